What follows belongs to an exercise in optimizing a design on an open flow for small area, a short achievable clock period and few clock cycles; a production flow would make more cautious choices. At most, simulation tests tie the RTL to the original design; equivalence was not proved. The runs stand in the order in which they began. Some may have run side by side, so a run need not build on the results above it, and the first need not be the original design. The series may have gaps, and a smaller design here may also do less where the tests do not look. The RTL of runs 5 to 9, 14, 16, 17, 22, 23, 29 to 31, 33, 34 and 38 was laid out without a check of its function.

==> flow/design.v <==
module demosaic(clk, reset, in_en, data_in, wr_r, addr_r, wdata_r, rdata_r, wr_g, addr_g, wdata_g, rdata_g, wr_b, addr_b, wdata_b, rdata_b, done);
input clk;
input reset;
input in_en;
input [7:0] data_in;
output reg wr_r;
output reg [13:0] addr_r;
output reg [7:0] wdata_r;
input [7:0] rdata_r;
output reg wr_g;
output reg [13:0] addr_g;
output reg [7:0] wdata_g;
input [7:0] rdata_g;
output reg wr_b;
output reg [13:0] addr_b;
output reg [7:0] wdata_b;
input [7:0] rdata_b;
output reg done;
reg [3:0] state,nextState;
parameter S0=0, S1=1,S6=14,S7=15;
parameter S2_0=2, S2_1=3, S2_2=4;
parameter S3_0=5, S3_1=6, S3_2=7;
parameter S4_0=8, S4_1=9, S4_2=10;
parameter S5_0=11, S5_1=12, S5_2=13;
reg [6:0] col,row;
reg [13:0] r_queue[3:0],g_queue[3:0],b_queue[3:0];
reg [2:0] count;
wire [13:0] position;
assign position={row[6:0],col[6:0]};
always @(*) begin
    case(state)
        S0:begin
			if(&col & &row)nextState<=S1;
            else nextState <= S0;
        end
        S1:begin
            nextState = S7;
        end
        S2_0:begin
            nextState<=S2_1;
        end
        S2_1:begin
            if (count==2) nextState<=S2_2;
            else nextState<=S2_1;            
        end
        S2_2:begin
            nextState<=S6;
        end
        S3_0:begin
            nextState<=S3_1;
        end
        S3_1:begin
            if (count==4) nextState<=S3_2;
            else nextState<=S3_1;            
        end
        S3_2:begin
            nextState<=S6;
        end
        S4_0:begin
            nextState<=S4_1;
        end
        S4_1:begin
            if (count==4) nextState<=S4_2;
            else nextState<=S4_1;            
        end
        S4_2:begin
            nextState<=S6;
        end
        S5_0:begin
            nextState<=S5_1;
        end
        S5_1:begin
            if (count==2) nextState<=S5_2;
            else nextState<=S5_1;            
        end
        S5_2:begin
            nextState<=S6;
        end
        S6:begin
            nextState<=S7;
        end			
		S7:begin
			if (row[0]) begin
                if (col[0]) begin
                    nextState<=S2_0;
                end
                else begin
                    nextState<=S3_0;
                end
            end
            else begin
                if (col[0]) begin
                    nextState<=S4_0;
                end
                else begin
                    nextState<=S5_0;
                end
            end
		end
        default:begin
            nextState = S0;
        end
    endcase
end
always @(posedge clk or posedge reset) begin
    if(reset) state <= S0;
    else state <= nextState;
end
always @(posedge clk) begin
    case (state)
        S0:begin
            if (reset) begin
                wr_r<=0; 
                wr_g<=0; 
                wr_b<=0; 
                row<=0;col<=0;
                done<=0;
            end
            else if (in_en) begin
                wr_r<=0;
                wr_g<=0;
                wr_b<=0;
                if (row[0]) begin
                    if (col[0]) begin
                        wr_g<=1;
                    end
                    else begin
                        wr_b<=1;
                    end
                end
                else begin
                    if (col[0]) begin
                        wr_r<=1;
                    end
                    else begin
                        wr_g<=1;
                    end
                end
                addr_r<=position;
                wdata_r<=data_in;
                addr_g<=position;
                wdata_g<=data_in;
                addr_b<=position;
                wdata_b<=data_in;
                col<=col+1;
                if(&col) begin
                    row<=row+1;
                end
            end
        end
        S1:begin
            row<=1;col<=1;
            wr_r<=0;wr_g<=0;wr_b<=0;   
            count<=0;         
        end
        S2_0:begin
            r_queue[0]<=position-128;
            r_queue[1]<=position+128;
            b_queue[0]<=position-1;
            b_queue[1]<=position+1;
        end
        S2_1:begin
            if (count<2) begin
                addr_r<=r_queue[count];
                addr_b<=b_queue[count];
            end
            if (count) begin
                r_queue[count-1]<=rdata_r;
                b_queue[count-1]<=rdata_b;
            end
            count<=count+1;
        end
        S2_2:begin
            wr_r<=1;wr_b<=1;
            addr_r<=position;
            addr_b<=position;
            wdata_r<=(r_queue[0]+r_queue[1])>>1;
            wdata_b<=(b_queue[0]+b_queue[1])>>1;
        end
        S3_0:begin
            g_queue[0]<=position-128;
            g_queue[1]<=position+128;
            g_queue[2]<=position+1;
            g_queue[3]<=position-1;
            r_queue[0]<=position-129;
            r_queue[1]<=position-127;
            r_queue[2]<=position+127;
            r_queue[3]<=position+129;
        end
        S3_1:begin
            if (count<4) begin
                addr_g<=g_queue[count];
                addr_r<=r_queue[count];
            end
            if (count) begin
                g_queue[count-1]<=rdata_g;
                r_queue[count-1]<=rdata_r;
            end
            count<=count+1;
        end
        S3_2:begin
            wr_g<=1;wr_r<=1;
            addr_g<=position;
            addr_r<=position;
            wdata_g<=((g_queue[0]+g_queue[1])+(g_queue[2]+g_queue[3]))>>2;
            wdata_r<=((r_queue[0]+r_queue[1])+(r_queue[2]+r_queue[3]))>>2;            
        end
        S4_0:begin
            g_queue[0]<=position-128;
            g_queue[1]<=position+128;
            g_queue[2]<=position+1;
            g_queue[3]<=position-1;
            b_queue[0]<=position-129;
            b_queue[1]<=position-127;
            b_queue[2]<=position+127;
            b_queue[3]<=position+129;
        end
        S4_1:begin
            if (count<4) begin
                addr_g<=g_queue[count];
                addr_b<=b_queue[count];
            end
            if (count) begin
                g_queue[count-1]<=rdata_g;
                b_queue[count-1]<=rdata_b;
            end
            count<=count+1;
        end
        S4_2:begin
            wr_g<=1;wr_b<=1;
            addr_g<=position;
            addr_b<=position;
            wdata_g<=((g_queue[0]+g_queue[1])+(g_queue[2]+g_queue[3]))>>2;
            wdata_b<=((b_queue[0]+b_queue[1])+(b_queue[2]+b_queue[3]))>>2;
        end
        S5_0:begin
            b_queue[0]<=position-128;
            b_queue[1]<=position+128;
            r_queue[0]<=position-1;
            r_queue[1]<=position+1;
        end
        S5_1:begin
            if (count<2) begin
                addr_r<=r_queue[count];
                addr_b<=b_queue[count];
            end
            if (count) begin
                r_queue[count-1]<=rdata_r;
                b_queue[count-1]<=rdata_b;
            end
            count<=count+1;
        end
        S5_2:begin
            wr_r<=1;wr_b<=1;
            addr_r<=position;
            addr_b<=position;
            wdata_r<=(r_queue[0]+r_queue[1])>>1;
            wdata_b<=(b_queue[0]+b_queue[1])>>1;
        end
        S6:begin
            wr_r<=0;wr_g<=0;wr_b<=0;    
            count<=0;            
            if(col==127) begin
                row<=row+1;
                col<=0;
            end
            else col<=col+1;
        end
        S7:begin
            if (&row) begin
                done<=1;
            end
        end
    endcase
end
endmodule
==> flow/run.sh <==
#!/bin/bash
# synth_recipe.tcl (not shown) runs the flow's synth.tcl, then flattens the netlist and writes it again
# the make line also repeats each setting of config.mk as NAME=value (left out here)
make -C /OpenROAD-flow-scripts/flow DESIGN_CONFIG=/design/flow/config.mk WORK_HOME=/design/flow/orfs CLKGATE_MAP_FILE= SYNTH_SCRIPT=/design/flow/synth_recipe.tcl finish
==> flow/config.mk <==
export PLATFORM = sky130hd
export DESIGN_NAME = demosaic
export DESIGN_NICKNAME = demosaic
export VERILOG_FILES = /design/flow/design.v
export SDC_FILE = /design/flow/constraint.sdc
export NUM_CORES = 4
export LEC_CHECK = 0
export CAP_MARGIN = 20
export CORE_MARGIN = 2
export CORE_UTILIZATION = 40
export SLEW_MARGIN = 20
==> flow/constraint.sdc <==
create_clock -name core_clock -period 5.5 [get_ports {clk}]
set_input_delay 1.1000 -clock core_clock [delete_from_list [all_inputs] [get_ports {clk}]]
set_output_delay 1.1000 -clock core_clock [all_outputs]
set_load 0.01 [all_outputs]
==> results of run 1 <==
worst paths after layout:
check	start	endpoint	slack (ns)	depth (start not counted)
setup / recovery	b_queue[1][0]$_DFFE_PP_	wdata_b[7]$_DFFE_PP_	1.26	17
hold / removal	b_queue[2][11]$_SDFFE_PP0P_	b_queue[2][11]$_SDFFE_PP0P_	0.48	2
setup reg to reg	b_queue[1][0]$_DFFE_PP_	wdata_b[7]$_DFFE_PP_	1.26	17
hold reg to reg	b_queue[2][11]$_SDFFE_PP0P_	b_queue[2][11]$_SDFFE_PP0P_	0.48	2
max in group asynchronous	reset	state[0]$_DFF_PP0_	4.19	2
min in group asynchronous	reset	state[1]$_DFF_PP0_	1.09	2
metrics by stage:
stage | instances | hold slack (ns)
after floorplan | 1631 | 0.444
after global placement | 2194 | 0.460
after detailed placement | 2194 | 0.468
after CTS | 2250 | 0.478
after global routing | 2250 | 0.496
final | 2250 | 0.475
cells in the mapped netlist (all sizes together), types with 7 or more instances:
cell type    n
xor2        37
a211oi      27
or3          7
nand3       21
nand2b      18
and3         9
clkbuf      54
a21oi      114
edfxtp     219
mux4        42
nand2      193
dfxtp       38
o21ai      127
xnor2       67
nor2b       17
a22oi       14
ha          57
nor3        19
nor2       175
a21o         7
o31ai        9
fa          38
inv         90
a31oi        9
buf         53
mux2        44
o22ai       35
o221ai      13
registers in the layout, summed over array words and instances, names as in the netlist, named ones only:
name     cells
done         1
b_queue     56
r_queue     56
wdata_g      8
addr_b      14
wr_b         1
wdata_b      8
wdata_r      8
row          7
wr_r         1
col          7
addr_g      14
addr_r      14
g_queue     56
wr_g         1
count        3
state        4
layout make-up:
cell class	count	area, sq um
clock buffers	40	861
clock inverters	16	166
fillers	3829	21800
inverters	91	342
multi-input cells	1172	8480
flip-flops and latches	261	7440
well taps	532	666
repair buffers	138	1300
worst max-delay path, cell delays in order, from the launching register on:
cell and delay [ns]:
edfxtp_1 0.39, ha_1 0.23, inv_1 0.08, fa_1 0.22, nor2b_1 0.06, o21ai_0 0.24, a21boi_0 0.16, or4_1 0.41
a31oi_1 0.21, xor2_1 0.14, fa_1 0.54, inv_1 0.04, ha_1 0.34, nor2b_1 0.15, a311o_1 0.33, xnor2_1 0.17
xnor2_1 0.14, o221ai_1 0.11
cells by family after synthesis:
family / after synthesis / synth area share [%]
AOI/OAI and AO/OA: 407 / 14.9
xor gates and xnor gates: 104 / 5.46
muxes: 87 / 8.70
DFF: 261 / 44.6
adders and majority gates: 95 / 8.83
buffers and inverters: 198 / 4.89
and+or+nand+nor: 479 / 12.6
routing by layer:
layer	GRT usage [%]	vias up
li1	-	6000
met1	33.0	6477
met2	40.0	683
met3	3.64	136
met4	10.7	0
met5	0	-
==> results by group, run 1 <==
Floorplan
  – Ports: 105
  – DIE WIDTH: 208 um
  – DIE AREA: 43400 sq um
  – Row Count: 74
  – Initial core utilization: ~40%
  – Core area: 41000 sq um
  – Die height: about 210 um

Clock tree
  – Clock buffer depth: 3
  – Clock transition at path regs: 0.06 ns
  – CTS HTree Levels: 1
  – CTS tree: done
  – Total CTS buffers: 30
  – PostCTS Resize Cnt: 0
  – Hold Buf Count CTS: 0
  – Root Driver: clkbuf_16
  – Clock latency on the worst-skew pair: 0.58 ns
  – TritonCTS Sinks: 261
  – Setup Fix Bufs, Post-CTS: 0

Worst setup path
  – CP Launch Type: flip-flop
  – Setup CP Type: flip-flop to flip-flop
  – Arrival time of the worst setup path: approximately 4.5 ns
  – CP required: 5.79 ns
  – CP endpoint kind: flip-flop
  – CP Max Fanout: 4

Layout
  – Most common cell after layout, fill and taps aside: edfxtp_1
  – Layout Utilization: 46.9%
  – Final net count: 1824
  – P&R area growth vs syn: 15.3%
  – Design area: 19200 sq um
  – Commonest cells after routing, fill and taps aside: edfxtp_1, nand2_1, nor2_1
  – Share of post-route cells with drive strength above 1: 11.7%
  – Antenna diodes: 0

Yosys
  – Synth top area cells: edfxtp_1, mux4_2, dfxtp_1
  – Post-synthesis cell count: 1631
  – Async SR Flop Fraction: 1.53%
  – Top-area cell type share of the netlist area: between 30% and 40%
  – Cell Area, Synth: 16700 sq um
  – Synth Warn #: 1
  – Area leader, netlist: edfxtp_1
  – #FFs+latches synth: roughly 260
  – Main flop type after synthesis: edfxtp_1
  – Avg Cell Area, Syn: 10.2 sq um
  – Synth Net Count: 1761
  – Post-synthesis sequential area ratio: ~45%
  – Cell variety after synth: 77
  – EDFF count, synth: 219

Route
  – Total routed wirelength: 53900 um
  – Vias per std cell: 5.91
  – Remaining antenna violation count after routing: 0
  – WL met2: 24800 um
  – Top Metal Used: met4
  – WL met1: 22300 um
  – Residual DRC: 0
  – DR WL/cell: 24.0 um
  – DRT iter0 DRCs: 1565
  – TritonRoute pass-1 iters: 6
  – Via count: 13300
  – Total length of routed met3 wires: a little over 4000 um

Placement
  – Placed cell areas: 18200 sq um
  – Routability Congestion: 0.976
  – Pre-CTS WS: around 1.3 ns
  – Port Buf Inserts: 104
  – Detailed Place HPWL: slightly below 40000 um

STA
  – Setup repair after global routing missed its margin: no
  – Setup skew after layout: 0.0152 ns
  – Final WS setup: 1.26 ns
  – FMAX: 236 MHz
  – Setup violators final: 0
  – Slew Limit Headroom: a little over a fifth
  – Fin. max-slew vios: 0
  – Worst Max-Slew Pin Slew: roughly 1.2 ns
  – Final Cycle Share: 77.1%
  – Minimum clock period: 4.24 ns
  – Final hold viol count: 0
  – Setup TNS: 0 ns

Status
  – Status: no timing/DRC/antenna violations

Global route
  – Vias in the first global route: 13000
  – Largest net degree at the start of global routing: 54
  – Initial antenna violation count: 0
  – First-pass GRT wire length: around 81000 um
  – Total GRT Usage: 24.7%
  – Aggregate global routing overflow: 0

Run
  – Max-Cap Viols: 0

Hold path
  – Worst hold path type: flip-flop to flip-flop
Testbench counts, summed over its fixed seeds: cycles 2,326,448.
Power of run 1 is not shown: the default activity estimate is doubtful for this run.
==> run 2, diff against run 1 <==
==> flow/design.v (replaced) <==
module demosaic(clk, reset, in_en, data_in, wr_r, addr_r, wdata_r, rdata_r, wr_g, addr_g, wdata_g, rdata_g, wr_b, addr_b, wdata_b, rdata_b, done);
input clk;
input reset;
input in_en;
input [7:0] data_in;
output reg wr_r;
output reg [13:0] addr_r;
output reg [7:0] wdata_r;
input [7:0] rdata_r;
output reg wr_g;
output reg [13:0] addr_g;
output reg [7:0] wdata_g;
input [7:0] rdata_g;
output reg wr_b;
output reg [13:0] addr_b;
output reg [7:0] wdata_b;
input [7:0] rdata_b;
output reg done;
localparam M_STREAM = 2'd0, M_LAST = 2'd1, M_INIT = 2'd2, M_POST = 2'd3;
reg [1:0] mode;
reg [13:0] pos;
reg [5:0] s;      
reg [5:0] c6;     
reg pre;          
reg [1:0] ph;     
reg [7:0] te_a, te_b, de_a, de_b, ue, mo_p, mo_q, uo, to_p, to_q, do_, me_a, me_b;
wire [6:0] x = pos[13:7];
wire [6:0] y = pos[6:0];
wire is_r = ~x[0] &  y[0];
wire is_b =  x[0] & ~y[0];
wire is_g = ~(is_r | is_b);
wire [6:0] ym2 = y - 7'd2;
wire [6:0] xb  = x[0] ? x - 7'd2 : x + 7'd2;
wire [13:0] s_addr_r = {is_g ? xb : x, is_r ? y : ym2};
wire [13:0] s_addr_g = {is_b ? xb : x, is_g ? y : ym2};
wire [13:0] s_addr_b = {is_r ? xb : x, is_b ? y : ym2};
wire last = (c6 == 6'd63) & ~pre;
reg [5:0] n_s, n_c6;
reg n_pre, n_fin;
reg [1:0] n_ph;
always @(*) begin
    n_s = s; n_c6 = c6; n_pre = pre; n_ph = ph; n_fin = 1'b0;
    if (mode == M_INIT) begin
        n_s = 6'd0; n_c6 = 6'd63; n_pre = 1'b1; n_ph = 2'd0;
    end else begin
        case (ph)
            2'd0: n_ph = 2'd1;
            2'd1: if (last) begin
                      n_fin = (s == 6'd62);
                      n_s = s + 6'd1; n_c6 = 6'd63; n_pre = 1'b1; n_ph = 2'd0;
                  end else n_ph = 2'd2;
            default: begin n_ph = 2'd0; n_pre = 1'b0; n_c6 = c6 + 6'd1; end
        endcase
    end
end
wire n_last = (n_c6 == 6'd63) & ~n_pre;
wire [6:0] rT  = {n_s, 1'b1};
wire [6:0] rM  = {n_s + 6'd1, 1'b0};
wire [6:0] rM2 = {n_s + 6'd2, 1'b0};
wire [6:0] cc0 = {n_c6, 1'b0};
wire [6:0] cc1 = {n_c6, 1'b1};
wire [6:0] cc4 = {n_c6 + 6'd2, 1'b0};
function [7:0] avg2(input [7:0] a, input [7:0] b);
    reg [8:0] t;
    begin t = a + b; avg2 = t[8:1]; end
endfunction
function [7:0] avg4(input [7:0] a, input [7:0] b, input [7:0] c, input [7:0] d);
    reg [9:0] t;
    begin t = (a + b) + (c + d); avg4 = t[9:2]; end
endfunction
always @(posedge clk or posedge reset) begin
    if (reset) begin
        mode <= M_STREAM;
        done <= 1'b0;
    end else begin
        case (mode)
            M_STREAM: if (in_en && pos == 14'h3fff) mode <= M_LAST;
            M_LAST:   mode <= M_INIT;
            M_INIT:   mode <= M_POST;
            default:  if (n_fin) done <= 1'b1;
        endcase
    end
end
always @(posedge clk) begin
    if (reset) begin
        pos <= 14'd0;
        wr_r <= 1'b0; wr_g <= 1'b0; wr_b <= 1'b0;
    end else begin
        case (mode)
            M_STREAM: begin
                wr_r <= in_en; wr_g <= in_en; wr_b <= in_en;
                addr_r <= s_addr_r; addr_g <= s_addr_g; addr_b <= s_addr_b;
                wdata_r <= data_in; wdata_g <= data_in; wdata_b <= data_in;
                if (in_en) pos <= pos + 14'd1;
            end
            M_LAST: begin
                wr_r <= 1'b0; wr_g <= 1'b0; wr_b <= 1'b0;
                addr_g <= {7'd2, 7'd0};
            end
            default: if (done) begin
                wr_r <= 1'b0; wr_g <= 1'b0; wr_b <= 1'b0;
            end else begin
                s <= n_s; c6 <= n_c6; pre <= n_pre; ph <= n_ph;
                if (mode == M_INIT) me_b <= rdata_g;
                else case (ph)
                    2'd0: begin te_b <= rdata_r; de_b <= rdata_g; end
                    2'd1: begin
                        ue <= rdata_r;
                        mo_p <= mo_q; mo_q <= rdata_g;
                        to_p <= to_q; to_q <= rdata_b;
                        if (last) me_b <= rdata_g;
                    end
                    default: begin
                        do_ <= rdata_r; uo <= rdata_b;
                        me_a <= me_b; me_b <= rdata_g;
                        te_a <= te_b; de_a <= de_b;
                    end
                endcase
                case (n_ph)
                    2'd0: begin
                        addr_r <= {rT, cc0}; addr_g <= {rT, cc0}; addr_b <= {rM, cc0};
                        wr_r <= ~n_pre & ~n_fin; wr_g <= ~n_pre & ~n_fin; wr_b <= ~n_pre & ~n_fin;
                        wdata_r <= avg4(uo, mo_p, rdata_b, mo_q);
                        wdata_g <= avg4(ue, me_b, to_p, to_q);
                        wdata_b <= avg2(te_b, de_b);
                    end
                    2'd1: begin
                        addr_r <= {rM, cc0};
                        addr_g <= n_last ? {rM2, 7'd0} : {rM, cc1};
                        addr_b <= {rT, cc1};
                        wr_r <= ~n_pre; wr_g <= ~n_pre & ~n_last; wr_b <= ~n_pre & ~n_last;
                        wdata_r <= avg2(mo_p, mo_q);
                        wdata_g <= avg4(to_q, do_, me_a, me_b);
                        wdata_b <= avg2(te_a, rdata_r);
                    end
                    default: begin
                        addr_r <= {rT, cc1}; addr_g <= {rM, cc4}; addr_b <= {rM, cc1};
                        wr_r <= ~n_pre; wr_g <= 1'b0; wr_b <= ~n_pre;
                        wdata_r <= avg2(uo, mo_q);
                        wdata_b <= avg4(te_a, te_b, de_a, de_b);
                    end
                endcase
            end
        endcase
    end
end
endmodule
==> run 2 against run 1 <==
Compared with the run above:
- clock skew fell by 0.0030 ns
- wire length down 41%
- highest routed layer unchanged
- core utilization is 0.50 points higher
- still clean
- final cell count decreased by 26%
==> results by group, run 2 <==
Worst setup path
  – Critical path capture point: wdata_r[7]$_DFFE_PP_
  – Reg2reg end: de_a[7]$_DFFE_PP_
  – Reg2Reg Setup Slack: 1.45 ns
  – Worst r2r path cells: 9
  – CP Max Fanout: 3
  – Crit path from: rdata_b[1]
  – CP endpoint kind: flip-flop
  – Setup CP Type: input pin to flip-flop
  – Critical R2R Launch: mode[1]$_DFFE_PP0P_
  – CP required: 5.75 ns
  – Arrival time of the worst setup path: 4.62 ns
  – CP Launch Type: input pin

Placement
  – Port Buf Inserts: between 100 and 150
  – Placed cell areas: 14200 sq um
  – Pre-CTS WS: 0.586 ns
  – Routability Congestion: 0.873
  – Detailed Place HPWL: ~24000 um

Clock tree
  – Root Driver: clkbuf_16
  – TritonCTS Sinks: 205
  – CTS tree: done
  – PostCTS Resize Cnt: 0
  – CTS HTree Levels: 1
  – Hold Buf Count CTS: 0
  – Clock buffer depth: 3
  – Setup Fix Bufs, Post-CTS: 0
  – Clock latency on the worst-skew pair: 0.52 ns
  – Clock transition at path regs: 0.07 ns
  – Total CTS buffers: 23

Yosys
  – Cell variety after synth: 79
  – Complex-gate fraction of the synthesized area: between 10% and 20%
  – Async SR Flop Fraction: 1.46%
  – Main flop type after synthesis: edfxtp_1
  – Post-synthesis cell count: 1137
  – Synth Net Count: 1309
  – #FFs+latches synth: 205
  – Simple-gate share of the synthesized area: between 10% and 20%
  – Synth Warn #: 1
  – Multiplexer share of the synthesized area: 0.808%
  – Most common library cells after synthesis: edfxtp_1, inv_1, nand2_1
  – EDFF count, synth: 185
  – Synth top area cells: edfxtp_1, fa_1, ha_1
  – Top-count cell post-synth: edfxtp_1
  – Avg Cell Area, Syn: 11.2 sq um
  – Synth Area in XOR/XNOR: between 6 and 7%
  – Post-synthesis sequential area ratio: 47.0%
  – Top-area cell type share of the netlist area: 43.7%
  – Adder-Cell Fraction of Synth Area: 17.5%
  – Area leader, netlist: edfxtp_1
  – Largest family of logic cells by synthesized area: adder cells
  – Cell Area, Synth: 12700 sq um

STA
  – Final hold viol count: 0
  – Final Cycle Share: 79.3%
  – Minimum clock period: 4.36 ns
  – Setup TNS: 0 ns
  – Worst Max-Slew Pin Slew: 1.06 ns
  – Setup skew after layout: around 0.012 ns
  – Fin. max-slew vios: 0
  – Setup violators final: 0
  – Slew Limit Headroom: 29.2%
  – FMAX: 229 MHz
  – Final WS setup: between 1 and 1.5 ns
  – Setup repair after global routing missed its margin: no

Route
  – TritonRoute pass-1 iters: 5
  – Total routed wirelength: 31600 um
  – Residual DRC: 0
  – DR WL/cell: 19.1 um
  – Via count: 8817
  – Vias per std cell: 5.33
  – DRT iter0 DRCs: 570
  – Remaining antenna violation count after routing: 0

Global route
  – Initial antenna violation count: 0
  – First-pass GRT wire length: 50200 um
  – Aggregate global routing overflow: 0
  – Largest net degree at the start of global routing: 80
  – Total GRT Usage: 19.4%
  – Vias in the first global route: 9150

Layout
  – Most common cell after layout, fill and taps aside: edfxtp_1
  – Design area: 14900 sq um
  – Commonest cells after routing, fill and taps aside: edfxtp_1, inv_1, clkdlybuf4s50_1
  – Share of post-route cells with drive strength above 1: under 10%
  – Final net count: 1411
  – P&R area growth vs syn: 17.2%
  – Antenna diodes: 0
  – Fillers: 2895

Hold path
  – Worst hold path type: flip-flop to flip-flop

Floorplan
  – Die height: 182 um
  – Row Count: 65
  – DIE WIDTH: roughly 180 um
  – Core area: 31400 sq um
  – Initial core utilization: 40.5%
  – Ports: approximately 110
  – DIE AREA: 33200 sq um

Run
  – Max-Cap Viols: 0

Status
  – Status: no timing/DRC/antenna violations
[run 2: changes by cell type in the layout (fill, tap and decap cells not counted), sizes merged, moves of 20 or more]
cell	previous run	this run
nor2	175	76
buf	34	14
a21oi	114	67
mux2	44	2
o21ai	127	55
inv	92	136
nand2	193	91
o22ai	35	4
a211oi	27	1
dfxtp	38	17
fa	38	68
mux4	42	0
edfxtp	219	185
[run 2: cell families after synthesis]
kind of cell | after synthesis
buf+inv | 178
simple gates | 284
mux | 10
fa+ha+maj | 137
compound gates | 233
xor+xnor | 90
flops | 205
[run 2: stage by stage]
stage / instances / utilization (%) / hold WS (ns)
floorplan: 1137 / - / 0.426
global placement: 1616 / 45.3 / 0.434
detailed placement: 1616 / 45.3 / 0.439
CTS: 1655 / 47.4 / 0.452
global route: 1655 / 47.4 / 0.480
finish: 1655 / 47.4 / 0.452
[run 2: area by class of cell]
class / instances / area, sq um / share of cell area, %
multi-input combinational: 754 / 6070 / 40.8
clock inverter: 9 / 68.8 / 0.462
inverter: 137 / 514 / 3.45
sequential: 205 / 5970 / 40.1
tap: 402 / 503 / 3.38
timing repair buffer: 118 / 1150 / 7.70
clock buffer: 30 / 612 / 4.11
[run 2: metal layers]
layer	vias up	track usage, %	wire, um
met1	4332	24.7	13600
li1	4209	-	-
met5	-	0	0
met2	217	34.4	15600
met3	59	2.43	1430
met4	0	6.29	1020
[run 2: how the worst min path moves through the flow]
stage | startpoint | to | slack, ns | cells past startpoint
after floorplan | me_b[1]$_DFFE_PP_ | me_a[1]$_DFFE_PP_ | 0.43 | 0
after global placement | me_b[3]$_DFFE_PP_ | me_a[3]$_DFFE_PP_ | 0.43 | 0
after detailed placement | me_b[4]$_DFFE_PP_ | me_a[4]$_DFFE_PP_ | 0.44 | 0
after CTS | me_b[4]$_DFFE_PP_ | me_a[4]$_DFFE_PP_ | 0.45 | 0
after global routing | me_b[1]$_DFFE_PP_ | me_a[1]$_DFFE_PP_ | 0.48 | 0
final | me_b[4]$_DFFE_PP_ | me_a[4]$_DFFE_PP_ | 0.45 | 0
[run 2: critical path: stages]
cell and delay [ns]:
clkdlybuf4s50_1 0.50, inv_1 0.07, fa_1 0.49, fa_1 0.54, and3b_1 0.19, fa_1 0.39, a21o_1 0.18, a21oi_1 0.25
o21bai_1 0.11, a21oi_1 0.23, o21bai_1 0.09, a2111oi_0 0.39, nor3_1 0.08
Testbench counts for the RTL of run 2, summed over its fixed seeds: cycles 457,760.
Power of run 2 is not shown: the default activity estimate is doubtful for this run.
==> run 3, diff against run 2 <==
--- a/flow/design.v
+++ b/flow/design.v
@@ -60,14 +60,22 @@
 wire [6:0] cc0 = {n_c6, 1'b0};
 wire [6:0] cc1 = {n_c6, 1'b1};
 wire [6:0] cc4 = {n_c6 + 6'd2, 1'b0};
-function [7:0] avg2(input [7:0] a, input [7:0] b);
-    reg [8:0] t;
-    begin t = a + b; avg2 = t[8:1]; end
-endfunction
-function [7:0] avg4(input [7:0] a, input [7:0] b, input [7:0] c, input [7:0] d);
-    reg [9:0] t;
-    begin t = (a + b) + (c + d); avg4 = t[9:2]; end
-endfunction
+wire p0 = (n_ph == 2'd0), p1 = (n_ph == 2'd1), p2 = ~p0 & ~p1;
+wire [7:0] r1 = uo & {8{~p1}};
+wire [7:0] r2 = mo_p & {8{~p2}};
+wire [7:0] r3 = rdata_b & {8{p0}};
+wire [9:0] tr = (r1 + r2) + (r3 + mo_q);
+wire [7:0] sum_r = p0 ? tr[9:2] : tr[8:1];
+wire [7:0] g1 = p0 ? ue : do_;
+wire [7:0] g3 = p0 ? to_p : me_a;
+wire [9:0] tg = (g1 + me_b) + (g3 + to_q);
+wire [7:0] sum_g = tg[9:2];
+wire [7:0] b1 = te_a & {8{~p0}};
+wire [7:0] b2 = p1 ? rdata_r : te_b;
+wire [7:0] b3 = de_a & {8{p2}};
+wire [7:0] b4 = de_b & {8{~p1}};
+wire [9:0] tb = (b1 + b2) + (b3 + b4);
+wire [7:0] sum_b = p2 ? tb[9:2] : tb[8:1];
 always @(posedge clk or posedge reset) begin
     if (reset) begin
         mode <= M_STREAM;
@@ -89,13 +97,10 @@
         case (mode)
             M_STREAM: begin
                 wr_r <= in_en; wr_g <= in_en; wr_b <= in_en;
-                addr_r <= s_addr_r; addr_g <= s_addr_g; addr_b <= s_addr_b;
-                wdata_r <= data_in; wdata_g <= data_in; wdata_b <= data_in;
                 if (in_en) pos <= pos + 14'd1;
             end
             M_LAST: begin
                 wr_r <= 1'b0; wr_g <= 1'b0; wr_b <= 1'b0;
-                addr_g <= {7'd2, 7'd0};
             end
             default: if (done) begin
                 wr_r <= 1'b0; wr_g <= 1'b0; wr_b <= 1'b0;
@@ -118,30 +123,30 @@
                 endcase
                 case (n_ph)
                     2'd0: begin
-                        addr_r <= {rT, cc0}; addr_g <= {rT, cc0}; addr_b <= {rM, cc0};
                         wr_r <= ~n_pre & ~n_fin; wr_g <= ~n_pre & ~n_fin; wr_b <= ~n_pre & ~n_fin;
-                        wdata_r <= avg4(uo, mo_p, rdata_b, mo_q);
-                        wdata_g <= avg4(ue, me_b, to_p, to_q);
-                        wdata_b <= avg2(te_b, de_b);
                     end
                     2'd1: begin
-                        addr_r <= {rM, cc0};
-                        addr_g <= n_last ? {rM2, 7'd0} : {rM, cc1};
-                        addr_b <= {rT, cc1};
                         wr_r <= ~n_pre; wr_g <= ~n_pre & ~n_last; wr_b <= ~n_pre & ~n_last;
-                        wdata_r <= avg2(mo_p, mo_q);
-                        wdata_g <= avg4(to_q, do_, me_a, me_b);
-                        wdata_b <= avg2(te_a, rdata_r);
                     end
                     default: begin
-                        addr_r <= {rT, cc1}; addr_g <= {rM, cc4}; addr_b <= {rM, cc1};
                         wr_r <= ~n_pre; wr_g <= 1'b0; wr_b <= ~n_pre;
-                        wdata_r <= avg2(uo, mo_q);
-                        wdata_b <= avg4(te_a, te_b, de_a, de_b);
                     end
                 endcase
             end
         endcase
     end
 end
+always @(posedge clk) begin
+    if (mode[1] && !done) begin
+        case (n_ph)
+            2'd0: begin addr_r <= {rT, cc0}; addr_g <= {rT, cc0}; addr_b <= {rM, cc0}; end
+            2'd1: begin addr_r <= {rM, cc0}; addr_g <= n_last ? {rM2, 7'd0} : {rM, cc1}; addr_b <= {rT, cc1}; end
+            default: begin addr_r <= {rT, cc1}; addr_g <= {rM, cc4}; addr_b <= {rM, cc1}; end
+        endcase
+        wdata_r <= sum_r; wdata_g <= sum_g; wdata_b <= sum_b;
+    end else begin
+        addr_r <= s_addr_r; addr_g <= (mode == M_LAST) ? {7'd2, 7'd0} : s_addr_g; addr_b <= s_addr_b;
+        wdata_r <= data_in; wdata_g <= data_in; wdata_b <= data_in;
+    end
+end
 endmodule
==> run 3 against run 2 <==
Compared with the run above:
- still clean
- count of clock-buffer cells in the layout up 4
- worst hold slack lost 0.0042 ns
- register-to-register slack worse by 1.0 ns
- sequential cell count did not move
- final cell count shrank 9.8%
- area after synthesis fell by 14%
- critical path depth rose by 5
- maximum frequency shrank 14%
- final area down 11%
- first-iteration DRC count fell by 11%
- non-clock buffer count rose by 7
- synthesized cell count shrank 9.1%
- largest cell class is now registers
==> results by group, run 3 <==
Yosys
  – Avg Cell Area, Syn: 10.6 sq um
  – Cell variety after synth: around 70
  – Area leader, netlist: edfxtp_1
  – Top-count cell post-synth: edfxtp_1
  – Main flop type after synthesis: edfxtp_1
  – Synth Warn #: 1
  – Top-area cell type share of the netlist area: 32.8%
  – Synth Area in XOR/XNOR: under 10%
  – Synth Net Count: 1160
  – Cell Area, Synth: approximately 11000 sq um
  – Async SR Flop Fraction: 1.46%
  – Adder-Cell Fraction of Synth Area: between 10% and 20%
  – #FFs+latches synth: about 210
  – EDFF count, synth: 119
  – Most common library cells after synthesis: edfxtp_1, nand2_1, inv_1
  – Simple-gate share of the synthesized area: 13.4%
  – Largest family of logic cells by synthesized area: adder cells
  – Post-synthesis sequential area ratio: between 40% and 50%
  – Multiplexer share of the synthesized area: roughly 2.9%
  – Complex-gate fraction of the synthesized area: 10.5%
  – Synth top area cells: edfxtp_1, dfxtp_1, fa_1
  – Post-synthesis cell count: 1033

Clock tree
  – Root Driver: clkbuf_16
  – Total CTS buffers: 24
  – Hold Buf Count CTS: 0
  – Clock buffer depth: 3
  – TritonCTS Sinks: 205
  – CTS tree: done
  – CTS HTree Levels: 1
  – Clock latency on the worst-skew pair: 0.52 ns
  – Clock transition at path regs: approximately 0.060 ns

Global route
  – Gr busiest metal: met2
  – Aggregate global routing overflow: 0
  – Largest net degree at the start of global routing: 59
  – First-pass GRT wire length: roughly 43000 um
  – Total GRT Usage: 19.4%
  – Routing usage on met2: 32.3%
  – Met3 GRT Util: 2.64%
  – Initial antenna violation count: 0
  – Vias in the first global route: 7784
  – M1 GR Usage: 27.1%

Layout
  – Most common cell after layout, fill and taps aside: edfxtp_1
  – Share of post-route cells with drive strength above 1: 6.69%
  – Fillers: roughly 2500
  – Antenna diodes: 0
  – P&R area growth vs syn: 21.1%
  – Commonest cells after routing, fill and taps aside: edfxtp_1, nand2_1, clkdlybuf4s50_1
  – Final net count: 1261

Hold path
  – Min-delay src: me_b[4]$_DFFE_PP_
  – Hold path depth: 0
  – End of the worst hold path: me_a[4]$_DFFE_PP_
  – Worst hold path type: flip-flop to flip-flop

Placement
  – Routability Congestion: 0.857
  – Port Buf Inserts: 104
  – Detailed Place HPWL: 19800 um

Worst setup path
  – CP Max Fanout: 8
  – CP endpoint kind: flip-flop
  – Buf/Inv on CP: 3
  – CP cell instances: ha_1 > nand3b_2 > o211ai_1 > buf_4 > nand2_1 > and2_1 > fa_1 > inv_1 > fa_1 > inv_1 > ha_1 > a21o_1 > a21oi_1 > o21bai_1 > a2111oi_0 > nor2_1 > xnor2_1 > a311oi_1
  – Setup CP Type: flip-flop to flip-flop
  – Crit-path slowest cell: fa_1
  – Reg2reg end: wdata_b[7]$_DFF_P_
  – Critical R2R Launch: c6[0]$_DFFE_PP_
  – CP peak stage delay: between 0.5 and 0.6 ns
  – Crit-path leading delay family: adder cells
  – Reg2Reg Setup Slack: between 0.4 and 0.5 ns
  – CP Launch Type: flip-flop
  – Arrival time of the worst setup path: 5.47 ns
  – Worst r2r path cells: 18
  – CP required: 5.91 ns

Floorplan
  – DIE WIDTH: roughly 170 um
  – Row Count: 60
  – Core area: 26900 sq um
  – Initial core utilization: 40.6%
  – Ports: 105
  – DIE AREA: 28600 sq um
  – Die height: between 150 and 200 um

STA
  – Setup violators final: 0
  – FMAX: 198 MHz
  – Final Cycle Share: 92.0%
  – Setup repair after global routing missed its margin: no
  – Minimum clock period: 5.06 ns
  – Worst Max-Slew Pin Slew: 0.851 ns
  – Fin. max-slew vios: 0
  – Final hold viol count: 0
  – Setup skew after layout: roughly 0.011 ns
  – Setup TNS: 0 ns
  – Slew Limit Headroom: between 40% and 50%

Route
  – Total routed wirelength: 27300 um
  – Via count: 7781
  – DRT iter0 DRCs: 506
  – Remaining antenna violation count after routing: 0
  – TritonRoute pass-1 iters: 5
  – Vias per std cell: around 5.2
  – DR WL/cell: 18.3 um
  – Residual DRC: 0

Status
  – Status: no timing/DRC/antenna violations

Run
  – Max-Cap Viols: 0
==> run 3: cell count changes after synthesis, moves of 12 or more <==
cell | before | now
ha_1 | 69 | 43
inv_1 | 133 | 101
edfxtp_1 | 185 | 119
nand2_1 | 91 | 113
a21o_1 | 22 | 8
xor2_1 | 33 | 20
mux2i_1 | 8 | 27
o21ai_0 | 51 | 37
xnor2_1 | 56 | 44
dfxtp_1 | 17 | 83
and2_1 | 8 | 24
fa_1 | 68 | 49
clkbuf_1 | 28 | 40
==> run 3: per-stage QoR <==
stage	setup WS (ns)	utilization, %	area, sq um	std cells	hold slack, ns
floorplan	0.504	-	10900	1033	0.417
finish	0.442	49.1	13200	1492	0.448
global route	0.0639	49.1	13200	1492	0.453
CTS	0.0380	49.1	13200	1491	0.448
global placement	0.333	46.0	12400	1448	0.428
detailed placement	0.0457	46.0	12400	1448	0.434
==> run 3: cell type report <==
class	instances	area [sq um]	share of cell area, %
multi-input combinational	676	5030	38.1
tap	341	427	3.23
clock inverter	9	77.6	0.587
clock buffer	34	763	5.78
sequential	205	5310	40.2
timing repair buffer	125	1210	9.17
inverter	102	387	2.93
==> run 3: worst max-delay path by stage <==
stage | start | end | slack (ns) | cells past startpoint
after floorplan | reset | de_a[0]$_DFFE_PP_ | 0.50 | 3
after global placement | c6[1]$_DFFE_PP_ | wdata_b[7]$_DFF_P_ | 0.33 | 17
after detailed placement | c6[0]$_DFFE_PP_ | wdata_b[7]$_DFF_P_ | 0.05 | 17
after CTS | c6[0]$_DFFE_PP_ | wdata_b[7]$_DFF_P_ | 0.04 | 17
after global routing | c6[0]$_DFFE_PP_ | wdata_b[7]$_DFF_P_ | 0.06 | 18
final | c6[0]$_DFFE_PP_ | wdata_b[7]$_DFF_P_ | 0.44 | 18
==> run 3: logic make-up after synthesis <==
kind of cell,count (synthesis)
DFF,205
and+or+nand+nor,307
xor gates and xnor gates,64
muxes,30
buffers and inverters,152
AOI/OAI and AO/OA,183
adders and majority gates,92
==> run 3: timing repair <==
action,4_1_cts,5_1_grt
gates resized for setup,0,1
setup buffers,0,1
endpoints found under the setup margin,0,3
==> run 3: metal layers <==
metal | vias to the layer above | routed length (um)
met5 | - | 0
met4 | 0 | 433
met3 | 31 | 1420
met2 | 229 | 12900
met1 | 3775 | 12500
li1 | 3746 | -
Testbench counts for the RTL of run 3, summed over its fixed seeds: cycles 457,760.
Power of run 3 is not shown: the default activity estimate is doubtful for this run.
==> run 4, diff against run 3 <==
--- a/flow/config.mk
+++ b/flow/config.mk
@@ -5,7 +5,9 @@
 export SDC_FILE = /design/flow/constraint.sdc
 export NUM_CORES = 4
 export LEC_CHECK = 0
+export ABC_CLOCK_PERIOD_IN_PS = 2500
 export CAP_MARGIN = 20
 export CORE_MARGIN = 2
 export CORE_UTILIZATION = 40
+export SETUP_SLACK_MARGIN = 3
 export SLEW_MARGIN = 20
==> run 4 against run 3 <==
Compared with the run above:
- highest routed layer unchanged
- non-clock buffer count is 123 higher
- worst hold slack got worse by 0.0077 ns
- sequential share of layout area down 5.5 points
- maximum frequency increased by 20%
==> results by group, run 4 <==
STA
  – Setup skew after layout: 0.0254 ns
  – Slew Limit Headroom: 48.0%
  – Final hold viol count: 0
  – Setup TNS: 0 ns
  – Setup violators final: 0
  – FMAX: 238 MHz
  – Worst Max-Slew Pin Slew: 0.778 ns
  – Minimum clock period: 4.21 ns
  – Setup repair after global routing missed its margin: yes
  – Fin. max-slew vios: 0
  – Final Cycle Share: 76.5%

Floorplan
  – Die height: ~170 um
  – DIE WIDTH: around 170 um
  – Ports: 105
  – Initial core utilization: 40.6%
  – DIE AREA: between 20000 and 30000 sq um
  – Core area: 26900 sq um
  – Row Count: 60

Layout
  – Most common cell after layout, fill and taps aside: edfxtp_1
  – Antenna diodes: 0
  – Share of post-route cells with drive strength above 1: 27.1%
  – P&R area growth vs syn: 40.5%
  – Final net count: 1383
  – Fillers: 2240
  – Commonest cells after routing, fill and taps aside: edfxtp_1, nand2_1, buf_4

Global route
  – Total GRT Usage: 21.4%
  – First-pass GRT wire length: 47300 um
  – Vias in the first global route: roughly 8400
  – Aggregate global routing overflow: 0
  – Initial antenna violation count: 0
  – Largest net degree at the start of global routing: 45

Yosys
  – EDFF count, synth: about 120
  – Post-synthesis sequential area ratio: 48.7%
  – Synth Net Count: approximately 1200
  – Top-count cell post-synth: edfxtp_1
  – Cell variety after synth: just under 70
  – Most common library cells after synthesis: edfxtp_1, nand2_1, inv_1
  – Top-area cell type share of the netlist area: 32.8%
  – Async SR Flop Fraction: 1.46%
  – Post-synthesis cell count: 1033
  – Main flop type after synthesis: edfxtp_1
  – Synth top area cells: edfxtp_1, dfxtp_1, fa_1
  – Synth Warn #: 1
  – Area leader, netlist: edfxtp_1
  – #FFs+latches synth: around 200
  – Cell Area, Synth: 10900 sq um
  – Avg Cell Area, Syn: 10.6 sq um

Route
  – Remaining antenna violation count after routing: 0
  – WL met1: 14000 um
  – Via count: 8548
  – Vias per std cell: 5.30
  – WL met2: 14400 um
  – DR WL/cell: 19.3 um
  – Total routed wirelength: 31200 um
  – DRT iter0 DRCs: roughly 640
  – Total length of routed met3 wires: approximately 2000 um
  – Residual DRC: 0
  – Top Metal Used: met4
  – TritonRoute pass-1 iters: 5

Clock tree
  – CTS HTree Levels: 1
  – Total CTS buffers: 23
  – CTS tree: done
  – Clock transition at path regs: about 0.060 ns
  – TritonCTS Sinks: 205
  – Root Driver: clkbuf_16
  – Clock buffer depth: 3
  – Clock latency on the worst-skew pair: roughly 0.53 ns

Status
  – Status: no timing/DRC/antenna violations

Hold path
  – Worst hold path type: flip-flop to flip-flop

Run
  – Max-Cap Viols: 0

Worst setup path
  – Arrival time of the worst setup path: 4.61 ns
  – Buf/Inv on CP: 2
  – Crit-path leading delay family: adder cells
  – Critical path's most frequent cell: a21oi_2
  – CP Launch Type: flip-flop
  – CP cell instances: ha_4 > nand3b_4 > buf_4 > o21ai_4 > mux2i_2 > fa_1 > fa_1 > nor2_2 > nand2_1 > mux2_4 > inv_2 > fa_2 > a21o_1 > a21oi_2 > o21bai_1 > a21oi_2 > nor2b_1 > o21ai_1 > a21oi_2
  – CP peak stage delay: 0.56 ns
  – Crit-path slowest cell: fa_1
  – CP endpoint kind: flip-flop
  – CP Max Fanout: 4
  – Setup CP Type: flip-flop to flip-flop
  – CP required: between 5 and 6 ns

Placement
  – Port Buf Inserts: 104
  – Routability Congestion: 0.874
  – Detailed Place HPWL: 20000 um
run 4: cell counts after synthesis:
Identical to the previous run, type by type.
run 4: area by class of cell:
class                      count  area, sq um  share of cell area [%]
clock buffer                  33          634                    4.14
inverter                     102          395                    2.58
clock inverter                 9         88.8                   0.580
timing repair buffer         248         2470                    16.1
multi-input combinational    676         5990                    39.1
sequential                   205         5310                    34.7
tap                          341          427                    2.79
run 4: layer usage:
metal  vias to the layer above  GRT usage [%]
met5                         -              0
met4                         0           6.21
met3                        63           4.02
met2                       299           33.4
met1                      4192           30.6
li1                       3994              -
run 4: logic make-up after synthesis:
family	Yosys count	share of synthesized area, %
compound gates	183	10.5
xor+xnor	64	5.14
fa+ha+maj	92	13.9
buf+inv	152	5.43
flops	205	48.7
mux	30	2.89
simple gates	307	13.4
run 4: path summary, 6_finish.rpt:
kind | start | endpoint | slack, ns | cells after the start
setup reg to reg | c6[1]$_DFFE_PP_ | wdata_g[7]$_DFF_P_ | 1.29 | 19
max in group asynchronous | reset | mode[1]$_DFFE_PP0P_ | 4.45 | 4
setup / recovery | c6[1]$_DFFE_PP_ | wdata_g[7]$_DFF_P_ | 1.29 | 19
hold reg to reg | te_b[6]$_DFFE_PP_ | te_a[6]$_DFFE_PP_ | 0.44 | 0
min in group asynchronous | reset | done$_DFFE_PP0P_ | 0.90 | 4
hold / removal | te_b[6]$_DFFE_PP_ | te_a[6]$_DFFE_PP_ | 0.44 | 0
run 4: through the flow:
step	utilization, %	cell area (sq um)	hold slack [ns]	setup WS [ns]	cells
6_report	57.0	15300	0.441	1.29	1614
2_1_floorplan	-	11100	0.417	1.06	1033
3_3_place_gp	46.2	12400	0.430	0.822	1444
3_5_place_dp	46.2	12400	0.436	0.780	1444
5_1_grt	57.0	15300	0.453	1.13	1614
4_1_cts	54.5	14600	0.435	1.35	1581
run 4: worst reg2reg max path: stages, from the launching register on:
cell and delay, ns:
edfxtp_1 0.43, ha_4 0.18, nand3b_4 0.08, buf_4 0.16
o21ai_4 0.21, mux2i_2 0.29, fa_1 0.48, fa_1 0.56
nor2_2 0.05, nand2_1 0.06, mux2_4 0.17, inv_2 0.05
fa_2 0.34, a21o_1 0.18, a21oi_2 0.18, o21bai_1 0.12
a21oi_2 0.21, nor2b_1 0.08, o21ai_1 0.17, a21oi_2 0.09
run 4: timing repair:
action / in CTS / in global routing
cloned: 5 / 0
hold endpoints to repair: 0 / 0
hold buffers: 0 / 0
endpoints found under the setup margin: 171 / 140
gates resized for setup: 188 / 94
pin swaps: 94 / 60
buffers inserted: 90 / 33
Power of run 4 is not shown: the default activity estimate is doubtful for this run.
==> run 5, diff against run 4 <==
==> flow/design.v (replaced) <==
module demosaic(clk, reset, in_en, data_in, wr_r, addr_r, wdata_r, rdata_r, wr_g, addr_g, wdata_g, rdata_g, wr_b, addr_b, wdata_b, rdata_b, done);
input clk;
input reset;
input in_en;
input [7:0] data_in;
output reg wr_r;
output reg [13:0] addr_r;
output reg [7:0] wdata_r;
input [7:0] rdata_r;
output reg wr_g;
output reg [13:0] addr_g;
output reg [7:0] wdata_g;
input [7:0] rdata_g;
output reg wr_b;
output reg [13:0] addr_b;
output reg [7:0] wdata_b;
input [7:0] rdata_b;
output reg done;
localparam M_STREAM = 2'd0, M_LAST = 2'd1, M_POST = 2'd2;
reg [1:0] mode;
reg [13:0] pos;
reg [5:0] s;      
reg [5:0] sm;     
reg [5:0] c6;     
reg pre;          
reg q0, q1, q2;   
reg [7:0] te_a, te_b, de_a, de_b, ue, mo_p, mo_q, uo, to_p, to_q, do_, me_a, me_b;
wire [6:0] x = pos[13:7];
wire [6:0] y = pos[6:0];
wire is_r = ~x[0] &  y[0];
wire is_b =  x[0] & ~y[0];
wire is_g = ~(is_r | is_b);
wire [6:0] ym2 = y - 7'd2;
wire [6:0] xb  = x[0] ? x - 7'd2 : x + 7'd2;
wire [13:0] s_addr_r = {is_g ? xb : x, is_r ? y : ym2};
wire [13:0] s_addr_g = {is_b ? xb : x, is_g ? y : ym2};
wire [13:0] s_addr_b = {is_r ? xb : x, is_b ? y : ym2};
wire post = (mode == M_POST) & ~done;
wire last = (&c6) & ~pre;
wire fin  = q1 & last & (s == 6'd62);
wire [5:0] c6p1 = c6 + 6'd1;
wire [5:0] c6p2 = c6 + 6'd2;
wire [5:0] smp1 = sm + 6'd1;
wire [9:0] sr0 = (uo & {8{~q0}}) + (mo_p & {8{~q1}}) + mo_q;
wire [9:0] tr  = sr0 + (rdata_b & {8{q2}});
wire [7:0] sum_r = q2 ? tr[9:2] : tr[8:1];
wire [7:0] g1 = q2 ? ue : do_;
wire [7:0] g3 = q2 ? to_p : me_a;
wire [9:0] tg = (g1 + me_b) + (g3 + to_q);
wire [7:0] sum_g = tg[9:2];
wire [9:0] sb0 = (te_a & {8{~q2}}) + (te_b & {8{~q0}}) + (de_a & {8{q1}}) + (de_b & {8{~q0}});
wire [9:0] tb  = sb0 + (rdata_r & {8{q0}});
wire [7:0] sum_b = q1 ? tb[9:2] : tb[8:1];
always @(posedge clk or posedge reset) begin
    if (reset) begin
        mode <= M_STREAM;
        done <= 1'b0;
    end else begin
        case (mode)
            M_STREAM: if (in_en && (&pos)) mode <= M_LAST;
            M_LAST:   mode <= M_POST;
            default:  if (post && fin) done <= 1'b1;
        endcase
    end
end
always @(posedge clk) begin
    if (reset) begin
        pos <= 14'd0;
        wr_r <= 1'b0; wr_g <= 1'b0; wr_b <= 1'b0;
    end else if (mode == M_STREAM) begin
        wr_r <= in_en; wr_g <= in_en; wr_b <= in_en;
        if (in_en) pos <= pos + 14'd1;
    end else if (mode == M_LAST) begin
        wr_r <= 1'b0; wr_g <= 1'b0; wr_b <= 1'b0;
        s <= 6'd63; sm <= 6'd0; c6 <= 6'd63; pre <= 1'b0;
        q0 <= 1'b0; q1 <= 1'b1; q2 <= 1'b0;
    end else if (post) begin
        q0 <= q2 | (q1 & last);
        q1 <= q0;
        q2 <= q1 & ~last;
        if (q1 & last) begin
            s <= s + 6'd1; sm <= smp1; pre <= 1'b1;
        end
        if (q2) begin
            pre <= 1'b0; c6 <= c6p1;
        end
        wr_r <= (q0 & ~pre) | (q1 & ~last & ~pre) | q2;
        wr_g <= (q0 & ~pre & ~last) | q2;
        wr_b <= (q0 & ~pre & ~last) | (q1 & ~last & ~pre) | q2;
    end else begin
        wr_r <= 1'b0; wr_g <= 1'b0; wr_b <= 1'b0;
    end
end
always @(posedge clk) begin
    if (post) begin
        if (q0) begin
            te_b <= rdata_r; de_b <= rdata_g;
        end
        if (q1) begin
            ue <= rdata_r;
            mo_p <= mo_q; mo_q <= rdata_g;
            to_p <= to_q; to_q <= rdata_b;
            if (last) me_b <= rdata_g;
        end
        if (q2) begin
            do_ <= rdata_r; uo <= rdata_b;
            me_a <= me_b; me_b <= rdata_g;
            te_a <= te_b; de_a <= de_b;
        end
    end
end
always @(posedge clk) begin
    if (mode == M_STREAM) begin
        addr_r <= s_addr_r; addr_g <= s_addr_g; addr_b <= s_addr_b;
        wdata_r <= data_in; wdata_g <= data_in; wdata_b <= data_in;
    end else begin
        if (q0 | mode[0]) begin
            addr_r <= {sm, 1'b0, c6, 1'b0};
            addr_g <= mode[0] ? {7'd2, 7'd0} : last ? {smp1, 8'd0} : {sm, 1'b0, c6, 1'b1};
            addr_b <= {s, 1'b1, c6, 1'b1};
        end else if (q1 & ~last) begin
            addr_r <= {s, 1'b1, c6, 1'b1};
            addr_g <= {sm, 1'b0, c6p2, 1'b0};
            addr_b <= {sm, 1'b0, c6, 1'b1};
        end else begin
            addr_r <= {q2 ? s : sm, 1'b1, q2 ? c6p1 : c6, 1'b0};
            addr_g <= {q2 ? s : sm, 1'b1, q2 ? c6p1 : c6, 1'b0};
            addr_b <= {sm, 1'b0, c6p1, 1'b0};
        end
        wdata_r <= sum_r; wdata_g <= sum_g; wdata_b <= sum_b;
    end
end
endmodule
==> run 5 against run 4 <==
Compared with the run above:
- first-iteration DRC count rose by 13%
- sequential cell count rose by 7
- highest routed layer unchanged
- die area rose by 4.0%
- core utilization fell by 3.7 points
- worst hold slack improved by 0.0059 ns
- sequential share of layout area rose by 2.5 points
- maximum frequency rose by 9.1%
- non-clock buffer count fell by 66
- final cell count fell by 1.7%
- register-to-register slack improved by 0.35 ns
- clock skew fell by 0.013 ns
- still clean on timing, DRC and antenna
- setup slack improved by 0.35 ns
- critical path type unchanged
==> results by group, run 5 <==
Placement
  – Port Buf Inserts: 104
  – Routability Congestion: between 0.8 and 0.9
  – Detailed Place HPWL: about 20000 um

STA
  – Setup repair after global routing missed its margin: yes
  – Final hold viol count: 0
  – Fin. max-slew vios: 0
  – Setup TNS: 0 ns
  – FMAX: 259 MHz
  – Minimum clock period: between 3 and 4 ns
  – Slew Limit Headroom: between 30% and 40%
  – Setup violators final: 0
  – Final Cycle Share: between 70% and 80%
  – Worst Max-Slew Pin Slew: 0.983 ns
  – Setup skew after layout: 0.0128 ns

Hold path
  – Worst hold path type: flip-flop to flip-flop

Layout
  – Share of post-route cells with drive strength above 1: 20.8%
  – Commonest cells after routing, fill and taps aside: edfxtp_1, nand2_1, dfxtp_1
  – P&R area growth vs syn: 30.9%
  – Final net count: 1320
  – Antenna diodes: 0
  – Most common cell after layout, fill and taps aside: edfxtp_1

Yosys
  – Most common library cells after synthesis: edfxtp_1, nand2_1, nor2_1
  – Synth Net Count: 1171
  – Async SR Flop Fraction: 1.42%
  – Cell variety after synth: 68
  – Synth Warn #: 1
  – Top-count cell post-synth: edfxtp_1
  – #FFs+latches synth: 212
  – Avg Cell Area, Syn: 10.9 sq um
  – Cell Area, Synth: 11300 sq um
  – Area leader, netlist: edfxtp_1
  – Post-synthesis sequential area ratio: 48.6%
  – EDFF count, synth: 126
  – Top-area cell type share of the netlist area: about a third
  – Main flop type after synthesis: edfxtp_1
  – Synth top area cells: edfxtp_1, dfxtp_1, fa_1
  – Post-synthesis cell count: between 1000 and 1500

Floorplan
  – DIE AREA: 29700 sq um
  – Core area: 27900 sq um
  – Ports: ~110
  – Initial core utilization: 40.7%
  – Die height: 172 um
  – DIE WIDTH: 172 um
  – Row Count: 61

Clock tree
  – Hold Buf Count CTS: 0
  – Clock latency on the worst-skew pair: 0.53 ns
  – TritonCTS Sinks: 212
  – CTS tree: done
  – Clock buffer depth: 3
  – Clock transition at path regs: 0.07 ns
  – CTS HTree Levels: 1
  – Total CTS buffers: 24
  – Root Driver: clkbuf_16

Global route
  – First-pass GRT wire length: about 45000 um
  – Vias in the first global route: 7905
  – Initial antenna violation count: 0
  – Largest net degree at the start of global routing: between 40 and 50
  – Total GRT Usage: between 10% and 20%
  – Aggregate global routing overflow: 0

Route
  – Vias per std cell: 5.18
  – TritonRoute pass-1 iters: 5
  – Via count: between 8000 and 9000
  – Remaining antenna violation count after routing: 0
  – Residual DRC: 0
  – Total routed wirelength: 29300 um
  – DRT iter0 DRCs: 727
  – DR WL/cell: 18.5 um

Status
  – Status: no timing/DRC/antenna violations

Worst setup path
  – CP Max Fanout: 4
  – CP required: 5.92 ns
  – CP Launch Type: flip-flop
  – CP endpoint kind: flip-flop
  – Setup CP Type: flip-flop to flip-flop
  – Arrival time of the worst setup path: 4.27 ns

Run
  – Max-Cap Viols: 0
## run 5: changes by cell type in the layout (fill, tap and decap cells not counted), moves of 8 or more
| cell | before | now |
|---|---|---|
| nand2_1 | 108 | 89 |
| buf_4 | 106 | 54 |
| inv_1 | 88 | 67 |
| nand3_1 | 13 | 23 |
| nor2b_1 | 10 | 21 |
| xor2_1 | 20 | 33 |
| mux2_2 | 1 | 15 |
| nor2_1 | 63 | 78 |
| dlygate4sd2_1 | 18 | 10 |
| nand2b_1 | 3 | 15 |
| xnor2_2 | 13 | 3 |
| o21ai_0 | 15 | 34 |
## run 5: cells by family after synthesis
kind of cell               count (synthesis)  synth area share [%]
AOI/OAI and AO/OA                        184                  10.5
muxes                                     34                  3.20
DFF                                      212                  48.6
and+or+nand+nor                          313                  13.3
adders and majority gates                 95                  14.2
buffers and inverters                    134                  4.78
xor gates and xnor gates                  69                  5.33
## run 5: through the flow
| stage | setup slack (ns) | instance area [sq um] | util [%] | hold WS, ns | std cells |
|---|---|---|---|---|---|
| final | 1.64 | 14900 | 53.3 | 0.446 | 1586 |
| after detailed placement | 1.30 | 12900 | 46.3 | 0.430 | 1474 |
| after global placement | 1.39 | 12900 | 46.3 | 0.424 | 1474 |
| after CTS | 1.68 | 14300 | 51.4 | 0.448 | 1560 |
| after floorplan | 1.68 | 11600 | - | 0.417 | 1041 |
| after global routing | 1.51 | 14900 | 53.3 | 0.459 | 1586 |
## run 5: area by class of cell
| class | instances | area, sq um |
|---|---|---|
| flip-flops and latches | 212 | 5530 |
| multi-input cells | 696 | 5890 |
| clock inverters | 11 | 114 |
| inverters | 74 | 282 |
| clock buffers | 33 | 727 |
| fillers | 2424 | 13000 |
| well taps | 378 | 473 |
| repair buffers | 182 | 1840 |
## run 5: metal layers
layer | vias to the layer above | GRT usage [%] | routed length (um)
met5 | - | 0 | 0
met4 | 0 | 5.70 | 992
met3 | 54 | 2.24 | 1200
met2 | 226 | 34.8 | 14800
met1 | 4042 | 25.5 | 12300
li1 | 3889 | - | -
## run 5: worst max-delay path, stage by stage (launching register included)
cell and delay, ns:
edfxtp_1 0.46, buf_6 0.15, nor2b_4 0.04, fa_1 0.51
inv_2 0.04, fa_1 0.50, inv_1 0.05, fa_1 0.49
ha_2 0.19, inv_2 0.04, fa_2 0.41, nor2b_4 0.14
buf_4 0.11, o21ai_1 0.05, nand2b_1 0.11, xnor2_2 0.13
mux2i_1 0.11, o21ba_2 0.20
## run 5: path summary, 6_finish.rpt
check / start / to / slack, ns / cells past startpoint
worst max-delay path: q0$_SDFFCE_PP0P_ / wdata_b[3]$_DFF_P_ / 1.64 / 17
worst min-delay path: mo_q[7]$_DFFE_PP_ / mo_p[7]$_DFFE_PP_ / 0.45 / 0
worst max register to register: q0$_SDFFCE_PP0P_ / wdata_b[3]$_DFF_P_ / 1.64 / 17
worst min register to register: mo_q[7]$_DFFE_PP_ / mo_p[7]$_DFFE_PP_ / 0.45 / 0
max in group asynchronous: reset / mode[1]$_DFFE_PP0P_ / 4.29 / 2
min in group asynchronous: reset / done$_DFFE_PP0P_ / 1.03 / 2
## run 5: repair_timing
item,in CTS,in global routing
cloned,2,1
resized for setup,74,79
endpoints found under the setup margin,175,99
buffers inserted,40,25
pin swaps,37,51
Power of run 5 is not shown: the default activity estimate is doubtful for this run.
==> run 6, diff against run 5 <==
--- a/flow/design.v
+++ b/flow/design.v
@@ -24,7 +24,12 @@
 reg [5:0] c6;     
 reg pre;          
 reg q0, q1, q2;   
-reg [7:0] te_a, te_b, de_a, de_b, ue, mo_p, mo_q, uo, to_p, to_q, do_, me_a, me_b;
+reg [7:0] mo_p, mo_q, uo;    
+reg [8:0] vr;                
+reg [7:0] to_q, me_b;        
+reg [8:0] p1, p2;            
+reg [7:0] te;                
+reg [8:0] w_a, w_b;          
 wire [6:0] x = pos[13:7];
 wire [6:0] y = pos[6:0];
 wire is_r = ~x[0] &  y[0];
@@ -41,16 +46,14 @@
 wire [5:0] c6p1 = c6 + 6'd1;
 wire [5:0] c6p2 = c6 + 6'd2;
 wire [5:0] smp1 = sm + 6'd1;
-wire [9:0] sr0 = (uo & {8{~q0}}) + (mo_p & {8{~q1}}) + mo_q;
-wire [9:0] tr  = sr0 + (rdata_b & {8{q2}});
+wire [8:0] ra = q0 ? {1'b0, mo_p} : q1 ? {1'b0, uo} : vr;
+wire [9:0] tr = ra + mo_q + (rdata_b & {8{q2}});
 wire [7:0] sum_r = q2 ? tr[9:2] : tr[8:1];
-wire [7:0] g1 = q2 ? ue : do_;
-wire [7:0] g3 = q2 ? to_p : me_a;
-wire [9:0] tg = (g1 + me_b) + (g3 + to_q);
+wire [9:0] tg = p1 + p2;
 wire [7:0] sum_g = tg[9:2];
-wire [9:0] sb0 = (te_a & {8{~q2}}) + (te_b & {8{~q0}}) + (de_a & {8{q1}}) + (de_b & {8{~q0}});
-wire [9:0] tb  = sb0 + (rdata_r & {8{q0}});
-wire [7:0] sum_b = q1 ? tb[9:2] : tb[8:1];
+wire [8:0] bl = te + rdata_r;
+wire [9:0] bd = w_a + w_b;
+wire [7:0] sum_b = q0 ? bl[8:1] : q1 ? bd[9:2] : w_b[8:1];
 always @(posedge clk or posedge reset) begin
     if (reset) begin
         mode <= M_STREAM;
@@ -94,18 +97,23 @@
 always @(posedge clk) begin
     if (post) begin
         if (q0) begin
-            te_b <= rdata_r; de_b <= rdata_g;
+            te <= rdata_r;
+            w_b <= rdata_r + rdata_g;
         end
         if (q1) begin
-            ue <= rdata_r;
             mo_p <= mo_q; mo_q <= rdata_g;
-            to_p <= to_q; to_q <= rdata_b;
+            vr <= tr[8:0];
+            to_q <= rdata_b;
             if (last) me_b <= rdata_g;
         end
         if (q2) begin
-            do_ <= rdata_r; uo <= rdata_b;
-            me_a <= me_b; me_b <= rdata_g;
-            te_a <= te_b; de_a <= de_b;
+            uo <= rdata_b;
+            me_b <= rdata_g;
+            w_a <= w_b;
+        end
+        if (q1 | q2) begin
+            p1 <= me_b + to_q;
+            p2 <= rdata_r + (q1 ? rdata_b : rdata_g);
         end
     end
 end
==> run 6 against run 5 <==
Compared with the run above:
- sequential cell count is 11 lower
- global-route usage hardly changed
- critical path depth is 6 lower
- die area is 4.2% lower
- count of clock-buffer cells in the layout is 1 lower
- non-clock buffer count is 32 lower
- register-to-register slack better by 0.90 ns
- worst hold slack better by 0.0013 ns
==> results by group, run 6 <==
Route
  – Vias per std cell: 5.38
  – DR WL/cell: 18.5 um
  – Residual DRC: 0
  – DRT iter0 DRCs: 602
  – Via count: between 8000 and 9000
  – TritonRoute pass-1 iters: 5
  – Total routed wirelength: 28500 um
  – Remaining antenna violation count after routing: 0

Worst setup path
  – CP Max Fanout: 5
  – Crit-path slowest cell: fa_1
  – Crit-path leading delay family: compound AO/OA/AOI/OAI gates
  – Buf/Inv on CP: 2
  – Setup CP Type: input pin to flip-flop
  – Crit path depth: 11
  – CP peak stage delay: 0.49 ns
  – Critical path's most frequent cell: o31a_1
  – CP cell instances: dlygate4sd2_1 > and2_1 > fa_1 > ha_4 > o21a_1 > o31a_1 > o31a_1 > buf_6 > nor2_4 > nand2_1 > a31oi_1
  – Worst r2r path cells: 14
  – CP Launch Type: input pin
  – CP required: between 5 and 6 ns
  – CP endpoint kind: flip-flop
  – Arrival time of the worst setup path: 3.43 ns

Layout
  – Multi-input logic area: 5630 sq um
  – FF/Latch Area: 5200 sq um
  – Final net count: 1297
  – Fillers: 2415
  – Design area: 13500 sq um
  – Antenna diodes: 0
  – Share of post-route cells with drive strength above 1: 14.9%
  – Commonest cells after routing, fill and taps aside: edfxtp_1, nand2_1, nor2_1
  – P&R area growth vs syn: 24.6%
  – Most common cell after layout, fill and taps aside: edfxtp_1

Placement
  – Detailed Place HPWL: 20400 um
  – Placed cell areas: 12200 sq um
  – Port Buf Inserts: 104
  – Routability Congestion: 0.838

Global route
  – Vias in the first global route: about 8000
  – Total GRT Usage: between 10% and 20%
  – Aggregate global routing overflow: 0
  – Initial antenna violation count: 1
  – Largest net degree at the start of global routing: 52
  – First-pass GRT wire length: 44100 um

STA
  – Setup TNS: 0 ns
  – Setup skew after layout: 0.0131 ns
  – Slew Limit Headroom: 45.9%
  – Setup repair after global routing missed its margin: yes
  – Final hold viol count: 0
  – Fin. max-slew vios: 0
  – Setup violators final: 0
  – FMAX: 334 MHz
  – Final Cycle Share: between 50 and 60%
  – Worst Max-Slew Pin Slew: 0.812 ns
  – Minimum clock period: 2.99 ns

Clock tree
  – Clock latency on the worst-skew pair: 0.52 ns
  – Hold Buf Count CTS: 0
  – Root Driver: clkbuf_16
  – CTS tree: done
  – Clock transition at path regs: 0.06 ns
  – Clock buffer depth: 3
  – Total CTS buffers: 23
  – TritonCTS Sinks: 201
  – CTS HTree Levels: 1

Yosys
  – Cell Area, Synth: 10900 sq um
  – Top-count cell post-synth: edfxtp_1
  – Synth Warn #: 1
  – Async SR Flop Fraction: 1.49%
  – Top-area cell type share of the netlist area: 31.8%
  – Cell variety after synth: 68
  – #FFs+latches synth: 201
  – Area leader, netlist: edfxtp_1
  – Post-synthesis cell count: 1057
  – Synth Net Count: 1175
  – EDFF count, synth: 115
  – Post-synthesis sequential area ratio: 47.8%
  – Most common library cells after synthesis: edfxtp_1, nor2_1, nand2_1
  – Main flop type after synthesis: edfxtp_1
  – Synth top area cells: edfxtp_1, dfxtp_1, ha_1
  – Avg Cell Area, Syn: 10.3 sq um

Run
  – Max-Cap Viols: 0

Floorplan
  – Initial core utilization: 40.5%
  – DIE AREA: 28500 sq um
  – Core area: 26800 sq um
  – DIE WIDTH: roughly 170 um
  – Row Count: 60
  – Die height: 169 um
  – Ports: 105

Status
  – Status: no timing/DRC/antenna violations

Hold path
  – Worst hold path type: flip-flop to flip-flop
  – Hold path depth: 0
==> run 6: final cells by class <==
class                           instances  share of cell area [%]
Multi-Input combinational cell        764                    41.6
Clock inverter                         10                   0.490
Sequential cell                       201                    38.4
Timing Repair Buffer                  150                    10.4
Inverter                               39                    1.14
Clock buffer                           32                    4.81
Tap cell                              341                    3.15
==> run 6: path summary, 6_finish.rpt <==
| kind | startpoint | to | slack [ns] |
|---|---|---|---|
| min in group asynchronous | reset | mode[1]$_DFFE_PP0P_ | 1.02 |
| worst max-delay path | rdata_b[4] | wdata_r[6]$_DFF_P_ | 2.51 |
| worst max register to register | q1$_SDFFCE_PP1P_ | wdata_r[6]$_DFF_P_ | 2.54 |
| worst min register to register | mo_q[0]$_DFFE_PP_ | mo_p[0]$_DFFE_PP_ | 0.45 |
| worst min-delay path | mo_q[0]$_DFFE_PP_ | mo_p[0]$_DFFE_PP_ | 0.45 |
| max in group asynchronous | reset | mode[1]$_DFFE_PP0P_ | 4.26 |
==> run 6: per-stage QoR <==
step                      setup WS [ns]  cells  utilization, %  hold WS (ns)
after floorplan                    2.39   1057               -         0.426
after global placement             1.73   1457            45.7         0.437
after detailed placement           1.71   1457            45.7         0.439
after CTS                          2.60   1523            49.6         0.449
after global routing               2.34   1537            50.5         0.464
final                              2.51   1537            50.5         0.448
==> run 6: routing by layer <==
layer  vias to the layer above  wire length (um)  track usage (%)
li1                       4047                 -                -
met1                      3885             12500             25.8
met2                       283             13500             33.3
met3                        59              1530             3.06
met4                         2               980             6.78
met5                         -                16                0
==> run 6: cells by family (layout without fill, tap and decap cells) <==
logic type / Yosys count / count (layout) / share of synthesized area [%]
adder cells (fa/ha/maj): 83 / 83 / 10.5
buffers and inverters: 92 / 231 / 3.46
AND/OR/NAND/NOR: 316 / 316 / 13.4
AO/OA/AOI/OAI: 235 / 235 / 13.7
XOR/XNOR: 87 / 87 / 7.09
flip-flops: 201 / 201 / 47.8
multiplexers: 43 / 43 / 4.08
==> run 6: what timing repair did <==
item / in CTS / in global routing
pin swaps: 18 / 21
endpoints found under the setup margin: 181 / 56
hold endpoints to repair: 0 / 0
gates resized for setup: 91 / 46
buffers inserted: 24 / 14
==> run 6: worst reg2reg max path, delay by kind of cell (launching register included) <==
family / cells / cell delay, ns
flip-flops: 1 / 0.40
multiplexers: 1 / 0.12
buffers and inverters: 3 / 0.37
adder cells (fa/ha/maj): 3 / 0.86
AO/OA/AOI/OAI: 4 / 0.93
AND/OR/NAND/NOR: 3 / 0.20
Power of run 6 is not shown: the default activity estimate is doubtful for this run.
==> run 7, diff against run 6 <==
==> flow/flow/run.sh (new file) <==
#!/bin/bash
# Standard layout, but with small port buffers instead of the delay-cell
# default that buffer_ports picks.
cp standard.sh standard_sh_copy.log
export BUFFER_PORTS_ARGS="-buffer_cell sky130_fd_sc_hd__buf_2"
bash standard.sh > standard.log 2>&1
==> flow/standard.sh (new file) <==
#!/bin/bash
# synth_recipe.tcl (not shown) runs the flow's synth.tcl, then flattens the netlist and writes it again
# the make line also repeats each setting of config.mk as NAME=value (left out here)
make -C /OpenROAD-flow-scripts/flow DESIGN_CONFIG=/design/flow/config.mk WORK_HOME=/design/flow/orfs CLKGATE_MAP_FILE= SYNTH_SCRIPT=/design/flow/synth_recipe.tcl "${@:-finish}"
removed: flow/run.sh
==> run 7 against run 6 <==
Compared with the run above:
- still clean on timing, DRC and antenna
- die area unchanged
- first-iteration DRC count down 8.5%
- area after synthesis unchanged
==> results by group, run 7 <==
Global route
  – Total GRT Usage: 20.1%
  – First-pass GRT wire length: 44700 um
  – Largest net degree at the start of global routing: 34
  – Aggregate global routing overflow: 0
  – Vias in the first global route: 7906
  – Initial antenna violation count: 0

Yosys
  – Async SR Flop Fraction: ~1.5%
  – EDFF count, synth: 115
  – Synth Warn #: 1
  – Synth top area cells: edfxtp_1, dfxtp_1, ha_1
  – Cell Area, Synth: 10900 sq um
  – Synth Net Count: 1175
  – Most common library cells after synthesis: edfxtp_1, nor2_1, nand2_1
  – Post-synthesis cell count: between 1000 and 1500
  – Post-synthesis sequential area ratio: 47.8%
  – Main flop type after synthesis: edfxtp_1
  – Top-count cell post-synth: edfxtp_1
  – #FFs+latches synth: between 200 and 250
  – Area leader, netlist: edfxtp_1
  – Top-area cell type share of the netlist area: 31.8%
  – Cell variety after synth: 68
  – Avg Cell Area, Syn: 10.3 sq um

Route
  – Vias per std cell: 5.45
  – DR WL/cell: 18.9 um
  – Total routed wirelength: 29200 um
  – Via count: between 8000 and 9000
  – Residual DRC: 0
  – DRT iter0 DRCs: 551
  – Remaining antenna violation count after routing: 0
  – TritonRoute pass-1 iters: 5

Worst setup path
  – Critical R2R Launch: q1$_SDFFCE_PP1P_
  – Reg2reg end: vr[7]$_DFFE_PP_
  – Critical path capture point: vr[7]$_DFFE_PP_
  – CP Max Fanout: 6
  – Reg2Reg Setup Slack: 2.45 ns
  – CP cell instances: buf_12 > mux2i_1 > nor2_1 > a21oi_1 > fa_2 > inv_1 > ha_2 > inv_2 > fa_2 > nor2b_2 > o31a_1 > o31a_1 > buf_4 > nor2_2 > buf_4
  – CP endpoint kind: flip-flop
  – Buf/Inv on CP: 5
  – Crit-path leading delay family: adder cells
  – CP Launch Type: flip-flop
  – CP required: roughly 5.8 ns
  – Crit path from: q1$_SDFFCE_PP1P_
  – Crit-path slowest cell: edfxtp_1
  – Arrival time of the worst setup path: 3.33 ns
  – Crit path depth: 15
  – Setup CP Type: flip-flop to flip-flop
  – CP peak stage delay: between 0.4 and 0.5 ns
  – Worst r2r path cells: 15

Floorplan
  – Initial core utilization: 40.5%
  – Ports: 105
  – DIE AREA: ~28000 sq um
  – DIE WIDTH: 169 um
  – Row Count: 60
  – Die height: 169 um
  – Core area: 26800 sq um

STA
  – Fin. max-slew vios: 0
  – Final Cycle Share: 55.4%
  – Minimum clock period: 3.05 ns
  – FMAX: 328 MHz
  – Setup repair after global routing missed its margin: yes
  – Setup skew after layout: around 0.012 ns
  – Setup violators final: 0
  – Fin Hold WS: 0.456 ns
  – Worst Max-Slew Pin Slew: 0.686 ns
  – Slew Limit Headroom: 54.2%
  – Final hold viol count: 0
  – Setup TNS: 0 ns

Placement
  – Port Buf Inserts: 104
  – Detailed Place HPWL: 20500 um
  – Routability Congestion: a little under 0.9

Layout
  – Antenna diodes: 0
  – Commonest cells after routing, fill and taps aside: edfxtp_1, buf_2, nand2_1
  – Layout Utilization: 48.7%
  – P&R area growth vs syn: 20.3%
  – Final net count: 1303
  – Most common cell after layout, fill and taps aside: edfxtp_1
  – Share of post-route cells with drive strength above 1: 22.1%

Clock tree
  – CTS HTree Levels: 1
  – Clock latency on the worst-skew pair: 0.51 ns
  – Hold Buf Count CTS: 0
  – Total CTS buffers: 23
  – Root Driver: clkbuf_16
  – Clock buffer depth: 3
  – TritonCTS Sinks: 201
  – CTS tree: done
  – Clock transition at path regs: 0.07 ns

Status
  – Status: no timing/DRC/antenna violations

Hold path
  – Worst hold path type: flip-flop to flip-flop

Run
  – Max-Cap Viols: 0
run 7: worst register-to-register path, stage by stage, from the launching register on:
cell and delay, ns:
edfxtp_1 0.45, buf_12 0.18, mux2i_1 0.13, nor2_1 0.15
a21oi_1 0.08, fa_2 0.36, inv_1 0.06, ha_2 0.18
inv_2 0.04, fa_2 0.35, nor2b_2 0.15, o31a_1 0.20
o31a_1 0.19, buf_4 0.14, nor2_2 0.04, buf_4 0.13
run 7: kinds of logic (layout without fill, tap and decap cells):
group / after synthesis / count (layout) / share of synthesized area (%)
xor+xnor: 87 / 87 / 7.09
buf+inv: 92 / 234 / 3.46
flops: 201 / 201 / 47.8
fa+ha+maj: 83 / 83 / 10.5
compound gates: 235 / 235 / 13.7
simple gates: 316 / 318 / 13.4
mux: 43 / 43 / 4.08
run 7: area by class of cell:
cell class,instances,area (sq um)
Tap cell,341,427
Fill cell,2464,13700
Inverter,39,154
Sequential cell,201,5200
Multi-Input combinational cell,766,5580
Clock inverter,6,40.0
Clock buffer,35,683
Timing Repair Buffer,154,981
run 7: worst min path at each step:
stage | startpoint | end | cells after the start
floorplan | mo_q[0]$_DFFE_PP_ | mo_p[0]$_DFFE_PP_ | 0
global placement | mo_q[0]$_DFFE_PP_ | mo_p[0]$_DFFE_PP_ | 0
detailed placement | mo_q[0]$_DFFE_PP_ | mo_p[0]$_DFFE_PP_ | 0
CTS | mo_q[0]$_DFFE_PP_ | mo_p[0]$_DFFE_PP_ | 0
global route | mo_q[0]$_DFFE_PP_ | mo_p[0]$_DFFE_PP_ | 0
finish | mo_q[0]$_DFFE_PP_ | mo_p[0]$_DFFE_PP_ | 0
run 7: routing by layer:
metal	track usage, %	routed length (um)
met5	0	0
met3	2.64	1440
met2	33.7	13700
met4	6.60	1080
met1	26.8	12900
run 7: repair_timing:
item                       CTS  global route
pin swaps                   29            22
setup endpoints to repair  174            99
resized for setup           40            19
cloned                       2             1
buffers inserted            31            10
run 7: through the flow:
stage                     setup slack, ns  instance area [sq um]  instances
after global placement               2.11                  11700       1457
after detailed placement             1.87                  11700       1457
after CTS                            2.50                  12900       1531
after floorplan                      2.39                  10900       1057
final                                2.45                  13100       1542
after global routing                 2.36                  13100       1542
Power of run 7 is not shown: the default activity estimate is doubtful for this run.
==> run 8, diff against run 7 <==
--- a/flow/design.v
+++ b/flow/design.v
@@ -19,13 +19,11 @@
 localparam M_STREAM = 2'd0, M_LAST = 2'd1, M_POST = 2'd2;
 reg [1:0] mode;
 reg [13:0] pos;
-reg [5:0] s;      
-reg [5:0] sm;     
-reg [5:0] c6;     
 reg pre;          
+reg last;         
 reg q0, q1, q2;   
 reg [7:0] mo_p, mo_q, uo;    
-reg [8:0] vr;                
+reg [9:0] vm;                
 reg [7:0] to_q, me_b;        
 reg [8:0] p1, p2;            
 reg [7:0] te;                
@@ -41,14 +39,16 @@
 wire [13:0] s_addr_g = {is_b ? xb : x, is_g ? y : ym2};
 wire [13:0] s_addr_b = {is_r ? xb : x, is_b ? y : ym2};
 wire post = (mode == M_POST) & ~done;
-wire last = (&c6) & ~pre;
-wire fin  = q1 & last & (s == 6'd62);
+wire [5:0] s  = pos[13:8];
+wire [5:0] c6 = pos[5:0];
+wire [5:0] sm = s + 6'd1;      
+wire [5:0] smp1 = s + 6'd2;
 wire [5:0] c6p1 = c6 + 6'd1;
 wire [5:0] c6p2 = c6 + 6'd2;
-wire [5:0] smp1 = sm + 6'd1;
-wire [8:0] ra = q0 ? {1'b0, mo_p} : q1 ? {1'b0, uo} : vr;
-wire [9:0] tr = ra + mo_q + (rdata_b & {8{q2}});
-wire [7:0] sum_r = q2 ? tr[9:2] : tr[8:1];
+wire fin = q1 & last & (s == 6'd62);
+wire [8:0] ra = (q0 ? mo_p : uo) + mo_q;
+wire [9:0] rd = vm + rdata_b;
+wire [7:0] sum_r = q2 ? rd[9:2] : ra[8:1];
 wire [9:0] tg = p1 + p2;
 wire [7:0] sum_g = tg[9:2];
 wire [8:0] bl = te + rdata_r;
@@ -75,17 +75,18 @@
         if (in_en) pos <= pos + 14'd1;
     end else if (mode == M_LAST) begin
         wr_r <= 1'b0; wr_g <= 1'b0; wr_b <= 1'b0;
-        s <= 6'd63; sm <= 6'd0; c6 <= 6'd63; pre <= 1'b0;
+        pos <= {6'd63, 2'd0, 6'd63};
+        pre <= 1'b0; last <= 1'b1;
         q0 <= 1'b0; q1 <= 1'b1; q2 <= 1'b0;
     end else if (post) begin
         q0 <= q2 | (q1 & last);
         q1 <= q0;
         q2 <= q1 & ~last;
         if (q1 & last) begin
-            s <= s + 6'd1; sm <= smp1; pre <= 1'b1;
+            pos[13:8] <= sm; pre <= 1'b1; last <= 1'b0;
         end
         if (q2) begin
-            pre <= 1'b0; c6 <= c6p1;
+            pre <= 1'b0; pos[5:0] <= c6p1; last <= (c6 == 6'd62);
         end
         wr_r <= (q0 & ~pre) | (q1 & ~last & ~pre) | q2;
         wr_g <= (q0 & ~pre & ~last) | q2;
@@ -95,26 +96,24 @@
     end
 end
 always @(posedge clk) begin
-    if (post) begin
-        if (q0) begin
-            te <= rdata_r;
-            w_b <= rdata_r + rdata_g;
-        end
-        if (q1) begin
-            mo_p <= mo_q; mo_q <= rdata_g;
-            vr <= tr[8:0];
-            to_q <= rdata_b;
-            if (last) me_b <= rdata_g;
-        end
-        if (q2) begin
-            uo <= rdata_b;
-            me_b <= rdata_g;
-            w_a <= w_b;
-        end
-        if (q1 | q2) begin
-            p1 <= me_b + to_q;
-            p2 <= rdata_r + (q1 ? rdata_b : rdata_g);
-        end
+    if (q0) begin
+        te <= rdata_r;
+        w_b <= rdata_r + rdata_g;
+    end
+    if (q1) begin
+        mo_p <= mo_q; mo_q <= rdata_g;
+        vm <= ra + rdata_g;
+        to_q <= rdata_b;
+        if (last) me_b <= rdata_g;
+    end
+    if (q2) begin
+        uo <= rdata_b;
+        me_b <= rdata_g;
+        w_a <= w_b;
+    end
+    if (q1 | q2) begin
+        p1 <= me_b + to_q;
+        p2 <= rdata_r + (q1 ? rdata_b : rdata_g);
     end
 end
 always @(posedge clk) begin
==> flow/flow/run.sh (replaced) <==
#!/bin/bash
# Standard layout, but with small port buffers instead of the delay-cell
# default that buffer_ports picks.
cp standard.sh standard_sh_copy.log
export BUFFER_PORTS_ARGS="-buffer_cell sky130_fd_sc_hd__buf_1"
bash standard.sh > standard.log 2>&1
==> run 8 against run 7 <==
Compared with the run above:
- still clean on timing, DRC and antenna
- area after synthesis fell by 3.6%
- core utilization fell by 1.1 points
- register-to-register slack worse by 0.02 ns
- wire length shrank 5.0%
- die area shrank 3.5%
- critical path type unchanged
- highest routed layer unchanged
==> results by group, run 8 <==
Status
  – Status: no timing/DRC/antenna violations

Layout
  – Share of post-route cells with drive strength above 1: 13.4%
  – Antenna diodes: 0
  – Fillers: 2388
  – Layout Utilization: 47.7%
  – Multi-input logic area: around 5700 sq um
  – FF/Latch Area: 4710 sq um
  – P&R area growth vs syn: 17.7%
  – Finished Layout Cells: roughly 1500
  – Most common cell after layout, fill and taps aside: edfxtp_1
  – Design area: 12300 sq um
  – Final net count: 1283
  – Commonest cells after routing, fill and taps aside: edfxtp_1, buf_1, nor2_1

STA
  – Setup violators final: 0
  – Setup skew after layout: approximately 0.014 ns
  – Fin. max-slew vios: 0
  – Final hold viol count: 0
  – FMAX: 326 MHz
  – Setup TNS: 0 ns
  – Worst Max-Slew Pin Slew: 0.921 ns
  – Setup repair after global routing missed its margin: yes
  – Minimum clock period: 3.07 ns
  – Final Cycle Share: around 56%
  – Slew Limit Headroom: 38.6%

Hold path
  – End of the worst hold path: mo_p[7]$_DFFE_PP_
  – Min-delay src: mo_q[7]$_DFFE_PP_
  – Worst hold path type: flip-flop to flip-flop
  – Hold path depth: 0

Placement
  – Detailed Place HPWL: roughly 19000 um
  – Routability Congestion: between 0.8 and 0.9
  – Port Buf Inserts: 104
  – Placed cell areas: 11200 sq um
  – Dpl cells: 1450

Worst setup path
  – Buf/Inv on CP: 0
  – CP Max Fanout: 3
  – CP endpoint kind: flip-flop
  – Crit-path slowest cell: edfxtp_1
  – Critical path's most frequent cell: a21oi_2
  – Arrival time of the worst setup path: 3.26 ns
  – Reg2reg end: vm[8]$_DFFE_PP_
  – Setup CP Type: flip-flop to flip-flop
  – CP Launch Type: flip-flop
  – Crit-path leading delay family: adder cells
  – CP peak stage delay: approximately 0.47 ns
  – Worst r2r path cells: 12
  – Reg2Reg Setup Slack: 2.43 ns
  – CP required: between 5 and 6 ns
  – Critical R2R Launch: q0$_SDFFCE_PP0P_
  – CP cell instances: mux2_4 > ha_4 > fa_2 > a211oi_2 > o21ai_1 > a21oi_2 > xnor2_2 > ha_1 > or2_4 > a21oi_2 > a21oi_1 > xnor2_1

Floorplan
  – DIE AREA: 27500 sq um
  – Initial core utilization: between 40 and 50%
  – Ports: 105
  – DIE WIDTH: around 170 um
  – Die height: ~170 um
  – Row Count: 59
  – Core area: 25800 sq um

Route
  – Vias per std cell: 5.56
  – TritonRoute pass-1 iters: 5
  – DRT iter0 DRCs: 707
  – Via count: 8372
  – Residual DRC: 0
  – DR WL/cell: between 15 and 20 um
  – Remaining antenna violation count after routing: 0
  – Total routed wirelength: 27800 um

Clock tree
  – CTS HTree Levels: 4
  – Clock latency on the worst-skew pair: 0.44 ns
  – Clock transition at path regs: approximately 0.070 ns
  – Total CTS buffers: 17
  – TritonCTS Sinks: about 190
  – CTS tree: done
  – Root Driver: clkbuf_16
  – Hold Buf Count CTS: 0
  – Clock buffer depth: 2

Global route
  – Total GRT Usage: 20.0%
  – First-pass GRT wire length: 43500 um
  – Largest net degree at the start of global routing: 56
  – M1 GR Usage: around 28%
  – Vias in the first global route: 8028
  – Aggregate global routing overflow: 0
  – Initial antenna violation count: 0
  – Routing usage on met2: 31.8%
  – Met3 GRT Util: 3.29%
  – Gr busiest metal: met2

Yosys
  – Simple-gate share of the synthesized area: 13.3%
  – Cell Area, Synth: 10500 sq um
  – Top-count cell post-synth: edfxtp_1
  – #FFs+latches synth: 185
  – Synth Warn #: 1
  – Avg Cell Area, Syn: 9.86 sq um
  – Top-area cell type share of the netlist area: 28.4%
  – Most common library cells after synthesis: edfxtp_1, a21oi_1, nor2_1
  – Main flop type after synthesis: edfxtp_1
  – Cell variety after synth: 74
  – Largest family of logic cells by synthesized area: compound AO/OA/AOI/OAI gates
  – Synth top area cells: edfxtp_1, dfxtp_1, ha_1
  – Area leader, netlist: edfxtp_1
  – Async SR Flop Fraction: 1.62%
  – Multiplexer share of the synthesized area: 2.89%
  – Synth Area in XOR/XNOR: 7.36%
  – Synth Net Count: ~1200
  – Post-synthesis sequential area ratio: between 40% and 50%
  – Adder-Cell Fraction of Synth Area: ~11%
  – EDFF count, synth: 99
  – Post-synthesis cell count: 1061
  – Complex-gate fraction of the synthesized area: 16.7%

Run
  – Max-Cap Viols: 0
-- run 8: cell families (layout without fill, tap and decap cells) --
family	after synthesis	in the layout
mux	28	28
xor+xnor	88	88
buf+inv	92	203
flops	185	185
simple gates	299	299
compound gates	280	280
fa+ha+maj	89	89
-- run 8: cell type report --
type	instances	area share (%)
Multi-Input combinational cell	784	46.3
Sequential cell	185	38.3
Timing Repair Buffer	135	5.93
Clock buffer	18	3.48
Tap cell	335	3.40
Clock inverter	14	1.55
Inverter	36	1.12
-- run 8: timing repair --
action / in CTS / in global routing
pin swaps: 20 / 26
cloned: 2 / 0
endpoints found under the setup margin: 32 / 27
gates resized for setup: 25 / 29
setup buffers: 15 / 8
-- run 8: stage by stage --
step | hold WS (ns) | worst slack, ns
6_report | 0.465 | 2.43
5_1_grt | 0.499 | 2.28
4_1_cts | 0.466 | 2.43
3_5_place_dp | 0.449 | 2.02
3_3_place_gp | 0.445 | 2.10
2_1_floorplan | 0.433 | 1.89
-- run 8: routing by layer --
layer / vias up / part of all wire (%)
li1: 4053 / -
met1: 4041 / 47
met2: 254 / 46
met3: 24 / 5.8
met4: 0 / 1.3
met5: - / 0
-- run 8: how the worst max path moves through the flow --
stage	from	to	slack (ns)	depth (start not counted)
after global placement	q0$_SDFFCE_PP0P_	vm[8]$_DFFE_PP_	2.10	12
after detailed placement	q0$_SDFFCE_PP0P_	vm[7]$_DFFE_PP_	2.02	12
after global routing	q0$_SDFFCE_PP0P_	vm[9]$_DFFE_PP_	2.28	13
after CTS	q0$_SDFFCE_PP0P_	vm[8]$_DFFE_PP_	2.43	12
final	q0$_SDFFCE_PP0P_	vm[8]$_DFFE_PP_	2.43	12
after floorplan	q0$_SDFFCE_PP0P_	vm[8]$_DFFE_PP_	1.89	14
Power of run 8 is not shown: the default activity estimate is doubtful for this run.
==> run 9, diff against run 8 <==
==> flow/flow/run.sh (replaced) <==
#!/bin/bash
# Standard layout, but with small port buffers instead of the delay-cell
# default that buffer_ports picks.
cp standard.sh standard_sh_copy.log
export BUFFER_PORTS_ARGS="-buffer_cell sky130_fd_sc_hd__buf_2"
bash standard.sh > standard.log 2>&1
==> run 9 against run 8 <==
Compared with the run above:
- still clean on timing, DRC and antenna
- die area stayed put
- register-to-register slack worse by 0.09 ns
- setup slack worse by 0.088 ns
- global-route usage is 0.092 points higher
- sequential share of layout area is 1.2 points lower
- final area is 3.3% higher
- first-iteration DRC count is 25% lower
- critical endpoint unchanged
==> results by group, run 9 <==
Status
  – Status: no timing/DRC/antenna violations

Hold path
  – Min-delay src: mo_q[7]$_DFFE_PP_
  – Worst hold path type: flip-flop to flip-flop
  – End of the worst hold path: mo_p[7]$_DFFE_PP_
  – Hold path depth: 0

STA
  – Setup violators final: 0
  – Setup skew after layout: 0.0153 ns
  – Final Cycle Share: 57.4%
  – Setup TNS: 0 ns
  – Minimum clock period: 3.16 ns
  – Slew Limit Headroom: 49.5%
  – Setup repair after global routing missed its margin: yes
  – Fin. max-slew vios: 0
  – FMAX: 317 MHz
  – Final hold viol count: 0
  – Final WS setup: 2.34 ns
  – Worst Max-Slew Pin Slew: 0.757 ns

Route
  – WL met2: 12600 um
  – DRT iter0 DRCs: 529
  – Via count: 8389
  – Residual DRC: 0
  – Top Metal Used: met5
  – TritonRoute pass-1 iters: 5
  – Vias per std cell: 5.49
  – WL met1: 13100 um
  – DR WL/cell: 18.1 um
  – Total length of routed met3 wires: 1450 um
  – Total routed wirelength: between 20000 and 30000 um
  – Remaining antenna violation count after routing: 0

Worst setup path
  – Worst r2r path cells: 12
  – Arrival time of the worst setup path: 3.35 ns
  – CP Max Fanout: 4
  – Setup CP Type: flip-flop to flip-flop
  – Critical R2R Launch: q0$_SDFFCE_PP0P_
  – CP endpoint kind: flip-flop
  – Reg2reg end: vm[8]$_DFFE_PP_
  – Reg2Reg Setup Slack: 2.34 ns
  – CP Launch Type: flip-flop
  – CP required: 5.69 ns

Placement
  – Port Buf Inserts: 104
  – Pre-CTS WS: 2.11 ns
  – Routability Congestion: about 0.9
  – Detailed Place HPWL: about 19000 um

Yosys
  – Area leader, netlist: edfxtp_1
  – Post-synthesis cell count: 1061
  – Synth Net Count: 1185
  – Most common library cells after synthesis: edfxtp_1, a21oi_1, nor2_1
  – Top-area cell type share of the netlist area: 28.4%
  – Avg Cell Area, Syn: 9.86 sq um
  – Adder-Cell Fraction of Synth Area: 11.1%
  – Top-count cell post-synth: edfxtp_1
  – #FFs+latches synth: 185
  – Cell Area, Synth: between 10000 and 15000 sq um
  – Multiplexer share of the synthesized area: 2.89%
  – Complex-gate fraction of the synthesized area: 16.7%
  – Synth Area in XOR/XNOR: 7.36%
  – Async SR Flop Fraction: 1.62%
  – Main flop type after synthesis: edfxtp_1
  – Simple-gate share of the synthesized area: 13.3%
  – Cell variety after synth: between 70 and 80
  – Post-synthesis sequential area ratio: 45.0%
  – EDFF count, synth: 99
  – Synth Warn #: 1
  – Synth top area cells: edfxtp_1, dfxtp_1, ha_1
  – Largest family of logic cells by synthesized area: compound AO/OA/AOI/OAI gates

Floorplan
  – DIE AREA: around 27000 sq um
  – DIE WIDTH: about 170 um
  – Row Count: 59
  – Initial core utilization: just over 40%
  – Ports: 105
  – Die height: 166 um
  – Core area: 25800 sq um

Layout
  – Commonest cells after routing, fill and taps aside: buf_2, edfxtp_1, nor2_1
  – Most common cell after layout, fill and taps aside: buf_2
  – Final net count: approximately 1300
  – Antenna diodes: 0
  – Share of post-route cells with drive strength above 1: 23.7%
  – Fillers: 2407
  – P&R area growth vs syn: 21.5%

Clock tree
  – Clock transition at path regs: 0.08 ns
  – Total CTS buffers: 17
  – CTS HTree Levels: 4
  – TritonCTS Sinks: 185
  – Clock latency on the worst-skew pair: 0.44 ns
  – CTS tree: done
  – Root Driver: clkbuf_16
  – Clock buffer depth: 2

Global route
  – Largest net degree at the start of global routing: 56
  – Aggregate global routing overflow: 0
  – Vias in the first global route: around 8000
  – Total GRT Usage: 20.1%
  – Initial antenna violation count: 1
  – First-pass GRT wire length: 43900 um

Run
  – Max-Cap Viols: 0
-- run 9: cell counts after synthesis --
Identical to the previous run, type by type.
-- run 9: repair_timing --
item	CTS	global route
setup endpoints to repair	22	40
hold buffers	0	0
gates resized for setup	27	37
pin swaps	31	23
setup buffers	33	9
cloned	2	0
-- run 9: critical path: stages, from the launching register on --
cell      delay [ns]
edfxtp_1        0.47
buf_4           0.18
mux2_4          0.32
fa_2            0.40
a211oi_2        0.25
o21ai_1         0.11
a21oi_2         0.19
xnor2_2         0.15
ha_1            0.28
or2_4           0.25
a21oi_2         0.12
a21oi_1         0.06
xnor2_1         0.13
-- run 9: layer usage --
layer  GRT usage [%]  vias to the layer above
li1                -                     4086
met5               0                        -
met3            3.41                       31
met1            28.4                     4011
met2            31.7                      259
met4            5.97                        2
-- run 9: how the worst max path moves through the flow --
stage / start / to / slack [ns]
floorplan: q0$_SDFFCE_PP0P_ / vm[8]$_DFFE_PP_ / 1.89
detailed placement: q0$_SDFFCE_PP0P_ / vm[8]$_DFFE_PP_ / 2.11
finish: q0$_SDFFCE_PP0P_ / vm[8]$_DFFE_PP_ / 2.34
global placement: q0$_SDFFCE_PP0P_ / vm[8]$_DFFE_PP_ / 2.21
global route: q0$_SDFFCE_PP0P_ / vm[9]$_DFFE_PP_ / 2.23
CTS: q0$_SDFFCE_PP0P_ / vm[8]$_DFFE_PP_ / 2.42
-- run 9: cells by family after synthesis --
logic type,after synthesis
multiplexers,28
XOR/XNOR,88
flip-flops,185
adder cells (fa/ha/maj),89
AND/OR/NAND/NOR,299
AO/OA/AOI/OAI,280
buffers and inverters,92
-- run 9: per-stage QoR --
step | cell area, sq um | utilization (%) | std cells | hold slack [ns]
6_report | 12700 | 49.2 | 1527 | 0.469
3_5_place_dp | 11400 | 44.0 | 1451 | 0.451
5_1_grt | 12700 | 49.2 | 1527 | 0.497
4_1_cts | 12500 | 48.5 | 1518 | 0.469
3_3_place_gp | 11400 | 44.0 | 1451 | 0.440
2_1_floorplan | 10700 | - | 1061 | 0.433
-- run 9: cell type report --
type | instances | area, sq um | share of cell area, %
Multi-Input combinational cell | 784 | 5740 | 45.2
Sequential cell | 185 | 4710 | 37.1
Timing Repair Buffer | 155 | 1010 | 7.96
Clock buffer | 18 | 429 | 3.37
Tap cell | 335 | 419 | 3.30
Clock inverter | 14 | 259 | 2.04
Inverter | 36 | 144 | 1.13
Power of run 9 is not shown: the default activity estimate is doubtful for this run.
==> run 10, diff against run 9 <==
--- a/flow/design.v
+++ b/flow/design.v
@@ -23,6 +23,7 @@
 reg last;         
 reg q0, q1, q2;   
 reg [7:0] mo_p, mo_q, uo;    
+reg [8:0] vr;                
 reg [9:0] vm;                
 reg [7:0] to_q, me_b;        
 reg [8:0] p1, p2;            
@@ -46,9 +47,9 @@
 wire [5:0] c6p1 = c6 + 6'd1;
 wire [5:0] c6p2 = c6 + 6'd2;
 wire fin = q1 & last & (s == 6'd62);
-wire [8:0] ra = (q0 ? mo_p : uo) + mo_q;
+wire [8:0] rl = mo_p + mo_q;
 wire [9:0] rd = vm + rdata_b;
-wire [7:0] sum_r = q2 ? rd[9:2] : ra[8:1];
+wire [7:0] sum_r = q0 ? rl[8:1] : q1 ? vr[8:1] : rd[9:2];
 wire [9:0] tg = p1 + p2;
 wire [7:0] sum_g = tg[9:2];
 wire [8:0] bl = te + rdata_r;
@@ -96,25 +97,21 @@
     end
 end
 always @(posedge clk) begin
-    if (q0) begin
-        te <= rdata_r;
-        w_b <= rdata_r + rdata_g;
-    end
+    if (q0) te <= rdata_r;
     if (q1) begin
         mo_p <= mo_q; mo_q <= rdata_g;
-        vm <= ra + rdata_g;
         to_q <= rdata_b;
-        if (last) me_b <= rdata_g;
     end
-    if (q2) begin
-        uo <= rdata_b;
-        me_b <= rdata_g;
-        w_a <= w_b;
-    end
-    if (q1 | q2) begin
-        p1 <= me_b + to_q;
-        p2 <= rdata_r + (q1 ? rdata_b : rdata_g);
-    end
+    if (q2) uo <= rdata_b;
+    if (q2 | (q1 & last)) me_b <= rdata_g;
+end
+always @(posedge clk) begin
+    w_b <= q0 ? rdata_r + rdata_g : w_b;
+    w_a <= w_b;                         
+    vr  <= uo + mo_q;                   
+    vm  <= vr + rdata_g;                
+    p1  <= me_b + to_q;                 
+    p2  <= rdata_r + (q1 ? rdata_b : rdata_g);
 end
 always @(posedge clk) begin
     if (mode == M_STREAM) begin
==> flow/flow/run.sh (replaced) <==
#!/bin/bash
# Standard layout, but with small port buffers instead of the delay-cell
# default that buffer_ports picks.
cp standard.sh standard_sh_copy.log
export BUFFER_PORTS_ARGS="-buffer_cell sky130_fd_sc_hd__buf_1"
bash standard.sh > standard.log 2>&1
==> run 10 against run 9 <==
Compared with the run above:
- final cell count fell by 0.20%
- critical path depth fell by 3
- area after synthesis fell by 0.67%
- sequential share of layout area rose by 0.95 points
- maximum frequency rose by 29%
- synthesized cell count rose by 2.6%
- worst hold slack got worse by 0.062 ns
- highest routed layer is now met4
==> results by group, run 10 <==
STA
  – Setup skew after layout: approximately 0.018 ns
  – Final Cycle Share: 44.7%
  – Setup violators final: 0
  – Setup TNS: 0 ns
  – Setup repair after global routing missed its margin: yes
  – FMAX: 407 MHz
  – Fin Hold WS: just over 0.4 ns
  – Final hold viol count: 0
  – Fin. max-slew vios: 0
  – Minimum clock period: 2.46 ns
  – Slew Limit Headroom: 33.0%
  – Worst Max-Slew Pin Slew: between 1 and 1.5 ns

Yosys
  – Synth top area cells: dfxtp_1, edfxtp_1, ha_1
  – Top-area cell type share of the netlist area: 24.8%
  – EDFF count, synth: 62
  – Most common library cells after synthesis: dfxtp_1, nand2_1, nor2_1
  – Complex-gate fraction of the synthesized area: around a fifth
  – Multiplexer share of the synthesized area: 2.21%
  – Post-synthesis cell count: 1089
  – Synth Net Count: 1219
  – Largest family of logic cells by synthesized area: compound AO/OA/AOI/OAI gates
  – Cell variety after synth: 73
  – Adder-Cell Fraction of Synth Area: about an eighth
  – #FFs+latches synth: 194
  – Async SR Flop Fraction: 1.55%
  – Top-count cell post-synth: dfxtp_1
  – Synth Area in XOR/XNOR: 6.91%
  – Main flop type after synthesis: dfxtp_1
  – Area leader, netlist: dfxtp_1
  – Post-synthesis sequential area ratio: 43.5%
  – Cell Area, Synth: just over 10000 sq um
  – Simple-gate share of the synthesized area: 13.0%
  – Avg Cell Area, Syn: 9.55 sq um
  – Synth Warn #: 1

Route
  – Vias per std cell: approximately 5.6
  – Residual DRC: 0
  – DR WL/cell: 17.8 um
  – Total routed wirelength: 27100 um
  – DRT iter0 DRCs: roughly 620
  – TritonRoute pass-1 iters: 5
  – Via count: 8489
  – Remaining antenna violation count after routing: 0

Clock tree
  – Clock transition at path regs: 0.08 ns
  – Total CTS buffers: 17
  – TritonCTS Sinks: a little under 200
  – Clock latency on the worst-skew pair: ~0.45 ns
  – CTS HTree Levels: 4
  – Root Driver: clkbuf_16
  – CTS tree: done
  – Clock buffer depth: 2

Run
  – Max-Cap Viols: 0

Worst setup path
  – Reg2Reg Setup Slack: ~3.1 ns
  – Crit path from: rdata_g[0]
  – Worst r2r path cells: 9
  – CP endpoint kind: flip-flop
  – Setup CP Type: input pin to flip-flop
  – Reg2reg end: p2[6]$_DFF_P_
  – Critical R2R Launch: q1$_SDFFCE_PP1P_
  – Critical path capture point: p2[6]$_DFF_P_
  – CP required: 5.83 ns
  – CP Launch Type: input pin
  – Arrival time of the worst setup path: 2.78 ns
  – CP Max Fanout: 5

Layout
  – Final net count: 1306
  – Design area: about 12000 sq um
  – FF/Latch Area: 4530 sq um
  – P&R area growth vs syn: 14.6%
  – Share of post-route cells with drive strength above 1: between 10% and 20%
  – Most common cell after layout, fill and taps aside: dfxtp_1
  – Fillers: 2481
  – Commonest cells after routing, fill and taps aside: dfxtp_1, nand2_1, buf_1
  – Multi-input logic area: 5670 sq um
  – Antenna diodes: 0

Floorplan
  – Die height: ~170 um
  – DIE WIDTH: approximately 170 um
  – DIE AREA: 27300 sq um
  – Row Count: 59
  – Ports: approximately 110
  – Core area: between 20000 and 30000 sq um
  – Initial core utilization: approximately two fifths

Status
  – Status: no timing/DRC/antenna violations

Global route
  – Total GRT Usage: 20.0%
  – Initial antenna violation count: 0
  – Largest net degree at the start of global routing: 68
  – First-pass GRT wire length: about 42000 um
  – Vias in the first global route: 7804
  – Aggregate global routing overflow: 0

Placement
  – Placed cell areas: 11100 sq um
  – Routability Congestion: 0.893
  – Port Buf Inserts: between 100 and 150
  – Detailed Place HPWL: 19400 um

Hold path
  – Worst hold path type: flip-flop to flip-flop
## run 10: cell types whose count changed in the layout (fill, tap and decap cells not counted), moves of 11 or more
cell,change
buf_4,-32
dfxtp_1,+44
nand2_1,+12
buf_1,+97
o21ai_0,+43
buf_2,-98
ha_1,+11
edfxtp_1,-37
o21ai_1,-20
## run 10: cells by family after synthesis
kind of cell	Yosys count
AOI/OAI and AO/OA	315
and+or+nand+nor	299
DFF	194
adders and majority gates	95
xor gates and xnor gates	82
buffers and inverters	82
muxes	22
## run 10: per-stage QoR
step	worst slack, ns	std cells	util [%]
6_report	3.04	1524	46.2
4_1_cts	2.92	1512	45.4
3_3_place_gp	2.20	1480	43.0
2_1_floorplan	2.72	1089	-
3_5_place_dp	2.16	1480	43.0
5_1_grt	2.98	1524	46.2
## run 10: layout make-up
type                       instances  share of cell area [%]
timing repair buffer             122                    5.07
clock buffer                      20                    3.93
sequential                       194                    38.0
clock inverter                    12                   0.977
multi-input combinational        813                    47.6
tap                              335                    3.52
inverter                          28                   0.882
## run 10: timing repair
item	CTS	global route
gates cloned	0	2
resized for setup	10	36
pin swaps	0	11
endpoints found under the setup margin	14	28
buffers inserted	0	10
hold buffers	0	0
## run 10: worst max-delay path, cell delays in order
cell and delay (ns):
buf_8 0.11, mux2_4 0.28, ha_4 0.17, fa_2 0.35, a21o_1 0.20, a21oi_2 0.18, o21bai_1 0.11, a21oi_2 0.19
xnor2_1 0.09
## run 10: metal layers
| metal | global-route usage, % | share of wire [%] |
|---|---|---|
| met1 | 28.7 | 46 |
| met2 | 31.5 | 46 |
| met3 | 2.90 | 6.4 |
| met4 | 5.61 | 1.3 |
| met5 | 0 | 0 |
## run 10: worst min-delay path by stage
stage	depth (start not counted)	start	slack (ns)	endpoint
after floorplan	0	w_b[2]$_DFFE_PP_	0.37	w_a[2]$_DFF_P_
after global placement	0	w_b[2]$_DFFE_PP_	0.38	w_a[2]$_DFF_P_
after detailed placement	0	w_b[2]$_DFFE_PP_	0.39	w_a[2]$_DFF_P_
after CTS	0	w_b[2]$_DFFE_PP_	0.41	w_a[2]$_DFF_P_
after global routing	0	w_b[3]$_DFFE_PP_	0.43	w_a[3]$_DFF_P_
final	0	w_b[0]$_DFFE_PP_	0.41	w_a[0]$_DFF_P_
Testbench counts for the RTL of run 10, summed over its fixed seeds: cycles 457,760.
Power of run 10 is not shown: the default activity estimate is doubtful for this run.
==> run 11, diff against run 10 <==
--- a/flow/config.mk
+++ b/flow/config.mk
@@ -9,5 +9,6 @@
 export CAP_MARGIN = 20
 export CORE_MARGIN = 2
 export CORE_UTILIZATION = 40
+export CTS_BUF_LIST = sky130_fd_sc_hd__clkbuf_8
 export SETUP_SLACK_MARGIN = 3
 export SLEW_MARGIN = 20
==> run 11 against run 10 <==
Compared with the run above:
- wire length is 0.55% lower
- synthesized cell count stayed put
- die area stayed put
- final cell count hardly changed
- setup slack better by 0.012 ns
- worst hold slack better by 0.0074 ns
==> results by group, run 11 <==
STA
  – Worst Max-Slew Pin Slew: 1.05 ns
  – Fin Hold WS: 0.414 ns
  – Setup skew after layout: around 0.024 ns
  – Setup TNS: 0 ns
  – Final WS setup: 3.06 ns
  – FMAX: 409 MHz
  – Setup repair after global routing missed its margin: yes
  – Setup violators final: 0
  – Final Cycle Share: 44.4%
  – Final hold viol count: 0
  – Minimum clock period: 2.44 ns
  – Slew Limit Headroom: 30.3%
  – Fin. max-slew vios: 0

Worst setup path
  – CP required: 5.91 ns
  – Arrival time of the worst setup path: between 2 and 3 ns
  – CP endpoint kind: flip-flop
  – CP Max Fanout: 5
  – CP Launch Type: input pin
  – Setup CP Type: input pin to flip-flop

Yosys
  – Cell variety after synth: 73
  – Synth Net Count: 1219
  – Area leader, netlist: dfxtp_1
  – Main flop type after synthesis: dfxtp_1
  – Synth top area cells: dfxtp_1, edfxtp_1, ha_1
  – Async SR Flop Fraction: under 10%
  – Top-count cell post-synth: dfxtp_1
  – EDFF count, synth: 62
  – Synth Warn #: 1
  – Avg Cell Area, Syn: 9.55 sq um
  – Post-synthesis sequential area ratio: 43.5%
  – #FFs+latches synth: 194
  – Top-area cell type share of the netlist area: 24.8%
  – Cell Area, Synth: roughly 10000 sq um
  – Post-synthesis cell count: ~1100
  – Most common library cells after synthesis: dfxtp_1, nand2_1, nor2_1

Global route
  – Initial antenna violation count: 0
  – First-pass GRT wire length: 41700 um
  – Aggregate global routing overflow: 0
  – Vias in the first global route: 7796
  – Largest net degree at the start of global routing: between 60 and 70
  – Total GRT Usage: 19.7%

Layout
  – Commonest cells after routing, fill and taps aside: dfxtp_1, nand2_1, buf_1
  – Final net count: 1307
  – Antenna diodes: 0
  – P&R area growth vs syn: 12.5%
  – Layout Utilization: between 40% and 50%
  – Most common cell after layout, fill and taps aside: dfxtp_1
  – Share of post-route cells with drive strength above 1: 9.58%

Route
  – Vias per std cell: between 5 and 6
  – DR WL/cell: approximately 18 um
  – Total routed wirelength: 27000 um
  – Remaining antenna violation count after routing: 0
  – Residual DRC: 0
  – DRT iter0 DRCs: about 620
  – TritonRoute pass-1 iters: 6
  – Via count: approximately 8500

Clock tree
  – Clock latency on the worst-skew pair: 0.48 ns
  – Clock buffer depth: 2
  – Clock transition at path regs: 0.11 ns
  – Root Driver: clkbuf_8
  – Hold Buf Count CTS: 0
  – TritonCTS Sinks: 194
  – Total CTS buffers: 17
  – CTS HTree Levels: 4
  – CTS tree: done

Floorplan
  – Initial core utilization: between 40% and 50%
  – Row Count: 59
  – DIE AREA: 27300 sq um
  – Core area: 25800 sq um
  – Die height: 165 um
  – DIE WIDTH: 165 um
  – Ports: 105

Hold path
  – Worst hold path type: flip-flop to flip-flop

Placement
  – Detailed Place HPWL: 19400 um
  – Pre-CTS WS: 2.16 ns
  – Port Buf Inserts: about 100
  – Routability Congestion: 0.893

Status
  – Status: no timing/DRC/antenna violations

Run
  – Max-Cap Viols: 0
## run 11: final timing paths
path / start / cells past startpoint / endpoint / slack, ns
setup / recovery: rdata_g[0] / 9 / p2[6]$_DFF_P_ / 3.06
hold / removal: w_b[0]$_DFFE_PP_ / 0 / w_a[0]$_DFF_P_ / 0.41
setup reg to reg: q1$_SDFFCE_PP1P_ / 9 / p2[6]$_DFF_P_ / 3.06
hold reg to reg: w_b[0]$_DFFE_PP_ / 0 / w_a[0]$_DFF_P_ / 0.41
max in group asynchronous: reset / 2 / mode[0]$_DFFE_PP0P_ / 4.35
min in group asynchronous: reset / 2 / mode[1]$_DFFE_PP0P_ / 0.95
## run 11: layout make-up
class	instances	area, sq um
fillers	2508	14100
repair buffers	123	593
multi-input cells	813	5650
well taps	335	419
inverters	28	105
clock inverters	14	150
flip-flops and latches	194	4530
clock buffers	18	248
## run 11: cells by family after synthesis
family,count (synthesis),share of synthesized area (%)
flops,194,43.5
compound gates,315,19.2
simple gates,299,13.0
xor+xnor,82,6.91
mux,22,2.21
buf+inv,82,3.30
fa+ha+maj,95,11.9
## run 11: per-layer routing
layer	track usage [%]	wire length [um]	vias to the layer above
li1	-	-	4112
met1	28.6	12600	4061
met2	30.8	12300	254
met3	2.77	1560	32
met4	5.49	442	0
met5	0	0	-
## run 11: what timing repair did
action | 4_1_cts | 5_1_grt
gates cloned | 0 | 2
setup buffers | 0 | 11
pin swaps | 0 | 8
resized for setup | 7 | 26
endpoints found under the setup margin | 10 | 30
## run 11: stage by stage
step                      std cells  cell area (sq um)
after floorplan                1089              10500
after global placement         1480              11100
after detailed placement       1480              11100
after CTS                      1512              11500
after global routing           1525              11700
final                          1525              11700
## run 11: worst max-delay path, cell delays in order
cell and delay [ns]:
buf_4 0.13, mux2_4 0.29, ha_4 0.17, fa_2 0.35, a21o_1 0.20, a21oi_2 0.17
o21bai_1 0.11, a21oi_2 0.19, xnor2_1 0.13
Power of run 11 is not shown: the default activity estimate is doubtful for this run.
==> run 12, diff against run 11 <==
--- a/flow/config.mk
+++ b/flow/config.mk
@@ -8,7 +8,7 @@
 export ABC_CLOCK_PERIOD_IN_PS = 2500
 export CAP_MARGIN = 20
 export CORE_MARGIN = 2
-export CORE_UTILIZATION = 40
+export CORE_UTILIZATION = 55
 export CTS_BUF_LIST = sky130_fd_sc_hd__clkbuf_8
 export SETUP_SLACK_MARGIN = 3
 export SLEW_MARGIN = 20
==> run 12 against run 11 <==
Compared with the run above:
- still clean
- area after synthesis stayed put
- core utilization is 16 points higher
- global-route usage is 7.0 points higher
- wire length is 3.6% lower
- die area is 27% lower
- final area is 2.4% lower
- clock skew is 0.0016 ns lower
- critical path type unchanged
- critical endpoint unchanged
==> results by group, run 12 <==
Status
  – Status: no timing/DRC/antenna violations

Global route
  – Total GRT Usage: 26.7%
  – Aggregate global routing overflow: 0
  – Initial antenna violation count: 0
  – Vias in the first global route: a little under 8000
  – First-pass GRT wire length: slightly above 40000 um
  – Largest net degree at the start of global routing: 50

Route
  – Remaining antenna violation count after routing: 0
  – DRT iter0 DRCs: 735
  – Via count: 8370
  – Vias per std cell: 5.91
  – Residual DRC: 0
  – DR WL/cell: 18.4 um
  – TritonRoute pass-1 iters: 5
  – Total routed wirelength: 26000 um

Worst setup path
  – CP Max Fanout: 5
  – Critical R2R Launch: q1$_SDFFCE_PP1P_
  – Reg2reg end: p2[6]$_DFF_P_
  – Crit path from: rdata_g[0]
  – Worst r2r path cells: 9
  – CP required: 5.90 ns
  – CP endpoint kind: flip-flop
  – Critical path capture point: p2[6]$_DFF_P_
  – CP Launch Type: input pin
  – Reg2Reg Setup Slack: 3.13 ns
  – Setup CP Type: input pin to flip-flop
  – Arrival time of the worst setup path: 2.86 ns

STA
  – Fin. max-slew vios: 0
  – Minimum clock period: roughly 2.5 ns
  – Slew Limit Headroom: 29.4%
  – Final hold viol count: 0
  – Setup repair after global routing missed its margin: yes
  – Final Cycle Share: 44.8%
  – Setup violators final: 0
  – Setup TNS: 0 ns
  – Worst Max-Slew Pin Slew: 1.06 ns
  – Setup skew after layout: 0.0222 ns
  – FMAX: 406 MHz

Clock tree
  – Clock transition at path regs: 0.10 ns
  – Root Driver: clkbuf_8
  – CTS tree: done
  – Clock buffer depth: 2
  – Total CTS buffers: 17
  – Hold Buf Count CTS: 0
  – CTS HTree Levels: 4
  – TritonCTS Sinks: approximately 190
  – Clock latency on the worst-skew pair: 0.48 ns

Yosys
  – Cell Area, Synth: 10400 sq um
  – Post-synthesis sequential area ratio: 43.5%
  – Top-area cell type share of the netlist area: 24.8%
  – #FFs+latches synth: 194
  – Post-synthesis cell count: 1089
  – Avg Cell Area, Syn: 9.55 sq um
  – Most common library cells after synthesis: dfxtp_1, nand2_1, nor2_1
  – Area leader, netlist: dfxtp_1
  – Main flop type after synthesis: dfxtp_1
  – Synth Net Count: around 1200
  – Async SR Flop Fraction: 1.55%
  – Cell variety after synth: 73
  – Synth Warn #: 1
  – Synth top area cells: dfxtp_1, edfxtp_1, ha_1
  – EDFF count, synth: 62
  – Top-count cell post-synth: dfxtp_1

Floorplan
  – Row Count: 50
  – DIE WIDTH: 141 um
  – Die height: roughly 140 um
  – Ports: 105
  – Initial core utilization: between 50% and 60%
  – DIE AREA: 20000 sq um
  – Core area: 18600 sq um

Layout
  – Final net count: between 1000 and 1500
  – P&R area growth vs syn: 9.81%
  – Share of post-route cells with drive strength above 1: 8.80%
  – Commonest cells after routing, fill and taps aside: dfxtp_1, nand2_1, buf_1
  – Antenna diodes: 0
  – Most common cell after layout, fill and taps aside: dfxtp_1
  – Fillers: 1658

Hold path
  – Worst hold path type: flip-flop to flip-flop

Placement
  – Routability Congestion: 0.876
  – Detailed Place HPWL: 18600 um
  – Port Buf Inserts: 104

Run
  – Max-Cap Viols: 0
-- run 12: cell types whose count changed in the layout (fill, tap and decap cells not counted), moves of 2 or more --
| cell | change |
|---|---|
| ha_1 | +2 |
| nor2_2 | +3 |
| clkinvlp_4 | +2 |
| clkinv_1 | +2 |
| buf_2 | +2 |
| nor2_1 | -2 |
| buf_4 | -7 |
| clkbuf_16 | -2 |
| inv_8 | -4 |
| ha_2 | -2 |
| inv_6 | +3 |
-- run 12: worst min path at each step --
stage / from / endpoint / slack, ns / cells past startpoint
floorplan: w_b[2]$_DFFE_PP_ / w_a[2]$_DFF_P_ / 0.37 / 0
global placement: w_b[2]$_DFFE_PP_ / w_a[2]$_DFF_P_ / 0.38 / 0
finish: w_b[2]$_DFFE_PP_ / w_a[2]$_DFF_P_ / 0.40 / 0
global route: w_b[2]$_DFFE_PP_ / w_a[2]$_DFF_P_ / 0.42 / 0
CTS: w_b[2]$_DFFE_PP_ / w_a[2]$_DFF_P_ / 0.41 / 0
detailed placement: w_b[2]$_DFFE_PP_ / w_a[2]$_DFF_P_ / 0.39 / 0
-- run 12: logic make-up (layout without fill, tap and decap cells) --
logic type	count (synthesis)	in the layout	synth area share (%)
AOI/OAI and AO/OA	315	315	19.2
xor gates and xnor gates	82	82	6.91
adders and majority gates	95	95	11.9
buffers and inverters	82	174	3.30
DFF	194	194	43.5
muxes	22	22	2.21
and+or+nand+nor	299	300	13.0
-- run 12: what timing repair did --
action / in CTS / in global routing
buffers inserted: 3 / 1
setup endpoints to repair: 45 / 29
pin swaps: 1 / 4
gates cloned: 1 / 0
gates resized for setup: 6 / 20
hold endpoints to repair: 0 / 0
-- run 12: per-layer routing --
metal | up-vias | global-route usage, % | wire length, um
met4 | 0 | 7.00 | 325
met1 | 3949 | 40.0 | 12900
met5 | - | 0 | 0
met2 | 295 | 39.6 | 11100
met3 | 23 | 5.30 | 1730
li1 | 4103 | - | -
-- run 12: area by class of cell --
type	instances	area, sq um	area share, %
multi-input cells	814	5650	49.5
clock inverters	15	133	1.16
flip-flops and latches	194	4530	39.7
inverters	28	105	0.921
repair buffers	114	475	4.17
clock buffers	17	234	2.05
well taps	234	293	2.56
-- run 12: worst max-delay path: stages --
cell and delay (ns):
clkbuf_2 0.14, mux2_4 0.30, ha_4 0.17, fa_2 0.39, a21o_1 0.17, a21oi_2 0.16
o21bai_1 0.10, a21oi_2 0.18, xnor2_1 0.14
-- run 12: stage by stage --
stage | setup slack, ns | instance area (sq um) | cells | util [%] | hold WS (ns)
floorplan | 2.72 | 10500 | 1089 | - | 0.366
global placement | 2.24 | 11000 | 1379 | 58.8 | 0.383
detailed placement | 2.13 | 11000 | 1379 | 58.8 | 0.386
CTS | 3.02 | 11400 | 1415 | 61.0 | 0.410
global route | 3.00 | 11400 | 1416 | 61.2 | 0.424
finish | 3.04 | 11400 | 1416 | 61.2 | 0.403
Power of run 12 is not shown: the default activity estimate is doubtful for this run.
==> run 13, diff against run 12 <==
--- a/flow/config.mk
+++ b/flow/config.mk
@@ -5,10 +5,11 @@
 export SDC_FILE = /design/flow/constraint.sdc
 export NUM_CORES = 4
 export LEC_CHECK = 0
+export ABC_AREA = 1
 export ABC_CLOCK_PERIOD_IN_PS = 2500
 export CAP_MARGIN = 20
 export CORE_MARGIN = 2
-export CORE_UTILIZATION = 55
+export CORE_UTILIZATION = 40
 export CTS_BUF_LIST = sky130_fd_sc_hd__clkbuf_8
 export SETUP_SLACK_MARGIN = 3
 export SLEW_MARGIN = 20
==> run 13 against run 12 <==
Compared with the run above:
- still clean
- critical path depth unchanged
- core utilization down 17 points
- count of clock-buffer cells in the layout up 2
- synthesized cell count up 24%
- first-iteration DRC count up 1.4%
- clock skew up 0.0015 ns
- global-route usage down 5.3 points
- sequential share of layout area down 1.8 points
- final area up 4.6%
- area after synthesis up 4.2%
- final cell count up 27%
- register-to-register slack about the same
- critical path type is now flip-flop to flip-flop
==> results by group, run 13 <==
Clock tree
  – Root Driver: clkbuf_8
  – Total CTS buffers: 17
  – Clock buffer depth: 2
  – Clock latency on the worst-skew pair: between 0.4 and 0.5 ns
  – Clock transition at path regs: 0.11 ns
  – TritonCTS Sinks: 194
  – CTS tree: done
  – CTS HTree Levels: 4
  – Hold Buf Count CTS: 0

Placement
  – Routability Congestion: 0.964
  – Port Buf Inserts: 104
  – Detailed Place HPWL: 22900 um

Global route
  – Total GRT Usage: 21.4%
  – Vias in the first global route: 8643
  – First-pass GRT wire length: around 47000 um
  – Largest net degree at the start of global routing: 47
  – Initial antenna violation count: 1
  – Aggregate global routing overflow: 0

Worst setup path
  – CP required: between 5 and 6 ns
  – Critical path's most frequent cell: nand2_1
  – CP endpoint kind: flip-flop
  – Buf/Inv on CP: 2
  – Reg2reg end: pos[8]$_SDFFE_PP0P_
  – Arrival time of the worst setup path: 2.75 ns
  – Reg2Reg Setup Slack: between 3 and 4 ns
  – Crit-path leading delay family: simple AND/OR/NAND/NOR gates
  – CP peak stage delay: roughly 0.54 ns
  – Crit-path slowest cell: dfrtp_1
  – Setup CP Type: flip-flop to flip-flop
  – CP Max Fanout: 37
  – CP cell instances: nor2_4 > buf_4 > nand2_1 > a21oi_4 > inv_2 > a21oi_2 > nand3_1 > nand2_1 > nor2_1
  – CP Launch Type: flip-flop
  – Critical R2R Launch: mode[1]$_DFFE_PP0P_
  – Crit path from: mode[1]$_DFFE_PP0P_
  – Worst r2r path cells: 9

STA
  – Final Cycle Share: 43.3%
  – Setup skew after layout: 0.0237 ns
  – FMAX: 420 MHz
  – Setup TNS: 0 ns
  – Setup repair after global routing missed its margin: yes
  – Minimum clock period: 2.38 ns
  – Setup violators final: 0
  – Fin. max-slew vios: 0
  – Worst Max-Slew Pin Slew: 0.954 ns
  – Slew Limit Headroom: 36.3%
  – Final hold viol count: 0

Yosys
  – Area leader, netlist: dfxtp_1
  – Cell variety after synth: between 40 and 50
  – Top-count cell post-synth: nand2_1
  – Synth top area cells: dfxtp_1, edfxtp_1, nand2_1
  – Async SR Flop Fraction: 1.55%
  – Avg Cell Area, Syn: 8.01 sq um
  – EDFF count, synth: 62
  – Post-synthesis sequential area ratio: 41.7%
  – Most common library cells after synthesis: nand2_1, inv_1, dfxtp_1
  – Synth Warn #: 1
  – Synth Net Count: between 1000 and 1500
  – Top-area cell type share of the netlist area: 23.8%
  – #FFs+latches synth: 194
  – Post-synthesis cell count: between 1000 and 1500
  – Cell Area, Synth: between 10000 and 15000 sq um
  – Main flop type after synthesis: dfxtp_1

Floorplan
  – DIE WIDTH: 169 um
  – Initial core utilization: 40.4%
  – Die height: 169 um
  – DIE AREA: 28400 sq um
  – Core area: 26800 sq um
  – Row Count: 60
  – Ports: approximately 110

Route
  – Total routed wirelength: 30100 um
  – DR WL/cell: 16.8 um
  – Residual DRC: 0
  – DRT iter0 DRCs: around 750
  – TritonRoute pass-1 iters: 5
  – Vias per std cell: 5.17
  – Remaining antenna violation count after routing: 0
  – Via count: between 9000 and 10000

Layout
  – Antenna diodes: 0
  – Most common cell after layout, fill and taps aside: nand2_1
  – Share of post-route cells with drive strength above 1: 4.47%
  – Commonest cells after routing, fill and taps aside: nand2_1, inv_1, dfxtp_1
  – P&R area growth vs syn: 10.2%
  – Final net count: 1571

Run
  – Max-Cap Viols: 0

Hold path
  – Min-delay src: w_b[0]$_DFFE_PP_
  – Hold path depth: 0
  – Worst hold path type: flip-flop to flip-flop
  – End of the worst hold path: w_a[0]$_DFF_P_

Status
  – Status: no timing/DRC/antenna violations
## run 13: per-layer routing
metal  wire [um]  part of all wire, %  track usage [%]  up-vias
met5           0                    0                0        -
met4         504                  1.7             5.85        0
met3        1880                  6.2             2.95       34
met2       13000                   43             33.2      308
met1       14700                   49             31.4     4251
li1            -                    -                -     4694
## run 13: cell families (layout without fill, tap and decap cells)
group / count (synthesis) / after routing / share of synthesized area (%)
adder cells (fa/ha/maj): 95 / 95 / 11.5
flip-flops: 194 / 194 / 41.7
AND/OR/NAND/NOR: 549 / 549 / 21.0
buffers and inverters: 189 / 290 / 6.92
AO/OA/AOI/OAI: 264 / 264 / 13.9
XOR/XNOR: 62 / 62 / 5.01
## run 13: final cells by class
cell class | count | area (sq um)
fill | 2714 | 14900
multi-input combinational | 970 | 5590
sequential | 194 | 4520
inverter | 149 | 564
timing repair buffer | 109 | 454
tap | 341 | 427
clock buffer | 19 | 262
clock inverter | 13 | 123
## run 13: worst max path at each step
| stage | to | slack (ns) | cells after the start |
|---|---|---|---|
| 2_1_floorplan | p2[8]$_DFF_P_ | 2.87 | 15 |
| 3_3_place_gp | w_b[6]$_DFFE_PP_ | 2.61 | 9 |
| 3_5_place_dp | p2[5]$_DFF_P_ | 2.57 | 9 |
| 6_report | pos[8]$_SDFFE_PP0P_ | 3.12 | 9 |
| 4_1_cts | p2[8]$_DFF_P_ | 3.06 | 14 |
| 5_1_grt | addr_r[13]$_DFF_P_ | 2.96 | 7 |
## run 13: timing repair
item	in CTS	in global routing
setup buffers	1	0
pin swaps	0	0
endpoints found under the setup margin	9	12
endpoints found under the hold margin	0	0
resized for setup	2	9
## run 13: metrics by stage
step	hold slack (ns)	area [sq um]	setup slack (ns)	util (%)	std cells
2_1_floorplan	0.349	10900	2.87	-	1353
3_3_place_gp	0.363	11500	2.61	43.0	1761
3_5_place_dp	0.364	11500	2.57	43.0	1762
4_1_cts	0.372	11900	3.06	44.5	1795
5_1_grt	0.385	11900	2.96	44.6	1795
6_report	0.370	11900	3.12	44.6	1795
Power of run 13 is not shown: the default activity estimate is doubtful for this run.
==> run 14, diff against run 13 <==
--- a/flow/design.v
+++ b/flow/design.v
@@ -47,14 +47,16 @@
 wire [5:0] c6p1 = c6 + 6'd1;
 wire [5:0] c6p2 = c6 + 6'd2;
 wire fin = q1 & last & (s == 6'd62);
-wire [8:0] rl = mo_p + mo_q;
-wire [9:0] rd = vm + rdata_b;
-wire [7:0] sum_r = q0 ? rl[8:1] : q1 ? vr[8:1] : rd[9:2];
+wire [7:0] ai = q0 ? rdata_r : q1 ? rdata_g : rdata_b;
+wire [9:0] ar = q0 ? {2'b0, te} : q1 ? {1'b0, vr} : vm;
+wire [9:0] ax = ar + ai;         
+wire [8:0] py = rdata_r + (q1 ? rdata_b : rdata_g);    
+wire [8:0] s2 = (q0 ? mo_p : me_b) + (q0 ? mo_q : to_q);    
+wire [9:0] s3 = (q0 ? {1'b0, uo} : w_a) + (q0 ? {1'b0, mo_q} : w_b);   
+wire [7:0] sum_r = q0 ? s2[8:1] : q1 ? vr[8:1] : ax[9:2];
 wire [9:0] tg = p1 + p2;
 wire [7:0] sum_g = tg[9:2];
-wire [8:0] bl = te + rdata_r;
-wire [9:0] bd = w_a + w_b;
-wire [7:0] sum_b = q0 ? bl[8:1] : q1 ? bd[9:2] : w_b[8:1];
+wire [7:0] sum_b = q0 ? ax[8:1] : q1 ? s3[9:2] : w_b[8:1];
 always @(posedge clk or posedge reset) begin
     if (reset) begin
         mode <= M_STREAM;
@@ -76,9 +78,9 @@
         if (in_en) pos <= pos + 14'd1;
     end else if (mode == M_LAST) begin
         wr_r <= 1'b0; wr_g <= 1'b0; wr_b <= 1'b0;
-        pos <= {6'd63, 2'd0, 6'd63};
-        pre <= 1'b0; last <= 1'b1;
-        q0 <= 1'b0; q1 <= 1'b1; q2 <= 1'b0;
+        pos <= {6'd0, 2'd0, 6'd63};
+        pre <= 1'b1; last <= 1'b0;
+        q0 <= 1'b1; q1 <= 1'b0; q2 <= 1'b0;
     end else if (post) begin
         q0 <= q2 | (q1 & last);
         q1 <= q0;
@@ -103,24 +105,27 @@
         to_q <= rdata_b;
     end
     if (q2) uo <= rdata_b;
-    if (q2 | (q1 & last)) me_b <= rdata_g;
+    if (q2) me_b <= rdata_g;
+    else if (q0 & pre) me_b <= rdata_b;    
 end
 always @(posedge clk) begin
-    w_b <= q0 ? rdata_r + rdata_g : w_b;
+    if (q0) w_b <= py;
     w_a <= w_b;                         
-    vr  <= uo + mo_q;                   
-    vm  <= vr + rdata_g;                
-    p1  <= me_b + to_q;                 
-    p2  <= rdata_r + (q1 ? rdata_b : rdata_g);
+    vr  <= s3[8:0];                     
+    vm  <= ax;                          
+    p1  <= s2;                          
+    p2  <= py;
 end
 always @(posedge clk) begin
     if (mode == M_STREAM) begin
         addr_r <= s_addr_r; addr_g <= s_addr_g; addr_b <= s_addr_b;
         wdata_r <= data_in; wdata_g <= data_in; wdata_b <= data_in;
     end else begin
-        if (q0 | mode[0]) begin
+        if (mode[0]) begin
+            addr_r <= {7'd1, 7'd126}; addr_g <= {7'd1, 7'd126}; addr_b <= {7'd2, 7'd126};
+        end else if (q0) begin
             addr_r <= {sm, 1'b0, c6, 1'b0};
-            addr_g <= mode[0] ? {7'd2, 7'd0} : last ? {smp1, 8'd0} : {sm, 1'b0, c6, 1'b1};
+            addr_g <= {sm, 1'b0, c6, 1'b1};
             addr_b <= {s, 1'b1, c6, 1'b1};
         end else if (q1 & ~last) begin
             addr_r <= {s, 1'b1, c6, 1'b1};
@@ -129,7 +134,7 @@
         end else begin
             addr_r <= {q2 ? s : sm, 1'b1, q2 ? c6p1 : c6, 1'b0};
             addr_g <= {q2 ? s : sm, 1'b1, q2 ? c6p1 : c6, 1'b0};
-            addr_b <= {sm, 1'b0, c6p1, 1'b0};
+            addr_b <= {q2 ? sm : smp1, 1'b0, q2 ? c6p1 : c6, 1'b0};
         end
         wdata_r <= sum_r; wdata_g <= sum_g; wdata_b <= sum_b;
     end
--- a/flow/config.mk
+++ b/flow/config.mk
@@ -5,7 +5,6 @@
 export SDC_FILE = /design/flow/constraint.sdc
 export NUM_CORES = 4
 export LEC_CHECK = 0
-export ABC_AREA = 1
 export ABC_CLOCK_PERIOD_IN_PS = 2500
 export CAP_MARGIN = 20
 export CORE_MARGIN = 2
==> run 14 against run 13 <==
Compared with the run above:
- register-to-register slack got worse by 0.61 ns
- first-iteration DRC count decreased by 4.8%
- wire length decreased by 3.4%
- global-route usage increased by 0.12 points
- count of clock-buffer cells in the layout decreased by 1
- clock skew decreased by 0.0011 ns
- final cell count decreased by 16%
- die area decreased by 7.6%
- critical path depth increased by 6
- highest routed layer unchanged
==> results by group, run 14 <==
Status
  – Status: no timing/DRC/antenna violations

STA
  – Fin Hold WS: 0.382 ns
  – FMAX: 334 MHz
  – Setup repair after global routing missed its margin: yes
  – Setup violators final: 0
  – Minimum clock period: around 3.0 ns
  – Setup TNS: 0 ns
  – Worst Max-Slew Pin Slew: 0.825 ns
  – Slew Limit Headroom: 44.9%
  – Final Cycle Share: 54.4%
  – Setup skew after layout: roughly 0.023 ns
  – Fin. max-slew vios: 0
  – Final WS setup: 2.51 ns
  – Final hold viol count: 0

Route
  – DRT iter0 DRCs: about 710
  – Total routed wirelength: 29100 um
  – TritonRoute pass-1 iters: 5
  – Remaining antenna violation count after routing: 0
  – Residual DRC: 0
  – DR WL/cell: between 15 and 20 um
  – Vias per std cell: 5.50
  – Via count: ~8300

Yosys
  – Synth Warn #: 1
  – Post-synthesis sequential area ratio: 45.2%
  – Avg Cell Area, Syn: 9.61 sq um
  – Main flop type after synthesis: dfxtp_1
  – Synth top area cells: dfxtp_1, edfxtp_1, ha_1
  – EDFF count, synth: 62
  – Top-area cell type share of the netlist area: 25.8%
  – Post-synthesis cell count: 1040
  – Synth Net Count: roughly 1100
  – Area leader, netlist: dfxtp_1
  – Cell variety after synth: 77
  – #FFs+latches synth: 194
  – Async SR Flop Fraction: around 1.5%
  – Top-count cell post-synth: dfxtp_1
  – Most common library cells after synthesis: dfxtp_1, o21ai_0, nand2_1
  – Cell Area, Synth: between 9000 and 10000 sq um

Placement
  – Pre-CTS WS: 1.99 ns
  – Port Buf Inserts: 104
  – Routability Congestion: about 0.86
  – Detailed Place HPWL: 18500 um

Clock tree
  – Hold Buf Count CTS: 0
  – CTS HTree Levels: 4
  – Clock buffer depth: 2
  – Clock transition at path regs: 0.09 ns
  – Clock latency on the worst-skew pair: around 0.48 ns
  – CTS tree: done
  – Total CTS buffers: 17
  – TritonCTS Sinks: 194
  – Root Driver: clkbuf_8

Worst setup path
  – Setup CP Type: flip-flop to flip-flop
  – Critical R2R Launch: q0$_SDFFCE_PP1P_
  – CP endpoint kind: flip-flop
  – CP required: about 6 ns
  – Reg2Reg Setup Slack: 2.51 ns
  – CP Max Fanout: 6
  – Arrival time of the worst setup path: ~3.4 ns
  – CP Launch Type: flip-flop
  – Reg2reg end: wdata_b[6]$_DFF_P_
  – Worst r2r path cells: 15

Global route
  – Total GRT Usage: 21.6%
  – First-pass GRT wire length: about 44000 um
  – Aggregate global routing overflow: 0
  – Initial antenna violation count: 0
  – Vias in the first global route: around 7800
  – Largest net degree at the start of global routing: 58

Floorplan
  – Ports: roughly 110
  – DIE AREA: 26300 sq um
  – Die height: 162 um
  – DIE WIDTH: between 150 and 200 um
  – Row Count: 57
  – Initial core utilization: 41.0%
  – Core area: around 24000 sq um

Layout
  – Layout Utilization: between 50% and 60%
  – Antenna diodes: 0
  – Final net count: 1265
  – Share of post-route cells with drive strength above 1: 20.2%
  – Most common cell after layout, fill and taps aside: dfxtp_1
  – Commonest cells after routing, fill and taps aside: dfxtp_1, buf_1, o21ai_0
  – P&R area growth vs syn: 23.2%

Hold path
  – Worst hold path type: flip-flop to flip-flop
  – End of the worst hold path: w_a[4]$_DFF_P_
  – Min-delay src: w_b[4]$_DFFE_PP_
  – Hold path depth: 0

Run
  – Max-Cap Viols: 0
-- run 14: through the flow --
step,cells,cell area [sq um]
after floorplan,1040,10200
after global placement,1416,10700
after detailed placement,1416,10700
after CTS,1490,11800
after global routing,1510,12300
final,1510,12300
-- run 14: kinds of logic (layout without fill, tap and decap cells) --
| family | Yosys count | in the layout | synth area share, % |
|---|---|---|---|
| adder cells (fa/ha/maj) | 57 | 57 | 7.44 |
| flip-flops | 194 | 194 | 45.2 |
| XOR/XNOR | 65 | 65 | 5.70 |
| buffers and inverters | 111 | 257 | 4.66 |
| AND/OR/NAND/NOR | 266 | 266 | 12.9 |
| AO/OA/AOI/OAI | 289 | 289 | 17.9 |
| multiplexers | 58 | 58 | 6.22 |
-- run 14: what timing repair did --
item | CTS | global route
endpoints found under the setup margin | 87 | 48
pin swaps | 34 | 44
cloned | 6 | 0
buffers inserted | 36 | 20
resized for setup | 71 | 67
-- run 14: critical path: stages, from the launching register on --
cell and delay, ns:
edfxtp_1 0.42, buf_6 0.17, buf_12 0.13, buf_4 0.13, buf_8 0.12, nand2_2 0.05
o21a_1 0.19, inv_2 0.07, ha_4 0.21, a21o_1 0.20, and4_4 0.20, a311oi_4 0.27
buf_6 0.19, o22ai_4 0.11, a221oi_4 0.29, a211o_2 0.18
-- run 14: cell type report --
class / count / area [sq um]
Clock buffer: 18 / 248
Clock inverter: 14 / 153
Fill cell: 2272 / 12100
Inverter: 50 / 191
Multi-Input combinational cell: 735 / 5580
Sequential cell: 194 / 4520
Tap cell: 324 / 405
Timing Repair Buffer: 175 / 1200
-- run 14: worst max path at each step --
stage                     start            endpoint  slack, ns  depth (start not counted)
2_1_floorplan  q0$_SDFFCE_PP1P_  wdata_b[6]$_DFF_P_       2.15                         12
3_3_place_gp         rdata_b[1]  wdata_r[5]$_DFF_P_       2.04                         11
3_5_place_dp         rdata_b[1]  wdata_r[5]$_DFF_P_       1.99                         11
4_1_cts        q0$_SDFFCE_PP1P_  wdata_b[6]$_DFF_P_       2.61                         11
5_1_grt        q0$_SDFFCE_PP1P_  wdata_b[6]$_DFF_P_       2.49                         15
6_report       q0$_SDFFCE_PP1P_  wdata_b[6]$_DFF_P_       2.51                         15
-- run 14: routing by layer --
layer  wire length, um  global-route usage (%)  part of all wire (%)  vias up
met4               539                    6.60                   1.9        0
met5                 0                       0                     0        -
met1             12700                    28.5                    44     4010
li1                  -                       -                     -     3964
met3              1610                    3.88                   5.5       38
met2             14300                    36.0                    49      300
Power of run 14 is not shown: the default activity estimate is doubtful for this run.
==> run 15, diff against run 14 <==
--- a/flow/design.v
+++ b/flow/design.v
@@ -47,16 +47,14 @@
 wire [5:0] c6p1 = c6 + 6'd1;
 wire [5:0] c6p2 = c6 + 6'd2;
 wire fin = q1 & last & (s == 6'd62);
-wire [7:0] ai = q0 ? rdata_r : q1 ? rdata_g : rdata_b;
-wire [9:0] ar = q0 ? {2'b0, te} : q1 ? {1'b0, vr} : vm;
-wire [9:0] ax = ar + ai;         
-wire [8:0] py = rdata_r + (q1 ? rdata_b : rdata_g);    
-wire [8:0] s2 = (q0 ? mo_p : me_b) + (q0 ? mo_q : to_q);    
-wire [9:0] s3 = (q0 ? {1'b0, uo} : w_a) + (q0 ? {1'b0, mo_q} : w_b);   
-wire [7:0] sum_r = q0 ? s2[8:1] : q1 ? vr[8:1] : ax[9:2];
+wire [8:0] rl = mo_p + mo_q;
+wire [9:0] rd = vm + rdata_b;
+wire [7:0] sum_r = q0 ? rl[8:1] : q1 ? vr[8:1] : rd[9:2];
 wire [9:0] tg = p1 + p2;
 wire [7:0] sum_g = tg[9:2];
-wire [7:0] sum_b = q0 ? ax[8:1] : q1 ? s3[9:2] : w_b[8:1];
+wire [8:0] bl = te + rdata_r;
+wire [9:0] bd = w_a + w_b;
+wire [7:0] sum_b = q0 ? bl[8:1] : q1 ? bd[9:2] : w_b[8:1];
 always @(posedge clk or posedge reset) begin
     if (reset) begin
         mode <= M_STREAM;
@@ -109,12 +107,12 @@
     else if (q0 & pre) me_b <= rdata_b;    
 end
 always @(posedge clk) begin
-    if (q0) w_b <= py;
+    w_b <= q0 ? rdata_r + rdata_g : w_b;
     w_a <= w_b;                         
-    vr  <= s3[8:0];                     
-    vm  <= ax;                          
-    p1  <= s2;                          
-    p2  <= py;
+    vr  <= uo + mo_q;                   
+    vm  <= vr + rdata_g;                
+    p1  <= me_b + to_q;                 
+    p2  <= rdata_r + (q1 ? rdata_b : rdata_g);
 end
 always @(posedge clk) begin
     if (mode == M_STREAM) begin
==> run 15 against run 14 <==
Compared with the run above:
- core utilization fell by 4.6 points
- setup slack gained 0.52 ns
- via count is 2.6% lower
- critical path depth decreased by 6
- sequential cell count unchanged
- first-iteration DRC count up 0.14%
- sequential share of layout area rose by 2.2 points
- maximum frequency rose by 21%
- die area is 3.8% higher
- non-clock buffer count down 54
- register-to-register slack gained 0.64 ns
- critical path type is now input pin to flip-flop
- largest cell class unchanged
- highest routed layer unchanged
==> results by group, run 15 <==
Floorplan
  – Core area: 25300 sq um
  – DIE AREA: 27300 sq um
  – Die height: 165 um
  – Ports: 105
  – Row Count: 58
  – Initial core utilization: 41.0%
  – DIE WIDTH: 165 um

Hold path
  – Worst hold path type: flip-flop to flip-flop
  – Hold path depth: 0

Yosys
  – Async SR Flop Fraction: 1.55%
  – Top-count cell post-synth: dfxtp_1
  – Post-synthesis sequential area ratio: 43.5%
  – Area leader, netlist: dfxtp_1
  – Synth top area cells: dfxtp_1, edfxtp_1, ha_1
  – Avg Cell Area, Syn: 9.80 sq um
  – EDFF count, synth: slightly above 60
  – Most common library cells after synthesis: dfxtp_1, a21oi_1, ha_1
  – Synth Warn #: 1
  – Cell Area, Synth: just over 10000 sq um
  – Synth Net Count: 1189
  – Cell variety after synth: 73
  – #FFs+latches synth: 194
  – Top-area cell type share of the netlist area: 24.9%
  – Post-synthesis cell count: 1059
  – Main flop type after synthesis: dfxtp_1

Route
  – Vias per std cell: 5.41
  – DR WL/cell: between 15 and 20 um
  – DRT iter0 DRCs: a little over 700
  – Total routed wirelength: approximately 27000 um
  – TritonRoute pass-1 iters: 5
  – Remaining antenna violation count after routing: 0
  – Via count: 8095
  – Residual DRC: 0

STA
  – Setup violators final: 0
  – Setup skew after layout: 0.0179 ns
  – Fin. max-slew vios: 0
  – Final Cycle Share: 44.9%
  – Final hold viol count: 0
  – Setup TNS: 0 ns
  – FMAX: 405 MHz
  – Slew Limit Headroom: 43.9%
  – Worst Max-Slew Pin Slew: ~0.84 ns
  – Setup repair after global routing missed its margin: yes
  – Minimum clock period: 2.47 ns

Placement
  – Routability Congestion: about 0.86
  – Detailed Place HPWL: 18800 um
  – Port Buf Inserts: approximately 100
  – Dpl cells: 1448

Global route
  – Aggregate global routing overflow: 0
  – Total GRT Usage: roughly a fifth
  – Largest net degree at the start of global routing: 60
  – First-pass GRT wire length: 41600 um
  – Initial antenna violation count: 1
  – Vias in the first global route: just under 8000

Worst setup path
  – CP Launch Type: input pin
  – Crit-path leading delay family: compound AO/OA/AOI/OAI gates
  – CP cell instances: buf_6 > ha_2 > fa_2 > a21o_1 > a21oi_2 > nor2b_1 > o21a_1 > o41a_1 > xor2_1
  – Buf/Inv on CP: 1
  – CP endpoint kind: flip-flop
  – CP required: a little under 6 ns
  – Crit path depth: 9
  – Arrival time of the worst setup path: approximately 2.8 ns
  – CP peak stage delay: 0.35 ns
  – Crit-path slowest cell: fa_2
  – Worst r2r path cells: 9
  – Setup CP Type: input pin to flip-flop
  – CP Max Fanout: 5

Clock tree
  – Root Driver: clkbuf_8
  – CTS tree: done
  – Hold Buf Count CTS: 0
  – Clock transition at path regs: 0.12 ns
  – Clock buffer depth: 2
  – TritonCTS Sinks: roughly 190
  – Clock latency on the worst-skew pair: 0.49 ns
  – Total CTS buffers: 17
  – CTS HTree Levels: 4

Layout
  – Most common cell after layout, fill and taps aside: dfxtp_1
  – Finished Layout Cells: about 1500
  – Share of post-route cells with drive strength above 1: 9.97%
  – Fillers: about 2400
  – Commonest cells after routing, fill and taps aside: dfxtp_1, buf_1, a21oi_1
  – P&R area growth vs syn: 11.8%
  – Final net count: 1280

Status
  – Status: no timing/DRC/antenna violations

Run
  – Max-Cap Viols: 0
-- run 15: path summary, 6_finish.rpt --
path | to | from | slack [ns]
min reg2reg | w_a[4]$_DFF_P_ | w_b[4]$_DFFE_PP_ | 0.40
max reg2reg | p2[6]$_DFF_P_ | q1$_SDFFCE_PP0P_ | 3.15
max in group asynchronous | mode[1]$_DFFE_PP0P_ | reset | 4.33
min | w_a[4]$_DFF_P_ | w_b[4]$_DFFE_PP_ | 0.40
max | vm[8]$_DFF_P_ | rdata_g[0] | 3.03
min in group asynchronous | mode[0]$_DFFE_PP0P_ | reset | 0.93
-- run 15: layout make-up --
type	count	area, sq um	area share [%]
flip-flops and latches	194	4520	39.0
well taps	330	413	3.56
repair buffers	121	597	5.14
inverters	29	114	0.981
clock buffers	17	234	2.02
diodes	2	5.00	0.0431
clock inverters	15	144	1.24
multi-input cells	787	5580	48.1
-- run 15: cell families (layout without fill, tap and decap cells) --
kind of cell | after synthesis | after routing | share of synthesized area (%)
XOR/XNOR | 86 | 86 | 7.26
AND/OR/NAND/NOR | 290 | 291 | 13.4
adder cells (fa/ha/maj) | 95 | 95 | 12.0
buffers and inverters | 79 | 182 | 3.74
other | 0 | 2 | 0
AO/OA/AOI/OAI | 291 | 291 | 17.6
multiplexers | 24 | 24 | 2.51
flip-flops | 194 | 194 | 43.5
-- run 15: routing by layer --
metal | track usage [%] | vias up | wire length [um]
met4 | 5.81 | 0 | 367
li1 | - | 4013 | -
met1 | 28.8 | 3840 | 13000
met5 | 0 | - | 0
met2 | 30.6 | 209 | 11900
met3 | 3.75 | 33 | 1410
-- run 15: through the flow --
| step | cell area, sq um | util (%) | worst slack [ns] | hold WS [ns] |
|---|---|---|---|---|
| after detailed placement | 11000 | 43.5 | 2.29 | 0.392 |
| after CTS | 11500 | 45.3 | 3.02 | 0.413 |
| after global routing | 11600 | 45.8 | 2.98 | 0.432 |
| final | 11600 | 45.8 | 3.03 | 0.404 |
| after global placement | 11000 | 43.5 | 2.30 | 0.386 |
| after floorplan | 10500 | - | 2.54 | 0.366 |
-- run 15: worst register-to-register path: cells and delay by family, from the launching register on --
family / cells / cell delay, ns
AOI/OAI and AO/OA: 4 / 0.64
DFF: 1 / 0.48
adders and majority gates: 2 / 0.56
xor gates and xnor gates: 1 / 0.13
muxes: 1 / 0.31
buffers and inverters: 1 / 0.19
-- run 15: timing repair --
action,in CTS,in global routing
gates cloned,2,1
resized for setup,12,16
buffers inserted,1,9
endpoints found under the setup margin,26,14
pin swaps,2,8
Testbench counts for the RTL of run 15, summed over its fixed seeds: cycles 457,744.
Power of run 15 is not shown: the default activity estimate is doubtful for this run.
==> run 16, diff against run 15 <==
--- a/flow/design.v
+++ b/flow/design.v
@@ -26,7 +26,8 @@
 reg [8:0] vr;                
 reg [9:0] vm;                
 reg [7:0] to_q, me_b;        
-reg [8:0] p1, p2;            
+reg [8:0] p1;                
+reg [8:0] gy, gz;            
 reg [7:0] te;                
 reg [8:0] w_a, w_b;          
 wire [6:0] x = pos[13:7];
@@ -49,8 +50,9 @@
 wire fin = q1 & last & (s == 6'd62);
 wire [8:0] rl = mo_p + mo_q;
 wire [9:0] rd = vm + rdata_b;
+wire [8:0] gzs = rdata_r + rdata_g;    
 wire [7:0] sum_r = q0 ? rl[8:1] : q1 ? vr[8:1] : rd[9:2];
-wire [9:0] tg = p1 + p2;
+wire [9:0] tg = p1 + (q2 ? gy : gz);
 wire [7:0] sum_g = tg[9:2];
 wire [8:0] bl = te + rdata_r;
 wire [9:0] bd = w_a + w_b;
@@ -107,12 +109,13 @@
     else if (q0 & pre) me_b <= rdata_b;    
 end
 always @(posedge clk) begin
-    w_b <= q0 ? rdata_r + rdata_g : w_b;
+    if (q0) w_b <= gzs;
     w_a <= w_b;                         
     vr  <= uo + mo_q;                   
     vm  <= vr + rdata_g;                
     p1  <= me_b + to_q;                 
-    p2  <= rdata_r + (q1 ? rdata_b : rdata_g);
+    gy  <= rdata_r + rdata_b;           
+    gz  <= gzs;                         
 end
 always @(posedge clk) begin
     if (mode == M_STREAM) begin
--- a/flow/config.mk
+++ b/flow/config.mk
@@ -10,5 +10,5 @@
 export CORE_MARGIN = 2
 export CORE_UTILIZATION = 40
 export CTS_BUF_LIST = sky130_fd_sc_hd__clkbuf_8
-export SETUP_SLACK_MARGIN = 3
+export SETUP_SLACK_MARGIN = 3.2
 export SLEW_MARGIN = 20
==> run 16 against run 15 <==
Compared with the run above:
- still clean
- global-route usage up 0.27 points
- critical endpoint is now wdata_g[6]$_DFF_P_
- core utilization up 2.3 points
- critical path depth down 1
- synthesized cell count up 5.4%
- die area up 3.2%
==> results by group, run 16 <==
STA
  – Final Cycle Share: 43.1%
  – Minimum clock period: 2.37 ns
  – Setup violators final: 0
  – Fin. max-slew vios: 0
  – Slew Limit Headroom: between 50% and 60%
  – Worst Max-Slew Pin Slew: 0.651 ns
  – Setup skew after layout: approximately 0.023 ns
  – FMAX: between 400 and 500 MHz
  – Final hold viol count: 0
  – Setup TNS: 0 ns
  – Setup repair after global routing missed its margin: yes

Layout
  – P&R area growth vs syn: 17.7%
  – Commonest cells after routing, fill and taps aside: dfxtp_1, nand2_1, nor2_1
  – Antenna diodes: 0
  – Layout Utilization: 48.1%
  – Most common cell after layout, fill and taps aside: dfxtp_1
  – Final net count: roughly 1400
  – Share of post-route cells with drive strength above 1: approximately 15%

Status
  – Status: no timing/DRC/antenna violations

Clock tree
  – Clock buffer depth: 3
  – CTS HTree Levels: 2
  – Clock latency on the worst-skew pair: 0.54 ns
  – Root Driver: clkbuf_8
  – Clock transition at path regs: about 0.06 ns
  – CTS tree: done
  – Hold Buf Count CTS: 0
  – Total CTS buffers: 37
  – TritonCTS Sinks: 203

Yosys
  – #FFs+latches synth: 203
  – EDFF count, synth: 62
  – Async SR Flop Fraction: between 1 and 1.5%
  – Avg Cell Area, Syn: 9.60 sq um
  – Post-synthesis sequential area ratio: 43.8%
  – Top-area cell type share of the netlist area: ~26%
  – Area leader, netlist: dfxtp_1
  – Main flop type after synthesis: dfxtp_1
  – Top-count cell post-synth: dfxtp_1
  – Post-synthesis cell count: ~1100
  – Most common library cells after synthesis: dfxtp_1, nand2_1, nor2_1
  – Synth Warn #: 1
  – Synth top area cells: dfxtp_1, edfxtp_1, ha_1
  – Synth Net Count: 1246
  – Cell Area, Synth: 10700 sq um
  – Cell variety after synth: 77

Worst setup path
  – CP endpoint kind: flip-flop
  – CP Max Fanout: 9
  – Arrival time of the worst setup path: 2.79 ns
  – Worst r2r path cells: 8
  – CP Launch Type: flip-flop
  – CP required: slightly below 6 ns
  – Setup CP Type: flip-flop to flip-flop
  – Reg2Reg Setup Slack: 3.13 ns

Global route
  – Aggregate global routing overflow: 0
  – Largest net degree at the start of global routing: 49
  – Vias in the first global route: 8397
  – First-pass GRT wire length: 45100 um
  – Initial antenna violation count: 0
  – Total GRT Usage: 20.3%

Floorplan
  – Initial core utilization: 40.9%
  – Ports: about 110
  – Die height: approximately 170 um
  – Core area: 26200 sq um
  – DIE WIDTH: 168 um
  – Row Count: 59
  – DIE AREA: 28100 sq um

Route
  – Residual DRC: 0
  – Total routed wirelength: 28500 um
  – DRT iter0 DRCs: 533
  – Vias per std cell: 5.44
  – TritonRoute pass-1 iters: 5
  – Via count: 8639
  – Remaining antenna violation count after routing: 0
  – DR WL/cell: 17.9 um

Placement
  – Detailed Place HPWL: 20000 um
  – Port Buf Inserts: 104
  – Routability Congestion: between 0.8 and 0.9

Run
  – Max-Cap Viols: 0

Hold path
  – Hold path depth: 0
  – Worst hold path type: flip-flop to flip-flop
-- run 16: cells by family (layout without fill, tap and decap cells) --
| family | Yosys count | after routing | share of synthesized area [%] |
|---|---|---|---|
| simple gates | 313 | 313 | 13.5 |
| compound gates | 299 | 299 | 17.2 |
| flops | 203 | 203 | 43.8 |
| fa+ha+maj | 95 | 95 | 11.6 |
| buf+inv | 90 | 228 | 3.85 |
| xor+xnor | 89 | 89 | 7.27 |
| mux | 27 | 27 | 2.71 |
-- run 16: critical path: stages (launching register included) --
cell and delay [ns]:
edfxtp_1 0.43, buf_12 0.17, mux2_4 0.31, ha_4 0.23, and2_1 0.16, o2111ai_2 0.17, o21ai_2 0.09, or4_1 0.46
a31o_2 0.24
-- run 16: path summary, 6_finish.rpt --
path	to	startpoint
worst max-delay path	wdata_g[6]$_DFF_P_	q2$_SDFFCE_PP0P_
max in group asynchronous	done$_DFFE_PP0P_	reset
worst max register to register	wdata_g[6]$_DFF_P_	q2$_SDFFCE_PP0P_
worst min-delay path	w_a[0]$_DFF_P_	w_b[0]$_DFFE_PP_
worst min register to register	w_a[0]$_DFF_P_	w_b[0]$_DFFE_PP_
min in group asynchronous	mode[1]$_DFFE_PP0P_	reset
-- run 16: timing repair --
action | in CTS | in global routing
gates cloned | 1 | 0
endpoints found under the hold margin | 0 | 0
resized for setup | 17 | 49
endpoints found under the setup margin | 54 | 34
buffers inserted | 4 | 6
pin swaps | 0 | 15
-- run 16: metrics by stage --
step,setup slack (ns),hold slack [ns],instance area [sq um],std cells
after floorplan,2.90,0.349,11000,1116
after global placement,2.55,0.357,11600,1511
after detailed placement,2.50,0.374,11600,1511
after CTS,3.13,0.389,12400,1583
after global routing,3.06,0.411,12600,1589
final,3.13,0.386,12600,1589
-- run 16: routing by layer --
metal  global-route usage (%)  part of all wire [%]
met5                        0                     0
met4                     6.77                   2.7
met1                     28.9                    48
met3                     3.76                   6.1
met2                     31.1                    43
-- run 16: layout make-up --
class | count | area [sq um]
Timing Repair Buffer | 122 | 626
Clock inverter | 25 | 156
Sequential cell | 203 | 4710
Inverter | 39 | 155
Clock buffer | 42 | 578
Multi-Input combinational cell | 823 | 5970
Fill cell | 2479 | 13600
Tap cell | 335 | 419
Power of run 16 is not shown: the default activity estimate is doubtful for this run.
==> run 17, diff against run 16 <==
--- a/flow/config.mk
+++ b/flow/config.mk
@@ -10,5 +10,5 @@
 export CORE_MARGIN = 2
 export CORE_UTILIZATION = 40
 export CTS_BUF_LIST = sky130_fd_sc_hd__clkbuf_8
-export SETUP_SLACK_MARGIN = 3.2
+export SETUP_SLACK_MARGIN = 3
 export SLEW_MARGIN = 20
==> run 17 against run 16 <==
Compared with the run above:
- still clean on timing, DRC and antenna
- first-iteration DRC count rose by 9.9%
- register-to-register slack got worse by 0.11 ns
- clock skew rose by 0.0050 ns
==> results by group, run 17 <==
Yosys
  – Synth top area cells: dfxtp_1, edfxtp_1, ha_1
  – Cell variety after synth: 77
  – Avg Cell Area, Syn: 9.60 sq um
  – Synth Warn #: 1
  – Post-synthesis cell count: around 1100
  – Main flop type after synthesis: dfxtp_1
  – Cell Area, Synth: around 11000 sq um
  – Top-area cell type share of the netlist area: between 20 and 30%
  – Post-synthesis sequential area ratio: 43.8%
  – Async SR Flop Fraction: 1.48%
  – EDFF count, synth: 62
  – #FFs+latches synth: 203
  – Synth Net Count: 1246
  – Most common library cells after synthesis: dfxtp_1, nand2_1, nor2_1
  – Top-count cell post-synth: dfxtp_1
  – Area leader, netlist: dfxtp_1

Layout
  – Fillers: 2520
  – Most common cell after layout, fill and taps aside: dfxtp_1
  – Multi-input logic area: about 5700 sq um
  – Share of post-route cells with drive strength above 1: around a tenth
  – Commonest cells after routing, fill and taps aside: dfxtp_1, buf_1, nand2_1
  – Final net count: 1346
  – FF/Latch Area: 4700 sq um
  – P&R area growth vs syn: 14.4%
  – Antenna diodes: 0

Clock tree
  – CTS tree: done
  – Hold Buf Count CTS: 0
  – Clock transition at path regs: 0.07 ns
  – Clock buffer depth: 3
  – Total CTS buffers: 37
  – TritonCTS Sinks: 203
  – Root Driver: clkbuf_8
  – CTS HTree Levels: 2
  – Clock latency on the worst-skew pair: 0.55 ns

STA
  – FMAX: 404 MHz
  – Setup skew after layout: 0.0281 ns
  – Setup TNS: 0 ns
  – Minimum clock period: roughly 2.5 ns
  – Slew Limit Headroom: 37.8%
  – Final hold viol count: 0
  – Setup violators final: 0
  – Setup repair after global routing missed its margin: yes
  – Fin. max-slew vios: 0
  – Worst Max-Slew Pin Slew: about 0.93 ns
  – Final Cycle Share: 45.0%

Run
  – Max-Cap Viols: 0

Global route
  – First-pass GRT wire length: 44400 um
  – Largest net degree at the start of global routing: 49
  – Aggregate global routing overflow: 0
  – Initial antenna violation count: 0
  – Vias in the first global route: 8331
  – Total GRT Usage: between 15 and 20%

Placement
  – Detailed Place HPWL: slightly above 20000 um
  – Port Buf Inserts: 104
  – Routability Congestion: slightly below 0.9

Worst setup path
  – CP peak stage delay: 0.47 ns
  – Crit-path slowest cell: or4_1
  – CP Launch Type: flip-flop
  – Setup CP Type: flip-flop to flip-flop
  – CP endpoint kind: flip-flop
  – Worst r2r path cells: 8
  – CP cell instances: buf_6 > mux2_2 > ha_1 > and2_1 > o2111ai_2 > o21ai_2 > or4_1 > a31o_2
  – CP Max Fanout: 18
  – CP required: 5.93 ns
  – Arrival time of the worst setup path: 2.91 ns

Route
  – TritonRoute pass-1 iters: 4
  – Via count: 8586
  – DRT iter0 DRCs: 586
  – Total routed wirelength: 28300 um
  – Residual DRC: 0
  – Remaining antenna violation count after routing: 0
  – DR WL/cell: 17.9 um
  – Vias per std cell: around 5.4

Hold path
  – Worst hold path type: flip-flop to flip-flop
  – Hold path depth: 0

Floorplan
  – Initial core utilization: roughly 41%
  – DIE AREA: 28100 sq um
  – Core area: 26200 sq um
  – DIE WIDTH: 168 um
  – Die height: 168 um
  – Row Count: 59
  – Ports: roughly 110

Status
  – Status: no timing/DRC/antenna violations
==> run 17: cell counts after synthesis <==
No cell type changed its count.
==> run 17: per-layer routing <==
| layer | vias up | track usage, % | part of all wire (%) |
|---|---|---|---|
| met5 | - | 0 | 0 |
| met4 | 0 | 5.71 | 2.0 |
| met3 | 43 | 3.47 | 6.4 |
| met2 | 274 | 30.2 | 43 |
| met1 | 4068 | 29.1 | 49 |
| li1 | 4201 | - | - |
==> run 17: layout make-up <==
type	count	area share (%)
flip-flops and latches	203	38.3
inverters	39	1.27
well taps	335	3.42
multi-input cells	823	46.7
clock inverters	27	1.91
repair buffers	112	3.79
clock buffers	41	4.60
==> run 17: worst paths after layout <==
kind                                  startpoint             endpoint  slack (ns)
worst max-delay path            q2$_SDFFCE_PP0P_   wdata_g[6]$_DFF_P_        3.02
worst min-delay path            w_b[0]$_DFFE_PP_       w_a[0]$_DFF_P_        0.40
worst max register to register  q2$_SDFFCE_PP0P_   wdata_g[6]$_DFF_P_        3.02
worst min register to register  w_b[0]$_DFFE_PP_       w_a[0]$_DFF_P_        0.40
max in group asynchronous                  reset     done$_DFFE_PP0P_        4.37
min in group asynchronous                  reset  mode[1]$_DFFE_PP0P_        0.92
==> run 17: cells by family after synthesis <==
family	count (synthesis)	synth area share, %
mux	27	2.71
simple gates	313	13.5
flops	203	43.8
xor+xnor	89	7.27
compound gates	299	17.2
buf+inv	90	3.85
fa+ha+maj	95	11.6
==> run 17: stage by stage <==
step	hold WS, ns	setup WS, ns	utilization (%)	cell area, sq um	instances
floorplan	0.349	2.90	-	10800	1116
global placement	0.362	2.39	43.5	11400	1510
detailed placement	0.385	2.38	43.5	11400	1510
CTS	0.398	2.95	46.6	12200	1580
global route	0.410	2.91	46.8	12300	1580
finish	0.396	3.02	46.8	12300	1580
==> run 17: what timing repair did <==
item / 4_1_cts / 5_1_grt
buffers inserted: 2 / 0
cloned: 0 / 0
gates resized for setup: 3 / 15
endpoints found under the setup margin: 23 / 23
==> run 17: critical path: cells and delay by family, from the launching register on <==
family	cells	cell delay (ns)
AOI/OAI and AO/OA	3	0.50
muxes	1	0.36
and+or+nand+nor	2	0.63
buffers and inverters	1	0.24
DFF	1	0.40
adders and majority gates	1	0.21
Power of run 17 is not shown: the default activity estimate is doubtful for this run.
==> run 18, diff against run 17 <==
--- a/flow/design.v
+++ b/flow/design.v
@@ -26,8 +26,7 @@
 reg [8:0] vr;                
 reg [9:0] vm;                
 reg [7:0] to_q, me_b;        
-reg [8:0] p1;                
-reg [8:0] gy, gz;            
+reg [8:0] p1, p2;            
 reg [7:0] te;                
 reg [8:0] w_a, w_b;          
 wire [6:0] x = pos[13:7];
@@ -50,9 +49,8 @@
 wire fin = q1 & last & (s == 6'd62);
 wire [8:0] rl = mo_p + mo_q;
 wire [9:0] rd = vm + rdata_b;
-wire [8:0] gzs = rdata_r + rdata_g;    
 wire [7:0] sum_r = q0 ? rl[8:1] : q1 ? vr[8:1] : rd[9:2];
-wire [9:0] tg = p1 + (q2 ? gy : gz);
+wire [9:0] tg = p1 + p2;
 wire [7:0] sum_g = tg[9:2];
 wire [8:0] bl = te + rdata_r;
 wire [9:0] bd = w_a + w_b;
@@ -109,13 +107,12 @@
     else if (q0 & pre) me_b <= rdata_b;    
 end
 always @(posedge clk) begin
-    if (q0) w_b <= gzs;
+    w_b <= q0 ? rdata_r + rdata_g : w_b;
     w_a <= w_b;                         
     vr  <= uo + mo_q;                   
     vm  <= vr + rdata_g;                
     p1  <= me_b + to_q;                 
-    gy  <= rdata_r + rdata_b;           
-    gz  <= gzs;                         
+    p2  <= rdata_r + (q1 ? rdata_b : rdata_g);
 end
 always @(posedge clk) begin
     if (mode == M_STREAM) begin
--- a/flow/config.mk
+++ b/flow/config.mk
@@ -10,5 +10,7 @@
 export CORE_MARGIN = 2
 export CORE_UTILIZATION = 40
 export CTS_BUF_LIST = sky130_fd_sc_hd__clkbuf_8
+export CTS_CLUSTER_DIAMETER = 80
+export CTS_CLUSTER_SIZE = 20
 export SETUP_SLACK_MARGIN = 3
 export SLEW_MARGIN = 20
==> run 18 against run 17 <==
Compared with the run above:
- still clean
- maximum frequency rose by 0.31%
- wire length fell by 5.8%
- critical path depth rose by 1
- synthesized cell count decreased by 5.1%
- final area decreased by 5.3%
- worst hold slack better by 0.0080 ns
- via count is 5.7% lower
- die area down 3.1%
- sequential share of layout area grew 0.63 points
- core utilization down 0.96 points
- critical endpoint is now vm[8]$_DFF_P_
- largest cell class unchanged
- highest routed layer unchanged
==> results by group, run 18 <==
Global route
  – Total GRT Usage: around 20%
  – First-pass GRT wire length: 41600 um
  – Initial antenna violation count: 1
  – Vias in the first global route: 7855
  – Largest net degree at the start of global routing: 60
  – Aggregate global routing overflow: 0

Yosys
  – Post-synthesis sequential area ratio: 43.5%
  – Area leader, netlist: dfxtp_1
  – Main flop type after synthesis: dfxtp_1
  – EDFF count, synth: 62
  – Complex-gate fraction of the synthesized area: 17.6%
  – Cell Area, Synth: 10400 sq um
  – Cell variety after synth: 73
  – Most common library cells after synthesis: dfxtp_1, a21oi_1, ha_1
  – Async SR Flop Fraction: about 1.5%
  – Top-count cell post-synth: dfxtp_1
  – Top-area cell type share of the netlist area: 24.9%
  – Simple-gate share of the synthesized area: a little over an eighth
  – Synth Warn #: 1
  – Avg Cell Area, Syn: 9.80 sq um
  – Adder-Cell Fraction of Synth Area: 12.0%
  – Multiplexer share of the synthesized area: about 2.5%
  – Synth Area in XOR/XNOR: between 7 and 8%
  – Largest family of logic cells by synthesized area: compound AO/OA/AOI/OAI gates
  – #FFs+latches synth: 194
  – Synth top area cells: dfxtp_1, edfxtp_1, ha_1
  – Synth Net Count: 1189
  – Post-synthesis cell count: ~1100

Worst setup path
  – CP peak stage delay: roughly 0.35 ns
  – Crit-path leading delay family: compound AO/OA/AOI/OAI gates
  – Crit-path slowest cell: fa_2
  – Crit path from: rdata_g[0]
  – CP Max Fanout: 5
  – CP required: about 6 ns
  – Buf/Inv on CP: 1
  – CP Launch Type: input pin
  – Arrival time of the worst setup path: 2.84 ns
  – Critical R2R Launch: q1$_SDFFCE_PP0P_
  – Setup CP Type: input pin to flip-flop
  – CP cell instances: buf_6 > ha_2 > fa_2 > a21o_1 > a21oi_2 > nor2b_1 > o21a_1 > o41a_1 > xor2_1
  – CP endpoint kind: flip-flop

Floorplan
  – Die height: 165 um
  – DIE WIDTH: 165 um
  – DIE AREA: 27300 sq um
  – Core area: ~25000 sq um
  – Ports: approximately 110
  – Initial core utilization: 41.0%
  – Row Count: 58

Placement
  – Port Buf Inserts: around 100
  – Dpl cells: about 1400
  – Detailed Place HPWL: around 19000 um
  – Routability Congestion: between 0.8 and 0.9

STA
  – Setup violators final: 0
  – FMAX: between 400 and 500 MHz
  – Setup TNS: 0 ns
  – Final hold viol count: 0
  – Setup skew after layout: 0.0179 ns
  – Slew Limit Headroom: a little over two fifths
  – Fin. max-slew vios: 0
  – Final Cycle Share: 44.9%
  – Worst Max-Slew Pin Slew: 0.841 ns
  – Minimum clock period: 2.47 ns
  – Setup repair after global routing missed its margin: yes

Route
  – TritonRoute pass-1 iters: 5
  – DR WL/cell: 17.8 um
  – Residual DRC: 0
  – DRT iter0 DRCs: 710
  – Remaining antenna violation count after routing: 0
  – Via count: 8095
  – Vias per std cell: 5.41
  – Total routed wirelength: roughly 27000 um

Clock tree
  – Total CTS buffers: 17
  – CTS HTree Levels: 4
  – TritonCTS Sinks: 194
  – Hold Buf Count CTS: 0
  – Clock transition at path regs: between 0.1 and 0.15 ns
  – CTS tree: done
  – Root Driver: clkbuf_8
  – Clock buffer depth: 2
  – Clock latency on the worst-skew pair: approximately 0.49 ns

Layout
  – Most common cell after layout, fill and taps aside: dfxtp_1
  – Finished Layout Cells: 1495
  – P&R area growth vs syn: 11.8%
  – Share of post-route cells with drive strength above 1: 9.97%
  – Commonest cells after routing, fill and taps aside: dfxtp_1, buf_1, a21oi_1
  – Final net count: roughly 1300

Hold path
  – Min-delay src: w_b[4]$_DFFE_PP_
  – Worst hold path type: flip-flop to flip-flop

Status
  – Status: no timing/DRC/antenna violations

Run
  – Max-Cap Viols: 0
==> run 18: cell count changes after synthesis, moves of 8 or more <==
cell and delta:
nand2_1 -27, o21ai_0 -16, xnor2_1 -11, nor2_1 -10
dfxtp_1 -9, inv_1 -9, o21a_1 +9, xor2_1 +8
==> run 18: metal layers <==
layer,wire length (um),GRT usage (%)
met1,13000,28.8
met4,367,5.81
met3,1410,3.75
met5,0,0
met2,11900,30.6
==> run 18: timing repair <==
| item | in CTS | in global routing |
|---|---|---|
| gates cloned | 2 | 1 |
| setup endpoints to repair | 26 | 14 |
| pin swaps | 2 | 8 |
| buffers inserted | 1 | 9 |
| resized for setup | 12 | 16 |
==> run 18: logic make-up after synthesis <==
group | Yosys count
AO/OA/AOI/OAI | 291
AND/OR/NAND/NOR | 290
flip-flops | 194
adder cells (fa/ha/maj) | 95
XOR/XNOR | 86
buffers and inverters | 79
multiplexers | 24
==> run 18: worst paths after layout <==
kind / endpoint / slack (ns) / depth (start not counted)
worst max-delay path: vm[8]$_DFF_P_ / 3.03 / 9
worst min-delay path: w_a[4]$_DFF_P_ / 0.40 / 0
worst max register to register: p2[6]$_DFF_P_ / 3.15 / 9
worst min register to register: w_a[4]$_DFF_P_ / 0.40 / 0
max in group asynchronous: mode[1]$_DFFE_PP0P_ / 4.33 / 2
min in group asynchronous: mode[0]$_DFFE_PP0P_ / 0.93 / 2
==> run 18: cell type report <==
type / count / area [sq um]
Fill cell: 2413 / 13700
Multi-Input combinational cell: 787 / 5580
Sequential cell: 194 / 4520
Timing Repair Buffer: 121 / 597
Tap cell: 330 / 413
Clock buffer: 17 / 234
Clock inverter: 15 / 144
Inverter: 29 / 114
Antenna cell: 2 / 5.00
==> run 18: stage by stage <==
step	setup WS (ns)	utilization, %	instance area (sq um)	hold slack [ns]
2_1_floorplan	2.54	-	10500	0.366
5_1_grt	2.98	45.8	11600	0.432
4_1_cts	3.02	45.3	11500	0.413
3_3_place_gp	2.30	43.5	11000	0.386
6_report	3.03	45.8	11600	0.404
3_5_place_dp	2.29	43.5	11000	0.392
Testbench counts for the RTL of run 18, summed over its fixed seeds: cycles 457,744.
Power of run 18 is not shown: the default activity estimate is doubtful for this run.
==> run 19, diff against run 18 <==
--- a/flow/config.mk
+++ b/flow/config.mk
@@ -10,7 +10,7 @@
 export CORE_MARGIN = 2
 export CORE_UTILIZATION = 40
 export CTS_BUF_LIST = sky130_fd_sc_hd__clkbuf_8
-export CTS_CLUSTER_DIAMETER = 80
-export CTS_CLUSTER_SIZE = 20
+export CTS_CLUSTER_DIAMETER = 150
+export CTS_CLUSTER_SIZE = 30
 export SETUP_SLACK_MARGIN = 3
 export SLEW_MARGIN = 20
==> run 19 against run 18 <==
Compared with the run above:
- setup slack is the same
- count of clock-buffer cells in the layout is the same
- die area unchanged
- final area stayed put
- worst hold slack is the same
- global-route usage did not move
- critical path depth did not move
- synthesized cell count did not move
- wire length unchanged
- largest cell class unchanged
- still clean
- final cell count unchanged
==> results by group, run 19 <==
Status
  – Status: no timing/DRC/antenna violations

Yosys
  – Main flop type after synthesis: dfxtp_1
  – Avg Cell Area, Syn: 9.80 sq um
  – Cell variety after synth: 73
  – Async SR Flop Fraction: 1.55%
  – Post-synthesis sequential area ratio: between 40% and 50%
  – Synth Net Count: 1189
  – Cell Area, Synth: around 10000 sq um
  – Area leader, netlist: dfxtp_1
  – Synth Area in XOR/XNOR: 7.26%
  – Synth Warn #: 1
  – Top-area cell type share of the netlist area: approximately a quarter
  – Largest family of logic cells by synthesized area: compound AO/OA/AOI/OAI gates
  – Adder-Cell Fraction of Synth Area: 12.0%
  – Complex-gate fraction of the synthesized area: 17.6%
  – Synth top area cells: dfxtp_1, edfxtp_1, ha_1
  – Simple-gate share of the synthesized area: 13.4%
  – Most common library cells after synthesis: dfxtp_1, a21oi_1, ha_1
  – EDFF count, synth: 62
  – #FFs+latches synth: a little under 200
  – Multiplexer share of the synthesized area: 2.51%
  – Post-synthesis cell count: approximately 1100
  – Top-count cell post-synth: dfxtp_1

Worst setup path
  – Reg2reg end: p2[6]$_DFF_P_
  – CP endpoint kind: flip-flop
  – CP cell instances: buf_6 > ha_2 > fa_2 > a21o_1 > a21oi_2 > nor2b_1 > o21a_1 > o41a_1 > xor2_1
  – Reg2Reg Setup Slack: 3.15 ns
  – CP peak stage delay: 0.35 ns
  – CP Max Fanout: 5
  – Crit-path leading delay family: compound AO/OA/AOI/OAI gates
  – Arrival time of the worst setup path: 2.84 ns
  – Critical R2R Launch: q1$_SDFFCE_PP0P_
  – Worst r2r path cells: 9
  – Setup CP Type: input pin to flip-flop
  – Crit path depth: 9
  – CP required: 5.87 ns
  – Buf/Inv on CP: 1
  – CP Launch Type: input pin
  – Crit-path slowest cell: fa_2

Clock tree
  – CTS HTree Levels: 4
  – Clock transition at path regs: around 0.12 ns
  – Clock latency on the worst-skew pair: 0.49 ns
  – CTS tree: done
  – Total CTS buffers: 17
  – TritonCTS Sinks: 194
  – Clock buffer depth: 2
  – Hold Buf Count CTS: 0
  – Root Driver: clkbuf_8

Hold path
  – Min-delay src: w_b[4]$_DFFE_PP_
  – Worst hold path type: flip-flop to flip-flop
  – Hold path depth: 0
  – End of the worst hold path: w_a[4]$_DFF_P_

Route
  – Vias per std cell: 5.41
  – Residual DRC: 0
  – TritonRoute pass-1 iters: 5
  – Remaining antenna violation count after routing: 0
  – Total routed wirelength: 26700 um
  – DRT iter0 DRCs: between 700 and 800
  – Via count: 8095
  – DR WL/cell: 17.8 um

STA
  – Minimum clock period: 2.47 ns
  – Worst Max-Slew Pin Slew: 0.841 ns
  – Setup skew after layout: 0.0179 ns
  – Fin. max-slew vios: 0
  – Setup repair after global routing missed its margin: yes
  – Slew Limit Headroom: 43.9%
  – Setup TNS: 0 ns
  – Final Cycle Share: 44.9%
  – Final hold viol count: 0
  – Setup violators final: 0
  – FMAX: 405 MHz

Layout
  – Design area: 11600 sq um
  – Share of post-route cells with drive strength above 1: between 9 and 10%
  – Most common cell after layout, fill and taps aside: dfxtp_1
  – P&R area growth vs syn: 11.8%
  – Layout Utilization: a little under half
  – Final net count: roughly 1300
  – Commonest cells after routing, fill and taps aside: dfxtp_1, buf_1, a21oi_1

Floorplan
  – Core area: 25300 sq um
  – Die height: 165 um
  – Row Count: 58
  – DIE WIDTH: 165 um
  – Initial core utilization: 41.0%
  – DIE AREA: roughly 27000 sq um
  – Ports: 105

Placement
  – Port Buf Inserts: between 100 and 150
  – Routability Congestion: 0.857
  – Placed cell areas: roughly 11000 sq um
  – Detailed Place HPWL: 18800 um

Global route
  – Aggregate global routing overflow: 0
  – First-pass GRT wire length: between 40000 and 50000 um
  – Vias in the first global route: 7855
  – Total GRT Usage: 20.0%
  – Largest net degree at the start of global routing: 60
  – Initial antenna violation count: 1

Run
  – Max-Cap Viols: 0
## run 19: cell counts after synthesis
Identical to the previous run, type by type.
## run 19: final cells by class
class,instances,area [sq um]
multi-input cells,787,5580
clock buffers,17,234
repair buffers,121,597
inverters,29,114
well taps,330,413
diodes,2,5.00
fillers,2413,13700
flip-flops and latches,194,4520
clock inverters,15,144
## run 19: cells by family after synthesis
logic type | Yosys count
adders and majority gates | 95
muxes | 24
and+or+nand+nor | 290
AOI/OAI and AO/OA | 291
xor gates and xnor gates | 86
buffers and inverters | 79
DFF | 194
## run 19: worst max path at each step
stage	slack (ns)	start	end
floorplan	2.54	q1$_SDFFCE_PP0P_	p2[6]$_DFF_P_
global placement	2.30	rdata_g[1]	p2[7]$_DFF_P_
detailed placement	2.29	rdata_g[1]	p2[7]$_DFF_P_
CTS	3.02	rdata_g[0]	vm[8]$_DFF_P_
global route	2.98	q1$_SDFFCE_PP0P_	addr_g[6]$_DFF_P_
finish	3.03	rdata_g[0]	vm[8]$_DFF_P_
## run 19: layer usage
layer  GRT usage, %  up-vias  routed length, um
met4           5.81        0                367
met5              0        -                  0
met3           3.75       33               1410
met2           30.6      209              11900
li1               -     4013                  -
met1           28.8     3840              13000
## run 19: timing repair
item | in CTS | in global routing
pin swaps | 2 | 8
gates resized for setup | 12 | 16
buffers inserted | 1 | 9
endpoints found under the setup margin | 26 | 14
cloned | 2 | 1
## run 19: per-stage QoR
step	setup slack, ns	instances	hold slack [ns]
2_1_floorplan	2.54	1059	0.366
3_3_place_gp	2.30	1448	0.386
3_5_place_dp	2.29	1448	0.392
4_1_cts	3.02	1483	0.413
5_1_grt	2.98	1494	0.432
6_report	3.03	1495	0.404
Power of run 19 is not shown: the default activity estimate is doubtful for this run.
==> run 20, diff against run 19 <==
--- a/flow/config.mk
+++ b/flow/config.mk
@@ -8,9 +8,7 @@
 export ABC_CLOCK_PERIOD_IN_PS = 2500
 export CAP_MARGIN = 20
 export CORE_MARGIN = 2
-export CORE_UTILIZATION = 40
+export CORE_UTILIZATION = 60
 export CTS_BUF_LIST = sky130_fd_sc_hd__clkbuf_8
-export CTS_CLUSTER_DIAMETER = 150
-export CTS_CLUSTER_SIZE = 30
 export SETUP_SLACK_MARGIN = 3
 export SLEW_MARGIN = 20
==> run 20 against run 19 <==
Compared with the run above:
- via count grew 0.32%
- count of clock-buffer cells in the layout is the same
- maximum frequency shrank 0.51%
- setup slack lost 0.013 ns
- critical path depth shrank 2
- first-iteration DRC count shrank 15%
- still clean on timing, DRC and antenna
- wire length shrank 6.0%
- critical endpoint is now addr_r[5]$_DFF_P_
- area after synthesis is the same
- register-to-register slack lost 0.13 ns
==> results by group, run 20 <==
Floorplan
  – Row Count: 48
  – DIE WIDTH: between 100 and 150 um
  – Ports: 105
  – Die height: 136 um
  – Initial core utilization: 60.6%
  – Core area: 17100 sq um
  – DIE AREA: 18400 sq um

Yosys
  – Top-count cell post-synth: dfxtp_1
  – Async SR Flop Fraction: 1.55%
  – Main flop type after synthesis: dfxtp_1
  – Post-synthesis cell count: 1059
  – Synth Warn #: 1
  – #FFs+latches synth: 194
  – EDFF count, synth: 62
  – Post-synthesis sequential area ratio: a little over two fifths
  – Most common library cells after synthesis: dfxtp_1, a21oi_1, ha_1
  – Area leader, netlist: dfxtp_1
  – Cell variety after synth: 73
  – Synth top area cells: dfxtp_1, edfxtp_1, ha_1
  – Top-area cell type share of the netlist area: 24.9%
  – Synth Net Count: 1189
  – Avg Cell Area, Syn: a little under 10 sq um
  – Cell Area, Synth: 10400 sq um

Route
  – Via count: 8121
  – DRT iter0 DRCs: 606
  – Remaining antenna violation count after routing: 0
  – Total routed wirelength: around 25000 um
  – Vias per std cell: 5.87
  – TritonRoute pass-1 iters: 5
  – DR WL/cell: 18.1 um
  – Residual DRC: 0

Worst setup path
  – CP Max Fanout: 17
  – Reg2Reg Setup Slack: ~3.0 ns
  – CP Launch Type: flip-flop
  – CP endpoint kind: flip-flop
  – Reg2reg end: addr_r[5]$_DFF_P_
  – Critical R2R Launch: q2$_SDFFCE_PP0P_
  – CP required: 5.86 ns
  – Arrival time of the worst setup path: 2.85 ns
  – Setup CP Type: flip-flop to flip-flop
  – Worst r2r path cells: 7
  – Crit path from: q2$_SDFFCE_PP0P_

Hold path
  – Worst hold path type: flip-flop to flip-flop
  – Hold path depth: 0
  – End of the worst hold path: w_a[5]$_DFF_P_
  – Min-delay src: w_b[5]$_DFFE_PP_

Global route
  – Vias in the first global route: 7408
  – Aggregate global routing overflow: 0
  – Largest net degree at the start of global routing: 60
  – Total GRT Usage: roughly 28%
  – Initial antenna violation count: 0
  – First-pass GRT wire length: 39000 um

Layout
  – Most common cell after layout, fill and taps aside: dfxtp_1
  – Share of post-route cells with drive strength above 1: 9.67%
  – Final net count: 1275
  – Commonest cells after routing, fill and taps aside: dfxtp_1, buf_1, a21oi_1
  – Design area: about 11000 sq um
  – Antenna diodes: 0
  – P&R area growth vs syn: 9.29%
  – Finished Layout Cells: between 1000 and 1500

Placement
  – Detailed Place HPWL: about 18000 um
  – Port Buf Inserts: 104
  – Dpl cells: ~1300
  – Routability Congestion: ~0.86
  – Placed cell areas: 10900 sq um
  – Pre-CTS WS: 2.15 ns

STA
  – FMAX: 403 MHz
  – Fin. max-slew vios: 0
  – Setup TNS: 0 ns
  – Setup skew after layout: 0.0150 ns
  – Setup repair after global routing missed its margin: yes
  – Setup violators final: 0
  – Final WS setup: roughly 3.0 ns
  – Minimum clock period: 2.48 ns
  – Worst Max-Slew Pin Slew: 0.848 ns
  – Final Cycle Share: 45.1%
  – Final hold viol count: 0
  – Slew Limit Headroom: 43.4%

Clock tree
  – CTS HTree Levels: 4
  – Clock latency on the worst-skew pair: 0.48 ns
  – Hold Buf Count CTS: 0
  – Root Driver: clkbuf_8
  – CTS tree: done
  – Total CTS buffers: 17
  – Clock buffer depth: 2
  – Clock transition at path regs: 0.10 ns
  – TritonCTS Sinks: slightly below 200

Run
  – Max-Cap Viols: 0

Status
  – Status: no timing/DRC/antenna violations
## run 20: logic make-up after synthesis
group                    share of synthesized area (%)
AO/OA/AOI/OAI                                     17.6
XOR/XNOR                                          7.26
adder cells (fa/ha/maj)                           12.0
buffers and inverters                             3.74
flip-flops                                        43.5
multiplexers                                      2.51
AND/OR/NAND/NOR                                   13.4
## run 20: cell type report
type                            instances  area, sq um
Clock buffer                           17          234
Clock inverter                         15          110
Fill cell                            1435         5770
Inverter                               29          109
Multi-Input combinational cell        787         5590
Sequential cell                       194         4520
Tap cell                              225          282
Timing Repair Buffer                  116          500
## run 20: repair_timing
item                       CTS  global route
gates resized for setup      8            16
pin swaps                    2             7
buffers inserted             3             2
hold endpoints to repair     0             0
setup endpoints to repair   51            25
gates cloned                 1             0
## run 20: metal layers
metal	share of wire, %	up-vias	global-route usage [%]
met5	0	-	0
met3	5.5	21	4.79
met4	1.4	0	7.23
li1	-	3994	-
met1	50	3865	41.5
met2	44	241	41.3
## run 20: worst max path at each step
| stage | endpoint | slack [ns] |
|---|---|---|
| 6_report | addr_r[5]$_DFF_P_ | 3.02 |
| 2_1_floorplan | p2[6]$_DFF_P_ | 2.54 |
| 4_1_cts | p2[6]$_DFF_P_ | 3.01 |
| 5_1_grt | addr_r[5]$_DFF_P_ | 2.91 |
| 3_3_place_gp | p2[7]$_DFF_P_ | 2.29 |
| 3_5_place_dp | p2[7]$_DFF_P_ | 2.15 |
## run 20: critical path: stages, from the launching register on
cell and delay (ns):
edfxtp_1 0.60, buf_4 0.35, inv_2 0.15, nor3_2 0.61, nand2_1 0.20, xnor2_1 0.17
a21oi_1 0.18, o21ai_0 0.11
## run 20: stage by stage
stage | utilization (%) | hold slack, ns
floorplan | - | 0.366
global placement | 63.7 | 0.385
detailed placement | 63.7 | 0.391
CTS | 66.0 | 0.412
global route | 66.3 | 0.434
finish | 66.3 | 0.415
Power of run 20 is not shown: the default activity estimate is doubtful for this run.
==> run 21, diff against run 20 <==
==> flow/config.mk (replaced) <==
export PLATFORM = sky130hd
export DESIGN_NAME = demosaic
export DESIGN_NICKNAME = demosaic
export VERILOG_FILES = /design/flow/design.v
export SDC_FILE = /design/flow/constraint.sdc
export NUM_CORES = 4
export LEC_CHECK = 0
export ABC_CLOCK_PERIOD_IN_PS = 3500
export CAP_MARGIN = 20
export CORE_MARGIN = 2
export CORE_UTILIZATION = 40
export CTS_BUF_LIST = sky130_fd_sc_hd__clkbuf_8
export SETUP_SLACK_MARGIN = 3
export SLEW_MARGIN = 20
==> run 21 against run 20 <==
Compared with the run above:
- maximum frequency is 0.51% higher
- setup slack improved by 0.013 ns
- critical path type is now input pin to flip-flop
- via count decreased by 0.32%
==> results by group, run 21 <==
Hold path
  – Worst hold path type: flip-flop to flip-flop
  – Hold path depth: 0

Route
  – Vias per std cell: 5.41
  – Residual DRC: 0
  – Remaining antenna violation count after routing: 0
  – TritonRoute pass-1 iters: 5
  – Via count: 8095
  – DRT iter0 DRCs: 710
  – DR WL/cell: 17.8 um
  – Total routed wirelength: between 20000 and 30000 um

Yosys
  – #FFs+latches synth: about 190
  – Synth top area cells: dfxtp_1, edfxtp_1, ha_1
  – Cell Area, Synth: 10400 sq um
  – Area leader, netlist: dfxtp_1
  – Top-count cell post-synth: dfxtp_1
  – Post-synthesis cell count: 1059
  – Synth Net Count: about 1200
  – Avg Cell Area, Syn: 9.80 sq um
  – Top-area cell type share of the netlist area: 24.9%
  – Synth Warn #: 1
  – Async SR Flop Fraction: 1.55%
  – Post-synthesis sequential area ratio: 43.5%
  – Most common library cells after synthesis: dfxtp_1, a21oi_1, ha_1
  – EDFF count, synth: 62
  – Cell variety after synth: 73
  – Main flop type after synthesis: dfxtp_1

Clock tree
  – Clock transition at path regs: 0.12 ns
  – CTS tree: done
  – Hold Buf Count CTS: 0
  – Total CTS buffers: 17
  – Clock buffer depth: 2
  – CTS HTree Levels: 4
  – TritonCTS Sinks: 194
  – Root Driver: clkbuf_8
  – Clock latency on the worst-skew pair: approximately 0.49 ns

Worst setup path
  – Arrival time of the worst setup path: 2.84 ns
  – CP required: 5.87 ns
  – Worst r2r path cells: 9
  – CP Launch Type: input pin
  – CP Max Fanout: 5
  – Setup CP Type: input pin to flip-flop
  – CP endpoint kind: flip-flop

Floorplan
  – DIE WIDTH: ~170 um
  – Core area: 25300 sq um
  – Die height: 165 um
  – DIE AREA: around 27000 sq um
  – Row Count: 58
  – Ports: 105
  – Initial core utilization: 41.0%

Global route
  – Total GRT Usage: 20.0%
  – Largest net degree at the start of global routing: 60
  – Vias in the first global route: 7855
  – Aggregate global routing overflow: 0
  – Initial antenna violation count: 1
  – First-pass GRT wire length: 41600 um

Run
  – Max-Cap Viols: 0

STA
  – Final Cycle Share: 44.9%
  – Minimum clock period: 2.47 ns
  – Fin. max-slew vios: 0
  – Setup violators final: 0
  – Setup repair after global routing missed its margin: yes
  – Slew Limit Headroom: around 44%
  – Setup skew after layout: 0.0179 ns
  – Worst Max-Slew Pin Slew: 0.841 ns
  – FMAX: approximately 400 MHz
  – Final hold viol count: 0
  – Setup TNS: 0 ns
  – Fin Hold WS: 0.404 ns

Layout
  – Final net count: 1280
  – Design area: 11600 sq um
  – Share of post-route cells with drive strength above 1: about 10%
  – Most common cell after layout, fill and taps aside: dfxtp_1
  – Commonest cells after routing, fill and taps aside: dfxtp_1, buf_1, a21oi_1
  – Fillers: 2413
  – Multi-input logic area: roughly 5600 sq um
  – FF/Latch Area: 4520 sq um
  – P&R area growth vs syn: 11.8%

Status
  – Status: no timing/DRC/antenna violations

Placement
  – Detailed Place HPWL: 18800 um
  – Port Buf Inserts: 104
  – Placed cell areas: 11000 sq um
  – Routability Congestion: between 0.8 and 0.9
==> run 21: cell count changes in the layout (fill, tap and decap cells not counted), sizes merged <==
cell      before  now
clkbuf        19   20
diode          0    2
clkinvlp       3    0
bufbuf         0    1
buf          114  117
inv           34   39
clkinv         7    5
==> run 21: per-layer routing <==
layer | vias up | wire length (um) | GRT usage [%]
li1 | 4013 | - | -
met4 | 0 | 367 | 5.81
met1 | 3840 | 13000 | 28.8
met2 | 209 | 11900 | 30.6
met3 | 33 | 1410 | 3.75
met5 | - | 0 | 0
==> run 21: area by class of cell <==
cell class / instances / area share (%)
Multi-Input combinational cell: 787 / 48.1
Sequential cell: 194 / 39.0
Timing Repair Buffer: 121 / 5.14
Tap cell: 330 / 3.56
Clock buffer: 17 / 2.02
Clock inverter: 15 / 1.24
Inverter: 29 / 0.981
Antenna cell: 2 / 0.0431
==> run 21: timing repair <==
action / 4_1_cts / 5_1_grt
setup buffers: 1 / 9
pin swaps: 2 / 8
gates cloned: 2 / 1
gates resized for setup: 12 / 16
endpoints found under the setup margin: 26 / 14
==> run 21: kinds of logic after synthesis <==
kind of cell,Yosys count,synth area share [%]
multiplexers,24,2.51
flip-flops,194,43.5
XOR/XNOR,86,7.26
adder cells (fa/ha/maj),95,12.0
AND/OR/NAND/NOR,290,13.4
buffers and inverters,79,3.74
AO/OA/AOI/OAI,291,17.6
==> run 21: worst paths after layout <==
kind                                  start                  end  slack [ns]
setup / recovery                 rdata_g[0]        vm[8]$_DFF_P_        3.03
hold / removal             w_b[4]$_DFFE_PP_       w_a[4]$_DFF_P_        0.40
setup reg to reg           q1$_SDFFCE_PP0P_        p2[6]$_DFF_P_        3.15
hold reg to reg            w_b[4]$_DFFE_PP_       w_a[4]$_DFF_P_        0.40
max in group asynchronous             reset  mode[1]$_DFFE_PP0P_        4.33
min in group asynchronous             reset  mode[0]$_DFFE_PP0P_        0.93
==> run 21: worst max-delay path, cell delays in order <==
cell     delay, ns
buf_6         0.11
ha_2          0.19
fa_2          0.35
a21o_1        0.18
a21oi_2       0.18
nor2b_1       0.06
o21a_1        0.20
o41a_1        0.33
xor2_1        0.15
==> run 21: metrics by stage <==
stage / std cells / worst slack, ns / utilization, %
after CTS: 1483 / 3.02 / 45.3
after global routing: 1494 / 2.98 / 45.8
after global placement: 1448 / 2.30 / 43.5
after floorplan: 1059 / 2.54 / -
after detailed placement: 1448 / 2.29 / 43.5
final: 1495 / 3.03 / 45.8
Power of run 21 is not shown: the default activity estimate is doubtful for this run.
==> run 22, diff against run 21 <==
--- a/flow/design.v
+++ b/flow/design.v
@@ -22,23 +22,25 @@
 reg pre;          
 reg last;         
 reg q0, q1, q2;   
-reg [7:0] mo_p, mo_q, uo;    
+reg [7:0] ta, tb;            
+reg [8:0] st;                
+reg [7:0] de_a, de_b;        
+reg [7:0] mo_p, mo_q;        
+reg [7:0] uo;                
 reg [8:0] vr;                
-reg [9:0] vm;                
-reg [7:0] to_q, me_b;        
-reg [8:0] p1, p2;            
-reg [7:0] te;                
-reg [8:0] w_a, w_b;          
+reg [7:0] ue, to_q, me_b, do_;    
+reg [8:0] p1;                
 wire [6:0] x = pos[13:7];
 wire [6:0] y = pos[6:0];
 wire is_r = ~x[0] &  y[0];
 wire is_b =  x[0] & ~y[0];
 wire is_g = ~(is_r | is_b);
 wire [6:0] ym2 = y - 7'd2;
+wire [6:0] ym4 = y - 7'd4;
 wire [6:0] xb  = x[0] ? x - 7'd2 : x + 7'd2;
-wire [13:0] s_addr_r = {is_g ? xb : x, is_r ? y : ym2};
-wire [13:0] s_addr_g = {is_b ? xb : x, is_g ? y : ym2};
-wire [13:0] s_addr_b = {is_r ? xb : x, is_b ? y : ym2};
+wire [13:0] s_addr_r = is_r ? {x, y} : is_b ? {x, ym4} : {xb, ym2};
+wire [13:0] s_addr_g = is_g ? {x, y} : is_b ? {xb, ym2} : {x, ym2};
+wire [13:0] s_addr_b = is_b ? {x, y} : is_g ? {x, ym2} : {xb, ym4};
 wire post = (mode == M_POST) & ~done;
 wire [5:0] s  = pos[13:8];
 wire [5:0] c6 = pos[5:0];
@@ -48,13 +50,15 @@
 wire [5:0] c6p2 = c6 + 6'd2;
 wire fin = q1 & last & (s == 6'd62);
 wire [8:0] rl = mo_p + mo_q;
-wire [9:0] rd = vm + rdata_b;
+wire [8:0] vn = uo + mo_q;
+wire [9:0] rd = vr + uo + mo_q;
 wire [7:0] sum_r = q0 ? rl[8:1] : q1 ? vr[8:1] : rd[9:2];
-wire [9:0] tg = p1 + p2;
+wire [9:0] tg = p1 + (q0 ? do_ : ue) + (q0 ? me_b : to_q);
 wire [7:0] sum_g = tg[9:2];
-wire [8:0] bl = te + rdata_r;
-wire [9:0] bd = w_a + w_b;
-wire [7:0] sum_b = q0 ? bl[8:1] : q1 ? bd[9:2] : w_b[8:1];
+wire [8:0] tt = ta + tb;
+wire [9:0] bd = st + de_a + de_b;
+wire [8:0] bu = ta + de_b;
+wire [7:0] sum_b = q0 ? tt[8:1] : q1 ? bd[9:2] : bu[8:1];
 always @(posedge clk or posedge reset) begin
     if (reset) begin
         mode <= M_STREAM;
@@ -76,9 +80,9 @@
         if (in_en) pos <= pos + 14'd1;
     end else if (mode == M_LAST) begin
         wr_r <= 1'b0; wr_g <= 1'b0; wr_b <= 1'b0;
-        pos <= {6'd0, 2'd0, 6'd63};
-        pre <= 1'b1; last <= 1'b0;
-        q0 <= 1'b1; q1 <= 1'b0; q2 <= 1'b0;
+        pos <= {6'd63, 2'd0, 6'd63};
+        pre <= 1'b0; last <= 1'b1;
+        q0 <= 1'b0; q1 <= 1'b1; q2 <= 1'b0;
     end else if (post) begin
         q0 <= q2 | (q1 & last);
         q1 <= q0;
@@ -97,22 +101,27 @@
     end
 end
 always @(posedge clk) begin
-    if (q0) te <= rdata_r;
+    if (q0) begin
+        st <= tt;
+        ta <= tb; tb <= rdata_r;                  
+        de_a <= de_b; de_b <= rdata_g;            
+        if (pre) me_b <= rdata_b;                 
+    end
     if (q1) begin
-        mo_p <= mo_q; mo_q <= rdata_g;
-        to_q <= rdata_b;
+        if (pre) ta <= rdata_r;                   
+        else ue <= rdata_r;                       
+        mo_p <= mo_q; mo_q <= rdata_g;            
+        to_q <= rdata_b;                          
+        p1 <= me_b + to_q;                        
+        if (last) uo <= rdata_b;                  
     end
-    if (q2) uo <= rdata_b;
-    if (q2) me_b <= rdata_g;
-    else if (q0 & pre) me_b <= rdata_b;    
-end
-always @(posedge clk) begin
-    w_b <= q0 ? rdata_r + rdata_g : w_b;
-    w_a <= w_b;                         
-    vr  <= uo + mo_q;                   
-    vm  <= vr + rdata_g;                
-    p1  <= me_b + to_q;                 
-    p2  <= rdata_r + (q1 ? rdata_b : rdata_g);
+    if (q2) begin
+        do_ <= rdata_r;                           
+        vr <= vn;                                 
+        uo <= rdata_b;                            
+        p1 <= me_b + to_q;                        
+        me_b <= rdata_g;                          
+    end
 end
 always @(posedge clk) begin
     if (mode == M_STREAM) begin
@@ -120,11 +129,11 @@
         wdata_r <= data_in; wdata_g <= data_in; wdata_b <= data_in;
     end else begin
         if (mode[0]) begin
-            addr_r <= {7'd1, 7'd126}; addr_g <= {7'd1, 7'd126}; addr_b <= {7'd2, 7'd126};
+            addr_r <= {7'd2, 7'd125}; addr_g <= {7'd2, 7'd125}; addr_b <= {7'd2, 7'd125};
         end else if (q0) begin
-            addr_r <= {sm, 1'b0, c6, 1'b0};
+            addr_r <= pre ? {s, 1'b1, 6'd62, 1'b0} : {sm, 1'b0, c6, 1'b0};
             addr_g <= {sm, 1'b0, c6, 1'b1};
-            addr_b <= {s, 1'b1, c6, 1'b1};
+            addr_b <= last ? {smp1, 1'b0, 6'd62, 1'b1} : {s, 1'b1, c6, 1'b1};
         end else if (q1 & ~last) begin
             addr_r <= {s, 1'b1, c6, 1'b1};
             addr_g <= {sm, 1'b0, c6p2, 1'b0};
--- a/flow/config.mk
+++ b/flow/config.mk
@@ -5,7 +5,7 @@
 export SDC_FILE = /design/flow/constraint.sdc
 export NUM_CORES = 4
 export LEC_CHECK = 0
-export ABC_CLOCK_PERIOD_IN_PS = 3500
+export ABC_CLOCK_PERIOD_IN_PS = 2500
 export CAP_MARGIN = 20
 export CORE_MARGIN = 2
 export CORE_UTILIZATION = 40
==> run 22 against run 21 <==
Compared with the run above:
- area after synthesis up 12%
- critical endpoint is now wdata_g[5]$_DFF_P_
- via count up 15%
- global-route usage up 0.97 points
- final area up 20%
- synthesized cell count up 8.7%
- die area up 12%
- register-to-register slack worse by 0.69 ns
- critical path depth up 3
- core utilization up 2.9 points
- maximum frequency down 19%
- worst hold slack better by 0.12 ns
- highest routed layer unchanged
- final cell count up 14%
==> results by group, run 22 <==
Clock tree
  – TritonCTS Sinks: 206
  – Clock latency on the worst-skew pair: 0.54 ns
  – Clock transition at path regs: 0.07 ns
  – Root Driver: clkbuf_8
  – Total CTS buffers: 36
  – CTS tree: done
  – CTS HTree Levels: 2
  – Hold Buf Count CTS: 0
  – Clock buffer depth: 3

Worst setup path
  – Crit path depth: 12
  – Worst r2r path cells: 12
  – CP cell instances: buf_12 > mux2_4 > fa_2 > inv_2 > fa_2 > nor2b_4 > o21ai_2 > a21boi_2 > o21ai_1 > nand2b_1 > xnor2_1 > o21ai_1
  – Setup CP Type: flip-flop to flip-flop
  – Crit-path slowest cell: fa_2
  – CP Launch Type: flip-flop
  – CP endpoint kind: flip-flop
  – Crit-path leading delay family: adder cells
  – CP peak stage delay: 0.59 ns
  – CP required: 5.88 ns
  – Buf/Inv on CP: 2
  – CP Max Fanout: 7
  – Arrival time of the worst setup path: 3.41 ns

Yosys
  – Cell variety after synth: 70
  – Main flop type after synthesis: edfxtp_1
  – Area leader, netlist: edfxtp_1
  – Top-count cell post-synth: edfxtp_1
  – Synth top area cells: edfxtp_1, dfxtp_1, ha_1
  – Complex-gate fraction of the synthesized area: 16.5%
  – Most common library cells after synthesis: edfxtp_1, o21ai_0, nand2_1
  – Cell Area, Synth: ~12000 sq um
  – Multiplexer share of the synthesized area: 3.35%
  – Post-synthesis cell count: 1151
  – Adder-Cell Fraction of Synth Area: a little over an eighth
  – Top-area cell type share of the netlist area: 28.9%
  – Synth Net Count: 1290
  – #FFs+latches synth: slightly above 200
  – Largest family of logic cells by synthesized area: compound AO/OA/AOI/OAI gates
  – EDFF count, synth: between 100 and 150
  – Async SR Flop Fraction: 1.46%
  – Post-synthesis sequential area ratio: between 40% and 50%
  – Simple-gate share of the synthesized area: 12.4%
  – Synth Warn #: 1
  – Avg Cell Area, Syn: around 10 sq um
  – Synth Area in XOR/XNOR: under 10%

Route
  – Vias per std cell: 5.49
  – Via count: 9328
  – Remaining antenna violation count after routing: 0
  – Residual DRC: 0
  – TritonRoute pass-1 iters: 6
  – Total routed wirelength: about 33000 um
  – DR WL/cell: 19.2 um
  – DRT iter0 DRCs: 634

Placement
  – Detailed Place HPWL: ~22000 um
  – Routability Congestion: roughly 0.9
  – Port Buf Inserts: 104
  – Dpl cells: ~1600

STA
  – Slew Limit Headroom: 40.6%
  – Setup violators final: 0
  – Fin. max-slew vios: 0
  – Setup TNS: 0 ns
  – Setup skew after layout: 0.0280 ns
  – Final hold viol count: 0
  – Minimum clock period: a little over 3 ns
  – FMAX: 329 MHz
  – Final Cycle Share: 55.2%
  – Worst Max-Slew Pin Slew: 0.892 ns
  – Setup repair after global routing missed its margin: yes

Hold path
  – Worst hold path type: flip-flop to flip-flop
  – Hold path depth: 1

Floorplan
  – Die height: 174 um
  – Core area: 28600 sq um
  – Ports: 105
  – DIE WIDTH: 174 um
  – DIE AREA: 30400 sq um
  – Initial core utilization: 40.6%
  – Row Count: 62

Layout
  – Antenna diodes: 0
  – P&R area growth vs syn: 20.0%
  – Fillers: 2681
  – Final net count: 1426
  – Share of post-route cells with drive strength above 1: 16.4%
  – Finished Layout Cells: 1698
  – Layout Utilization: 48.7%
  – Most common cell after layout, fill and taps aside: edfxtp_1
  – Commonest cells after routing, fill and taps aside: edfxtp_1, buf_1, nand2_1

Global route
  – Aggregate global routing overflow: 0
  – Vias in the first global route: around 9200
  – Largest net degree at the start of global routing: between 50 and 60
  – Initial antenna violation count: 0
  – Total GRT Usage: 21.0%
  – First-pass GRT wire length: 49800 um

Status
  – Status: no timing/DRC/antenna violations

Run
  – Max-Cap Viols: 0
[run 22: worst reg2reg max path, cell delays in order, from the launching register on]
cell and delay [ns]:
edfxtp_1 0.51, buf_12 0.20, mux2_4 0.30, fa_2 0.59, inv_2 0.05, fa_2 0.40, nor2b_4 0.13, o21ai_2 0.07
a21boi_2 0.16, o21ai_1 0.10, nand2b_1 0.14, xnor2_1 0.15, o21ai_1 0.09
[run 22: cell families (layout without fill, tap and decap cells)]
group / Yosys count / count (layout)
AOI/OAI and AO/OA: 316 / 316
DFF: 206 / 206
muxes: 36 / 36
and+or+nand+nor: 308 / 308
adders and majority gates: 104 / 104
buffers and inverters: 108 / 271
xor gates and xnor gates: 73 / 73
[run 22: through the flow]
stage	instance area [sq um]	worst slack [ns]	hold slack (ns)
final	13900	2.46	0.528
after global routing	13900	2.34	0.550
after CTS	13500	2.51	0.528
after detailed placement	12300	2.05	0.515
after global placement	12300	2.16	0.515
after floorplan	11700	1.82	0.467
[run 22: path summary, 6_finish.rpt]
| kind | startpoint | endpoint | slack, ns |
|---|---|---|---|
| max in group asynchronous | reset | mode[0]$_DFFE_PP0P_ | 4.34 |
| max | q0$_SDFFCE_PP0P_ | wdata_g[5]$_DFF_P_ | 2.46 |
| min reg2reg | done$_DFFE_PP0P_ | done$_DFFE_PP0P_ | 0.53 |
| min | done$_DFFE_PP0P_ | done$_DFFE_PP0P_ | 0.53 |
| min in group asynchronous | reset | done$_DFFE_PP0P_ | 0.91 |
| max reg2reg | q0$_SDFFCE_PP0P_ | wdata_g[5]$_DFF_P_ | 2.46 |
[run 22: timing repair]
action | in CTS | in global routing
buffers inserted | 22 | 18
pin swaps | 33 | 42
cloned | 2 | 1
endpoints found under the setup margin | 44 | 45
gates resized for setup | 40 | 66
[run 22: area by class of cell]
type | count | area [sq um] | area share [%]
timing repair buffer | 157 | 907 | 6.51
tap | 384 | 480 | 3.45
clock inverter | 26 | 200 | 1.44
sequential | 206 | 5270 | 37.8
multi-input combinational | 837 | 6360 | 45.6
inverter | 49 | 188 | 1.35
clock buffer | 39 | 537 | 3.85
[run 22: routing by layer]
layer	GRT usage [%]	up-vias	wire length, um
li1	-	4427	-
met1	29.4	4540	15300
met2	33.2	319	14800
met3	3.74	42	2000
met4	6.16	0	578
met5	0	-	0
Power of run 22 is not shown: the default activity estimate is doubtful for this run.
==> run 23, diff against run 22 <==
==> flow/config.mk (replaced) <==
export PLATFORM = sky130hd
export DESIGN_NAME = demosaic
export DESIGN_NICKNAME = demosaic
export VERILOG_FILES = /design/flow/design.v
export SDC_FILE = /design/flow/constraint.sdc
export NUM_CORES = 4
export LEC_CHECK = 0
export CAP_MARGIN = 20
export CORE_MARGIN = 2
export CORE_UTILIZATION = 40
export CTS_BUF_LIST = sky130_fd_sc_hd__clkbuf_8
export SETUP_SLACK_MARGIN = 3.3
export SLEW_MARGIN = 20
==> run 23 against run 22 <==
Compared with the run above:
- still clean on timing, DRC and antenna
- final cell count rose by 1.2%
- area after synthesis did not move
- highest routed layer unchanged
- global-route usage rose by 0.21 points
- critical path depth rose by 1
- count of clock-buffer cells in the layout rose by 3
- core utilization rose by 0.82 points
- clock skew fell by 0.0058 ns
- register-to-register slack improved by 0.12 ns
==> results by group, run 23 <==
Status
  – Status: no timing/DRC/antenna violations

Yosys
  – Avg Cell Area, Syn: just over 10 sq um
  – Post-synthesis sequential area ratio: between 40% and 50%
  – Main flop type after synthesis: edfxtp_1
  – Async SR Flop Fraction: 1.46%
  – #FFs+latches synth: 206
  – Top-area cell type share of the netlist area: 28.9%
  – EDFF count, synth: approximately 110
  – Cell Area, Synth: 11600 sq um
  – Synth top area cells: edfxtp_1, dfxtp_1, ha_1
  – Most common library cells after synthesis: edfxtp_1, o21ai_0, nand2_1
  – Post-synthesis cell count: 1151
  – Cell variety after synth: 70
  – Synth Warn #: 1
  – Top-count cell post-synth: edfxtp_1
  – Area leader, netlist: edfxtp_1
  – Synth Net Count: 1290

STA
  – Setup violators final: 0
  – Final Cycle Share: between 50 and 60%
  – FMAX: 343 MHz
  – Fin. max-slew vios: 0
  – Final hold viol count: 0
  – Fin Hold WS: between 0.5 and 0.6 ns
  – Setup repair after global routing missed its margin: yes
  – Slew Limit Headroom: 47.0%
  – Setup TNS: 0 ns
  – Minimum clock period: 2.91 ns
  – Setup skew after layout: ~0.022 ns
  – Worst Max-Slew Pin Slew: 0.792 ns

Clock tree
  – Total CTS buffers: 37
  – CTS HTree Levels: 2
  – CTS tree: done
  – TritonCTS Sinks: 206
  – Root Driver: clkbuf_8
  – Clock latency on the worst-skew pair: around 0.55 ns
  – Clock transition at path regs: approximately 0.06 ns
  – Hold Buf Count CTS: 0
  – Clock buffer depth: 3

Layout
  – P&R area growth vs syn: 22.0%
  – Design area: 14200 sq um
  – Final net count: 1445
  – Commonest cells after routing, fill and taps aside: edfxtp_1, buf_1, nand2_1
  – Antenna diodes: 0
  – Most common cell after layout, fill and taps aside: edfxtp_1
  – Finished Layout Cells: around 1700
  – Share of post-route cells with drive strength above 1: between 20% and 30%

Worst setup path
  – CP Launch Type: flip-flop
  – Critical path capture point: wdata_g[6]$_DFF_P_
  – Reg2reg end: wdata_g[6]$_DFF_P_
  – CP Max Fanout: 8
  – Critical R2R Launch: q0$_SDFFCE_PP0P_
  – CP endpoint kind: flip-flop
  – Setup CP Type: flip-flop to flip-flop
  – CP required: 5.94 ns
  – Worst r2r path cells: 13
  – Reg2Reg Setup Slack: 2.59 ns
  – Arrival time of the worst setup path: 3.36 ns
  – Crit path from: q0$_SDFFCE_PP0P_

Global route
  – Largest net degree at the start of global routing: 55
  – Initial antenna violation count: 0
  – Total GRT Usage: a little over a fifth
  – Vias in the first global route: 9216
  – Aggregate global routing overflow: 0
  – First-pass GRT wire length: 50500 um

Floorplan
  – Row Count: 62
  – DIE WIDTH: roughly 170 um
  – Initial core utilization: 40.6%
  – DIE AREA: a little over 30000 sq um
  – Ports: ~110
  – Die height: 174 um
  – Core area: 28600 sq um

Route
  – DR WL/cell: about 19 um
  – Total routed wirelength: 32600 um
  – Residual DRC: 0
  – TritonRoute pass-1 iters: 6
  – Via count: 9402
  – DRT iter0 DRCs: between 900 and 1000
  – Remaining antenna violation count after routing: 0
  – Vias per std cell: 5.47

Hold path
  – Worst hold path type: flip-flop to flip-flop
  – Min-delay src: de_b[2]$_DFFE_PP_

Placement
  – Port Buf Inserts: 104
  – Dpl cells: roughly 1600
  – Detailed Place HPWL: about 23000 um
  – Placed cell areas: 12400 sq um
  – Routability Congestion: 0.876

Run
  – Max-Cap Viols: 0
run 23: cell counts after synthesis:
Identical to the previous run, type by type.
run 23: timing repair:
item / in CTS / in global routing
endpoints found under the setup margin: 104 / 60
cloned: 1 / 0
setup buffers: 36 / 22
resized for setup: 81 / 70
pin swaps: 41 / 35
run 23: how the worst min path moves through the flow:
stage	endpoint	slack (ns)	cells past startpoint
2_1_floorplan	de_a[0]$_DFFE_PP_	0.47	0
3_3_place_gp	done$_DFFE_PP0P_	0.52	1
3_5_place_dp	mo_p[0]$_DFFE_PP_	0.52	0
4_1_cts	de_a[2]$_DFFE_PP_	0.54	0
5_1_grt	de_a[2]$_DFFE_PP_	0.56	0
6_report	de_a[2]$_DFFE_PP_	0.53	0
run 23: area by class of cell:
type,instances,area (sq um)
inverters,49,195
fillers,2649,14500
flip-flops and latches,206,5290
well taps,384,480
multi-input cells,837,6460
clock inverters,26,144
repair buffers,175,1020
clock buffers,42,578
run 23: kinds of logic (layout without fill, tap and decap cells):
group           after synthesis  count (layout)  synth area share, %
mux                          36              36                 3.35
simple gates                308             308                 12.4
xor+xnor                     73              73                 5.50
fa+ha+maj                   104             104                 13.1
flops                       206             206                 45.3
buf+inv                     108             292                 3.90
compound gates              316             316                 16.5
run 23: per-stage QoR:
stage / util (%) / setup slack, ns
final: 49.5 / 2.59
after global routing: 49.5 / 2.44
after CTS: 48.0 / 2.59
after detailed placement: 43.4 / 1.75
after global placement: 43.4 / 1.79
after floorplan: - / 1.82
run 23: per-layer routing:
metal  part of all wire (%)  vias up  wire length (um)  global-route usage [%]
met1                     47     4560             15100                    30.3
met3                    6.8       62              2200                    3.48
met2                     44      301             14500                    33.0
met5                      0        -                 0                       0
met4                    2.3        0               735                    6.37
li1                       -     4479                 -                       -
run 23: critical path, stage by stage, from the launching register on:
cell and delay [ns]:
edfxtp_1 0.34, buf_6 0.15, buf_8 0.13, mux2_2 0.36, fa_2 0.57, buf_4 0.12, ha_4 0.19, a31oi_2 0.20
o21ai_2 0.10, a211oi_2 0.23, o21bai_2 0.13, nand3_2 0.10, nand4_1 0.09, o311ai_1 0.11
Power of run 23 is not shown: the default activity estimate is doubtful for this run.
==> run 24, diff against run 23 <==
==> flow/design.v: back to that of run 15 <==
==> flow/config.mk (replaced) <==
export PLATFORM = sky130hd
export DESIGN_NAME = demosaic
export DESIGN_NICKNAME = demosaic
export VERILOG_FILES = /design/flow/design.v
export SDC_FILE = /design/flow/constraint.sdc
export NUM_CORES = 4
export LEC_CHECK = 0
export CAP_MARGIN = 0
export CORE_MARGIN = 2
export CORE_UTILIZATION = 40
export CTS_BUF_LIST = sky130_fd_sc_hd__clkbuf_8
export SETUP_SLACK_MARGIN = 3
export SLEW_MARGIN = 0
==> run 24 against run 23 <==
Compared with the run above:
- register-to-register slack improved by 0.56 ns
- via count decreased by 14%
- core utilization decreased by 3.7 points
- critical path depth decreased by 4
- highest routed layer unchanged
- critical endpoint is now vm[8]$_DFF_P_
- area after synthesis decreased by 11%
- worst hold slack got worse by 0.13 ns
- sequential share of layout area increased by 1.6 points
- still clean on timing, DRC and antenna
- die area decreased by 10%
==> results by group, run 24 <==
Status
  – Status: no timing/DRC/antenna violations

Yosys
  – Async SR Flop Fraction: 1.55%
  – EDFF count, synth: 62
  – Synth top area cells: dfxtp_1, edfxtp_1, ha_1
  – Top-area cell type share of the netlist area: 24.9%
  – Post-synthesis sequential area ratio: 43.5%
  – Cell variety after synth: 73
  – #FFs+latches synth: 194
  – Cell Area, Synth: 10400 sq um
  – Synth Warn #: 1
  – Top-count cell post-synth: dfxtp_1
  – Post-synthesis cell count: 1059
  – Most common library cells after synthesis: dfxtp_1, a21oi_1, ha_1
  – Avg Cell Area, Syn: 9.80 sq um
  – Synth Net Count: 1189
  – Area leader, netlist: dfxtp_1
  – Main flop type after synthesis: dfxtp_1

Worst setup path
  – CP peak stage delay: roughly 0.35 ns
  – CP required: about 6 ns
  – Arrival time of the worst setup path: 2.84 ns
  – CP endpoint kind: flip-flop
  – Crit-path slowest cell: fa_2
  – Critical R2R Launch: q1$_SDFFCE_PP0P_
  – Reg2Reg Setup Slack: 3.15 ns
  – Worst r2r path cells: 9
  – CP Launch Type: input pin
  – CP cell instances: buf_6 > ha_2 > fa_2 > a21o_1 > a21oi_2 > nor2b_1 > o21a_1 > o41a_1 > xor2_1
  – CP Max Fanout: 5
  – Reg2reg end: p2[6]$_DFF_P_
  – Setup CP Type: input pin to flip-flop

Clock tree
  – CTS HTree Levels: 4
  – Clock buffer depth: 2
  – CTS tree: done
  – Hold Buf Count CTS: 0
  – Total CTS buffers: 17
  – Clock latency on the worst-skew pair: 0.49 ns
  – Clock transition at path regs: ~0.12 ns
  – Root Driver: clkbuf_8
  – TritonCTS Sinks: between 150 and 200

STA
  – Minimum clock period: about 2.5 ns
  – Slew Limit Headroom: 43.9%
  – Final WS setup: between 3 and 4 ns
  – Setup skew after layout: 0.0179 ns
  – Setup TNS: 0 ns
  – Worst Max-Slew Pin Slew: 0.841 ns
  – Final hold viol count: 0
  – FMAX: 405 MHz
  – Fin. max-slew vios: 0
  – Setup repair after global routing missed its margin: yes
  – Final Cycle Share: 44.9%
  – Setup violators final: 0

Floorplan
  – DIE AREA: 27300 sq um
  – Die height: 165 um
  – Initial core utilization: roughly two fifths
  – Row Count: 58
  – Ports: 105
  – Core area: 25300 sq um
  – DIE WIDTH: 165 um

Global route
  – Largest net degree at the start of global routing: 60
  – First-pass GRT wire length: 41600 um
  – Vias in the first global route: around 7900
  – Initial antenna violation count: 1
  – Total GRT Usage: 20.0%
  – Aggregate global routing overflow: 0

Route
  – Via count: 8095
  – Remaining antenna violation count after routing: 0
  – Total routed wirelength: 26700 um
  – DRT iter0 DRCs: between 700 and 800
  – TritonRoute pass-1 iters: 5
  – Vias per std cell: 5.41
  – DR WL/cell: 17.8 um
  – Residual DRC: 0

Placement
  – Detailed Place HPWL: 18800 um
  – Port Buf Inserts: between 100 and 150
  – Pre-CTS WS: 2.29 ns
  – Routability Congestion: roughly 0.86

Hold path
  – Hold path depth: 0
  – Worst hold path type: flip-flop to flip-flop
  – End of the worst hold path: w_a[4]$_DFF_P_
  – Min-delay src: w_b[4]$_DFFE_PP_

Layout
  – Fillers: 2413
  – Commonest cells after routing, fill and taps aside: dfxtp_1, buf_1, a21oi_1
  – P&R area growth vs syn: 11.8%
  – Final net count: 1280
  – Share of post-route cells with drive strength above 1: 9.97%
  – Most common cell after layout, fill and taps aside: dfxtp_1

Run
  – Max-Cap Viols: 0
-- run 24: cell count changes after synthesis, moves of 20 or more --
cell / change
fa_1: -22
nand2_1: -20
o21ai_0: -28
edfxtp_1: -50
inv_1: -22
dfxtp_1: +38
-- run 24: worst max-delay path, delay by kind of cell --
family	cells	cell delay, ns
AOI/OAI and AO/OA	4	0.89
xor gates and xnor gates	1	0.15
adders and majority gates	2	0.54
buffers and inverters	1	0.11
and+or+nand+nor	1	0.06
-- run 24: layout make-up --
cell class | count | area, sq um | area share, %
tap | 330 | 413 | 3.56
clock inverter | 15 | 144 | 1.24
inverter | 29 | 114 | 0.981
timing repair buffer | 121 | 597 | 5.14
multi-input combinational | 787 | 5580 | 48.1
sequential | 194 | 4520 | 39.0
clock buffer | 17 | 234 | 2.02
antenna | 2 | 5.00 | 0.0431
-- run 24: kinds of logic (layout without fill, tap and decap cells) --
family,count (synthesis),after routing,share of synthesized area (%)
AOI/OAI and AO/OA,291,291,17.6
and+or+nand+nor,290,291,13.4
DFF,194,194,43.5
adders and majority gates,95,95,12.0
xor gates and xnor gates,86,86,7.26
buffers and inverters,79,182,3.74
muxes,24,24,2.51
other,0,2,0
-- run 24: worst max path at each step --
stage,start,endpoint,slack [ns],depth (start not counted)
5_1_grt,q1$_SDFFCE_PP0P_,addr_g[6]$_DFF_P_,2.98,7
2_1_floorplan,q1$_SDFFCE_PP0P_,p2[6]$_DFF_P_,2.54,10
3_3_place_gp,rdata_g[1],p2[7]$_DFF_P_,2.30,10
6_report,rdata_g[0],vm[8]$_DFF_P_,3.03,9
4_1_cts,rdata_g[0],vm[8]$_DFF_P_,3.02,9
3_5_place_dp,rdata_g[1],p2[7]$_DFF_P_,2.29,10
-- run 24: metal layers --
layer,vias to the layer above,global-route usage [%],wire length [um]
met5,-,0,0
met4,0,5.81,367
met3,33,3.75,1410
met2,209,30.6,11900
met1,3840,28.8,13000
li1,4013,-,-
-- run 24: stage by stage --
stage,instances,hold slack (ns),cell area [sq um],util (%)
4_1_cts,1483,0.413,11500,45.3
3_3_place_gp,1448,0.386,11000,43.5
6_report,1495,0.404,11600,45.8
2_1_floorplan,1059,0.366,10500,-
3_5_place_dp,1448,0.392,11000,43.5
5_1_grt,1494,0.432,11600,45.8
-- run 24: what timing repair did --
action,in CTS,in global routing
pin swaps,2,8
setup buffers,1,9
endpoints found under the setup margin,26,14
cloned,2,1
resized for setup,12,16
Testbench counts for the RTL of run 24, summed over its fixed seeds: cycles 457,744.
Power of run 24 is not shown: the default activity estimate is doubtful for this run.
==> run 25, diff against run 24 <==
==> flow/config.mk (replaced) <==
export PLATFORM = sky130hd
export DESIGN_NAME = demosaic
export DESIGN_NICKNAME = demosaic
export VERILOG_FILES = /design/flow/design.v
export SDC_FILE = /design/flow/constraint.sdc
export NUM_CORES = 4
export LEC_CHECK = 0
export CAP_MARGIN = 20
export CORE_MARGIN = 2
export CORE_UTILIZATION = 50
export CTS_BUF_LIST = sky130_fd_sc_hd__clkbuf_8 sky130_fd_sc_hd__clkbuf_16
export SETUP_SLACK_MARGIN = 3
export SLEW_MARGIN = 20
==> run 25 against run 24 <==
Compared with the run above:
- still clean on timing, DRC and antenna
- core utilization grew 12 points
- area after synthesis is the same
- global-route usage grew 3.6 points
- register-to-register slack is essentially flat
- wire length shrank 4.9%
- worst hold slack gained 0.0016 ns
- final cell count shrank 4.1%
- final area grew 1.3%
- synthesized cell count is the same
- first-iteration DRC count shrank 18%
- non-clock buffer count shrank 1
- critical path type unchanged
- critical endpoint is now p2[7]$_DFF_P_
==> results by group, run 25 <==
Worst setup path
  – Crit-path leading delay family: compound AO/OA/AOI/OAI gates
  – CP cell instances: buf_1 > mux2_2 > ha_1 > nor2b_1 > o21a_1 > o41a_1 > xor2_1
  – CP endpoint kind: flip-flop
  – Crit path depth: 7
  – CP Launch Type: input pin
  – Setup CP Type: input pin to flip-flop
  – CP Max Fanout: 5
  – Buf/Inv on CP: 1
  – CP peak stage delay: ~0.41 ns
  – Arrival time of the worst setup path: roughly 2.8 ns
  – Crit-path slowest cell: o41a_1
  – Worst r2r path cells: 7
  – CP required: roughly 5.8 ns

Status
  – Status: no timing/DRC/antenna violations

Hold path
  – Hold path depth: 0
  – Worst hold path type: flip-flop to flip-flop

Layout
  – P&R area growth vs syn: 13.3%
  – Share of post-route cells with drive strength above 1: 10.6%
  – Most common cell after layout, fill and taps aside: dfxtp_1
  – Final net count: 1279
  – FF/Latch Area: 4520 sq um
  – Fillers: 1837
  – Multi-input logic area: 5640 sq um
  – Commonest cells after routing, fill and taps aside: dfxtp_1, buf_1, a21oi_1, nor2_1, ha_1

Clock tree
  – Root Driver: clkbuf_16
  – TritonCTS Sinks: 194
  – Clock buffer depth: 2
  – Clock transition at path regs: 0.07 ns
  – Hold Buf Count CTS: 0
  – CTS HTree Levels: 4
  – CTS tree: done
  – Clock latency on the worst-skew pair: 0.43 ns
  – Total CTS buffers: 17

Route
  – Remaining antenna violation count after routing: 0
  – Total routed wirelength: 25300 um
  – TritonRoute pass-1 iters: 6
  – Via count: 8035
  – DR WL/cell: 17.7 um
  – DRT iter0 DRCs: 583
  – Vias per std cell: 5.61
  – Residual DRC: 0

Floorplan
  – DIE AREA: 21900 sq um
  – Core area: 20300 sq um
  – Die height: around 150 um
  – Ports: between 100 and 150
  – DIE WIDTH: 148 um
  – Row Count: 52
  – Initial core utilization: between 50% and 60%

Yosys
  – Most common library cells after synthesis: dfxtp_1, a21oi_1, ha_1
  – Synth Warn #: 1
  – Post-synthesis cell count: 1059
  – Top-count cell post-synth: dfxtp_1
  – Area leader, netlist: dfxtp_1
  – Post-synthesis sequential area ratio: a little over two fifths
  – Cell variety after synth: between 70 and 80
  – Synth Net Count: 1189
  – Main flop type after synthesis: dfxtp_1
  – Top-area cell type share of the netlist area: 24.9%
  – Synth top area cells: dfxtp_1, edfxtp_1, ha_1
  – Avg Cell Area, Syn: 9.80 sq um
  – Cell Area, Synth: 10400 sq um
  – EDFF count, synth: 62
  – Async SR Flop Fraction: ~1.5%
  – #FFs+latches synth: just under 200

STA
  – FMAX: just under 400 MHz
  – Final Cycle Share: 45.7%
  – Minimum clock period: about 2.5 ns
  – Final hold viol count: 0
  – Fin. max-slew vios: 0
  – Setup skew after layout: 0.0142 ns
  – Setup repair after global routing missed its margin: yes
  – Setup TNS: 0 ns
  – Slew Limit Headroom: 44.0%
  – Worst Max-Slew Pin Slew: 0.838 ns
  – Setup violators final: 0
  – Final WS setup: 2.99 ns

Run
  – Max-Cap Viols: 0

Global route
  – Largest net degree at the start of global routing: 52
  – Total GRT Usage: 23.6%
  – Aggregate global routing overflow: 0
  – First-pass GRT wire length: 40600 um
  – Initial antenna violation count: 0
  – Vias in the first global route: 7700

Placement
  – Detailed Place HPWL: 18100 um
  – Port Buf Inserts: 104
  – Routability Congestion: 0.813
  – Pre-CTS WS: 2.21 ns
run 25: cell counts after synthesis:
No cell type changed its count.
run 25: worst paths after layout:
| kind | start | end | slack, ns |
|---|---|---|---|
| worst max-delay path | rdata_g[3] | p2[7]$_DFF_P_ | 2.99 |
| worst min-delay path | w_b[1]$_DFFE_PP_ | w_a[1]$_DFF_P_ | 0.41 |
| worst max register to register | mode[1]$_DFFE_PP0P_ | wdata_b[6]$_DFF_P_ | 3.15 |
| worst min register to register | w_b[1]$_DFFE_PP_ | w_a[1]$_DFF_P_ | 0.41 |
| max in group asynchronous | reset | mode[1]$_DFFE_PP0P_ | 4.29 |
| min in group asynchronous | reset | mode[0]$_DFFE_PP0P_ | 0.96 |
run 25: metrics by stage:
stage | utilization [%] | instance area, sq um | hold slack (ns) | instances
final | 57.9 | 11800 | 0.405 | 1433
after global routing | 57.9 | 11800 | 0.420 | 1432
after CTS | 57.3 | 11600 | 0.408 | 1428
after detailed placement | 54.0 | 11000 | 0.392 | 1388
after global placement | 54.0 | 11000 | 0.391 | 1388
after floorplan | - | 10500 | 0.366 | 1059
run 25: kinds of logic after synthesis:
logic type	count (synthesis)	synth area share (%)
AND/OR/NAND/NOR	290	13.4
XOR/XNOR	86	7.26
flip-flops	194	43.5
adder cells (fa/ha/maj)	95	12.0
multiplexers	24	2.51
AO/OA/AOI/OAI	291	17.6
buffers and inverters	79	3.74
run 25: cell type report:
class | instances | share of cell area, %
clock buffers | 20 | 3.97
diodes | 1 | 0.0213
flip-flops and latches | 194 | 38.5
inverters | 29 | 1.01
multi-input cells | 787 | 47.9
well taps | 270 | 2.87
repair buffers | 120 | 5.04
clock inverters | 12 | 0.681
run 25: what timing repair did:
action                                  4_1_cts  5_1_grt
endpoints found under the setup margin       41       23
pin swaps                                     4       13
cloned                                        1        0
setup buffers                                 7        4
gates resized for setup                      13       36
run 25: routing by layer:
metal | wire (um) | vias up | track usage (%)
met5 | 0 | - | 0
met4 | 323 | 0 | 6.00
met3 | 1250 | 25 | 4.02
met2 | 10900 | 229 | 35.3
met1 | 12900 | 3775 | 35.6
li1 | - | 4006 | -
Power of run 25 is not shown: the default activity estimate is doubtful for this run.
==> run 26, diff against run 25 <==
--- a/flow/config.mk
+++ b/flow/config.mk
@@ -8,6 +8,6 @@
 export CAP_MARGIN = 20
 export CORE_MARGIN = 2
 export CORE_UTILIZATION = 50
-export CTS_BUF_LIST = sky130_fd_sc_hd__clkbuf_8 sky130_fd_sc_hd__clkbuf_16
+export CTS_BUF_LIST = sky130_fd_sc_hd__clkbuf_8
 export SETUP_SLACK_MARGIN = 3
 export SLEW_MARGIN = 20
==> run 26 against run 25 <==
Compared with the run above:
- still clean
- sequential cell count unchanged
- setup slack improved by 0.045 ns
- worst hold slack improved by 0.0070 ns
- critical path type unchanged
- critical endpoint is now vm[8]$_DFF_P_
==> results by group, run 26 <==
Worst setup path
  – CP endpoint kind: flip-flop
  – CP Max Fanout: 5
  – CP peak stage delay: 0.35 ns
  – Reg2reg end: addr_b[12]$_DFF_P_
  – Reg2Reg Setup Slack: 3.19 ns
  – Setup CP Type: input pin to flip-flop
  – CP Launch Type: input pin
  – CP cell instances: buf_2 > ha_2 > fa_2 > a21o_1 > a21oi_2 > nor2b_1 > o21a_1 > o41a_1 > xor2_1
  – CP required: 5.88 ns
  – Critical R2R Launch: q1$_SDFFCE_PP0P_
  – Worst r2r path cells: 7
  – Arrival time of the worst setup path: 2.85 ns
  – Crit-path slowest cell: fa_2

Layout
  – Most common cell after layout, fill and taps aside: dfxtp_1
  – P&R area growth vs syn: 10.5%
  – Antenna diodes: 0
  – Share of post-route cells with drive strength above 1: 9.84%
  – Commonest cells after routing, fill and taps aside: dfxtp_1, buf_1, a21oi_1
  – Fillers: about 1900
  – Final net count: 1276

STA
  – Setup repair after global routing missed its margin: yes
  – Fin. max-slew vios: 0
  – Setup skew after layout: 0.0136 ns
  – FMAX: 405 MHz
  – Worst Max-Slew Pin Slew: 0.838 ns
  – Setup TNS: 0 ns
  – Slew Limit Headroom: 44.0%
  – Setup violators final: 0
  – Minimum clock period: 2.47 ns
  – Final Cycle Share: 44.9%
  – Final hold viol count: 0

Yosys
  – Post-synthesis sequential area ratio: 43.5%
  – Post-synthesis cell count: 1059
  – EDFF count, synth: 62
  – #FFs+latches synth: 194
  – Synth Warn #: 1
  – Most common library cells after synthesis: dfxtp_1, a21oi_1, ha_1
  – Area leader, netlist: dfxtp_1
  – Synth Net Count: 1189
  – Cell Area, Synth: around 10000 sq um
  – Top-area cell type share of the netlist area: between 20% and 30%
  – Async SR Flop Fraction: 1.55%
  – Cell variety after synth: between 70 and 80
  – Top-count cell post-synth: dfxtp_1
  – Synth top area cells: dfxtp_1, edfxtp_1, ha_1
  – Avg Cell Area, Syn: 9.80 sq um
  – Main flop type after synthesis: dfxtp_1

Route
  – Remaining antenna violation count after routing: 0
  – Total routed wirelength: 25400 um
  – DR WL/cell: 17.8 um
  – Via count: about 8000
  – Vias per std cell: ~5.6
  – DRT iter0 DRCs: 617
  – TritonRoute pass-1 iters: 5
  – Residual DRC: 0

Global route
  – Aggregate global routing overflow: 0
  – Total GRT Usage: 23.7%
  – Largest net degree at the start of global routing: 52
  – Initial antenna violation count: 0
  – First-pass GRT wire length: 40500 um
  – Vias in the first global route: around 7600

Clock tree
  – Root Driver: clkbuf_8
  – TritonCTS Sinks: 194
  – Total CTS buffers: 17
  – CTS HTree Levels: 4
  – Clock transition at path regs: 0.10 ns
  – Hold Buf Count CTS: 0
  – Clock latency on the worst-skew pair: between 0.4 and 0.5 ns
  – Clock buffer depth: 2
  – CTS tree: done

Placement
  – Routability Congestion: 0.813
  – Port Buf Inserts: 104
  – Detailed Place HPWL: 18100 um

Hold path
  – End of the worst hold path: w_a[1]$_DFF_P_
  – Hold path depth: 0
  – Min-delay src: w_b[1]$_DFFE_PP_
  – Worst hold path type: flip-flop to flip-flop

Floorplan
  – Initial core utilization: 51.1%
  – DIE AREA: 21900 sq um
  – Core area: 20300 sq um
  – Die height: between 100 and 150 um
  – DIE WIDTH: 148 um
  – Ports: 105
  – Row Count: 52

Run
  – Max-Cap Viols: 0

Status
  – Status: no timing/DRC/antenna violations
==> run 26: worst max-delay path by stage <==
stage                          to  slack [ns]        startpoint  cells after the start
floorplan           p2[6]$_DFF_P_        2.54  q1$_SDFFCE_PP0P_                     10
global placement    p2[7]$_DFF_P_        2.30        rdata_g[1]                     10
detailed placement  p2[7]$_DFF_P_        2.21        rdata_g[1]                     10
CTS                 vm[8]$_DFF_P_        3.00        rdata_g[0]                      9
global route        vm[8]$_DFF_P_        2.93        rdata_g[0]                      9
finish              vm[8]$_DFF_P_        3.03        rdata_g[0]                      9
==> run 26: area by class of cell <==
type	instances	area (sq um)	area share [%]
well taps	270	338	2.95
clock inverters	12	80.1	0.698
flip-flops and latches	194	4520	39.4
repair buffers	117	543	4.73
multi-input cells	787	5600	48.8
inverters	29	111	0.971
clock buffers	20	275	2.40
==> run 26: kinds of logic (layout without fill, tap and decap cells) <==
| kind of cell | Yosys count | count (layout) | synth area share [%] |
|---|---|---|---|
| AOI/OAI and AO/OA | 291 | 291 | 17.6 |
| xor gates and xnor gates | 86 | 86 | 7.26 |
| adders and majority gates | 95 | 95 | 12.0 |
| buffers and inverters | 79 | 178 | 3.74 |
| DFF | 194 | 194 | 43.5 |
| muxes | 24 | 24 | 2.51 |
| and+or+nand+nor | 290 | 291 | 13.4 |
==> run 26: metal layers <==
layer	part of all wire, %	vias up	wire length [um]	global-route usage, %
met1	50	3748	12600	35.6
met5	0	-	0	0
li1	-	4002	-	-
met4	1.7	0	425	7.10
met2	43	242	10800	35.1
met3	6.0	35	1530	3.96
==> run 26: per-stage QoR <==
| step | util, % | cell area [sq um] | hold slack, ns | setup slack, ns | instances |
|---|---|---|---|---|---|
| after global placement | 54.0 | 11000 | 0.391 | 2.30 | 1388 |
| after floorplan | - | 10500 | 0.366 | 2.54 | 1059 |
| after global routing | 56.5 | 11500 | 0.433 | 2.93 | 1429 |
| final | 56.5 | 11500 | 0.412 | 3.03 | 1429 |
| after CTS | 56.2 | 11400 | 0.415 | 3.00 | 1426 |
| after detailed placement | 54.0 | 11000 | 0.392 | 2.21 | 1388 |
==> run 26: worst max-delay path: cells and delay by family <==
kind                       cells  cell delay (ns)
and+or+nand+nor                1             0.06
buffers and inverters          1             0.14
adders and majority gates      2             0.55
xor gates and xnor gates       1             0.15
AOI/OAI and AO/OA              4             0.85
==> run 26: repair_timing <==
action                     CTS  global route
pin swaps                    3             9
resized for setup            8            20
buffers inserted             5             3
setup endpoints to repair   38            23
gates cloned                 1             0
Power of run 26 is not shown: the default activity estimate is doubtful for this run.
==> run 27, diff against run 26 <==
--- a/flow/config.mk
+++ b/flow/config.mk
@@ -7,7 +7,7 @@
 export LEC_CHECK = 0
 export CAP_MARGIN = 20
 export CORE_MARGIN = 2
-export CORE_UTILIZATION = 50
+export CORE_UTILIZATION = 40
 export CTS_BUF_LIST = sky130_fd_sc_hd__clkbuf_8
-export SETUP_SLACK_MARGIN = 3
+export SETUP_SLACK_MARGIN = 3.2
 export SLEW_MARGIN = 20
==> run 27 against run 26 <==
Compared with the run above:
- synthesized cell count did not move
- sequential cell count did not move
- core utilization fell by 9.3 points
- area after synthesis did not move
- wire length rose by 6.8%
- highest routed layer unchanged
- non-clock buffer count rose by 16
- die area rose by 24%
- critical path depth did not move
- final area rose by 4.2%
- via count rose by 2.6%
- register-to-register slack barely moved
==> results by group, run 27 <==
Status
  – Status: no timing/DRC/antenna violations

Yosys
  – Complex-gate fraction of the synthesized area: between 10% and 20%
  – Avg Cell Area, Syn: 9.80 sq um
  – Multiplexer share of the synthesized area: around 2.5%
  – EDFF count, synth: 62
  – Post-synthesis sequential area ratio: 43.5%
  – Top-count cell post-synth: dfxtp_1
  – Top-area cell type share of the netlist area: 24.9%
  – Cell Area, Synth: 10400 sq um
  – Synth Net Count: 1189
  – Cell variety after synth: 73
  – Synth top area cells: dfxtp_1, edfxtp_1, ha_1
  – Synth Warn #: 1
  – Post-synthesis cell count: 1059
  – Adder-Cell Fraction of Synth Area: 12.0%
  – Async SR Flop Fraction: under 10%
  – Synth Area in XOR/XNOR: 7.26%
  – Main flop type after synthesis: dfxtp_1
  – Largest family of logic cells by synthesized area: compound AO/OA/AOI/OAI gates
  – Most common library cells after synthesis: dfxtp_1, a21oi_1, ha_1
  – Area leader, netlist: dfxtp_1
  – #FFs+latches synth: just under 200
  – Simple-gate share of the synthesized area: 13.4%

STA
  – Final Cycle Share: 43.4%
  – Setup skew after layout: between 0.015 and 0.02 ns
  – Minimum clock period: 2.39 ns
  – Worst Max-Slew Pin Slew: 0.795 ns
  – Setup repair after global routing missed its margin: yes
  – Setup violators final: 0
  – Setup TNS: 0 ns
  – Final hold viol count: 0
  – Slew Limit Headroom: 47.0%
  – Fin. max-slew vios: 0
  – FMAX: ~420 MHz

Worst setup path
  – Crit path from: rdata_g[0]
  – CP endpoint kind: flip-flop
  – Arrival time of the worst setup path: 2.76 ns
  – CP Max Fanout: 4
  – Reg2reg end: p2[7]$_DFF_P_
  – Setup CP Type: input pin to flip-flop
  – Worst r2r path cells: 7
  – Reg2Reg Setup Slack: around 3.2 ns
  – Critical R2R Launch: q1$_SDFFCE_PP0P_
  – CP required: 5.87 ns
  – CP Launch Type: input pin

Floorplan
  – Die height: 165 um
  – DIE WIDTH: 165 um
  – Row Count: 58
  – Initial core utilization: 41.0%
  – Core area: about 25000 sq um
  – Ports: 105
  – DIE AREA: 27300 sq um

Hold path
  – Worst hold path type: flip-flop to flip-flop
  – Min-delay src: w_b[4]$_DFFE_PP_
  – End of the worst hold path: w_a[4]$_DFF_P_
  – Hold path depth: 0

Route
  – Vias per std cell: 5.47
  – Via count: 8232
  – Residual DRC: 0
  – Total routed wirelength: 27100 um
  – TritonRoute pass-1 iters: 8
  – DR WL/cell: 18.0 um
  – Remaining antenna violation count after routing: 0
  – DRT iter0 DRCs: 688

Layout
  – Final net count: 1292
  – Share of post-route cells with drive strength above 1: 14.2%
  – Finished Layout Cells: roughly 1500
  – Antenna diodes: 0
  – Commonest cells after routing, fill and taps aside: dfxtp_1, buf_1, nor2_1
  – Most common cell after layout, fill and taps aside: dfxtp_1
  – P&R area growth vs syn: 15.2%

Global route
  – First-pass GRT wire length: 41800 um
  – Initial antenna violation count: 0
  – Largest net degree at the start of global routing: 60
  – Total GRT Usage: 20.1%
  – Aggregate global routing overflow: 0
  – Vias in the first global route: 7568

Clock tree
  – TritonCTS Sinks: 194
  – CTS tree: done
  – Hold Buf Count CTS: 0
  – Root Driver: clkbuf_8
  – Clock buffer depth: 2
  – Total CTS buffers: 17
  – Clock latency on the worst-skew pair: ~0.48 ns
  – CTS HTree Levels: 4
  – Clock transition at path regs: ~0.12 ns

Placement
  – Port Buf Inserts: 104
  – Dpl cells: between 1000 and 1500
  – Routability Congestion: 0.859
  – Detailed Place HPWL: 19200 um

Run
  – Max-Cap Viols: 0
## run 27: cell types whose count changed in the layout (fill, tap and decap cells not counted), moves of 4 or more
cell	before	now
a21oi_1	85	80
ha_4	2	13
buf_1	97	93
ha_1	84	74
dfxtp_2	1	6
dfxtp_1	128	123
o21ai_1	3	9
o21ai_0	67	60
buf_4	9	29
## run 27: kinds of logic (layout without fill, tap and decap cells)
group	Yosys count	count (layout)
AOI/OAI and AO/OA	291	291
xor gates and xnor gates	86	86
adders and majority gates	95	95
buffers and inverters	79	194
DFF	194	194
muxes	24	24
and+or+nand+nor	290	291
## run 27: layer usage
layer  vias to the layer above  global-route usage (%)  share of wire [%]
met4                         0                    4.55                1.2
met1                      3924                    29.6                 49
li1                       4028                       -                  -
met5                         -                       0                  0
met2                       253                    31.1                 44
met3                        27                    2.92                5.7
## run 27: through the flow
stage	utilization, %	cell area, sq um	setup WS, ns	hold WS [ns]
6_report	47.2	12000	3.11	0.415
2_1_floorplan	-	10600	2.54	0.366
3_3_place_gp	44.2	11200	2.15	0.382
5_1_grt	47.2	12000	3.05	0.425
4_1_cts	46.4	11800	3.01	0.416
3_5_place_dp	44.2	11200	2.13	0.385
## run 27: critical path: stages
cell,delay [ns]
buf_12,0.11
ha_4,0.15
fa_2,0.35
a21o_1,0.18
a21oi_2,0.15
nor2b_1,0.07
o21a_1,0.18
o41a_1,0.32
xor2_1,0.14
## run 27: how the worst max path moves through the flow
stage / endpoint / slack, ns / cells past startpoint
6_report: vm[8]$_DFF_P_ / 3.11 / 9
5_1_grt: p2[6]$_DFF_P_ / 3.05 / 9
4_1_cts: p2[7]$_DFF_P_ / 3.01 / 10
3_5_place_dp: p2[7]$_DFF_P_ / 2.13 / 10
3_3_place_gp: p2[7]$_DFF_P_ / 2.15 / 10
2_1_floorplan: p2[6]$_DFF_P_ / 2.54 / 10
## run 27: area by class of cell
cell class	count	area, sq um
Inverter	29	113
Sequential cell	194	4530
Timing Repair Buffer	133	677
Clock buffer	17	234
Clock inverter	15	150
Multi-Input combinational cell	787	5840
Tap cell	330	413
Fill cell	2426	13400
## run 27: timing repair
item	in CTS	in global routing
gates resized for setup	25	35
endpoints found under the setup margin	69	47
gates cloned	1	0
pin swaps	8	23
buffers inserted	14	8
Power of run 27 is not shown: the default activity estimate is doubtful for this run.
==> run 28, diff against run 27 <==
--- a/flow/design.v
+++ b/flow/design.v
@@ -29,23 +29,20 @@
 reg [8:0] p1, p2;            
 reg [7:0] te;                
 reg [8:0] w_a, w_b;          
-wire [6:0] x = pos[13:7];
-wire [6:0] y = pos[6:0];
-wire is_r = ~x[0] &  y[0];
-wire is_b =  x[0] & ~y[0];
+wire stream = (mode == M_STREAM);
+wire [5:0] rb = pos[13:8];
+wire [5:0] cb = pos[6:1];
+wire [5:0] radj = rb + (pos[7] ? 6'h3f : 6'h01);
+wire [5:0] cadj = cb + (stream ? 6'h3f : 6'h01);
+wire [5:0] c6p2 = cb + 6'd2;
+wire [5:0] smp1 = rb + 6'd2;
+wire is_r = ~pos[7] &  pos[0];
+wire is_b =  pos[7] & ~pos[0];
 wire is_g = ~(is_r | is_b);
-wire [6:0] ym2 = y - 7'd2;
-wire [6:0] xb  = x[0] ? x - 7'd2 : x + 7'd2;
-wire [13:0] s_addr_r = {is_g ? xb : x, is_r ? y : ym2};
-wire [13:0] s_addr_g = {is_b ? xb : x, is_g ? y : ym2};
-wire [13:0] s_addr_b = {is_r ? xb : x, is_b ? y : ym2};
 wire post = (mode == M_POST) & ~done;
-wire [5:0] s  = pos[13:8];
-wire [5:0] c6 = pos[5:0];
-wire [5:0] sm = s + 6'd1;      
-wire [5:0] smp1 = s + 6'd2;
-wire [5:0] c6p1 = c6 + 6'd1;
-wire [5:0] c6p2 = c6 + 6'd2;
+wire [5:0] s  = rb;
+wire [5:0] c6 = cb;
+wire [5:0] sm = radj;          
 wire fin = q1 & last & (s == 6'd62);
 wire [8:0] rl = mo_p + mo_q;
 wire [9:0] rd = vm + rdata_b;
@@ -76,7 +73,7 @@
         if (in_en) pos <= pos + 14'd1;
     end else if (mode == M_LAST) begin
         wr_r <= 1'b0; wr_g <= 1'b0; wr_b <= 1'b0;
-        pos <= {6'd0, 2'd0, 6'd63};
+        pos <= {6'd0, 1'b0, 6'd63, 1'b0};
         pre <= 1'b1; last <= 1'b0;
         q0 <= 1'b1; q1 <= 1'b0; q2 <= 1'b0;
     end else if (post) begin
@@ -87,7 +84,7 @@
             pos[13:8] <= sm; pre <= 1'b1; last <= 1'b0;
         end
         if (q2) begin
-            pre <= 1'b0; pos[5:0] <= c6p1; last <= (c6 == 6'd62);
+            pre <= 1'b0; pos[6:1] <= cadj; last <= (c6 == 6'd62);
         end
         wr_r <= (q0 & ~pre) | (q1 & ~last & ~pre) | q2;
         wr_g <= (q0 & ~pre & ~last) | q2;
@@ -114,26 +111,49 @@
     p1  <= me_b + to_q;                 
     p2  <= rdata_r + (q1 ? rdata_b : rdata_g);
 end
+reg ra_r, ra_g, c_r, c_g, c_b;       
+reg [1:0] ra_b;                      
+reg c2_g;                            
+reg r0_r, r0_g, r0_b, k0_r, k0_g, k0_b;    
+always @(*) begin
+    if (stream) begin
+        ra_r = is_g; ra_g = is_b; ra_b = {1'b0, is_r};
+        c_r = ~is_r; c_g = ~is_g; c_b = ~is_b; c2_g = 1'b0;
+        r0_r = pos[7]; r0_g = pos[7]; r0_b = pos[7];
+        k0_r = pos[0]; k0_g = pos[0]; k0_b = pos[0];
+    end else if (q0) begin           
+        ra_r = 1'b1; ra_g = 1'b1; ra_b = 2'd0;
+        c_r = 1'b0; c_g = 1'b0; c_b = 1'b0; c2_g = 1'b0;
+        r0_r = 1'b0; r0_g = 1'b0; r0_b = 1'b1;
+        k0_r = 1'b0; k0_g = 1'b1; k0_b = 1'b1;
+    end else if (q1 & ~last) begin   
+        ra_r = 1'b0; ra_g = 1'b1; ra_b = 2'd1;
+        c_r = 1'b0; c_g = 1'b0; c_b = 1'b0; c2_g = 1'b1;
+        r0_r = 1'b1; r0_g = 1'b0; r0_b = 1'b0;
+        k0_r = 1'b1; k0_g = 1'b0; k0_b = 1'b1;
+    end else if (q2) begin           
+        ra_r = 1'b0; ra_g = 1'b0; ra_b = 2'd1;
+        c_r = 1'b1; c_g = 1'b1; c_b = 1'b1; c2_g = 1'b0;
+        r0_r = 1'b1; r0_g = 1'b1; r0_b = 1'b0;
+        k0_r = 1'b0; k0_g = 1'b0; k0_b = 1'b0;
+    end else begin                   
+        ra_r = 1'b1; ra_g = 1'b1; ra_b = 2'd2;
+        c_r = 1'b0; c_g = 1'b0; c_b = 1'b0; c2_g = 1'b0;
+        r0_r = 1'b1; r0_g = 1'b1; r0_b = 1'b0;
+        k0_r = 1'b0; k0_g = 1'b0; k0_b = 1'b0;
+    end
+end
 always @(posedge clk) begin
-    if (mode == M_STREAM) begin
-        addr_r <= s_addr_r; addr_g <= s_addr_g; addr_b <= s_addr_b;
+    if (mode[0]) begin
+        addr_r <= {7'd1, 7'd126}; addr_g <= {7'd1, 7'd126}; addr_b <= {7'd2, 7'd126};
+    end else begin
+        addr_r <= {ra_r ? radj : rb, r0_r, c_r ? cadj : cb, k0_r};
+        addr_g <= {ra_g ? radj : rb, r0_g, c2_g ? c6p2 : c_g ? cadj : cb, k0_g};
+        addr_b <= {ra_b[1] ? smp1 : ra_b[0] ? radj : rb, r0_b, c_b ? cadj : cb, k0_b};
+    end
+    if (stream) begin
         wdata_r <= data_in; wdata_g <= data_in; wdata_b <= data_in;
     end else begin
-        if (mode[0]) begin
-            addr_r <= {7'd1, 7'd126}; addr_g <= {7'd1, 7'd126}; addr_b <= {7'd2, 7'd126};
-        end else if (q0) begin
-            addr_r <= {sm, 1'b0, c6, 1'b0};
-            addr_g <= {sm, 1'b0, c6, 1'b1};
-            addr_b <= {s, 1'b1, c6, 1'b1};
-        end else if (q1 & ~last) begin
-            addr_r <= {s, 1'b1, c6, 1'b1};
-            addr_g <= {sm, 1'b0, c6p2, 1'b0};
-            addr_b <= {sm, 1'b0, c6, 1'b1};
-        end else begin
-            addr_r <= {q2 ? s : sm, 1'b1, q2 ? c6p1 : c6, 1'b0};
-            addr_g <= {q2 ? s : sm, 1'b1, q2 ? c6p1 : c6, 1'b0};
-            addr_b <= {q2 ? sm : smp1, 1'b0, q2 ? c6p1 : c6, 1'b0};
-        end
         wdata_r <= sum_r; wdata_g <= sum_g; wdata_b <= sum_b;
     end
 end
--- a/flow/config.mk
+++ b/flow/config.mk
@@ -9,5 +9,5 @@
 export CORE_MARGIN = 2
 export CORE_UTILIZATION = 40
 export CTS_BUF_LIST = sky130_fd_sc_hd__clkbuf_8
-export SETUP_SLACK_MARGIN = 3.2
+export SETUP_SLACK_MARGIN = 3
 export SLEW_MARGIN = 20
==> run 28 against run 27 <==
Compared with the run above:
- final cell count shrank 5.6%
- worst hold slack gained 0.0078 ns
- wire length shrank 11%
- maximum frequency shrank 2.5%
- non-clock buffer count shrank 15
- critical path depth shrank 1
- synthesized cell count shrank 7.5%
- sequential share of layout area grew 2.0 points
- register-to-register slack lost 0.04 ns
- sequential cell count is the same
- setup slack lost 0.061 ns
- count of clock-buffer cells in the layout is the same
- highest routed layer unchanged
==> results by group, run 28 <==
Status
  – Status: no timing/DRC/antenna violations

STA
  – Final Cycle Share: ~45%
  – Fin Hold WS: 0.423 ns
  – Setup repair after global routing missed its margin: yes
  – Worst Max-Slew Pin Slew: 0.989 ns
  – Fin. max-slew vios: 0
  – Slew Limit Headroom: between 30% and 40%
  – Setup TNS: 0 ns
  – Setup skew after layout: ~0.019 ns
  – Minimum clock period: 2.45 ns
  – Setup violators final: 0
  – FMAX: 408 MHz
  – Final hold viol count: 0

Worst setup path
  – Critical path's most frequent cell: o21bai_1
  – Setup CP Type: input pin to flip-flop
  – Critical R2R Launch: q1$_SDFFCE_PP0P_
  – Buf/Inv on CP: 1
  – Crit-path slowest cell: a2111oi_0
  – Crit-path leading delay family: compound AO/OA/AOI/OAI gates
  – Arrival time of the worst setup path: 2.81 ns
  – CP Launch Type: input pin
  – Worst r2r path cells: 9
  – CP peak stage delay: around 0.38 ns
  – CP endpoint kind: flip-flop
  – Reg2Reg Setup Slack: around 3.2 ns
  – CP required: 5.86 ns
  – CP Max Fanout: 7
  – Reg2reg end: p2[6]$_DFF_P_
  – CP cell instances: buf_2 > ha_4 > a311oi_1 > o21bai_1 > a21oi_2 > o21bai_1 > a2111oi_0 > nor3_1

Yosys
  – Synth Net Count: 1114
  – Synth top area cells: dfxtp_1, edfxtp_1, ha_1
  – Synth Warn #: 1
  – #FFs+latches synth: approximately 190
  – Main flop type after synthesis: dfxtp_1
  – Top-count cell post-synth: dfxtp_1
  – Avg Cell Area, Syn: 10.3 sq um
  – Async SR Flop Fraction: 1.55%
  – Area leader, netlist: dfxtp_1
  – Cell variety after synth: 77
  – EDFF count, synth: 62
  – Most common library cells after synthesis: dfxtp_1, ha_1, nor2_1
  – Post-synthesis sequential area ratio: between 40 and 50%
  – Post-synthesis cell count: 980
  – Cell Area, Synth: 10100 sq um
  – Top-area cell type share of the netlist area: between 20% and 30%

Route
  – TritonRoute pass-1 iters: 4
  – Vias per std cell: 5.14
  – Total routed wirelength: 24000 um
  – Residual DRC: 0
  – Remaining antenna violation count after routing: 0
  – Via count: 7308
  – DRT iter0 DRCs: 433
  – DR WL/cell: 16.9 um

Layout
  – Layout Utilization: 45.4%
  – Finished Layout Cells: between 1000 and 1500
  – FF/Latch Area: around 4500 sq um
  – Antenna diodes: 0
  – Multi-input logic area: roughly 5300 sq um
  – P&R area growth vs syn: 12.7%
  – Commonest cells after routing, fill and taps aside: dfxtp_1, buf_1, ha_1
  – Fillers: roughly 2500
  – Most common cell after layout, fill and taps aside: dfxtp_1
  – Share of post-route cells with drive strength above 1: between 10 and 15%
  – Final net count: 1212

Clock tree
  – CTS HTree Levels: 4
  – Total CTS buffers: 17
  – TritonCTS Sinks: 194
  – Clock latency on the worst-skew pair: 0.49 ns
  – CTS tree: done
  – Clock transition at path regs: 0.11 ns
  – Clock buffer depth: 2
  – Root Driver: clkbuf_8

Global route
  – Largest net degree at the start of global routing: 51
  – First-pass GRT wire length: 38400 um
  – Initial antenna violation count: 0
  – Total GRT Usage: a little under a fifth
  – Aggregate global routing overflow: 0
  – Vias in the first global route: 7035

Hold path
  – End of the worst hold path: w_a[3]$_DFF_P_
  – Min-delay src: w_b[3]$_DFFE_PP_
  – Hold path depth: 0
  – Worst hold path type: flip-flop to flip-flop

Placement
  – Dpl cells: 1381
  – Port Buf Inserts: between 100 and 150
  – Routability Congestion: around 0.81
  – Detailed Place HPWL: 17700 um

Run
  – Max-Cap Viols: 0

Floorplan
  – Row Count: 58
  – Core area: 25000 sq um
  – DIE WIDTH: 163 um
  – DIE AREA: 26400 sq um
  – Die height: 163 um
  – Initial core utilization: between 40% and 50%
  – Ports: 105
[run 28: cell types whose count changed after synthesis, moves of 7 or more]
cell / before / now
mux2i_1: 8 / 16
xor2_1: 26 / 14
a21oi_1: 94 / 76
or3_1: 8 / 0
o22ai_1: 11 / 2
clkbuf_1: 19 / 10
nor3_1: 27 / 18
o21bai_1: 2 / 9
o21ai_0: 69 / 57
nor2b_1: 22 / 11
nand3_1: 23 / 13
[run 28: worst max path at each step]
| stage | startpoint | endpoint | slack [ns] | cells past startpoint |
|---|---|---|---|---|
| 2_1_floorplan | q1$_SDFFCE_PP0P_ | p2[6]$_DFF_P_ | 2.73 | 10 |
| 3_3_place_gp | rdata_r[1] | wdata_b[6]$_DFF_P_ | 2.44 | 8 |
| 3_5_place_dp | rdata_g[1] | p2[7]$_DFF_P_ | 2.40 | 9 |
| 4_1_cts | rdata_g[0] | vm[8]$_DFF_P_ | 3.04 | 8 |
| 5_1_grt | rdata_r[1] | wdata_b[6]$_DFF_P_ | 2.93 | 8 |
| 6_report | rdata_r[1] | wdata_b[6]$_DFF_P_ | 3.05 | 8 |
[run 28: what timing repair did]
action,4_1_cts,5_1_grt
hold buffers,0,0
hold endpoints to repair,0,0
pin swaps,0,4
setup endpoints to repair,11,14
resized for setup,5,5
setup buffers,3,5
gates cloned,0,0
[run 28: routing by layer]
layer  GRT usage, %  up-vias  wire, um
met5              0        -         0
met4           5.55        0       381
met3           3.31       28      1020
met2           31.8      152     11500
met1           24.5     3375     11100
li1               -     3753         -
[run 28: through the flow]
stage               cell area [sq um]  worst slack [ns]
floorplan                       10200              2.73
global placement                10800              2.44
detailed placement              10800              2.40
CTS                             11300              3.04
global route                    11300              2.93
finish                          11300              3.05
[run 28: cells by family (layout without fill, tap and decap cells)]
kind of cell               count (synthesis)  count (layout)  synth area share (%)
AOI/OAI and AO/OA                        265             265                  17.2
muxes                                     35              35                  3.72
buffers and inverters                     70             181                  3.53
xor gates and xnor gates                  72              72                  6.27
and+or+nand+nor                          245             245                  11.4
adders and majority gates                 99              99                  13.0
DFF                                      194             194                  44.9
[run 28: area by class of cell]
class	count	area share, %
clock buffer	17	2.06
clock inverter	15	1.91
inverter	31	1.03
multi-input combinational	716	46.9
sequential	194	39.9
tap	330	3.64
timing repair buffer	118	4.57
Testbench counts for the RTL of run 28, summed over its fixed seeds: cycles 457,744.
Power of run 28 is not shown: the default activity estimate is doubtful for this run.
==> run 29, diff against run 28 <==
--- a/flow/design.v
+++ b/flow/design.v
@@ -35,7 +35,6 @@
 wire [5:0] radj = rb + (pos[7] ? 6'h3f : 6'h01);
 wire [5:0] cadj = cb + (stream ? 6'h3f : 6'h01);
 wire [5:0] c6p2 = cb + 6'd2;
-wire [5:0] smp1 = rb + 6'd2;
 wire is_r = ~pos[7] &  pos[0];
 wire is_b =  pos[7] & ~pos[0];
 wire is_g = ~(is_r | is_b);
@@ -43,7 +42,7 @@
 wire [5:0] s  = rb;
 wire [5:0] c6 = cb;
 wire [5:0] sm = radj;          
-wire fin = q1 & last & (s == 6'd62);
+wire fin = q1 & last & (s == 6'd63);    
 wire [8:0] rl = mo_p + mo_q;
 wire [9:0] rd = vm + rdata_b;
 wire [7:0] sum_r = q0 ? rl[8:1] : q1 ? vr[8:1] : rd[9:2];
@@ -80,8 +79,9 @@
         q0 <= q2 | (q1 & last);
         q1 <= q0;
         q2 <= q1 & ~last;
+        if (q0 & last) pos[13:8] <= sm;        
         if (q1 & last) begin
-            pos[13:8] <= sm; pre <= 1'b1; last <= 1'b0;
+            pre <= 1'b1; last <= 1'b0;
         end
         if (q2) begin
             pre <= 1'b0; pos[6:1] <= cadj; last <= (c6 == 6'd62);
@@ -112,32 +112,32 @@
     p2  <= rdata_r + (q1 ? rdata_b : rdata_g);
 end
 reg ra_r, ra_g, c_r, c_g, c_b;       
-reg [1:0] ra_b;                      
+reg ra_b;
 reg c2_g;                            
 reg r0_r, r0_g, r0_b, k0_r, k0_g, k0_b;    
 always @(*) begin
     if (stream) begin
-        ra_r = is_g; ra_g = is_b; ra_b = {1'b0, is_r};
+        ra_r = is_g; ra_g = is_b; ra_b = is_r;
         c_r = ~is_r; c_g = ~is_g; c_b = ~is_b; c2_g = 1'b0;
         r0_r = pos[7]; r0_g = pos[7]; r0_b = pos[7];
         k0_r = pos[0]; k0_g = pos[0]; k0_b = pos[0];
     end else if (q0) begin           
-        ra_r = 1'b1; ra_g = 1'b1; ra_b = 2'd0;
+        ra_r = 1'b1; ra_g = 1'b1; ra_b = 1'b0;
         c_r = 1'b0; c_g = 1'b0; c_b = 1'b0; c2_g = 1'b0;
         r0_r = 1'b0; r0_g = 1'b0; r0_b = 1'b1;
         k0_r = 1'b0; k0_g = 1'b1; k0_b = 1'b1;
     end else if (q1 & ~last) begin   
-        ra_r = 1'b0; ra_g = 1'b1; ra_b = 2'd1;
+        ra_r = 1'b0; ra_g = 1'b1; ra_b = 1'b1;
         c_r = 1'b0; c_g = 1'b0; c_b = 1'b0; c2_g = 1'b1;
         r0_r = 1'b1; r0_g = 1'b0; r0_b = 1'b0;
         k0_r = 1'b1; k0_g = 1'b0; k0_b = 1'b1;
     end else if (q2) begin           
-        ra_r = 1'b0; ra_g = 1'b0; ra_b = 2'd1;
+        ra_r = 1'b0; ra_g = 1'b0; ra_b = 1'b1;
         c_r = 1'b1; c_g = 1'b1; c_b = 1'b1; c2_g = 1'b0;
         r0_r = 1'b1; r0_g = 1'b1; r0_b = 1'b0;
         k0_r = 1'b0; k0_g = 1'b0; k0_b = 1'b0;
     end else begin                   
-        ra_r = 1'b1; ra_g = 1'b1; ra_b = 2'd2;
+        ra_r = 1'b0; ra_g = 1'b0; ra_b = 1'b1;
         c_r = 1'b0; c_g = 1'b0; c_b = 1'b0; c2_g = 1'b0;
         r0_r = 1'b1; r0_g = 1'b1; r0_b = 1'b0;
         k0_r = 1'b0; k0_g = 1'b0; k0_b = 1'b0;
@@ -149,7 +149,7 @@
     end else begin
         addr_r <= {ra_r ? radj : rb, r0_r, c_r ? cadj : cb, k0_r};
         addr_g <= {ra_g ? radj : rb, r0_g, c2_g ? c6p2 : c_g ? cadj : cb, k0_g};
-        addr_b <= {ra_b[1] ? smp1 : ra_b[0] ? radj : rb, r0_b, c_b ? cadj : cb, k0_b};
+        addr_b <= {ra_b ? radj : rb, r0_b, c_b ? cadj : cb, k0_b};
     end
     if (stream) begin
         wdata_r <= data_in; wdata_g <= data_in; wdata_b <= data_in;
==> run 29 against run 28 <==
Compared with the run above:
- die area fell by 1.2%
- non-clock buffer count fell by 5
- still clean on timing, DRC and antenna
- sequential cell count did not move
- area after synthesis fell by 1.2%
- maximum frequency fell by 0.44%
- first-iteration DRC count fell by 13%
- clock skew rose by 0.0019 ns
- final area fell by 1.1%
==> results by group, run 29 <==
Global route
  – Initial antenna violation count: 0
  – Total GRT Usage: 18.6%
  – Vias in the first global route: 7154
  – First-pass GRT wire length: 37900 um
  – Aggregate global routing overflow: 0
  – Largest net degree at the start of global routing: 38

Layout
  – P&R area growth vs syn: 12.8%
  – Layout Utilization: 46.0%
  – FF/Latch Area: 4520 sq um
  – Most common cell after layout, fill and taps aside: dfxtp_1
  – Commonest cells after routing, fill and taps aside: dfxtp_1, buf_1, ha_1
  – Antenna diodes: 0
  – Share of post-route cells with drive strength above 1: between 10% and 20%
  – Fillers: about 2400
  – Multi-input logic area: approximately 5300 sq um
  – Final net count: between 1000 and 1500

STA
  – FMAX: 406 MHz
  – Fin. max-slew vios: 0
  – Setup repair after global routing missed its margin: yes
  – Setup TNS: 0 ns
  – Final WS setup: 3.04 ns
  – Setup violators final: 0
  – Minimum clock period: 2.46 ns
  – Setup skew after layout: 0.0208 ns
  – Worst Max-Slew Pin Slew: 0.981 ns
  – Final Cycle Share: 44.7%
  – Slew Limit Headroom: approximately 35%
  – Final hold viol count: 0

Placement
  – Detailed Place HPWL: 17400 um
  – Pre-CTS WS: approximately 2.2 ns
  – Routability Congestion: roughly 0.83
  – Port Buf Inserts: 104

Route
  – Residual DRC: 0
  – Remaining antenna violation count after routing: 0
  – Vias per std cell: 5.27
  – TritonRoute pass-1 iters: 5
  – DR WL/cell: 17.2 um
  – Via count: around 7300
  – Total routed wirelength: 23900 um
  – DRT iter0 DRCs: 378

Yosys
  – Top-count cell post-synth: dfxtp_1
  – Post-synthesis cell count: 959
  – Synth Net Count: 1092
  – Synth top area cells: dfxtp_1, edfxtp_1, ha_1
  – Cell Area, Synth: around 10000 sq um
  – Area leader, netlist: dfxtp_1
  – Top-area cell type share of the netlist area: 26.0%
  – Main flop type after synthesis: dfxtp_1
  – Async SR Flop Fraction: 1.55%
  – Avg Cell Area, Syn: 10.4 sq um
  – Synth Warn #: 1
  – EDFF count, synth: a little over 60
  – Cell variety after synth: a little under 80
  – Post-synthesis sequential area ratio: 45.5%
  – #FFs+latches synth: between 150 and 200
  – Most common library cells after synthesis: dfxtp_1, ha_1, nand2_1

Clock tree
  – Clock latency on the worst-skew pair: 0.46 ns
  – Clock transition at path regs: 0.10 ns
  – Total CTS buffers: 17
  – CTS HTree Levels: 4
  – Hold Buf Count CTS: 0
  – Root Driver: clkbuf_8
  – Clock buffer depth: 2
  – TritonCTS Sinks: 194
  – CTS tree: done

Worst setup path
  – Crit-path slowest cell: fa_2
  – Reg2reg end: addr_r[6]$_SDFF_PP1_
  – CP peak stage delay: 0.35 ns
  – CP Launch Type: input pin
  – Arrival time of the worst setup path: 2.79 ns
  – Crit-path leading delay family: compound AO/OA/AOI/OAI gates
  – Setup CP Type: input pin to flip-flop
  – CP cell instances: buf_2 > and2_4 > fa_2 > a21o_1 > a21o_4 > a2111oi_4 > a41oi_1 > a21oi_1 > a211oi_1
  – Worst r2r path cells: 8
  – CP required: 5.83 ns
  – CP Max Fanout: 5
  – Critical R2R Launch: mode[1]$_DFFE_PP0P_
  – Reg2Reg Setup Slack: between 3 and 4 ns
  – CP endpoint kind: flip-flop
  – Buf/Inv on CP: 1

Status
  – Status: no timing/DRC/antenna violations

Hold path
  – End of the worst hold path: w_a[6]$_DFF_P_
  – Min-delay src: w_b[6]$_DFFE_PP_
  – Worst hold path type: flip-flop to flip-flop
  – Hold path depth: 0

Floorplan
  – Die height: 162 um
  – Row Count: 57
  – Ports: 105
  – Core area: 24400 sq um
  – DIE AREA: 26100 sq um
  – DIE WIDTH: 162 um
  – Initial core utilization: between 40% and 50%

Run
  – Max-Cap Viols: 0
## run 29: how the worst max path moves through the flow
stage / start / to / depth (start not counted)
global placement: rdata_g[1] / p2[7]$_DFF_P_ / 9
global route: mode[1]$_DFFE_PP0P_ / addr_r[6]$_SDFF_PP1_ / 8
detailed placement: rdata_g[1] / p2[7]$_DFF_P_ / 9
CTS: mode[1]$_DFFE_PP0P_ / addr_r[6]$_SDFF_PP1_ / 7
finish: rdata_r[0] / wdata_b[5]$_DFF_P_ / 9
floorplan: q1$_SDFFCE_PP0P_ / p2[6]$_DFF_P_ / 10
## run 29: worst reg2reg max path, delay by kind of cell (launching register included)
family,cells,cell delay [ns]
flip-flops,1,0.60
AO/OA/AOI/OAI,3,0.61
XOR/XNOR,1,0.15
adder cells (fa/ha/maj),1,0.29
AND/OR/NAND/NOR,3,0.67
## run 29: logic make-up (layout without fill, tap and decap cells)
family | after synthesis | in the layout | share of synthesized area (%)
simple gates | 242 | 242 | 11.4
fa+ha+maj | 98 | 98 | 13.0
mux | 34 | 34 | 3.64
xor+xnor | 75 | 75 | 6.61
buf+inv | 63 | 173 | 2.88
flops | 194 | 194 | 45.5
compound gates | 253 | 253 | 17.0
## run 29: layout make-up
cell class / instances / area share (%)
clock buffers: 18 / 2.21
clock inverters: 14 / 1.34
inverters: 27 / 0.982
multi-input cells: 702 / 47.1
flip-flops and latches: 194 / 40.4
well taps: 324 / 3.62
repair buffers: 113 / 4.32
repair inverters: 1 / 0.0446
## run 29: repair_timing
action                                  4_1_cts  5_1_grt
pin swaps                                     1        5
setup buffers                                 1        2
cloned                                        0        1
resized for setup                            10       20
endpoints found under the setup margin       61       45
hold endpoints to repair                      0        0
## run 29: per-layer routing
metal / vias up / share of wire [%] / routed length, um / global-route usage (%)
li1: 3697 / - / - / -
met1: 3472 / 51 / 12200 / 27.2
met2: 154 / 44 / 10500 / 28.6
met3: 17 / 4.1 / 977 / 3.24
met4: 0 / 1.1 / 255 / 4.75
met5: - / 0 / 0 / 0
## run 29: through the flow
| stage | hold slack, ns | cell area [sq um] | std cells |
|---|---|---|---|
| 2_1_floorplan | 0.369 | 10000 | 959 |
| 3_3_place_gp | 0.387 | 10700 | 1357 |
| 3_5_place_dp | 0.390 | 10700 | 1357 |
| 4_1_cts | 0.399 | 11100 | 1390 |
| 5_1_grt | 0.418 | 11200 | 1393 |
| 6_report | 0.396 | 11200 | 1393 |
Power of run 29 is not shown: the default activity estimate is doubtful for this run.
==> run 30, diff against run 29 <==
--- a/flow/config.mk
+++ b/flow/config.mk
@@ -9,5 +9,5 @@
 export CORE_MARGIN = 2
 export CORE_UTILIZATION = 40
 export CTS_BUF_LIST = sky130_fd_sc_hd__clkbuf_8
-export SETUP_SLACK_MARGIN = 3
+export SETUP_SLACK_MARGIN = 3.2
 export SLEW_MARGIN = 20
==> run 30 against run 29 <==
Compared with the run above:
- still clean
- die area did not move
- sequential share of layout area decreased by 2.1 points
- clock skew is essentially flat
- first-iteration DRC count grew 3.7%
- maximum frequency grew 2.5%
- setup slack improved by 0.061 ns
- register-to-register slack improved by 0.05 ns
==> results by group, run 30 <==
Status
  – Status: no timing/DRC/antenna violations

Global route
  – Aggregate global routing overflow: 0
  – Met3 GRT Util: 3.34%
  – Vias in the first global route: 7357
  – Largest net degree at the start of global routing: 35
  – M1 GR Usage: 27.6%
  – Initial antenna violation count: 0
  – Total GRT Usage: 19.2%
  – Gr busiest metal: met2
  – First-pass GRT wire length: 39000 um
  – Routing usage on met2: 29.9%

Yosys
  – Area leader, netlist: dfxtp_1
  – Avg Cell Area, Syn: 10.4 sq um
  – Synth top area cells: dfxtp_1, edfxtp_1, ha_1
  – #FFs+latches synth: 194
  – Cell variety after synth: 77
  – Main flop type after synthesis: dfxtp_1
  – Synth Net Count: 1092
  – Synth Warn #: 1
  – EDFF count, synth: 62
  – Top-area cell type share of the netlist area: around 26%
  – Cell Area, Synth: 9940 sq um
  – Most common library cells after synthesis: dfxtp_1, ha_1, nand2_1
  – Post-synthesis cell count: 959
  – Async SR Flop Fraction: 1.55%
  – Top-count cell post-synth: dfxtp_1
  – Post-synthesis sequential area ratio: 45.5%

Worst setup path
  – Arrival time of the worst setup path: ~2.7 ns
  – CP endpoint kind: flip-flop
  – Critical R2R Launch: q1$_SDFFCE_PP0P_
  – CP Max Fanout: 5
  – Reg2Reg Setup Slack: 3.16 ns
  – Reg2reg end: p2[6]$_DFF_P_
  – Setup CP Type: input pin to flip-flop
  – CP Launch Type: input pin
  – Worst r2r path cells: 10
  – CP required: just under 6 ns

STA
  – Minimum clock period: approximately 2.4 ns
  – Setup skew after layout: 0.0210 ns
  – Final Cycle Share: 43.6%
  – Setup violators final: 0
  – Worst Max-Slew Pin Slew: 1.01 ns
  – FMAX: 417 MHz
  – Setup TNS: 0 ns
  – Setup repair after global routing missed its margin: yes
  – Final hold viol count: 0
  – Slew Limit Headroom: 32.6%
  – Fin. max-slew vios: 0

Clock tree
  – Total CTS buffers: 17
  – Clock latency on the worst-skew pair: 0.48 ns
  – Clock buffer depth: 2
  – Root Driver: clkbuf_8
  – CTS HTree Levels: 4
  – TritonCTS Sinks: 194
  – CTS tree: done
  – Clock transition at path regs: 0.10 ns

Route
  – Remaining antenna violation count after routing: 0
  – TritonRoute pass-1 iters: 5
  – Total routed wirelength: 24600 um
  – DRT iter0 DRCs: 392
  – Vias per std cell: 5.30
  – DR WL/cell: 17.3 um
  – Residual DRC: 0
  – Via count: 7531

Layout
  – Fillers: between 2000 and 2500
  – Share of post-route cells with drive strength above 1: 17.9%
  – Final net count: 1217
  – FF/Latch Area: 4530 sq um
  – P&R area growth vs syn: 19.0%
  – Most common cell after layout, fill and taps aside: dfxtp_1
  – Multi-input logic area: 5610 sq um
  – Commonest cells after routing, fill and taps aside: dfxtp_1, buf_1, nand2_1
  – Antenna diodes: 0

Floorplan
  – Row Count: 57
  – Initial core utilization: about two fifths
  – Ports: 105
  – DIE WIDTH: 162 um
  – Core area: 24400 sq um
  – Die height: 162 um
  – DIE AREA: 26100 sq um

Hold path
  – Min-delay src: w_b[6]$_DFFE_PP_
  – Worst hold path type: flip-flop to flip-flop
  – End of the worst hold path: w_a[6]$_DFF_P_
  – Hold path depth: 0

Placement
  – Routability Congestion: 0.865
  – Port Buf Inserts: 104
  – Detailed Place HPWL: 17500 um

Run
  – Max-Cap Viols: 0
==> run 30: changes by cell type in the layout (fill, tap and decap cells not counted), moves of 5 or more <==
cell and change:
buf_4 +23, ha_1 -16, ha_4 +15, buf_1 -8, inv_1 -7, o21ai_0 -7, clkinv_2 +5, o21ai_1 +5
==> run 30: what timing repair did <==
item,in CTS,in global routing
setup buffers,18,13
endpoints found under the setup margin,78,30
cloned,1,1
gates resized for setup,31,34
pin swaps,14,28
hold buffers,0,0
==> run 30: worst max-delay path, cell delays in order <==
cell       delay [ns]
buf_6            0.12
and2_4           0.14
fa_2             0.35
a21o_1           0.18
a21o_4           0.24
a2111oi_4        0.28
a41oi_1          0.07
a21oi_1          0.19
a211oi_1         0.07
==> run 30: final cells by class <==
cell class / count / share of cell area (%)
clock buffer: 18 / 2.09
clock inverter: 14 / 1.17
inverter: 27 / 0.899
multi-input combinational: 703 / 47.4
sequential: 194 / 38.3
tap: 324 / 3.43
timing repair buffer: 141 / 6.70
==> run 30: worst max-delay path by stage <==
stage                      from                 end  slack, ns  cells after the start
2_1_floorplan  q1$_SDFFCE_PP0P_       p2[6]$_DFF_P_       2.55                     10
3_3_place_gp         rdata_g[1]       p2[7]$_DFF_P_       2.06                      9
3_5_place_dp         rdata_g[1]       p2[7]$_DFF_P_       2.02                      9
4_1_cts              rdata_g[1]       p2[7]$_DFF_P_       3.04                      9
5_1_grt        q1$_SDFFCE_PP0P_       p2[6]$_DFF_P_       3.02                     10
6_report             rdata_r[0]  wdata_b[5]$_DFF_P_       3.10                      9
==> run 30: kinds of logic after synthesis <==
logic type	after synthesis	share of synthesized area [%]
buffers and inverters	63	2.88
AND/OR/NAND/NOR	242	11.4
multiplexers	34	3.64
flip-flops	194	45.5
AO/OA/AOI/OAI	253	17.0
adder cells (fa/ha/maj)	98	13.0
XOR/XNOR	75	6.61
==> run 30: metrics by stage <==
stage               instance area, sq um  worst slack, ns  hold slack (ns)  util [%]  instances
floorplan                          10300             2.55            0.369         -        959
global placement                   10900             2.06            0.383      44.8       1356
detailed placement                 10900             2.02            0.390      44.8       1356
CTS                                11600             3.04            0.401      47.4       1407
global route                       11800             3.02            0.411      48.5       1421
finish                             11800             3.10            0.403      48.5       1421
==> run 30: routing by layer <==
metal	part of all wire, %	wire (um)	vias up
met3	4.7	1150	16
met2	44	10900	150
met4	1.1	276	0
li1	-	-	3750
met1	50	12200	3615
met5	0	0	-
Power of run 30 is not shown: the default activity estimate is doubtful for this run.
==> run 31, diff against run 30 <==
--- a/flow/config.mk
+++ b/flow/config.mk
@@ -9,5 +9,5 @@
 export CORE_MARGIN = 2
 export CORE_UTILIZATION = 40
 export CTS_BUF_LIST = sky130_fd_sc_hd__clkbuf_8
-export SETUP_SLACK_MARGIN = 3.2
+export SETUP_SLACK_MARGIN = 3.4
 export SLEW_MARGIN = 20
==> run 31 against run 30 <==
Compared with the run above:
- still clean on timing, DRC and antenna
- final area is 8.7% higher
- sequential cell count stayed put
- die area stayed put
- highest routed layer unchanged
- first-iteration DRC count is 51% higher
- critical path type unchanged
- wire length is 8.8% higher
- register-to-register slack better by 0.11 ns
- global-route usage is 0.71 points higher
- via count is 6.2% higher
- setup slack better by 0.060 ns
- area after synthesis stayed put
- sequential share of layout area is 2.9 points lower
- clock skew is 0.011 ns higher
==> results by group, run 31 <==
Floorplan
  – Initial core utilization: 40.7%
  – Die height: 162 um
  – Row Count: 57
  – DIE WIDTH: between 150 and 200 um
  – Core area: 24400 sq um
  – Ports: 105
  – DIE AREA: 26100 sq um

Global route
  – Initial antenna violation count: 1
  – Total GRT Usage: 19.9%
  – First-pass GRT wire length: 40100 um
  – Vias in the first global route: 7529
  – Aggregate global routing overflow: 0
  – Largest net degree at the start of global routing: 35

Layout
  – P&R area growth vs syn: 29.4%
  – Layout Utilization: between 50% and 60%
  – Final net count: approximately 1300
  – Commonest cells after routing, fill and taps aside: dfxtp_1, nand2_1, ha_1
  – Finished Layout Cells: around 1500
  – Most common cell after layout, fill and taps aside: dfxtp_1
  – Share of post-route cells with drive strength above 1: between 20% and 30%

Worst setup path
  – CP required: 5.86 ns
  – CP endpoint kind: flip-flop
  – Setup CP Type: input pin to flip-flop
  – Worst r2r path cells: 9
  – CP cell instances: buf_12 > and2_4 > fa_2 > a21o_1 > a21o_1 > buf_6 > a211oi_2 > o21bai_1 > a21oi_1 > o211ai_1
  – Reg2Reg Setup Slack: 3.27 ns
  – Critical path's most frequent cell: a21o_1
  – CP peak stage delay: 0.33 ns
  – Crit path from: rdata_r[0]
  – CP Launch Type: input pin
  – Crit-path slowest cell: fa_2
  – Critical path capture point: wdata_b[7]$_DFF_P_
  – Critical R2R Launch: q1$_SDFFCE_PP0P_
  – Arrival time of the worst setup path: 2.70 ns
  – CP Max Fanout: 3
  – Reg2reg end: p2[8]$_DFF_P_

Yosys
  – #FFs+latches synth: 194
  – Most common library cells after synthesis: dfxtp_1, ha_1, nand2_1
  – Top-count cell post-synth: dfxtp_1
  – EDFF count, synth: 62
  – Synth top area cells: dfxtp_1, edfxtp_1, ha_1
  – Area leader, netlist: dfxtp_1
  – Async SR Flop Fraction: 1.55%
  – Cell variety after synth: 77
  – Synth Warn #: 1
  – Avg Cell Area, Syn: around 10 sq um
  – Main flop type after synthesis: dfxtp_1
  – Post-synthesis sequential area ratio: 45.5%
  – Post-synthesis cell count: 959
  – Synth Net Count: 1092
  – Top-area cell type share of the netlist area: 26.0%
  – Cell Area, Synth: 9940 sq um

Clock tree
  – CTS tree: done
  – Clock latency on the worst-skew pair: between 0.4 and 0.5 ns
  – Hold Buf Count CTS: 0
  – CTS HTree Levels: 4
  – Clock transition at path regs: 0.10 ns
  – Root Driver: clkbuf_8
  – Clock buffer depth: 2
  – Total CTS buffers: 17
  – TritonCTS Sinks: 194

Route
  – Vias per std cell: 5.42
  – TritonRoute pass-1 iters: 5
  – Residual DRC: 0
  – Remaining antenna violation count after routing: 0
  – DRT iter0 DRCs: about 590
  – DR WL/cell: about 18 um
  – Via count: between 8000 and 9000
  – Total routed wirelength: between 20000 and 30000 um

STA
  – Fin. max-slew vios: 0
  – Worst Max-Slew Pin Slew: 0.612 ns
  – Setup skew after layout: approximately 0.032 ns
  – FMAX: 427 MHz
  – Fin Hold WS: 0.398 ns
  – Minimum clock period: 2.34 ns
  – Setup TNS: 0 ns
  – Final hold viol count: 0
  – Setup violators final: 0
  – Final Cycle Share: 42.5%
  – Slew Limit Headroom: 59.2%
  – Setup repair after global routing missed its margin: yes

Hold path
  – Worst hold path type: flip-flop to flip-flop
  – Hold path depth: 0

Placement
  – Port Buf Inserts: 104
  – Detailed Place HPWL: between 15000 and 20000 um
  – Routability Congestion: 0.840
  – Dpl cells: 1357

Status
  – Status: no timing/DRC/antenna violations

Run
  – Max-Cap Viols: 0
run 31: critical path: cells and delay by family:
family | cells | cell delay [ns]
fa+ha+maj | 1 | 0.33
buf+inv | 2 | 0.24
simple gates | 1 | 0.15
compound gates | 6 | 0.88
run 31: how the worst min path moves through the flow:
stage,start,slack [ns],end
floorplan,w_b[8]$_DFFE_PP_,0.37,w_a[8]$_DFF_P_
global placement,w_b[8]$_DFFE_PP_,0.39,w_a[8]$_DFF_P_
detailed placement,w_b[8]$_DFFE_PP_,0.39,w_a[8]$_DFF_P_
CTS,w_b[7]$_DFFE_PP_,0.40,w_a[7]$_DFF_P_
global route,w_b[5]$_DFFE_PP_,0.41,w_a[5]$_DFF_P_
finish,w_b[5]$_DFFE_PP_,0.40,w_a[5]$_DFF_P_
run 31: layer usage:
| metal | GRT usage (%) | wire (um) | vias up |
|---|---|---|---|
| met5 | 0 | 0 | - |
| met3 | 3.26 | 1570 | 28 |
| met1 | 29.0 | 12800 | 3866 |
| met2 | 30.7 | 12000 | 240 |
| met4 | 5.11 | 369 | 0 |
| li1 | - | - | 3867 |
run 31: cells by family (layout without fill, tap and decap cells):
group / Yosys count / in the layout / share of synthesized area [%]
mux: 34 / 34 / 3.64
fa+ha+maj: 98 / 98 / 13.0
buf+inv: 63 / 252 / 2.88
other cells: 0 / 1 / 0
compound gates: 253 / 255 / 17.0
flops: 194 / 194 / 45.5
xor+xnor: 75 / 75 / 6.61
simple gates: 242 / 243 / 11.4
run 31: stage by stage:
step | instance area [sq um] | setup slack [ns]
finish | 12900 | 3.16
global route | 12900 | 3.12
CTS | 12200 | 3.13
detailed placement | 11000 | 2.00
global placement | 11000 | 2.08
floorplan | 10400 | 2.55
run 31: area by class of cell:
| cell class | instances | area [sq um] |
|---|---|---|
| fillers | 2252 | 11500 |
| flip-flops and latches | 194 | 4550 |
| diodes | 1 | 2.50 |
| inverters | 27 | 124 |
| clock buffers | 19 | 262 |
| repair inverters | 2 | 13.8 |
| clock inverters | 13 | 86.3 |
| well taps | 324 | 405 |
| multi-input cells | 705 | 6010 |
| repair buffers | 191 | 1410 |
run 31: timing repair:
action | CTS | global route
setup buffers | 49 | 29
gates resized for setup | 108 | 118
cloned | 5 | 3
pin swaps | 43 | 64
setup endpoints to repair | 100 | 95
Power of run 31 is not shown: the default activity estimate is doubtful for this run.
==> run 32, diff against run 31 <==
==> flow/design.v: back to that of run 28 <==
--- a/flow/config.mk
+++ b/flow/config.mk
@@ -9,5 +9,5 @@
 export CORE_MARGIN = 2
 export CORE_UTILIZATION = 40
 export CTS_BUF_LIST = sky130_fd_sc_hd__clkbuf_8
-export SETUP_SLACK_MARGIN = 3.4
+export SETUP_SLACK_MARGIN = 3.2
 export SLEW_MARGIN = 20
==> run 32 against run 31 <==
Compared with the run above:
- maximum frequency rose by 1.5%
- core utilization is 5.4 points lower
- worst hold slack better by 0.014 ns
- sequential share of layout area is 2.9 points higher
- register-to-register slack got worse by 0.02 ns
- largest cell class unchanged
==> results by group, run 32 <==
Route
  – Via count: 7538
  – Remaining antenna violation count after routing: 0
  – TritonRoute pass-1 iters: 5
  – DRT iter0 DRCs: 456
  – Vias per std cell: 5.22
  – Total routed wirelength: approximately 25000 um
  – DR WL/cell: 17.6 um
  – Residual DRC: 0

Yosys
  – Cell variety after synth: 77
  – Async SR Flop Fraction: 1.55%
  – Adder-Cell Fraction of Synth Area: 13.0%
  – Post-synthesis sequential area ratio: about 45%
  – Synth Warn #: 1
  – EDFF count, synth: between 60 and 70
  – Cell Area, Synth: 10100 sq um
  – Most common library cells after synthesis: dfxtp_1, ha_1, nor2_1
  – Synth Net Count: 1114
  – Multiplexer share of the synthesized area: 3.72%
  – Complex-gate fraction of the synthesized area: 17.2%
  – Simple-gate share of the synthesized area: roughly 11%
  – Post-synthesis cell count: 980
  – Main flop type after synthesis: dfxtp_1
  – Avg Cell Area, Syn: 10.3 sq um
  – Top-area cell type share of the netlist area: 25.7%
  – Largest family of logic cells by synthesized area: compound AO/OA/AOI/OAI gates
  – Synth Area in XOR/XNOR: 6.27%
  – Synth top area cells: dfxtp_1, edfxtp_1, ha_1
  – #FFs+latches synth: approximately 190
  – Area leader, netlist: dfxtp_1
  – Top-count cell post-synth: dfxtp_1

Status
  – Status: no timing/DRC/antenna violations

Clock tree
  – Total CTS buffers: 17
  – Clock buffer depth: 2
  – CTS HTree Levels: 4
  – CTS tree: done
  – TritonCTS Sinks: 194
  – Clock latency on the worst-skew pair: between 0.4 and 0.5 ns
  – Root Driver: clkbuf_8
  – Clock transition at path regs: around 0.1 ns
  – Hold Buf Count CTS: 0

Worst setup path
  – CP endpoint kind: flip-flop
  – Critical path's most frequent cell: a21oi_2
  – CP Max Fanout: 3
  – Reg2Reg Setup Slack: 3.25 ns
  – CP required: 5.90 ns
  – Arrival time of the worst setup path: approximately 2.7 ns
  – CP Launch Type: input pin
  – Reg2reg end: p2[6]$_DFF_P_
  – CP cell instances: buf_12 > mux2_4 > ha_4 > fa_2 > a21o_1 > a21oi_2 > o21bai_1 > a21oi_2 > xnor2_1
  – Critical R2R Launch: q1$_SDFFCE_PP0P_
  – Crit-path slowest cell: fa_2
  – Worst r2r path cells: 9
  – Crit path from: rdata_g[0]
  – Setup CP Type: input pin to flip-flop
  – CP peak stage delay: between 0.3 and 0.4 ns

Layout
  – Antenna diodes: 0
  – Final net count: ~1200
  – Fillers: around 2400
  – Commonest cells after routing, fill and taps aside: dfxtp_1, buf_1, nor2_1
  – P&R area growth vs syn: 17.5%
  – Most common cell after layout, fill and taps aside: dfxtp_1
  – Share of post-route cells with drive strength above 1: ~16%

STA
  – Final hold viol count: 0
  – Setup skew after layout: 0.0201 ns
  – Setup repair after global routing missed its margin: yes
  – Final Cycle Share: 41.9%
  – FMAX: around 430 MHz
  – Minimum clock period: between 2 and 2.5 ns
  – Final WS setup: 3.20 ns
  – Slew Limit Headroom: between 30% and 40%
  – Setup violators final: 0
  – Setup TNS: 0 ns
  – Fin. max-slew vios: 0
  – Worst Max-Slew Pin Slew: just under 1 ns

Global route
  – Total GRT Usage: 19.2%
  – Aggregate global routing overflow: 0
  – Initial antenna violation count: 1
  – Largest net degree at the start of global routing: 54
  – First-pass GRT wire length: 39100 um
  – Vias in the first global route: 7046

Hold path
  – End of the worst hold path: w_a[2]$_DFF_P_
  – Hold path depth: 0
  – Min-delay src: w_b[2]$_DFFE_PP_
  – Worst hold path type: flip-flop to flip-flop

Floorplan
  – DIE AREA: between 20000 and 30000 sq um
  – Initial core utilization: approximately two fifths
  – Core area: 25000 sq um
  – Ports: 105
  – Die height: about 160 um
  – DIE WIDTH: 163 um
  – Row Count: between 50 and 60

Run
  – Max-Cap Viols: 0

Placement
  – Pre-CTS WS: 2.32 ns
  – Routability Congestion: 0.818
  – Port Buf Inserts: 104
  – Detailed Place HPWL: 18000 um
## run 32: changes by cell type in the layout (fill, tap and decap cells not counted), sizes merged, moves of 5 or more
cell    change
a21o        -6
a221oi      -6
a31oi       +5
buf        -33
clkbuf     -16
nor2        +8
nor2b       +5
nor3        -7
o31ai       +5
## run 32: logic make-up after synthesis
family | after synthesis
AOI/OAI and AO/OA | 265
and+or+nand+nor | 245
adders and majority gates | 99
DFF | 194
muxes | 35
buffers and inverters | 70
xor gates and xnor gates | 72
## run 32: metal layers
layer / part of all wire, % / vias to the layer above / GRT usage, % / wire [um]
met5: 0.028 / - / 0 / 7
met4: 0.96 / 2 / 3.70 / 243
met3: 4.8 / 20 / 3.72 / 1220
met2: 49 / 196 / 32.7 / 12300
met1: 46 / 3512 / 25.7 / 11500
li1: - / 3808 / - / -
## run 32: what timing repair did
item | in CTS | in global routing
endpoints found under the setup margin | 57 | 30
cloned | 1 | 1
gates resized for setup | 43 | 26
buffers inserted | 13 | 15
pin swaps | 21 | 35
## run 32: metrics by stage
stage	util [%]	std cells	cell area, sq um	hold WS (ns)
3_5_place_dp	43.8	1381	10900	0.393
2_1_floorplan	-	980	10400	0.369
6_report	47.4	1443	11800	0.412
3_3_place_gp	43.8	1381	10900	0.396
5_1_grt	47.4	1443	11800	0.438
4_1_cts	46.4	1427	11600	0.417
## run 32: worst max path at each step
stage               endpoint  slack [ns]  cells after the start
2_1_floorplan  p2[6]$_DFF_P_        2.73                     10
3_3_place_gp   p2[7]$_DFF_P_        2.36                      9
3_5_place_dp   p2[7]$_DFF_P_        2.32                      9
4_1_cts        p2[6]$_DFF_P_        3.14                      9
5_1_grt        p2[6]$_DFF_P_        3.14                      9
6_report       p2[6]$_DFF_P_        3.20                      9
## run 32: critical path: cells and delay by family
kind,cells,cell delay [ns]
AO/OA/AOI/OAI,4,0.59
adder cells (fa/ha/maj),2,0.50
multiplexers,1,0.28
XOR/XNOR,1,0.13
buffers and inverters,1,0.11
## run 32: final cells by class
| cell class | count | area [sq um] | share of cell area (%) |
|---|---|---|---|
| repair buffers | 139 | 785 | 6.63 |
| multi-input cells | 717 | 5570 | 47.1 |
| clock buffers | 19 | 262 | 2.21 |
| inverters | 31 | 121 | 1.03 |
| clock inverters | 13 | 148 | 1.25 |
| flip-flops and latches | 194 | 4530 | 38.3 |
| well taps | 330 | 413 | 3.49 |
Testbench counts for the RTL of run 32, summed over its fixed seeds: cycles 457,744.
Power of run 32 is not shown: the default activity estimate is doubtful for this run.
==> run 33, diff against run 32 <==
==> flow/design.v: back to that of run 29 <==
--- a/flow/config.mk
+++ b/flow/config.mk
@@ -9,5 +9,5 @@
 export CORE_MARGIN = 2
 export CORE_UTILIZATION = 40
 export CTS_BUF_LIST = sky130_fd_sc_hd__clkbuf_8
-export SETUP_SLACK_MARGIN = 3.2
+export SETUP_SLACK_MARGIN = 3.1
 export SLEW_MARGIN = 20
==> run 33 against run 32 <==
Compared with the run above:
- critical path depth up 1
- non-clock buffer count decreased by 6
- setup slack got worse by 0.14 ns
- sequential share of layout area up 0.68 points
- maximum frequency down 5.6%
- critical endpoint is now wdata_b[7]$_DFF_P_
- largest cell class unchanged
==> results by group, run 33 <==
Layout
  – FF/Latch Area: approximately 4500 sq um
  – Most common cell after layout, fill and taps aside: dfxtp_1
  – P&R area growth vs syn: 16.9%
  – Layout Utilization: 47.6%
  – Share of post-route cells with drive strength above 1: 14.5%
  – Antenna diodes: 0
  – Commonest cells after routing, fill and taps aside: dfxtp_1, buf_1, ha_1
  – Multi-input logic area: 5450 sq um
  – Final net count: 1208
  – Fillers: 2346

Clock tree
  – Clock latency on the worst-skew pair: 0.48 ns
  – Clock buffer depth: 2
  – Total CTS buffers: 17
  – Clock transition at path regs: 0.09 ns
  – CTS tree: done
  – Hold Buf Count CTS: 0
  – CTS HTree Levels: 4
  – Root Driver: clkbuf_8
  – TritonCTS Sinks: 194

Worst setup path
  – CP required: approximately 5.9 ns
  – Reg2reg end: p2[8]$_DFF_P_
  – Crit path from: rdata_r[0]
  – CP Launch Type: input pin
  – Critical path capture point: wdata_b[7]$_DFF_P_
  – CP endpoint kind: flip-flop
  – CP peak stage delay: 0.33 ns
  – Setup CP Type: input pin to flip-flop
  – Arrival time of the worst setup path: 2.80 ns
  – Worst r2r path cells: 9
  – CP cell instances: buf_12 > and2_4 > fa_2 > a21o_1 > a21o_4 > buf_4 > a211oi_2 > o21bai_1 > a21oi_1 > o211ai_1
  – Crit-path leading delay family: compound AO/OA/AOI/OAI gates
  – Critical R2R Launch: q1$_SDFFCE_PP0P_
  – Reg2Reg Setup Slack: 3.22 ns
  – Buf/Inv on CP: 2
  – Crit path depth: 10
  – CP Max Fanout: 4
  – Crit-path slowest cell: fa_2

Yosys
  – #FFs+latches synth: 194
  – Cell variety after synth: between 70 and 80
  – Area leader, netlist: dfxtp_1
  – Async SR Flop Fraction: 1.55%
  – Avg Cell Area, Syn: 10.4 sq um
  – Synth top area cells: dfxtp_1, edfxtp_1, ha_1
  – Most common library cells after synthesis: dfxtp_1, ha_1, nand2_1
  – Post-synthesis cell count: 959
  – Top-area cell type share of the netlist area: approximately 26%
  – Synth Net Count: 1092
  – Synth Warn #: 1
  – Main flop type after synthesis: dfxtp_1
  – EDFF count, synth: 62
  – Top-count cell post-synth: dfxtp_1
  – Cell Area, Synth: between 9000 and 10000 sq um
  – Post-synthesis sequential area ratio: 45.5%

Route
  – Residual DRC: 0
  – Remaining antenna violation count after routing: 0
  – DR WL/cell: 17.3 um
  – Via count: between 7000 and 8000
  – Vias per std cell: 5.31
  – Total routed wirelength: 24400 um
  – DRT iter0 DRCs: 566
  – TritonRoute pass-1 iters: 5

STA
  – FMAX: 409 MHz
  – Setup repair after global routing missed its margin: yes
  – Worst Max-Slew Pin Slew: 0.952 ns
  – Setup skew after layout: 0.0157 ns
  – Setup violators final: 0
  – Final hold viol count: 0
  – Setup TNS: 0 ns
  – Final Cycle Share: 44.4%
  – Fin. max-slew vios: 0
  – Minimum clock period: 2.44 ns
  – Slew Limit Headroom: approximately 37%

Floorplan
  – DIE AREA: 26100 sq um
  – Initial core utilization: 40.7%
  – Ports: 105
  – Core area: approximately 24000 sq um
  – DIE WIDTH: 162 um
  – Row Count: 57
  – Die height: roughly 160 um

Hold path
  – Hold path depth: 0
  – Worst hold path type: flip-flop to flip-flop

Global route
  – Largest net degree at the start of global routing: 35
  – Vias in the first global route: roughly 7300
  – First-pass GRT wire length: 39200 um
  – Aggregate global routing overflow: 0
  – Total GRT Usage: 19.2%
  – Initial antenna violation count: 0

Placement
  – Routability Congestion: 0.820
  – Detailed Place HPWL: ~18000 um
  – Port Buf Inserts: between 100 and 150

Run
  – Max-Cap Viols: 0

Status
  – Status: no timing/DRC/antenna violations
[run 33: logic make-up after synthesis]
logic type | synth area share, %
compound gates | 17.0
xor+xnor | 6.61
fa+ha+maj | 13.0
buf+inv | 2.88
flops | 45.5
mux | 3.64
simple gates | 11.4
[run 33: worst min path at each step]
stage                           from        endpoint  slack (ns)
global placement    w_b[8]$_DFFE_PP_  w_a[8]$_DFF_P_        0.38
finish              w_b[8]$_DFFE_PP_  w_a[8]$_DFF_P_        0.41
CTS                 w_b[8]$_DFFE_PP_  w_a[8]$_DFF_P_        0.41
detailed placement  w_b[8]$_DFFE_PP_  w_a[8]$_DFF_P_        0.39
global route        w_b[8]$_DFFE_PP_  w_a[8]$_DFF_P_        0.41
floorplan           w_b[8]$_DFFE_PP_  w_a[8]$_DFF_P_        0.37
[run 33: what timing repair did]
item / 4_1_cts / 5_1_grt
gates cloned: 0 / 0
setup buffers: 13 / 11
gates resized for setup: 23 / 26
setup endpoints to repair: 57 / 42
pin swaps: 14 / 21
[run 33: cell type report]
type | count | share of cell area (%)
clock inverters | 14 | 1.79
inverters | 27 | 0.916
clock buffers | 18 | 2.13
multi-input cells | 702 | 46.9
flip-flops and latches | 194 | 39.0
repair buffers | 133 | 5.80
well taps | 324 | 3.49
[run 33: layer usage]
metal  track usage (%)  wire length [um]
met1              28.0             12100
met4              5.51               432
met3              2.62              1100
met2              29.6             10700
met5                 0                 0
[run 33: metrics by stage]
step / hold WS, ns / instance area [sq um] / worst slack, ns / std cells
CTS: 0.405 / 11400 / 3.06 / 1401
finish: 0.409 / 11600 / 3.06 / 1412
global placement: 0.380 / 10800 / 2.19 / 1356
floorplan: 0.369 / 10200 / 2.55 / 959
detailed placement: 0.389 / 10800 / 2.14 / 1356
global route: 0.413 / 11600 / 3.03 / 1412
Power of run 33 is not shown: the default activity estimate is doubtful for this run.
==> run 34, diff against run 33 <==
--- a/flow/config.mk
+++ b/flow/config.mk
@@ -7,7 +7,7 @@
 export LEC_CHECK = 0
 export CAP_MARGIN = 20
 export CORE_MARGIN = 2
-export CORE_UTILIZATION = 40
+export CORE_UTILIZATION = 50
 export CTS_BUF_LIST = sky130_fd_sc_hd__clkbuf_8
-export SETUP_SLACK_MARGIN = 3.1
+export SETUP_SLACK_MARGIN = 3
 export SLEW_MARGIN = 20
==> run 34 against run 33 <==
Compared with the run above:
- still clean
- first-iteration DRC count is 13% lower
- synthesized cell count did not move
- critical path depth down 2
- count of clock-buffer cells in the layout fell by 1
- worst hold slack worse by 0.0034 ns
- die area down 20%
- largest cell class unchanged
- highest routed layer unchanged
==> results by group, run 34 <==
Floorplan
  – DIE AREA: 21000 sq um
  – Core area: just under 20000 sq um
  – Ports: 105
  – Initial core utilization: 51.1%
  – Die height: between 100 and 150 um
  – DIE WIDTH: about 140 um
  – Row Count: 51

STA
  – Setup skew after layout: 0.0136 ns
  – Fin. max-slew vios: 0
  – Slew Limit Headroom: ~28%
  – Setup repair after global routing missed its margin: yes
  – Minimum clock period: 2.46 ns
  – Worst Max-Slew Pin Slew: 1.08 ns
  – Setup TNS: 0 ns
  – FMAX: 407 MHz
  – Setup violators final: 0
  – Final hold viol count: 0
  – Final Cycle Share: 44.7%

Yosys
  – Avg Cell Area, Syn: 10.4 sq um
  – Cell Area, Synth: 9940 sq um
  – Synth top area cells: dfxtp_1, edfxtp_1, ha_1
  – Post-synthesis sequential area ratio: 45.5%
  – Top-count cell post-synth: dfxtp_1
  – Cell variety after synth: 77
  – Main flop type after synthesis: dfxtp_1
  – Synth Net Count: 1092
  – Post-synthesis cell count: approximately 960
  – EDFF count, synth: 62
  – Most common library cells after synthesis: dfxtp_1, ha_1, nand2_1
  – Top-area cell type share of the netlist area: 26.0%
  – #FFs+latches synth: 194
  – Area leader, netlist: dfxtp_1
  – Async SR Flop Fraction: approximately 1.5%
  – Synth Warn #: 1

Global route
  – Largest net degree at the start of global routing: 35
  – Met3 GRT Util: 4.43%
  – M1 GR Usage: between 30% and 40%
  – Routing usage on met2: 33.3%
  – Aggregate global routing overflow: 0
  – Gr busiest metal: met2
  – Vias in the first global route: around 7100
  – First-pass GRT wire length: 37100 um
  – Initial antenna violation count: 0
  – Total GRT Usage: between 20% and 30%

Worst setup path
  – Worst r2r path cells: 9
  – CP required: 5.88 ns
  – Reg2Reg Setup Slack: 3.14 ns
  – Reg2reg end: p2[6]$_DFF_P_
  – Setup CP Type: input pin to flip-flop
  – CP Max Fanout: 5
  – Crit path from: rdata_b[3]
  – CP endpoint kind: flip-flop
  – CP Launch Type: input pin
  – Critical path capture point: wdata_r[6]$_DFF_P_
  – Critical R2R Launch: q1$_SDFFCE_PP0P_
  – Arrival time of the worst setup path: around 2.8 ns

Route
  – Remaining antenna violation count after routing: 0
  – Total routed wirelength: 23000 um
  – Vias per std cell: between 5 and 6
  – Via count: 7376
  – TritonRoute pass-1 iters: 5
  – DR WL/cell: 17.2 um
  – DRT iter0 DRCs: 492
  – Residual DRC: 0

Run
  – Max-Cap Viols: 0

Status
  – Status: no timing/DRC/antenna violations

Layout
  – Antenna diodes: 0
  – P&R area growth vs syn: 12.0%
  – Design area: 11100 sq um
  – Fillers: roughly 1800
  – Finished Layout Cells: 1336
  – Most common cell after layout, fill and taps aside: dfxtp_1
  – Final net count: 1191
  – Commonest cells after routing, fill and taps aside: dfxtp_1, buf_1, ha_1
  – Share of post-route cells with drive strength above 1: 10.4%

Clock tree
  – TritonCTS Sinks: ~190
  – Clock latency on the worst-skew pair: 0.48 ns
  – CTS tree: done
  – Clock buffer depth: 2
  – Clock transition at path regs: ~0.10 ns
  – Root Driver: clkbuf_8
  – CTS HTree Levels: 4
  – Total CTS buffers: 17

Placement
  – Port Buf Inserts: 104
  – Dpl cells: 1299
  – Detailed Place HPWL: 16600 um
  – Placed cell areas: 10600 sq um
  – Routability Congestion: 0.876

Hold path
  – Worst hold path type: flip-flop to flip-flop
run 34: cell counts after synthesis:
No cell type changed its count.
run 34: area by class of cell:
cell class	instances	area (sq um)	share of cell area, %
clock buffers	17	234	2.10
clock inverters	15	166	1.49
inverters	27	106	0.955
multi-input cells	703	5290	47.5
flip-flops and latches	194	4520	40.6
well taps	265	332	2.98
repair buffers	115	488	4.38
run 34: what timing repair did:
action	CTS	global route
pin swaps	2	3
cloned	1	0
endpoints found under the setup margin	30	17
buffers inserted	3	1
hold buffers	0	0
endpoints found under the hold margin	0	0
resized for setup	6	14
run 34: worst min path at each step:
stage	slack [ns]	from	depth (start not counted)	end
global placement	0.39	w_b[8]$_DFFE_PP_	0	w_a[8]$_DFF_P_
finish	0.41	w_b[7]$_DFFE_PP_	0	w_a[7]$_DFF_P_
detailed placement	0.39	w_b[8]$_DFFE_PP_	0	w_a[8]$_DFF_P_
CTS	0.41	w_b[8]$_DFFE_PP_	0	w_a[8]$_DFF_P_
global route	0.42	w_b[7]$_DFFE_PP_	0	w_a[7]$_DFF_P_
floorplan	0.37	w_b[8]$_DFFE_PP_	0	w_a[8]$_DFF_P_
run 34: through the flow:
stage	hold WS [ns]	utilization, %	setup slack [ns]
floorplan	0.369	-	2.55
global route	0.422	57.2	2.99
detailed placement	0.390	54.5	2.21
global placement	0.388	54.5	2.23
CTS	0.413	56.8	3.01
finish	0.406	57.2	3.04
run 34: layer usage:
| metal | vias up | wire length [um] |
|---|---|---|
| met4 | 0 | 270 |
| met1 | 3471 | 11600 |
| met2 | 193 | 9770 |
| met5 | - | 0 |
| li1 | 3689 | - |
| met3 | 23 | 1320 |
run 34: logic make-up after synthesis:
group	synth area share (%)
buffers and inverters	2.88
XOR/XNOR	6.61
multiplexers	3.64
flip-flops	45.5
AND/OR/NAND/NOR	11.4
adder cells (fa/ha/maj)	13.0
AO/OA/AOI/OAI	17.0
run 34: worst max-delay path, stage by stage:
cell and delay [ns]:
buf_1 0.18, ha_1 0.29, nor3_1 0.31, a211oi_4 0.14, a221oi_2 0.31, o21bai_1 0.12, xnor2_1 0.13, a21oi_1 0.25
Power of run 34 is not shown: the default activity estimate is doubtful for this run.
==> run 35, diff against run 34 <==
==> flow/design.v: back to that of run 28 <==
--- a/flow/config.mk
+++ b/flow/config.mk
@@ -7,7 +7,7 @@
 export LEC_CHECK = 0
 export CAP_MARGIN = 20
 export CORE_MARGIN = 2
-export CORE_UTILIZATION = 50
+export CORE_UTILIZATION = 40
 export CTS_BUF_LIST = sky130_fd_sc_hd__clkbuf_8
-export SETUP_SLACK_MARGIN = 3
+export SETUP_SLACK_MARGIN = 3.3
 export SLEW_MARGIN = 20
==> run 35 against run 34 <==
Compared with the run above:
- via count is 5.1% higher
- setup slack gained 0.12 ns
- core utilization shrank 7.9 points
- wire length rose by 13%
- die area rose by 26%
- count of clock-buffer cells in the layout increased by 3
- synthesized cell count increased by 2.2%
- critical path type unchanged
- highest routed layer unchanged
==> results by group, run 35 <==
Yosys
  – EDFF count, synth: 62
  – Avg Cell Area, Syn: 10.3 sq um
  – #FFs+latches synth: 194
  – Most common library cells after synthesis: dfxtp_1, ha_1, nor2_1
  – Area leader, netlist: dfxtp_1
  – Synth Warn #: 1
  – Top-area cell type share of the netlist area: 25.7%
  – Synth Net Count: 1114
  – Post-synthesis sequential area ratio: 44.9%
  – Cell Area, Synth: 10100 sq um
  – Main flop type after synthesis: dfxtp_1
  – Post-synthesis cell count: 980
  – Synth top area cells: dfxtp_1, edfxtp_1, ha_1
  – Async SR Flop Fraction: 1.55%
  – Top-count cell post-synth: dfxtp_1
  – Cell variety after synth: 77

STA
  – Final Cycle Share: a little over two fifths
  – Minimum clock period: 2.34 ns
  – Setup skew after layout: 0.0156 ns
  – Worst Max-Slew Pin Slew: ~0.68 ns
  – Setup violators final: 0
  – Fin. max-slew vios: 0
  – FMAX: 427 MHz
  – Slew Limit Headroom: 54.8%
  – Setup TNS: 0 ns
  – Setup repair after global routing missed its margin: yes
  – Final hold viol count: 0

Clock tree
  – TritonCTS Sinks: 194
  – Clock transition at path regs: roughly 0.11 ns
  – Hold Buf Count CTS: 0
  – Root Driver: clkbuf_8
  – Clock latency on the worst-skew pair: between 0.4 and 0.5 ns
  – CTS tree: done
  – Clock buffer depth: 2
  – CTS HTree Levels: 4
  – Total CTS buffers: 17

Global route
  – First-pass GRT wire length: 39600 um
  – Initial antenna violation count: 0
  – Aggregate global routing overflow: 0
  – Vias in the first global route: around 7300
  – Total GRT Usage: 19.5%
  – Largest net degree at the start of global routing: 46

Layout
  – Antenna diodes: 0
  – Fillers: 2350
  – Commonest cells after routing, fill and taps aside: dfxtp_1, buf_1, nor2_1
  – Layout Utilization: 49.3%
  – Share of post-route cells with drive strength above 1: about 20%
  – Most common cell after layout, fill and taps aside: dfxtp_1
  – FF/Latch Area: 4530 sq um
  – Multi-input logic area: ~5800 sq um
  – P&R area growth vs syn: 22.3%
  – Final net count: 1254

Run
  – Max-Cap Viols: 0

Status
  – Status: no timing/DRC/antenna violations

Worst setup path
  – CP endpoint kind: flip-flop
  – CP required: about 6 ns
  – CP Max Fanout: 3
  – Arrival time of the worst setup path: between 2 and 3 ns
  – Setup CP Type: input pin to flip-flop
  – CP Launch Type: input pin

Hold path
  – Worst hold path type: flip-flop to flip-flop

Floorplan
  – Row Count: 58
  – Core area: ~25000 sq um
  – Die height: 163 um
  – DIE AREA: 26400 sq um
  – Ports: 105
  – Initial core utilization: 40.3%
  – DIE WIDTH: between 150 and 200 um

Route
  – DRT iter0 DRCs: 446
  – Via count: 7751
  – Remaining antenna violation count after routing: 0
  – Total routed wirelength: 25900 um
  – DR WL/cell: 17.7 um
  – Residual DRC: 0
  – Vias per std cell: 5.30
  – TritonRoute pass-1 iters: 5

Placement
  – Port Buf Inserts: 104
  – Detailed Place HPWL: roughly 18000 um
  – Routability Congestion: 0.835
-- run 35: critical path: stages --
cell	delay, ns
buf_12	0.10
mux2_4	0.28
ha_4	0.16
fa_2	0.35
a21o_1	0.19
a21oi_2	0.16
o21bai_1	0.10
a21oi_2	0.18
xnor2_1	0.13
-- run 35: kinds of logic after synthesis --
| logic type | share of synthesized area (%) |
|---|---|
| compound gates | 17.2 |
| xor+xnor | 6.27 |
| fa+ha+maj | 13.0 |
| buf+inv | 3.53 |
| flops | 44.9 |
| mux | 3.72 |
| simple gates | 11.4 |
-- run 35: path summary, 6_finish.rpt --
kind,slack [ns],cells after the start,to,start
worst max-delay path,3.16,9,p2[6]$_DFF_P_,rdata_g[0]
worst min-delay path,0.41,0,w_a[1]$_DFF_P_,w_b[1]$_DFFE_PP_
worst min register to register,0.41,0,w_a[1]$_DFF_P_,w_b[1]$_DFFE_PP_
worst max register to register,3.23,9,p2[6]$_DFF_P_,q1$_SDFFCE_PP0P_
max in group asynchronous,4.46,2,mode[0]$_DFFE_PP0P_,reset
min in group asynchronous,0.84,2,done$_DFFE_PP0P_,reset
-- run 35: routing by layer --
metal,GRT usage (%),part of all wire (%),vias to the layer above,wire (um)
met5,0,0,-,0
met4,5.35,1.4,0,357
met3,3.34,5.4,27,1390
met1,25.2,44,3637,11400
met2,33.6,49,236,12700
li1,-,-,3851,-
-- run 35: area by class of cell --
type | count | share of cell area, %
Clock buffer | 20 | 2.24
Clock inverter | 12 | 1.37
Inverter | 31 | 1.03
Multi-Input combinational cell | 717 | 47.0
Sequential cell | 194 | 36.8
Tap cell | 330 | 3.36
Timing Repair Buffer | 159 | 8.17
-- run 35: metrics by stage --
step	setup WS [ns]	hold slack, ns	cells	cell area (sq um)
2_1_floorplan	2.73	0.369	980	10400
3_3_place_gp	2.37	0.393	1381	11000
3_5_place_dp	2.33	0.393	1381	11000
4_1_cts	3.09	0.418	1446	11900
5_1_grt	3.10	0.425	1463	12300
6_report	3.16	0.413	1463	12300
-- run 35: timing repair --
| action | 4_1_cts | 5_1_grt |
|---|---|---|
| cloned | 3 | 0 |
| pin swaps | 47 | 47 |
| gates resized for setup | 65 | 44 |
| buffers inserted | 30 | 17 |
| hold endpoints to repair | 0 | 0 |
| setup endpoints to repair | 74 | 39 |
Testbench counts for the RTL of run 35, summed over its fixed seeds: cycles 457,744.
Power of run 35 is not shown: the default activity estimate is doubtful for this run.
==> run 36, diff against run 35 <==
--- a/flow/config.mk
+++ b/flow/config.mk
@@ -8,6 +8,6 @@
 export CAP_MARGIN = 20
 export CORE_MARGIN = 2
 export CORE_UTILIZATION = 40
-export CTS_BUF_LIST = sky130_fd_sc_hd__clkbuf_8
-export SETUP_SLACK_MARGIN = 3.3
+export CTS_BUF_LIST = sky130_fd_sc_hd__clkbuf_4 sky130_fd_sc_hd__clkbuf_8
+export SETUP_SLACK_MARGIN = 3.2
 export SLEW_MARGIN = 20
==> run 36 against run 35 <==
Compared with the run above:
- still clean on timing, DRC and antenna
- clock skew up 0.00052 ns
- wire length down 2.1%
- critical path depth unchanged
- sequential cell count unchanged
- maximum frequency up 1.5%
- sequential share of layout area up 1.5 points
- final cell count down 1.4%
- via count down 2.7%
- critical path type unchanged
==> results by group, run 36 <==
STA
  – Final hold viol count: 0
  – Slew Limit Headroom: between 30 and 40%
  – Fin. max-slew vios: 0
  – Setup TNS: 0 ns
  – Minimum clock period: 2.31 ns
  – Final Cycle Share: approximately two fifths
  – FMAX: 434 MHz
  – Final WS setup: 3.19 ns
  – Setup repair after global routing missed its margin: yes
  – Setup skew after layout: 0.0161 ns
  – Setup violators final: 0
  – Worst Max-Slew Pin Slew: slightly below 1 ns
  – Fin Hold WS: between 0.4 and 0.5 ns

Layout
  – Most common cell after layout, fill and taps aside: dfxtp_1
  – Final net count: 1234
  – Share of post-route cells with drive strength above 1: 16.4%
  – Antenna diodes: 0
  – Commonest cells after routing, fill and taps aside: dfxtp_1, buf_1, nor2_1
  – Fillers: between 2000 and 2500
  – P&R area growth vs syn: 17.5%

Floorplan
  – Die height: about 160 um
  – Core area: approximately 25000 sq um
  – DIE AREA: 26400 sq um
  – DIE WIDTH: roughly 160 um
  – Row Count: 58
  – Ports: 105
  – Initial core utilization: 40.3%

Yosys
  – Top-area cell type share of the netlist area: between 20% and 30%
  – Cell Area, Synth: 10100 sq um
  – Main flop type after synthesis: dfxtp_1
  – EDFF count, synth: 62
  – Area leader, netlist: dfxtp_1
  – Synth Net Count: 1114
  – Async SR Flop Fraction: between 1.5 and 2%
  – Avg Cell Area, Syn: roughly 10 sq um
  – Top-count cell post-synth: dfxtp_1
  – Post-synthesis cell count: 980
  – Adder-Cell Fraction of Synth Area: 13.0%
  – Post-synthesis sequential area ratio: 44.9%
  – Synth Area in XOR/XNOR: 6.27%
  – Multiplexer share of the synthesized area: 3.72%
  – Complex-gate fraction of the synthesized area: 17.2%
  – Largest family of logic cells by synthesized area: compound AO/OA/AOI/OAI gates
  – Most common library cells after synthesis: dfxtp_1, ha_1, nor2_1
  – #FFs+latches synth: about 190
  – Simple-gate share of the synthesized area: 11.4%
  – Cell variety after synth: 77
  – Synth top area cells: dfxtp_1, edfxtp_1, ha_1
  – Synth Warn #: 1

Worst setup path
  – Crit-path slowest cell: fa_2
  – CP cell instances: buf_12 > mux2_4 > ha_4 > fa_2 > a21o_1 > a21oi_2 > o21bai_1 > a21oi_2 > xnor2_1
  – Setup CP Type: input pin to flip-flop
  – CP peak stage delay: 0.34 ns
  – CP Max Fanout: 3
  – Arrival time of the worst setup path: roughly 2.7 ns
  – CP required: 5.90 ns
  – Critical path's most frequent cell: a21oi_2
  – CP endpoint kind: flip-flop
  – CP Launch Type: input pin

Global route
  – Vias in the first global route: just over 7000
  – Initial antenna violation count: 1
  – First-pass GRT wire length: slightly below 40000 um
  – Aggregate global routing overflow: 0
  – Largest net degree at the start of global routing: 54
  – Total GRT Usage: 19.2%

Route
  – DRT iter0 DRCs: 462
  – Via count: 7543
  – Total routed wirelength: 25300 um
  – TritonRoute pass-1 iters: 5
  – Remaining antenna violation count after routing: 0
  – Residual DRC: 0
  – Vias per std cell: 5.23
  – DR WL/cell: 17.6 um

Clock tree
  – Clock buffer depth: 2
  – Clock latency on the worst-skew pair: 0.48 ns
  – CTS tree: done
  – TritonCTS Sinks: between 150 and 200
  – Hold Buf Count CTS: 0
  – Root Driver: clkbuf_8
  – CTS HTree Levels: 4
  – Total CTS buffers: 17
  – Clock transition at path regs: 0.10 ns

Placement
  – Pre-CTS WS: 2.32 ns
  – Routability Congestion: around 0.8
  – Port Buf Inserts: ~100
  – Detailed Place HPWL: 18000 um

Hold path
  – Worst hold path type: flip-flop to flip-flop

Run
  – Max-Cap Viols: 0

Status
  – Status: no timing/DRC/antenna violations
run 36: cell counts after synthesis:
Identical to the previous run, type by type.
run 36: routing by layer:
layer / global-route usage [%] / vias to the layer above / part of all wire, %
met2: 32.7 / 189 / 49
met5: 0 / - / 0.028
li1: - / 3809 / -
met4: 3.70 / 2 / 1.0
met1: 25.7 / 3521 / 45
met3: 3.72 / 22 / 4.8
run 36: worst paths after layout:
check / cells after the start / slack [ns] / end / from
max reg2reg: 9 / 3.24 / p2[6]$_DFF_P_ / q1$_SDFFCE_PP0P_
min in group asynchronous: 2 / 0.96 / done$_DFFE_PP0P_ / reset
max in group asynchronous: 2 / 4.33 / mode[1]$_DFFE_PP0P_ / reset
max: 9 / 3.19 / p2[6]$_DFF_P_ / rdata_g[0]
min: 0 / 0.41 / w_a[2]$_DFF_P_ / w_b[2]$_DFFE_PP_
min reg2reg: 0 / 0.41 / w_a[2]$_DFF_P_ / w_b[2]$_DFFE_PP_
run 36: cell type report:
| type | instances | area, sq um | area share [%] |
|---|---|---|---|
| repair buffers | 139 | 785 | 6.63 |
| well taps | 330 | 413 | 3.49 |
| clock buffers | 20 | 269 | 2.27 |
| multi-input cells | 717 | 5570 | 47.1 |
| clock inverters | 12 | 144 | 1.22 |
| inverters | 31 | 121 | 1.03 |
| flip-flops and latches | 194 | 4530 | 38.3 |
run 36: logic make-up after synthesis:
logic type | Yosys count
fa+ha+maj | 99
xor+xnor | 72
buf+inv | 70
flops | 194
compound gates | 265
mux | 35
simple gates | 245
run 36: stage by stage:
step	utilization [%]	cell area [sq um]	cells
2_1_floorplan	-	10400	980
3_3_place_gp	43.8	10900	1381
3_5_place_dp	43.8	10900	1381
4_1_cts	46.4	11600	1427
5_1_grt	47.4	11800	1443
6_report	47.4	11800	1443
run 36: critical path: cells and delay by family:
kind / cells / cell delay (ns)
AOI/OAI and AO/OA: 4 / 0.59
adders and majority gates: 2 / 0.50
muxes: 1 / 0.28
xor gates and xnor gates: 1 / 0.13
buffers and inverters: 1 / 0.11
run 36: repair_timing:
item / CTS / global route
resized for setup: 43 / 26
endpoints found under the hold margin: 0 / 0
endpoints found under the setup margin: 57 / 30
pin swaps: 21 / 35
buffers inserted: 13 / 15
cloned: 1 / 1
Power of run 36 is not shown: the default activity estimate is doubtful for this run.
==> run 37, diff against run 36 <==
--- a/flow/config.mk
+++ b/flow/config.mk
@@ -7,7 +7,7 @@
 export LEC_CHECK = 0
 export CAP_MARGIN = 20
 export CORE_MARGIN = 2
-export CORE_UTILIZATION = 40
-export CTS_BUF_LIST = sky130_fd_sc_hd__clkbuf_4 sky130_fd_sc_hd__clkbuf_8
+export CORE_UTILIZATION = 50
+export CTS_BUF_LIST = sky130_fd_sc_hd__clkbuf_8
 export SETUP_SLACK_MARGIN = 3.2
 export SLEW_MARGIN = 20
==> run 37 against run 36 <==
Compared with the run above:
- still clean on timing, DRC and antenna
- first-iteration DRC count decreased by 28%
- wire length decreased by 3.0%
- sequential cell count unchanged
- area after synthesis unchanged
- worst hold slack got worse by 0.0012 ns
- largest cell class unchanged
==> results by group, run 37 <==
STA
  – Setup violators final: 0
  – Final hold viol count: 0
  – Final Cycle Share: between 40% and 50%
  – Setup skew after layout: approximately 0.013 ns
  – FMAX: about 430 MHz
  – Setup repair after global routing missed its margin: yes
  – Final WS setup: 3.20 ns
  – Worst Max-Slew Pin Slew: between 0.9 and 1 ns
  – Fin. max-slew vios: 0
  – Setup TNS: 0 ns
  – Minimum clock period: approximately 2.3 ns
  – Slew Limit Headroom: 33.5%

Yosys
  – Synth top area cells: dfxtp_1, edfxtp_1, ha_1
  – Top-count cell post-synth: dfxtp_1
  – Synth Net Count: ~1100
  – EDFF count, synth: 62
  – Post-synthesis sequential area ratio: 44.9%
  – Async SR Flop Fraction: 1.55%
  – Avg Cell Area, Syn: 10.3 sq um
  – Cell Area, Synth: 10100 sq um
  – Most common library cells after synthesis: dfxtp_1, ha_1, nor2_1
  – Post-synthesis cell count: 980
  – Synth Warn #: 1
  – Main flop type after synthesis: dfxtp_1
  – Cell variety after synth: 77
  – #FFs+latches synth: just under 200
  – Area leader, netlist: dfxtp_1
  – Top-area cell type share of the netlist area: ~26%

Clock tree
  – TritonCTS Sinks: 194
  – Clock buffer depth: 2
  – Total CTS buffers: 17
  – Root Driver: clkbuf_8
  – Clock latency on the worst-skew pair: 0.47 ns
  – CTS HTree Levels: 4
  – Clock transition at path regs: roughly 0.090 ns
  – CTS tree: done

Hold path
  – Min-delay src: w_b[0]$_DFFE_PP_
  – Worst hold path type: flip-flop to flip-flop
  – Hold path depth: 0
  – End of the worst hold path: w_a[0]$_DFF_P_

Worst setup path
  – Buf/Inv on CP: 2
  – Setup CP Type: input pin to flip-flop
  – Arrival time of the worst setup path: roughly 2.7 ns
  – CP Launch Type: input pin
  – Critical R2R Launch: q1$_SDFFCE_PP0P_
  – Crit-path leading delay family: compound AO/OA/AOI/OAI gates
  – Reg2Reg Setup Slack: 3.26 ns
  – Critical path's most frequent cell: o21ai_2
  – CP Max Fanout: 6
  – CP required: 5.85 ns
  – CP cell instances: buf_4 > inv_1 > o21ai_2 > ha_1 > a21o_1 > a21oi_2 > o21ai_2 > o41ai_2 > xnor2_1
  – CP peak stage delay: 0.31 ns
  – Worst r2r path cells: 7
  – Crit-path slowest cell: o41ai_2
  – Reg2reg end: p2[7]$_DFF_P_
  – CP endpoint kind: flip-flop

Route
  – DR WL/cell: about 18 um
  – Remaining antenna violation count after routing: 0
  – Vias per std cell: between 5 and 6
  – TritonRoute pass-1 iters: 4
  – Total routed wirelength: 24600 um
  – Residual DRC: 0
  – DRT iter0 DRCs: about 330
  – Via count: 7487

Layout
  – Share of post-route cells with drive strength above 1: 16.5%
  – Final net count: 1230
  – P&R area growth vs syn: 16.1%
  – Antenna diodes: 0
  – Most common cell after layout, fill and taps aside: dfxtp_1
  – Layout Utilization: 59.6%
  – Commonest cells after routing, fill and taps aside: dfxtp_1, buf_1, nor2_1

Placement
  – Pre-CTS WS: around 2.3 ns
  – Detailed Place HPWL: 17700 um
  – Routability Congestion: 0.847
  – Port Buf Inserts: 104

Global route
  – First-pass GRT wire length: slightly below 40000 um
  – Total GRT Usage: 23.4%
  – Met3 GRT Util: 3.61%
  – Routing usage on met2: 41.0%
  – Aggregate global routing overflow: 0
  – M1 GR Usage: a little under a third
  – Vias in the first global route: around 7300
  – Largest net degree at the start of global routing: 52
  – Initial antenna violation count: 0
  – Gr busiest metal: met2

Run
  – Max-Cap Viols: 0

Floorplan
  – Core area: 19600 sq um
  – Die height: 146 um
  – DIE WIDTH: 146 um
  – Row Count: between 50 and 60
  – DIE AREA: around 21000 sq um
  – Ports: 105
  – Initial core utilization: 51.4%

Status
  – Status: no timing/DRC/antenna violations
==> run 37: worst register-to-register path, stage by stage (launching register included) <==
cell,delay [ns]
edfxtp_1,0.45
buf_8,0.36
mux2_2,0.41
ha_1,0.33
nand2_1,0.11
o21ai_2,0.07
o41ai_2,0.31
xnor2_1,0.11
==> run 37: layout make-up <==
class                           count  area (sq um)
Inverter                           31           119
Timing Repair Buffer              135           749
Tap cell                          265           332
Clock inverter                     15           133
Fill cell                        1775          7910
Clock buffer                       17           234
Multi-Input combinational cell    717          5590
Sequential cell                   194          4530
==> run 37: cells by family (layout without fill, tap and decap cells) <==
| logic type | Yosys count | after routing | share of synthesized area (%) |
|---|---|---|---|
| AO/OA/AOI/OAI | 265 | 265 | 17.2 |
| XOR/XNOR | 72 | 72 | 6.27 |
| adder cells (fa/ha/maj) | 99 | 99 | 13.0 |
| buffers and inverters | 70 | 198 | 3.53 |
| flip-flops | 194 | 194 | 44.9 |
| multiplexers | 35 | 35 | 3.72 |
| AND/OR/NAND/NOR | 245 | 246 | 11.4 |
==> run 37: repair_timing <==
item	4_1_cts	5_1_grt
hold buffers	0	0
endpoints found under the setup margin	70	34
setup buffers	15	10
resized for setup	37	36
gates cloned	1	1
pin swaps	16	30
==> run 37: through the flow <==
step | cell area, sq um | hold WS, ns | cells
2_1_floorplan | 10400 | 0.369 | 980
3_3_place_gp | 10900 | 0.382 | 1315
3_5_place_dp | 10900 | 0.387 | 1315
4_1_cts | 11400 | 0.409 | 1363
5_1_grt | 11700 | 0.424 | 1374
6_report | 11700 | 0.411 | 1374
==> run 37: worst max path at each step <==
stage | endpoint | from | depth (start not counted) | slack, ns
6_report | p2[7]$_DFF_P_ | rdata_g[1] | 9 | 3.20
5_1_grt | p2[7]$_DFF_P_ | rdata_g[1] | 9 | 3.05
4_1_cts | p2[6]$_DFF_P_ | rdata_g[0] | 9 | 3.17
3_5_place_dp | p2[7]$_DFF_P_ | rdata_g[1] | 9 | 2.28
3_3_place_gp | p2[7]$_DFF_P_ | rdata_g[1] | 9 | 2.29
2_1_floorplan | p2[6]$_DFF_P_ | q1$_SDFFCE_PP0P_ | 10 | 2.73
==> run 37: layer usage <==
layer / up-vias / part of all wire, %
li1: 3788 / -
met3: 33 / 3.6
met1: 3499 / 45
met4: 0 / 1.5
met2: 167 / 50
met5: - / 0
Power of run 37 is not shown: the default activity estimate is doubtful for this run.
==> run 38, diff against run 37 <==
==> flow/design.v: back to that of run 29 <==
==> run 38 against run 37 <==
Compared with the run above:
- first-iteration DRC count is 1.2% higher
- critical path depth stayed put
- sequential share of layout area hardly changed
- highest routed layer unchanged
- global-route usage is 0.68 points lower
- non-clock buffer count is 3 higher
- synthesized cell count is 2.1% lower
- via count hardly changed
- still clean on timing, DRC and antenna
==> results by group, run 38 <==
Yosys
  – Area leader, netlist: dfxtp_1
  – Most common library cells after synthesis: dfxtp_1, ha_1, nand2_1
  – Post-synthesis sequential area ratio: 45.5%
  – EDFF count, synth: 62
  – #FFs+latches synth: ~190
  – Cell variety after synth: 77
  – Top-area cell type share of the netlist area: 26.0%
  – Cell Area, Synth: 9940 sq um
  – Synth Warn #: 1
  – Top-count cell post-synth: dfxtp_1
  – Synth Net Count: 1092
  – Async SR Flop Fraction: 1.55%
  – Main flop type after synthesis: dfxtp_1
  – Avg Cell Area, Syn: 10.4 sq um
  – Synth top area cells: dfxtp_1, edfxtp_1, ha_1
  – Post-synthesis cell count: roughly 960

Floorplan
  – DIE AREA: 21000 sq um
  – Row Count: 51
  – Die height: 145 um
  – DIE WIDTH: 145 um
  – Ports: 105
  – Initial core utilization: 51.1%
  – Core area: 19500 sq um

Layout
  – Multi-input logic area: 5570 sq um
  – Fillers: 1712
  – Design area: 11700 sq um
  – P&R area growth vs syn: 17.5%
  – FF/Latch Area: 4530 sq um
  – Most common cell after layout, fill and taps aside: dfxtp_1
  – Antenna diodes: 0
  – Commonest cells after routing, fill and taps aside: dfxtp_1, buf_1, nand2_1
  – Final net count: 1213
  – Share of post-route cells with drive strength above 1: 16.0%

STA
  – Worst Max-Slew Pin Slew: 0.662 ns
  – Slew Limit Headroom: 55.8%
  – Setup violators final: 0
  – Final hold viol count: 0
  – Final Cycle Share: between 40 and 50%
  – Setup TNS: 0 ns
  – Setup skew after layout: 0.0189 ns
  – Fin. max-slew vios: 0
  – Minimum clock period: 2.42 ns
  – FMAX: between 400 and 500 MHz
  – Setup repair after global routing missed its margin: yes

Worst setup path
  – Worst r2r path cells: 9
  – CP endpoint kind: flip-flop
  – Arrival time of the worst setup path: around 2.7 ns
  – CP peak stage delay: 0.38 ns
  – CP cell instances: buf_12 > and2_4 > fa_2 > a21o_1 > a21o_1 > a2111oi_4 > a41oi_2 > a21oi_1 > a211oi_1
  – Crit-path slowest cell: fa_2
  – CP Launch Type: input pin
  – Setup CP Type: input pin to flip-flop
  – CP required: roughly 5.8 ns
  – Critical path's most frequent cell: a21o_1
  – CP Max Fanout: 3

Hold path
  – Hold path depth: 0
  – Worst hold path type: flip-flop to flip-flop

Clock tree
  – Clock buffer depth: 2
  – Hold Buf Count CTS: 0
  – Root Driver: clkbuf_8
  – Clock transition at path regs: 0.09 ns
  – CTS HTree Levels: 4
  – Total CTS buffers: 17
  – TritonCTS Sinks: 194
  – Clock latency on the worst-skew pair: between 0.4 and 0.5 ns
  – CTS tree: done

Global route
  – Met3 GRT Util: 2.92%
  – Largest net degree at the start of global routing: 33
  – Gr busiest metal: met2
  – Total GRT Usage: 22.7%
  – M1 GR Usage: 28.2%
  – Initial antenna violation count: 0
  – Aggregate global routing overflow: 0
  – First-pass GRT wire length: around 38000 um
  – Vias in the first global route: 7257
  – Routing usage on met2: 40.7%

Route
  – TritonRoute pass-1 iters: 4
  – DRT iter0 DRCs: 335
  – Remaining antenna violation count after routing: 0
  – Via count: 7492
  – Residual DRC: 0
  – Total routed wirelength: 23900 um
  – Vias per std cell: 5.52
  – DR WL/cell: 17.6 um

Placement
  – Detailed Place HPWL: between 15000 and 20000 um
  – Port Buf Inserts: roughly 100
  – Placed cell areas: approximately 11000 sq um
  – Routability Congestion: roughly 0.82

Status
  – Status: no timing/DRC/antenna violations

Run
  – Max-Cap Viols: 0
run 38: cell count changes in the layout (fill, tap and decap cells not counted), sizes merged, moves of 5 or more:
cell	delta
nor3	+7
nor2	-9
nor2b	-5
a221oi	+6
a31oi	-5
o31ai	-5
a21o	+6
run 38: logic make-up (layout without fill, tap and decap cells):
family | Yosys count | after routing | share of synthesized area, %
AO/OA/AOI/OAI | 253 | 253 | 17.0
AND/OR/NAND/NOR | 242 | 242 | 11.4
flip-flops | 194 | 194 | 45.5
adder cells (fa/ha/maj) | 98 | 98 | 13.0
XOR/XNOR | 75 | 75 | 6.61
buffers and inverters | 63 | 197 | 2.88
multiplexers | 34 | 34 | 3.64
run 38: critical path, delay by kind of cell:
| kind | cells | cell delay, ns |
|---|---|---|
| buffers and inverters | 1 | 0.10 |
| adders and majority gates | 1 | 0.38 |
| AOI/OAI and AO/OA | 6 | 1.03 |
| and+or+nand+nor | 1 | 0.13 |
run 38: routing by layer:
layer,up-vias,share of wire (%)
met2,166,51
met4,0,2.0
met3,31,3.5
met1,3564,43
li1,3731,-
met5,-,0
run 38: worst paths after layout:
path / startpoint / to / slack [ns]
worst max register to register: q1$_SDFFCE_PP0P_ / p2[6]$_DFF_P_ / 3.22
max in group asynchronous: reset / mode[0]$_DFFE_PP0P_ / 4.64
min in group asynchronous: reset / mode[1]$_DFFE_PP0P_ / 0.71
worst max-delay path: rdata_r[0] / wdata_b[5]$_DFF_P_ / 3.08
worst min register to register: w_b[8]$_DFFE_PP_ / w_a[8]$_DFF_P_ / 0.40
worst min-delay path: w_b[8]$_DFFE_PP_ / w_a[8]$_DFF_P_ / 0.40
run 38: through the flow:
step | util [%] | instances | setup WS [ns] | hold slack, ns
after detailed placement | 55.8 | 1298 | 2.04 | 0.389
after global routing | 60.0 | 1358 | 2.98 | 0.434
after floorplan | - | 959 | 2.55 | 0.369
after global placement | 55.8 | 1298 | 2.07 | 0.382
final | 60.0 | 1358 | 3.08 | 0.401
after CTS | 59.2 | 1351 | 3.05 | 0.408
run 38: layout make-up:
| type | count | area share, % |
|---|---|---|
| timing repair buffer | 138 | 6.63 |
| multi-input combinational | 702 | 47.7 |
| clock inverter | 14 | 1.09 |
| inverter | 27 | 0.911 |
| clock buffer | 18 | 2.12 |
| sequential | 194 | 38.8 |
| tap | 265 | 2.84 |
run 38: repair_timing:
| item | 4_1_cts | 5_1_grt |
|---|---|---|
| buffers inserted | 20 | 7 |
| cloned | 1 | 0 |
| hold endpoints to repair | 0 | 0 |
| pin swaps | 27 | 30 |
| gates resized for setup | 33 | 28 |
| endpoints found under the setup margin | 76 | 32 |
Power of run 38 is not shown: the default activity estimate is doubtful for this run.
==> run 39, diff against run 38 <==
==> flow/design.v: back to that of run 28 <==
--- a/flow/config.mk
+++ b/flow/config.mk
@@ -7,7 +7,7 @@
 export LEC_CHECK = 0
 export CAP_MARGIN = 20
 export CORE_MARGIN = 2
-export CORE_UTILIZATION = 50
+export CORE_UTILIZATION = 60
 export CTS_BUF_LIST = sky130_fd_sc_hd__clkbuf_8
 export SETUP_SLACK_MARGIN = 3.2
 export SLEW_MARGIN = 20
==> run 39 against run 38 <==
Compared with the run above:
- still clean
- register-to-register slack worse by 0.07 ns
- area after synthesis is 1.3% higher
- count of clock-buffer cells in the layout is 2 higher
- synthesized cell count is 2.2% higher
- maximum frequency is 2.9% higher
- die area is 15% lower
- core utilization is 10 points higher
- critical endpoint is now p2[4]$_DFF_P_
- largest cell class unchanged
==> results by group, run 39 <==
Placement
  – Port Buf Inserts: 104
  – Routability Congestion: between 0.8 and 0.9
  – Detailed Place HPWL: between 15000 and 20000 um

Worst setup path
  – CP Max Fanout: 3
  – Setup CP Type: input pin to flip-flop
  – CP endpoint kind: flip-flop
  – Worst r2r path cells: 8
  – CP peak stage delay: 0.34 ns
  – Crit-path leading delay family: adder cells
  – CP Launch Type: input pin
  – Reg2reg end: p2[7]$_DFF_P_
  – CP cell instances: buf_12 > mux2_4 > ha_4 > fa_2 > a21o_1 > a21oi_2 > buf_4 > buf_4 > buf_4 > xnor2_1
  – Critical path's most frequent cell: buf_4
  – Buf/Inv on CP: 4
  – Critical R2R Launch: q1$_SDFFCE_PP0P_
  – Reg2Reg Setup Slack: 3.15 ns
  – CP required: 5.90 ns
  – Crit-path slowest cell: fa_2
  – Arrival time of the worst setup path: 2.76 ns

Yosys
  – Synth Warn #: 1
  – Cell variety after synth: 77
  – Main flop type after synthesis: dfxtp_1
  – Top-area cell type share of the netlist area: 25.7%
  – Cell Area, Synth: 10100 sq um
  – Post-synthesis sequential area ratio: about 45%
  – Synth Net Count: 1114
  – Post-synthesis cell count: 980
  – Synth top area cells: dfxtp_1, edfxtp_1, ha_1
  – Async SR Flop Fraction: 1.55%
  – Area leader, netlist: dfxtp_1
  – EDFF count, synth: 62
  – Most common library cells after synthesis: dfxtp_1, ha_1, nor2_1
  – Top-count cell post-synth: dfxtp_1
  – #FFs+latches synth: roughly 190
  – Avg Cell Area, Syn: 10.3 sq um

STA
  – Setup skew after layout: 0.0129 ns
  – Fin Hold WS: around 0.42 ns
  – Final Cycle Share: 42.8%
  – Worst Max-Slew Pin Slew: between 1 and 1.5 ns
  – Setup TNS: 0 ns
  – Slew Limit Headroom: approximately a third
  – Final hold viol count: 0
  – Minimum clock period: 2.36 ns
  – Fin. max-slew vios: 0
  – FMAX: 425 MHz
  – Setup violators final: 0
  – Setup repair after global routing missed its margin: yes

Layout
  – P&R area growth vs syn: 14.6%
  – FF/Latch Area: 4520 sq um
  – Commonest cells after routing, fill and taps aside: dfxtp_1, buf_1, nor2_1
  – Final net count: 1225
  – Fillers: approximately 1300
  – Layout Utilization: 70.0%
  – Share of post-route cells with drive strength above 1: 15.1%
  – Multi-input logic area: 5560 sq um
  – Most common cell after layout, fill and taps aside: dfxtp_1
  – Antenna diodes: 0

Route
  – DRT iter0 DRCs: between 500 and 600
  – Remaining antenna violation count after routing: 0
  – Total routed wirelength: 23500 um
  – Vias per std cell: 5.76
  – DR WL/cell: 17.7 um
  – TritonRoute pass-1 iters: 5
  – Residual DRC: 0
  – Via count: between 7000 and 8000

Global route
  – Vias in the first global route: ~7100
  – First-pass GRT wire length: 37500 um
  – Initial antenna violation count: 0
  – Largest net degree at the start of global routing: 54
  – Aggregate global routing overflow: 0
  – Total GRT Usage: a little over a quarter

Floorplan
  – Core area: 16500 sq um
  – Initial core utilization: 61.1%
  – DIE AREA: about 18000 sq um
  – DIE WIDTH: 134 um
  – Die height: ~130 um
  – Ports: between 100 and 150
  – Row Count: 47

Clock tree
  – CTS HTree Levels: 4
  – Clock latency on the worst-skew pair: 0.47 ns
  – Root Driver: clkbuf_8
  – Clock buffer depth: 2
  – TritonCTS Sinks: 194
  – Clock transition at path regs: approximately 0.09 ns
  – Total CTS buffers: 17
  – CTS tree: done
  – Hold Buf Count CTS: 0

Status
  – Status: no timing/DRC/antenna violations

Run
  – Max-Cap Viols: 0

Hold path
  – Worst hold path type: flip-flop to flip-flop
  – End of the worst hold path: w_a[0]$_DFF_P_
  – Hold path depth: 0
  – Min-delay src: w_b[0]$_DFFE_PP_
-- run 39: cell types whose count changed after synthesis, sizes merged, moves of 6 or more --
cell | before | now
a221oi | 9 | 3
nor2 | 74 | 82
clkbuf | 16 | 10
nor3 | 25 | 18
a21o | 29 | 23
buf | 20 | 29
-- run 39: cell families after synthesis --
group	after synthesis	synth area share, %
fa+ha+maj	99	13.0
mux	35	3.72
buf+inv	70	3.53
xor+xnor	72	6.27
simple gates	245	11.4
compound gates	265	17.2
flops	194	44.9
-- run 39: worst max-delay path by stage --
| stage | startpoint | endpoint | slack (ns) | cells after the start |
|---|---|---|---|---|
| finish | rdata_g[0] | p2[4]$_DFF_P_ | 3.14 | 10 |
| global placement | rdata_g[1] | p2[7]$_DFF_P_ | 2.37 | 9 |
| floorplan | q1$_SDFFCE_PP0P_ | p2[6]$_DFF_P_ | 2.73 | 10 |
| CTS | rdata_g[1] | p2[7]$_DFF_P_ | 3.09 | 9 |
| detailed placement | rdata_g[1] | p2[7]$_DFF_P_ | 2.32 | 9 |
| global route | rdata_g[1] | p2[7]$_DFF_P_ | 3.06 | 9 |
-- run 39: per-layer routing --
metal | part of all wire (%) | global-route usage [%]
met1 | 44 | 34.8
met2 | 50 | 46.4
met3 | 3.8 | 4.41
met4 | 2.6 | 9.57
met5 | 0 | 0
-- run 39: cell type report --
cell class	count	share of cell area (%)
clock buffer	20	2.39
clock inverter	12	0.998
inverter	31	1.07
multi-input combinational	716	48.2
sequential	194	39.2
tap	220	2.39
timing repair buffer	131	5.70
-- run 39: what timing repair did --
item	4_1_cts	5_1_grt
pin swaps	17	18
setup buffers	14	7
setup endpoints to repair	54	31
resized for setup	25	28
-- run 39: stage by stage --
step | setup WS (ns) | cells | instance area, sq um
after detailed placement | 2.32 | 1271 | 10800
after floorplan | 2.73 | 980 | 10400
final | 3.14 | 1324 | 11500
after global routing | 3.06 | 1324 | 11500
after CTS | 3.09 | 1317 | 11400
after global placement | 2.37 | 1271 | 10800
Testbench counts for the RTL of run 39, summed over its fixed seeds: cycles 457,744.
Power of run 39 is not shown: the default activity estimate is doubtful for this run.
==> run 40, diff against run 39 <==
--- a/flow/config.mk
+++ b/flow/config.mk
@@ -7,7 +7,7 @@
 export LEC_CHECK = 0
 export CAP_MARGIN = 20
 export CORE_MARGIN = 2
-export CORE_UTILIZATION = 60
+export CORE_UTILIZATION = 50
 export CTS_BUF_LIST = sky130_fd_sc_hd__clkbuf_8
-export SETUP_SLACK_MARGIN = 3.2
+export SETUP_SLACK_MARGIN = 3.1
 export SLEW_MARGIN = 20
==> run 40 against run 39 <==
Compared with the run above:
- via count fell by 3.1%
- still clean on timing, DRC and antenna
- critical path depth fell by 1
- final area fell by 0.29%
- worst hold slack improved by 0.0063 ns
- final cell count rose by 3.5%
==> results by group, run 40 <==
Status
  – Status: no timing/DRC/antenna violations

STA
  – Setup violators final: 0
  – Setup repair after global routing missed its margin: yes
  – Setup skew after layout: ~0.017 ns
  – Setup TNS: 0 ns
  – FMAX: 420 MHz
  – Slew Limit Headroom: between 30 and 40%
  – Final Cycle Share: between 40 and 50%
  – Minimum clock period: 2.38 ns
  – Worst Max-Slew Pin Slew: 0.949 ns
  – Fin. max-slew vios: 0
  – Fin Hold WS: approximately 0.42 ns
  – Final hold viol count: 0

Route
  – Total routed wirelength: between 20000 and 25000 um
  – WL met1: 11000 um
  – DRT iter0 DRCs: ~320
  – TritonRoute pass-1 iters: 5
  – DR WL/cell: 17.5 um
  – Vias per std cell: about 5.4
  – Via count: 7384
  – Remaining antenna violation count after routing: 0
  – WL met2: 11700 um
  – Top Metal Used: met4
  – Total length of routed met3 wires: 948 um
  – Residual DRC: 0

Global route
  – Largest net degree at the start of global routing: 46
  – Aggregate global routing overflow: 0
  – Initial antenna violation count: 1
  – Total GRT Usage: between 20% and 30%
  – Vias in the first global route: 6862
  – First-pass GRT wire length: 37100 um

Placement
  – Routability Congestion: 0.799
  – Port Buf Inserts: 104
  – Detailed Place HPWL: 17500 um
  – Placed cell areas: 10800 sq um

Clock tree
  – Root Driver: clkbuf_8
  – Clock transition at path regs: 0.10 ns
  – TritonCTS Sinks: 194
  – Clock latency on the worst-skew pair: about 0.46 ns
  – Total CTS buffers: 17
  – Clock buffer depth: 2
  – CTS tree: done
  – CTS HTree Levels: 4

Yosys
  – EDFF count, synth: 62
  – Avg Cell Area, Syn: 10.3 sq um
  – Async SR Flop Fraction: 1.55%
  – Area leader, netlist: dfxtp_1
  – Main flop type after synthesis: dfxtp_1
  – Post-synthesis sequential area ratio: about 45%
  – Top-area cell type share of the netlist area: 25.7%
  – Cell Area, Synth: 10100 sq um
  – Top-count cell post-synth: dfxtp_1
  – #FFs+latches synth: 194
  – Post-synthesis cell count: 980
  – Synth Warn #: 1
  – Synth Net Count: 1114
  – Cell variety after synth: 77
  – Synth top area cells: dfxtp_1, edfxtp_1, ha_1
  – Most common library cells after synthesis: dfxtp_1, ha_1, nor2_1

Layout
  – Commonest cells after routing, fill and taps aside: dfxtp_1, buf_1, ha_1
  – Share of post-route cells with drive strength above 1: 13.8%
  – Most common cell after layout, fill and taps aside: dfxtp_1
  – P&R area growth vs syn: 14.3%
  – Layout Utilization: 58.7%
  – Fillers: 1741
  – Final net count: 1226
  – Design area: approximately 11000 sq um

Worst setup path
  – Setup CP Type: input pin to flip-flop
  – CP Max Fanout: 5
  – Critical path's most frequent cell: a21oi_2
  – CP required: 5.84 ns
  – CP peak stage delay: 0.39 ns
  – CP cell instances: buf_8 > mux2_4 > ha_4 > fa_2 > a21o_1 > a21oi_2 > o21bai_1 > a21oi_2 > o21ai_1
  – Crit-path slowest cell: fa_2
  – Arrival time of the worst setup path: around 2.7 ns
  – CP endpoint kind: flip-flop
  – CP Launch Type: input pin

Floorplan
  – Die height: about 150 um
  – DIE WIDTH: 146 um
  – Initial core utilization: around half
  – Core area: 19600 sq um
  – DIE AREA: 21300 sq um
  – Row Count: slightly above 50
  – Ports: 105

Run
  – Max-Cap Viols: 0

Hold path
  – Worst hold path type: flip-flop to flip-flop
-- run 40: cell counts after synthesis --
No cell type changed its count.
-- run 40: cell type report --
cell class	count	area (sq um)	share of cell area [%]
inverter	31	119	1.03
clock buffer	17	234	2.03
timing repair buffer	132	696	6.05
tap	265	332	2.88
clock inverter	14	159	1.38
antenna	1	2.50	0.0218
sequential	194	4530	39.4
multi-input combinational	716	5430	47.2
-- run 40: timing repair --
| action | 4_1_cts | 5_1_grt |
|---|---|---|
| pin swaps | 7 | 20 |
| setup buffers | 7 | 15 |
| gates cloned | 0 | 1 |
| hold buffers | 0 | 0 |
| endpoints found under the setup margin | 58 | 24 |
| gates resized for setup | 14 | 33 |
-- run 40: metal layers --
metal | GRT usage, % | up-vias
li1 | - | 3777
met4 | 6.27 | 0
met1 | 28.9 | 3430
met2 | 37.9 | 159
met3 | 4.04 | 18
met5 | 0 | -
-- run 40: metrics by stage --
step,setup slack (ns),cells
final,3.12,1370
after detailed placement,2.37,1315
after global routing,3.06,1369
after floorplan,2.73,980
after CTS,3.11,1353
after global placement,2.43,1315
-- run 40: final timing paths --
path / from / end / slack [ns] / depth (start not counted)
worst min-delay path: w_b[8]$_DFFE_PP_ / w_a[8]$_DFF_P_ / 0.42 / 0
worst max-delay path: rdata_g[0] / p2[8]$_DFF_P_ / 3.12 / 9
worst max register to register: mode[1]$_DFFE_PP0P_ / wdata_r[6]$_DFF_P_ / 3.17 / 7
max in group asynchronous: reset / mode[1]$_DFFE_PP0P_ / 4.34 / 2
worst min register to register: w_b[8]$_DFFE_PP_ / w_a[8]$_DFF_P_ / 0.42 / 0
min in group asynchronous: reset / mode[0]$_DFFE_PP0P_ / 0.95 / 2
-- run 40: critical path, delay by kind of cell --
family / cells / cell delay (ns)
mux: 1 / 0.28
fa+ha+maj: 2 / 0.56
buf+inv: 1 / 0.11
compound gates: 5 / 0.69
-- run 40: cell families (layout without fill, tap and decap cells) --
logic type	Yosys count	after routing	share of synthesized area, %
AO/OA/AOI/OAI	265	265	17.2
XOR/XNOR	72	72	6.27
adder cells (fa/ha/maj)	99	99	13.0
buffers and inverters	70	194	3.53
flip-flops	194	194	44.9
multiplexers	35	35	3.72
other	0	1	0
AND/OR/NAND/NOR	245	245	11.4
Power of run 40 is not shown: the default activity estimate is doubtful for this run.

## port drivers added, routing unchanged
No port has a modelled driver above. Below, the same layouts with a new extraction and two added sets of constraints.
Step 1: set_driving_cell puts a clkbuf_16 on clk and a buf_2 on each other input, an assumption about the parent block.
Step 2 adds t to the input delays and takes it off the output delays; t is the mean of the earliest and latest rising clock arrival at the registers after step 1. Input paths then give back, and output paths get back, about the clock's delay inside the block.
a / b / c = ideal ports / drivers / drivers and shift; a / b = the first two.
run	t (ns)	setup slack, ns	worst setup path after step 2	latest minus earliest clock arrival (ns)
run 1	0.625	1.261 / 1.261 / 1.261	register to register	0.016 / 0.015
run 2	0.561	1.138 / 1.163 / 0.602	input to register	0.012 / 0.012
run 3	0.566	0.442 / 0.442 / 0.442	register to register	0.011 / 0.010
run 4	0.571	1.294 / 1.294 / 0.960	input to register	0.026 / 0.026
run 5	0.570	1.644 / 1.644 / 1.464	input to register	0.014 / 0.015
run 6	0.561	2.510 / 2.542 / 1.981	input to register	0.016 / 0.016
run 7	0.551	2.452 / 2.452 / 1.967	input to register	0.013 / 0.012
run 8	0.479	2.430 / 2.430 / 2.430	register to register	0.015 / 0.015
run 9	0.483	2.342 / 2.342 / 2.342	register to register	0.018 / 0.018
run 10	0.482	3.044 / 3.043 / 2.561	input to register	0.019 / 0.020
run 11	0.509	3.055 / 3.062 / 2.562	input to register	0.029 / 0.030
run 12	0.514	3.036 / 3.056 / 2.542	input to register	0.022 / 0.022
run 13	0.512	3.119 / 3.119 / 2.659	input to register	0.025 / 0.025
run 14	0.515	2.508 / 2.508 / 2.109	input to register	0.022 / 0.022
run 15	0.520	3.031 / 3.045 / 2.525	input to register	0.025 / 0.025
run 16	0.570	3.131 / 3.131 / 2.663	input to register	0.024 / 0.023
run 17	0.573	3.023 / 3.023 / 2.513	input to register	0.028 / 0.028
run 18	0.520	3.031 / 3.045 / 2.525	input to register	0.025 / 0.025
run 19	0.520	3.031 / 3.045 / 2.525	input to register	0.025 / 0.025
run 20	0.516	3.018 / 3.018 / 2.524	input to register	0.015 / 0.015
run 21	0.520	3.031 / 3.045 / 2.525	input to register	0.025 / 0.025
run 22	0.565	2.465 / 2.465 / 2.465	register to register	0.028 / 0.028
run 23	0.579	2.586 / 2.586 / 2.586	register to register	0.023 / 0.022
run 24	0.520	3.031 / 3.045 / 2.525	input to register	0.025 / 0.025
run 25	0.473	2.986 / 2.977 / 2.504	input to register	0.014 / 0.014
run 26	0.519	3.031 / 3.052 / 2.533	input to register	0.013 / 0.014
run 27	0.514	3.110 / 3.108 / 2.593	input to register	0.020 / 0.019
run 28	0.524	3.050 / 3.070 / 2.546	input to register	0.019 / 0.019
run 29	0.492	3.039 / 3.056 / 2.564	input to register	0.021 / 0.021
run 30	0.506	3.100 / 3.107 / 2.601	input to register	0.024 / 0.023
run 31	0.504	3.160 / 3.153 / 2.648	input to register	0.033 / 0.033
run 32	0.510	3.195 / 3.191 / 2.681	input to register	0.020 / 0.020
run 33	0.510	3.058 / 3.046 / 2.536	input to register	0.016 / 0.015
run 34	0.509	3.040 / 3.061 / 2.552	input to register	0.014 / 0.014
run 35	0.506	3.160 / 3.154 / 2.648	input to register	0.017 / 0.017
run 36	0.511	3.195 / 3.191 / 2.680	input to register	0.017 / 0.016
run 37	0.508	3.198 / 3.217 / 2.708	input to register	0.012 / 0.013
run 38	0.499	3.077 / 3.068 / 2.569	input to register	0.019 / 0.019
run 39	0.506	3.145 / 3.136 / 2.629	input to register	0.013 / 0.013
run 40	0.493	3.117 / 3.117 / 2.624	input to register	0.018 / 0.019
After both steps every run listed still meets setup and hold. For run 2, which loses most, drivers alone change the setup slack by +0.025 ns; drivers and shift together by -0.536 ns.
